Source: an optimization exercise on an open RTL-to-GDS flow (aim: small area, a short achievable clock period and few clock cycles). Production flows keep margins and buffers that such runs may drop.
RTL that was checked went through simulation tests only; none was proved equivalent to the original.
Runs are listed by start time; runs that overlapped did not see each other's results, and the first one shown may already differ from the original design.
Some runs may be left out. An edit can pass the tests and still lose a function that they never use.
The RTL of runs 13 and 20 to 22 was laid out without a check of its function.
No activity file was given, so power comes from the tool's default toggle rates.

## flow/design.v

```verilog
module RA1SH(Q, CLK, CEN, WEN, A, D, OEN);
output reg [7:0] Q;
input CLK, CEN, WEN, OEN;
input [7:0] A;
input [7:0] D;
reg [7:0] mem [0:255];
always @(posedge CLK) begin
	if (!CEN) begin
		if (!WEN) mem[A] <= D;
		else Q <= mem[A];
	end
end
endmodule
module MS(
	rst_n,
	clk,
	in_valid,
	maze,
	player_x,
	player_y,
	prize_x_1,
	prize_y_1,
	prize_x_2,
	prize_y_2,
	prize_x_3,
	prize_y_3,
	out_valid,
	out_x,
	out_y
);
input rst_n, clk, in_valid;
input [14:0] maze;
input [3:0] player_x, player_y;
input [3:0] prize_x_1, prize_y_1;
input [3:0] prize_x_2, prize_y_2;
input [3:0] prize_x_3, prize_y_3;
output reg out_valid;
output reg [3:0] out_x, out_y;
localparam ST_IDLE  = 3'd0,
           ST_LOAD  = 3'd1,
           ST_INJ   = 3'd2,
           ST_FLOOD = 3'd3,
           ST_WALK  = 3'd4;
reg [2:0] st;
reg [3:0] cnt;
reg [2:0] rem;      
reg [2:0] pend;     
reg       clrf;     
reg       par;      
reg [1:0] wd;       
reg [3:0] qx1, qy1, qx2, qy2, qx3, qy3;
reg [55:0] hw, vw;
wire [6:0] hrow = {maze[13], maze[11], maze[9], maze[7], maze[5], maze[3], maze[1]};
wire [7:0] vrow = {maze[14], maze[12], maze[10], maze[8], maze[6], maze[4], maze[2], maze[0]};
always @(posedge clk) begin
	if (in_valid & ~par) hw <= {hrow, hw[55:7]};
	if (in_valid &  par) vw <= {vrow, vw[55:8]};
end
always @(posedge clk or negedge rst_n) begin
	if (!rst_n) par <= 1'b0;
	else par <= in_valid & ~par;
end
wire [2:0] pfirst = pend[0] ? 3'b001 : pend[1] ? 3'b010 : 3'b100;
wire inj = (st == ST_INJ) || (st == ST_LOAD && cnt >= 4'd2 && pend != 3'b000);
wire [3:0] sx = pfirst[0] ? qx1 : pfirst[1] ? qx2 : qx3;
wire [3:0] sy = pfirst[0] ? qy1 : pfirst[1] ? qy2 : qy3;
wire s_hp = sx[0];
wire s_vp = sy[0];
wire s_nd = ~sx[0] & ~sy[0];
wire [7:0] ca = 8'b1 << sx[3:1];
wire [7:0] ra = 8'b1 << sy[3:1];
wire [7:0] cb = s_hp ? {ca[6:0], 1'b0} : (s_vp ? ca : 8'b0);
wire [7:0] rb = s_vp ? {ra[6:0], 1'b0} : ra;
wire fl = (st == ST_FLOOD) || (st == ST_WALK);
reg [63:0] R, F, D0, D1;
genvar gi, gj;
generate
for (gj = 0; gj < 8; gj = gj + 1) begin : row
	for (gi = 0; gi < 8; gi = gi + 1) begin : col
		localparam integer N = gj * 8 + gi;
		wire nr = (gi < 7) ? (~hw[(gj*7+gi) % 56]   & R[(N+1) % 64]) : 1'b0;
		wire nl = (gi > 0) ? (~hw[(gj*7+gi+55) % 56] & R[(N+63) % 64]) : 1'b0;
		wire nd = (gj < 7) ? (~vw[(gj*8+gi) % 56]   & R[(N+8) % 64]) : 1'b0;
		wire nu = (gj > 0) ? (~vw[(gj*8+gi+48) % 56] & R[(N+56) % 64]) : 1'b0;
		wire er = nr & ~F[(N+1) % 64];
		wire el = nl & ~F[(N+63) % 64];
		wire ed = nd & ~F[(N+8) % 64];
		wire eu = nu & ~F[(N+56) % 64];
		wire anye = er | el | ed | eu;
		wire anyn = nr | nl | nd | nu;
		wire sr = anye ? er : nr;
		wire sl = anye ? el : nl;
		wire sd = anye ? ed : nd;
		wire nax = ~(sr | sl);
		wire nng = nax ? ~sd : sl;
		wire isA = ca[gi] & ra[gj];
		wire isB = cb[gi] & rb[gj];
		wire Rb = R[N] & ~clrf;
		wire Fb = F[N] & ~clrf;
		always @(posedge clk) begin
			if (inj) begin
				if (isA & s_nd) begin
					R[N] <= 1'b1; F[N] <= 1'b0;
				end else if ((isA | isB) & ~s_nd & ~Rb) begin
					R[N] <= 1'b1; F[N] <= 1'b1;
					D0[N] <= s_vp; D1[N] <= isB;
				end else begin
					R[N] <= Rb; F[N] <= Fb;
				end
			end else if (fl) begin
				if (~R[N] & anyn) begin
					R[N] <= 1'b1; F[N] <= ~anye;
					D0[N] <= nax; D1[N] <= nng;
				end else begin
					F[N] <= 1'b0;
				end
			end
		end
	end
end
endgenerate
wire [5:0] ia = {out_y[3:1], out_x[3:1]};
wire at_node = ~out_x[0] & ~out_y[0];
wire w_vp = out_y[0];
wire [5:0] ib = ia + (w_vp ? 6'd8 : 6'd1);
wire RA = R[ia];
wire FA = F[ia];
wire RB = R[ib];
wire FB = F[ib];
wire [1:0] DA = {D0[ia], D1[ia]};
wire goA = RA & (~RB | ~FA);
wire sdet = at_node ? RA : (RA | RB);
wire [1:0] pdir = {w_vp, goA};
wire [1:0] dir = at_node ? DA : ((st == ST_FLOOD) ? pdir : wd);
wire [3:0] nx = dir[1] ? out_x : (dir[0] ? out_x - 4'd1 : out_x + 4'd1);
wire [3:0] ny = dir[1] ? (dir[0] ? out_y - 4'd1 : out_y + 4'd1) : out_y;
wire m1 = rem[0] && out_x == qx1 && out_y == qy1;
wire m2 = rem[1] && out_x == qx2 && out_y == qy2;
wire m3 = rem[2] && out_x == qx3 && out_y == qy3;
wire [2:0] mv = {m3, m2, m1};
wire match = m1 | m2 | m3;
wire [2:0] rem_n = rem & ~mv;
wire start = in_valid && (st != ST_LOAD);
wire step = ((st == ST_FLOOD) && sdet) || ((st == ST_WALK) && !match);
always @(posedge clk or negedge rst_n) begin
	if (!rst_n) begin
		st <= ST_IDLE;
		cnt <= 4'd0;
		rem <= 3'b000;
		pend <= 3'b000;
		clrf <= 1'b0;
		out_valid <= 1'b0;
	end else begin
		out_valid <= 1'b0;
		if (inj) begin
			pend <= pend & ~pfirst;
			clrf <= 1'b0;
		end
		if (start) begin
			st <= ST_LOAD;
			cnt <= 4'd1;
			rem <= 3'b111;
			pend <= 3'b111;
			clrf <= 1'b1;
		end else begin
			case (st)
			ST_LOAD: begin
				cnt <= cnt + 4'd1;
				if (cnt == 4'd1) out_valid <= 1'b1;
				if (cnt == 4'd14) st <= ST_FLOOD;
			end
			ST_INJ: begin
				if ((pend & ~pfirst) == 3'b000) st <= ST_FLOOD;
			end
			ST_FLOOD: begin
				if (sdet) begin
					st <= ST_WALK;
					out_valid <= 1'b1;
				end
			end
			ST_WALK: begin
				if (match) begin
					rem <= rem_n;
					if (rem_n == 3'b000) st <= ST_IDLE;
					else begin
						st <= ST_INJ;
						pend <= rem_n;
						clrf <= 1'b1;
					end
				end else out_valid <= 1'b1;
			end
			default: st <= ST_IDLE;
			endcase
		end
	end
end
always @(posedge clk) begin
	if (st == ST_LOAD) begin
		qx1 <= prize_x_1; qy1 <= prize_y_1;
		qx2 <= prize_x_2; qy2 <= prize_y_2;
		qx3 <= prize_x_3; qy3 <= prize_y_3;
	end
	if (st == ST_LOAD && cnt == 4'd1) begin
		out_x <= player_x; out_y <= player_y;
	end else if (step) begin
		out_x <= nx; out_y <= ny;
		wd <= dir;
	end
end
endmodule
```

## flow/run.sh

```bash
#!/bin/bash
# synth_recipe.tcl (not shown) runs the flow's synth.tcl, then flattens the netlist and writes it again
# the make line also repeats each setting of config.mk as NAME=value (left out here)
make -C /OpenROAD-flow-scripts/flow DESIGN_CONFIG=/design/flow/config.mk WORK_HOME=/design/flow/orfs CLKGATE_MAP_FILE= SYNTH_SCRIPT=/design/flow/synth_recipe.tcl finish
```

## flow/config.mk

```make
export PLATFORM = sky130hd
export DESIGN_NAME = MS
export DESIGN_NICKNAME = MS
export VERILOG_FILES = /design/flow/design.v
export SDC_FILE = /design/flow/constraint.sdc
export NUM_CORES = 4
export LEC_CHECK = 0
export CAP_MARGIN = 20
export CORE_MARGIN = 2
export CORE_UTILIZATION = 40
export SLEW_MARGIN = 20
export SYNTH_MEMORY_MAX_BITS = 8192
```

## flow/constraint.sdc

```tcl
create_clock -name core_clock -period 12.0 [get_ports {clk}]
set_input_delay 2.4000 -clock core_clock [delete_from_list [all_inputs] [get_ports {clk}]]
set_output_delay 2.4000 -clock core_clock [all_outputs]
set_load 0.01 [all_outputs]
```

==> results of run 1 <==
## cells in the final DEF (no fill, tap or decap), types with 39 or more instances in the layout
| cell | synthesis | routed |
|---|---|---|
| sky130_fd_sc_hd__nor2b_1 | 93 | 92 |
| sky130_fd_sc_hd__mux2i_1 | 58 | 57 |
| sky130_fd_sc_hd__nand3_1 | 107 | 107 |
| sky130_fd_sc_hd__a31oi_1 | 55 | 55 |
| sky130_fd_sc_hd__mux4_2 | 63 | 63 |
| sky130_fd_sc_hd__o22ai_1 | 81 | 81 |
| sky130_fd_sc_hd__nand2_1 | 255 | 252 |
| sky130_fd_sc_hd__nand2b_1 | 173 | 173 |
| sky130_fd_sc_hd__o221ai_1 | 40 | 40 |
| sky130_fd_sc_hd__o31ai_1 | 47 | 47 |
| sky130_fd_sc_hd__a21oi_1 | 239 | 239 |
| sky130_fd_sc_hd__or3_1 | 39 | 39 |
| sky130_fd_sc_hd__a21boi_0 | 54 | 54 |
| sky130_fd_sc_hd__clkbuf_16 | 0 | 51 |
| sky130_fd_sc_hd__edfxtp_1 | 402 | 402 |
| sky130_fd_sc_hd__clkdlybuf4s50_1 | 0 | 58 |
| sky130_fd_sc_hd__o21ai_0 | 175 | 174 |
| sky130_fd_sc_hd__buf_4 | 6 | 44 |
| sky130_fd_sc_hd__inv_1 | 81 | 78 |
| sky130_fd_sc_hd__nor2_1 | 261 | 257 |
## Yosys cell counts, types with 26 or more instances
cell / n / share of area [%]
sky130_fd_sc_hd__o22ai_1: 81 / 1.8
sky130_fd_sc_hd__mux2i_1: 58 / 2.1
sky130_fd_sc_hd__nand2b_1: 173 / 3.9
sky130_fd_sc_hd__a21oi_1: 239 / 4.3
sky130_fd_sc_hd__buf_2: 26 / 0.47
sky130_fd_sc_hd__nor2_1: 261 / 3.6
sky130_fd_sc_hd__a31oi_1: 55 / 1.3
sky130_fd_sc_hd__nand3_1: 107 / 1.9
sky130_fd_sc_hd__clkbuf_1: 131 / 1.8
sky130_fd_sc_hd__mux4_2: 63 / 5.2
sky130_fd_sc_hd__edfxtp_1: 402 / 44
sky130_fd_sc_hd__a21boi_0: 54 / 1.5
sky130_fd_sc_hd__nor3_1: 30 / 0.55
sky130_fd_sc_hd__nor2b_1: 93 / 2.1
sky130_fd_sc_hd__or3b_2: 33 / 1.1
sky130_fd_sc_hd__o31ai_1: 47 / 1.3
sky130_fd_sc_hd__a31o_2: 27 / 0.86
sky130_fd_sc_hd__a221o_1: 26 / 0.95
sky130_fd_sc_hd__o21ai_0: 175 / 3.2
sky130_fd_sc_hd__or3_1: 39 / 0.89
sky130_fd_sc_hd__o221ai_1: 40 / 1.3
sky130_fd_sc_hd__inv_1: 81 / 1.1
sky130_fd_sc_hd__nand2_1: 255 / 3.5
## metal layers
metal  track usage [%]  up-vias
li1                  -    10720
met1             41.77    12360
met4             17.55        2
met5                 0        -
met3             5.970      353
met2             46.04     1943
## registers in the layout, indices dropped and copies added (netlist names), 2 cells and up
signal / flops
qy3: 4
R: 64
qy1: 4
rem: 3
vw: 56
F: 64
wd: 2
qy2: 4
D0: 64
D1: 64
cnt: 4
out_x: 4
out_y: 4
qx2: 4
hw: 56
st: 3
qx3: 4
qx1: 4
pend: 3
## cells by family (layout without fill, tap and decap cells)
| kind of cell | count (synthesis) | in the layout | share of synthesized area [%] |
|---|---|---|---|
| mux | 129 | 129 | 7.707 |
| buf+inv | 263 | 274 | 4.127 |
| flops | 418 | 418 | 45.35 |
| compound gates | 925 | 925 | 21.81 |
| xor+xnor | 39 | 39 | 1.310 |
| simple gates | 1049 | 1049 | 19.10 |
| fa+ha+maj | 12 | 12 | 0.6006 |
## stage by stage
stage	util (%)	setup WS, ps
after floorplan	-	6309
after global placement	42.05	6891
after detailed placement	42.07	6860
after CTS	44.47	6381
after global routing	44.48	6278
final	44.48	6404
## layout make-up
class	instances	area, um2
clock inverters	26	309.0
repair buffers	102	910.9
fillers	6310	37950
multi-input cells	2154	13970
well taps	882	1104
inverters	81	307.8
flip-flops and latches	418	12470
clock buffers	65	1329
## path summary, 6_finish.rpt
kind,depth (start not counted),end,start
min reg2reg,0,vw[44],vw[52]
max,3,out_x[1],out_x[1]
max reg2reg,14,out_y[3],out_x[1]
min,0,vw[44],vw[52]
min in group asynchronous,1,cnt[0],rst_n
max in group asynchronous,1,st[0],rst_n
==> metrics.cfg, run 1 <==
[floorplan]
design.portCount = 59
floorplan.initialDensity_pct = 40.24
horizontal_die_dimension_um = 266.2
core_um2 = 68350
fp-row-count = 96
die_h_um = 266.2
die_area_um2 = 70860

[layout]
number_of_antenna_cells_inserted = 0
layoutNonFillerInstCount = 3728
layout-drive-gt1-share_pct = 9.733
syn2layout_area_growth_pct = 10.54
finalInstanceArea_um2 = 30400
design.final.nets = 2869

[clock_tree]
cts_made_buffers = 50
max-clock-path-buffers = 3
post_cts.resized_instances = 0
worstSkewPairLatency_ps = 620
cts-htree-levels = 2
root_buffer = sky130_fd_sc_hd__clkbuf_16
post_cts_buffers = 0
numClockSinks = 418
postCtsHoldBufs = 0
clock_tree_from_tritoncts = built
cts.reportedPaths.clkPinSlew_ps = 60

[setup_path]
critical_path.top_delay_family = buffers and inverters
largest_fanout_on_the_critical_path = 41
setup.worst_path.start_class = flop
crit_top_cell = sky130_fd_sc_hd__buf_4
timing.critical_path.buf_inv = 3
crit_path_end_kind = output pin
worstPathRequired_ps = 9600
crit_type = reg -> out
critical_path.slowest_cell = sky130_fd_sc_hd__buf_4
cp_cell_sequence = buf_4 -> buf_4 -> clkdlybuf4s50_1
r2r_setup_slack_ps = 6820
critical_path_arrival_ps = 3200
timing.critical_path.slowest_cell_delay_ps = 790

[global_route]
grt.total_usage_pct = 30.79
grt_start_max_net_pins = 93
vias_in_the_first_global_route = 24160
grt_residual_overflow = 0
first_pass_grt_wire_length_um = 161600
initial_antenna_violation_count = 1

[timing]
hold_violations = 0
fmax_mhz = 178.7
layout_min_cycle_time_ps = 5596
rsz_0062_raised_after_global_routing = no
maxSlewHeadroom_pct = 11.16
final.period_utilization_pct = 46.64
final.setup_skew_ps = 21.47
worst_margin_slew_ps = 1322
holdWs_ps = 467.5
totalNegativeSetupSlack_ps = 0
setup-violations-final = 0
slew_viol_final = 0

[yosys]
ys_warn_count = 1
syn_nets = 2897
syn_avg_cell_area_um2 = 9.700
synthCells = 2835
postSynthRegisterBits = 418
seq_area_frac_synth_pct = 45.35
synth_ff_type = sky130_fd_sc_hd__edfxtp_1
netlist-cell-type-count = 80
async_flop_share_pct = 3.828
syn_area_um2 = 27500
number_of_synthesized_flops_with_an_enable_pin = 402

[route]
remaining_drc_errors = 0
dr.pass1.iters = 7
met3RoutedLength_um = 13180
detailroute.wirelength.met2_um = 48410
route.layer.met1.wl_um = 42960
detail_route.vias_per_cell = 6.807
finalWirelength_um = 111600
top_layer = met5
dr.first_iter.drc_count = 3531
num_vias = 25380
routed_wire_length_per_instance_um = 29.93
drt.antenna.violating_nets = 0

[placed_design]
buffer_ports.inserted = 58
dpl.cell_count = 3637
place_congestion = 0.9750
dp_hpwl_um = 77370
place_area_um2 = 28760

[worst_hold_path]
min_path_type = reg -> reg

[flow_run]
maxCapViolations = 0

[outcome]
run_status = complete, no violations

Testbench counts, summed over its fixed seeds: cycles 7,026.
Power of run 1 is not shown: the default activity estimate is doubtful for this run.
==> run 2: changes to the inputs <==
--- a/flow/design.v
+++ b/flow/design.v
@@ -40,14 +40,21 @@
            ST_LOAD  = 3'd1,
            ST_INJ   = 3'd2,
            ST_FLOOD = 3'd3,
-           ST_WALK  = 3'd4;
+           ST_WALK  = 3'd4,
+           ST_PRE   = 3'd5;
 reg [2:0] st;
 reg [3:0] cnt;
 reg [2:0] rem;      
 reg [2:0] pend;     
 reg       clrf;     
 reg       par;      
+reg       sv;       
+reg [3:0] wx, wy;   
 reg [1:0] wd;       
+reg [5:0] ia, ib;   
+reg       sRA, sFA, sRB, sFB, sD0, sD1;
+reg       ij, jclr;
+reg [3:0] jx, jy;
 reg [3:0] qx1, qy1, qx2, qy2, qx3, qy3;
 reg [55:0] hw, vw;
 wire [6:0] hrow = {maze[13], maze[11], maze[9], maze[7], maze[5], maze[3], maze[1]};
@@ -61,17 +68,15 @@
 	else par <= in_valid & ~par;
 end
 wire [2:0] pfirst = pend[0] ? 3'b001 : pend[1] ? 3'b010 : 3'b100;
-wire inj = (st == ST_INJ) || (st == ST_LOAD && cnt >= 4'd2 && pend != 3'b000);
-wire [3:0] sx = pfirst[0] ? qx1 : pfirst[1] ? qx2 : qx3;
-wire [3:0] sy = pfirst[0] ? qy1 : pfirst[1] ? qy2 : qy3;
-wire s_hp = sx[0];
-wire s_vp = sy[0];
-wire s_nd = ~sx[0] & ~sy[0];
-wire [7:0] ca = 8'b1 << sx[3:1];
-wire [7:0] ra = 8'b1 << sy[3:1];
+wire pgo = (st == ST_INJ) || (st == ST_LOAD && cnt >= 4'd2);
+wire s_hp = jx[0];
+wire s_vp = jy[0];
+wire s_nd = ~jx[0] & ~jy[0];
+wire [7:0] ca = 8'b1 << jx[3:1];
+wire [7:0] ra = 8'b1 << jy[3:1];
 wire [7:0] cb = s_hp ? {ca[6:0], 1'b0} : (s_vp ? ca : 8'b0);
 wire [7:0] rb = s_vp ? {ra[6:0], 1'b0} : ra;
-wire fl = (st == ST_FLOOD) || (st == ST_WALK);
+wire fl = (st == ST_FLOOD) || (st == ST_WALK) || (st == ST_PRE);
 reg [63:0] R, F, D0, D1;
 genvar gi, gj;
 generate
@@ -95,10 +100,10 @@
 		wire nng = nax ? ~sd : sl;
 		wire isA = ca[gi] & ra[gj];
 		wire isB = cb[gi] & rb[gj];
-		wire Rb = R[N] & ~clrf;
-		wire Fb = F[N] & ~clrf;
+		wire Rb = R[N] & ~jclr;
+		wire Fb = F[N] & ~jclr;
 		always @(posedge clk) begin
-			if (inj) begin
+			if (ij) begin
 				if (isA & s_nd) begin
 					R[N] <= 1'b1; F[N] <= 1'b0;
 				end else if ((isA | isB) & ~s_nd & ~Rb) begin
@@ -119,29 +124,32 @@
 	end
 end
 endgenerate
-wire [5:0] ia = {out_y[3:1], out_x[3:1]};
-wire at_node = ~out_x[0] & ~out_y[0];
-wire w_vp = out_y[0];
-wire [5:0] ib = ia + (w_vp ? 6'd8 : 6'd1);
-wire RA = R[ia];
-wire FA = F[ia];
-wire RB = R[ib];
-wire FB = F[ib];
-wire [1:0] DA = {D0[ia], D1[ia]};
-wire goA = RA & (~RB | ~FA);
-wire sdet = at_node ? RA : (RA | RB);
+wire at_node = ~wx[0] & ~wy[0];
+wire w_vp = wy[0];
+wire goA = sRA & (~sRB | ~sFA);
+wire sdet = sv & (at_node ? sRA : (sRA | sRB));
 wire [1:0] pdir = {w_vp, goA};
-wire [1:0] dir = at_node ? DA : ((st == ST_FLOOD) ? pdir : wd);
-wire [3:0] nx = dir[1] ? out_x : (dir[0] ? out_x - 4'd1 : out_x + 4'd1);
-wire [3:0] ny = dir[1] ? (dir[0] ? out_y - 4'd1 : out_y + 4'd1) : out_y;
-wire m1 = rem[0] && out_x == qx1 && out_y == qy1;
-wire m2 = rem[1] && out_x == qx2 && out_y == qy2;
-wire m3 = rem[2] && out_x == qx3 && out_y == qy3;
+wire [1:0] dir = at_node ? {sD0, sD1} : wd;
+wire [3:0] nx = dir[1] ? wx : (dir[0] ? wx - 4'd1 : wx + 4'd1);
+wire [3:0] ny = dir[1] ? (dir[0] ? wy - 4'd1 : wy + 4'd1) : wy;
+wire [2:0] hx = dir[0] ? wx[3:1] - 3'd1 : wx[3:1] + 3'd1;
+wire [2:0] hy = dir[0] ? wy[3:1] - 3'd1 : wy[3:1] + 3'd1;
+wire [5:0] ahead = dir[1] ? {hy, wx[3:1]} : {wy[3:1], hx};
+wire [5:0] pa = {wy[3:1], wx[3:1]};
+wire [5:0] pb = pa + (w_vp ? 6'd8 : 6'd1);
+wire m1 = rem[0] && wx == qx1 && wy == qy1;
+wire m2 = rem[1] && wx == qx2 && wy == qy2;
+wire m3 = rem[2] && wx == qx3 && wy == qy3;
 wire [2:0] mv = {m3, m2, m1};
 wire match = m1 | m2 | m3;
 wire [2:0] rem_n = rem & ~mv;
 wire start = in_valid && (st != ST_LOAD);
-wire step = ((st == ST_FLOOD) && sdet) || ((st == ST_WALK) && !match);
+wire step = (st == ST_PRE) || ((st == ST_FLOOD) && sdet && at_node) ||
+            ((st == ST_WALK) && !match);
+always @(posedge clk) begin
+	sRA <= R[ia]; sFA <= F[ia]; sD0 <= D0[ia]; sD1 <= D1[ia];
+	sRB <= R[ib]; sFB <= F[ib];
+end
 always @(posedge clk or negedge rst_n) begin
 	if (!rst_n) begin
 		st <= ST_IDLE;
@@ -149,10 +157,15 @@
 		rem <= 3'b000;
 		pend <= 3'b000;
 		clrf <= 1'b0;
+		ij <= 1'b0;
+		sv <= 1'b0;
 		out_valid <= 1'b0;
 	end else begin
-		out_valid <= 1'b0;
-		if (inj) begin
+		out_valid <= step;
+		sv <= ((st == ST_FLOOD) || (st == ST_LOAD)) && !ij;
+		ij <= 1'b0;
+		if (pgo && pend != 3'b000) begin
+			ij <= 1'b1;
 			pend <= pend & ~pfirst;
 			clrf <= 1'b0;
 		end
@@ -173,11 +186,9 @@
 				if ((pend & ~pfirst) == 3'b000) st <= ST_FLOOD;
 			end
 			ST_FLOOD: begin
-				if (sdet) begin
-					st <= ST_WALK;
-					out_valid <= 1'b1;
-				end
-			end
+				if (sdet) st <= at_node ? ST_WALK : ST_PRE;
+			end
+			ST_PRE: st <= ST_WALK;
 			ST_WALK: begin
 				if (match) begin
 					rem <= rem_n;
@@ -187,7 +198,7 @@
 						pend <= rem_n;
 						clrf <= 1'b1;
 					end
-				end else out_valid <= 1'b1;
+				end
 			end
 			default: st <= ST_IDLE;
 			endcase
@@ -195,16 +206,34 @@
 	end
 end
 always @(posedge clk) begin
+	if (pgo) begin
+		jx <= pfirst[0] ? qx1 : pfirst[1] ? qx2 : qx3;
+		jy <= pfirst[0] ? qy1 : pfirst[1] ? qy2 : qy3;
+		jclr <= clrf;
+	end
 	if (st == ST_LOAD) begin
 		qx1 <= prize_x_1; qy1 <= prize_y_1;
 		qx2 <= prize_x_2; qy2 <= prize_y_2;
 		qx3 <= prize_x_3; qy3 <= prize_y_3;
 	end
+	if (st == ST_FLOOD && sdet && !at_node) begin
+		ia <= goA ? pa : pb;
+		wd <= pdir;
+	end else if (step) begin
+		if (at_node) ia <= ahead;
+		wd <= dir;
+	end else if (st != ST_FLOOD && st != ST_WALK) begin
+		ia <= pa;
+		ib <= pb;
+	end
 	if (st == ST_LOAD && cnt == 4'd1) begin
+		wx <= player_x; wy <= player_y;
 		out_x <= player_x; out_y <= player_y;
 	end else if (step) begin
+		wx <= nx; wy <= ny;
 		out_x <= nx; out_y <= ny;
-		wd <= dir;
+	end else begin
+		out_x <= 4'd0; out_y <= 4'd0;
 	end
 end
 endmodule
==> metrics.cfg, run 2 <==
[power]
total_switching_power_mw = 4.451
share_clk_of_total_power_pct = 17.8
seqPwrFrac_pct = 34.8
internal_power_mw = 5.167
pwr-share-comb_pct = 47.3
ir_worst_vdd_mv = 0.2075
sw_frac_of_total_pct = 46.28
total_leakage_power_nw = 10.73
finalPower_mw = 9.618
p_per_area_nw_per_um2 = 298.8

[timing]
hold_violations = 0
setup-violations-final = 0
worst_margin_slew_ps = 1164
final.setup_skew_ps = 39.04
fmax_mhz = 234.6
setup_ws_ps = 7738
totalNegativeSetupSlack_ps = 0
rsz_0062_raised_after_global_routing = no
slew_viol_final = 0
maxSlewHeadroom_pct = 22.13
layout_min_cycle_time_ps = 4262
holdWs_ps = 445.9
final.period_utilization_pct = 35.52

[yosys]
postSynthRegisterBits = 454
syn_area_um2 = 28970
netlist-cell-type-count = 79
synthCells = 2973
syn_nets = 3037
number_of_synthesized_flops_with_an_enable_pin = 423
seq_area_frac_synth_pct = 46.30
yosys.area.top_type_share_pct = 43.85
synth_area_leader_cell = sky130_fd_sc_hd__edfxtp_1
synth_ff_type = sky130_fd_sc_hd__edfxtp_1
ys_warn_count = 1
netlist_top_cells_count = 423 x sky130_fd_sc_hd__edfxtp_1, 386 x sky130_fd_sc_hd__nand2_1, 262 x sky130_fd_sc_hd__o21ai_0
synth_area_leaders = sky130_fd_sc_hd__edfxtp_1 44%, sky130_fd_sc_hd__mux4_2 7.9%, sky130_fd_sc_hd__nand2_1 5.0%, sky130_fd_sc_hd__o21ai_0 4.5%, sky130_fd_sc_hd__nand2b_1 4.2%
synth_most_common_cell = sky130_fd_sc_hd__edfxtp_1
async_flop_share_pct = 3.965
syn_avg_cell_area_um2 = 9.744

[route]
detail_route.vias_per_cell = 6.466
finalWirelength_um = 103100
drt.antenna.violating_nets = 0
num_vias = 25470
dr.first_iter.drc_count = 3230
dr.pass1.iters = 8
remaining_drc_errors = 0
routed_wire_length_per_instance_um = 26.18

[floorplan]
die_h_um = 273.1
die_area_um2 = 74590
floorplan.initialDensity_pct = 40.46
horizontal_die_dimension_um = 273.1
design.portCount = 59
core_um2 = 71610
fp-row-count = 98

[layout]
highest_count_cells_in_the_layout_ignoring_fill_and_taps = 423 x sky130_fd_sc_hd__edfxtp_1, 384 x sky130_fd_sc_hd__nand2_1, 262 x sky130_fd_sc_hd__o21ai_0, 241 x sky130_fd_sc_hd__nor2_1, 198 x sky130_fd_sc_hd__a21oi_1
design.final.nets = 3009
syn2layout_area_growth_pct = 11.10
layoutNonFillerInstCount = 3939
filler_cell_count = 6742
finalInstanceArea_um2 = 32190
layout-drive-gt1-share_pct = 9.502
number_of_antenna_cells_inserted = 0
post-route-util_pct = 44.95
most_frequent_standard_cell_in_the_layout_excluding_fill_and_tap_cells = sky130_fd_sc_hd__edfxtp_1

[setup_path]
r2r_setup_slack_ps = 7740
critical_path_arrival_ps = 4620
largest_fanout_on_the_critical_path = 157
timing.rr.end = R[5]
crit_type = reg -> reg
worstPathRequired_ps = 12360
worst_r2r_startpoint = ij
crit_path_end_kind = flop
setup.worst_path.start_class = flop
reg2reg_depth = 6

[worst_hold_path]
min_path_type = reg -> reg
min_delay_worst_endpoint = jclr
hold_path_startpoint = clrf
holdPathStages = 0

[placed_design]
place_congestion = 0.9244
post-place-ws_ps = 7239
place_area_um2 = 30360
dp_hpwl_um = 70350
dpl.cell_count = 3839
buffer_ports.inserted = 58

[clock_tree]
post_cts_buffers = 0
postCtsHoldBufs = 0
cts.reportedPaths.clkPinSlew_ps = 60
cts-htree-levels = 2
root_buffer = sky130_fd_sc_hd__clkbuf_16
numClockSinks = 454
max-clock-path-buffers = 3
post_cts.resized_instances = 0
clock_tree_from_tritoncts = built
cts_made_buffers = 54
worstSkewPairLatency_ps = 640

[global_route]
globalRoute.busiestLayer = met2
use_met3_pct = 4.490
use_met2_pct = 42.23
globalRouteMet1Util_pct = 36.74
grt.total_usage_pct = 27.11
grt_start_max_net_pins = 158
vias_in_the_first_global_route = 24380
grt_residual_overflow = 0
initial_antenna_violation_count = 0
first_pass_grt_wire_length_um = 152200

[flow_run]
maxCapViolations = 0

[outcome]
run_status = complete, no violations

## run 2: cell count changes after synthesis, sizes merged, moves of 27 or more
cell    previous run  this run
a21boi            54        14
a21oi            239       201
a22oi             25        55
a31o              27         0
and2               6        35
inv               81        48
mux2i             58        16
mux4              65       101
nand2            255       387
nand3            108        56
nand3b             5        64
nor3              36        90
o21ai            191       262
or3               39         9
## run 2: final cells by class
class / count / area (um2) / area share [%]
Inverter: 48 / 182.7 / 0.5676
Tap cell: 950 / 1189 / 3.693
Clock inverter: 25 / 316.6 / 0.9835
Clock buffer: 75 / 1491 / 4.634
Sequential cell: 454 / 13420 / 41.68
Timing Repair Buffer: 98 / 893.4 / 2.776
Multi-Input combinational cell: 2289 / 14700 / 45.66
## run 2: how the worst max path moves through the flow
stage,startpoint,end,cells after the start
floorplan,in_valid,hw[0],2
global placement,in_valid,hw[0],3
detailed placement,in_valid,hw[0],3
CTS,ij,R[5],6
global route,ij,R[5],6
finish,ij,R[5],6
## run 2: routing by layer
layer | routed length [um] | up-vias
met2 | 46490 | 1691
met3 | 10780 | 299
met5 | 0 | -
met1 | 40940 | 12360
li1 | - | 11120
met4 | 4935 | 0
## run 2: power groups by stage
stage | sequential (mW) | clock, mW | combinational [mW]
2_1_floorplan | 2.80 | 0 | 3.28
3_3_place_gp | 3.34 | 0 | 4.32
3_5_place_dp | 3.35 | 0 | 4.41
4_1_cts | 3.32 | 1.73 | 4.43
5_1_grt | 3.40 | 1.80 | 4.86
6_report | 3.35 | 1.71 | 4.55
## run 2: cells by family (layout without fill, tap and decap cells)
family	count (synthesis)	after routing	share of synthesized area (%)
DFF	454	454	46.30
and+or+nand+nor	1257	1257	21.65
buffers and inverters	230	246	3.269
xor gates and xnor gates	39	39	1.179
AOI/OAI and AO/OA	857	857	18.25
muxes	122	122	8.642
adders and majority gates	14	14	0.7083
## run 2: worst max-delay path, cell delays in order (launching register included)
cell                      delay (ps)
sky130_fd_sc_hd__dfrtp_4         700
sky130_fd_sc_hd__buf_4           630
sky130_fd_sc_hd__buf_4           660
sky130_fd_sc_hd__buf_12          490
sky130_fd_sc_hd__buf_4           730
sky130_fd_sc_hd__o21ai_0         260
sky130_fd_sc_hd__a221o_1         310
Testbench counts for the RTL of run 2, summed over its fixed seeds: cycles 7,456.
==> run 3: changes to the inputs <==
--- a/flow/config.mk
+++ b/flow/config.mk
@@ -5,6 +5,7 @@
 export SDC_FILE = /design/flow/constraint.sdc
 export NUM_CORES = 4
 export LEC_CHECK = 0
+export ABC_CLOCK_PERIOD_IN_PS = 3000
 export CAP_MARGIN = 20
 export CORE_MARGIN = 2
 export CORE_UTILIZATION = 40
==> metrics.cfg, run 3 <==
[timing]
final.period_utilization_pct = 35.52
worst_margin_slew_ps = 1164
maxSlewHeadroom_pct = 22.13
fmax_mhz = 234.6
setup_ws_ps = 7738
final.setup_skew_ps = 39.04
totalNegativeSetupSlack_ps = 0
hold_violations = 0
holdWs_ps = 445.9
layout_min_cycle_time_ps = 4262
setup-violations-final = 0
rsz_0062_raised_after_global_routing = no
slew_viol_final = 0

[yosys]
yosys.area.top_type_share_pct = 43.85
seq_area_frac_synth_pct = 46.30
netlist-cell-type-count = 79
netlist_top_cells_count = 423 x sky130_fd_sc_hd__edfxtp_1, 386 x sky130_fd_sc_hd__nand2_1, 262 x sky130_fd_sc_hd__o21ai_0
postSynthRegisterBits = 454
synth_area_leader_cell = sky130_fd_sc_hd__edfxtp_1
synthCells = 2973
synth_most_common_cell = sky130_fd_sc_hd__edfxtp_1
ys_warn_count = 1
syn_area_um2 = 28970
syn_nets = 3037
number_of_synthesized_flops_with_an_enable_pin = 423
synth_area_leaders = sky130_fd_sc_hd__edfxtp_1 44%, sky130_fd_sc_hd__mux4_2 7.9%, sky130_fd_sc_hd__nand2_1 5.0%, sky130_fd_sc_hd__o21ai_0 4.5%, sky130_fd_sc_hd__nand2b_1 4.2%
syn_avg_cell_area_um2 = 9.744
async_flop_share_pct = 3.965
synth_ff_type = sky130_fd_sc_hd__edfxtp_1

[route]
dr.pass1.iters = 8
finalWirelength_um = 103100
routed_wire_length_per_instance_um = 26.18
remaining_drc_errors = 0
num_vias = 25470
detail_route.vias_per_cell = 6.466
drt.antenna.violating_nets = 0
dr.first_iter.drc_count = 3230

[placed_design]
buffer_ports.inserted = 58
dpl.cell_count = 3839
post-place-ws_ps = 7239
dp_hpwl_um = 70350
place_congestion = 0.9244

[worst_hold_path]
min_path_type = reg -> reg

[setup_path]
largest_fanout_on_the_critical_path = 157
setup.worst_path.start_class = flop
crit_path_end_kind = flop
critical_path_arrival_ps = 4620
crit_type = reg -> reg
worstPathRequired_ps = 12360

[floorplan]
die_area_um2 = 74590
design.portCount = 59
horizontal_die_dimension_um = 273.1
core_um2 = 71610
die_h_um = 273.1
floorplan.initialDensity_pct = 40.46
fp-row-count = 98

[clock_tree]
post_cts_buffers = 0
numClockSinks = 454
post_cts.resized_instances = 0
postCtsHoldBufs = 0
max-clock-path-buffers = 3
root_buffer = sky130_fd_sc_hd__clkbuf_16
clock_tree_from_tritoncts = built
cts.reportedPaths.clkPinSlew_ps = 60
worstSkewPairLatency_ps = 640
cts_made_buffers = 54
cts-htree-levels = 2

[layout]
design.final.nets = 3009
highest_count_cells_in_the_layout_ignoring_fill_and_taps = 423 x sky130_fd_sc_hd__edfxtp_1, 384 x sky130_fd_sc_hd__nand2_1, 262 x sky130_fd_sc_hd__o21ai_0, 241 x sky130_fd_sc_hd__nor2_1, 198 x sky130_fd_sc_hd__a21oi_1
number_of_antenna_cells_inserted = 0
reg_area_um2 = 13420
multiInputGateArea_um2 = 14700
filler_cell_count = 6742
layout-drive-gt1-share_pct = 9.502
post-route-util_pct = 44.95
syn2layout_area_growth_pct = 11.10
most_frequent_standard_cell_in_the_layout_excluding_fill_and_tap_cells = sky130_fd_sc_hd__edfxtp_1
layoutNonFillerInstCount = 3939

[global_route]
grt_residual_overflow = 0
grt.total_usage_pct = 27.11
first_pass_grt_wire_length_um = 152200
initial_antenna_violation_count = 0
vias_in_the_first_global_route = 24380
grt_start_max_net_pins = 158

[outcome]
run_status = complete, no violations

[power]
total_leakage_power_nw = 10.73
p_per_area_nw_per_um2 = 298.8
ir_worst_vdd_mv = 0.2075

[flow_run]
maxCapViolations = 0

run 3: cell counts after synthesis:
Identical to the previous run, type by type.
run 3: kinds of logic after synthesis:
logic type      share of synthesized area, %
flops                                  46.30
mux                                    8.642
simple gates                           21.65
xor+xnor                               1.179
fa+ha+maj                             0.7083
buf+inv                                3.269
compound gates                         18.25
run 3: critical path, cell delays in order (launching register included):
cell                      delay (ps)
sky130_fd_sc_hd__dfrtp_4         700
sky130_fd_sc_hd__buf_4           630
sky130_fd_sc_hd__buf_4           660
sky130_fd_sc_hd__buf_12          490
sky130_fd_sc_hd__buf_4           730
sky130_fd_sc_hd__o21ai_0         260
sky130_fd_sc_hd__a221o_1         310
run 3: stage by stage:
stage	total power [mW]	area, um2
floorplan	6.084	28970
global placement	7.657	30360
detailed placement	7.762	30360
CTS	9.485	32170
global route	10.06	32190
finish	9.618	32190
run 3: area by class of cell:
| class | count | share of cell area, % |
|---|---|---|
| Inverter | 48 | 0.5676 |
| Clock buffer | 75 | 4.634 |
| Tap cell | 950 | 3.693 |
| Multi-Input combinational cell | 2289 | 45.66 |
| Sequential cell | 454 | 41.68 |
| Clock inverter | 25 | 0.9835 |
| Timing Repair Buffer | 98 | 2.776 |
run 3: final timing paths:
check | from | to | slack (ps) | depth (start not counted)
min | clrf | jclr | 450 | 0
min in group asynchronous | rst_n | st[2] | 2270 | 1
max | ij | R[5] | 7740 | 6
max in group asynchronous | rst_n | ij | 9110 | 1
min reg2reg | clrf | jclr | 450 | 0
max reg2reg | ij | R[5] | 7740 | 6
run 3: power by group:
| group | internal, mW | switching (mW) |
|---|---|---|
| combinational | 1.67 | 2.88 |
| clock | 1.02 | 0.697 |
| sequential | 2.48 | 0.873 |
| total | 5.17 | 4.45 |
run 3: layer usage:
metal  vias to the layer above  share of wire, %  global-route usage, %  routed length [um]
met3                       299                10                  4.490               10780
met2                      1691                45                  42.23               46490
met1                     12360                40                  36.74               40940
met5                         -                 0                      0                   0
li1                      11120                 -                      -                   -
met4                         0               4.8                  13.29                4935
==> run 4: changes to the inputs <==
--- a/flow/config.mk
+++ b/flow/config.mk
@@ -5,7 +5,7 @@
 export SDC_FILE = /design/flow/constraint.sdc
 export NUM_CORES = 4
 export LEC_CHECK = 0
-export ABC_CLOCK_PERIOD_IN_PS = 3000
+export ABC_AREA = 1
 export CAP_MARGIN = 20
 export CORE_MARGIN = 2
 export CORE_UTILIZATION = 40
==> metrics.cfg, run 4 <==
[floorplan]
die_h_um = 272.7
core_um2 = 71490
fp-row-count = 98
horizontal_die_dimension_um = 272.7
floorplan.initialDensity_pct = 40.39
die_area_um2 = 74340
design.portCount = 59

[layout]
syn2layout_area_growth_pct = 10.80
post-route-util_pct = 44.75
highest_count_cells_in_the_layout_ignoring_fill_and_taps = 867 x sky130_fd_sc_hd__nand2_1, 552 x sky130_fd_sc_hd__o21ai_0, 423 x sky130_fd_sc_hd__edfxtp_1, 419 x sky130_fd_sc_hd__inv_1, 376 x sky130_fd_sc_hd__nor2_1
number_of_antenna_cells_inserted = 0
filler_cell_count = 7145
layout-drive-gt1-share_pct = 4.373
layoutNonFillerInstCount = 4769
most_frequent_standard_cell_in_the_layout_excluding_fill_and_tap_cells = sky130_fd_sc_hd__nand2_1
reg_area_um2 = 13420
design.final.nets = 3841
multiInputGateArea_um2 = 13160

[setup_path]
reg2reg_depth = 7
critical_path.slowest_cell = sky130_fd_sc_hd__nor2_4
worstPathRequired_ps = 12240
largest_fanout_on_the_critical_path = 34
cp_cell_sequence = clkdlybuf4s50_1 -> inv_1 -> nor2_4 -> buf_4
critical_path.top_delay_family = buffers and inverters
critical_path_arrival_ps = 4600
timing.critical_path.slowest_cell_delay_ps = 800
crit_path_end_kind = flop
crit_type = in -> reg
setup.worst_path.start_class = primary input
timing.rr.end = D0[16]
timing.critical_path.buf_inv = 3
r2r_setup_slack_ps = 8640
worst_r2r_startpoint = jx[1]

[yosys]
synthCells = 3804
async_flop_share_pct = 3.965
yosys.area.top_type_share_pct = 44.00
postSynthRegisterBits = 454
netlist_top_cells_count = 868 x sky130_fd_sc_hd__nand2_1, 552 x sky130_fd_sc_hd__o21ai_0, 423 x sky130_fd_sc_hd__edfxtp_1
syn_area_um2 = 28870
syn_nets = 3868
syn_avg_cell_area_um2 = 7.589
ys_warn_count = 1
synth_ff_type = sky130_fd_sc_hd__edfxtp_1
seq_area_frac_synth_pct = 46.46
netlist-cell-type-count = 43
synth_most_common_cell = sky130_fd_sc_hd__nand2_1
synth_area_leader_cell = sky130_fd_sc_hd__edfxtp_1
number_of_synthesized_flops_with_an_enable_pin = 423
synth_area_leaders = sky130_fd_sc_hd__edfxtp_1 44%, sky130_fd_sc_hd__nand2_1 11%, sky130_fd_sc_hd__o21ai_0 9.6%, sky130_fd_sc_hd__a21oi_1 6.0%, sky130_fd_sc_hd__inv_1 5.5%

[clock_tree]
postCtsHoldBufs = 0
cts.reportedPaths.clkPinSlew_ps = 50
post_cts_buffers = 0
cts_made_buffers = 54
numClockSinks = 454
clock_tree_from_tritoncts = built
root_buffer = sky130_fd_sc_hd__clkbuf_16
cts-htree-levels = 2
max-clock-path-buffers = 3
post_cts.resized_instances = 0
worstSkewPairLatency_ps = 630

[timing]
slew_viol_final = 0
worst_margin_slew_ps = 1188
setup_ws_ps = 7647
fmax_mhz = 229.8
final.period_utilization_pct = 36.27
layout_min_cycle_time_ps = 4353
totalNegativeSetupSlack_ps = 0
maxSlewHeadroom_pct = 20.80
final.setup_skew_ps = 20.92
rsz_0062_raised_after_global_routing = no
setup-violations-final = 0
hold_violations = 0

[worst_hold_path]
min_path_type = reg -> reg
min_delay_worst_endpoint = vw[6]
hold_path_startpoint = vw[14]
holdPathStages = 0

[global_route]
grt_start_max_net_pins = 128
grt.total_usage_pct = 26.92
initial_antenna_violation_count = 0
grt_residual_overflow = 0
vias_in_the_first_global_route = 26350
first_pass_grt_wire_length_um = 153700

[placed_design]
dp_hpwl_um = 70120
post-place-ws_ps = 7032
buffer_ports.inserted = 58
dpl.cell_count = 4671
place_congestion = 0.9008

[flow_run]
maxCapViolations = 0

[route]
finalWirelength_um = 101900
drt.antenna.violating_nets = 0
routed_wire_length_per_instance_um = 21.38
dr.pass1.iters = 6
num_vias = 27570
detail_route.vias_per_cell = 5.780
dr.first_iter.drc_count = 3266
remaining_drc_errors = 0

[outcome]
run_status = complete, no violations

==> run 4: worst max path at each step <==
| stage | slack, ps | from | cells after the start | end |
|---|---|---|---|---|
| 2_1_floorplan | 6690 | in_valid | 2 | hw[0] |
| 4_1_cts | 7680 | in_valid | 4 | hw[28] |
| 3_3_place_gp | 7020 | in_valid | 4 | hw[7] |
| 5_1_grt | 7590 | in_valid | 4 | hw[28] |
| 6_report | 7650 | in_valid | 4 | hw[28] |
| 3_5_place_dp | 7030 | in_valid | 4 | hw[7] |
==> run 4: layout make-up <==
type / instances / area share [%]
Sequential cell: 454 / 41.94
Clock inverter: 19 / 0.3677
Multi-Input combinational cell: 2738 / 41.15
Inverter: 435 / 5.132
Tap cell: 950 / 3.716
Timing Repair Buffer: 94 / 2.699
Clock buffer: 79 / 4.999
==> run 4: layer usage <==
| layer | share of wire (%) | global-route usage, % | vias to the layer above |
|---|---|---|---|
| li1 | - | - | 13060 |
| met1 | 40 | 34.44 | 12790 |
| met2 | 47 | 44.63 | 1468 |
| met3 | 9.4 | 5.026 | 249 |
| met4 | 4.3 | 11.39 | 0 |
| met5 | 0 | 0 | - |
==> run 4: metrics by stage <==
step	hold WS [ps]	cell area (um2)
final	446.9	31990
after detailed placement	433.9	30270
after CTS	446.8	31980
after global placement	432.4	30260
after floorplan	425.2	28870
after global routing	463.6	31990
==> run 4: kinds of logic after synthesis <==
logic type | after synthesis | share of synthesized area (%)
XOR/XNOR | 19 | 0.5764
adder cells (fa/ha/maj) | 14 | 0.7108
buffers and inverters | 612 | 8.052
AND/OR/NAND/NOR | 1476 | 20.53
flip-flops | 454 | 46.46
AO/OA/AOI/OAI | 1229 | 23.68
Power of run 4 is not shown: the default activity estimate is doubtful for this run.
==> run 5: changes to the inputs <==
--- a/flow/design.v
+++ b/flow/design.v
@@ -53,7 +53,10 @@
 reg [1:0] wd;       
 reg [5:0] ia, ib;   
 reg       sRA, sFA, sRB, sFB, sD0, sD1;
-reg       ij, jclr;
+reg       ij;
+reg [7:0] irow;     
+reg [7:0] krow;     
+reg [7:0] erow;     
 reg [3:0] jx, jy;
 reg [3:0] qx1, qy1, qx2, qy2, qx3, qy3;
 reg [55:0] hw, vw;
@@ -76,7 +79,13 @@
 wire [7:0] ra = 8'b1 << jy[3:1];
 wire [7:0] cb = s_hp ? {ca[6:0], 1'b0} : (s_vp ? ca : 8'b0);
 wire [7:0] rb = s_vp ? {ra[6:0], 1'b0} : ra;
-wire fl = (st == ST_FLOOD) || (st == ST_WALK) || (st == ST_PRE);
+wire ij_n = pgo && pend != 3'b000;
+wire [2:0] py_n3 = (pfirst[0] ? qy1[3:1] : pfirst[1] ? qy2[3:1] : qy3[3:1]);
+wire pv_n = pfirst[0] ? qy1[0] : pfirst[1] ? qy2[0] : qy3[0];
+wire [7:0] hitA = 8'b1 << py_n3;
+wire [7:0] hit_n = hitA | (pv_n ? {hitA[6:0], 1'b0} : 8'b0);
+reg [2:0] st_n;
+wire fl_n = (st_n == ST_FLOOD) || (st_n == ST_WALK) || (st_n == ST_PRE);
 reg [63:0] R, F, D0, D1;
 genvar gi, gj;
 generate
@@ -100,10 +109,11 @@
 		wire nng = nax ? ~sd : sl;
 		wire isA = ca[gi] & ra[gj];
 		wire isB = cb[gi] & rb[gj];
-		wire Rb = R[N] & ~jclr;
-		wire Fb = F[N] & ~jclr;
+		wire Rb = R[N] & krow[gj];
+		wire Fb = F[N] & krow[gj];
 		always @(posedge clk) begin
-			if (ij) begin
+			if (erow[gj]) begin
+			if (irow[gj]) begin
 				if (isA & s_nd) begin
 					R[N] <= 1'b1; F[N] <= 1'b0;
 				end else if ((isA | isB) & ~s_nd & ~Rb) begin
@@ -112,13 +122,14 @@
 				end else begin
 					R[N] <= Rb; F[N] <= Fb;
 				end
-			end else if (fl) begin
+			end else begin
 				if (~R[N] & anyn) begin
 					R[N] <= 1'b1; F[N] <= ~anye;
 					D0[N] <= nax; D1[N] <= nng;
 				end else begin
 					F[N] <= 1'b0;
 				end
+			end
 			end
 		end
 	end
@@ -150,6 +161,23 @@
 	sRA <= R[ia]; sFA <= F[ia]; sD0 <= D0[ia]; sD1 <= D1[ia];
 	sRB <= R[ib]; sFB <= F[ib];
 end
+always @(*) begin
+	st_n = st;
+	if (start) st_n = ST_LOAD;
+	else case (st)
+	ST_LOAD:  if (cnt == 4'd14) st_n = ST_FLOOD;
+	ST_INJ:   if ((pend & ~pfirst) == 3'b000) st_n = ST_FLOOD;
+	ST_FLOOD: if (sdet) st_n = at_node ? ST_WALK : ST_PRE;
+	ST_PRE:   st_n = ST_WALK;
+	ST_WALK:  if (match) st_n = (rem_n == 3'b000) ? ST_IDLE : ST_INJ;
+	default:  st_n = ST_IDLE;
+	endcase
+end
+always @(posedge clk) begin
+	irow <= {8{ij_n}} & ({8{clrf}} | hit_n);
+	krow <= {8{ij_n & ~clrf}} & hit_n;
+	erow <= ({8{ij_n}} & ({8{clrf}} | hit_n)) | {8{fl_n & ~ij_n}};
+end
 always @(posedge clk or negedge rst_n) begin
 	if (!rst_n) begin
 		st <= ST_IDLE;
@@ -161,47 +189,31 @@
 		sv <= 1'b0;
 		out_valid <= 1'b0;
 	end else begin
+		st <= st_n;
 		out_valid <= step;
 		sv <= ((st == ST_FLOOD) || (st == ST_LOAD)) && !ij;
-		ij <= 1'b0;
-		if (pgo && pend != 3'b000) begin
-			ij <= 1'b1;
+		ij <= ij_n;
+		if (ij_n) begin
 			pend <= pend & ~pfirst;
 			clrf <= 1'b0;
 		end
 		if (start) begin
-			st <= ST_LOAD;
 			cnt <= 4'd1;
 			rem <= 3'b111;
 			pend <= 3'b111;
 			clrf <= 1'b1;
 		end else begin
-			case (st)
-			ST_LOAD: begin
+			if (st == ST_LOAD) begin
 				cnt <= cnt + 4'd1;
 				if (cnt == 4'd1) out_valid <= 1'b1;
-				if (cnt == 4'd14) st <= ST_FLOOD;
-			end
-			ST_INJ: begin
-				if ((pend & ~pfirst) == 3'b000) st <= ST_FLOOD;
-			end
-			ST_FLOOD: begin
-				if (sdet) st <= at_node ? ST_WALK : ST_PRE;
-			end
-			ST_PRE: st <= ST_WALK;
-			ST_WALK: begin
-				if (match) begin
-					rem <= rem_n;
-					if (rem_n == 3'b000) st <= ST_IDLE;
-					else begin
-						st <= ST_INJ;
-						pend <= rem_n;
-						clrf <= 1'b1;
-					end
+			end
+			if (st == ST_WALK && match) begin
+				rem <= rem_n;
+				if (rem_n != 3'b000) begin
+					pend <= rem_n;
+					clrf <= 1'b1;
 				end
 			end
-			default: st <= ST_IDLE;
-			endcase
 		end
 	end
 end
@@ -209,7 +221,6 @@
 	if (pgo) begin
 		jx <= pfirst[0] ? qx1 : pfirst[1] ? qx2 : qx3;
 		jy <= pfirst[0] ? qy1 : pfirst[1] ? qy2 : qy3;
-		jclr <= clrf;
 	end
 	if (st == ST_LOAD) begin
 		qx1 <= prize_x_1; qy1 <= prize_y_1;
--- a/flow/config.mk
+++ b/flow/config.mk
@@ -5,7 +5,6 @@
 export SDC_FILE = /design/flow/constraint.sdc
 export NUM_CORES = 4
 export LEC_CHECK = 0
-export ABC_AREA = 1
 export CAP_MARGIN = 20
 export CORE_MARGIN = 2
 export CORE_UTILIZATION = 40
==> metrics.cfg, run 5 <==
[clock_tree]
post_cts_buffers = 0
cts-htree-levels = 2
cts.reportedPaths.clkPinSlew_ps = 60
cts_made_buffers = 55
root_buffer = sky130_fd_sc_hd__clkbuf_16
max-clock-path-buffers = 3
numClockSinks = 477
postCtsHoldBufs = 0
post_cts.resized_instances = 0
worstSkewPairLatency_ps = 640
clock_tree_from_tritoncts = built

[setup_path]
timing.critical_path.slowest_cell_delay_ps = 830
r2r_setup_slack_ps = 7860
critical_path.top_delay_family = buffers and inverters
cp_cell_sequence = clkdlybuf4s50_1 -> nor2b_4 -> buf_4
crit_path_end_kind = flop
critical_path_arrival_ps = 4620
timing.critical_path.buf_inv = 2
largest_fanout_on_the_critical_path = 35
worstPathRequired_ps = 12260
setup.worst_path.start_class = primary input
crit_type = in -> reg
critical_path.slowest_cell = sky130_fd_sc_hd__nor2b_4

[timing]
final.setup_skew_ps = 32.59
slew_viol_final = 0
holdWs_ps = 403.5
fmax_mhz = 229.2
hold_violations = 0
worst_margin_slew_ps = 1233
rsz_0062_raised_after_global_routing = no
setup_ws_ps = 7637
maxSlewHeadroom_pct = 17.78
totalNegativeSetupSlack_ps = 0
final.period_utilization_pct = 36.36
layout_min_cycle_time_ps = 4363
setup-violations-final = 0

[floorplan]
core_um2 = 74570
design.portCount = 59
floorplan.initialDensity_pct = 40.45
die_area_um2 = 77630
die_h_um = 278.6
horizontal_die_dimension_um = 278.6
fp-row-count = 100

[power]
finalPower_mw = 7.454
ir_worst_vdd_mv = 0.1243
total_leakage_power_nw = 10.80
p_per_area_nw_per_um2 = 223.9

[layout]
filler_cell_count = 6954
number_of_antenna_cells_inserted = 0
highest_count_cells_in_the_layout_ignoring_fill_and_taps = 422 x sky130_fd_sc_hd__edfxtp_1, 295 x sky130_fd_sc_hd__nand2_1, 243 x sky130_fd_sc_hd__a21oi_1, 214 x sky130_fd_sc_hd__nor2_1, 208 x sky130_fd_sc_hd__nand2b_1
post-route-util_pct = 44.65
syn2layout_area_growth_pct = 10.39
most_frequent_standard_cell_in_the_layout_excluding_fill_and_tap_cells = sky130_fd_sc_hd__edfxtp_1
design.final.nets = 3024
layout-drive-gt1-share_pct = 11.87

[global_route]
use_met3_pct = 5.431
first_pass_grt_wire_length_um = 163600
grt_start_max_net_pins = 65
initial_antenna_violation_count = 5
vias_in_the_first_global_route = 24860
globalRouteMet1Util_pct = 37.71
use_met2_pct = 43.39
grt_residual_overflow = 0
grt.total_usage_pct = 28.07
globalRoute.busiestLayer = met2

[yosys]
synthCells = 3007
postSynthRegisterBits = 477
netlist_top_cells_count = 422 x sky130_fd_sc_hd__edfxtp_1, 295 x sky130_fd_sc_hd__nand2_1, 244 x sky130_fd_sc_hd__a21oi_1
synth_most_common_cell = sky130_fd_sc_hd__edfxtp_1
synth_ff_type = sky130_fd_sc_hd__edfxtp_1
yosys.area.top_type_share_pct = 42.01
netlist-cell-type-count = 84
number_of_synthesized_flops_with_an_enable_pin = 422
async_flop_share_pct = 3.774
syn_area_um2 = 30170
synth_area_leader_cell = sky130_fd_sc_hd__edfxtp_1
syn_avg_cell_area_um2 = 10.03
synth_area_leaders = sky130_fd_sc_hd__edfxtp_1 42%, sky130_fd_sc_hd__mux4_2 7.8%, sky130_fd_sc_hd__nand2b_1 4.3%, sky130_fd_sc_hd__a21oi_1 4.0%, sky130_fd_sc_hd__nand2_1 3.7%
syn_nets = 3071
seq_area_frac_synth_pct = 45.96
ys_warn_count = 1

[route]
dr.first_iter.drc_count = 3628
remaining_drc_errors = 0
routed_wire_length_per_instance_um = 28.07
finalWirelength_um = 111600
num_vias = 25930
detail_route.vias_per_cell = 6.522
dr.pass1.iters = 7
drt.antenna.violating_nets = 0

[placed_design]
post-place-ws_ps = 7015
place_congestion = 0.9355
buffer_ports.inserted = 58
dp_hpwl_um = 78100

[outcome]
run_status = complete, no violations

[worst_hold_path]
min_path_type = reg -> reg

[flow_run]
maxCapViolations = 0

## run 5: worst paths after layout
check,from,to,cells past startpoint
hold / removal,ij,sv,1
max in group asynchronous,rst_n,clrf,1
setup / recovery,in_valid,hw[50],3
min in group asynchronous,rst_n,cnt[0],1
setup reg to reg,jx[1],D1[60],6
hold reg to reg,ij,sv,1
## run 5: report_power, final
group	switching, mW	leakage, nW	internal [mW]
clock network	0.739	0.887	0.964
logic	1.88	5.51	1.12
registers	0.541	4.41	2.21
total	3.16	10.8	4.29
## run 5: through the flow
stage	area, um2	std cells
2_1_floorplan	30170	3007
3_3_place_gp	31450	3869
3_5_place_dp	31470	3870
4_1_cts	33250	3974
5_1_grt	33300	3976
6_report	33300	3976
## run 5: logic make-up (layout without fill, tap and decap cells)
| logic type | Yosys count | in the layout | synth area share [%] |
|---|---|---|---|
| and+or+nand+nor | 1130 | 1130 | 19.75 |
| AOI/OAI and AO/OA | 936 | 936 | 20.09 |
| DFF | 477 | 477 | 45.96 |
| buffers and inverters | 288 | 288 | 3.891 |
| muxes | 123 | 123 | 8.495 |
| xor gates and xnor gates | 38 | 38 | 1.103 |
| adders and majority gates | 15 | 15 | 0.7134 |
## run 5: final cells by class
cell class              instances  area [um2]  share of cell area, %
multi-input cells            2242       15200                  45.65
flip-flops and latches        477       13870                  41.64
clock buffers                  79        1598                  4.798
well taps                     969        1212                  3.641
repair buffers                100       919.6                  2.762
inverters                      84       315.3                 0.9469
clock inverters                25       185.2                 0.5561
## run 5: worst reg2reg max path, delay by kind of cell (launching register included)
kind / cells / cell delay, ps
buffers and inverters: 1 / 370
AOI/OAI and AO/OA: 3 / 1220
DFF: 1 / 810
and+or+nand+nor: 2 / 1410
## run 5: routing by layer
metal	up-vias	part of all wire [%]	routed length (um)
li1	11250	-	-
met1	12780	40	44200
met2	1580	44	49450
met3	310	11	11880
met4	4	5.4	6054
met5	-	0.024	27
Testbench counts for the RTL of run 5, summed over its fixed seeds: cycles 7,456.
==> run 6: changes to the inputs <==
==> flow/design.v: back to that of run 2 <==
==> flow/flow/run.sh (new file) <==
#!/bin/bash
cp standard.sh synth_recipe.tcl config.mk constraint.sdc flow_copy_ 2>/dev/null
mkdir -p ref && cp standard.sh synth_recipe.tcl config.mk ref/
bash standard.sh > standard.log 2>&1
==> flow/standard.sh (new file) <==
#!/bin/bash
# synth_recipe.tcl (not shown) runs the flow's synth.tcl, then flattens the netlist and writes it again
# the make line also repeats each setting of config.mk as NAME=value (left out here)
make -C /OpenROAD-flow-scripts/flow DESIGN_CONFIG=/design/flow/config.mk WORK_HOME=/design/flow/orfs CLKGATE_MAP_FILE= SYNTH_SCRIPT=/design/flow/synth_recipe.tcl "${@:-finish}"
removed: flow/run.sh
==> metrics.cfg, run 6 <==
[yosys]
synthCells = 2973
syn_avg_cell_area_um2 = 9.744
synth_area_leaders = sky130_fd_sc_hd__edfxtp_1 44%, sky130_fd_sc_hd__mux4_2 7.9%, sky130_fd_sc_hd__nand2_1 5.0%, sky130_fd_sc_hd__o21ai_0 4.5%, sky130_fd_sc_hd__nand2b_1 4.2%
postSynthRegisterBits = 454
yosys.area.top_type_share_pct = 43.85
synth_area_leader_cell = sky130_fd_sc_hd__edfxtp_1
seq_area_frac_synth_pct = 46.30
syn_nets = 3037
async_flop_share_pct = 3.965
syn_area_um2 = 28970
netlist_top_cells_count = 423 x sky130_fd_sc_hd__edfxtp_1, 386 x sky130_fd_sc_hd__nand2_1, 262 x sky130_fd_sc_hd__o21ai_0
netlist-cell-type-count = 79
ys_warn_count = 1
synth_ff_type = sky130_fd_sc_hd__edfxtp_1
number_of_synthesized_flops_with_an_enable_pin = 423
synth_most_common_cell = sky130_fd_sc_hd__edfxtp_1

[setup_path]
crit_type = reg -> reg
critical_path_arrival_ps = 4620
critical_path.top_delay_family = buffers and inverters
timing.critical_path.slowest_cell_delay_ps = 730
setup.worst_path.start_class = flop
largest_fanout_on_the_critical_path = 157
cp_cell_sequence = buf_4 -> buf_4 -> buf_12 -> buf_4 -> o21ai_0 -> a221o_1
worstPathRequired_ps = 12360
timing.critical_path.buf_inv = 4
critical_path.slowest_cell = sky130_fd_sc_hd__buf_4
crit_top_cell = sky130_fd_sc_hd__buf_4
crit_path_end_kind = flop

[floorplan]
floorplan.initialDensity_pct = 40.46
core_um2 = 71610
horizontal_die_dimension_um = 273.1
die_area_um2 = 74590
design.portCount = 59
fp-row-count = 98
die_h_um = 273.1

[global_route]
globalRoute.busiestLayer = met2
grt_start_max_net_pins = 158
vias_in_the_first_global_route = 24380
grt_residual_overflow = 0
initial_antenna_violation_count = 0
use_met3_pct = 4.490
first_pass_grt_wire_length_um = 152200
globalRouteMet1Util_pct = 36.74
use_met2_pct = 42.23
grt.total_usage_pct = 27.11

[route]
finalWirelength_um = 103100
dr.pass1.iters = 8
routed_wire_length_per_instance_um = 26.18
drt.antenna.violating_nets = 0
dr.first_iter.drc_count = 3230
detail_route.vias_per_cell = 6.466
remaining_drc_errors = 0
num_vias = 25470

[power]
ir_worst_vdd_mv = 0.2075
total_leakage_power_nw = 10.73
p_per_area_nw_per_um2 = 298.8

[worst_hold_path]
min_path_type = reg -> reg

[timing]
rsz_0062_raised_after_global_routing = no
hold_violations = 0
totalNegativeSetupSlack_ps = 0
layout_min_cycle_time_ps = 4262
final.period_utilization_pct = 35.52
final.setup_skew_ps = 39.04
setup-violations-final = 0
fmax_mhz = 234.6
worst_margin_slew_ps = 1164
slew_viol_final = 0
maxSlewHeadroom_pct = 22.13

[outcome]
run_status = complete, no violations

[layout]
syn2layout_area_growth_pct = 11.10
number_of_antenna_cells_inserted = 0
finalInstanceArea_um2 = 32190
layout-drive-gt1-share_pct = 9.502
design.final.nets = 3009
most_frequent_standard_cell_in_the_layout_excluding_fill_and_tap_cells = sky130_fd_sc_hd__edfxtp_1
highest_count_cells_in_the_layout_ignoring_fill_and_taps = 423 x sky130_fd_sc_hd__edfxtp_1, 384 x sky130_fd_sc_hd__nand2_1, 262 x sky130_fd_sc_hd__o21ai_0, 241 x sky130_fd_sc_hd__nor2_1, 198 x sky130_fd_sc_hd__a21oi_1

[clock_tree]
worstSkewPairLatency_ps = 640
postCtsHoldBufs = 0
cts_made_buffers = 54
clock_tree_from_tritoncts = built
max-clock-path-buffers = 3
cts.reportedPaths.clkPinSlew_ps = 60
post_cts_buffers = 0
numClockSinks = 454
root_buffer = sky130_fd_sc_hd__clkbuf_16
cts-htree-levels = 2
post_cts.resized_instances = 0

[placed_design]
buffer_ports.inserted = 58
place_area_um2 = 30360
place_congestion = 0.9244
dp_hpwl_um = 70350

[flow_run]
maxCapViolations = 0

[run 6: cell types whose count changed after synthesis, moves of 44 or more]
cell / before / now
sky130_fd_sc_hd__nand2_1: 295 / 386
sky130_fd_sc_hd__nor2b_1: 53 / 119
sky130_fd_sc_hd__or3b_2: 79 / 13
sky130_fd_sc_hd__o21ai_0: 174 / 262
sky130_fd_sc_hd__nand3b_1: 8 / 64
sky130_fd_sc_hd__a21oi_1: 244 / 200
sky130_fd_sc_hd__o21a_1: 84 / 7
sky130_fd_sc_hd__a21boi_0: 74 / 10
[run 6: stage by stage]
step	utilization, %	power [mW]	cells	hold WS, ps	setup WS, ps
2_1_floorplan	-	6.084	2973	425.4	6312
3_3_place_gp	42.39	7.657	3839	440.2	7254
3_5_place_dp	42.39	7.762	3839	441.7	7239
4_1_cts	44.92	9.485	3939	451.9	7866
5_1_grt	44.95	10.06	3939	473.7	7551
6_report	44.95	9.618	3939	445.9	7738
[run 6: path summary, 6_finish.rpt]
| kind | start | end | slack [ps] | cells past startpoint |
|---|---|---|---|---|
| worst max-delay path | ij | R[5] | 7740 | 6 |
| worst min-delay path | clrf | jclr | 450 | 0 |
| worst max register to register | ij | R[5] | 7740 | 6 |
| worst min register to register | clrf | jclr | 450 | 0 |
| max in group asynchronous | rst_n | ij | 9110 | 1 |
| min in group asynchronous | rst_n | st[2] | 2270 | 1 |
[run 6: worst register-to-register path: stages (launching register included)]
cell and delay (ps):
sky130_fd_sc_hd__dfrtp_4 700, sky130_fd_sc_hd__buf_4 660, sky130_fd_sc_hd__buf_4 680, sky130_fd_sc_hd__buf_12 530, sky130_fd_sc_hd__buf_4 850, sky130_fd_sc_hd__o21ai_0 290
sky130_fd_sc_hd__a221o_1 310
[run 6: cell type report]
cell class / count / area (um2)
sequential: 454 / 13420
tap: 950 / 1189
clock inverter: 25 / 316.6
multi-input combinational: 2289 / 14700
timing repair buffer: 98 / 893.4
clock buffer: 75 / 1491
inverter: 48 / 182.7
fill: 6742 / 39420
[run 6: per-layer routing]
layer / vias to the layer above / part of all wire [%]
met5: - / 0
met1: 12360 / 40
met4: 0 / 4.8
met2: 1691 / 45
met3: 299 / 10
li1: 11120 / -
[run 6: power breakdown]
| group | total, mW | internal, mW | switching (mW) |
|---|---|---|---|
| sequential | 3.35 | 2.48 | 0.873 |
| combinational | 4.55 | 1.67 | 2.88 |
| clock | 1.71 | 1.02 | 0.697 |
[run 6: logic make-up (layout without fill, tap and decap cells)]
| family | after synthesis | in the layout | share of synthesized area, % |
|---|---|---|---|
| multiplexers | 122 | 122 | 8.642 |
| buffers and inverters | 230 | 246 | 3.269 |
| flip-flops | 454 | 454 | 46.30 |
| AND/OR/NAND/NOR | 1257 | 1257 | 21.65 |
| XOR/XNOR | 39 | 39 | 1.179 |
| AO/OA/AOI/OAI | 857 | 857 | 18.25 |
| adder cells (fa/ha/maj) | 14 | 14 | 0.7083 |
Testbench counts for the RTL of run 6, summed over its fixed seeds: cycles 7,456.
==> run 7: changes to the inputs <==
==> flow/flow/run.sh (replaced) <==
#!/bin/bash
bash standard.sh SETUP_SLACK_MARGIN=8 finish > standard.log 2>&1
==> metrics.cfg, run 7 <==
[outcome]
run_status = complete, no violations

[yosys]
syn_area_um2 = 28970
netlist-cell-type-count = 79
synth_area_leader_cell = sky130_fd_sc_hd__edfxtp_1
synth_ff_type = sky130_fd_sc_hd__edfxtp_1
yosys.area.top_type_share_pct = 43.85
postSynthRegisterBits = 454
synth_most_common_cell = sky130_fd_sc_hd__edfxtp_1
synth_area_leaders = sky130_fd_sc_hd__edfxtp_1 44%, sky130_fd_sc_hd__mux4_2 7.9%, sky130_fd_sc_hd__nand2_1 5.0%, sky130_fd_sc_hd__o21ai_0 4.5%, sky130_fd_sc_hd__nand2b_1 4.2%
netlist_top_cells_count = 423 x sky130_fd_sc_hd__edfxtp_1, 386 x sky130_fd_sc_hd__nand2_1, 262 x sky130_fd_sc_hd__o21ai_0
seq_area_frac_synth_pct = 46.30
ys_warn_count = 1
syn_avg_cell_area_um2 = 9.744
synthCells = 2973
syn_nets = 3037
async_flop_share_pct = 3.965
number_of_synthesized_flops_with_an_enable_pin = 423

[clock_tree]
worstSkewPairLatency_ps = 620
cts.reportedPaths.clkPinSlew_ps = 60
clock_tree_from_tritoncts = built
root_buffer = sky130_fd_sc_hd__clkbuf_16
max-clock-path-buffers = 3
cts_made_buffers = 52
numClockSinks = 454
cts-htree-levels = 2

[route]
drt.antenna.violating_nets = 0
detail_route.vias_per_cell = 6.491
routed_wire_length_per_instance_um = 26.67
dr.first_iter.drc_count = 3540
detailroute.wirelength.met2_um = 48060
remaining_drc_errors = 0
dr.pass1.iters = 6
route.layer.met1.wl_um = 40810
finalWirelength_um = 105000
num_vias = 25550
met3RoutedLength_um = 11520
top_layer = met4

[layout]
layout-drive-gt1-share_pct = 9.310
syn2layout_area_growth_pct = 10.49
number_of_antenna_cells_inserted = 0
design.final.nets = 3013
filler_cell_count = 6753
highest_count_cells_in_the_layout_ignoring_fill_and_taps = 423 x sky130_fd_sc_hd__edfxtp_1, 384 x sky130_fd_sc_hd__nand2_1, 262 x sky130_fd_sc_hd__o21ai_0, 241 x sky130_fd_sc_hd__nor2_1, 198 x sky130_fd_sc_hd__a21oi_1
most_frequent_standard_cell_in_the_layout_excluding_fill_and_tap_cells = sky130_fd_sc_hd__edfxtp_1
post-route-util_pct = 44.70

[global_route]
grt.total_usage_pct = 27.41
vias_in_the_first_global_route = 24240
initial_antenna_violation_count = 0
grt_residual_overflow = 0
first_pass_grt_wire_length_um = 154100
grt_start_max_net_pins = 211

[setup_path]
critical_path.slowest_cell = sky130_fd_sc_hd__clkdlybuf4s50_1
cp_cell_sequence = clkdlybuf4s50_1
critical_path.top_delay_family = buffers and inverters
setup.worst_path.start_class = flop
crit_path_end_kind = output pin
critical_path_arrival_ps = 1550
timing.critical_path.buf_inv = 1
largest_fanout_on_the_critical_path = 1
crit_type = reg -> out
worstPathRequired_ps = 9600
timing.critical_path.slowest_cell_delay_ps = 560

[placed_design]
place_congestion = 0.9627
buffer_ports.inserted = 58
dp_hpwl_um = 71230

[timing]
setup-violations-final = 0
totalNegativeSetupSlack_ps = 0
final.setup_skew_ps = 21.68
maxSlewHeadroom_pct = 16.36
fmax_mhz = 252.9
final.period_utilization_pct = 32.95
worst_margin_slew_ps = 1247
slew_viol_final = 0
hold_violations = 0
layout_min_cycle_time_ps = 3954
rsz_0062_raised_after_global_routing = no

[power]
ir_worst_vdd_mv = 0.2256
total_leakage_power_nw = 10.65
p_per_area_nw_per_um2 = 296.5

[floorplan]
die_area_um2 = 74590
floorplan.initialDensity_pct = 40.46
design.portCount = 59
horizontal_die_dimension_um = 273.1
die_h_um = 273.1
core_um2 = 71610
fp-row-count = 98

[worst_hold_path]
min_path_type = reg -> reg

[flow_run]
maxCapViolations = 0

run 7: cell counts after synthesis:
No cell type changed its count.
run 7: cell type report:
| cell class | count | area, um2 | share of cell area, % |
|---|---|---|---|
| Clock buffer | 71 | 1424 | 4.448 |
| Clock inverter | 20 | 165.2 | 0.5159 |
| Sequential cell | 454 | 13420 | 41.91 |
| Multi-Input combinational cell | 2290 | 14690 | 45.90 |
| Tap cell | 950 | 1189 | 3.713 |
| Timing Repair Buffer | 103 | 942.2 | 2.943 |
| Inverter | 48 | 182.7 | 0.5707 |
run 7: metrics by stage:
stage / std cells / cell area [um2] / power, mW / worst slack (ps) / hold WS, ps
3_5_place_dp: 3843 / 30380 / 7.786 / 6974 / 442.7
4_1_cts: 3935 / 31990 / 9.355 / 8018 / 447.9
6_report: 3936 / 32010 / 9.490 / 8046 / 444.7
2_1_floorplan: 2973 / 28980 / 6.083 / 8001 / 425.4
5_1_grt: 3936 / 32010 / 9.912 / 8019 / 468.1
3_3_place_gp: 3843 / 30380 / 7.683 / 7023 / 435.5
run 7: final timing paths:
| check | start | to | slack, ps | cells past startpoint |
|---|---|---|---|---|
| setup reg to reg | jy[0] | F[6] | 8280 | 5 |
| hold reg to reg | hw[23] | hw[16] | 440 | 0 |
| hold / removal | hw[23] | hw[16] | 440 | 0 |
| max in group asynchronous | rst_n | ij | 9100 | 1 |
| setup / recovery | out_valid | out_valid | 8050 | 1 |
| min in group asynchronous | rst_n | cnt[0] | 2280 | 1 |
run 7: logic make-up (layout without fill, tap and decap cells):
| logic type | count (synthesis) | count (layout) | synth area share [%] |
|---|---|---|---|
| AO/OA/AOI/OAI | 857 | 857 | 18.25 |
| adder cells (fa/ha/maj) | 14 | 14 | 0.7083 |
| multiplexers | 122 | 122 | 8.642 |
| AND/OR/NAND/NOR | 1257 | 1258 | 21.65 |
| flip-flops | 454 | 454 | 46.30 |
| XOR/XNOR | 39 | 39 | 1.179 |
| buffers and inverters | 230 | 242 | 3.269 |
run 7: metal layers:
layer / vias to the layer above / GRT usage (%)
met2: 1703 / 43.28
met5: - / 0
met3: 316 / 5.421
li1: 11130 / -
met4: 0 / 11.56
met1: 12400 / 36.81
run 7: report_power, final:
part           internal (mW)  switching [mW]  leakage (nW)
Clock                  0.886           0.680         0.774
Sequential              2.48           0.848          4.28
Combinational           1.68            2.92          5.60
run 7: what timing repair did:
item                       CTS  global route
setup endpoints to repair   75            35
hold buffers                 0             0
gates resized for setup      2             1
setup buffers                1             0
cloned                       0             1
pin swaps                    0             1
==> run 8: changes to the inputs <==
==> flow/design.v (replaced) <==
module RA1SH(Q, CLK, CEN, WEN, A, D, OEN);
output reg [7:0] Q;
input CLK, CEN, WEN, OEN;
input [7:0] A;
input [7:0] D;
reg [7:0] mem [0:255];
always @(posedge CLK) begin
	if (!CEN) begin
		if (!WEN) mem[A] <= D;
		else Q <= mem[A];
	end
end
endmodule
module MS(
	rst_n,
	clk,
	in_valid,
	maze,
	player_x,
	player_y,
	prize_x_1,
	prize_y_1,
	prize_x_2,
	prize_y_2,
	prize_x_3,
	prize_y_3,
	out_valid,
	out_x,
	out_y
);
input rst_n, clk, in_valid;
input [14:0] maze;
input [3:0] player_x, player_y;
input [3:0] prize_x_1, prize_y_1;
input [3:0] prize_x_2, prize_y_2;
input [3:0] prize_x_3, prize_y_3;
output reg out_valid;
output reg [3:0] out_x, out_y;
localparam ST_IDLE  = 3'd0,
           ST_LOAD  = 3'd1,
           ST_INJ   = 3'd2,
           ST_FLOOD = 3'd3,
           ST_CHASE = 3'd4,
           ST_WAIT  = 3'd5;
reg [2:0] st;
reg [3:0] cnt;
reg [2:0] remc;     
reg [2:0] pend;     
reg       clrf;     
reg       sv;       
reg       ij;
reg [3:0] jx, jy;   
reg [3:0] sx, sy;   
reg [5:0] ci;       
reg       sRA, sFA, sRB, sFB;
reg [3:0] qx1, qy1, qx2, qy2, qx3, qy3;
reg       wact, wstart;
reg [2:0] remw;     
reg [3:0] wx, wy;
reg [1:0] wd;
reg [1:0] fm [0:7];
reg [2:0] wp, rp;
reg [3:0] fc;
reg [55:0] hw, vw;
wire [6:0] hrow = {maze[13], maze[11], maze[9], maze[7], maze[5], maze[3], maze[1]};
wire [7:0] vrow = {maze[14], maze[12], maze[10], maze[8], maze[6], maze[4], maze[2], maze[0]};
wire idl = (st == ST_IDLE) || (st == ST_WAIT);
wire ldh = idl || (st == ST_LOAD && !cnt[0]);
wire ldv = idl || (st == ST_LOAD && cnt[0]);
always @(posedge clk) begin
	if (ldh) hw <= {hrow, hw[55:7]};
	if (ldv) vw <= {vrow, vw[55:8]};
end
wire [2:0] pfirst = pend[0] ? 3'b001 : pend[1] ? 3'b010 : 3'b100;
wire pgo = (st == ST_INJ) || (st == ST_LOAD && cnt >= 4'd2);
wire s_hp = jx[0];
wire s_vp = jy[0];
wire s_nd = ~jx[0] & ~jy[0];
wire [7:0] ca = 8'b1 << jx[3:1];
wire [7:0] ra = 8'b1 << jy[3:1];
wire [7:0] cb = s_hp ? {ca[6:0], 1'b0} : (s_vp ? ca : 8'b0);
wire [7:0] rb = s_vp ? {ra[6:0], 1'b0} : ra;
wire fl = (st == ST_FLOOD);
reg [63:0] R, F, D0, D1;
genvar gi, gj;
generate
for (gj = 0; gj < 8; gj = gj + 1) begin : row
	for (gi = 0; gi < 8; gi = gi + 1) begin : col
		localparam integer N = gj * 8 + gi;
		wire nr = (gi < 7) ? (~hw[(gj*7+gi) % 56]   & R[(N+1) % 64]) : 1'b0;
		wire nl = (gi > 0) ? (~hw[(gj*7+gi+55) % 56] & R[(N+63) % 64]) : 1'b0;
		wire nd = (gj < 7) ? (~vw[(gj*8+gi) % 56]   & R[(N+8) % 64]) : 1'b0;
		wire nu = (gj > 0) ? (~vw[(gj*8+gi+48) % 56] & R[(N+56) % 64]) : 1'b0;
		wire er = nr & ~F[(N+1) % 64];
		wire el = nl & ~F[(N+63) % 64];
		wire ed = nd & ~F[(N+8) % 64];
		wire eu = nu & ~F[(N+56) % 64];
		wire anye = er | el | ed | eu;
		wire anyn = nr | nl | nd | nu;
		wire sr = anye ? er : nr;
		wire sl = anye ? el : nl;
		wire sd = anye ? ed : nd;
		wire nax = ~(sr | sl);
		wire nng = nax ? ~sd : sl;
		wire isA = ca[gi] & ra[gj];
		wire isB = cb[gi] & rb[gj];
		wire Rb = R[N] & ~clrf_j;
		wire Fb = F[N] & ~clrf_j;
		always @(posedge clk) begin
			if (ij) begin
				if (isA & s_nd) begin
					R[N] <= 1'b1; F[N] <= 1'b0;
				end else if ((isA | isB) & ~s_nd & ~Rb) begin
					R[N] <= 1'b1; F[N] <= 1'b1;
					D0[N] <= s_vp; D1[N] <= isB;
				end else begin
					R[N] <= Rb; F[N] <= Fb;
				end
			end else if (fl) begin
				if (~R[N] & anyn) begin
					R[N] <= 1'b1; F[N] <= ~anye;
					D0[N] <= nax; D1[N] <= nng;
				end else begin
					F[N] <= 1'b0;
				end
			end
		end
	end
end
endgenerate
reg clrf_j;
wire s_pv = sy[0];
wire s_node = ~sx[0] & ~sy[0];
wire [5:0] ciB = {sy[3:1] + {2'b00, sy[0]}, sx[3:1] + {2'b00, sx[0]}};
wire goA = sRA & (~sRB | ~sFA);
wire sdet = sv & (s_node ? sRA : (sRA | sRB));
wire [1:0] cd = {D0[ci], D1[ci]};
wire [2:0] cxp = cd[0] ? ci[2:0] - 3'd1 : ci[2:0] + 3'd1;
wire [2:0] cyp = cd[0] ? ci[5:3] - 3'd1 : ci[5:3] + 3'd1;
wire [5:0] cnext = cd[1] ? {cyp, ci[2:0]} : {ci[5:3], cxp};
function [1:0] pend_at;    
	input [5:0] n;
	input [3:0] x, y;
	begin
		pend_at[1] = ~x[0] & ~y[0] & (n == {y[3:1], x[3:1]});
		pend_at[0] = (x[0] | y[0]) & ((n == {y[3:1], x[3:1]}) ||
		             (n == {y[3:1] + {2'b00, y[0]}, x[3:1] + {2'b00, x[0]}}));
	end
endfunction
wire [1:0] e1 = pend_at(ci, qx1, qy1);
wire [1:0] e2 = pend_at(ci, qx2, qy2);
wire [1:0] e3 = pend_at(ci, qx3, qy3);
wire [2:0] fnode = remc & {e3[1], e2[1], e1[1]};
wire [2:0] fpass = remc & {e3[0], e2[0], e1[0]};
wire [2:0] fid = (|fnode) ? fnode : fpass;
wire found = |fid;
wire [2:0] remc_n = remc & ~fid;
wire [3:0] fx = fid[0] ? qx1 : fid[1] ? qx2 : qx3;
wire [3:0] fy = fid[0] ? qy1 : fid[1] ? qy2 : qy3;
wire full = fc[3];
wire chase = (st == ST_CHASE);
wire c_push = chase & ~(|fnode) & ~full;
wire c_fin = chase & ((|fnode) | ((|fpass) & ~full));
wire d_push = (st == ST_FLOOD) & sdet & ~s_node & ~full;
wire d_go = (st == ST_FLOOD) & sdet & (s_node | ~full);
wire push = c_push | d_push;
wire [1:0] pdat = chase ? cd : {s_pv, goA};
wire w_node = ~wx[0] & ~wy[0];
wire m1 = remw[0] && wx == qx1 && wy == qy1;
wire m2 = remw[1] && wx == qx2 && wy == qy2;
wire m3 = remw[2] && wx == qx3 && wy == qy3;
wire [2:0] mv = {m3, m2, m1};
wire match = wact & (m1 | m2 | m3);
wire [2:0] remw_n = remw & ~mv;
wire last = match & (remw_n == 3'b000);
wire need_pop = w_node | match | wstart;
wire [1:0] fhead = fm[rp];
wire move = wact & ~last & (need_pop ? (fc != 4'd0) : 1'b1);
wire pop = move & need_pop;
wire [1:0] mdir = need_pop ? fhead : wd;
wire [3:0] nx = mdir[1] ? wx : (mdir[0] ? wx - 4'd1 : wx + 4'd1);
wire [3:0] ny = mdir[1] ? (mdir[0] ? wy - 4'd1 : wy + 4'd1) : wy;
wire start = in_valid && (st != ST_LOAD);
always @(posedge clk) begin
	sRA <= R[ci]; sFA <= F[ci];
	sRB <= R[ciB]; sFB <= F[ciB];
	if (push) fm[wp] <= pdat;
end
always @(posedge clk or negedge rst_n) begin
	if (!rst_n) begin
		st <= ST_IDLE;
		cnt <= 4'd0;
		remc <= 3'b000;
		remw <= 3'b000;
		pend <= 3'b000;
		clrf <= 1'b0;
		ij <= 1'b0;
		sv <= 1'b0;
		wact <= 1'b0;
		wstart <= 1'b0;
		wp <= 3'd0;
		rp <= 3'd0;
		fc <= 4'd0;
		out_valid <= 1'b0;
	end else begin
		out_valid <= move;
		sv <= ((st == ST_FLOOD) || (st == ST_LOAD)) && !ij;
		ij <= 1'b0;
		if (pgo && pend != 3'b000) begin
			ij <= 1'b1;
			pend <= pend & ~pfirst;
			clrf <= 1'b0;
		end
		if (push) wp <= wp + 3'd1;
		if (pop) rp <= rp + 3'd1;
		fc <= fc + {3'b000, push} - {3'b000, pop};
		if (move) wstart <= 1'b0;
		if (match && (move || last)) remw <= remw_n;
		if (last) wact <= 1'b0;
		if (start) begin
			st <= ST_LOAD;
			cnt <= 4'd1;
			remc <= 3'b111;
			remw <= 3'b111;
			pend <= 3'b111;
			clrf <= 1'b1;
			wact <= 1'b0;
			wp <= 3'd0;
			rp <= 3'd0;
			fc <= 4'd0;
		end else begin
			case (st)
			ST_LOAD: begin
				cnt <= cnt + 4'd1;
				if (cnt == 4'd1) begin
					out_valid <= 1'b1;
					wstart <= 1'b1;
				end
				if (cnt == 4'd14) begin
					st <= ST_FLOOD;
					wact <= 1'b1;
				end
			end
			ST_INJ: begin
				if ((pend & ~pfirst) == 3'b000) st <= ST_FLOOD;
			end
			ST_FLOOD: begin
				if (d_go) st <= ST_CHASE;
			end
			ST_CHASE: begin
				if (c_fin) begin
					remc <= remc_n;
					if (remc_n == 3'b000) st <= ST_WAIT;
					else begin
						st <= ST_INJ;
						pend <= remc_n;
						clrf <= 1'b1;
					end
				end
			end
			ST_WAIT: ;
			default: st <= ST_IDLE;
			endcase
		end
	end
end
always @(posedge clk) begin
	if (pgo) begin
		jx <= pfirst[0] ? qx1 : pfirst[1] ? qx2 : qx3;
		jy <= pfirst[0] ? qy1 : pfirst[1] ? qy2 : qy3;
		clrf_j <= clrf;
	end
	if (st == ST_LOAD) begin
		qx1 <= prize_x_1; qy1 <= prize_y_1;
		qx2 <= prize_x_2; qy2 <= prize_y_2;
		qx3 <= prize_x_3; qy3 <= prize_y_3;
	end
	if (st == ST_LOAD && cnt == 4'd1) begin
		sx <= player_x; sy <= player_y;
		ci <= {player_y[3:1], player_x[3:1]};
	end else if (d_go) begin
		if (!s_node && !goA) ci <= ciB;
	end else if (c_fin) begin
		sx <= fx; sy <= fy;
		ci <= {fy[3:1], fx[3:1]};
	end else if (c_push) begin
		ci <= cnext;
	end
	if (st == ST_LOAD && cnt == 4'd1) begin
		wx <= player_x; wy <= player_y;
		out_x <= player_x; out_y <= player_y;
	end else if (move) begin
		wx <= nx; wy <= ny;
		wd <= mdir;
		out_x <= nx; out_y <= ny;
	end else begin
		out_x <= 4'd0; out_y <= 4'd0;
	end
end
endmodule
==> flow/run.sh (new file) <==
#!/bin/bash
# synth_recipe.tcl (not shown) runs the flow's synth.tcl, then flattens the netlist and writes it again
# the make line also repeats each setting of config.mk as NAME=value (left out here)
make -C /OpenROAD-flow-scripts/flow DESIGN_CONFIG=/design/flow/config.mk WORK_HOME=/design/flow/orfs CLKGATE_MAP_FILE= SYNTH_SCRIPT=/design/flow/synth_recipe.tcl finish
removed: flow/flow/run.sh
removed: flow/standard.sh
==> metrics.cfg, run 8 <==
[outcome]
run_status = complete, no violations

[floorplan]
floorplan.initialDensity_pct = 40.40
core_um2 = 78870
die_h_um = 286.2
die_area_um2 = 81930
fp-row-count = 103
design.portCount = 59
horizontal_die_dimension_um = 286.2

[yosys]
synth_ff_type = sky130_fd_sc_hd__edfxtp_1
netlist_top_cells_count = 441 x sky130_fd_sc_hd__edfxtp_1, 301 x sky130_fd_sc_hd__nand2_1, 283 x sky130_fd_sc_hd__nor2_1
syn_area_um2 = 31860
async_flop_share_pct = 6.612
number_of_synthesized_flops_with_an_enable_pin = 441
postSynthRegisterBits = 484
seq_area_frac_synth_pct = 44.77
ys_warn_count = 1
yosys.area.top_type_share_pct = 41.56
syn_nets = 3356
synth_area_leaders = sky130_fd_sc_hd__edfxtp_1 42%, sky130_fd_sc_hd__mux4_2 7.0%, sky130_fd_sc_hd__nand2b_1 5.2%, sky130_fd_sc_hd__o21ai_0 4.0%, sky130_fd_sc_hd__a21oi_1 3.8%
synth_area_leader_cell = sky130_fd_sc_hd__edfxtp_1
syn_avg_cell_area_um2 = 9.741
synthCells = 3271
synth_most_common_cell = sky130_fd_sc_hd__edfxtp_1
netlist-cell-type-count = 84

[clock_tree]
clock_tree_from_tritoncts = built
numClockSinks = 484
post_cts.resized_instances = 0
postCtsHoldBufs = 0
cts-htree-levels = 2
cts_made_buffers = 58
post_cts_buffers = 0
max-clock-path-buffers = 3
root_buffer = sky130_fd_sc_hd__clkbuf_16
cts.reportedPaths.clkPinSlew_ps = 60
worstSkewPairLatency_ps = 640

[placed_design]
dpl.cell_count = 4235
buffer_ports.inserted = 58
dp_hpwl_um = 78820
place_congestion = 0.9344
place_area_um2 = 33460

[layout]
highest_count_cells_in_the_layout_ignoring_fill_and_taps = 441 x sky130_fd_sc_hd__edfxtp_1, 300 x sky130_fd_sc_hd__nand2_1, 281 x sky130_fd_sc_hd__nor2_1, 267 x sky130_fd_sc_hd__nand2b_1, 256 x sky130_fd_sc_hd__o21ai_0
number_of_antenna_cells_inserted = 0
layoutNonFillerInstCount = 4344
finalInstanceArea_um2 = 35250
filler_cell_count = 7581
syn2layout_area_growth_pct = 10.64
most_frequent_standard_cell_in_the_layout_excluding_fill_and_tap_cells = sky130_fd_sc_hd__edfxtp_1
design.final.nets = 3330
layout-drive-gt1-share_pct = 9.016

[global_route]
initial_antenna_violation_count = 1
first_pass_grt_wire_length_um = 170300
grt.total_usage_pct = 27.62
vias_in_the_first_global_route = 25850
grt_residual_overflow = 0
grt_start_max_net_pins = 261

[setup_path]
crit_path_end_kind = flop
critical_path.top_delay_family = buffers and inverters
timing.critical_path.buf_inv = 3
critical_path.slowest_cell = sky130_fd_sc_hd__buf_4
timing.critical_path.slowest_cell_delay_ps = 620
critical_path_arrival_ps = 5240
largest_fanout_on_the_critical_path = 31
setup.worst_path.start_class = flop
cp_cell_sequence = buf_4 -> buf_4 -> mux4_1 -> mux4_2 -> or2_1 -> a21o_1 -> nand2_1 -> inv_1 -> fa_1 -> xnor2_1 -> and3_1 -> o2111ai_1 -> o311ai_1
crit_type = reg -> reg
crit_top_cell = sky130_fd_sc_hd__buf_4
worstPathRequired_ps = 12370

[route]
drt.antenna.violating_nets = 0
dr.pass1.iters = 6
num_vias = 27570
remaining_drc_errors = 0
finalWirelength_um = 115800
dr.first_iter.drc_count = 4197
routed_wire_length_per_instance_um = 26.65
detail_route.vias_per_cell = 6.346

[timing]
layout_min_cycle_time_ps = 4878
final.setup_skew_ps = 26.64
maxSlewHeadroom_pct = 18.46
worst_margin_slew_ps = 1222
final.period_utilization_pct = 40.65
hold_violations = 0
totalNegativeSetupSlack_ps = 0
fmax_mhz = 205.0
rsz_0062_raised_after_global_routing = no
setup-violations-final = 0
slew_viol_final = 0

[worst_hold_path]
min_path_type = reg -> reg

[flow_run]
maxCapViolations = 0

[run 8: cell count changes in the layout (fill, tap and decap cells not counted), sizes merged, moves of 29 or more]
cell and delta:
a22oi -29, nand3 -29, a21oi +43, inv +34, o221ai +29, nand2b +74
nor2 +41, xnor2 +55, nand2 -86, nor2b +32, o31ai +29
[run 8: metrics by stage]
stage / setup WS, ps / util (%) / hold slack (ps)
2_1_floorplan: 6557 / - / 418.6
3_3_place_gp: 7152 / 42.42 / 439.4
3_5_place_dp: 7086 / 42.42 / 444.4
4_1_cts: 7063 / 44.69 / 457.9
5_1_grt: 6748 / 44.70 / 470.3
6_report: 7122 / 44.70 / 463.7
[run 8: path summary, 6_finish.rpt]
path | start | to | slack [ps] | depth (start not counted)
min in group asynchronous | rst_n | remw[2] | 1850 | 1
setup / recovery | ci[0] | ci[2] | 7120 | 13
max in group asynchronous | rst_n | ij | 9560 | 1
hold reg to reg | clrf | clrf_j | 460 | 0
setup reg to reg | ci[0] | ci[2] | 7120 | 13
hold / removal | clrf | clrf_j | 460 | 0
[run 8: layout make-up]
cell class | instances | area, um2 | share of cell area, %
flip-flops and latches | 484 | 14270 | 40.47
inverters | 82 | 307.8 | 0.8731
well taps | 1050 | 1314 | 3.727
clock buffers | 88 | 1668 | 4.731
clock inverters | 21 | 126.4 | 0.3585
repair buffers | 113 | 1026 | 2.910
multi-input cells | 2506 | 16540 | 46.93
[run 8: kinds of logic (layout without fill, tap and decap cells)]
| group | after synthesis | after routing | synth area share [%] |
|---|---|---|---|
| simple gates | 1305 | 1305 | 21.18 |
| compound gates | 953 | 953 | 18.63 |
| flops | 484 | 484 | 44.77 |
| buf+inv | 281 | 304 | 3.514 |
| mux | 134 | 134 | 8.246 |
| xor+xnor | 79 | 79 | 2.172 |
| fa+ha+maj | 35 | 35 | 1.492 |
[run 8: metal layers]
metal  track usage, %  vias up  routed length (um)  share of wire, %
met5                0        -                  18             0.016
met4            12.32        2                5717               4.9
met3            4.475      320               12130                10
met2            42.45     1711               51210                44
met1            38.49    13380               46690                40
li1                 -    12160                   -                 -
[run 8: worst register-to-register path: cells and delay by family, from the launching register on]
family / cells / cell delay, ps
mux: 2 / 1160
flops: 1 / 550
buf+inv: 3 / 1270
fa+ha+maj: 1 / 370
xor+xnor: 1 / 150
compound gates: 3 / 490
simple gates: 3 / 620
Testbench counts for the RTL of run 8, summed over its fixed seeds: cycles 6,564.
Power of run 8 is not shown: the default activity estimate is doubtful for this run.
==> run 9: changes to the inputs <==
--- a/flow/design.v
+++ b/flow/design.v
@@ -52,6 +52,7 @@
 reg [3:0] jx, jy;   
 reg [3:0] sx, sy;   
 reg [5:0] ci;       
+reg [7:0] cr, cc;   
 reg       sRA, sFA, sRB, sFB;
 reg [3:0] qx1, qy1, qx2, qy2, qx3, qy3;
 reg       wact, wstart;
@@ -133,8 +134,20 @@
 wire s_node = ~sx[0] & ~sy[0];
 wire [5:0] ciB = {sy[3:1] + {2'b00, sy[0]}, sx[3:1] + {2'b00, sx[0]}};
 wire goA = sRA & (~sRB | ~sFA);
+wire [7:0] crB = s_pv ? {cr[6:0], 1'b0} : cr;
+wire [7:0] ccB = s_pv ? cc : {cc[6:0], 1'b0};
+function sel64;    
+	input [63:0] v;
+	input [7:0] r, c;
+	integer j;
+	begin
+		sel64 = 1'b0;
+		for (j = 0; j < 8; j = j + 1)
+			sel64 = sel64 | (r[j] & |(v[j*8 +: 8] & c));
+	end
+endfunction
 wire sdet = sv & (s_node ? sRA : (sRA | sRB));
-wire [1:0] cd = {D0[ci], D1[ci]};
+wire [1:0] cd = {sel64(D0, cr, cc), sel64(D1, cr, cc)};
 wire [2:0] cxp = cd[0] ? ci[2:0] - 3'd1 : ci[2:0] + 3'd1;
 wire [2:0] cyp = cd[0] ? ci[5:3] - 3'd1 : ci[5:3] + 3'd1;
 wire [5:0] cnext = cd[1] ? {cyp, ci[2:0]} : {ci[5:3], cxp};
@@ -182,8 +195,8 @@
 wire [3:0] ny = mdir[1] ? (mdir[0] ? wy - 4'd1 : wy + 4'd1) : wy;
 wire start = in_valid && (st != ST_LOAD);
 always @(posedge clk) begin
-	sRA <= R[ci]; sFA <= F[ci];
-	sRB <= R[ciB]; sFB <= F[ciB];
+	sRA <= sel64(R, cr, cc); sFA <= sel64(F, cr, cc);
+	sRB <= sel64(R, crB, ccB); sFB <= sel64(F, crB, ccB);
 	if (push) fm[wp] <= pdat;
 end
 always @(posedge clk or negedge rst_n) begin
@@ -278,13 +291,23 @@
 	if (st == ST_LOAD && cnt == 4'd1) begin
 		sx <= player_x; sy <= player_y;
 		ci <= {player_y[3:1], player_x[3:1]};
+		cr <= 8'b1 << player_y[3:1];
+		cc <= 8'b1 << player_x[3:1];
 	end else if (d_go) begin
-		if (!s_node && !goA) ci <= ciB;
+		if (!s_node && !goA) begin
+			ci <= ciB;
+			cr <= crB;
+			cc <= ccB;
+		end
 	end else if (c_fin) begin
 		sx <= fx; sy <= fy;
 		ci <= {fy[3:1], fx[3:1]};
+		cr <= 8'b1 << fy[3:1];
+		cc <= 8'b1 << fx[3:1];
 	end else if (c_push) begin
 		ci <= cnext;
+		if (cd[1]) cr <= cd[0] ? {1'b0, cr[7:1]} : {cr[6:0], 1'b0};
+		else       cc <= cd[0] ? {1'b0, cc[7:1]} : {cc[6:0], 1'b0};
 	end
 	if (st == ST_LOAD && cnt == 4'd1) begin
 		wx <= player_x; wy <= player_y;
==> metrics.cfg, run 9 <==
[global_route]
grt.total_usage_pct = 30.37
first_pass_grt_wire_length_um = 184200
grt_start_max_net_pins = 96
vias_in_the_first_global_route = 27460
grt_residual_overflow = 0
initial_antenna_violation_count = 2

[yosys]
ys_warn_count = 1
seq_area_frac_synth_pct = 46.45
async_flop_share_pct = 6.400
syn_nets = 3556
synth_area_leaders = sky130_fd_sc_hd__edfxtp_1 43%, sky130_fd_sc_hd__a22oi_1 5.0%, sky130_fd_sc_hd__a21oi_1 4.8%, sky130_fd_sc_hd__nand2_1 4.7%, sky130_fd_sc_hd__nand2b_1 4.2%
synth_most_common_cell = sky130_fd_sc_hd__edfxtp_1
syn_area_um2 = 31740
postSynthRegisterBits = 500
number_of_synthesized_flops_with_an_enable_pin = 457
synthCells = 3471
netlist-cell-type-count = 86
netlist_top_cells_count = 457 x sky130_fd_sc_hd__edfxtp_1, 401 x sky130_fd_sc_hd__nand2_1, 304 x sky130_fd_sc_hd__a21oi_1
syn_avg_cell_area_um2 = 9.145
synth_ff_type = sky130_fd_sc_hd__edfxtp_1
synth_area_leader_cell = sky130_fd_sc_hd__edfxtp_1
yosys.area.top_type_share_pct = 43.23

[route]
drt.antenna.violating_nets = 0
num_vias = 29560
routed_wire_length_per_instance_um = 28.46
dr.first_iter.drc_count = 4804
remaining_drc_errors = 0
dr.pass1.iters = 9
detail_route.vias_per_cell = 6.588
finalWirelength_um = 127700

[setup_path]
worstPathRequired_ps = 12390
crit_type = reg -> reg
reg2reg_depth = 14
largest_fanout_on_the_critical_path = 6
crit_path_end_kind = flop
setup.worst_path.start_class = flop
critical_path_arrival_ps = 4760

[worst_hold_path]
min_path_type = reg -> reg
holdPathStages = 0

[clock_tree]
cts.reportedPaths.clkPinSlew_ps = 60
root_buffer = sky130_fd_sc_hd__clkbuf_16
max-clock-path-buffers = 3
cts_made_buffers = 59
numClockSinks = 500
worstSkewPairLatency_ps = 660
post_cts.resized_instances = 0
postCtsHoldBufs = 0
post_cts_buffers = 0
cts-htree-levels = 2
clock_tree_from_tritoncts = built

[timing]
layout_min_cycle_time_ps = 4369
hold_violations = 0
final.setup_skew_ps = 34.62
rsz_0062_raised_after_global_routing = no
setup_ws_ps = 7631
maxSlewHeadroom_pct = 17.92
worst_margin_slew_ps = 1227
setup-violations-final = 0
fmax_mhz = 228.9
final.period_utilization_pct = 36.41
slew_viol_final = 0
totalNegativeSetupSlack_ps = 0

[layout]
syn2layout_area_growth_pct = 10.03
most_frequent_standard_cell_in_the_layout_excluding_fill_and_tap_cells = sky130_fd_sc_hd__edfxtp_1
layout-drive-gt1-share_pct = 6.608
highest_count_cells_in_the_layout_ignoring_fill_and_taps = 457 x sky130_fd_sc_hd__edfxtp_1, 399 x sky130_fd_sc_hd__nand2_1, 303 x sky130_fd_sc_hd__a21oi_1, 288 x sky130_fd_sc_hd__nor2_1, 225 x sky130_fd_sc_hd__o21ai_0
design.final.nets = 3473

[floorplan]
floorplan.initialDensity_pct = 40.31
core_um2 = 78740
die_h_um = 285.7
fp-row-count = 103
design.portCount = 59
die_area_um2 = 81630
horizontal_die_dimension_um = 285.7

[placed_design]
post-place-ws_ps = 7604
dp_hpwl_um = 87990
buffer_ports.inserted = 58
place_congestion = 0.9684

[outcome]
run_status = complete, no violations

[flow_run]
maxCapViolations = 0

-- run 9: worst paths after layout --
check	startpoint	slack [ps]	endpoint
setup / recovery	wy[0]	7630	wx[3]
hold / removal	vw[19]	460	vw[11]
setup reg to reg	wy[0]	7630	wx[3]
hold reg to reg	vw[19]	460	vw[11]
max in group asynchronous	rst_n	9540	ij
min in group asynchronous	rst_n	1840	out_valid
-- run 9: logic make-up after synthesis --
group,after synthesis,synth area share [%]
XOR/XNOR,83,2.290
adder cells (fa/ha/maj),35,1.498
flip-flops,500,46.45
multiplexers,51,1.912
AND/OR/NAND/NOR,1382,21.68
AO/OA/AOI/OAI,1123,22.53
buffers and inverters,297,3.650
-- run 9: cell type report --
class	instances	area (um2)
Timing Repair Buffer	103	917.1
Inverter	50	191.4
Sequential cell	500	14750
Multi-Input combinational cell	2674	15930
Clock inverter	26	186.4
Fill cell	7518	43820
Antenna cell	2	5.005
Tap cell	1050	1314
Clock buffer	82	1634
-- run 9: per-layer routing --
layer  wire (um)  part of all wire (%)  track usage, %  up-vias
met5          61                 0.048          0.4651        -
met4        6572                   5.1           14.48        4
met3       15480                    12           6.786      391
met2       55160                    43           45.50     2134
met1       50410                    39           41.64    14230
li1            -                     -               -    12800
-- run 9: worst max-delay path: stages (launching register included) --
cell	delay, ps
sky130_fd_sc_hd__edfxtp_1	520
sky130_fd_sc_hd__xor2_1	210
sky130_fd_sc_hd__nor4_1	690
sky130_fd_sc_hd__and3_1	280
sky130_fd_sc_hd__or3_1	130
sky130_fd_sc_hd__a211o_1	340
sky130_fd_sc_hd__mux2_2	450
sky130_fd_sc_hd__ha_1	290
sky130_fd_sc_hd__a21o_1	180
sky130_fd_sc_hd__a21oi_1	300
sky130_fd_sc_hd__xor2_1	180
sky130_fd_sc_hd__nor2_1	50
sky130_fd_sc_hd__mux2i_1	180
sky130_fd_sc_hd__xor2_1	200
sky130_fd_sc_hd__o21ai_0	100
-- run 9: per-stage QoR --
| stage | instances | instance area (um2) | hold slack [ps] | utilization (%) |
|---|---|---|---|---|
| 3_3_place_gp | 4376 | 33080 | 441.4 | 42.01 |
| 5_1_grt | 4485 | 34920 | 466.2 | 44.35 |
| 6_report | 4487 | 34930 | 459.8 | 44.36 |
| 3_5_place_dp | 4377 | 33090 | 445.9 | 42.02 |
| 4_1_cts | 4485 | 34910 | 453.9 | 44.33 |
| 2_1_floorplan | 3471 | 31740 | 418.6 | - |
Testbench counts for the RTL of run 9, summed over its fixed seeds: cycles 6,564.
Power of run 9 is not shown: the default activity estimate is doubtful for this run.
==> run 10: changes to the inputs <==
--- a/flow/design.v
+++ b/flow/design.v
@@ -73,7 +73,7 @@
 	if (ldv) vw <= {vrow, vw[55:8]};
 end
 wire [2:0] pfirst = pend[0] ? 3'b001 : pend[1] ? 3'b010 : 3'b100;
-wire pgo = (st == ST_INJ) || (st == ST_LOAD && cnt >= 4'd2);
+wire pgo = (st == ST_INJ) || (st == ST_LOAD && cnt >= 4'd11);
 wire s_hp = jx[0];
 wire s_vp = jy[0];
 wire s_nd = ~jx[0] & ~jy[0];
@@ -81,7 +81,6 @@
 wire [7:0] ra = 8'b1 << jy[3:1];
 wire [7:0] cb = s_hp ? {ca[6:0], 1'b0} : (s_vp ? ca : 8'b0);
 wire [7:0] rb = s_vp ? {ra[6:0], 1'b0} : ra;
-wire fl = (st == ST_FLOOD);
 reg [63:0] R, F, D0, D1;
 genvar gi, gj;
 generate
@@ -107,23 +106,14 @@
 		wire isB = cb[gi] & rb[gj];
 		wire Rb = R[N] & ~clrf_j;
 		wire Fb = F[N] & ~clrf_j;
+		wire ns = isA & s_nd;
+		wire pe = (isA | isB) & ~s_nd & ~Rb;
 		always @(posedge clk) begin
-			if (ij) begin
-				if (isA & s_nd) begin
-					R[N] <= 1'b1; F[N] <= 1'b0;
-				end else if ((isA | isB) & ~s_nd & ~Rb) begin
-					R[N] <= 1'b1; F[N] <= 1'b1;
-					D0[N] <= s_vp; D1[N] <= isB;
-				end else begin
-					R[N] <= Rb; F[N] <= Fb;
-				end
-			end else if (fl) begin
-				if (~R[N] & anyn) begin
-					R[N] <= 1'b1; F[N] <= ~anye;
-					D0[N] <= nax; D1[N] <= nng;
-				end else begin
-					F[N] <= 1'b0;
-				end
+			R[N] <= ij ? (Rb | ns | pe) : (R[N] | anyn);
+			F[N] <= ij ? ((Fb & ~ns) | pe) : (~R[N] & anyn & ~anye);
+			if (ij ? pe : ~R[N]) begin
+				D0[N] <= ij ? s_vp : nax;
+				D1[N] <= ij ? isB : nng;
 			end
 		end
 	end
==> metrics.cfg, run 10 <==
[yosys]
seq_area_frac_synth_pct = 44.21
yosys.area.top_type_share_pct = 32.44
synth_area_leader_cell = sky130_fd_sc_hd__edfxtp_1
postSynthRegisterBits = 500
ys_warn_count = 1
number_of_synthesized_flops_with_an_enable_pin = 329
synthCells = 3439
async_flop_share_pct = 6.400
syn_area_um2 = 30450
syn_avg_cell_area_um2 = 8.856
synth_area_leaders = sky130_fd_sc_hd__edfxtp_1 32%, sky130_fd_sc_hd__dfxtp_1 9.1%, sky130_fd_sc_hd__a21oi_1 4.9%, sky130_fd_sc_hd__nand2b_1 4.6%, sky130_fd_sc_hd__a22oi_1 4.5%
netlist-cell-type-count = 98
synth_ff_type = sky130_fd_sc_hd__edfxtp_1
syn_nets = 3524
netlist_top_cells_count = 341 x sky130_fd_sc_hd__nand2_1, 330 x sky130_fd_sc_hd__nor2_1, 329 x sky130_fd_sc_hd__edfxtp_1
synth_most_common_cell = sky130_fd_sc_hd__nand2_1

[clock_tree]
post_cts.resized_instances = 0
cts.reportedPaths.clkPinSlew_ps = 70
post_cts_buffers = 0
postCtsHoldBufs = 0
numClockSinks = 500
max-clock-path-buffers = 3
root_buffer = sky130_fd_sc_hd__clkbuf_16
worstSkewPairLatency_ps = 650
cts_made_buffers = 58
cts-htree-levels = 2
clock_tree_from_tritoncts = built

[outcome]
run_status = complete, no violations

[route]
remaining_drc_errors = 0
routed_wire_length_per_instance_um = 29.12
num_vias = 29360
detail_route.vias_per_cell = 6.700
dr.pass1.iters = 9
finalWirelength_um = 127600
drt.antenna.violating_nets = 0
dr.first_iter.drc_count = 4256

[layout]
design.final.nets = 3437
most_frequent_standard_cell_in_the_layout_excluding_fill_and_tap_cells = sky130_fd_sc_hd__nand2_1
highest_count_cells_in_the_layout_ignoring_fill_and_taps = 339 x sky130_fd_sc_hd__nand2_1, 329 x sky130_fd_sc_hd__edfxtp_1, 324 x sky130_fd_sc_hd__nor2_1, 297 x sky130_fd_sc_hd__a21oi_1, 224 x sky130_fd_sc_hd__nand2b_1
filler_cell_count = 7287
layout-drive-gt1-share_pct = 6.526
reg_area_um2 = 13470
layoutNonFillerInstCount = 4382
multiInputGateArea_um2 = 15860
finalInstanceArea_um2 = 33640
syn2layout_area_growth_pct = 10.47

[floorplan]
horizontal_die_dimension_um = 279.9
die_h_um = 279.9
fp-row-count = 101
floorplan.initialDensity_pct = 40.23
core_um2 = 75700
die_area_um2 = 78360
design.portCount = 59

[power]
finalPower_mw = 10.29
total_leakage_power_nw = 12.04
p_per_area_nw_per_um2 = 305.9
ir_worst_vdd_mv = 0.3949

[global_route]
grt_residual_overflow = 0
vias_in_the_first_global_route = 27320
grt_start_max_net_pins = 90
initial_antenna_violation_count = 1
first_pass_grt_wire_length_um = 183600
grt.total_usage_pct = 31.62

[timing]
maxSlewHeadroom_pct = 20.93
rsz_0062_raised_after_global_routing = no
final.setup_skew_ps = 24.94
worst_margin_slew_ps = 1186
setup-violations-final = 0
totalNegativeSetupSlack_ps = 0
final.period_utilization_pct = 34.31
holdWs_ps = 443.9
slew_viol_final = 0
layout_min_cycle_time_ps = 4118
fmax_mhz = 242.9
hold_violations = 0

[placed_design]
place_area_um2 = 31720
dp_hpwl_um = 85880
buffer_ports.inserted = 58
place_congestion = 0.9668
dpl.cell_count = 4270

[setup_path]
r2r_setup_slack_ps = 7880
cp_cell_sequence = ha_1 -> ha_1 -> xnor2_1 -> nand4_1 -> a2111oi_2 -> nor2_1 -> a31o_2 -> a21o_1 -> nand3_1 -> nor2b_1
critical_path.slowest_cell = sky130_fd_sc_hd__nor2b_1
crit_path_end_kind = flop
timing.critical_path.slowest_cell_delay_ps = 840
crit_type = reg -> reg
setup.worst_path.start_class = flop
critical_path_arrival_ps = 4380
worstPathRequired_ps = 12260
timing.critical_path.buf_inv = 0
critical_path.top_delay_family = simple AND/OR/NAND/NOR gates
crit_top_cell = sky130_fd_sc_hd__ha_1
largest_fanout_on_the_critical_path = 25

[flow_run]
maxCapViolations = 0

[worst_hold_path]
min_path_type = reg -> reg

-- run 10: cell count changes after synthesis, sizes merged, moves of 49 or more --
| cell | before | now |
|---|---|---|
| o31ai | 82 | 16 |
| nand3b | 80 | 13 |
| o221ai | 6 | 61 |
| edfxtp | 457 | 329 |
| nand3 | 35 | 115 |
| dfxtp | 11 | 139 |
| nor3 | 118 | 47 |
| o22ai | 87 | 38 |
| nand2 | 401 | 341 |
-- run 10: layout make-up --
class / instances / area share (%)
multi-input combinational: 2620 / 47.15
sequential: 500 / 40.03
clock buffer: 77 / 4.742
tap: 978 / 3.637
timing repair buffer: 104 / 2.737
clock inverter: 33 / 0.9260
inverter: 68 / 0.7661
antenna: 2 / 0.01488
-- run 10: cells by family after synthesis --
| group | after synthesis | synth area share, % |
|---|---|---|
| AOI/OAI and AO/OA | 1161 | 25.11 |
| xor gates and xnor gates | 77 | 2.305 |
| adders and majority gates | 35 | 1.561 |
| buffers and inverters | 319 | 4.084 |
| DFF | 500 | 44.21 |
| muxes | 48 | 1.849 |
| and+or+nand+nor | 1299 | 20.89 |
-- run 10: through the flow --
stage                     util (%)  worst slack (ps)
after global placement       41.90              7701
after CTS                    44.42              7944
after global routing         44.44              7581
after detailed placement     41.90              7776
final                        44.45              7882
after floorplan                  -              6567
-- run 10: worst paths after layout --
path,to,cells past startpoint,start
max,cr[1],10,qx2[0]
min,clrf_j,0,clrf
max reg2reg,cr[1],10,qx2[0]
min reg2reg,clrf_j,0,clrf
max in group asynchronous,ij,1,rst_n
min in group asynchronous,remw[1],1,rst_n
-- run 10: metal layers --
metal	track usage, %	share of wire (%)	vias up
met5	0	0	-
met4	17.70	6.4	0
met3	8.249	13	446
met2	46.27	42	2099
met1	42.37	39	14080
li1	-	-	12740
-- run 10: where the power goes --
group / internal (mW) / leakage (nW) / switching [mW]
Sequential: 2.84 / 4.61 / 0.993
Clock: 1.03 / 0.920 / 0.791
Combinational: 1.59 / 6.51 / 3.05
Total: 5.46 / 12.0 / 4.83
Testbench counts for the RTL of run 10, summed over its fixed seeds: cycles 6,569.
==> run 11: changes to the inputs <==
--- a/flow/design.v
+++ b/flow/design.v
@@ -55,11 +55,10 @@
 reg [7:0] cr, cc;   
 reg       sRA, sFA, sRB, sFB;
 reg [3:0] qx1, qy1, qx2, qy2, qx3, qy3;
-reg       wact, wstart;
-reg [2:0] remw;     
+reg       wpop;     
 reg [3:0] wx, wy;
 reg [1:0] wd;
-reg [1:0] fm [0:7];
+reg [2:0] fm [0:7];
 reg [2:0] wp, rp;
 reg [3:0] fc;
 reg [55:0] hw, vw;
@@ -167,22 +166,19 @@
 wire d_push = (st == ST_FLOOD) & sdet & ~s_node & ~full;
 wire d_go = (st == ST_FLOOD) & sdet & (s_node | ~full);
 wire push = c_push | d_push;
-wire [1:0] pdat = chase ? cd : {s_pv, goA};
+wire [2:0] pdat = chase ? {|fpass, cd} : {1'b0, s_pv, goA};
 wire w_node = ~wx[0] & ~wy[0];
-wire m1 = remw[0] && wx == qx1 && wy == qy1;
-wire m2 = remw[1] && wx == qx2 && wy == qy2;
-wire m3 = remw[2] && wx == qx3 && wy == qy3;
-wire [2:0] mv = {m3, m2, m1};
-wire match = wact & (m1 | m2 | m3);
-wire [2:0] remw_n = remw & ~mv;
-wire last = match & (remw_n == 3'b000);
-wire need_pop = w_node | match | wstart;
-wire [1:0] fhead = fm[rp];
-wire move = wact & ~last & (need_pop ? (fc != 4'd0) : 1'b1);
+wire need_pop = w_node | wpop;
+wire [2:0] fhead = fm[rp];
+wire move = need_pop ? (fc != 4'd0) : 1'b1;
 wire pop = move & need_pop;
-wire [1:0] mdir = need_pop ? fhead : wd;
-wire [3:0] nx = mdir[1] ? wx : (mdir[0] ? wx - 4'd1 : wx + 4'd1);
-wire [3:0] ny = mdir[1] ? (mdir[0] ? wy - 4'd1 : wy + 4'd1) : wy;
+wire [1:0] mdir = need_pop ? fhead[1:0] : wd;
+wire [3:0] xi = wx + 4'd1;
+wire [3:0] xd = wx - 4'd1;
+wire [3:0] yi = wy + 4'd1;
+wire [3:0] yd = wy - 4'd1;
+wire [3:0] nx = mdir[1] ? wx : (mdir[0] ? xd : xi);
+wire [3:0] ny = mdir[1] ? (mdir[0] ? yd : yi) : wy;
 wire start = in_valid && (st != ST_LOAD);
 always @(posedge clk) begin
 	sRA <= sel64(R, cr, cc); sFA <= sel64(F, cr, cc);
@@ -194,13 +190,11 @@
 		st <= ST_IDLE;
 		cnt <= 4'd0;
 		remc <= 3'b000;
-		remw <= 3'b000;
 		pend <= 3'b000;
 		clrf <= 1'b0;
 		ij <= 1'b0;
 		sv <= 1'b0;
-		wact <= 1'b0;
-		wstart <= 1'b0;
+		wpop <= 1'b1;
 		wp <= 3'd0;
 		rp <= 3'd0;
 		fc <= 4'd0;
@@ -217,17 +211,13 @@
 		if (push) wp <= wp + 3'd1;
 		if (pop) rp <= rp + 3'd1;
 		fc <= fc + {3'b000, push} - {3'b000, pop};
-		if (move) wstart <= 1'b0;
-		if (match && (move || last)) remw <= remw_n;
-		if (last) wact <= 1'b0;
+		if (move) wpop <= pop & fhead[2];
 		if (start) begin
 			st <= ST_LOAD;
 			cnt <= 4'd1;
 			remc <= 3'b111;
-			remw <= 3'b111;
 			pend <= 3'b111;
 			clrf <= 1'b1;
-			wact <= 1'b0;
 			wp <= 3'd0;
 			rp <= 3'd0;
 			fc <= 4'd0;
@@ -237,12 +227,9 @@
 				cnt <= cnt + 4'd1;
 				if (cnt == 4'd1) begin
 					out_valid <= 1'b1;
-					wstart <= 1'b1;
-				end
-				if (cnt == 4'd14) begin
-					st <= ST_FLOOD;
-					wact <= 1'b1;
+					wpop <= 1'b1;
 				end
+				if (cnt == 4'd14) st <= ST_FLOOD;
 			end
 			ST_INJ: begin
 				if ((pend & ~pfirst) == 3'b000) st <= ST_FLOOD;
==> metrics.cfg, run 11 <==
[timing]
final.period_utilization_pct = 34.53
rsz_0062_raised_after_global_routing = no
final.setup_skew_ps = 39.99
totalNegativeSetupSlack_ps = 0
hold_violations = 0
worst_margin_slew_ps = 1273
slew_viol_final = 0
maxSlewHeadroom_pct = 15.01
setup-violations-final = 0
layout_min_cycle_time_ps = 4144
fmax_mhz = 241.3

[yosys]
synth_ff_type = sky130_fd_sc_hd__edfxtp_1
netlist-cell-type-count = 91
ys_warn_count = 1
syn_avg_cell_area_um2 = 8.962
synth_most_common_cell = sky130_fd_sc_hd__edfxtp_1
seq_area_frac_synth_pct = 45.10
yosys.area.top_type_share_pct = 33.55
async_flop_share_pct = 5.556
synth_area_leader_cell = sky130_fd_sc_hd__edfxtp_1
syn_area_um2 = 30170
netlist_top_cells_count = 337 x sky130_fd_sc_hd__edfxtp_1, 333 x sky130_fd_sc_hd__nand2_1, 304 x sky130_fd_sc_hd__a21oi_1
synthCells = 3366
synth_area_leaders = sky130_fd_sc_hd__edfxtp_1 34%, sky130_fd_sc_hd__dfxtp_1 9.2%, sky130_fd_sc_hd__a21oi_1 5.0%, sky130_fd_sc_hd__nand2b_1 4.8%, sky130_fd_sc_hd__a22oi_1 4.2%
syn_nets = 3451
number_of_synthesized_flops_with_an_enable_pin = 337
postSynthRegisterBits = 504

[floorplan]
die_area_um2 = 77630
design.portCount = 59
fp-row-count = 100
die_h_um = 278.6
core_um2 = 74570
horizontal_die_dimension_um = 278.6
floorplan.initialDensity_pct = 40.45

[global_route]
vias_in_the_first_global_route = 26940
grt_residual_overflow = 0
initial_antenna_violation_count = 2
grt.total_usage_pct = 31.88
grt_start_max_net_pins = 91
first_pass_grt_wire_length_um = 183600

[power]
p_per_area_nw_per_um2 = 301.5
total_leakage_power_nw = 11.88
finalPower_mw = 10.07
ir_worst_vdd_mv = 0.1342

[worst_hold_path]
hold_path_startpoint = clrf
holdPathStages = 0
min_path_type = reg -> reg
min_delay_worst_endpoint = clrf_j

[setup_path]
worstPathRequired_ps = 12590
worst_r2r_startpoint = cc[2]
crit_type = in -> reg
critical_path_arrival_ps = 4730
critPathLaunch = in_valid
reg2reg_depth = 7
setup.worst_path.start_class = primary input
timing.rr.end = cc[2]
largest_fanout_on_the_critical_path = 12
r2r_setup_slack_ps = 8160
crit_path_end_kind = flop

[placed_design]
place_congestion = 1.002
dp_hpwl_um = 84490
buffer_ports.inserted = 58

[clock_tree]
clock_tree_from_tritoncts = built
postCtsHoldBufs = 0
cts_made_buffers = 56
cts-htree-levels = 2
worstSkewPairLatency_ps = 660
post_cts_buffers = 0
cts.reportedPaths.clkPinSlew_ps = 70
post_cts.resized_instances = 0
numClockSinks = 504
root_buffer = sky130_fd_sc_hd__clkbuf_16
max-clock-path-buffers = 3

[layout]
filler_cell_count = 7313
layout-drive-gt1-share_pct = 6.683
design.final.nets = 3375
most_frequent_standard_cell_in_the_layout_excluding_fill_and_tap_cells = sky130_fd_sc_hd__edfxtp_1
number_of_antenna_cells_inserted = 0
syn2layout_area_growth_pct = 10.65
highest_count_cells_in_the_layout_ignoring_fill_and_taps = 337 x sky130_fd_sc_hd__edfxtp_1, 331 x sky130_fd_sc_hd__nand2_1, 302 x sky130_fd_sc_hd__a21oi_1, 298 x sky130_fd_sc_hd__nor2_1, 238 x sky130_fd_sc_hd__o21ai_0

[flow_run]
maxCapViolations = 0

[route]
dr.pass1.iters = 8
routed_wire_length_per_instance_um = 29.56
num_vias = 28780
dr.first_iter.drc_count = 4448
drt.antenna.violating_nets = 0
finalWirelength_um = 127300
detail_route.vias_per_cell = 6.683
remaining_drc_errors = 0

[outcome]
run_status = complete, no violations

[run 11: cell types whose count changed in the layout (fill, tap and decap cells not counted), moves of 7 or more]
cell,before,now
sky130_fd_sc_hd__o21ai_0,222,238
sky130_fd_sc_hd__nor2_1,324,298
sky130_fd_sc_hd__o221ai_1,61,54
sky130_fd_sc_hd__o21ai_1,16,8
sky130_fd_sc_hd__a22oi_1,178,165
sky130_fd_sc_hd__nand2_1,339,331
sky130_fd_sc_hd__clkinv_2,9,16
sky130_fd_sc_hd__edfxtp_1,329,337
sky130_fd_sc_hd__xor2_1,40,19
sky130_fd_sc_hd__clkbuf_1,14,5
[run 11: final cells by class]
class	instances	area, um2	area share [%]
multi-input cells	2556	15470	46.34
flip-flops and latches	504	13610	40.77
clock buffers	70	1544	4.626
well taps	969	1212	3.632
repair buffers	105	940.9	2.819
clock inverters	35	352.8	1.057
inverters	67	252.7	0.7572
[run 11: cell families (layout without fill, tap and decap cells)]
| group | after synthesis | after routing | share of synthesized area, % |
|---|---|---|---|
| AND/OR/NAND/NOR | 1258 | 1258 | 20.51 |
| AO/OA/AOI/OAI | 1154 | 1154 | 24.93 |
| flip-flops | 504 | 504 | 45.10 |
| buffers and inverters | 306 | 277 | 3.998 |
| XOR/XNOR | 58 | 58 | 1.825 |
| multiplexers | 50 | 50 | 2.032 |
| adder cells (fa/ha/maj) | 36 | 36 | 1.609 |
[run 11: per-stage QoR]
step | utilization, % | setup slack, ps | hold WS, ps | cell area (um2) | std cells
final | 44.76 | 7856 | 468.1 | 33380 | 4306
after global routing | 44.76 | 7737 | 486.4 | 33380 | 4306
after CTS | 44.71 | 7900 | 476.1 | 33340 | 4304
after detailed placement | 42.16 | 7234 | 460.1 | 31440 | 4199
after global placement | 42.16 | 7249 | 459.6 | 31440 | 4199
after floorplan | - | 6555 | 418.6 | 30170 | 3366
[run 11: worst max-delay path by stage]
stage / depth (start not counted) / slack [ps] / to
6_report: 6 / 7860 / st[1]
5_1_grt: 6 / 7740 / st[1]
4_1_cts: 6 / 7900 / st[1]
3_5_place_dp: 6 / 7230 / st[1]
3_3_place_gp: 6 / 7250 / st[1]
2_1_floorplan: 3 / 6550 / hw[0]
[run 11: critical path: stages]
cell and delay (ps):
sky130_fd_sc_hd__clkdlybuf4s50_1 670, sky130_fd_sc_hd__inv_1 140, sky130_fd_sc_hd__nor2_1 730, sky130_fd_sc_hd__o32ai_2 250, sky130_fd_sc_hd__or4_1 450, sky130_fd_sc_hd__nand3_1 80
[run 11: power breakdown]
part | switching, mW | total [mW] | internal (mW) | leakage (nW)
Sequential | 0.954 | 3.75 | 2.80 | 4.65
Combinational | 2.99 | 4.51 | 1.52 | 6.29
Clock | 0.769 | 1.81 | 1.04 | 0.939
[run 11: layer usage]
layer / part of all wire, % / track usage [%]
met1: 38 / 42.39
met3: 14 / 9.589
met2: 42 / 46.40
met4: 6.2 / 17.37
met5: 0.0071 / 0
Testbench counts for the RTL of run 11, summed over its fixed seeds: cycles 6,569.
==> run 12: changes to the inputs <==
--- a/flow/design.v
+++ b/flow/design.v
@@ -47,13 +47,11 @@
 reg [2:0] remc;     
 reg [2:0] pend;     
 reg       clrf;     
-reg       sv;       
 reg       ij;
 reg [3:0] jx, jy;   
 reg [3:0] sx, sy;   
 reg [5:0] ci;       
 reg [7:0] cr, cc;   
-reg       sRA, sFA, sRB, sFB;
 reg [3:0] qx1, qy1, qx2, qy2, qx3, qy3;
 reg       wpop;     
 reg [3:0] wx, wy;
@@ -72,6 +70,7 @@
 	if (ldv) vw <= {vrow, vw[55:8]};
 end
 wire [2:0] pfirst = pend[0] ? 3'b001 : pend[1] ? 3'b010 : 3'b100;
+wire [2:0] nfirst = remc_n[0] ? 3'b001 : remc_n[1] ? 3'b010 : 3'b100;
 wire pgo = (st == ST_INJ) || (st == ST_LOAD && cnt >= 4'd11);
 wire s_hp = jx[0];
 wire s_vp = jy[0];
@@ -119,12 +118,6 @@
 end
 endgenerate
 reg clrf_j;
-wire s_pv = sy[0];
-wire s_node = ~sx[0] & ~sy[0];
-wire [5:0] ciB = {sy[3:1] + {2'b00, sy[0]}, sx[3:1] + {2'b00, sx[0]}};
-wire goA = sRA & (~sRB | ~sFA);
-wire [7:0] crB = s_pv ? {cr[6:0], 1'b0} : cr;
-wire [7:0] ccB = s_pv ? cc : {cc[6:0], 1'b0};
 function sel64;    
 	input [63:0] v;
 	input [7:0] r, c;
@@ -135,7 +128,16 @@
 			sel64 = sel64 | (r[j] & |(v[j*8 +: 8] & c));
 	end
 endfunction
-wire sdet = sv & (s_node ? sRA : (sRA | sRB));
+wire s_pv = sy[0];
+wire s_node = ~sx[0] & ~sy[0];
+wire [5:0] ciB = {sy[3:1] + {2'b00, sy[0]}, sx[3:1] + {2'b00, sx[0]}};
+wire [7:0] crB = s_pv ? {cr[6:0], 1'b0} : cr;
+wire [7:0] ccB = s_pv ? cc : {cc[6:0], 1'b0};
+wire sRA = sel64(R, cr, cc);
+wire sFA = sel64(F, cr, cc);
+wire sRB = sel64(R, crB, ccB);
+wire goA = sRA & (~sRB | ~sFA);
+wire sdet = ~ij & (s_node ? sRA : (sRA | sRB));
 wire [1:0] cd = {sel64(D0, cr, cc), sel64(D1, cr, cc)};
 wire [2:0] cxp = cd[0] ? ci[2:0] - 3'd1 : ci[2:0] + 3'd1;
 wire [2:0] cyp = cd[0] ? ci[5:3] - 3'd1 : ci[5:3] + 3'd1;
@@ -181,8 +183,6 @@
 wire [3:0] ny = mdir[1] ? (mdir[0] ? yd : yi) : wy;
 wire start = in_valid && (st != ST_LOAD);
 always @(posedge clk) begin
-	sRA <= sel64(R, cr, cc); sFA <= sel64(F, cr, cc);
-	sRB <= sel64(R, crB, ccB); sFB <= sel64(F, crB, ccB);
 	if (push) fm[wp] <= pdat;
 end
 always @(posedge clk or negedge rst_n) begin
@@ -193,7 +193,6 @@
 		pend <= 3'b000;
 		clrf <= 1'b0;
 		ij <= 1'b0;
-		sv <= 1'b0;
 		wpop <= 1'b1;
 		wp <= 3'd0;
 		rp <= 3'd0;
@@ -201,13 +200,13 @@
 		out_valid <= 1'b0;
 	end else begin
 		out_valid <= move;
-		sv <= ((st == ST_FLOOD) || (st == ST_LOAD)) && !ij;
 		ij <= 1'b0;
 		if (pgo && pend != 3'b000) begin
 			ij <= 1'b1;
 			pend <= pend & ~pfirst;
 			clrf <= 1'b0;
 		end
+		if (c_fin && remc_n != 3'b000) ij <= 1'b1;
 		if (push) wp <= wp + 3'd1;
 		if (pop) rp <= rp + 3'd1;
 		fc <= fc + {3'b000, push} - {3'b000, pop};
@@ -242,9 +241,9 @@
 					remc <= remc_n;
 					if (remc_n == 3'b000) st <= ST_WAIT;
 					else begin
-						st <= ST_INJ;
-						pend <= remc_n;
-						clrf <= 1'b1;
+						pend <= remc_n & ~nfirst;
+						clrf <= 1'b0;
+						st <= ((remc_n & ~nfirst) == 3'b000) ? ST_FLOOD : ST_INJ;
 					end
 				end
 			end
@@ -255,7 +254,11 @@
 	end
 end
 always @(posedge clk) begin
-	if (pgo) begin
+	if (c_fin) begin
+		jx <= nfirst[0] ? qx1 : nfirst[1] ? qx2 : qx3;
+		jy <= nfirst[0] ? qy1 : nfirst[1] ? qy2 : qy3;
+		clrf_j <= 1'b1;
+	end else if (pgo) begin
 		jx <= pfirst[0] ? qx1 : pfirst[1] ? qx2 : qx3;
 		jy <= pfirst[0] ? qy1 : pfirst[1] ? qy2 : qy3;
 		clrf_j <= clrf;
==> metrics.cfg, run 12 <==
[outcome]
run_status = complete, no violations

[layout]
layout-drive-gt1-share_pct = 6.423
syn2layout_area_growth_pct = 10.34
most_frequent_standard_cell_in_the_layout_excluding_fill_and_tap_cells = sky130_fd_sc_hd__nor2_1
finalInstanceArea_um2 = 33930
number_of_antenna_cells_inserted = 0
post-route-util_pct = 44.60
highest_count_cells_in_the_layout_ignoring_fill_and_taps = 352 x sky130_fd_sc_hd__nor2_1, 336 x sky130_fd_sc_hd__edfxtp_1, 335 x sky130_fd_sc_hd__a21oi_1, 247 x sky130_fd_sc_hd__nand2_1, 236 x sky130_fd_sc_hd__nand2b_1
filler_cell_count = 7522
layoutNonFillerInstCount = 4424
design.final.nets = 3428

[setup_path]
timing.rr.end = ci[4]
reg2reg_depth = 10
worstSetupEndpoint = ci[4]
worst_r2r_startpoint = cc[5]
worstPathRequired_ps = 12380
critical_path_arrival_ps = 4600
crit_type = reg -> reg
critPathLaunch = cc[5]
largest_fanout_on_the_critical_path = 20
crit_path_end_kind = flop
r2r_setup_slack_ps = 7780
setup.worst_path.start_class = flop

[power]
ir_worst_vdd_mv = 0.2097
total_leakage_power_nw = 12.11
finalPower_mw = 10.98
p_per_area_nw_per_um2 = 323.6

[yosys]
ys_warn_count = 1
syn_nets = 3534
number_of_synthesized_flops_with_an_enable_pin = 336
postSynthRegisterBits = 500
syn_area_um2 = 30750
yosys.area.top_type_share_pct = 32.81
synth_most_common_cell = sky130_fd_sc_hd__nor2_1
seq_area_frac_synth_pct = 43.93
synth_ff_type = sky130_fd_sc_hd__edfxtp_1
synthCells = 3449
async_flop_share_pct = 5.400
synth_area_leaders = sky130_fd_sc_hd__edfxtp_1 33%, sky130_fd_sc_hd__dfxtp_1 8.9%, sky130_fd_sc_hd__a21oi_1 5.5%, sky130_fd_sc_hd__a22oi_1 5.0%, sky130_fd_sc_hd__nand2b_1 4.8%
netlist_top_cells_count = 357 x sky130_fd_sc_hd__nor2_1, 336 x sky130_fd_sc_hd__edfxtp_1, 335 x sky130_fd_sc_hd__a21oi_1
netlist-cell-type-count = 88
synth_area_leader_cell = sky130_fd_sc_hd__edfxtp_1
syn_avg_cell_area_um2 = 8.916

[placed_design]
place_congestion = 0.9614
place_area_um2 = 32010
dp_hpwl_um = 84090
dpl.cell_count = 4311
buffer_ports.inserted = 58

[timing]
maxSlewHeadroom_pct = 22.52
worst_margin_slew_ps = 1156
final.period_utilization_pct = 35.19
fmax_mhz = 236.8
totalNegativeSetupSlack_ps = 0
hold_violations = 0
slew_viol_final = 0
rsz_0062_raised_after_global_routing = no
layout_min_cycle_time_ps = 4223
final.setup_skew_ps = 35.22
setup-violations-final = 0

[clock_tree]
cts-htree-levels = 2
post_cts.resized_instances = 0
max-clock-path-buffers = 3
root_buffer = sky130_fd_sc_hd__clkbuf_16
cts.reportedPaths.clkPinSlew_ps = 60
clock_tree_from_tritoncts = built
worstSkewPairLatency_ps = 660
postCtsHoldBufs = 0
cts_made_buffers = 60
post_cts_buffers = 0
numClockSinks = 500

[route]
finalWirelength_um = 122800
top_layer = met5
drt.antenna.violating_nets = 0
remaining_drc_errors = 0
dr.pass1.iters = 9
met3RoutedLength_um = 13810
detail_route.vias_per_cell = 6.532
detailroute.wirelength.met2_um = 52830
route.layer.met1.wl_um = 49530
num_vias = 28900
routed_wire_length_per_instance_um = 27.77
dr.first_iter.drc_count = 4296

[floorplan]
fp-row-count = 101
die_area_um2 = 79110
die_h_um = 281.3
core_um2 = 76080
horizontal_die_dimension_um = 281.3
design.portCount = 59
floorplan.initialDensity_pct = 40.42

[global_route]
grt_start_max_net_pins = 212
grt_residual_overflow = 0
vias_in_the_first_global_route = 26790
first_pass_grt_wire_length_um = 179600
grt.total_usage_pct = 30.41
initial_antenna_violation_count = 2

[flow_run]
maxCapViolations = 0

[worst_hold_path]
min_path_type = reg -> reg

==> run 12: changes by cell type after synthesis, sizes merged, moves of 27 or more <==
cell and change:
a21boi +29, a21o +37, a21oi +32, a22oi +35, nand2 -82, nor2 +53, o21ai -38, o221ai -41
o22ai +27
==> run 12: logic make-up (layout without fill, tap and decap cells) <==
logic type / after synthesis / count (layout) / share of synthesized area (%)
fa+ha+maj: 36 / 36 / 1.579
mux: 37 / 37 / 1.501
compound gates: 1268 / 1268 / 27.04
xor+xnor: 57 / 57 / 1.900
flops: 500 / 500 / 43.93
simple gates: 1201 / 1201 / 19.64
buf+inv: 350 / 295 / 4.402
==> run 12: per-stage QoR <==
step | hold slack, ps | setup WS [ps]
4_1_cts | 458.8 | 7934
3_5_place_dp | 440.9 | 7696
3_3_place_gp | 438.3 | 7734
5_1_grt | 470.4 | 7549
6_report | 456.9 | 7777
2_1_floorplan | 426.4 | 6531
==> run 12: power by group <==
| part | switching, mW | internal (mW) | leakage [nW] |
|---|---|---|---|
| Clock | 0.775 | 1.02 | 0.939 |
| Sequential | 1.05 | 2.94 | 4.58 |
| Combinational | 3.33 | 1.85 | 6.59 |
==> run 12: worst min path at each step <==
stage | startpoint | to | slack, ps | depth (start not counted)
2_1_floorplan | hw[23] | hw[16] | 430 | 0
3_3_place_gp | hw[53] | hw[46] | 440 | 0
3_5_place_dp | vw[27] | vw[19] | 440 | 0
4_1_cts | vw[18] | vw[10] | 460 | 0
5_1_grt | vw[33] | vw[25] | 470 | 0
6_report | hw[51] | hw[44] | 460 | 0
==> run 12: final cells by class <==
type                       instances  area [um2]  area share, %
inverter                          75       284.0         0.8371
tap                             1030        1289          3.798
timing repair buffer             107       960.9          2.832
clock inverter                    26       214.0         0.6306
clock buffer                      87        1703          5.019
multi-input combinational       2599       15970          47.06
sequential                       500       13510          39.83
==> run 12: routing by layer <==
layer,track usage [%],vias up
met2,45.31,1896
met5,0,-
met3,6.534,350
li1,-,12780
met1,41.64,13870
met4,15.22,2
==> run 12: critical path: stages (launching register included) <==
cell,delay (ps)
sky130_fd_sc_hd__edfxtp_1,720
sky130_fd_sc_hd__a222oi_1,440
sky130_fd_sc_hd__nand2_1,100
sky130_fd_sc_hd__a222oi_1,720
sky130_fd_sc_hd__o211ai_1,270
sky130_fd_sc_hd__nor4b_4,430
sky130_fd_sc_hd__a21oi_1,150
sky130_fd_sc_hd__buf_4,240
sky130_fd_sc_hd__nor2_1,550
sky130_fd_sc_hd__a32oi_1,100
sky130_fd_sc_hd__buf_4,240
Testbench counts for the RTL of run 12, summed over its fixed seeds: cycles 6,323.
==> run 13: changes to the inputs <==
--- a/flow/design.v
+++ b/flow/design.v
@@ -60,8 +60,8 @@
 reg [2:0] wp, rp;
 reg [3:0] fc;
 reg [55:0] hw, vw;
-wire [6:0] hrow = {maze[13], maze[11], maze[9], maze[7], maze[5], maze[3], maze[1]};
-wire [7:0] vrow = {maze[14], maze[12], maze[10], maze[8], maze[6], maze[4], maze[2], maze[0]};
+wire [6:0] hrow = ~{maze[13], maze[11], maze[9], maze[7], maze[5], maze[3], maze[1]};
+wire [7:0] vrow = ~{maze[14], maze[12], maze[10], maze[8], maze[6], maze[4], maze[2], maze[0]};
 wire idl = (st == ST_IDLE) || (st == ST_WAIT);
 wire ldh = idl || (st == ST_LOAD && !cnt[0]);
 wire ldv = idl || (st == ST_LOAD && cnt[0]);
@@ -79,20 +79,20 @@
 wire [7:0] ra = 8'b1 << jy[3:1];
 wire [7:0] cb = s_hp ? {ca[6:0], 1'b0} : (s_vp ? ca : 8'b0);
 wire [7:0] rb = s_vp ? {ra[6:0], 1'b0} : ra;
-reg [63:0] R, F, D0, D1;
+reg [63:0] R, E, D0, D1;
 genvar gi, gj;
 generate
 for (gj = 0; gj < 8; gj = gj + 1) begin : row
 	for (gi = 0; gi < 8; gi = gi + 1) begin : col
 		localparam integer N = gj * 8 + gi;
-		wire nr = (gi < 7) ? (~hw[(gj*7+gi) % 56]   & R[(N+1) % 64]) : 1'b0;
-		wire nl = (gi > 0) ? (~hw[(gj*7+gi+55) % 56] & R[(N+63) % 64]) : 1'b0;
-		wire nd = (gj < 7) ? (~vw[(gj*8+gi) % 56]   & R[(N+8) % 64]) : 1'b0;
-		wire nu = (gj > 0) ? (~vw[(gj*8+gi+48) % 56] & R[(N+56) % 64]) : 1'b0;
-		wire er = nr & ~F[(N+1) % 64];
-		wire el = nl & ~F[(N+63) % 64];
-		wire ed = nd & ~F[(N+8) % 64];
-		wire eu = nu & ~F[(N+56) % 64];
+		wire nr = (gi < 7) ? (hw[(gj*7+gi) % 56]    & R[(N+1) % 64]) : 1'b0;
+		wire nl = (gi > 0) ? (hw[(gj*7+gi+55) % 56] & R[(N+63) % 64]) : 1'b0;
+		wire nd = (gj < 7) ? (vw[(gj*8+gi) % 56]    & R[(N+8) % 64]) : 1'b0;
+		wire nu = (gj > 0) ? (vw[(gj*8+gi+48) % 56] & R[(N+56) % 64]) : 1'b0;
+		wire er = (gi < 7) ? (hw[(gj*7+gi) % 56]    & E[(N+1) % 64]) : 1'b0;
+		wire el = (gi > 0) ? (hw[(gj*7+gi+55) % 56] & E[(N+63) % 64]) : 1'b0;
+		wire ed = (gj < 7) ? (vw[(gj*8+gi) % 56]    & E[(N+8) % 64]) : 1'b0;
+		wire eu = (gj > 0) ? (vw[(gj*8+gi+48) % 56] & E[(N+56) % 64]) : 1'b0;
 		wire anye = er | el | ed | eu;
 		wire anyn = nr | nl | nd | nu;
 		wire sr = anye ? er : nr;
@@ -103,13 +103,11 @@
 		wire isA = ca[gi] & ra[gj];
 		wire isB = cb[gi] & rb[gj];
 		wire Rb = R[N] & ~clrf_j;
-		wire Fb = F[N] & ~clrf_j;
-		wire ns = isA & s_nd;
-		wire pe = (isA | isB) & ~s_nd & ~Rb;
+		wire Eb = E[N] & ~clrf_j;
 		always @(posedge clk) begin
-			R[N] <= ij ? (Rb | ns | pe) : (R[N] | anyn);
-			F[N] <= ij ? ((Fb & ~ns) | pe) : (~R[N] & anyn & ~anye);
-			if (ij ? pe : ~R[N]) begin
+			R[N] <= ij ? (Rb | isA | isB) : (R[N] | anyn);
+			E[N] <= ij ? (Eb | (isA & s_nd)) : (R[N] | anye);
+			if (ij ? ((isA | isB) & ~s_nd & ~Rb) : ~R[N]) begin
 				D0[N] <= ij ? s_vp : nax;
 				D1[N] <= ij ? isB : nng;
 			end
@@ -134,9 +132,9 @@
 wire [7:0] crB = s_pv ? {cr[6:0], 1'b0} : cr;
 wire [7:0] ccB = s_pv ? cc : {cc[6:0], 1'b0};
 wire sRA = sel64(R, cr, cc);
-wire sFA = sel64(F, cr, cc);
+wire sEA = sel64(E, cr, cc);
 wire sRB = sel64(R, crB, ccB);
-wire goA = sRA & (~sRB | ~sFA);
+wire goA = sRA & (~sRB | sEA);
 wire sdet = ~ij & (s_node ? sRA : (sRA | sRB));
 wire [1:0] cd = {sel64(D0, cr, cc), sel64(D1, cr, cc)};
 wire [2:0] cxp = cd[0] ? ci[2:0] - 3'd1 : ci[2:0] + 3'd1;
==> flow/flow/run.sh (new file) <==
#!/bin/bash
set -euo pipefail
bash standard.sh SETUP_SLACK_MARGIN=8 finish > standard.log 2>&1
==> flow/standard.sh (new file) <==
#!/bin/bash
# synth_recipe.tcl (not shown) runs the flow's synth.tcl, then flattens the netlist and writes it again
# the make line also repeats each setting of config.mk as NAME=value (left out here)
make -C /OpenROAD-flow-scripts/flow DESIGN_CONFIG=/design/flow/config.mk WORK_HOME=/design/flow/orfs CLKGATE_MAP_FILE= SYNTH_SCRIPT=/design/flow/synth_recipe.tcl "${@:-finish}"
removed: flow/run.sh
==> metrics.cfg, run 13 <==
[outcome]
run_status = complete, no violations

[clock_tree]
numClockSinks = 500
cts_made_buffers = 58
root_buffer = sky130_fd_sc_hd__clkbuf_16
cts.reportedPaths.clkPinSlew_ps = 60
cts-htree-levels = 2
worstSkewPairLatency_ps = 660
clock_tree_from_tritoncts = built
max-clock-path-buffers = 3

[route]
top_layer = met5
num_vias = 27920
dr.first_iter.drc_count = 4460
remaining_drc_errors = 0
finalWirelength_um = 117900
dr.pass1.iters = 9
routed_wire_length_per_instance_um = 29.33
detailroute.wirelength.met2_um = 50750
drt.antenna.violating_nets = 0
met3RoutedLength_um = 13770
route.layer.met1.wl_um = 46880
detail_route.vias_per_cell = 6.946

[flow_run]
maxCapViolations = 0

[yosys]
postSynthRegisterBits = 500
async_flop_share_pct = 5.400
seq_area_frac_synth_pct = 46.48
synth_most_common_cell = sky130_fd_sc_hd__a21oi_1
syn_avg_cell_area_um2 = 9.283
netlist-cell-type-count = 94
synth_area_leader_cell = sky130_fd_sc_hd__edfxtp_1
synth_area_leaders = sky130_fd_sc_hd__edfxtp_1 35%, sky130_fd_sc_hd__dfxtp_1 9.4%, sky130_fd_sc_hd__a22oi_1 7.7%, sky130_fd_sc_hd__a21oi_1 7.0%, sky130_fd_sc_hd__nor2_1 4.2%
synth_ff_type = sky130_fd_sc_hd__edfxtp_1
yosys.area.top_type_share_pct = 34.71
netlist_top_cells_count = 407 x sky130_fd_sc_hd__a21oi_1, 336 x sky130_fd_sc_hd__edfxtp_1, 326 x sky130_fd_sc_hd__nor2_1
syn_nets = 3216
synthCells = 3131
syn_area_um2 = 29070
ys_warn_count = 1
number_of_synthesized_flops_with_an_enable_pin = 336

[placed_design]
dpl.cell_count = 3891
buffer_ports.inserted = 58
place_congestion = 0.9756
place_area_um2 = 30140
dp_hpwl_um = 79660

[timing]
layout_min_cycle_time_ps = 4024
totalNegativeSetupSlack_ps = 0
final.setup_skew_ps = 44.93
setup-violations-final = 0
maxSlewHeadroom_pct = 21.94
fmax_mhz = 248.5
final.period_utilization_pct = 33.54
slew_viol_final = 0
hold_violations = 0
rsz_0062_raised_after_global_routing = yes
worst_margin_slew_ps = 1167

[layout]
filler_cell_count = 6887
layoutNonFillerInstCount = 4020
design.final.nets = 3104
most_frequent_standard_cell_in_the_layout_excluding_fill_and_tap_cells = sky130_fd_sc_hd__a21oi_1
highest_count_cells_in_the_layout_ignoring_fill_and_taps = 405 x sky130_fd_sc_hd__a21oi_1, 336 x sky130_fd_sc_hd__edfxtp_1, 322 x sky130_fd_sc_hd__nor2_1, 297 x sky130_fd_sc_hd__a22oi_1, 214 x sky130_fd_sc_hd__nand2_1
finalInstanceArea_um2 = 32280
post-route-util_pct = 45.00
layout-drive-gt1-share_pct = 7.497
syn2layout_area_growth_pct = 11.05

[global_route]
vias_in_the_first_global_route = 26170
grt_residual_overflow = 0
initial_antenna_violation_count = 3
first_pass_grt_wire_length_um = 172400
grt.total_usage_pct = 30.46
grt_start_max_net_pins = 166

[setup_path]
setup.worst_path.start_class = flop
worstPathRequired_ps = 12250
critical_path_arrival_ps = 4270
largest_fanout_on_the_critical_path = 44
crit_type = reg -> reg
crit_path_end_kind = flop

[floorplan]
die_area_um2 = 74840
fp-row-count = 98
design.portCount = 59
core_um2 = 71730
die_h_um = 273.6
floorplan.initialDensity_pct = 40.52
horizontal_die_dimension_um = 273.6

[power]
finalPower_mw = 10.16
total_leakage_power_nw = 11.43
ir_worst_vdd_mv = 0.1513
p_per_area_nw_per_um2 = 314.8

[worst_hold_path]
min_path_type = reg -> reg

run 13: changes by cell type after synthesis, moves of 48 or more:
cell | previous run | this run
sky130_fd_sc_hd__nand2b_1 | 236 | 7
sky130_fd_sc_hd__a22oi_1 | 204 | 298
sky130_fd_sc_hd__a221oi_1 | 10 | 101
sky130_fd_sc_hd__a21oi_1 | 335 | 407
sky130_fd_sc_hd__nand3_1 | 91 | 27
sky130_fd_sc_hd__o211ai_1 | 76 | 18
sky130_fd_sc_hd__o22ai_1 | 66 | 18
run 13: worst max-delay path, cell delays in order, from the launching register on:
cell and delay [ps]:
sky130_fd_sc_hd__edfxtp_1 320, sky130_fd_sc_hd__buf_4 500, sky130_fd_sc_hd__mux2_2 420, sky130_fd_sc_hd__a21boi_0 130, sky130_fd_sc_hd__a311o_1 390, sky130_fd_sc_hd__o21ai_0 150, sky130_fd_sc_hd__nor4_4 130, sky130_fd_sc_hd__o22ai_2 700
sky130_fd_sc_hd__nor3_1 220, sky130_fd_sc_hd__a22oi_2 690
run 13: metal layers:
metal | vias to the layer above | global-route usage (%)
met5 | - | 0
met4 | 2 | 14.55
met3 | 431 | 6.184
met2 | 2181 | 45.76
met1 | 13540 | 41.92
li1 | 11770 | -
run 13: final timing paths:
| path | start | end | slack, ps | cells past startpoint |
|---|---|---|---|---|
| max | cc[3] | cr[6] | 7980 | 9 |
| min | vw[51] | vw[43] | 540 | 0 |
| max reg2reg | cc[3] | cr[6] | 7980 | 9 |
| min reg2reg | vw[51] | vw[43] | 540 | 0 |
| max in group asynchronous | rst_n | ij | 9500 | 2 |
| min in group asynchronous | rst_n | out_valid | 2170 | 2 |
run 13: metrics by stage:
stage          setup slack, ps  hold slack (ps)
3_3_place_gp              7638            527.2
3_5_place_dp              7584            521.9
6_report                  7976            535.6
5_1_grt                   7858            553.2
2_1_floorplan             6612            492.0
4_1_cts                   8017            535.5
run 13: power breakdown:
part	switching, mW	internal, mW
Sequential	1.31	2.90
Combinational	2.57	1.54
Clock	0.757	1.09
run 13: repair_timing:
item | CTS | global route
hold endpoints to repair | 0 | 0
gates resized for setup | 2 | 8
hold buffers | 0 | 0
pin swaps | 2 | 3
setup endpoints to repair | 15 | 90
buffers inserted | 1 | 16
run 13: cell families (layout without fill, tap and decap cells):
logic type / Yosys count / count (layout) / synth area share, %
and+or+nand+nor: 731 / 731 / 11.31
DFF: 500 / 500 / 46.48
buffers and inverters: 405 / 342 / 5.411
adders and majority gates: 36 / 36 / 1.675
xor gates and xnor gates: 57 / 57 / 1.864
muxes: 57 / 57 / 2.269
AOI/OAI and AO/OA: 1345 / 1345 / 30.99
other: 0 / 2 / 0
run 13: layout make-up:
type / instances / area (um2) / area share [%]
Sequential cell: 500 / 13510 / 41.87
Clock inverter: 20 / 241.5 / 0.7482
Inverter: 105 / 399.1 / 1.237
Tap cell: 950 / 1189 / 3.683
Multi-Input combinational cell: 2226 / 14090 / 43.65
Timing Repair Buffer: 128 / 1130 / 3.501
Clock buffer: 89 / 1710 / 5.299
Antenna cell: 2 / 5.005 / 0.01551
==> run 14: changes to the inputs <==
--- a/flow/design.v
+++ b/flow/design.v
@@ -44,6 +44,7 @@
            ST_WAIT  = 3'd5;
 reg [2:0] st;
 reg [3:0] cnt;
+reg       ivr;      
 reg [2:0] remc;     
 reg [2:0] pend;     
 reg       clrf;     
@@ -63,7 +64,7 @@
 wire [6:0] hrow = ~{maze[13], maze[11], maze[9], maze[7], maze[5], maze[3], maze[1]};
 wire [7:0] vrow = ~{maze[14], maze[12], maze[10], maze[8], maze[6], maze[4], maze[2], maze[0]};
 wire idl = (st == ST_IDLE) || (st == ST_WAIT);
-wire ldh = idl || (st == ST_LOAD && !cnt[0]);
+wire ldh = (idl && !ivr) || (st == ST_LOAD && !cnt[0]);
 wire ldv = idl || (st == ST_LOAD && cnt[0]);
 always @(posedge clk) begin
 	if (ldh) hw <= {hrow, hw[55:7]};
@@ -179,7 +180,7 @@
 wire [3:0] yd = wy - 4'd1;
 wire [3:0] nx = mdir[1] ? wx : (mdir[0] ? xd : xi);
 wire [3:0] ny = mdir[1] ? (mdir[0] ? yd : yi) : wy;
-wire start = in_valid && (st != ST_LOAD);
+wire start = ivr && idl;
 always @(posedge clk) begin
 	if (push) fm[wp] <= pdat;
 end
@@ -187,6 +188,7 @@
 	if (!rst_n) begin
 		st <= ST_IDLE;
 		cnt <= 4'd0;
+		ivr <= 1'b0;
 		remc <= 3'b000;
 		pend <= 3'b000;
 		clrf <= 1'b0;
@@ -198,6 +200,7 @@
 		out_valid <= 1'b0;
 	end else begin
 		out_valid <= move;
+		ivr <= in_valid;
 		ij <= 1'b0;
 		if (pgo && pend != 3'b000) begin
 			ij <= 1'b1;
@@ -211,7 +214,7 @@
 		if (move) wpop <= pop & fhead[2];
 		if (start) begin
 			st <= ST_LOAD;
-			cnt <= 4'd1;
+			cnt <= 4'd2;
 			remc <= 3'b111;
 			pend <= 3'b111;
 			clrf <= 1'b1;
@@ -222,7 +225,7 @@
 			case (st)
 			ST_LOAD: begin
 				cnt <= cnt + 4'd1;
-				if (cnt == 4'd1) begin
+				if (cnt == 4'd2) begin
 					out_valid <= 1'b1;
 					wpop <= 1'b1;
 				end
@@ -266,7 +269,7 @@
 		qx2 <= prize_x_2; qy2 <= prize_y_2;
 		qx3 <= prize_x_3; qy3 <= prize_y_3;
 	end
-	if (st == ST_LOAD && cnt == 4'd1) begin
+	if (st == ST_LOAD && cnt == 4'd2) begin
 		sx <= player_x; sy <= player_y;
 		ci <= {player_y[3:1], player_x[3:1]};
 		cr <= 8'b1 << player_y[3:1];
@@ -287,7 +290,7 @@
 		if (cd[1]) cr <= cd[0] ? {1'b0, cr[7:1]} : {cr[6:0], 1'b0};
 		else       cc <= cd[0] ? {1'b0, cc[7:1]} : {cc[6:0], 1'b0};
 	end
-	if (st == ST_LOAD && cnt == 4'd1) begin
+	if (st == ST_LOAD && cnt == 4'd2) begin
 		wx <= player_x; wy <= player_y;
 		out_x <= player_x; out_y <= player_y;
 	end else if (move) begin
==> flow/run.sh (new file) <==
#!/bin/bash
# synth_recipe.tcl (not shown) runs the flow's synth.tcl, then flattens the netlist and writes it again
# the make line also repeats each setting of config.mk as NAME=value (left out here)
make -C /OpenROAD-flow-scripts/flow DESIGN_CONFIG=/design/flow/config.mk WORK_HOME=/design/flow/orfs CLKGATE_MAP_FILE= SYNTH_SCRIPT=/design/flow/synth_recipe.tcl finish
removed: flow/flow/run.sh
removed: flow/standard.sh
==> metrics.cfg, run 14 <==
[route]
detail_route.vias_per_cell = 6.724
finalWirelength_um = 113700
dr.first_iter.drc_count = 4608
num_vias = 27080
dr.pass1.iters = 9
drt.antenna.violating_nets = 0
routed_wire_length_per_instance_um = 28.24
remaining_drc_errors = 0

[flow_run]
maxCapViolations = 0

[timing]
rsz_0062_raised_after_global_routing = no
slew_viol_final = 0
final.setup_skew_ps = 34.08
fmax_mhz = 254.0
final.period_utilization_pct = 32.80
hold_violations = 0
worst_margin_slew_ps = 1231
setup-violations-final = 0
holdWs_ps = 504.2
layout_min_cycle_time_ps = 3936
totalNegativeSetupSlack_ps = 0
maxSlewHeadroom_pct = 17.66

[setup_path]
crit_type = reg -> reg
cp_cell_sequence = xor2_1 -> nor4_2 -> nand4_1 -> nand3_1 -> or3_1 -> o211ai_2 -> inv_1 -> ha_1 -> inv_1 -> ha_1 -> fa_1 -> and2_1
timing.critical_path.buf_inv = 2
timing.critical_path.slowest_cell_delay_ps = 610
crit_path_end_kind = flop
largest_fanout_on_the_critical_path = 12
setup.worst_path.start_class = flop
worstPathRequired_ps = 12510
critical_path_arrival_ps = 4450
critical_path.slowest_cell = sky130_fd_sc_hd__edfxtp_1
critical_path.top_delay_family = simple AND/OR/NAND/NOR gates

[yosys]
synth_ff_type = sky130_fd_sc_hd__edfxtp_1
netlist_top_cells_count = 363 x sky130_fd_sc_hd__a22oi_1, 362 x sky130_fd_sc_hd__a21oi_1, 336 x sky130_fd_sc_hd__edfxtp_1
yosys.area.top_type_share_pct = 33.82
synth_top_family_by_area = compound AO/OA/AOI/OAI gates
yosys.area_share.simple_pct = 11.89
synth_area_leader_cell = sky130_fd_sc_hd__edfxtp_1
netlist-cell-type-count = 98
synth_adder_area_share_pct = 1.585
syn_nets = 3218
syn_avg_cell_area_um2 = 9.520
synthCells = 3134
number_of_synthesized_flops_with_an_enable_pin = 336
synth_most_common_cell = sky130_fd_sc_hd__a22oi_1
syn_area_um2 = 29840
synth_compound_area_share_pct = 31.64
seq_area_frac_synth_pct = 45.36
ys_warn_count = 1
yosys-mux-area-fraction_pct = 2.512
synth_area_leaders = sky130_fd_sc_hd__edfxtp_1 34%, sky130_fd_sc_hd__dfxtp_1 9.2%, sky130_fd_sc_hd__a22oi_1 9.1%, sky130_fd_sc_hd__a21oi_1 6.1%, sky130_fd_sc_hd__clkbuf_1 3.0%
postSynthRegisterBits = 501
synthXorXnorAreaFrac_pct = 1.753
async_flop_share_pct = 5.589

[placed_design]
place_area_um2 = 30930
dpl.cell_count = 3917
place_congestion = 0.9473
buffer_ports.inserted = 58
dp_hpwl_um = 77700

[floorplan]
fp-row-count = 100
floorplan.initialDensity_pct = 40.21
die_area_um2 = 76790
die_h_um = 277.1
design.portCount = 59
horizontal_die_dimension_um = 277.1
core_um2 = 74200

[clock_tree]
postCtsHoldBufs = 0
numClockSinks = 501
post_cts.resized_instances = 0
root_buffer = sky130_fd_sc_hd__clkbuf_16
cts-htree-levels = 2
worstSkewPairLatency_ps = 640
max-clock-path-buffers = 3
cts.reportedPaths.clkPinSlew_ps = 60
post_cts_buffers = 0
clock_tree_from_tritoncts = built
cts_made_buffers = 58

[power]
p_per_area_nw_per_um2 = 322.6
ir_worst_vdd_mv = 0.1510
total_leakage_power_nw = 11.73

[outcome]
run_status = complete, no violations

[global_route]
vias_in_the_first_global_route = 25610
initial_antenna_violation_count = 1
first_pass_grt_wire_length_um = 167900
grt_start_max_net_pins = 101
grt_residual_overflow = 0
grt.total_usage_pct = 28.56

[layout]
highest_count_cells_in_the_layout_ignoring_fill_and_taps = 363 x sky130_fd_sc_hd__a22oi_1, 362 x sky130_fd_sc_hd__a21oi_1, 336 x sky130_fd_sc_hd__edfxtp_1, 214 x sky130_fd_sc_hd__nor2_1, 203 x sky130_fd_sc_hd__nand2_1
layoutNonFillerInstCount = 4027
design.final.nets = 3092
layout-drive-gt1-share_pct = 7.946
finalInstanceArea_um2 = 33020
most_frequent_standard_cell_in_the_layout_excluding_fill_and_tap_cells = sky130_fd_sc_hd__a22oi_1
syn2layout_area_growth_pct = 10.68
number_of_antenna_cells_inserted = 0

[worst_hold_path]
min_path_type = reg -> reg

## run 14: cell types whose count changed in the layout (fill, tap and decap cells not counted), sizes merged, moves of 29 or more
cell and change:
a211oi -29, nor2 -108, a21oi -45, o21ai -31, a22oi +65, nor2b +84
o21a +49, a221oi -56, a21o +81
## run 14: worst paths after layout
kind                            startpoint     end  slack (ps)  cells past startpoint
worst max register to register       ci[1]   fc[1]        8060                     12
worst min register to register        clrf  clrf_j         500                      2
worst min-delay path                  clrf  clrf_j         500                      2
max in group asynchronous            rst_n    wpop        9500                      2
worst max-delay path                 ci[1]   fc[1]        8060                     12
min in group asynchronous            rst_n  cnt[0]        2180                      2
## run 14: final cells by class
type	count	area (um2)
fillers	7013	41170
clock buffers	80	1678
flip-flops and latches	501	13540
repair buffers	110	970.9
well taps	969	1212
clock inverters	30	396.6
multi-input cells	2237	14850
inverters	100	375.4
## run 14: kinds of logic (layout without fill, tap and decap cells)
group	count (synthesis)	in the layout
multiplexers	63	63
adder cells (fa/ha/maj)	35	35
buffers and inverters	396	320
AND/OR/NAND/NOR	710	710
XOR/XNOR	58	58
flip-flops	501	501
AO/OA/AOI/OAI	1371	1371
## run 14: worst reg2reg max path: cells and delay by family (launching register included)
family | cells | cell delay [ps]
XOR/XNOR | 1 | 240
flip-flops | 1 | 610
AND/OR/NAND/NOR | 5 | 1680
adder cells (fa/ha/maj) | 3 | 830
AO/OA/AOI/OAI | 1 | 250
buffers and inverters | 2 | 200
## run 14: report_power, final
group          switching [mW]  total [mW]  internal (mW)
Combinational            2.59        4.34           1.75
Sequential               1.40        4.37           2.97
Clock                   0.756        1.94           1.19
Total                    4.74        10.7           5.91
## run 14: metrics by stage
step                      power [mW]  utilization [%]  worst slack (ps)
after floorplan                6.909                -              6420
after global placement         8.468            41.67              8147
after detailed placement       8.565            41.68              8108
after CTS                      10.52            44.48              8039
after global routing           11.19            44.51              7786
final                          10.65            44.51              8064
## run 14: layer usage
metal	up-vias	global-route usage [%]	wire (um)
li1	11770	-	-
met1	13130	39.04	45960
met2	1817	43.36	49810
met3	358	5.349	11810
met4	2	14.16	6142
met5	-	0	12
Testbench counts for the RTL of run 14, summed over its fixed seeds: cycles 6,323.
==> run 15: changes to the inputs <==
--- a/flow/design.v
+++ b/flow/design.v
@@ -71,7 +71,6 @@
 	if (ldv) vw <= {vrow, vw[55:8]};
 end
 wire [2:0] pfirst = pend[0] ? 3'b001 : pend[1] ? 3'b010 : 3'b100;
-wire [2:0] nfirst = remc_n[0] ? 3'b001 : remc_n[1] ? 3'b010 : 3'b100;
 wire pgo = (st == ST_INJ) || (st == ST_LOAD && cnt >= 4'd11);
 wire s_hp = jx[0];
 wire s_vp = jy[0];
@@ -155,11 +154,24 @@
 wire [1:0] e3 = pend_at(ci, qx3, qy3);
 wire [2:0] fnode = remc & {e3[1], e2[1], e1[1]};
 wire [2:0] fpass = remc & {e3[0], e2[0], e1[0]};
+wire fpass_any = ~(|fnode) & (|fpass);
 wire [2:0] fid = (|fnode) ? fnode : fpass;
 wire found = |fid;
 wire [2:0] remc_n = remc & ~fid;
-wire [3:0] fx = fid[0] ? qx1 : fid[1] ? qx2 : qx3;
-wire [3:0] fy = fid[0] ? qy1 : fid[1] ? qy2 : qy3;
+function [2:0] first3;
+	input [2:0] m;
+	first3 = m[0] ? 3'b001 : m[1] ? 3'b010 : m[2] ? 3'b100 : 3'b000;
+endfunction
+wire [2:0] rw1 = remc & 3'b110, rw2 = remc & 3'b101, rw3 = remc & 3'b011;
+wire [2:0] nf1 = first3(rw1), nf2 = first3(rw2), nf3 = first3(rw3);
+wire [2:0] nfirst = (fid[0] ? nf1 : 3'b000) | (fid[1] ? nf2 : 3'b000) | (fid[2] ? nf3 : 3'b000);
+wire [2:0] npend = remc_n & ~nfirst;
+wire [2:0] cxm = ci[2:0] - 3'd1;
+wire [2:0] cym = ci[5:3] - 3'd1;
+wire hx = fpass_any & ~cd[1];
+wire hy = fpass_any & cd[1];
+wire [3:0] fx = hx ? (cd[0] ? {cxm, 1'b1} : {ci[2:0], 1'b1}) : {ci[2:0], 1'b0};
+wire [3:0] fy = hy ? (cd[0] ? {cym, 1'b1} : {ci[5:3], 1'b1}) : {ci[5:3], 1'b0};
 wire full = fc[3];
 wire chase = (st == ST_CHASE);
 wire c_push = chase & ~(|fnode) & ~full;
@@ -242,9 +254,9 @@
 					remc <= remc_n;
 					if (remc_n == 3'b000) st <= ST_WAIT;
 					else begin
-						pend <= remc_n & ~nfirst;
+						pend <= npend;
 						clrf <= 1'b0;
-						st <= ((remc_n & ~nfirst) == 3'b000) ? ST_FLOOD : ST_INJ;
+						st <= (npend == 3'b000) ? ST_FLOOD : ST_INJ;
 					end
 				end
 			end
@@ -280,16 +292,14 @@
 			cr <= crB;
 			cc <= ccB;
 		end
-	end else if (c_fin) begin
-		sx <= fx; sy <= fy;
-		ci <= {fy[3:1], fx[3:1]};
-		cr <= 8'b1 << fy[3:1];
-		cc <= 8'b1 << fx[3:1];
-	end else if (c_push) begin
+	end else if (c_push && !(c_fin && !cd[0])) begin
 		ci <= cnext;
 		if (cd[1]) cr <= cd[0] ? {1'b0, cr[7:1]} : {cr[6:0], 1'b0};
 		else       cc <= cd[0] ? {1'b0, cc[7:1]} : {cc[6:0], 1'b0};
 	end
+	if (c_fin) begin
+		sx <= fx; sy <= fy;
+	end
 	if (st == ST_LOAD && cnt == 4'd2) begin
 		wx <= player_x; wy <= player_y;
 		out_x <= player_x; out_y <= player_y;
==> flow/flow/run.sh (new file) <==
#!/bin/bash
set -euo pipefail
bash standard.sh SETUP_SLACK_MARGIN=8.5 finish > standard.log 2>&1
==> flow/standard.sh (new file) <==
#!/bin/bash
# synth_recipe.tcl (not shown) runs the flow's synth.tcl, then flattens the netlist and writes it again
# the make line also repeats each setting of config.mk as NAME=value (left out here)
make -C /OpenROAD-flow-scripts/flow DESIGN_CONFIG=/design/flow/config.mk WORK_HOME=/design/flow/orfs CLKGATE_MAP_FILE= SYNTH_SCRIPT=/design/flow/synth_recipe.tcl "${@:-finish}"
removed: flow/run.sh
==> metrics.cfg, run 15 <==
[yosys]
ys_warn_count = 1
netlist_top_cells_count = 376 x sky130_fd_sc_hd__a22oi_1, 347 x sky130_fd_sc_hd__a21oi_1, 336 x sky130_fd_sc_hd__edfxtp_1
seq_area_frac_synth_pct = 45.60
syn_avg_cell_area_um2 = 9.450
yosys.area.top_type_share_pct = 33.99
synth_area_leaders = sky130_fd_sc_hd__edfxtp_1 34%, sky130_fd_sc_hd__a22oi_1 9.5%, sky130_fd_sc_hd__dfxtp_1 9.2%, sky130_fd_sc_hd__a21oi_1 5.9%, sky130_fd_sc_hd__clkbuf_1 3.1%
synth_area_leader_cell = sky130_fd_sc_hd__edfxtp_1
syn_area_um2 = 29680
synth_ff_type = sky130_fd_sc_hd__edfxtp_1
syn_nets = 3227
netlist-cell-type-count = 87
async_flop_share_pct = 5.589
number_of_synthesized_flops_with_an_enable_pin = 336
synthCells = 3141
postSynthRegisterBits = 501
synth_most_common_cell = sky130_fd_sc_hd__a22oi_1

[placed_design]
dp_hpwl_um = 78910
place_congestion = 0.9763
buffer_ports.inserted = 58
post-place-ws_ps = 7980

[power]
ir_worst_vdd_mv = 0.1910
p_per_area_nw_per_um2 = 301.6
finalPower_mw = 10.22
total_leakage_power_nw = 12.34

[timing]
slew_viol_final = 0
rsz_0062_raised_after_global_routing = yes
fmax_mhz = 274.2
maxSlewHeadroom_pct = 21.90
holdWs_ps = 497.7
hold_violations = 0
setup-violations-final = 0
final.setup_skew_ps = 33.40
totalNegativeSetupSlack_ps = 0
setup_ws_ps = 8354
layout_min_cycle_time_ps = 3646
worst_margin_slew_ps = 1167
final.period_utilization_pct = 30.39

[floorplan]
core_um2 = 73210
floorplan.initialDensity_pct = 40.55
die_area_um2 = 76400
die_h_um = 276.4
design.portCount = 59
fp-row-count = 99
horizontal_die_dimension_um = 276.4

[route]
routed_wire_length_per_instance_um = 29.32
dr.pass1.iters = 9
detail_route.vias_per_cell = 6.745
finalWirelength_um = 120000
remaining_drc_errors = 0
dr.first_iter.drc_count = 4716
num_vias = 27620
drt.antenna.violating_nets = 0

[layout]
design.final.nets = 3171
most_frequent_standard_cell_in_the_layout_excluding_fill_and_tap_cells = sky130_fd_sc_hd__a22oi_1
number_of_antenna_cells_inserted = 0
highest_count_cells_in_the_layout_ignoring_fill_and_taps = 371 x sky130_fd_sc_hd__a22oi_1, 343 x sky130_fd_sc_hd__a21oi_1, 336 x sky130_fd_sc_hd__edfxtp_1, 219 x sky130_fd_sc_hd__nand2_1, 217 x sky130_fd_sc_hd__nor2_1
filler_cell_count = 6790
reg_area_um2 = 13550
syn2layout_area_growth_pct = 14.15
layout-drive-gt1-share_pct = 10.46
post-route-util_pct = 46.29
multiInputGateArea_um2 = 14870

[clock_tree]
clock_tree_from_tritoncts = built
worstSkewPairLatency_ps = 650
cts.reportedPaths.clkPinSlew_ps = 60
cts_made_buffers = 58
cts-htree-levels = 2
numClockSinks = 501
root_buffer = sky130_fd_sc_hd__clkbuf_16
max-clock-path-buffers = 3

[worst_hold_path]
min_path_type = reg -> reg
min_delay_worst_endpoint = clrf_j
hold_path_startpoint = clrf
holdPathStages = 2

[outcome]
run_status = complete, no violations

[global_route]
initial_antenna_violation_count = 1
grt.total_usage_pct = 30.18
vias_in_the_first_global_route = 26110
grt_residual_overflow = 0
grt_start_max_net_pins = 98
first_pass_grt_wire_length_um = 175500

[setup_path]
worst_r2r_startpoint = cc[0]
setup.worst_path.start_class = flop
largest_fanout_on_the_critical_path = 5
crit_path_end_kind = flop
crit_type = reg -> reg
reg2reg_depth = 16
critical_path_arrival_ps = 4170
worstPathRequired_ps = 12520
timing.rr.end = fc[1]
r2r_setup_slack_ps = 8350

[flow_run]
maxCapViolations = 0

run 15: cell count changes in the layout (fill, tap and decap cells not counted), moves of 9 or more:
| cell | previous run | this run |
|---|---|---|
| sky130_fd_sc_hd__buf_4 | 52 | 95 |
| sky130_fd_sc_hd__a21oi_1 | 362 | 343 |
| sky130_fd_sc_hd__buf_12 | 0 | 16 |
| sky130_fd_sc_hd__nand2_1 | 203 | 219 |
| sky130_fd_sc_hd__mux2i_1 | 31 | 45 |
| sky130_fd_sc_hd__mux2_2 | 23 | 13 |
| sky130_fd_sc_hd__nand3_1 | 26 | 16 |
| sky130_fd_sc_hd__o21ai_1 | 9 | 19 |
| sky130_fd_sc_hd__a21o_1 | 118 | 109 |
| sky130_fd_sc_hd__clkbuf_1 | 11 | 20 |
| sky130_fd_sc_hd__clkdlybuf4s50_1 | 58 | 49 |
| sky130_fd_sc_hd__o211ai_1 | 17 | 8 |
run 15: repair_timing:
action,CTS,global route
pin swaps,22,12
gates resized for setup,95,30
endpoints found under the setup margin,171,87
hold buffers,0,0
endpoints found under the hold margin,0,0
gates cloned,9,1
buffers inserted,31,34
run 15: per-layer routing:
metal,wire (um),track usage [%]
met2,52960,46.29
met5,7,0
met1,47590,40.73
met3,13460,6.397
met4,6030,14.03
run 15: cells by family (layout without fill, tap and decap cells):
family,Yosys count,after routing,share of synthesized area [%]
buffers and inverters,405,399,5.332
multiplexers,68,68,2.639
adder cells (fa/ha/maj),36,36,1.593
flip-flops,501,501,45.60
AND/OR/NAND/NOR,724,724,11.85
AO/OA/AOI/OAI,1345,1345,31.06
XOR/XNOR,62,62,1.931
run 15: worst max path at each step:
stage,slack (ps),end,cells after the start,start
after floorplan,8690,wx[3],13,rp[0]
after global placement,8020,fc[3],15,sy[0]
after detailed placement,7980,cc[5],8,ci[0]
after CTS,8390,fm[4][1],8,cc[0]
after global routing,8280,fc[1],15,cc[0]
final,8350,fc[1],16,cc[0]
run 15: area by class of cell:
class | instances | area share, %
Clock buffer | 89 | 5.051
Clock inverter | 21 | 0.6610
Inverter | 105 | 1.163
Multi-Input combinational cell | 2235 | 43.87
Sequential cell | 501 | 39.97
Tap cell | 959 | 3.541
Timing Repair Buffer | 184 | 5.738
run 15: where the power goes:
group	leakage, nW	internal, mW	total (mW)	switching (mW)
registers	4.59	2.84	4.19	1.35
logic	6.81	1.73	4.20	2.47
clock network	0.946	1.08	1.83	0.750
total	12.3	5.65	10.2	4.57
run 15: stage by stage:
| stage | instance area [um2] | instances |
|---|---|---|
| global placement | 30740 | 3909 |
| floorplan | 29700 | 3141 |
| detailed placement | 30740 | 3909 |
| global route | 33890 | 4094 |
| finish | 33890 | 4094 |
| CTS | 33410 | 4059 |
run 15: critical path, cell delays in order, from the launching register on:
cell and delay, ps:
sky130_fd_sc_hd__edfxtp_1 410, sky130_fd_sc_hd__buf_6 160, sky130_fd_sc_hd__buf_12 120, sky130_fd_sc_hd__buf_16 130, sky130_fd_sc_hd__buf_12 130, sky130_fd_sc_hd__a222oi_1 310, sky130_fd_sc_hd__and3_1 200, sky130_fd_sc_hd__o21ai_0 110
sky130_fd_sc_hd__a21oi_1 260, sky130_fd_sc_hd__nand4_1 250, sky130_fd_sc_hd__o31a_1 390, sky130_fd_sc_hd__inv_2 100, sky130_fd_sc_hd__ha_4 190, sky130_fd_sc_hd__inv_2 60, sky130_fd_sc_hd__ha_4 130, sky130_fd_sc_hd__fa_2 440
sky130_fd_sc_hd__and2_4 150
Testbench counts for the RTL of run 15, summed over its fixed seeds: cycles 6,323.
==> run 16: changes to the inputs <==
==> flow/flow/run.sh (replaced) <==
#!/bin/bash
set -euo pipefail
bash standard.sh SETUP_SLACK_MARGIN=9 finish > standard.log 2>&1
==> metrics.cfg, run 16 <==
[outcome]
run_status = complete, no violations

[timing]
slew_viol_final = 0
worst_margin_slew_ps = 1245
hold_violations = 0
final.period_utilization_pct = 29.25
layout_min_cycle_time_ps = 3510
fmax_mhz = 284.9
maxSlewHeadroom_pct = 16.90
setup_ws_ps = 8490
setup-violations-final = 0
rsz_0062_raised_after_global_routing = yes
totalNegativeSetupSlack_ps = 0
final.setup_skew_ps = 16.25

[placed_design]
dp_hpwl_um = 80090
dpl.cell_count = 3909
post-place-ws_ps = 8096
place_area_um2 = 30830
place_congestion = 0.9574
buffer_ports.inserted = 58

[yosys]
ys_warn_count = 1
synth_top_family_by_area = compound AO/OA/AOI/OAI gates
yosys.area_share.simple_pct = 11.85
synth_adder_area_share_pct = 1.593
synth_most_common_cell = sky130_fd_sc_hd__a22oi_1
syn_avg_cell_area_um2 = 9.450
synth_ff_type = sky130_fd_sc_hd__edfxtp_1
synth_area_leader_cell = sky130_fd_sc_hd__edfxtp_1
netlist-cell-type-count = 87
postSynthRegisterBits = 501
synthCells = 3141
synthXorXnorAreaFrac_pct = 1.931
netlist_top_cells_count = 376 x sky130_fd_sc_hd__a22oi_1, 347 x sky130_fd_sc_hd__a21oi_1, 336 x sky130_fd_sc_hd__edfxtp_1
syn_nets = 3227
synth_area_leaders = sky130_fd_sc_hd__edfxtp_1 34%, sky130_fd_sc_hd__a22oi_1 9.5%, sky130_fd_sc_hd__dfxtp_1 9.2%, sky130_fd_sc_hd__a21oi_1 5.9%, sky130_fd_sc_hd__clkbuf_1 3.1%
yosys.area.top_type_share_pct = 33.99
synth_compound_area_share_pct = 31.06
seq_area_frac_synth_pct = 45.60
async_flop_share_pct = 5.589
syn_area_um2 = 29680
yosys-mux-area-fraction_pct = 2.639
number_of_synthesized_flops_with_an_enable_pin = 336

[route]
dr.pass1.iters = 9
num_vias = 28140
remaining_drc_errors = 0
drt.antenna.violating_nets = 0
detail_route.vias_per_cell = 6.798
routed_wire_length_per_instance_um = 29.76
dr.first_iter.drc_count = 4639
finalWirelength_um = 123200

[setup_path]
largest_fanout_on_the_critical_path = 1
critPathLaunch = out_valid
critical_path.top_delay_family = flip-flops
timing.rr.end = fc[1]
reg2reg_depth = 14
critical_path_arrival_ps = 1110
timing.critical_path.buf_inv = 1
crit_type = reg -> out
crit_path_end_kind = output pin
timing.critical_path.slowest_cell_delay_ps = 360
r2r_setup_slack_ps = 8500
worst_r2r_startpoint = cc[0]
critical_path.slowest_cell = sky130_fd_sc_hd__dfrtp_1
cp_cell_sequence = buf_2
worstPathRequired_ps = 9600
setup.worst_path.start_class = flop

[global_route]
first_pass_grt_wire_length_um = 179200
grt.total_usage_pct = 30.84
grt_start_max_net_pins = 172
grt_residual_overflow = 0
initial_antenna_violation_count = 5
vias_in_the_first_global_route = 26450

[clock_tree]
postCtsHoldBufs = 0
cts.reportedPaths.clkPinSlew_ps = 60
clock_tree_from_tritoncts = built
root_buffer = sky130_fd_sc_hd__clkbuf_16
cts_made_buffers = 59
cts-htree-levels = 2
worstSkewPairLatency_ps = 630
max-clock-path-buffers = 3
numClockSinks = 501

[floorplan]
die_h_um = 276.4
core_um2 = 73210
design.portCount = 59
die_area_um2 = 76400
fp-row-count = 99
floorplan.initialDensity_pct = 40.55
horizontal_die_dimension_um = 276.4

[power]
total_leakage_power_nw = 12.82
finalPower_mw = 10.59
ir_worst_vdd_mv = 0.1635
p_per_area_nw_per_um2 = 301.5

[layout]
finalInstanceArea_um2 = 35130
syn2layout_area_growth_pct = 18.34
number_of_antenna_cells_inserted = 0
highest_count_cells_in_the_layout_ignoring_fill_and_taps = 365 x sky130_fd_sc_hd__a22oi_1, 336 x sky130_fd_sc_hd__edfxtp_1, 334 x sky130_fd_sc_hd__a21oi_1, 210 x sky130_fd_sc_hd__nand2_1, 205 x sky130_fd_sc_hd__nor2_1
layoutNonFillerInstCount = 4139
most_frequent_standard_cell_in_the_layout_excluding_fill_and_tap_cells = sky130_fd_sc_hd__a22oi_1
layout-drive-gt1-share_pct = 15.09
design.final.nets = 3216

[worst_hold_path]
min_path_type = reg -> reg
hold_path_startpoint = clrf
min_delay_worst_endpoint = clrf_j
holdPathStages = 2

[flow_run]
maxCapViolations = 0

run 16: cell type report:
class	instances	area [um2]
timing repair buffer	227	2530
clock buffer	86	1690
fill	6670	38080
multi-input combinational	2236	15540
inverter	105	399.1
tap	959	1200
clock inverter	25	220.2
sequential	501	13550
run 16: worst max path at each step:
stage	to	cells past startpoint
after floorplan	fc[1]	12
after global placement	cc[0]	3
after detailed placement	cc[0]	3
after CTS	out_valid	1
after global routing	fc[3]	16
final	out_valid	1
run 16: metrics by stage:
step / utilization (%) / hold WS (ps)
after CTS: 47.20 / 508.7
final: 47.99 / 510.2
after global routing: 47.99 / 535.8
after floorplan: - / 458.6
after global placement: 42.11 / 479.3
after detailed placement: 42.11 / 495.2
run 16: logic make-up (layout without fill, tap and decap cells):
group	after synthesis	count (layout)
AOI/OAI and AO/OA	1345	1345
and+or+nand+nor	724	725
DFF	501	501
buffers and inverters	405	443
muxes	68	68
xor gates and xnor gates	62	62
adders and majority gates	36	36
run 16: power breakdown:
group / switching [mW] / internal, mW
Clock: 0.758 / 1.04
Sequential: 1.40 / 2.84
Combinational: 2.61 / 1.94
run 16: repair_timing:
item | 4_1_cts | 5_1_grt
gates resized for setup | 217 | 87
hold endpoints to repair | 0 | 0
setup buffers | 84 | 18
cloned | 16 | 1
pin swaps | 57 | 34
endpoints found under the setup margin | 349 | 293
run 16: per-layer routing:
metal / GRT usage (%) / part of all wire [%]
met1: 42.29 / 40
met2: 46.87 / 44
met3: 5.501 / 11
met4: 15.30 / 5.5
met5: 0 / 0.031
==> run 17: changes to the inputs <==
--- a/flow/design.v
+++ b/flow/design.v
@@ -58,8 +58,7 @@
 reg [3:0] wx, wy;
 reg [1:0] wd;
 reg [2:0] fm [0:7];
-reg [2:0] wp, rp;
-reg [3:0] fc;
+reg [3:0] wp, rp;   
 reg [55:0] hw, vw;
 wire [6:0] hrow = ~{maze[13], maze[11], maze[9], maze[7], maze[5], maze[3], maze[1]};
 wire [7:0] vrow = ~{maze[14], maze[12], maze[10], maze[8], maze[6], maze[4], maze[2], maze[0]};
@@ -172,7 +171,8 @@
 wire hy = fpass_any & cd[1];
 wire [3:0] fx = hx ? (cd[0] ? {cxm, 1'b1} : {ci[2:0], 1'b1}) : {ci[2:0], 1'b0};
 wire [3:0] fy = hy ? (cd[0] ? {cym, 1'b1} : {ci[5:3], 1'b1}) : {ci[5:3], 1'b0};
-wire full = fc[3];
+wire full = (wp[2:0] == rp[2:0]) & (wp[3] ^ rp[3]);
+wire empty = (wp == rp);
 wire chase = (st == ST_CHASE);
 wire c_push = chase & ~(|fnode) & ~full;
 wire c_fin = chase & ((|fnode) | ((|fpass) & ~full));
@@ -182,8 +182,8 @@
 wire [2:0] pdat = chase ? {|fpass, cd} : {1'b0, s_pv, goA};
 wire w_node = ~wx[0] & ~wy[0];
 wire need_pop = w_node | wpop;
-wire [2:0] fhead = fm[rp];
-wire move = need_pop ? (fc != 4'd0) : 1'b1;
+wire [2:0] fhead = fm[rp[2:0]];
+wire move = need_pop ? ~empty : 1'b1;
 wire pop = move & need_pop;
 wire [1:0] mdir = need_pop ? fhead[1:0] : wd;
 wire [3:0] xi = wx + 4'd1;
@@ -194,7 +194,7 @@
 wire [3:0] ny = mdir[1] ? (mdir[0] ? yd : yi) : wy;
 wire start = ivr && idl;
 always @(posedge clk) begin
-	if (push) fm[wp] <= pdat;
+	if (push) fm[wp[2:0]] <= pdat;
 end
 always @(posedge clk or negedge rst_n) begin
 	if (!rst_n) begin
@@ -206,9 +206,8 @@
 		clrf <= 1'b0;
 		ij <= 1'b0;
 		wpop <= 1'b1;
-		wp <= 3'd0;
-		rp <= 3'd0;
-		fc <= 4'd0;
+		wp <= 4'd0;
+		rp <= 4'd0;
 		out_valid <= 1'b0;
 	end else begin
 		out_valid <= move;
@@ -220,9 +219,8 @@
 			clrf <= 1'b0;
 		end
 		if (c_fin && remc_n != 3'b000) ij <= 1'b1;
-		if (push) wp <= wp + 3'd1;
-		if (pop) rp <= rp + 3'd1;
-		fc <= fc + {3'b000, push} - {3'b000, pop};
+		if (push) wp <= wp + 4'd1;
+		if (pop) rp <= rp + 4'd1;
 		if (move) wpop <= pop & fhead[2];
 		if (start) begin
 			st <= ST_LOAD;
@@ -230,9 +228,8 @@
 			remc <= 3'b111;
 			pend <= 3'b111;
 			clrf <= 1'b1;
-			wp <= 3'd0;
-			rp <= 3'd0;
-			fc <= 4'd0;
+			wp <= 4'd0;
+			rp <= 4'd0;
 		end else begin
 			case (st)
 			ST_LOAD: begin
==> flow/flow/run.sh (replaced) <==
#!/bin/bash
set -euo pipefail
bash standard.sh SETUP_SLACK_MARGIN=8.5 finish > standard.log 2>&1
==> metrics.cfg, run 17 <==
[placed_design]
dp_hpwl_um = 76800
post-place-ws_ps = 7922
place_area_um2 = 30680
buffer_ports.inserted = 58
place_congestion = 0.9513

[timing]
setup-violations-final = 0
worst_margin_slew_ps = 1196
final.period_utilization_pct = 29.28
setup_ws_ps = 8486
layout_min_cycle_time_ps = 3514
holdWs_ps = 499.3
maxSlewHeadroom_pct = 19.96
final.setup_skew_ps = 28.47
fmax_mhz = 284.6
hold_violations = 0
slew_viol_final = 0
rsz_0062_raised_after_global_routing = yes
totalNegativeSetupSlack_ps = 0

[yosys]
synth_most_common_cell = sky130_fd_sc_hd__a22oi_1
syn_avg_cell_area_um2 = 9.452
postSynthRegisterBits = 499
async_flop_share_pct = 5.210
ys_warn_count = 1
synth_ff_type = sky130_fd_sc_hd__edfxtp_1
syn_nets = 3213
netlist-cell-type-count = 87
synth_area_leader_cell = sky130_fd_sc_hd__edfxtp_1
number_of_synthesized_flops_with_an_enable_pin = 336
syn_area_um2 = 29610
yosys.area.top_type_share_pct = 34.07
synthCells = 3133
seq_area_frac_synth_pct = 45.53
netlist_top_cells_count = 368 x sky130_fd_sc_hd__a22oi_1, 338 x sky130_fd_sc_hd__a21oi_1, 336 x sky130_fd_sc_hd__edfxtp_1
synth_area_leaders = sky130_fd_sc_hd__edfxtp_1 34%, sky130_fd_sc_hd__a22oi_1 9.3%, sky130_fd_sc_hd__dfxtp_1 9.3%, sky130_fd_sc_hd__a21oi_1 5.7%, sky130_fd_sc_hd__clkbuf_1 3.3%

[setup_path]
timing.critical_path.slowest_cell_delay_ps = 370
critical_path.slowest_cell = sky130_fd_sc_hd__dfrtp_1
critical_path.top_delay_family = flip-flops
worstPathRequired_ps = 9600
crit_type = reg -> out
cp_cell_sequence = buf_6
crit_path_end_kind = output pin
setup.worst_path.start_class = flop
timing.critical_path.buf_inv = 1
largest_fanout_on_the_critical_path = 1
critical_path_arrival_ps = 1110

[floorplan]
die_h_um = 276.1
design.portCount = 59
fp-row-count = 99
die_area_um2 = 76230
horizontal_die_dimension_um = 276.1
core_um2 = 73080
floorplan.initialDensity_pct = 40.52

[clock_tree]
cts-htree-levels = 2
clock_tree_from_tritoncts = built
numClockSinks = 499
cts_made_buffers = 58
root_buffer = sky130_fd_sc_hd__clkbuf_16
postCtsHoldBufs = 0
worstSkewPairLatency_ps = 650
max-clock-path-buffers = 3
cts.reportedPaths.clkPinSlew_ps = 60

[layout]
layout-drive-gt1-share_pct = 8.656
finalInstanceArea_um2 = 32900
design.final.nets = 3105
number_of_antenna_cells_inserted = 0
most_frequent_standard_cell_in_the_layout_excluding_fill_and_tap_cells = sky130_fd_sc_hd__a22oi_1
syn2layout_area_growth_pct = 11.11
highest_count_cells_in_the_layout_ignoring_fill_and_taps = 368 x sky130_fd_sc_hd__a22oi_1, 336 x sky130_fd_sc_hd__edfxtp_1, 336 x sky130_fd_sc_hd__a21oi_1, 215 x sky130_fd_sc_hd__nand2_1, 209 x sky130_fd_sc_hd__nor2_1

[route]
detail_route.vias_per_cell = 6.723
dr.pass1.iters = 10
remaining_drc_errors = 0
drt.antenna.violating_nets = 0
routed_wire_length_per_instance_um = 28.30
num_vias = 27110
finalWirelength_um = 114100
dr.first_iter.drc_count = 3989

[global_route]
grt_residual_overflow = 0
first_pass_grt_wire_length_um = 167700
grt_start_max_net_pins = 119
initial_antenna_violation_count = 1
grt.total_usage_pct = 28.69
vias_in_the_first_global_route = 25360

[power]
sw_frac_of_total_pct = 44.68
internal_power_mw = 5.262
seqPwrFrac_pct = 41.8
ir_worst_vdd_mv = 0.1722
total_switching_power_mw = 4.249
p_per_area_nw_per_um2 = 289.1
finalPower_mw = 9.511
pwr-share-comb_pct = 40.1
total_leakage_power_nw = 11.84
share_clk_of_total_power_pct = 18.1

[worst_hold_path]
min_path_type = reg -> reg

[flow_run]
maxCapViolations = 0

[outcome]
run_status = complete, no violations

-- run 17: cell count changes after synthesis, moves of 11 or more --
cell,previous run,this run
sky130_fd_sc_hd__o21ai_1,15,4
sky130_fd_sc_hd__o21ai_0,137,150
sky130_fd_sc_hd__a222oi_1,49,61
sky130_fd_sc_hd__xor2_1,21,34
sky130_fd_sc_hd__mux2_2,14,32
sky130_fd_sc_hd__nor2b_1,119,103
sky130_fd_sc_hd__nand3_1,17,28
sky130_fd_sc_hd__buf_1,24,12
-- run 17: area by class of cell --
type	count	area, um2
clock buffers	92	1723
clock inverters	16	80.08
fillers	6887	40180
inverters	115	431.7
multi-input cells	2223	14800
flip-flops and latches	499	13500
well taps	959	1200
repair buffers	128	1169
-- run 17: power groups by stage --
stage	clock, mW	sequential [mW]	combinational, mW
2_1_floorplan	0	3.16	2.98
4_1_cts	1.74	3.93	3.64
3_5_place_dp	0	3.96	3.61
5_1_grt	1.80	4.03	4.14
6_report	1.72	3.98	3.81
3_3_place_gp	0	3.94	3.53
-- run 17: timing repair --
action                                  CTS  global route
endpoints found under the setup margin  202           189
setup buffers                             0            16
cloned                                    0             2
resized for setup                        58            38
pin swaps                                 0             8
-- run 17: worst paths after layout --
kind	cells after the start	slack, ps	from	endpoint
max	1	8490	out_valid	out_valid
min	2	500	clrf	clrf_j
min reg2reg	2	500	clrf	clrf_j
min in group asynchronous	2	2160	rst_n	pend[1]
max reg2reg	9	8500	cc[1]	sx[3]
max in group asynchronous	2	9510	rst_n	rp[0]
-- run 17: through the flow --
| stage | util (%) | instances |
|---|---|---|
| 2_1_floorplan | - | 3133 |
| 4_1_cts | 44.51 | 4013 |
| 5_1_grt | 45.02 | 4032 |
| 3_3_place_gp | 41.97 | 3905 |
| 6_report | 45.02 | 4032 |
| 3_5_place_dp | 41.97 | 3905 |
-- run 17: metal layers --
metal,GRT usage [%],vias to the layer above,wire length [um]
met5,0,-,0
met4,14.71,0,6249
met3,4.994,309,12000
met2,43.57,1830,50000
met1,39.30,13220,45870
li1,-,11750,-
-- run 17: kinds of logic (layout without fill, tap and decap cells) --
logic type               after synthesis  after routing  synth area share, %
adder cells (fa/ha/maj)               30             30                1.318
XOR/XNOR                              66             66                2.155
AND/OR/NAND/NOR                      711            711                11.50
buffers and inverters                411            351                5.433
AO/OA/AOI/OAI                       1337           1337                30.97
multiplexers                          79             79                3.089
flip-flops                           499            499                45.53
Testbench counts for the RTL of run 17, summed over its fixed seeds: cycles 6,323.
==> run 18: changes to the inputs <==
--- a/flow/config.mk
+++ b/flow/config.mk
@@ -5,6 +5,7 @@
 export SDC_FILE = /design/flow/constraint.sdc
 export NUM_CORES = 4
 export LEC_CHECK = 0
+export ABC_AREA = 1
 export CAP_MARGIN = 20
 export CORE_MARGIN = 2
 export CORE_UTILIZATION = 40
==> metrics.cfg, run 18 <==
[setup_path]
crit_path_end_kind = flop
reg2reg_depth = 8
worstPathRequired_ps = 12270
setup.worst_path.start_class = flop
critical_path_arrival_ps = 3940
largest_fanout_on_the_critical_path = 10
crit_type = reg -> reg

[yosys]
yosys.area.top_type_share_pct = 33.55
synthXorXnorAreaFrac_pct = 0.8737
postSynthRegisterBits = 499
yosys-mux-area-fraction_pct = 0
number_of_synthesized_flops_with_an_enable_pin = 336
synth_compound_area_share_pct = 16.94
ys_warn_count = 1
synth_most_common_cell = sky130_fd_sc_hd__nand2_1
synth_area_leader_cell = sky130_fd_sc_hd__edfxtp_1
netlist-cell-type-count = 60
syn_area_um2 = 30080
async_flop_share_pct = 5.210
synth_top_family_by_area = simple AND/OR/NAND/NOR gates
synth_area_leaders = sky130_fd_sc_hd__edfxtp_1 34%, sky130_fd_sc_hd__nand2_1 15%, sky130_fd_sc_hd__dfxtp_1 9.1%, sky130_fd_sc_hd__nor2_1 5.4%, sky130_fd_sc_hd__o21ai_0 5.2%
synth_ff_type = sky130_fd_sc_hd__edfxtp_1
syn_avg_cell_area_um2 = 7.386
syn_nets = 4152
synthCells = 4072
yosys.area_share.simple_pct = 27.93
synth_adder_area_share_pct = 1.298
netlist_top_cells_count = 1222 x sky130_fd_sc_hd__nand2_1, 433 x sky130_fd_sc_hd__nor2_1, 396 x sky130_fd_sc_hd__inv_1
seq_area_frac_synth_pct = 44.84

[layout]
filler_cell_count = 7487
finalInstanceArea_um2 = 33470
number_of_antenna_cells_inserted = 0
reg_area_um2 = 13500
design.final.nets = 4145
layout-drive-gt1-share_pct = 5.859
syn2layout_area_growth_pct = 11.29
multiInputGateArea_um2 = 14240
highest_count_cells_in_the_layout_ignoring_fill_and_taps = 1221 x sky130_fd_sc_hd__nand2_1, 430 x sky130_fd_sc_hd__nor2_1, 394 x sky130_fd_sc_hd__inv_1, 336 x sky130_fd_sc_hd__edfxtp_1, 310 x sky130_fd_sc_hd__o21ai_0
most_frequent_standard_cell_in_the_layout_excluding_fill_and_tap_cells = sky130_fd_sc_hd__nand2_1

[power]
total_leakage_power_nw = 14.54
ir_worst_vdd_mv = 0.1804
p_per_area_nw_per_um2 = 306.5
finalPower_mw = 10.26

[route]
drt.antenna.violating_nets = 0
dr.pass1.iters = 7
routed_wire_length_per_instance_um = 23.88
remaining_drc_errors = 0
dr.first_iter.drc_count = 4229
detail_route.vias_per_cell = 5.989
num_vias = 30440
finalWirelength_um = 121400

[clock_tree]
cts_made_buffers = 57
numClockSinks = 499
worstSkewPairLatency_ps = 630
root_buffer = sky130_fd_sc_hd__clkbuf_16
clock_tree_from_tritoncts = built
max-clock-path-buffers = 3
cts-htree-levels = 2
cts.reportedPaths.clkPinSlew_ps = 60

[timing]
setup_ws_ps = 8332
totalNegativeSetupSlack_ps = 0
final.period_utilization_pct = 30.57
worst_margin_slew_ps = 947.6
maxSlewHeadroom_pct = 36.60
fmax_mhz = 272.6
hold_violations = 0
final.setup_skew_ps = 17.62
rsz_0062_raised_after_global_routing = yes
slew_viol_final = 0
layout_min_cycle_time_ps = 3668
setup-violations-final = 0

[global_route]
initial_antenna_violation_count = 0
grt_residual_overflow = 0
vias_in_the_first_global_route = 27990
grt.total_usage_pct = 30.41
first_pass_grt_wire_length_um = 178100
grt_start_max_net_pins = 134

[placed_design]
place_area_um2 = 31360
dp_hpwl_um = 85750
post-place-ws_ps = 8133
buffer_ports.inserted = 58
place_congestion = 1.007

[worst_hold_path]
min_path_type = reg -> reg
holdPathStages = 2

[floorplan]
fp-row-count = 100
core_um2 = 74450
horizontal_die_dimension_um = 278.2
die_area_um2 = 77400
floorplan.initialDensity_pct = 40.40
die_h_um = 278.2
design.portCount = 59

[outcome]
run_status = complete, no violations

[flow_run]
maxCapViolations = 0

run 18: through the flow:
stage	instances	hold slack, ps	util [%]
floorplan	4072	469.0	-
global placement	4955	491.7	42.13
detailed placement	4955	496.6	42.13
CTS	5065	506.2	44.67
global route	5082	522.0	44.96
finish	5082	510.5	44.96
run 18: kinds of logic after synthesis:
family,after synthesis
buffers and inverters,611
flip-flops,499
XOR/XNOR,30
AND/OR/NAND/NOR,2043
AO/OA/AOI/OAI,859
adder cells (fa/ha/maj),30
run 18: critical path, stage by stage, from the launching register on:
cell	delay, ps
sky130_fd_sc_hd__edfxtp_1	520
sky130_fd_sc_hd__inv_1	140
sky130_fd_sc_hd__nor3_1	670
sky130_fd_sc_hd__inv_2	370
sky130_fd_sc_hd__o22ai_1	540
sky130_fd_sc_hd__inv_2	250
sky130_fd_sc_hd__nor2_1	310
sky130_fd_sc_hd__o21ai_1	100
sky130_fd_sc_hd__o31ai_1	410
run 18: final timing paths:
check | startpoint | slack, ps | end
max in group asynchronous | rst_n | 9530 | ij
setup reg to reg | jx[3] | 8330 | D0[31]
setup / recovery | jx[3] | 8330 | D0[31]
min in group asynchronous | rst_n | 2150 | wp[2]
hold reg to reg | wpop | 510 | wpop
hold / removal | wpop | 510 | wpop
run 18: metal layers:
metal / part of all wire [%] / vias up / global-route usage (%)
li1: - / 13790 / -
met1: 41 / 14300 / 42.79
met2: 43 / 2029 / 46.72
met3: 11 / 316 / 4.407
met4: 4.5 / 0 / 12.82
met5: 0 / - / 0
run 18: cell type report:
cell class	count	share of cell area, %
multi-input combinational	2963	42.56
clock inverter	32	0.9009
clock buffer	75	4.710
timing repair buffer	107	2.908
tap	969	3.622
inverter	437	4.972
sequential	499	40.33
run 18: power breakdown:
group	total [mW]	internal (mW)	switching, mW
logic	4.59	1.36	3.22
clock network	1.79	1.03	0.759
registers	3.88	2.82	1.06
run 18: repair_timing:
action                                  in CTS  in global routing
endpoints found under the setup margin      91                101
hold buffers                                 0                  0
pin swaps                                    2                  3
gates resized for setup                     47                 18
buffers inserted                             2                 17
gates cloned                                 1                  0
==> run 19: changes to the inputs <==
--- a/flow/config.mk
+++ b/flow/config.mk
@@ -5,9 +5,8 @@
 export SDC_FILE = /design/flow/constraint.sdc
 export NUM_CORES = 4
 export LEC_CHECK = 0
-export ABC_AREA = 1
 export CAP_MARGIN = 20
 export CORE_MARGIN = 2
-export CORE_UTILIZATION = 40
+export CORE_UTILIZATION = 60
 export SLEW_MARGIN = 20
 export SYNTH_MEMORY_MAX_BITS = 8192
==> metrics.cfg, run 19 <==
[setup_path]
critical_path.top_delay_family = flip-flops
cp_cell_sequence = buf_2
critical_path.slowest_cell = sky130_fd_sc_hd__dfrtp_1
reg2reg_depth = 8
largest_fanout_on_the_critical_path = 1
timing.critical_path.slowest_cell_delay_ps = 360
timing.critical_path.buf_inv = 1
worstPathRequired_ps = 9600
crit_type = reg -> out
critical_path_arrival_ps = 1100
r2r_setup_slack_ps = 8580
timing.rr.end = fm[2][2]
setup.worst_path.start_class = flop
crit_path_end_kind = output pin
worst_r2r_startpoint = ci[4]

[timing]
maxSlewHeadroom_pct = 16.96
hold_violations = 0
setup-violations-final = 0
slew_viol_final = 0
layout_min_cycle_time_ps = 3501
rsz_0062_raised_after_global_routing = yes
fmax_mhz = 285.6
worst_margin_slew_ps = 1240
final.setup_skew_ps = 39.43
final.period_utilization_pct = 29.17
setup_ws_ps = 8499
totalNegativeSetupSlack_ps = 0

[power]
total_switching_power_mw = 4.203
p_per_area_nw_per_um2 = 294.1
internal_power_mw = 5.370
ir_worst_vdd_mv = 0.2070
seqPwrFrac_pct = 42.1
pwr-share-comb_pct = 38.7
sw_frac_of_total_pct = 43.91
share_clk_of_total_power_pct = 19.2
finalPower_mw = 9.573
total_leakage_power_nw = 11.87

[worst_hold_path]
min_delay_worst_endpoint = wp[3]
hold_path_startpoint = wp[3]
holdPathStages = 1
min_path_type = reg -> reg

[yosys]
number_of_synthesized_flops_with_an_enable_pin = 336
seq_area_frac_synth_pct = 45.53
synthCells = 3133
syn_area_um2 = 29610
synth_area_leader_cell = sky130_fd_sc_hd__edfxtp_1
async_flop_share_pct = 5.210
netlist_top_cells_count = 368 x sky130_fd_sc_hd__a22oi_1, 338 x sky130_fd_sc_hd__a21oi_1, 336 x sky130_fd_sc_hd__edfxtp_1
netlist-cell-type-count = 87
postSynthRegisterBits = 499
synth_area_leaders = sky130_fd_sc_hd__edfxtp_1 34%, sky130_fd_sc_hd__a22oi_1 9.3%, sky130_fd_sc_hd__dfxtp_1 9.3%, sky130_fd_sc_hd__a21oi_1 5.7%, sky130_fd_sc_hd__clkbuf_1 3.3%
ys_warn_count = 1
synth_ff_type = sky130_fd_sc_hd__edfxtp_1
yosys.area.top_type_share_pct = 34.07
syn_nets = 3213
synth_most_common_cell = sky130_fd_sc_hd__a22oi_1
syn_avg_cell_area_um2 = 9.452

[layout]
post-route-util_pct = 66.63
layout-drive-gt1-share_pct = 8.497
most_frequent_standard_cell_in_the_layout_excluding_fill_and_tap_cells = sky130_fd_sc_hd__a22oi_1
syn2layout_area_growth_pct = 9.904
highest_count_cells_in_the_layout_ignoring_fill_and_taps = 367 x sky130_fd_sc_hd__a22oi_1, 336 x sky130_fd_sc_hd__edfxtp_1, 336 x sky130_fd_sc_hd__a21oi_1, 216 x sky130_fd_sc_hd__nand2_1, 212 x sky130_fd_sc_hd__nor2_1
design.final.nets = 3094

[clock_tree]
cts.reportedPaths.clkPinSlew_ps = 60
clock_tree_from_tritoncts = built
postCtsHoldBufs = 0
cts-htree-levels = 2
numClockSinks = 499
cts_made_buffers = 55
max-clock-path-buffers = 3
worstSkewPairLatency_ps = 640
root_buffer = sky130_fd_sc_hd__clkbuf_16

[route]
finalWirelength_um = 108100
drt.antenna.violating_nets = 0
dr.pass1.iters = 12
routed_wire_length_per_instance_um = 29.02
dr.first_iter.drc_count = 5144
remaining_drc_errors = 0
detail_route.vias_per_cell = 7.332
num_vias = 27310

[global_route]
vias_in_the_first_global_route = 25720
grt_start_max_net_pins = 211
grt.total_usage_pct = 41.51
initial_antenna_violation_count = 2
first_pass_grt_wire_length_um = 159200
grt_residual_overflow = 0

[floorplan]
fp-row-count = 81
core_um2 = 48850
floorplan.initialDensity_pct = 60.62
design.portCount = 59
die_h_um = 226.2
die_area_um2 = 51150
horizontal_die_dimension_um = 226.2

[placed_design]
buffer_ports.inserted = 58
post-place-ws_ps = 8148
place_congestion = 1.015
dp_hpwl_um = 71650

[flow_run]
maxCapViolations = 0

[outcome]
run_status = complete, no violations

[run 19: changes by cell type after synthesis, moves of 59 or more]
cell                       delta
sky130_fd_sc_hd__nor2b_1    +103
sky130_fd_sc_hd__nor2_1     -216
sky130_fd_sc_hd__inv_1      -281
sky130_fd_sc_hd__a22oi_1    +336
sky130_fd_sc_hd__o22ai_1     -59
sky130_fd_sc_hd__clkbuf_1   +144
sky130_fd_sc_hd__nand3_1    -196
sky130_fd_sc_hd__nand2_1   -1004
sky130_fd_sc_hd__a222oi_1    +61
sky130_fd_sc_hd__a21oi_1    +111
sky130_fd_sc_hd__o21ai_0    -162
sky130_fd_sc_hd__a21o_1      +98
[run 19: how the worst max path moves through the flow]
stage | from | endpoint | slack (ps) | depth (start not counted)
after detailed placement | player_x[3] | cc[7] | 8150 | 4
final | out_valid | out_valid | 8500 | 1
after CTS | out_x[0] | out_x[0] | 8350 | 1
after global placement | cc[7] | cr[5] | 8080 | 9
after global routing | out_valid | out_valid | 8460 | 1
after floorplan | st[1] | ci[3] | 8030 | 9
[run 19: power by group through the flow]
stage	Sequential, mW	Combinational, mW	Clock [mW]
CTS	3.95	3.53	1.84
floorplan	3.16	2.98	0
global route	4.06	4.02	1.91
finish	4.03	3.71	1.84
global placement	3.97	3.42	0
detailed placement	3.99	3.51	0
[run 19: metal layers]
| metal | track usage [%] | share of wire [%] |
|---|---|---|
| met5 | 0 | 0.012 |
| met4 | 26.10 | 6.8 |
| met3 | 11.20 | 13 |
| met2 | 61.56 | 43 |
| met1 | 53.87 | 37 |
[run 19: final cells by class]
| cell class | count | area (um2) |
|---|---|---|
| Inverter | 115 | 431.7 |
| Sequential cell | 499 | 13490 |
| Multi-Input combinational cell | 2223 | 14720 |
| Timing Repair Buffer | 120 | 1120 |
| Tap cell | 664 | 830.8 |
| Clock buffer | 77 | 1602 |
| Clock inverter | 26 | 345.3 |
| Fill cell | 3931 | 16300 |
| Antenna cell | 1 | 2.502 |
[run 19: cells by family after synthesis]
| group | after synthesis | share of synthesized area (%) |
|---|---|---|
| buffers and inverters | 411 | 5.433 |
| AO/OA/AOI/OAI | 1337 | 30.97 |
| flip-flops | 499 | 45.53 |
| XOR/XNOR | 66 | 2.155 |
| adder cells (fa/ha/maj) | 30 | 1.318 |
| multiplexers | 79 | 3.089 |
| AND/OR/NAND/NOR | 711 | 11.50 |
[run 19: metrics by stage]
stage / area, um2 / hold slack (ps) / std cells
finish: 32550 / 492.9 / 3725
detailed placement: 30280 / 486.4 / 3605
global placement: 30270 / 479.2 / 3605
floorplan: 29620 / 459.0 / 3133
global route: 32540 / 524.5 / 3724
CTS: 32230 / 494.0 / 3709
[run 19: timing repair]
item                       in CTS  in global routing
setup endpoints to repair      85                111
setup buffers                   1                 13
cloned                          0                  2
resized for setup              43                 34
pin swaps                       0                  6
==> run 20: changes to the inputs <==
--- a/flow/design.v
+++ b/flow/design.v
@@ -278,11 +278,11 @@
 		qx2 <= prize_x_2; qy2 <= prize_y_2;
 		qx3 <= prize_x_3; qy3 <= prize_y_3;
 	end
-	if (st == ST_LOAD && cnt == 4'd2) begin
-		sx <= player_x; sy <= player_y;
-		ci <= {player_y[3:1], player_x[3:1]};
-		cr <= 8'b1 << player_y[3:1];
-		cc <= 8'b1 << player_x[3:1];
+	if (st == ST_LOAD && cnt == 4'd3) begin
+		sx <= wx; sy <= wy;
+		ci <= {wy[3:1], wx[3:1]};
+		cr <= 8'b1 << wy[3:1];
+		cc <= 8'b1 << wx[3:1];
 	end else if (d_go) begin
 		if (!s_node && !goA) begin
 			ci <= ciB;
--- a/flow/config.mk
+++ b/flow/config.mk
@@ -7,6 +7,6 @@
 export LEC_CHECK = 0
 export CAP_MARGIN = 20
 export CORE_MARGIN = 2
-export CORE_UTILIZATION = 60
+export CORE_UTILIZATION = 75
 export SLEW_MARGIN = 20
 export SYNTH_MEMORY_MAX_BITS = 8192
==> metrics.cfg, run 20 <==
[outcome]
run_status = complete, no violations

[yosys]
syn_avg_cell_area_um2 = 9.471
synthCells = 3137
yosys.area.top_type_share_pct = 33.96
syn_nets = 3221
synth_area_leader_cell = sky130_fd_sc_hd__edfxtp_1
synth_ff_type = sky130_fd_sc_hd__edfxtp_1
async_flop_share_pct = 5.210
syn_area_um2 = 29710
synth_most_common_cell = sky130_fd_sc_hd__a22oi_1
ys_warn_count = 1
synth_top_family_by_area = compound AO/OA/AOI/OAI gates
yosys.area_share.simple_pct = 11.96
synth_compound_area_share_pct = 30.49
synthXorXnorAreaFrac_pct = 2.144
yosys-mux-area-fraction_pct = 3.432
number_of_synthesized_flops_with_an_enable_pin = 336
synth_area_leaders = sky130_fd_sc_hd__edfxtp_1 34%, sky130_fd_sc_hd__a22oi_1 9.8%, sky130_fd_sc_hd__dfxtp_1 9.2%, sky130_fd_sc_hd__a21oi_1 5.6%, sky130_fd_sc_hd__clkbuf_1 3.2%
seq_area_frac_synth_pct = 45.38
synth_adder_area_share_pct = 1.482
netlist_top_cells_count = 386 x sky130_fd_sc_hd__a22oi_1, 336 x sky130_fd_sc_hd__edfxtp_1, 333 x sky130_fd_sc_hd__a21oi_1
postSynthRegisterBits = 499
netlist-cell-type-count = 85

[timing]
setup_ws_ps = 8423
final.setup_skew_ps = 54.03
rsz_0062_raised_after_global_routing = yes
totalNegativeSetupSlack_ps = 0
slew_viol_final = 0
hold_violations = 0
maxSlewHeadroom_pct = 13.67
holdWs_ps = 515.5
worst_margin_slew_ps = 1290
setup-violations-final = 0
fmax_mhz = 279.6
layout_min_cycle_time_ps = 3577
final.period_utilization_pct = 29.81

[route]
detail_route.vias_per_cell = 8.218
drt.antenna.violating_nets = 0
finalWirelength_um = 112900
num_vias = 29390
dr.first_iter.drc_count = 6847
remaining_drc_errors = 0
routed_wire_length_per_instance_um = 31.58
dr.pass1.iters = 16

[layout]
post-route-util_pct = 83.30
filler_cell_count = 2175
multiInputGateArea_um2 = 14980
finalInstanceArea_um2 = 32420
most_frequent_standard_cell_in_the_layout_excluding_fill_and_tap_cells = sky130_fd_sc_hd__a22oi_1
design.final.nets = 3094
highest_count_cells_in_the_layout_ignoring_fill_and_taps = 386 x sky130_fd_sc_hd__a22oi_1, 336 x sky130_fd_sc_hd__edfxtp_1, 327 x sky130_fd_sc_hd__a21oi_1, 215 x sky130_fd_sc_hd__nor2_1, 208 x sky130_fd_sc_hd__nand2_1
layout-drive-gt1-share_pct = 9.264
layoutNonFillerInstCount = 3576
reg_area_um2 = 13490
syn2layout_area_growth_pct = 9.117

[clock_tree]
postCtsHoldBufs = 0
cts_made_buffers = 53
numClockSinks = 499
root_buffer = sky130_fd_sc_hd__clkbuf_16
cts-htree-levels = 2
worstSkewPairLatency_ps = 660
cts.reportedPaths.clkPinSlew_ps = 60
max-clock-path-buffers = 3
clock_tree_from_tritoncts = built

[setup_path]
worstPathRequired_ps = 12280
crit_type = reg -> reg
crit_path_end_kind = flop
r2r_setup_slack_ps = 8420
critical_path_arrival_ps = 3850
largest_fanout_on_the_critical_path = 35
setup.worst_path.start_class = flop

[floorplan]
horizontal_die_dimension_um = 203.0
die_h_um = 203.0
fp-row-count = 72
floorplan.initialDensity_pct = 76.34
design.portCount = 59
die_area_um2 = 41220
core_um2 = 38920

[power]
total_leakage_power_nw = 11.84
finalPower_mw = 9.871
ir_worst_vdd_mv = 0.2496
p_per_area_nw_per_um2 = 304.5

[placed_design]
dpl.cell_count = 3461
post-place-ws_ps = 7779
place_congestion = 1.004
dp_hpwl_um = 68990
place_area_um2 = 30210
buffer_ports.inserted = 58

[global_route]
initial_antenna_violation_count = 3
first_pass_grt_wire_length_um = 166800
grt_start_max_net_pins = 113
grt_residual_overflow = 0
vias_in_the_first_global_route = 27950
grt.total_usage_pct = 53.38

[flow_run]
maxCapViolations = 0

[worst_hold_path]
min_path_type = reg -> reg

-- run 20: changes by cell type in the layout (fill, tap and decap cells not counted), sizes merged, moves of 8 or more --
cell    before  now
o211ai      15    7
nand2b      10   24
nand2      219  210
or2          5   15
xor2        34   22
a222oi      61   47
o22ai        1   11
nor2b      103  111
inv        116   93
a22oi      368  386
-- run 20: final cells by class --
type | count | share of cell area (%)
multi-input cells | 2247 | 46.22
flip-flops and latches | 499 | 41.62
clock buffers | 76 | 4.735
repair buffers | 116 | 3.427
well taps | 518 | 1.999
inverters | 93 | 1.088
clock inverters | 24 | 0.8877
diodes | 3 | 0.02316
-- run 20: path summary, 6_finish.rpt --
kind | start | to | cells after the start
setup reg to reg | cc[7] | cr[5] | 9
max in group asynchronous | rst_n | ij | 2
hold / removal | clrf | clrf | 1
min in group asynchronous | rst_n | rp[2] | 2
hold reg to reg | clrf | clrf | 1
setup / recovery | cc[7] | cr[5] | 9
-- run 20: kinds of logic after synthesis --
family          after synthesis
fa+ha+maj                    34
buf+inv                     391
compound gates             1328
xor+xnor                     63
flops                       499
simple gates                733
mux                          89
-- run 20: critical path, cell delays in order (launching register included) --
cell and delay, ps:
sky130_fd_sc_hd__edfxtp_1 400, sky130_fd_sc_hd__buf_6 260, sky130_fd_sc_hd__a222oi_1 460, sky130_fd_sc_hd__a21oi_1 140, sky130_fd_sc_hd__nand4b_1 180, sky130_fd_sc_hd__a2111o_1 500
sky130_fd_sc_hd__o41ai_4 560, sky130_fd_sc_hd__a211oi_4 140, sky130_fd_sc_hd__o21a_1 200, sky130_fd_sc_hd__a21oi_4 330
-- run 20: timing repair --
item	4_1_cts	5_1_grt
resized for setup	59	29
cloned	1	3
buffers inserted	2	6
endpoints found under the setup margin	121	135
pin swaps	1	4
-- run 20: per-layer routing --
| metal | share of wire [%] | GRT usage, % | wire (um) | vias up |
|---|---|---|---|---|
| met5 | 0.023 | 0 | 26 | - |
| met4 | 9.5 | 38.09 | 10730 | 4 |
| met3 | 18 | 21.46 | 20440 | 967 |
| met2 | 41 | 76.26 | 46410 | 3419 |
| met1 | 31 | 65.81 | 35340 | 13280 |
| li1 | - | - | - | 11710 |
-- run 20: power by group --
group | switching [mW] | internal (mW)
registers | 1.13 | 2.75
logic | 2.64 | 1.58
clock network | 0.760 | 1.02
==> run 21: changes to the inputs <==
--- a/flow/config.mk
+++ b/flow/config.mk
@@ -7,6 +7,8 @@
 export LEC_CHECK = 0
 export CAP_MARGIN = 20
 export CORE_MARGIN = 2
-export CORE_UTILIZATION = 75
+export CORE_UTILIZATION = 60
+export CTS_BUF_LIST = sky130_fd_sc_hd__clkbuf_4 sky130_fd_sc_hd__clkbuf_8
+export CTS_CLUSTER_SIZE = 24
 export SLEW_MARGIN = 20
 export SYNTH_MEMORY_MAX_BITS = 8192
==> metrics.cfg, run 21 <==
[route]
remaining_drc_errors = 0
routed_wire_length_per_instance_um = 28.68
dr.first_iter.drc_count = 5045
detail_route.vias_per_cell = 7.307
dr.pass1.iters = 12
drt.antenna.violating_nets = 0
num_vias = 27710
finalWirelength_um = 108800

[layout]
design.final.nets = 3135
number_of_antenna_cells_inserted = 0
highest_count_cells_in_the_layout_ignoring_fill_and_taps = 386 x sky130_fd_sc_hd__a22oi_1, 336 x sky130_fd_sc_hd__edfxtp_1, 328 x sky130_fd_sc_hd__a21oi_1, 217 x sky130_fd_sc_hd__nor2_1, 208 x sky130_fd_sc_hd__nand2_1
syn2layout_area_growth_pct = 10.13
layout-drive-gt1-share_pct = 11.16
most_frequent_standard_cell_in_the_layout_excluding_fill_and_tap_cells = sky130_fd_sc_hd__a22oi_1

[placed_design]
buffer_ports.inserted = 58
post-place-ws_ps = 7718
dp_hpwl_um = 71700
place_congestion = 0.9781

[timing]
final.period_utilization_pct = 29.96
final.setup_skew_ps = 30.60
hold_violations = 0
rsz_0062_raised_after_global_routing = yes
maxSlewHeadroom_pct = 15.68
setup_ws_ps = 8405
worst_margin_slew_ps = 1260
holdWs_ps = 542.8
setup-violations-final = 0
fmax_mhz = 278.2
layout_min_cycle_time_ps = 3595
totalNegativeSetupSlack_ps = 0
slew_viol_final = 0

[global_route]
initial_antenna_violation_count = 2
grt.total_usage_pct = 41.28
grt_start_max_net_pins = 106
grt_residual_overflow = 0
vias_in_the_first_global_route = 25630
first_pass_grt_wire_length_um = 158700

[yosys]
syn_avg_cell_area_um2 = 9.471
netlist-cell-type-count = 85
synthXorXnorAreaFrac_pct = 2.144
ys_warn_count = 1
yosys.area.top_type_share_pct = 33.96
synth_area_leaders = sky130_fd_sc_hd__edfxtp_1 34%, sky130_fd_sc_hd__a22oi_1 9.8%, sky130_fd_sc_hd__dfxtp_1 9.2%, sky130_fd_sc_hd__a21oi_1 5.6%, sky130_fd_sc_hd__clkbuf_1 3.2%
synthCells = 3137
yosys.area_share.simple_pct = 11.96
seq_area_frac_synth_pct = 45.38
async_flop_share_pct = 5.210
netlist_top_cells_count = 386 x sky130_fd_sc_hd__a22oi_1, 336 x sky130_fd_sc_hd__edfxtp_1, 333 x sky130_fd_sc_hd__a21oi_1
syn_area_um2 = 29710
syn_nets = 3221
yosys-mux-area-fraction_pct = 3.432
synth_most_common_cell = sky130_fd_sc_hd__a22oi_1
synth_adder_area_share_pct = 1.482
synth_compound_area_share_pct = 30.49
number_of_synthesized_flops_with_an_enable_pin = 336
synth_area_leader_cell = sky130_fd_sc_hd__edfxtp_1
synth_top_family_by_area = compound AO/OA/AOI/OAI gates
synth_ff_type = sky130_fd_sc_hd__edfxtp_1
postSynthRegisterBits = 499

[setup_path]
setup.worst_path.start_class = flop
critical_path.slowest_cell = sky130_fd_sc_hd__dfrtp_1
critical_path.top_delay_family = flip-flops
crit_type = reg -> out
critical_path_arrival_ps = 1200
cp_cell_sequence = buf_2
worstPathRequired_ps = 9600
timing.critical_path.buf_inv = 1
timing.critical_path.slowest_cell_delay_ps = 350
largest_fanout_on_the_critical_path = 1
crit_path_end_kind = output pin

[floorplan]
die_area_um2 = 51310
die_h_um = 226.5
core_um2 = 48950
floorplan.initialDensity_pct = 60.70
design.portCount = 59
horizontal_die_dimension_um = 226.5
fp-row-count = 81

[power]
total_leakage_power_nw = 11.99
p_per_area_nw_per_um2 = 293.4
seqPwrFrac_pct = 40.4
finalPower_mw = 9.600
ir_worst_vdd_mv = 0.2541
share_clk_of_total_power_pct = 18.1
pwr-share-comb_pct = 41.5
total_switching_power_mw = 4.313
sw_frac_of_total_pct = 44.93
internal_power_mw = 5.287

[clock_tree]
clock_tree_from_tritoncts = built
max-clock-path-buffers = 3
cts-htree-levels = 3
cts_made_buffers = 90
cts.reportedPaths.clkPinSlew_ps = 60
root_buffer = sky130_fd_sc_hd__clkbuf_8
numClockSinks = 499
worstSkewPairLatency_ps = 740

[outcome]
run_status = complete, no violations

[worst_hold_path]
min_path_type = reg -> reg

[flow_run]
maxCapViolations = 0

run 21: cell count changes in the layout (fill, tap and decap cells not counted), moves of 3 or more:
cell and change:
sky130_fd_sc_hd__nor2_2 -3, sky130_fd_sc_hd__clkbuf_16 -55, sky130_fd_sc_hd__bufinv_16 -3, sky130_fd_sc_hd__clkbuf_8 +97, sky130_fd_sc_hd__o21ai_1 +3, sky130_fd_sc_hd__clkbuf_1 -13
sky130_fd_sc_hd__clkbuf_4 +30, sky130_fd_sc_hd__clkinv_4 -4, sky130_fd_sc_hd__inv_8 +3, sky130_fd_sc_hd__buf_4 +3, sky130_fd_sc_hd__clkinv_1 +13, sky130_fd_sc_hd__diode_2 -3
run 21: power groups by stage:
stage                     logic, mW  registers (mW)  clock network [mW]
final                          3.99            3.87                1.74
after global routing           4.27            3.90                1.81
after CTS                      3.75            3.81                1.74
after detailed placement       3.72            3.84                   0
after global placement         3.61            3.82                   0
after floorplan                3.03            3.14                   0
run 21: layout make-up:
type	instances	area, um2
flip-flops and latches	499	13490
multi-input cells	2247	14950
repair buffers	120	1162
inverters	93	352.8
well taps	664	830.8
clock buffers	135	1670
clock inverters	34	260.3
fillers	3941	16230
run 21: path summary, 6_finish.rpt:
check	startpoint	endpoint	cells past startpoint	slack [ps]
max	out_valid	out_valid	1	8410
min	clrf	clrf	1	540
max reg2reg	cc[6]	cr[7]	10	8540
min reg2reg	clrf	clrf	1	540
max in group asynchronous	rst_n	ij	2	9610
min in group asynchronous	rst_n	rp[1]	2	2060
run 21: repair_timing:
item / in CTS / in global routing
hold buffers: 0 / 0
resized for setup: 56 / 27
buffers inserted: 0 / 11
endpoints found under the setup margin: 127 / 158
pin swaps: 1 / 7
cloned: 1 / 3
run 21: cells by family after synthesis:
kind of cell / Yosys count
compound gates: 1328
xor+xnor: 63
fa+ha+maj: 34
buf+inv: 391
flops: 499
mux: 89
simple gates: 733
run 21: per-stage QoR:
step	util, %	instances	area (um2)
2_1_floorplan	-	3137	29720
3_3_place_gp	62.11	3608	30400
3_5_place_dp	62.11	3608	30400
4_1_cts	66.22	3778	32420
5_1_grt	66.84	3792	32720
6_report	66.84	3792	32720
run 21: per-layer routing:
metal  vias to the layer above  part of all wire, %  wire length [um]  GRT usage (%)
met5                         -                0.024                26              0
met4                         4                  7.5              8165          27.29
met3                       507                   13             14520          10.38
met2                      2301                   43             46520          61.12
met1                     13070                   36             39530          53.69
li1                      11830                    -                 -              -
==> run 22: changes to the inputs <==
--- a/flow/config.mk
+++ b/flow/config.mk
@@ -8,7 +8,5 @@
 export CAP_MARGIN = 20
 export CORE_MARGIN = 2
 export CORE_UTILIZATION = 60
-export CTS_BUF_LIST = sky130_fd_sc_hd__clkbuf_4 sky130_fd_sc_hd__clkbuf_8
-export CTS_CLUSTER_SIZE = 24
 export SLEW_MARGIN = 20
 export SYNTH_MEMORY_MAX_BITS = 8192
==> metrics.cfg, run 22 <==
[outcome]
run_status = complete, no violations

[floorplan]
fp-row-count = 81
core_um2 = 48950
horizontal_die_dimension_um = 226.5
floorplan.initialDensity_pct = 60.70
die_area_um2 = 51310
die_h_um = 226.5
design.portCount = 59

[route]
drt.antenna.violating_nets = 0
dr.pass1.iters = 12
dr.first_iter.drc_count = 5294
route.layer.met1.wl_um = 39570
finalWirelength_um = 107600
top_layer = met5
detail_route.vias_per_cell = 7.368
detailroute.wirelength.met2_um = 46430
met3RoutedLength_um = 13810
num_vias = 27400
remaining_drc_errors = 0
routed_wire_length_per_instance_um = 28.93

[yosys]
syn_avg_cell_area_um2 = 9.471
netlist-cell-type-count = 85
synth_most_common_cell = sky130_fd_sc_hd__a22oi_1
syn_nets = 3221
netlist_top_cells_count = 386 x sky130_fd_sc_hd__a22oi_1, 336 x sky130_fd_sc_hd__edfxtp_1, 333 x sky130_fd_sc_hd__a21oi_1
ys_warn_count = 1
async_flop_share_pct = 5.210
synth_area_leader_cell = sky130_fd_sc_hd__edfxtp_1
synthCells = 3137
yosys.area.top_type_share_pct = 33.96
seq_area_frac_synth_pct = 45.38
postSynthRegisterBits = 499
number_of_synthesized_flops_with_an_enable_pin = 336
synth_area_leaders = sky130_fd_sc_hd__edfxtp_1 34%, sky130_fd_sc_hd__a22oi_1 9.8%, sky130_fd_sc_hd__dfxtp_1 9.2%, sky130_fd_sc_hd__a21oi_1 5.6%, sky130_fd_sc_hd__clkbuf_1 3.2%
synth_ff_type = sky130_fd_sc_hd__edfxtp_1
syn_area_um2 = 29710

[global_route]
grt_residual_overflow = 0
grt.total_usage_pct = 41.03
vias_in_the_first_global_route = 25360
grt_start_max_net_pins = 106
first_pass_grt_wire_length_um = 158300
initial_antenna_violation_count = 2

[placed_design]
place_area_um2 = 30400
dp_hpwl_um = 71700
buffer_ports.inserted = 58
place_congestion = 0.9781

[setup_path]
timing.critical_path.slowest_cell_delay_ps = 350
crit_cells = 1
critical_path_arrival_ps = 1090
largest_fanout_on_the_critical_path = 1
crit_type = reg -> out
reg2reg_depth = 4
critical_path.slowest_cell = sky130_fd_sc_hd__dfrtp_1
setup.worst_path.start_class = flop
worstPathRequired_ps = 9600
timing.rr.end = R[62]
critical_path.top_delay_family = flip-flops
crit_path_end_kind = output pin
worst_r2r_startpoint = ij
r2r_setup_slack_ps = 8530
cp_cell_sequence = buf_2
timing.critical_path.buf_inv = 1

[clock_tree]
numClockSinks = 499
cts_made_buffers = 55
cts.reportedPaths.clkPinSlew_ps = 60
max-clock-path-buffers = 3
cts-htree-levels = 2
worstSkewPairLatency_ps = 630
clock_tree_from_tritoncts = built
root_buffer = sky130_fd_sc_hd__clkbuf_16

[layout]
highest_count_cells_in_the_layout_ignoring_fill_and_taps = 386 x sky130_fd_sc_hd__a22oi_1, 336 x sky130_fd_sc_hd__edfxtp_1, 328 x sky130_fd_sc_hd__a21oi_1, 217 x sky130_fd_sc_hd__nor2_1, 208 x sky130_fd_sc_hd__nand2_1
design.final.nets = 3094
filler_cell_count = 3918
finalInstanceArea_um2 = 32480
number_of_antenna_cells_inserted = 0
syn2layout_area_growth_pct = 9.315
layout-drive-gt1-share_pct = 8.903
most_frequent_standard_cell_in_the_layout_excluding_fill_and_tap_cells = sky130_fd_sc_hd__a22oi_1

[timing]
hold_violations = 0
layout_min_cycle_time_ps = 3488
totalNegativeSetupSlack_ps = 0
worst_margin_slew_ps = 1258
final.period_utilization_pct = 29.07
fmax_mhz = 286.7
rsz_0062_raised_after_global_routing = yes
slew_viol_final = 0
final.setup_skew_ps = 19.14
setup-violations-final = 0
maxSlewHeadroom_pct = 15.83

[power]
ir_worst_vdd_mv = 0.2554
total_leakage_power_nw = 11.79
finalPower_mw = 9.531
p_per_area_nw_per_um2 = 293.5

[worst_hold_path]
hold_path_startpoint = clrf
min_delay_worst_endpoint = clrf
min_path_type = reg -> reg
holdPathStages = 1

[flow_run]
maxCapViolations = 0

## run 22: cell type report
type | count | area, um2 | share of cell area [%]
clock inverters | 14 | 145.1 | 0.4469
well taps | 664 | 830.8 | 2.558
inverters | 93 | 352.8 | 1.086
multi-input cells | 2247 | 14950 | 46.04
flip-flops and latches | 499 | 13490 | 41.54
clock buffers | 88 | 1673 | 5.151
repair buffers | 114 | 1032 | 3.178
## run 22: report_power, final
group	internal, mW	switching [mW]	leakage, nW
clock network	1.01	0.721	0.888
logic	1.54	2.38	6.29
registers	2.75	1.12	4.62
total	5.30	4.23	11.8
## run 22: cells by family after synthesis
family                     count (synthesis)  synth area share [%]
AOI/OAI and AO/OA                       1328                 30.49
xor gates and xnor gates                  63                 2.144
adders and majority gates                 34                 1.482
buffers and inverters                    391                 5.112
DFF                                      499                 45.38
muxes                                     89                 3.432
and+or+nand+nor                          733                 11.96
## run 22: worst max path at each step
stage	start	endpoint
finish	out_valid	out_valid
global route	st[2]	fm[6][0]
CTS	out_valid	out_valid
detailed placement	sy[0]	cc[4]
global placement	sy[0]	cc[3]
floorplan	st[0]	hw[0]
## run 22: timing repair
| action | in CTS | in global routing |
|---|---|---|
| setup buffers | 0 | 7 |
| pin swaps | 0 | 4 |
| setup endpoints to repair | 127 | 162 |
| hold endpoints to repair | 0 | 0 |
| hold buffers | 0 | 0 |
| cloned | 1 | 1 |
| resized for setup | 55 | 23 |
## run 22: stage by stage
step                std cells  hold slack [ps]  setup slack [ps]  utilization, %
floorplan                3137            483.7              8383               -
global route             3719            557.6              8445           66.35
finish                   3719            545.2              8512           66.35
global placement         3608            500.4              7867           62.11
detailed placement       3608            532.4              7718           62.11
CTS                      3711            547.4              8486           65.98
## run 22: layer usage
layer,up-vias,GRT usage [%]
met1,12980,53.62
met5,-,0.09775
li1,11720,-
met3,461,9.343
met2,2231,61.62
met4,2,26.19
==> run 23: changes to the inputs <==
--- a/flow/design.v
+++ b/flow/design.v
@@ -50,12 +50,11 @@
 reg       clrf;     
 reg       ij;
 reg [3:0] jx, jy;   
-reg [3:0] sx, sy;   
+reg       sxo, syo;  
 reg [5:0] ci;       
 reg [7:0] cr, cc;   
 reg [3:0] qx1, qy1, qx2, qy2, qx3, qy3;
 reg       wpop;     
-reg [3:0] wx, wy;
 reg [1:0] wd;
 reg [2:0] fm [0:7];
 reg [3:0] wp, rp;   
@@ -125,9 +124,9 @@
 			sel64 = sel64 | (r[j] & |(v[j*8 +: 8] & c));
 	end
 endfunction
-wire s_pv = sy[0];
-wire s_node = ~sx[0] & ~sy[0];
-wire [5:0] ciB = {sy[3:1] + {2'b00, sy[0]}, sx[3:1] + {2'b00, sx[0]}};
+wire s_pv = syo;
+wire s_node = ~sxo & ~syo;
+wire [5:0] ciB = ci + (s_pv ? 6'd8 : 6'd1);
 wire [7:0] crB = s_pv ? {cr[6:0], 1'b0} : cr;
 wire [7:0] ccB = s_pv ? cc : {cc[6:0], 1'b0};
 wire sRA = sel64(R, cr, cc);
@@ -165,12 +164,8 @@
 wire [2:0] nf1 = first3(rw1), nf2 = first3(rw2), nf3 = first3(rw3);
 wire [2:0] nfirst = (fid[0] ? nf1 : 3'b000) | (fid[1] ? nf2 : 3'b000) | (fid[2] ? nf3 : 3'b000);
 wire [2:0] npend = remc_n & ~nfirst;
-wire [2:0] cxm = ci[2:0] - 3'd1;
-wire [2:0] cym = ci[5:3] - 3'd1;
 wire hx = fpass_any & ~cd[1];
 wire hy = fpass_any & cd[1];
-wire [3:0] fx = hx ? (cd[0] ? {cxm, 1'b1} : {ci[2:0], 1'b1}) : {ci[2:0], 1'b0};
-wire [3:0] fy = hy ? (cd[0] ? {cym, 1'b1} : {ci[5:3], 1'b1}) : {ci[5:3], 1'b0};
 wire full = (wp[2:0] == rp[2:0]) & (wp[3] ^ rp[3]);
 wire empty = (wp == rp);
 wire chase = (st == ST_CHASE);
@@ -180,18 +175,18 @@
 wire d_go = (st == ST_FLOOD) & sdet & (s_node | ~full);
 wire push = c_push | d_push;
 wire [2:0] pdat = chase ? {|fpass, cd} : {1'b0, s_pv, goA};
-wire w_node = ~wx[0] & ~wy[0];
+wire w_node = ~out_x[0] & ~out_y[0];
 wire need_pop = w_node | wpop;
 wire [2:0] fhead = fm[rp[2:0]];
 wire move = need_pop ? ~empty : 1'b1;
 wire pop = move & need_pop;
 wire [1:0] mdir = need_pop ? fhead[1:0] : wd;
-wire [3:0] xi = wx + 4'd1;
-wire [3:0] xd = wx - 4'd1;
-wire [3:0] yi = wy + 4'd1;
-wire [3:0] yd = wy - 4'd1;
-wire [3:0] nx = mdir[1] ? wx : (mdir[0] ? xd : xi);
-wire [3:0] ny = mdir[1] ? (mdir[0] ? yd : yi) : wy;
+wire [3:0] xi = out_x + 4'd1;
+wire [3:0] xd = out_x - 4'd1;
+wire [3:0] yi = out_y + 4'd1;
+wire [3:0] yd = out_y - 4'd1;
+wire [3:0] nx = mdir[1] ? out_x : (mdir[0] ? xd : xi);
+wire [3:0] ny = mdir[1] ? (mdir[0] ? yd : yi) : out_y;
 wire start = ivr && idl;
 always @(posedge clk) begin
 	if (push) fm[wp[2:0]] <= pdat;
@@ -279,10 +274,10 @@
 		qx3 <= prize_x_3; qy3 <= prize_y_3;
 	end
 	if (st == ST_LOAD && cnt == 4'd3) begin
-		sx <= wx; sy <= wy;
-		ci <= {wy[3:1], wx[3:1]};
-		cr <= 8'b1 << wy[3:1];
-		cc <= 8'b1 << wx[3:1];
+		sxo <= out_x[0]; syo <= out_y[0];
+		ci <= {out_y[3:1], out_x[3:1]};
+		cr <= 8'b1 << out_y[3:1];
+		cc <= 8'b1 << out_x[3:1];
 	end else if (d_go) begin
 		if (!s_node && !goA) begin
 			ci <= ciB;
@@ -295,17 +290,13 @@
 		else       cc <= cd[0] ? {1'b0, cc[7:1]} : {cc[6:0], 1'b0};
 	end
 	if (c_fin) begin
-		sx <= fx; sy <= fy;
+		sxo <= hx; syo <= hy;
 	end
 	if (st == ST_LOAD && cnt == 4'd2) begin
-		wx <= player_x; wy <= player_y;
 		out_x <= player_x; out_y <= player_y;
 	end else if (move) begin
-		wx <= nx; wy <= ny;
-		wd <= mdir;
 		out_x <= nx; out_y <= ny;
-	end else begin
-		out_x <= 4'd0; out_y <= 4'd0;
+		wd <= mdir;
 	end
 end
 endmodule
==> metrics.cfg, run 23 <==
[timing]
layout_min_cycle_time_ps = 3584
slew_viol_final = 0
worst_margin_slew_ps = 1132
fmax_mhz = 279.0
totalNegativeSetupSlack_ps = 0
final.period_utilization_pct = 29.87
maxSlewHeadroom_pct = 24.03
final.setup_skew_ps = 18.14
setup-violations-final = 0
hold_violations = 0
rsz_0062_raised_after_global_routing = yes

[global_route]
initial_antenna_violation_count = 1
vias_in_the_first_global_route = 25480
first_pass_grt_wire_length_um = 157300
grt.total_usage_pct = 41.11
grt_start_max_net_pins = 173
grt_residual_overflow = 0

[route]
detail_route.vias_per_cell = 7.527
remaining_drc_errors = 0
drt.antenna.violating_nets = 0
num_vias = 27270
finalWirelength_um = 106800
dr.pass1.iters = 9
routed_wire_length_per_instance_um = 29.47
dr.first_iter.drc_count = 4641

[layout]
layout-drive-gt1-share_pct = 8.943
number_of_antenna_cells_inserted = 0
most_frequent_standard_cell_in_the_layout_excluding_fill_and_tap_cells = sky130_fd_sc_hd__a22oi_1
syn2layout_area_growth_pct = 9.543
post-route-util_pct = 66.82
design.final.nets = 3039
highest_count_cells_in_the_layout_ignoring_fill_and_taps = 373 x sky130_fd_sc_hd__a22oi_1, 330 x sky130_fd_sc_hd__edfxtp_1, 327 x sky130_fd_sc_hd__a21oi_1, 213 x sky130_fd_sc_hd__nor2_1, 187 x sky130_fd_sc_hd__nand2_1

[yosys]
synth_area_leaders = sky130_fd_sc_hd__edfxtp_1 34%, sky130_fd_sc_hd__a22oi_1 9.6%, sky130_fd_sc_hd__dfxtp_1 8.8%, sky130_fd_sc_hd__a21oi_1 5.6%, sky130_fd_sc_hd__clkbuf_1 3.2%
async_flop_share_pct = 5.361
syn_area_um2 = 29190
synth_area_leader_cell = sky130_fd_sc_hd__edfxtp_1
synthCells = 3069
netlist_top_cells_count = 373 x sky130_fd_sc_hd__a22oi_1, 330 x sky130_fd_sc_hd__edfxtp_1, 328 x sky130_fd_sc_hd__a21oi_1
number_of_synthesized_flops_with_an_enable_pin = 330
synth_most_common_cell = sky130_fd_sc_hd__a22oi_1
syn_avg_cell_area_um2 = 9.510
seq_area_frac_synth_pct = 45.03
ys_warn_count = 1
yosys.area.top_type_share_pct = 33.95
netlist-cell-type-count = 97
synth_ff_type = sky130_fd_sc_hd__edfxtp_1
postSynthRegisterBits = 485
syn_nets = 3146

[setup_path]
timing.critical_path.buf_inv = 1
cp_cell_sequence = buf_2
largest_fanout_on_the_critical_path = 2
critical_path_arrival_ps = 1180
setup.worst_path.start_class = flop
critical_path.slowest_cell = sky130_fd_sc_hd__edfxtp_1
crit_path_end_kind = output pin
critical_path.top_delay_family = flip-flops
crit_type = reg -> out
worstPathRequired_ps = 9600
timing.critical_path.slowest_cell_delay_ps = 400

[clock_tree]
max-clock-path-buffers = 3
numClockSinks = 485
cts.reportedPaths.clkPinSlew_ps = 60
cts_made_buffers = 54
clock_tree_from_tritoncts = built
postCtsHoldBufs = 0
cts-htree-levels = 2
root_buffer = sky130_fd_sc_hd__clkbuf_16
worstSkewPairLatency_ps = 640

[floorplan]
die_h_um = 224.6
design.portCount = 59
floorplan.initialDensity_pct = 61.00
horizontal_die_dimension_um = 224.6
core_um2 = 47850
fp-row-count = 80
die_area_um2 = 50420

[placed_design]
place_congestion = 0.9593
dp_hpwl_um = 70890
buffer_ports.inserted = 58

[worst_hold_path]
min_path_type = reg -> reg

[flow_run]
maxCapViolations = 0

[outcome]
run_status = complete, no violations

-- run 23: worst paths after layout --
| kind | startpoint | end | slack, ps | depth (start not counted) |
|---|---|---|---|---|
| max | out_y[0] | out_y[0] | 8420 | 1 |
| min reg2reg | clrf | clrf_j | 510 | 2 |
| max in group asynchronous | rst_n | ij | 9520 | 2 |
| min in group asynchronous | rst_n | wp[0] | 2160 | 2 |
| max reg2reg | cc[6] | cc[1] | 8560 | 9 |
| min | clrf | clrf_j | 510 | 2 |
-- run 23: area by class of cell --
type	instances	area [um2]
Fill cell	3890	15870
Sequential cell	485	13150
Tap cell	615	769.5
Multi-Input combinational cell	2197	14690
Timing Repair Buffer	135	1211
Inverter	89	334.1
Clock inverter	30	290.3
Clock buffer	72	1523
-- run 23: stage by stage --
stage / std cells / area, um2 / hold WS (ps) / setup slack, ps
5_1_grt: 3623 / 31970 / 541.4 / 8377
6_report: 3623 / 31970 / 513.9 / 8416
3_5_place_dp: 3491 / 29810 / 503.6 / 7864
2_1_floorplan: 3069 / 29220 / 459.0 / 8726
3_3_place_gp: 3490 / 29800 / 498.0 / 8008
4_1_cts: 3605 / 31730 / 518.1 / 8402
-- run 23: cell families after synthesis --
logic type                 synth area share [%]
xor gates and xnor gates                  2.131
muxes                                     3.288
and+or+nand+nor                           11.59
adders and majority gates                 1.260
AOI/OAI and AO/OA                         31.44
DFF                                       45.03
buffers and inverters                     5.264
-- run 23: metal layers --
metal,global-route usage (%),vias to the layer above,wire (um)
met2,61.87,2078,46150
met3,11.23,496,13820
li1,-,11560,-
met1,53.26,13130,39440
met5,0,-,11
met4,24.40,2,7322
-- run 23: repair_timing --
item	4_1_cts	5_1_grt
resized for setup	50	16
endpoints found under the setup margin	71	154
pin swaps	0	2
gates cloned	0	2
buffers inserted	12	15
-- run 23: worst register-to-register path, cell delays in order (launching register included) --
cell and delay, ps:
sky130_fd_sc_hd__edfxtp_1 330, sky130_fd_sc_hd__buf_4 520, sky130_fd_sc_hd__a22o_1 240, sky130_fd_sc_hd__a211oi_1 50, sky130_fd_sc_hd__a31oi_1 490, sky130_fd_sc_hd__a2111oi_4 180, sky130_fd_sc_hd__a21oi_2 190, sky130_fd_sc_hd__o21a_4 400
sky130_fd_sc_hd__or2_4 340, sky130_fd_sc_hd__a2bb2oi_4 370
Testbench counts for the RTL of run 23, summed over its fixed seeds: cycles 6,323.
Power of run 23 is not shown: the default activity estimate is doubtful for this run.
==> run 24: changes to the inputs <==
==> flow/flow/run.sh (replaced) <==
#!/bin/bash
set -euo pipefail
bash standard.sh SETUP_SLACK_MARGIN=8 finish > standard.log 2>&1
==> metrics.cfg, run 24 <==
[outcome]
run_status = complete, no violations

[worst_hold_path]
min_path_type = reg -> reg

[setup_path]
crit_type = reg -> out
critical_path_arrival_ps = 1530
timing.critical_path.buf_inv = 1
timing.critical_path.slowest_cell_delay_ps = 550
largest_fanout_on_the_critical_path = 2
cp_cell_sequence = clkdlybuf4s50_1
critical_path.slowest_cell = sky130_fd_sc_hd__clkdlybuf4s50_1
critical_path.top_delay_family = buffers and inverters
worstPathRequired_ps = 9600
setup.worst_path.start_class = flop
crit_path_end_kind = output pin

[route]
detail_route.vias_per_cell = 7.501
dr.first_iter.drc_count = 4744
dr.pass1.iters = 12
routed_wire_length_per_instance_um = 29.11
finalWirelength_um = 104800
drt.antenna.violating_nets = 0
num_vias = 27000
remaining_drc_errors = 0

[yosys]
syn_avg_cell_area_um2 = 9.510
number_of_synthesized_flops_with_an_enable_pin = 330
syn_area_um2 = 29190
synth_area_leader_cell = sky130_fd_sc_hd__edfxtp_1
syn_nets = 3146
yosys.area.top_type_share_pct = 33.95
netlist_top_cells_count = 373 x sky130_fd_sc_hd__a22oi_1, 330 x sky130_fd_sc_hd__edfxtp_1, 328 x sky130_fd_sc_hd__a21oi_1
postSynthRegisterBits = 485
ys_warn_count = 1
synthCells = 3069
netlist-cell-type-count = 97
synth_ff_type = sky130_fd_sc_hd__edfxtp_1
async_flop_share_pct = 5.361
synth_area_leaders = sky130_fd_sc_hd__edfxtp_1 34%, sky130_fd_sc_hd__a22oi_1 9.6%, sky130_fd_sc_hd__dfxtp_1 8.8%, sky130_fd_sc_hd__a21oi_1 5.6%, sky130_fd_sc_hd__clkbuf_1 3.2%
seq_area_frac_synth_pct = 45.03
synth_most_common_cell = sky130_fd_sc_hd__a22oi_1

[global_route]
grt_start_max_net_pins = 89
globalRouteMet1Util_pct = 53.10
first_pass_grt_wire_length_um = 154900
grt.total_usage_pct = 40.45
initial_antenna_violation_count = 2
use_met2_pct = 61.93
vias_in_the_first_global_route = 25320
grt_residual_overflow = 0
globalRoute.busiestLayer = met2
use_met3_pct = 9.288

[timing]
hold_violations = 0
setup-violations-final = 0
rsz_0062_raised_after_global_routing = no
fmax_mhz = 254.3
final.setup_skew_ps = 14.99
slew_viol_final = 0
totalNegativeSetupSlack_ps = 0
maxSlewHeadroom_pct = 16.90
layout_min_cycle_time_ps = 3933
worst_margin_slew_ps = 1242
final.period_utilization_pct = 32.77

[clock_tree]
max-clock-path-buffers = 3
worstSkewPairLatency_ps = 620
cts_made_buffers = 53
postCtsHoldBufs = 0
cts.reportedPaths.clkPinSlew_ps = 60
numClockSinks = 485
cts-htree-levels = 2
clock_tree_from_tritoncts = built
root_buffer = sky130_fd_sc_hd__clkbuf_16

[flow_run]
maxCapViolations = 0

[floorplan]
design.portCount = 59
die_area_um2 = 50420
fp-row-count = 80
floorplan.initialDensity_pct = 61.00
core_um2 = 47850
horizontal_die_dimension_um = 224.6
die_h_um = 224.6

[layout]
highest_count_cells_in_the_layout_ignoring_fill_and_taps = 373 x sky130_fd_sc_hd__a22oi_1, 330 x sky130_fd_sc_hd__edfxtp_1, 328 x sky130_fd_sc_hd__a21oi_1, 215 x sky130_fd_sc_hd__nor2_1, 187 x sky130_fd_sc_hd__nand2_1
design.final.nets = 3016
most_frequent_standard_cell_in_the_layout_excluding_fill_and_tap_cells = sky130_fd_sc_hd__a22oi_1
number_of_antenna_cells_inserted = 0
syn2layout_area_growth_pct = 8.689
layout-drive-gt1-share_pct = 7.507

[placed_design]
place_congestion = 0.9590
buffer_ports.inserted = 58
dp_hpwl_um = 69770

[run 24: cell counts after synthesis]
Identical to the previous run, type by type.
[run 24: worst min-delay path, stage by stage (launching register included)]
cell and delay [ps]:
sky130_fd_sc_hd__dfrtp_1 360, sky130_fd_sc_hd__mux2i_1 70, sky130_fd_sc_hd__nand2_1 60
[run 24: repair_timing]
item                                    CTS  global route
resized for setup                         1             2
endpoints found under the setup margin   19            80
setup buffers                             8             1
gates cloned                              0             0
[run 24: routing by layer]
layer  part of all wire (%)  wire [um]
met1                     37      39010
met2                     44      45690
met3                     13      13250
met4                    6.5       6831
met5                      0          0
[run 24: cell type report]
cell class                 count  area [um2]
tap                          615       769.5
clock buffer                  74        1508
timing repair buffer         114        1008
clock inverter                26       346.6
fill                        3803       16120
sequential                   485       13150
multi-input combinational   2196       14610
inverter                      89       334.1
[run 24: logic make-up after synthesis]
kind of cell | synth area share [%]
buffers and inverters | 5.264
AO/OA/AOI/OAI | 31.44
multiplexers | 3.288
adder cells (fa/ha/maj) | 1.260
flip-flops | 45.03
XOR/XNOR | 2.131
AND/OR/NAND/NOR | 11.59
[run 24: path summary, 6_finish.rpt]
path / cells past startpoint / slack [ps] / endpoint / start
max: 1 / 8070 / out_x[2] / out_x[2]
min: 2 / 520 / clrf_j / clrf
max reg2reg: 5 / 8140 / D0[43] / ij
min in group asynchronous: 2 / 2160 / rp[2] / rst_n
max in group asynchronous: 2 / 9530 / ij / rst_n
min reg2reg: 2 / 520 / clrf_j / clrf
[run 24: metrics by stage]
step | hold WS [ps] | instances | util, % | setup WS, ps | instance area, um2
2_1_floorplan | 459.0 | 3069 | - | 8432 | 29200
3_5_place_dp | 496.3 | 3489 | 62.23 | 7793 | 29780
5_1_grt | 567.8 | 3599 | 66.30 | 8008 | 31720
6_report | 517.8 | 3599 | 66.30 | 8067 | 31720
4_1_cts | 521.7 | 3597 | 66.25 | 8023 | 31700
3_3_place_gp | 489.1 | 3489 | 62.23 | 7865 | 29780
Power of run 24 is not shown: the default activity estimate is doubtful for this run.
==> run 25: changes to the inputs <==
--- a/flow/design.v
+++ b/flow/design.v
@@ -49,7 +49,10 @@
 reg [2:0] pend;     
 reg       clrf;     
 reg       ij;
-reg [3:0] jx, jy;   
+reg [2:0] jx, jy;   
+reg       jnd;      
+reg [1:0] jd;       
+reg       half;     
 reg       sxo, syo;  
 reg [5:0] ci;       
 reg [7:0] cr, cc;   
@@ -69,14 +72,15 @@
 	if (ldv) vw <= {vrow, vw[55:8]};
 end
 wire [2:0] pfirst = pend[0] ? 3'b001 : pend[1] ? 3'b010 : 3'b100;
-wire pgo = (st == ST_INJ) || (st == ST_LOAD && cnt >= 4'd11);
-wire s_hp = jx[0];
-wire s_vp = jy[0];
-wire s_nd = ~jx[0] & ~jy[0];
-wire [7:0] ca = 8'b1 << jx[3:1];
-wire [7:0] ra = 8'b1 << jy[3:1];
-wire [7:0] cb = s_hp ? {ca[6:0], 1'b0} : (s_vp ? ca : 8'b0);
-wire [7:0] rb = s_vp ? {ra[6:0], 1'b0} : ra;
+wire [3:0] px_s = pfirst[0] ? qx1 : pfirst[1] ? qx2 : qx3;
+wire [3:0] py_s = pfirst[0] ? qy1 : pfirst[1] ? qy2 : qy3;
+wire p_nd = ~px_s[0] & ~py_s[0];
+wire consume = p_nd | half;
+wire [2:0] nops = 3'd3 + {2'b00, qx1[0] | qy1[0]} + {2'b00, qx2[0] | qy2[0]} +
+                  {2'b00, qx3[0] | qy3[0]};
+wire pgo = (st == ST_INJ) || (st == ST_LOAD && cnt >= 4'd14 - {1'b0, nops});
+wire [7:0] ca = 8'b1 << jx;
+wire [7:0] ra = 8'b1 << jy;
 reg [63:0] R, E, D0, D1;
 genvar gi, gj;
 generate
@@ -93,21 +97,21 @@
 		wire eu = (gj > 0) ? (vw[(gj*8+gi+48) % 56] & E[(N+56) % 64]) : 1'b0;
 		wire anye = er | el | ed | eu;
 		wire anyn = nr | nl | nd | nu;
-		wire sr = anye ? er : nr;
-		wire sl = anye ? el : nl;
-		wire sd = anye ? ed : nd;
-		wire nax = ~(sr | sl);
-		wire nng = nax ? ~sd : sl;
+		wire axe = ~(er | el);
+		wire nge = axe ? ~ed : el;
+		wire axn = ~(nr | nl);
+		wire ngn = axn ? ~nd : nl;
+		wire nax = anye ? axe : axn;
+		wire nng = anye ? nge : ngn;
 		wire isA = ca[gi] & ra[gj];
-		wire isB = cb[gi] & rb[gj];
 		wire Rb = R[N] & ~clrf_j;
 		wire Eb = E[N] & ~clrf_j;
 		always @(posedge clk) begin
-			R[N] <= ij ? (Rb | isA | isB) : (R[N] | anyn);
-			E[N] <= ij ? (Eb | (isA & s_nd)) : (R[N] | anye);
-			if (ij ? ((isA | isB) & ~s_nd & ~Rb) : ~R[N]) begin
-				D0[N] <= ij ? s_vp : nax;
-				D1[N] <= ij ? isB : nng;
+			R[N] <= ij ? (Rb | isA) : (R[N] | anyn);
+			E[N] <= ij ? (Eb | (isA & jnd)) : (R[N] | anye);
+			if (ij ? (isA & ~jnd & ~Rb) : ~R[N]) begin
+				D0[N] <= ij ? jd[1] : nax;
+				D1[N] <= ij ? jd[0] : nng;
 			end
 		end
 	end
@@ -163,7 +167,10 @@
 wire [2:0] rw1 = remc & 3'b110, rw2 = remc & 3'b101, rw3 = remc & 3'b011;
 wire [2:0] nf1 = first3(rw1), nf2 = first3(rw2), nf3 = first3(rw3);
 wire [2:0] nfirst = (fid[0] ? nf1 : 3'b000) | (fid[1] ? nf2 : 3'b000) | (fid[2] ? nf3 : 3'b000);
-wire [2:0] npend = remc_n & ~nfirst;
+wire [3:0] nx_s = nfirst[0] ? qx1 : nfirst[1] ? qx2 : qx3;
+wire [3:0] ny_s = nfirst[0] ? qy1 : nfirst[1] ? qy2 : qy3;
+wire n_nd = ~nx_s[0] & ~ny_s[0];
+wire [2:0] npend = n_nd ? (remc_n & ~nfirst) : remc_n;
 wire hx = fpass_any & ~cd[1];
 wire hy = fpass_any & cd[1];
 wire full = (wp[2:0] == rp[2:0]) & (wp[3] ^ rp[3]);
@@ -198,6 +205,7 @@
 		ivr <= 1'b0;
 		remc <= 3'b000;
 		pend <= 3'b000;
+		half <= 1'b0;
 		clrf <= 1'b0;
 		ij <= 1'b0;
 		wpop <= 1'b1;
@@ -210,7 +218,8 @@
 		ij <= 1'b0;
 		if (pgo && pend != 3'b000) begin
 			ij <= 1'b1;
-			pend <= pend & ~pfirst;
+			half <= ~consume;
+			if (consume) pend <= pend & ~pfirst;
 			clrf <= 1'b0;
 		end
 		if (c_fin && remc_n != 3'b000) ij <= 1'b1;
@@ -222,6 +231,7 @@
 			cnt <= 4'd2;
 			remc <= 3'b111;
 			pend <= 3'b111;
+			half <= 1'b0;
 			clrf <= 1'b1;
 			wp <= 4'd0;
 			rp <= 4'd0;
@@ -236,7 +246,7 @@
 				if (cnt == 4'd14) st <= ST_FLOOD;
 			end
 			ST_INJ: begin
-				if ((pend & ~pfirst) == 3'b000) st <= ST_FLOOD;
+				if (consume && (pend & ~pfirst) == 3'b000) st <= ST_FLOOD;
 			end
 			ST_FLOOD: begin
 				if (d_go) st <= ST_CHASE;
@@ -247,6 +257,7 @@
 					if (remc_n == 3'b000) st <= ST_WAIT;
 					else begin
 						pend <= npend;
+						half <= ~n_nd;
 						clrf <= 1'b0;
 						st <= (npend == 3'b000) ? ST_FLOOD : ST_INJ;
 					end
@@ -260,12 +271,16 @@
 end
 always @(posedge clk) begin
 	if (c_fin) begin
-		jx <= nfirst[0] ? qx1 : nfirst[1] ? qx2 : qx3;
-		jy <= nfirst[0] ? qy1 : nfirst[1] ? qy2 : qy3;
+		jx <= nx_s[3:1];
+		jy <= ny_s[3:1];
+		jnd <= n_nd;
+		jd <= {ny_s[0], 1'b0};
 		clrf_j <= 1'b1;
 	end else if (pgo) begin
-		jx <= pfirst[0] ? qx1 : pfirst[1] ? qx2 : qx3;
-		jy <= pfirst[0] ? qy1 : pfirst[1] ? qy2 : qy3;
+		jx <= px_s[3:1] + {2'b00, half & px_s[0]};
+		jy <= py_s[3:1] + {2'b00, half & py_s[0]};
+		jnd <= p_nd;
+		jd <= {py_s[0], half};
 		clrf_j <= clrf;
 	end
 	if (st == ST_LOAD) begin
==> flow/flow/run.sh (replaced) <==
#!/bin/bash
set -euo pipefail
bash standard.sh SETUP_SLACK_MARGIN=8.5 finish > standard.log 2>&1
==> metrics.cfg, run 25 <==
[outcome]
run_status = complete, no violations

[placed_design]
buffer_ports.inserted = 58
place_congestion = 1.001
post-place-ws_ps = 7551
dp_hpwl_um = 70290

[setup_path]
crit_path_end_kind = flop
crit_top_cell = sky130_fd_sc_hd__buf_4
reg2reg_depth = 5
r2r_setup_slack_ps = 8380
cp_cell_sequence = buf_4 -> buf_12 -> nand2_2 -> buf_4 -> o31ai_1
critPathLaunch = ij
worstPathRequired_ps = 12430
largest_fanout_on_the_critical_path = 185
crit_type = reg -> reg
timing.critical_path.slowest_cell_delay_ps = 640
worstSetupEndpoint = D1[14]
critical_path.slowest_cell = sky130_fd_sc_hd__nand2_2
setup.worst_path.start_class = flop
timing.rr.end = D1[14]
worst_r2r_startpoint = ij
critical_path_arrival_ps = 4040

[timing]
worst_margin_slew_ps = 1257
setup-violations-final = 0
hold_violations = 0
final.period_utilization_pct = 30.14
layout_min_cycle_time_ps = 3617
rsz_0062_raised_after_global_routing = yes
maxSlewHeadroom_pct = 16.22
final.setup_skew_ps = 49.43
setup_ws_ps = 8383
totalNegativeSetupSlack_ps = 0
slew_viol_final = 0
fmax_mhz = 276.5

[yosys]
synth_ff_type = sky130_fd_sc_hd__edfxtp_1
postSynthRegisterBits = 487
ys_warn_count = 1
syn_nets = 2937
syn_area_um2 = 27710
yosys.area.top_type_share_pct = 35.76
synth_area_leaders = sky130_fd_sc_hd__edfxtp_1 36%, sky130_fd_sc_hd__dfxtp_1 9.4%, sky130_fd_sc_hd__a22oi_1 7.2%, sky130_fd_sc_hd__a21oi_1 4.7%, sky130_fd_sc_hd__nand2_1 3.9%
async_flop_share_pct = 5.544
netlist-cell-type-count = 94
number_of_synthesized_flops_with_an_enable_pin = 330
seq_area_frac_synth_pct = 47.59
synth_area_leader_cell = sky130_fd_sc_hd__edfxtp_1
synthCells = 2853
syn_avg_cell_area_um2 = 9.713
synth_most_common_cell = sky130_fd_sc_hd__edfxtp_1
netlist_top_cells_count = 330 x sky130_fd_sc_hd__edfxtp_1, 286 x sky130_fd_sc_hd__nand2_1, 267 x sky130_fd_sc_hd__a22oi_1

[power]
ir_worst_vdd_mv = 0.2599
p_per_area_nw_per_um2 = 306.5
share_clk_of_total_power_pct = 18.2
internal_power_mw = 5.104
sw_frac_of_total_pct = 45.71
total_leakage_power_nw = 10.97
seqPwrFrac_pct = 41.3
total_switching_power_mw = 4.297
pwr-share-comb_pct = 40.5

[route]
drt.antenna.violating_nets = 0
dr.first_iter.drc_count = 4872
detail_route.vias_per_cell = 7.851
num_vias = 26910
remaining_drc_errors = 0
dr.pass1.iters = 8
finalWirelength_um = 109500
routed_wire_length_per_instance_um = 31.93

[floorplan]
design.portCount = 59
fp-row-count = 78
die_h_um = 218.9
die_area_um2 = 47920
floorplan.initialDensity_pct = 60.93
core_um2 = 45480
horizontal_die_dimension_um = 218.9

[layout]
highest_count_cells_in_the_layout_ignoring_fill_and_taps = 330 x sky130_fd_sc_hd__edfxtp_1, 284 x sky130_fd_sc_hd__nand2_1, 266 x sky130_fd_sc_hd__a22oi_1, 262 x sky130_fd_sc_hd__a21oi_1, 167 x sky130_fd_sc_hd__nor2_1
most_frequent_standard_cell_in_the_layout_excluding_fill_and_tap_cells = sky130_fd_sc_hd__edfxtp_1
syn2layout_area_growth_pct = 10.68
layout-drive-gt1-share_pct = 10.65
design.final.nets = 2865
post-route-util_pct = 67.44

[global_route]
vias_in_the_first_global_route = 25300
initial_antenna_violation_count = 2
first_pass_grt_wire_length_um = 160700
grt_start_max_net_pins = 186
grt_residual_overflow = 0
grt.total_usage_pct = 44.85

[flow_run]
maxCapViolations = 0

[clock_tree]
numClockSinks = 487
max-clock-path-buffers = 3
cts-htree-levels = 2
root_buffer = sky130_fd_sc_hd__clkbuf_16
postCtsHoldBufs = 0
worstSkewPairLatency_ps = 650
cts.reportedPaths.clkPinSlew_ps = 70
clock_tree_from_tritoncts = built
cts_made_buffers = 53

[worst_hold_path]
min_path_type = reg -> reg

run 25: changes by cell type after synthesis, moves of 42 or more:
cell                       previous run  this run
sky130_fd_sc_hd__nand2_1            189       286
sky130_fd_sc_hd__o22ai_1              7        52
sky130_fd_sc_hd__a21oi_1            328       263
sky130_fd_sc_hd__a31oi_1             34        82
sky130_fd_sc_hd__a21o_1              97        25
sky130_fd_sc_hd__o21ai_0            143        86
sky130_fd_sc_hd__a211oi_1             8        83
sky130_fd_sc_hd__o31ai_1              1        86
sky130_fd_sc_hd__nor2b_1            113        10
sky130_fd_sc_hd__o21a_1              45         3
sky130_fd_sc_hd__nor2_1             217       172
sky130_fd_sc_hd__a22oi_1            373       267
sky130_fd_sc_hd__inv_1               89        44
run 25: worst min-delay path by stage:
stage / startpoint / cells past startpoint / end
final: wp[3] / 1 / wp[3]
after global placement: wp[3] / 1 / wp[3]
after global routing: wp[3] / 1 / wp[3]
after detailed placement: wp[3] / 1 / wp[3]
after CTS: wp[3] / 1 / wp[3]
after floorplan: wp[3] / 1 / wp[3]
run 25: final cells by class:
| type | instances | area, um2 |
|---|---|---|
| Fill cell | 3515 | 14810 |
| Multi-Input combinational cell | 2046 | 13460 |
| Sequential cell | 487 | 13190 |
| Clock buffer | 78 | 1551 |
| Timing Repair Buffer | 146 | 1301 |
| Tap cell | 600 | 750.7 |
| Clock inverter | 21 | 217.7 |
| Inverter | 47 | 186.4 |
| Antenna cell | 3 | 7.507 |
run 25: kinds of logic after synthesis:
kind of cell | after synthesis | synth area share, %
flops | 487 | 47.59
buf+inv | 320 | 4.520
xor+xnor | 64 | 2.023
fa+ha+maj | 35 | 1.707
mux | 86 | 3.589
compound gates | 1201 | 29.79
simple gates | 660 | 10.78
run 25: worst max-delay path, delay by kind of cell (launching register included):
| kind | cells | cell delay, ps |
|---|---|---|
| buf+inv | 3 | 1590 |
| compound gates | 1 | 200 |
| simple gates | 1 | 640 |
| flops | 1 | 440 |
run 25: layer usage:
metal | GRT usage [%] | share of wire [%] | up-vias
met5 | 0 | 0.026 | -
met4 | 26.24 | 7.1 | 2
met3 | 13.54 | 15 | 565
met2 | 66.18 | 42 | 2592
met1 | 58.49 | 35 | 12720
li1 | - | - | 11040
run 25: stage by stage:
stage | instance area, um2 | hold slack [ps] | power (mW) | cells
after floorplan | 27720 | 468.5 | 5.941 | 2853
after global placement | 28420 | 491.6 | 7.237 | 3286
after detailed placement | 28430 | 497.9 | 7.352 | 3287
after CTS | 30380 | 506.0 | 9.072 | 3404
after global routing | 30660 | 526.2 | 9.707 | 3425
final | 30670 | 504.8 | 9.401 | 3428
run 25: power by group through the flow:
stage / clock, mW / combinational [mW] / sequential, mW
4_1_cts: 1.69 / 3.59 / 3.79
2_1_floorplan: 0 / 2.79 / 3.15
5_1_grt: 1.76 / 4.06 / 3.89
3_5_place_dp: 0 / 3.51 / 3.84
6_report: 1.71 / 3.81 / 3.88
3_3_place_gp: 0 / 3.40 / 3.84
run 25: repair_timing:
item | 4_1_cts | 5_1_grt
pin swaps | 1 | 2
setup buffers | 17 | 20
endpoints found under the setup margin | 83 | 83
resized for setup | 57 | 27
cloned | 1 | 0
Testbench counts for the RTL of run 25, summed over its fixed seeds: cycles 6,411.
==> run 26: changes to the inputs <==
==> flow/flow/run.sh (replaced) <==
#!/bin/bash
set -euo pipefail
bash standard.sh SETUP_SLACK_MARGIN=8.7 finish > standard.log 2>&1
==> metrics.cfg, run 26 <==
[outcome]
run_status = complete, no violations

[placed_design]
buffer_ports.inserted = 58
dp_hpwl_um = 70210
dpl.cell_count = 3281
place_congestion = 1.019

[global_route]
grt_residual_overflow = 0
vias_in_the_first_global_route = 25130
first_pass_grt_wire_length_um = 160000
initial_antenna_violation_count = 3
grt.total_usage_pct = 44.95
grt_start_max_net_pins = 90

[setup_path]
setup.worst_path.start_class = flop
critical_path.top_delay_family = flip-flops
cp_cell_sequence = buf_2
crit_path_end_kind = output pin
worstPathRequired_ps = 9600
crit_type = reg -> out
r2r_setup_slack_ps = 8710
timing.critical_path.slowest_cell_delay_ps = 420
critical_path_arrival_ps = 1200
largest_fanout_on_the_critical_path = 2
critical_path.slowest_cell = sky130_fd_sc_hd__edfxtp_1
timing.critical_path.buf_inv = 1

[power]
ir_worst_vdd_mv = 0.2072
p_per_area_nw_per_um2 = 304.9
finalPower_mw = 9.445
total_leakage_power_nw = 11.07

[route]
dr.first_iter.drc_count = 5008
drt.antenna.violating_nets = 0
dr.pass1.iters = 12
num_vias = 27090
remaining_drc_errors = 0
finalWirelength_um = 111200
routed_wire_length_per_instance_um = 32.36
detail_route.vias_per_cell = 7.886

[yosys]
synth_adder_area_share_pct = 1.707
synth_area_leaders = sky130_fd_sc_hd__edfxtp_1 36%, sky130_fd_sc_hd__dfxtp_1 9.4%, sky130_fd_sc_hd__a22oi_1 7.2%, sky130_fd_sc_hd__a21oi_1 4.7%, sky130_fd_sc_hd__nand2_1 3.9%
yosys.area.top_type_share_pct = 35.76
synth_area_leader_cell = sky130_fd_sc_hd__edfxtp_1
syn_nets = 2937
syn_avg_cell_area_um2 = 9.713
number_of_synthesized_flops_with_an_enable_pin = 330
yosys-mux-area-fraction_pct = 3.589
synthXorXnorAreaFrac_pct = 2.023
syn_area_um2 = 27710
ys_warn_count = 1
synth_top_family_by_area = compound AO/OA/AOI/OAI gates
yosys.area_share.simple_pct = 10.78
synthCells = 2853
async_flop_share_pct = 5.544
netlist_top_cells_count = 330 x sky130_fd_sc_hd__edfxtp_1, 286 x sky130_fd_sc_hd__nand2_1, 267 x sky130_fd_sc_hd__a22oi_1
synth_compound_area_share_pct = 29.79
netlist-cell-type-count = 94
postSynthRegisterBits = 487
synth_most_common_cell = sky130_fd_sc_hd__edfxtp_1
seq_area_frac_synth_pct = 47.59
synth_ff_type = sky130_fd_sc_hd__edfxtp_1

[clock_tree]
clock_tree_from_tritoncts = built
root_buffer = sky130_fd_sc_hd__clkbuf_16
numClockSinks = 487
cts_made_buffers = 53
max-clock-path-buffers = 3
cts-htree-levels = 2
cts.reportedPaths.clkPinSlew_ps = 60
worstSkewPairLatency_ps = 640

[timing]
slew_viol_final = 0
fmax_mhz = 278.0
layout_min_cycle_time_ps = 3597
maxSlewHeadroom_pct = 24.36
totalNegativeSetupSlack_ps = 0
worst_margin_slew_ps = 1131
final.setup_skew_ps = 40.61
rsz_0062_raised_after_global_routing = yes
setup-violations-final = 0
final.period_utilization_pct = 29.97
hold_violations = 0

[layout]
post-route-util_pct = 68.12
design.final.nets = 2873
layoutNonFillerInstCount = 3435
syn2layout_area_growth_pct = 11.79
highest_count_cells_in_the_layout_ignoring_fill_and_taps = 330 x sky130_fd_sc_hd__edfxtp_1, 282 x sky130_fd_sc_hd__nand2_1, 264 x sky130_fd_sc_hd__a22oi_1, 261 x sky130_fd_sc_hd__a21oi_1, 164 x sky130_fd_sc_hd__nor2_1
filler_cell_count = 3530
most_frequent_standard_cell_in_the_layout_excluding_fill_and_tap_cells = sky130_fd_sc_hd__edfxtp_1
layout-drive-gt1-share_pct = 11.09

[floorplan]
design.portCount = 59
die_area_um2 = 47920
horizontal_die_dimension_um = 218.9
die_h_um = 218.9
floorplan.initialDensity_pct = 60.93
fp-row-count = 78
core_um2 = 45480

[worst_hold_path]
min_path_type = reg -> reg

[flow_run]
maxCapViolations = 0

==> run 26: layout make-up <==
cell class	instances	area, um2	share of cell area (%)
multi-input cells	2048	13570	43.81
flip-flops and latches	487	13200	42.60
clock buffers	77	1508	4.867
repair buffers	152	1471	4.750
well taps	600	750.7	2.423
clock inverters	21	280.3	0.9047
inverters	47	192.7	0.6220
diodes	3	7.507	0.02423
==> run 26: layer usage <==
layer / share of wire (%) / vias to the layer above / track usage [%] / routed length, um
met4: 7.7 / 0 / 29.32 / 8584
met3: 15 / 572 / 13.83 / 17140
met2: 42 / 2594 / 65.26 / 46740
met1: 35 / 12870 / 58.14 / 38710
met5: 0 / - / 0 / 0
li1: - / 11050 / - / -
==> run 26: logic make-up (layout without fill, tap and decap cells) <==
family / count (synthesis) / in the layout
and+or+nand+nor: 660 / 660
buffers and inverters: 320 / 297
AOI/OAI and AO/OA: 1201 / 1203
other: 0 / 3
muxes: 86 / 86
xor gates and xnor gates: 64 / 64
adders and majority gates: 35 / 35
DFF: 487 / 487
==> run 26: power by group <==
| part | switching (mW) | internal [mW] |
|---|---|---|
| clock | 0.711 | 1.02 |
| sequential | 1.21 | 2.71 |
| combinational | 2.37 | 1.42 |
==> run 26: worst reg2reg max path, cell delays in order (launching register included) <==
cell	delay, ps
sky130_fd_sc_hd__edfxtp_1	420
sky130_fd_sc_hd__buf_12	180
sky130_fd_sc_hd__mux2_2	360
sky130_fd_sc_hd__a222oi_1	360
sky130_fd_sc_hd__a31oi_1	160
sky130_fd_sc_hd__nor4_1	310
sky130_fd_sc_hd__and4b_2	360
sky130_fd_sc_hd__o22ai_4	150
sky130_fd_sc_hd__buf_4	240
sky130_fd_sc_hd__and3_1	190
sky130_fd_sc_hd__a31oi_1	170
sky130_fd_sc_hd__o41ai_1	100
==> run 26: path summary, 6_finish.rpt <==
check                           end  depth (start not counted)  startpoint
min in group asynchronous     rp[0]                          2       rst_n
max reg2reg                   cc[0]                         11         syo
max in group asynchronous        ij                          2       rst_n
min                           wp[3]                          1       wp[3]
max                        out_x[3]                          1    out_x[3]
min reg2reg                   wp[3]                          1       wp[3]
==> run 26: what timing repair did <==
| item | 4_1_cts | 5_1_grt |
|---|---|---|
| hold buffers | 0 | 0 |
| setup endpoints to repair | 140 | 103 |
| gates cloned | 3 | 5 |
| setup buffers | 28 | 17 |
| pin swaps | 4 | 19 |
| resized for setup | 83 | 30 |
==> run 26: through the flow <==
| stage | cell area [um2] | hold slack [ps] | worst slack [ps] |
|---|---|---|---|
| floorplan | 27740 | 468.5 | 8702 |
| global placement | 28370 | 491.7 | 7610 |
| detailed placement | 28370 | 501.9 | 7542 |
| CTS | 30620 | 503.6 | 8391 |
| global route | 30970 | 547.7 | 8386 |
| finish | 30980 | 501.6 | 8403 |
==> run 27: changes to the inputs <==
--- a/flow/design.v
+++ b/flow/design.v
@@ -58,6 +58,7 @@
 reg [7:0] cr, cc;   
 reg [3:0] qx1, qy1, qx2, qy2, qx3, qy3;
 reg       wpop;     
+reg [3:0] wx, wy;   
 reg [1:0] wd;
 reg [2:0] fm [0:7];
 reg [3:0] wp, rp;   
@@ -182,18 +183,18 @@
 wire d_go = (st == ST_FLOOD) & sdet & (s_node | ~full);
 wire push = c_push | d_push;
 wire [2:0] pdat = chase ? {|fpass, cd} : {1'b0, s_pv, goA};
-wire w_node = ~out_x[0] & ~out_y[0];
+wire w_node = ~wx[0] & ~wy[0];
 wire need_pop = w_node | wpop;
 wire [2:0] fhead = fm[rp[2:0]];
 wire move = need_pop ? ~empty : 1'b1;
 wire pop = move & need_pop;
 wire [1:0] mdir = need_pop ? fhead[1:0] : wd;
-wire [3:0] xi = out_x + 4'd1;
-wire [3:0] xd = out_x - 4'd1;
-wire [3:0] yi = out_y + 4'd1;
-wire [3:0] yd = out_y - 4'd1;
-wire [3:0] nx = mdir[1] ? out_x : (mdir[0] ? xd : xi);
-wire [3:0] ny = mdir[1] ? (mdir[0] ? yd : yi) : out_y;
+wire [3:0] xi = wx + 4'd1;
+wire [3:0] xd = wx - 4'd1;
+wire [3:0] yi = wy + 4'd1;
+wire [3:0] yd = wy - 4'd1;
+wire [3:0] nx = mdir[1] ? wx : (mdir[0] ? xd : xi);
+wire [3:0] ny = mdir[1] ? (mdir[0] ? yd : yi) : wy;
 wire start = ivr && idl;
 always @(posedge clk) begin
 	if (push) fm[wp[2:0]] <= pdat;
@@ -289,10 +290,10 @@
 		qx3 <= prize_x_3; qy3 <= prize_y_3;
 	end
 	if (st == ST_LOAD && cnt == 4'd3) begin
-		sxo <= out_x[0]; syo <= out_y[0];
-		ci <= {out_y[3:1], out_x[3:1]};
-		cr <= 8'b1 << out_y[3:1];
-		cc <= 8'b1 << out_x[3:1];
+		sxo <= wx[0]; syo <= wy[0];
+		ci <= {wy[3:1], wx[3:1]};
+		cr <= 8'b1 << wy[3:1];
+		cc <= 8'b1 << wx[3:1];
 	end else if (d_go) begin
 		if (!s_node && !goA) begin
 			ci <= ciB;
@@ -308,10 +309,14 @@
 		sxo <= hx; syo <= hy;
 	end
 	if (st == ST_LOAD && cnt == 4'd2) begin
+		wx <= player_x; wy <= player_y;
 		out_x <= player_x; out_y <= player_y;
 	end else if (move) begin
+		wx <= nx; wy <= ny;
 		out_x <= nx; out_y <= ny;
 		wd <= mdir;
+	end else begin
+		out_x <= 4'd0; out_y <= 4'd0;
 	end
 end
 endmodule
==> metrics.cfg, run 27 <==
[outcome]
run_status = complete, no violations

[yosys]
number_of_synthesized_flops_with_an_enable_pin = 330
ys_warn_count = 1
netlist_top_cells_count = 330 x sky130_fd_sc_hd__edfxtp_1, 258 x sky130_fd_sc_hd__a21oi_1, 258 x sky130_fd_sc_hd__nand2_1
netlist-cell-type-count = 91
synth_most_common_cell = sky130_fd_sc_hd__edfxtp_1
syn_area_um2 = 27710
seq_area_frac_synth_pct = 48.17
syn_nets = 2919
synthCells = 2835
synth_ff_type = sky130_fd_sc_hd__edfxtp_1
synth_area_leader_cell = sky130_fd_sc_hd__edfxtp_1
syn_avg_cell_area_um2 = 9.776
async_flop_share_pct = 5.455
yosys.area.top_type_share_pct = 35.76
postSynthRegisterBits = 495
synth_area_leaders = sky130_fd_sc_hd__edfxtp_1 36%, sky130_fd_sc_hd__dfxtp_1 10%, sky130_fd_sc_hd__a22oi_1 6.9%, sky130_fd_sc_hd__a21oi_1 4.7%, sky130_fd_sc_hd__nand2_1 3.5%

[clock_tree]
postCtsHoldBufs = 0
cts.reportedPaths.clkPinSlew_ps = 60
worstSkewPairLatency_ps = 640
max-clock-path-buffers = 3
root_buffer = sky130_fd_sc_hd__clkbuf_16
numClockSinks = 495
clock_tree_from_tritoncts = built
cts_made_buffers = 54
cts-htree-levels = 2

[floorplan]
fp-row-count = 78
die_area_um2 = 47930
floorplan.initialDensity_pct = 60.94
core_um2 = 45480
design.portCount = 59
horizontal_die_dimension_um = 218.9
die_h_um = 218.9

[setup_path]
timing.critical_path.slowest_cell_delay_ps = 350
critical_path.slowest_cell = sky130_fd_sc_hd__dfrtp_1
cp_cell_sequence = buf_2
timing.rr.end = ci[1]
worstPathRequired_ps = 9600
r2r_setup_slack_ps = 8580
reg2reg_depth = 12
critical_path_arrival_ps = 1100
crit_path_end_kind = output pin
largest_fanout_on_the_critical_path = 1
crit_cells = 1
timing.critical_path.buf_inv = 1
crit_type = reg -> out
critical_path.top_delay_family = flip-flops
setup.worst_path.start_class = flop
worst_r2r_startpoint = syo

[placed_design]
buffer_ports.inserted = 58
place_congestion = 0.9794
dp_hpwl_um = 69070

[layout]
most_frequent_standard_cell_in_the_layout_excluding_fill_and_tap_cells = sky130_fd_sc_hd__edfxtp_1
syn2layout_area_growth_pct = 13.13
layout-drive-gt1-share_pct = 11.69
design.final.nets = 2887
highest_count_cells_in_the_layout_ignoring_fill_and_taps = 330 x sky130_fd_sc_hd__edfxtp_1, 257 x sky130_fd_sc_hd__a21oi_1, 256 x sky130_fd_sc_hd__nand2_1, 254 x sky130_fd_sc_hd__a22oi_1, 173 x sky130_fd_sc_hd__nor2_1

[route]
finalWirelength_um = 110000
dr.pass1.iters = 10
drt.antenna.violating_nets = 0
detail_route.vias_per_cell = 7.829
routed_wire_length_per_instance_um = 31.86
num_vias = 27030
remaining_drc_errors = 0
dr.first_iter.drc_count = 5961

[global_route]
grt.total_usage_pct = 44.14
initial_antenna_violation_count = 3
first_pass_grt_wire_length_um = 158300
vias_in_the_first_global_route = 25080
grt_start_max_net_pins = 200
grt_residual_overflow = 0

[worst_hold_path]
min_delay_worst_endpoint = clrf
min_path_type = reg -> reg
hold_path_startpoint = clrf
holdPathStages = 1

[timing]
final.setup_skew_ps = 33.94
hold_violations = 0
layout_min_cycle_time_ps = 3497
totalNegativeSetupSlack_ps = 0
slew_viol_final = 0
fmax_mhz = 286.0
worst_margin_slew_ps = 1184
maxSlewHeadroom_pct = 21.04
rsz_0062_raised_after_global_routing = yes
setup-violations-final = 0
final.period_utilization_pct = 29.14

[power]
finalPower_mw = 9.608
seqPwrFrac_pct = 42.4
total_switching_power_mw = 4.436
pwr-share-comb_pct = 40.1
share_clk_of_total_power_pct = 17.4
p_per_area_nw_per_um2 = 306.4
ir_worst_vdd_mv = 0.2145
sw_frac_of_total_pct = 46.17
total_leakage_power_nw = 11.34
internal_power_mw = 5.172

[flow_run]
maxCapViolations = 0

[run 27: changes by cell type after synthesis, sizes merged, moves of 8 or more]
cell / delta
mux2: -33
nand2: -28
a22oi: -13
inv: +13
mux2i: +11
and2: +9
dfxtp: +8
xor2: -8
[run 27: cell type report]
class | count | area (um2)
fillers | 3538 | 14120
multi-input cells | 2015 | 13480
flip-flops and latches | 495 | 13360
repair buffers | 178 | 1795
clock buffers | 82 | 1556
well taps | 600 | 750.7
inverters | 59 | 225.2
clock inverters | 20 | 173.9
diodes | 4 | 10.01
[run 27: cells by family (layout without fill, tap and decap cells)]
group	after synthesis	after routing	share of synthesized area, %
flip-flops	495	495	48.17
AO/OA/AOI/OAI	1214	1216	30.47
adder cells (fa/ha/maj)	35	35	1.707
XOR/XNOR	65	65	2.153
other	0	4	0
multiplexers	64	64	2.673
buffers and inverters	331	339	4.704
AND/OR/NAND/NOR	631	635	10.13
[run 27: timing repair]
action,4_1_cts,5_1_grt
setup buffers,23,42
gates cloned,5,10
endpoints found under the setup margin,195,123
pin swaps,11,27
gates resized for setup,84,63
[run 27: worst max path at each step]
stage	startpoint	to	slack [ps]
4_1_cts	out_valid	out_valid	8480
3_5_place_dp	cc[0]	cc[0]	7770
3_3_place_gp	cc[0]	cc[0]	7910
5_1_grt	out_valid	out_valid	8470
6_report	out_valid	out_valid	8500
2_1_floorplan	cc[4]	ci[2]	8720
[run 27: layer usage]
layer | track usage [%] | share of wire (%) | vias to the layer above
li1 | - | - | 11030
met1 | 56.87 | 35 | 12750
met2 | 65.50 | 43 | 2636
met3 | 14.40 | 16 | 611
met4 | 25.05 | 6.6 | 2
met5 | 0 | 0.056 | -
[run 27: through the flow]
stage	utilization [%]	hold WS [ps]	instance area (um2)	std cells	worst slack, ps
2_1_floorplan	-	449.1	27720	2835	8723
3_3_place_gp	62.42	467.0	28390	3267	7914
3_5_place_dp	62.42	469.4	28390	3267	7771
4_1_cts	67.13	482.8	30530	3397	8481
5_1_grt	68.92	511.0	31340	3449	8473
6_report	68.94	486.5	31350	3453	8503
[run 27: worst register-to-register path, delay by kind of cell (launching register included)]
family | cells | cell delay (ps)
AO/OA/AOI/OAI | 7 | 1840
buffers and inverters | 3 | 510
flip-flops | 1 | 450
multiplexers | 1 | 320
AND/OR/NAND/NOR | 1 | 60
[run 27: power groups by stage]
| stage | combinational [mW] | clock (mW) | sequential [mW] |
|---|---|---|---|
| 2_1_floorplan | 2.85 | 0 | 3.19 |
| 3_3_place_gp | 3.30 | 0 | 3.99 |
| 3_5_place_dp | 3.40 | 0 | 4.00 |
| 4_1_cts | 3.54 | 1.66 | 3.96 |
| 5_1_grt | 4.10 | 1.72 | 4.09 |
| 6_report | 3.85 | 1.67 | 4.08 |
Testbench counts for the RTL of run 27, summed over its fixed seeds: cycles 6,411.
==> run 28: changes to the inputs <==
==> flow/flow/run.sh (replaced) <==
#!/bin/bash
set -euo pipefail
bash standard.sh SETUP_SLACK_MARGIN=8.5 finish > standard.log 2>&1
==> metrics.cfg, run 28 <==
[outcome]
run_status = complete, no violations

[clock_tree]
clock_tree_from_tritoncts = built
cts_made_buffers = 52
worstSkewPairLatency_ps = 630
max-clock-path-buffers = 3
cts-htree-levels = 2
cts.reportedPaths.clkPinSlew_ps = 60
postCtsHoldBufs = 0
root_buffer = sky130_fd_sc_hd__clkbuf_16
numClockSinks = 495

[setup_path]
timing.critical_path.slowest_cell_delay_ps = 350
critical_path_arrival_ps = 1100
worstPathRequired_ps = 9600
crit_path_end_kind = output pin
crit_type = reg -> out
timing.critical_path.buf_inv = 1
largest_fanout_on_the_critical_path = 1
setup.worst_path.start_class = flop
cp_cell_sequence = buf_2
r2r_setup_slack_ps = 8590
critical_path.slowest_cell = sky130_fd_sc_hd__dfrtp_1
critical_path.top_delay_family = flip-flops

[timing]
worst_margin_slew_ps = 1205
totalNegativeSetupSlack_ps = 0
fmax_mhz = 285.5
rsz_0062_raised_after_global_routing = yes
final.period_utilization_pct = 29.19
layout_min_cycle_time_ps = 3502
setup-violations-final = 0
maxSlewHeadroom_pct = 19.67
final.setup_skew_ps = 31.23
slew_viol_final = 0
setup_ws_ps = 8498
hold_violations = 0

[route]
routed_wire_length_per_instance_um = 31.14
drt.antenna.violating_nets = 0
dr.first_iter.drc_count = 5497
finalWirelength_um = 105600
remaining_drc_errors = 0
dr.pass1.iters = 8
num_vias = 26380
detail_route.vias_per_cell = 7.774

[global_route]
grt_residual_overflow = 0
vias_in_the_first_global_route = 24440
grt.total_usage_pct = 42.77
first_pass_grt_wire_length_um = 154300
initial_antenna_violation_count = 1
grt_start_max_net_pins = 200

[yosys]
syn_nets = 2919
synth_compound_area_share_pct = 30.47
synth_area_leader_cell = sky130_fd_sc_hd__edfxtp_1
seq_area_frac_synth_pct = 48.17
synth_top_family_by_area = compound AO/OA/AOI/OAI gates
yosys.area_share.simple_pct = 10.13
synth_adder_area_share_pct = 1.707
netlist_top_cells_count = 330 x sky130_fd_sc_hd__edfxtp_1, 258 x sky130_fd_sc_hd__a21oi_1, 258 x sky130_fd_sc_hd__nand2_1
yosys-mux-area-fraction_pct = 2.673
syn_avg_cell_area_um2 = 9.776
synthCells = 2835
number_of_synthesized_flops_with_an_enable_pin = 330
netlist-cell-type-count = 91
async_flop_share_pct = 5.455
synthXorXnorAreaFrac_pct = 2.153
synth_ff_type = sky130_fd_sc_hd__edfxtp_1
postSynthRegisterBits = 495
yosys.area.top_type_share_pct = 35.76
synth_area_leaders = sky130_fd_sc_hd__edfxtp_1 36%, sky130_fd_sc_hd__dfxtp_1 10%, sky130_fd_sc_hd__a22oi_1 6.9%, sky130_fd_sc_hd__a21oi_1 4.7%, sky130_fd_sc_hd__nand2_1 3.5%
syn_area_um2 = 27710
synth_most_common_cell = sky130_fd_sc_hd__edfxtp_1
ys_warn_count = 1

[layout]
finalInstanceArea_um2 = 30470
layout-drive-gt1-share_pct = 8.811
layoutNonFillerInstCount = 3393
syn2layout_area_growth_pct = 9.950
multiInputGateArea_um2 = 13200
reg_area_um2 = 13350
most_frequent_standard_cell_in_the_layout_excluding_fill_and_tap_cells = sky130_fd_sc_hd__edfxtp_1
design.final.nets = 2832
post-route-util_pct = 67.00
filler_cell_count = 3583
highest_count_cells_in_the_layout_ignoring_fill_and_taps = 330 x sky130_fd_sc_hd__edfxtp_1, 257 x sky130_fd_sc_hd__a21oi_1, 255 x sky130_fd_sc_hd__nand2_1, 254 x sky130_fd_sc_hd__a22oi_1, 177 x sky130_fd_sc_hd__nor2_1

[floorplan]
design.portCount = 59
floorplan.initialDensity_pct = 60.94
die_h_um = 218.9
core_um2 = 45480
horizontal_die_dimension_um = 218.9
fp-row-count = 78
die_area_um2 = 47930

[placed_design]
dpl.cell_count = 3265
dp_hpwl_um = 67910
post-place-ws_ps = 7639
place_area_um2 = 28370
place_congestion = 0.9582
buffer_ports.inserted = 58

[flow_run]
maxCapViolations = 0

[power]
total_leakage_power_nw = 10.94
ir_worst_vdd_mv = 0.2702
p_per_area_nw_per_um2 = 310.3

[worst_hold_path]
min_path_type = reg -> reg

## run 28: changes by cell type in the layout (fill, tap and decap cells not counted), moves of 7 or more
| cell | change |
|---|---|
| sky130_fd_sc_hd__buf_4 | -30 |
| sky130_fd_sc_hd__clkbuf_1 | -8 |
| sky130_fd_sc_hd__dfxtp_1 | +7 |
| sky130_fd_sc_hd__buf_6 | -15 |
| sky130_fd_sc_hd__dfxtp_2 | -7 |
## run 28: layer usage
layer / track usage (%) / part of all wire (%) / routed length (um) / vias up
met3: 12.00 / 15 / 15680 / 504
met2: 62.66 / 43 / 45090 / 2455
met5: 0 / 0.027 / 28 / -
li1: - / - / - / 10920
met4: 22.41 / 6.4 / 6743 / 4
met1: 57.86 / 36 / 38100 / 12490
## run 28: what timing repair did
| item | in CTS | in global routing |
|---|---|---|
| gates resized for setup | 46 | 24 |
| pin swaps | 1 | 7 |
| setup endpoints to repair | 89 | 125 |
| gates cloned | 0 | 4 |
| setup buffers | 4 | 21 |
## run 28: area by class of cell
class | count | share of cell area, %
flip-flops and latches | 495 | 43.82
multi-input cells | 2009 | 43.33
clock buffers | 70 | 4.866
repair buffers | 131 | 4.061
well taps | 600 | 2.464
inverters | 59 | 0.7391
clock inverters | 28 | 0.7062
diodes | 1 | 0.008212
## run 28: cells by family after synthesis
kind of cell / Yosys count
AO/OA/AOI/OAI: 1214
AND/OR/NAND/NOR: 631
flip-flops: 495
buffers and inverters: 331
XOR/XNOR: 65
multiplexers: 64
adder cells (fa/ha/maj): 35
## run 28: final timing paths
check	from	end	cells past startpoint
worst max-delay path	out_valid	out_valid	1
worst min-delay path	clrf	clrf	1
worst max register to register	cc[3]	ci[2]	11
worst min register to register	clrf	clrf	1
max in group asynchronous	rst_n	ij	2
min in group asynchronous	rst_n	out_valid	2
## run 28: where the power goes
group          switching, mW  internal (mW)
Clock                  0.723          0.929
Sequential              1.35           2.78
Combinational           2.30           1.39
## run 28: stage by stage
| stage | power [mW] | hold slack (ps) |
|---|---|---|
| floorplan | 6.040 | 449.1 |
| global placement | 7.360 | 461.8 |
| detailed placement | 7.469 | 470.9 |
| CTS | 9.104 | 484.7 |
| global route | 9.791 | 495.2 |
| finish | 9.456 | 482.9 |
==> run 29: changes to the inputs <==
--- a/flow/design.v
+++ b/flow/design.v
@@ -176,11 +176,11 @@
 wire hy = fpass_any & cd[1];
 wire full = (wp[2:0] == rp[2:0]) & (wp[3] ^ rp[3]);
 wire empty = (wp == rp);
-wire chase = (st == ST_CHASE);
+wire chase = (st == ST_CHASE) | ((st == ST_FLOOD) & sdet & s_node);
 wire c_push = chase & ~(|fnode) & ~full;
 wire c_fin = chase & ((|fnode) | ((|fpass) & ~full));
 wire d_push = (st == ST_FLOOD) & sdet & ~s_node & ~full;
-wire d_go = (st == ST_FLOOD) & sdet & (s_node | ~full);
+wire d_go = (st == ST_FLOOD) & sdet & ~s_node & ~full;
 wire push = c_push | d_push;
 wire [2:0] pdat = chase ? {|fpass, cd} : {1'b0, s_pv, goA};
 wire w_node = ~wx[0] & ~wy[0];
@@ -249,10 +249,9 @@
 			ST_INJ: begin
 				if (consume && (pend & ~pfirst) == 3'b000) st <= ST_FLOOD;
 			end
-			ST_FLOOD: begin
+			ST_FLOOD, ST_CHASE: begin
 				if (d_go) st <= ST_CHASE;
-			end
-			ST_CHASE: begin
+				if (chase && !c_fin) st <= ST_CHASE;
 				if (c_fin) begin
 					remc <= remc_n;
 					if (remc_n == 3'b000) st <= ST_WAIT;
==> metrics.cfg, run 29 <==
[yosys]
async_flop_share_pct = 5.455
netlist-cell-type-count = 84
netlist_top_cells_count = 330 x sky130_fd_sc_hd__edfxtp_1, 259 x sky130_fd_sc_hd__a21oi_1, 259 x sky130_fd_sc_hd__nand2_1
synth_area_leaders = sky130_fd_sc_hd__edfxtp_1 36%, sky130_fd_sc_hd__dfxtp_1 10%, sky130_fd_sc_hd__a22oi_1 6.8%, sky130_fd_sc_hd__a21oi_1 4.7%, sky130_fd_sc_hd__nand2_1 3.5%
ys_warn_count = 1
synth_most_common_cell = sky130_fd_sc_hd__edfxtp_1
synthCells = 2828
synth_area_leader_cell = sky130_fd_sc_hd__edfxtp_1
syn_nets = 2912
syn_area_um2 = 27530
yosys.area.top_type_share_pct = 36.00
seq_area_frac_synth_pct = 48.50
number_of_synthesized_flops_with_an_enable_pin = 330
postSynthRegisterBits = 495
syn_avg_cell_area_um2 = 9.733
synth_ff_type = sky130_fd_sc_hd__edfxtp_1

[setup_path]
critPathLaunch = cc[4]
cp_cell_sequence = buf_4 -> a22oi_1 -> nand4_1 -> a22o_1 -> a221o_1 -> nor2_2 -> buf_8 -> inv_1 -> fa_1 -> xnor2_1 -> xnor2_1 -> o221ai_1
worstPathRequired_ps = 12350
crit_path_end_kind = flop
crit_top_cell = sky130_fd_sc_hd__xnor2_1
setup.worst_path.start_class = flop
reg2reg_depth = 12
largest_fanout_on_the_critical_path = 41
critical_path.top_delay_family = compound AO/OA/AOI/OAI gates
critical_path_arrival_ps = 3880
worst_r2r_startpoint = cc[4]
timing.rr.end = ci[2]
timing.critical_path.slowest_cell_delay_ps = 400
critical_path.slowest_cell = sky130_fd_sc_hd__fa_1
crit_type = reg -> reg
r2r_setup_slack_ps = 8470
timing.critical_path.buf_inv = 3

[power]
ir_worst_vdd_mv = 0.2516
p_per_area_nw_per_um2 = 310.1
total_leakage_power_nw = 10.74

[global_route]
grt_residual_overflow = 0
use_met2_pct = 65.56
vias_in_the_first_global_route = 25060
globalRouteMet1Util_pct = 57.29
grt_start_max_net_pins = 88
globalRoute.busiestLayer = met2
grt.total_usage_pct = 44.42
initial_antenna_violation_count = 2
first_pass_grt_wire_length_um = 157700
use_met3_pct = 12.39

[timing]
totalNegativeSetupSlack_ps = 0
slew_viol_final = 0
worst_margin_slew_ps = 1186
setup_ws_ps = 8470
final.period_utilization_pct = 29.42
rsz_0062_raised_after_global_routing = yes
layout_min_cycle_time_ps = 3530
maxSlewHeadroom_pct = 20.91
hold_violations = 0
fmax_mhz = 283.3
final.setup_skew_ps = 34.39
setup-violations-final = 0

[route]
num_vias = 26400
dr.pass1.iters = 7
detail_route.vias_per_cell = 7.816
finalWirelength_um = 107900
remaining_drc_errors = 0
drt.antenna.violating_nets = 0
dr.first_iter.drc_count = 4661
routed_wire_length_per_instance_um = 31.96

[clock_tree]
postCtsHoldBufs = 0
max-clock-path-buffers = 3
clock_tree_from_tritoncts = built
cts-htree-levels = 2
root_buffer = sky130_fd_sc_hd__clkbuf_16
cts.reportedPaths.clkPinSlew_ps = 60
numClockSinks = 495
cts_made_buffers = 52
worstSkewPairLatency_ps = 630

[placed_design]
post-place-ws_ps = 7853
place_area_um2 = 28230
dp_hpwl_um = 68610
buffer_ports.inserted = 58
place_congestion = 0.9683
dpl.cell_count = 3258

[worst_hold_path]
min_path_type = reg -> reg
holdPathStages = 2
min_delay_worst_endpoint = clrf
hold_path_startpoint = clrf

[layout]
finalInstanceArea_um2 = 30320
design.final.nets = 2815
post-route-util_pct = 66.95
most_frequent_standard_cell_in_the_layout_excluding_fill_and_tap_cells = sky130_fd_sc_hd__edfxtp_1
layout-drive-gt1-share_pct = 9.009
syn2layout_area_growth_pct = 10.14
highest_count_cells_in_the_layout_ignoring_fill_and_taps = 330 x sky130_fd_sc_hd__edfxtp_1, 257 x sky130_fd_sc_hd__a21oi_1, 251 x sky130_fd_sc_hd__a22oi_1, 250 x sky130_fd_sc_hd__nand2_1, 163 x sky130_fd_sc_hd__nor2_1
filler_cell_count = 3575
layoutNonFillerInstCount = 3377

[floorplan]
core_um2 = 45280
die_area_um2 = 47600
horizontal_die_dimension_um = 218.2
design.portCount = 59
die_h_um = 218.2
floorplan.initialDensity_pct = 60.78
fp-row-count = 78

[outcome]
run_status = complete, no violations

[flow_run]
maxCapViolations = 0

[run 29: cell types whose count changed in the layout (fill, tap and decap cells not counted), moves of 8 or more]
cell,change
sky130_fd_sc_hd__o211ai_1,+8
sky130_fd_sc_hd__o21ai_0,+20
sky130_fd_sc_hd__nand3_1,+16
sky130_fd_sc_hd__nor2_1,-14
[run 29: logic make-up after synthesis]
family          count (synthesis)  share of synthesized area [%]
fa+ha+maj                      35                          1.718
xor+xnor                       64                          2.036
compound gates               1216                          30.38
buf+inv                       330                          4.600
mux                            57                          2.386
flops                         495                          48.50
simple gates                  631                          10.38
[run 29: worst reg2reg max path, stage by stage (launching register included)]
cell and delay (ps):
sky130_fd_sc_hd__edfxtp_1 360, sky130_fd_sc_hd__buf_4 310, sky130_fd_sc_hd__a22oi_1 330, sky130_fd_sc_hd__nand4_1 290
sky130_fd_sc_hd__a22o_1 280, sky130_fd_sc_hd__a221o_1 280, sky130_fd_sc_hd__nor2_2 140, sky130_fd_sc_hd__buf_8 240
sky130_fd_sc_hd__inv_1 90, sky130_fd_sc_hd__fa_1 400, sky130_fd_sc_hd__xnor2_1 220, sky130_fd_sc_hd__xnor2_1 180
sky130_fd_sc_hd__o221ai_1 150
[run 29: worst max-delay path by stage]
stage               depth (start not counted)  slack (ps)   endpoint
floorplan                                   3        8520      vw[0]
global placement                           10        7860      cr[7]
detailed placement                         10        7850      cr[7]
CTS                                         1        8490  out_valid
global route                               12        8370      ci[2]
finish                                     12        8470      ci[2]
[run 29: cell type report]
class | instances | area, um2 | share of cell area (%)
Sequential cell | 495 | 13350 | 44.05
Multi-Input combinational cell | 2004 | 13110 | 43.25
Clock buffer | 65 | 1401 | 4.622
Timing Repair Buffer | 124 | 1074 | 3.541
Tap cell | 600 | 750.7 | 2.476
Clock inverter | 33 | 410.4 | 1.354
Inverter | 54 | 210.2 | 0.6934
Antenna cell | 2 | 5.005 | 0.01651
[run 29: power by group]
part	switching, mW	internal [mW]	total, mW	leakage, nW
Sequential	1.27	2.74	4.02	4.52
Combinational	2.32	1.31	3.63	5.34
Clock	0.727	1.02	1.75	0.882
[run 29: layer usage]
metal  vias to the layer above  share of wire (%)
li1                      10880                  -
met1                     12510                 35
met2                      2460                 43
met3                       546                 15
met4                         4                7.6
met5                         -              0.031
[run 29: through the flow]
step	total power, mW	hold WS, ps
after global placement	7.256	517.0
after global routing	9.717	582.9
after detailed placement	7.354	519.0
after floorplan	5.893	488.5
final	9.401	528.3
after CTS	9.103	531.2
[run 29: timing repair]
action | in CTS | in global routing
endpoints found under the setup margin | 131 | 150
pin swaps | 0 | 4
setup buffers | 7 | 11
gates cloned | 0 | 1
gates resized for setup | 52 | 25
Testbench counts for the RTL of run 29, summed over its fixed seeds: cycles 6,345.
==> run 30: changes to the inputs <==
--- a/flow/design.v
+++ b/flow/design.v
@@ -176,11 +176,11 @@
 wire hy = fpass_any & cd[1];
 wire full = (wp[2:0] == rp[2:0]) & (wp[3] ^ rp[3]);
 wire empty = (wp == rp);
-wire chase = (st == ST_CHASE) | ((st == ST_FLOOD) & sdet & s_node);
+wire chase = (st == ST_CHASE);
 wire c_push = chase & ~(|fnode) & ~full;
 wire c_fin = chase & ((|fnode) | ((|fpass) & ~full));
 wire d_push = (st == ST_FLOOD) & sdet & ~s_node & ~full;
-wire d_go = (st == ST_FLOOD) & sdet & ~s_node & ~full;
+wire d_go = (st == ST_FLOOD) & sdet & (s_node | ~full);
 wire push = c_push | d_push;
 wire [2:0] pdat = chase ? {|fpass, cd} : {1'b0, s_pv, goA};
 wire w_node = ~wx[0] & ~wy[0];
@@ -249,9 +249,10 @@
 			ST_INJ: begin
 				if (consume && (pend & ~pfirst) == 3'b000) st <= ST_FLOOD;
 			end
-			ST_FLOOD, ST_CHASE: begin
+			ST_FLOOD: begin
 				if (d_go) st <= ST_CHASE;
-				if (chase && !c_fin) st <= ST_CHASE;
+			end
+			ST_CHASE: begin
 				if (c_fin) begin
 					remc <= remc_n;
 					if (remc_n == 3'b000) st <= ST_WAIT;
==> flow/run.sh (new file) <==
#!/bin/bash
# synth_recipe.tcl (not shown) runs the flow's synth.tcl, then flattens the netlist and writes it again
# the make line also repeats each setting of config.mk as NAME=value (left out here)
make -C /OpenROAD-flow-scripts/flow DESIGN_CONFIG=/design/flow/config.mk WORK_HOME=/design/flow/orfs CLKGATE_MAP_FILE= SYNTH_SCRIPT=/design/flow/synth_recipe.tcl finish
removed: flow/flow/run.sh
removed: flow/standard.sh
==> metrics.cfg, run 30 <==
[yosys]
synth_ff_type = sky130_fd_sc_hd__edfxtp_1
ys_warn_count = 1
netlist-cell-type-count = 91
netlist_top_cells_count = 330 x sky130_fd_sc_hd__edfxtp_1, 258 x sky130_fd_sc_hd__a21oi_1, 258 x sky130_fd_sc_hd__nand2_1
syn_avg_cell_area_um2 = 9.776
async_flop_share_pct = 5.455
syn_area_um2 = 27710
number_of_synthesized_flops_with_an_enable_pin = 330
syn_nets = 2919
synthCells = 2835
synth_area_leader_cell = sky130_fd_sc_hd__edfxtp_1
postSynthRegisterBits = 495
seq_area_frac_synth_pct = 48.17
synth_most_common_cell = sky130_fd_sc_hd__edfxtp_1
synth_area_leaders = sky130_fd_sc_hd__edfxtp_1 36%, sky130_fd_sc_hd__dfxtp_1 10%, sky130_fd_sc_hd__a22oi_1 6.9%, sky130_fd_sc_hd__a21oi_1 4.7%, sky130_fd_sc_hd__nand2_1 3.5%
yosys.area.top_type_share_pct = 35.76

[timing]
final.setup_skew_ps = 25.31
slew_viol_final = 0
worst_margin_slew_ps = 1198
holdWs_ps = 515.0
layout_min_cycle_time_ps = 4423
totalNegativeSetupSlack_ps = 0
hold_violations = 0
maxSlewHeadroom_pct = 20.15
fmax_mhz = 226.1
rsz_0062_raised_after_global_routing = no
setup_ws_ps = 7577
setup-violations-final = 0
final.period_utilization_pct = 36.86

[setup_path]
critical_path_arrival_ps = 4650
largest_fanout_on_the_critical_path = 31
cp_cell_sequence = buf_4 -> mux2_4 -> a22oi_1 -> a21oi_1 -> a211oi_1 -> o2111ai_1 -> o22a_1 -> o21ai_2 -> buf_4 -> o31a_1 -> nor2b_1
timing.critical_path.slowest_cell_delay_ps = 880
crit_type = reg -> reg
crit_path_end_kind = flop
worstPathRequired_ps = 12230
setup.worst_path.start_class = flop
crit_top_cell = sky130_fd_sc_hd__buf_4
critical_path.slowest_cell = sky130_fd_sc_hd__edfxtp_1
critical_path.top_delay_family = compound AO/OA/AOI/OAI gates
timing.critical_path.buf_inv = 2

[outcome]
run_status = complete, no violations

[clock_tree]
cts.reportedPaths.clkPinSlew_ps = 60
root_buffer = sky130_fd_sc_hd__clkbuf_16
max-clock-path-buffers = 3
postCtsHoldBufs = 0
cts-htree-levels = 2
numClockSinks = 495
worstSkewPairLatency_ps = 630
clock_tree_from_tritoncts = built
post_cts_buffers = 0
cts_made_buffers = 53
post_cts.resized_instances = 0

[floorplan]
horizontal_die_dimension_um = 218.9
core_um2 = 45480
design.portCount = 59
die_area_um2 = 47930
floorplan.initialDensity_pct = 60.94
die_h_um = 218.9
fp-row-count = 78

[global_route]
use_met2_pct = 63.26
grt_start_max_net_pins = 94
vias_in_the_first_global_route = 24330
globalRoute.busiestLayer = met2
globalRouteMet1Util_pct = 56.78
initial_antenna_violation_count = 3
use_met3_pct = 12.42
grt.total_usage_pct = 42.77
grt_residual_overflow = 0
first_pass_grt_wire_length_um = 153700

[placed_design]
dp_hpwl_um = 67810
post-place-ws_ps = 7685
place_area_um2 = 28360
place_congestion = 0.9808
buffer_ports.inserted = 58

[layout]
highest_count_cells_in_the_layout_ignoring_fill_and_taps = 330 x sky130_fd_sc_hd__edfxtp_1, 258 x sky130_fd_sc_hd__a21oi_1, 256 x sky130_fd_sc_hd__nand2_1, 254 x sky130_fd_sc_hd__a22oi_1, 178 x sky130_fd_sc_hd__nor2_1
design.final.nets = 2804
syn2layout_area_growth_pct = 8.397
most_frequent_standard_cell_in_the_layout_excluding_fill_and_tap_cells = sky130_fd_sc_hd__edfxtp_1
finalInstanceArea_um2 = 30040
layout-drive-gt1-share_pct = 7.094

[route]
drt.antenna.violating_nets = 0
detail_route.vias_per_cell = 7.689
dr.pass1.iters = 10
finalWirelength_um = 103600
num_vias = 25870
remaining_drc_errors = 0
routed_wire_length_per_instance_um = 30.79
dr.first_iter.drc_count = 5050

[worst_hold_path]
min_path_type = reg -> reg

[flow_run]
maxCapViolations = 0

[power]
total_leakage_power_nw = 10.70
ir_worst_vdd_mv = 0.2469
p_per_area_nw_per_um2 = 310.4

## run 30: cell types whose count changed in the layout (fill, tap and decap cells not counted), moves of 7 or more
| cell | previous run | this run |
|---|---|---|
| sky130_fd_sc_hd__o21ai_0 | 112 | 92 |
| sky130_fd_sc_hd__nand3_1 | 38 | 22 |
| sky130_fd_sc_hd__buf_4 | 59 | 44 |
| sky130_fd_sc_hd__nor2_1 | 163 | 178 |
| sky130_fd_sc_hd__buf_2 | 9 | 0 |
| sky130_fd_sc_hd__clkdlybuf4s50_1 | 49 | 58 |
| sky130_fd_sc_hd__o211ai_1 | 11 | 3 |
| sky130_fd_sc_hd__bufinv_16 | 9 | 2 |
## run 30: power by group
group          switching [mW]  total [mW]  internal [mW]
Clock                   0.708        1.62          0.915
Combinational            2.22        3.56           1.34
Sequential               1.36        4.14           2.78
Total                    4.30        9.33           5.03
## run 30: area by class of cell
cell class	count	area [um2]
multi-input combinational	2009	13120
timing repair buffer	102	910.9
fill	3727	15440
inverter	59	225.2
tap	600	750.7
sequential	495	13350
antenna	1	2.502
clock buffer	75	1510
clock inverter	23	165.2
## run 30: metrics by stage
step	std cells	total power, mW	utilization (%)
floorplan	2835	6.043	-
global placement	3265	7.361	62.36
detailed placement	3265	7.465	62.36
CTS	3363	9.080	66.04
global route	3364	9.679	66.06
finish	3364	9.325	66.06
## run 30: cells by family after synthesis
kind of cell / after synthesis / synth area share, %
buf+inv: 331 / 4.704
xor+xnor: 65 / 2.153
fa+ha+maj: 35 / 1.707
simple gates: 631 / 10.13
compound gates: 1214 / 30.47
mux: 64 / 2.673
flops: 495 / 48.17
## run 30: worst paths after layout
kind                       start  depth (start not counted)  slack, ps        end
setup / recovery           cc[3]                         11       7580      ci[5]
hold / removal              clrf                          1        510       clrf
setup reg to reg           cc[3]                         11       7580      ci[5]
hold reg to reg             clrf                          1        510       clrf
max in group asynchronous  rst_n                          2       9500         ij
min in group asynchronous  rst_n                          2       2150  out_valid
## run 30: metal layers
| metal | routed length, um | vias up |
|---|---|---|
| li1 | - | 10860 |
| met1 | 37830 | 12310 |
| met2 | 44540 | 2284 |
| met3 | 14920 | 414 |
| met4 | 6267 | 4 |
| met5 | 23 | - |
Testbench counts for the RTL of run 30, summed over its fixed seeds: cycles 6,411.

-- port drivers added, routing unchanged --
How much do the figures lean on ideal ports? The routed layouts below were timed once more, with nothing changed but the port constraints. Step 1: set_driving_cell puts a clkbuf_16 on clk and a buf_2 on each other input, an assumption about the parent block. Step 2, shift: input delay + t, output delay - t, t = (earliest + latest rising clock arrival at the registers) / 2. This alone moves slack from input paths to output paths. Three values: ideal ports, drivers, drivers and shift; two values: the first two.
run	shift t [ns]	setup WS [ns]	worst setup path after step 2	pins driven straight from the clock port
run 1	0.677	6.404 / 6.340 / 6.820	register to register	1
run 2	0.688	7.738 / 7.738 / 7.201	input to register	1
run 3	0.688	7.738 / 7.738 / 7.201	input to register	1
run 4	0.681	7.647 / 7.686 / 7.005	input to register	1
run 5	0.691	7.637 / 7.675 / 6.984	input to register	1
run 6	0.688	7.738 / 7.738 / 7.201	input to register	1
run 7	0.675	8.046 / 7.977 / 7.449	input to register	1
run 8	0.691	7.122 / 7.122 / 7.122	register to register	1
run 9	0.706	7.631 / 7.631 / 7.454	input to register	1
run 10	0.703	7.882 / 7.882 / 7.755	input to register	1
run 11	0.714	7.856 / 7.897 / 7.184	input to register	1
run 12	0.706	7.777 / 7.777 / 7.657	input to register	1
run 13	0.700	7.976 / 7.976 / 7.501	input to register	1
run 14	0.696	8.064 / 8.024 / 8.064	register to register	1
run 15	0.700	8.354 / 8.354 / 8.076	input to register	1
run 16	0.688	8.490 / 8.422 / 8.221	input to register	1
run 17	0.696	8.486 / 8.422 / 8.063	input to register	1
run 18	0.693	8.332 / 8.332 / 8.328	input to register	1
run 19	0.690	8.499 / 8.430 / 8.070	input to register	1
run 20	0.691	8.423 / 8.369 / 8.365	input to register	1
run 21	0.782	8.405 / 8.347 / 8.545	register to register	1
run 22	0.684	8.512 / 8.443 / 8.533	register to register	1
run 23	0.692	8.416 / 8.352 / 8.564	register to register	1
run 24	0.679	8.067 / 8.003 / 8.137	register to register	1
run 25	0.681	8.383 / 8.330 / 8.383	register to register	1
run 26	0.681	8.403 / 8.342 / 8.631	input to register	1
run 27	0.686	8.503 / 8.438 / 8.576	register to register	1
run 28	0.673	8.498 / 8.437 / 8.592	register to register	1
run 29	0.675	8.470 / 8.451 / 8.470	register to register	1
run 30	0.679	7.577 / 7.577 / 7.577	register to register	1
After both steps setup and hold are still met in every run listed. For run 11, which loses most, drivers alone change the setup slack by +0.041 ns; drivers and shift together by -0.672 ns.
